This is an optimization exercise on Yosys and OpenROAD, whose aim is small area, a short achievable clock period and few clock cycles per item, not a production implementation.
Where RTL was checked, it was by simulation tests only, not by an equivalence proof against the original.
Runs are listed by start time; runs that overlapped did not see each other's results, and the first one shown may already differ from the original design.
Not every run is shown, and edits may drop behaviour that the tests do not exercise.
No functional check of the RTL was part of runs 2 to 8 and 14.
Power is estimated from default activity; no workload was simulated.

`flow/config.mk`:
```
export PLATFORM = sky130hd
export DESIGN_NAME = atanh
export DESIGN_NICKNAME = atanh
export VERILOG_FILES = /design/flow/design.v
export SDC_FILE = /design/flow/constraint.sdc
export NUM_CORES = 4
export LEC_CHECK = 0
export CAP_MARGIN = 20
export CORE_MARGIN = 2
export CORE_UTILIZATION = 40
export PLACE_DENSITY = 0.6
export SLEW_MARGIN = 20
```
`flow/constraint.sdc`:
```
create_clock -name core_clock -period 7.5 [get_ports {clk}]
set_input_delay 1.5000 -clock core_clock [delete_from_list [all_inputs] [get_ports {clk}]]
set_output_delay 1.5000 -clock core_clock [all_outputs]
set_load 0.01 [all_outputs]
```
`flow/design.v`:
```
module atanh (
  input                     clk,
  input                     rstn,
  input                     trig,
  input  signed       [8:0] tanha,
  output logic              vld,
  output logic signed [8:0] a2_latch
);
  logic signed [8:0] a2;
  always_comb begin
    case (tanha)
      9'd0: a2 = 9'h1ff;
      9'd1: a2 = 9'h000;
      9'd2: a2 = 9'h001;
      9'd3: a2 = 9'h001;
      9'd4: a2 = 9'h002;
      9'd5: a2 = 9'h003;
      9'd6: a2 = 9'h003;
      9'd7: a2 = 9'h004;
      9'd8: a2 = 9'h005;
      9'd9: a2 = 9'h005;
      9'd10: a2 = 9'h006;
      9'd11: a2 = 9'h007;
      9'd12: a2 = 9'h007;
      9'd13: a2 = 9'h008;
      9'd14: a2 = 9'h008;
      9'd15: a2 = 9'h009;
      9'd16: a2 = 9'h00a;
      9'd17: a2 = 9'h00a;
      9'd18: a2 = 9'h00b;
      9'd19: a2 = 9'h00c;
      9'd20: a2 = 9'h00c;
      9'd21: a2 = 9'h00d;
      9'd22: a2 = 9'h00e;
      9'd23: a2 = 9'h00e;
      9'd24: a2 = 9'h00f;
      9'd25: a2 = 9'h00f;
      9'd26: a2 = 9'h010;
      9'd27: a2 = 9'h011;
      9'd28: a2 = 9'h011;
      9'd29: a2 = 9'h012;
      9'd30: a2 = 9'h013;
      9'd31: a2 = 9'h013;
      9'd32: a2 = 9'h014;
      9'd33: a2 = 9'h015;
      9'd34: a2 = 9'h015;
      9'd35: a2 = 9'h016;
      9'd36: a2 = 9'h017;
      9'd37: a2 = 9'h017;
      9'd38: a2 = 9'h018;
      9'd39: a2 = 9'h019;
      9'd40: a2 = 9'h019;
      9'd41: a2 = 9'h01a;
      9'd42: a2 = 9'h01a;
      9'd43: a2 = 9'h01b;
      9'd44: a2 = 9'h01c;
      9'd45: a2 = 9'h01c;
      9'd46: a2 = 9'h01d;
      9'd47: a2 = 9'h01e;
      9'd48: a2 = 9'h01e;
      9'd49: a2 = 9'h01f;
      9'd50: a2 = 9'h020;
      9'd51: a2 = 9'h020;
      9'd52: a2 = 9'h021;
      9'd53: a2 = 9'h022;
      9'd54: a2 = 9'h022;
      9'd55: a2 = 9'h023;
      9'd56: a2 = 9'h024;
      9'd57: a2 = 9'h024;
      9'd58: a2 = 9'h025;
      9'd59: a2 = 9'h026;
      9'd60: a2 = 9'h026;
      9'd61: a2 = 9'h027;
      9'd62: a2 = 9'h028;
      9'd63: a2 = 9'h028;
      9'd64: a2 = 9'h029;
      9'd65: a2 = 9'h02a;
      9'd66: a2 = 9'h02a;
      9'd67: a2 = 9'h02b;
      9'd68: a2 = 9'h02c;
      9'd69: a2 = 9'h02d;
      9'd70: a2 = 9'h02d;
      9'd71: a2 = 9'h02e;
      9'd72: a2 = 9'h02f;
      9'd73: a2 = 9'h02f;
      9'd74: a2 = 9'h030;
      9'd75: a2 = 9'h031;
      9'd76: a2 = 9'h031;
      9'd77: a2 = 9'h032;
      9'd78: a2 = 9'h033;
      9'd79: a2 = 9'h033;
      9'd80: a2 = 9'h034;
      9'd81: a2 = 9'h035;
      9'd82: a2 = 9'h036;
      9'd83: a2 = 9'h036;
      9'd84: a2 = 9'h037;
      9'd85: a2 = 9'h038;
      9'd86: a2 = 9'h038;
      9'd87: a2 = 9'h039;
      9'd88: a2 = 9'h03a;
      9'd89: a2 = 9'h03b;
      9'd90: a2 = 9'h03b;
      9'd91: a2 = 9'h03c;
      9'd92: a2 = 9'h03d;
      9'd93: a2 = 9'h03e;
      9'd94: a2 = 9'h03e;
      9'd95: a2 = 9'h03f;
      9'd96: a2 = 9'h040;
      9'd97: a2 = 9'h040;
      9'd98: a2 = 9'h041;
      9'd99: a2 = 9'h042;
      9'd100: a2 = 9'h043;
      9'd101: a2 = 9'h043;
      9'd102: a2 = 9'h044;
      9'd103: a2 = 9'h045;
      9'd104: a2 = 9'h046;
      9'd105: a2 = 9'h047;
      9'd106: a2 = 9'h047;
      9'd107: a2 = 9'h048;
      9'd108: a2 = 9'h049;
      9'd109: a2 = 9'h04a;
      9'd110: a2 = 9'h04a;
      9'd111: a2 = 9'h04b;
      9'd112: a2 = 9'h04c;
      9'd113: a2 = 9'h04d;
      9'd114: a2 = 9'h04e;
      9'd115: a2 = 9'h04e;
      9'd116: a2 = 9'h04f;
      9'd117: a2 = 9'h050;
      9'd118: a2 = 9'h051;
      9'd119: a2 = 9'h052;
      9'd120: a2 = 9'h052;
      9'd121: a2 = 9'h053;
      9'd122: a2 = 9'h054;
      9'd123: a2 = 9'h055;
      9'd124: a2 = 9'h056;
      9'd125: a2 = 9'h056;
      9'd126: a2 = 9'h057;
      9'd127: a2 = 9'h058;
      9'd128: a2 = 9'h059;
      9'd129: a2 = 9'h05a;
      9'd130: a2 = 9'h05b;
      9'd131: a2 = 9'h05c;
      9'd132: a2 = 9'h05c;
      9'd133: a2 = 9'h05d;
      9'd134: a2 = 9'h05e;
      9'd135: a2 = 9'h05f;
      9'd136: a2 = 9'h060;
      9'd137: a2 = 9'h061;
      9'd138: a2 = 9'h062;
      9'd139: a2 = 9'h063;
      9'd140: a2 = 9'h064;
      9'd141: a2 = 9'h064;
      9'd142: a2 = 9'h065;
      9'd143: a2 = 9'h066;
      9'd144: a2 = 9'h067;
      9'd145: a2 = 9'h068;
      9'd146: a2 = 9'h069;
      9'd147: a2 = 9'h06a;
      9'd148: a2 = 9'h06b;
      9'd149: a2 = 9'h06c;
      9'd150: a2 = 9'h06d;
      9'd151: a2 = 9'h06e;
      9'd152: a2 = 9'h06f;
      9'd153: a2 = 9'h070;
      9'd154: a2 = 9'h071;
      9'd155: a2 = 9'h072;
      9'd156: a2 = 9'h073;
      9'd157: a2 = 9'h074;
      9'd158: a2 = 9'h075;
      9'd159: a2 = 9'h076;
      9'd160: a2 = 9'h077;
      9'd161: a2 = 9'h078;
      9'd162: a2 = 9'h079;
      9'd163: a2 = 9'h07a;
      9'd164: a2 = 9'h07b;
      9'd165: a2 = 9'h07c;
      9'd166: a2 = 9'h07d;
      9'd167: a2 = 9'h07f;
      9'd168: a2 = 9'h080;
      9'd169: a2 = 9'h081;
      9'd170: a2 = 9'h082;
      9'd171: a2 = 9'h083;
      9'd172: a2 = 9'h084;
      9'd173: a2 = 9'h085;
      9'd174: a2 = 9'h087;
      9'd175: a2 = 9'h088;
      9'd176: a2 = 9'h089;
      9'd177: a2 = 9'h08a;
      9'd178: a2 = 9'h08b;
      9'd179: a2 = 9'h08d;
      9'd180: a2 = 9'h08e;
      9'd181: a2 = 9'h08f;
      9'd182: a2 = 9'h090;
      9'd183: a2 = 9'h092;
      9'd184: a2 = 9'h093;
      9'd185: a2 = 9'h094;
      9'd186: a2 = 9'h096;
      9'd187: a2 = 9'h097;
      9'd188: a2 = 9'h098;
      9'd189: a2 = 9'h09a;
      9'd190: a2 = 9'h09b;
      9'd191: a2 = 9'h09d;
      9'd192: a2 = 9'h09e;
      9'd193: a2 = 9'h0a0;
      9'd194: a2 = 9'h0a1;
      9'd195: a2 = 9'h0a3;
      9'd196: a2 = 9'h0a4;
      9'd197: a2 = 9'h0a6;
      9'd198: a2 = 9'h0a7;
      9'd199: a2 = 9'h0a9;
      9'd200: a2 = 9'h0aa;
      9'd201: a2 = 9'h0ac;
      9'd202: a2 = 9'h0ae;
      9'd203: a2 = 9'h0af;
      9'd204: a2 = 9'h0b1;
      9'd205: a2 = 9'h0b3;
      9'd206: a2 = 9'h0b5;
      9'd207: a2 = 9'h0b6;
      9'd208: a2 = 9'h0b6;
      9'd209: a2 = 9'h0b6;
      9'd210: a2 = 9'h0b6;
      9'd211: a2 = 9'h0b6;
      9'd212: a2 = 9'h0b6;
      9'd213: a2 = 9'h0b6;
      9'd214: a2 = 9'h0b6;
      9'd215: a2 = 9'h0b6;
      9'd216: a2 = 9'h0b6;
      9'd217: a2 = 9'h0b6;
      9'd218: a2 = 9'h0b6;
      9'd219: a2 = 9'h0b6;
      9'd220: a2 = 9'h0b6;
      9'd221: a2 = 9'h0b6;
      9'd222: a2 = 9'h0b6;
      9'd223: a2 = 9'h0b6;
      9'd224: a2 = 9'h0b6;
      9'd225: a2 = 9'h0b6;
      9'd226: a2 = 9'h0b6;
      9'd227: a2 = 9'h0b6;
      9'd228: a2 = 9'h0b6;
      9'd229: a2 = 9'h0b6;
      9'd230: a2 = 9'h0b6;
      9'd231: a2 = 9'h0b6;
      9'd232: a2 = 9'h0b6;
      9'd233: a2 = 9'h0b6;
      9'd234: a2 = 9'h0b6;
      9'd235: a2 = 9'h0b6;
      9'd236: a2 = 9'h0b6;
      9'd237: a2 = 9'h0b6;
      9'd238: a2 = 9'h0b6;
      9'd239: a2 = 9'h0b6;
      9'd240: a2 = 9'h0b6;
      9'd241: a2 = 9'h0b6;
      9'd242: a2 = 9'h0b6;
      9'd243: a2 = 9'h0b6;
      9'd244: a2 = 9'h0b6;
      9'd245: a2 = 9'h0b6;
      9'd246: a2 = 9'h0b6;
      9'd247: a2 = 9'h0b6;
      9'd248: a2 = 9'h0b6;
      9'd249: a2 = 9'h0b6;
      9'd250: a2 = 9'h0b6;
      9'd251: a2 = 9'h0b6;
      9'd252: a2 = 9'h0b6;
      9'd253: a2 = 9'h0b6;
      9'd254: a2 = 9'h0b6;
      9'd255: a2 = 9'h0b6;
      9'd256: a2 = 9'h149;
      9'd257: a2 = 9'h149;
      9'd258: a2 = 9'h149;
      9'd259: a2 = 9'h149;
      9'd260: a2 = 9'h149;
      9'd261: a2 = 9'h149;
      9'd262: a2 = 9'h149;
      9'd263: a2 = 9'h149;
      9'd264: a2 = 9'h149;
      9'd265: a2 = 9'h149;
      9'd266: a2 = 9'h149;
      9'd267: a2 = 9'h149;
      9'd268: a2 = 9'h149;
      9'd269: a2 = 9'h149;
      9'd270: a2 = 9'h149;
      9'd271: a2 = 9'h149;
      9'd272: a2 = 9'h149;
      9'd273: a2 = 9'h149;
      9'd274: a2 = 9'h149;
      9'd275: a2 = 9'h149;
      9'd276: a2 = 9'h149;
      9'd277: a2 = 9'h149;
      9'd278: a2 = 9'h149;
      9'd279: a2 = 9'h149;
      9'd280: a2 = 9'h149;
      9'd281: a2 = 9'h149;
      9'd282: a2 = 9'h149;
      9'd283: a2 = 9'h149;
      9'd284: a2 = 9'h149;
      9'd285: a2 = 9'h149;
      9'd286: a2 = 9'h149;
      9'd287: a2 = 9'h149;
      9'd288: a2 = 9'h149;
      9'd289: a2 = 9'h149;
      9'd290: a2 = 9'h149;
      9'd291: a2 = 9'h149;
      9'd292: a2 = 9'h149;
      9'd293: a2 = 9'h149;
      9'd294: a2 = 9'h149;
      9'd295: a2 = 9'h149;
      9'd296: a2 = 9'h149;
      9'd297: a2 = 9'h149;
      9'd298: a2 = 9'h149;
      9'd299: a2 = 9'h149;
      9'd300: a2 = 9'h149;
      9'd301: a2 = 9'h149;
      9'd302: a2 = 9'h149;
      9'd303: a2 = 9'h149;
      9'd304: a2 = 9'h149;
      9'd305: a2 = 9'h149;
      9'd306: a2 = 9'h14a;
      9'd307: a2 = 9'h14c;
      9'd308: a2 = 9'h14e;
      9'd309: a2 = 9'h150;
      9'd310: a2 = 9'h151;
      9'd311: a2 = 9'h153;
      9'd312: a2 = 9'h155;
      9'd313: a2 = 9'h156;
      9'd314: a2 = 9'h158;
      9'd315: a2 = 9'h159;
      9'd316: a2 = 9'h15b;
      9'd317: a2 = 9'h15c;
      9'd318: a2 = 9'h15e;
      9'd319: a2 = 9'h15f;
      9'd320: a2 = 9'h161;
      9'd321: a2 = 9'h162;
      9'd322: a2 = 9'h164;
      9'd323: a2 = 9'h165;
      9'd324: a2 = 9'h167;
      9'd325: a2 = 9'h168;
      9'd326: a2 = 9'h169;
      9'd327: a2 = 9'h16b;
      9'd328: a2 = 9'h16c;
      9'd329: a2 = 9'h16d;
      9'd330: a2 = 9'h16f;
      9'd331: a2 = 9'h170;
      9'd332: a2 = 9'h171;
      9'd333: a2 = 9'h172;
      9'd334: a2 = 9'h174;
      9'd335: a2 = 9'h175;
      9'd336: a2 = 9'h176;
      9'd337: a2 = 9'h177;
      9'd338: a2 = 9'h178;
      9'd339: a2 = 9'h17a;
      9'd340: a2 = 9'h17b;
      9'd341: a2 = 9'h17c;
      9'd342: a2 = 9'h17d;
      9'd343: a2 = 9'h17e;
      9'd344: a2 = 9'h17f;
      9'd345: a2 = 9'h180;
      9'd346: a2 = 9'h182;
      9'd347: a2 = 9'h183;
      9'd348: a2 = 9'h184;
      9'd349: a2 = 9'h185;
      9'd350: a2 = 9'h186;
      9'd351: a2 = 9'h187;
      9'd352: a2 = 9'h188;
      9'd353: a2 = 9'h189;
      9'd354: a2 = 9'h18a;
      9'd355: a2 = 9'h18b;
      9'd356: a2 = 9'h18c;
      9'd357: a2 = 9'h18d;
      9'd358: a2 = 9'h18e;
      9'd359: a2 = 9'h18f;
      9'd360: a2 = 9'h190;
      9'd361: a2 = 9'h191;
      9'd362: a2 = 9'h192;
      9'd363: a2 = 9'h193;
      9'd364: a2 = 9'h194;
      9'd365: a2 = 9'h195;
      9'd366: a2 = 9'h196;
      9'd367: a2 = 9'h197;
      9'd368: a2 = 9'h198;
      9'd369: a2 = 9'h199;
      9'd370: a2 = 9'h19a;
      9'd371: a2 = 9'h19b;
      9'd372: a2 = 9'h19b;
      9'd373: a2 = 9'h19c;
      9'd374: a2 = 9'h19d;
      9'd375: a2 = 9'h19e;
      9'd376: a2 = 9'h19f;
      9'd377: a2 = 9'h1a0;
      9'd378: a2 = 9'h1a1;
      9'd379: a2 = 9'h1a2;
      9'd380: a2 = 9'h1a3;
      9'd381: a2 = 9'h1a3;
      9'd382: a2 = 9'h1a4;
      9'd383: a2 = 9'h1a5;
      9'd384: a2 = 9'h1a6;
      9'd385: a2 = 9'h1a7;
      9'd386: a2 = 9'h1a8;
      9'd387: a2 = 9'h1a9;
      9'd388: a2 = 9'h1a9;
      9'd389: a2 = 9'h1aa;
      9'd390: a2 = 9'h1ab;
      9'd391: a2 = 9'h1ac;
      9'd392: a2 = 9'h1ad;
      9'd393: a2 = 9'h1ad;
      9'd394: a2 = 9'h1ae;
      9'd395: a2 = 9'h1af;
      9'd396: a2 = 9'h1b0;
      9'd397: a2 = 9'h1b1;
      9'd398: a2 = 9'h1b1;
      9'd399: a2 = 9'h1b2;
      9'd400: a2 = 9'h1b3;
      9'd401: a2 = 9'h1b4;
      9'd402: a2 = 9'h1b5;
      9'd403: a2 = 9'h1b5;
      9'd404: a2 = 9'h1b6;
      9'd405: a2 = 9'h1b7;
      9'd406: a2 = 9'h1b8;
      9'd407: a2 = 9'h1b8;
      9'd408: a2 = 9'h1b9;
      9'd409: a2 = 9'h1ba;
      9'd410: a2 = 9'h1bb;
      9'd411: a2 = 9'h1bc;
      9'd412: a2 = 9'h1bc;
      9'd413: a2 = 9'h1bd;
      9'd414: a2 = 9'h1be;
      9'd415: a2 = 9'h1bf;
      9'd416: a2 = 9'h1bf;
      9'd417: a2 = 9'h1c0;
      9'd418: a2 = 9'h1c1;
      9'd419: a2 = 9'h1c1;
      9'd420: a2 = 9'h1c2;
      9'd421: a2 = 9'h1c3;
      9'd422: a2 = 9'h1c4;
      9'd423: a2 = 9'h1c4;
      9'd424: a2 = 9'h1c5;
      9'd425: a2 = 9'h1c6;
      9'd426: a2 = 9'h1c7;
      9'd427: a2 = 9'h1c7;
      9'd428: a2 = 9'h1c8;
      9'd429: a2 = 9'h1c9;
      9'd430: a2 = 9'h1c9;
      9'd431: a2 = 9'h1ca;
      9'd432: a2 = 9'h1cb;
      9'd433: a2 = 9'h1cc;
      9'd434: a2 = 9'h1cc;
      9'd435: a2 = 9'h1cd;
      9'd436: a2 = 9'h1ce;
      9'd437: a2 = 9'h1ce;
      9'd438: a2 = 9'h1cf;
      9'd439: a2 = 9'h1d0;
      9'd440: a2 = 9'h1d0;
      9'd441: a2 = 9'h1d1;
      9'd442: a2 = 9'h1d2;
      9'd443: a2 = 9'h1d2;
      9'd444: a2 = 9'h1d3;
      9'd445: a2 = 9'h1d4;
      9'd446: a2 = 9'h1d5;
      9'd447: a2 = 9'h1d5;
      9'd448: a2 = 9'h1d6;
      9'd449: a2 = 9'h1d7;
      9'd450: a2 = 9'h1d7;
      9'd451: a2 = 9'h1d8;
      9'd452: a2 = 9'h1d9;
      9'd453: a2 = 9'h1d9;
      9'd454: a2 = 9'h1da;
      9'd455: a2 = 9'h1db;
      9'd456: a2 = 9'h1db;
      9'd457: a2 = 9'h1dc;
      9'd458: a2 = 9'h1dd;
      9'd459: a2 = 9'h1dd;
      9'd460: a2 = 9'h1de;
      9'd461: a2 = 9'h1df;
      9'd462: a2 = 9'h1df;
      9'd463: a2 = 9'h1e0;
      9'd464: a2 = 9'h1e1;
      9'd465: a2 = 9'h1e1;
      9'd466: a2 = 9'h1e2;
      9'd467: a2 = 9'h1e3;
      9'd468: a2 = 9'h1e3;
      9'd469: a2 = 9'h1e4;
      9'd470: a2 = 9'h1e5;
      9'd471: a2 = 9'h1e5;
      9'd472: a2 = 9'h1e6;
      9'd473: a2 = 9'h1e6;
      9'd474: a2 = 9'h1e7;
      9'd475: a2 = 9'h1e8;
      9'd476: a2 = 9'h1e8;
      9'd477: a2 = 9'h1e9;
      9'd478: a2 = 9'h1ea;
      9'd479: a2 = 9'h1ea;
      9'd480: a2 = 9'h1eb;
      9'd481: a2 = 9'h1ec;
      9'd482: a2 = 9'h1ec;
      9'd483: a2 = 9'h1ed;
      9'd484: a2 = 9'h1ee;
      9'd485: a2 = 9'h1ee;
      9'd486: a2 = 9'h1ef;
      9'd487: a2 = 9'h1f0;
      9'd488: a2 = 9'h1f0;
      9'd489: a2 = 9'h1f1;
      9'd490: a2 = 9'h1f1;
      9'd491: a2 = 9'h1f2;
      9'd492: a2 = 9'h1f3;
      9'd493: a2 = 9'h1f3;
      9'd494: a2 = 9'h1f4;
      9'd495: a2 = 9'h1f5;
      9'd496: a2 = 9'h1f5;
      9'd497: a2 = 9'h1f6;
      9'd498: a2 = 9'h1f7;
      9'd499: a2 = 9'h1f7;
      9'd500: a2 = 9'h1f8;
      9'd501: a2 = 9'h1f8;
      9'd502: a2 = 9'h1f9;
      9'd503: a2 = 9'h1fa;
      9'd504: a2 = 9'h1fa;
      9'd505: a2 = 9'h1fb;
      9'd506: a2 = 9'h1fc;
      9'd507: a2 = 9'h1fc;
      9'd508: a2 = 9'h1fd;
      9'd509: a2 = 9'h1fe;
      9'd510: a2 = 9'h1fe;
      9'd511: a2 = 9'h1ff;
      default: a2 = 9'h000;
    endcase
  end
  always_ff @(posedge clk or negedge rstn) begin
    if (!rstn) vld <= 1'b0;
    else vld <= trig;
  end
  always_ff @(posedge clk or negedge rstn) begin
    if (!rstn) a2_latch <= 9'd0;
    else if (trig) a2_latch <= a2;
  end
endmodule
```
`flow/run.sh`:
```
#!/bin/bash
# synth_recipe.tcl (not shown) runs the flow's synth.tcl, then flattens the netlist and writes it again
# the make line also repeats each setting of config.mk as NAME=value (left out here)
make -C /OpenROAD-flow-scripts/flow DESIGN_CONFIG=/design/flow/config.mk WORK_HOME=/design/flow/orfs CLKGATE_MAP_FILE= SYNTH_SCRIPT=/design/flow/synth_recipe.tcl finish
```
==> qor.txt, run 1 <==
status = aborted with a tool error
Stop stage = 1_2_yosys
first error = ERROR: TCL interpreter returned an error: Source files actually used in the design:
Warnings, synthesis = 1
Testbench counts, summed over its fixed seeds: cycles 2,048, ops 2,048.
==> inputs of run 2 (changes only) <==
==> flow/design.v (replaced) <==
module atanh (
  input                     clk,
  input                     rstn,
  input                     trig,
  input  signed       [8:0] tanha,
  output logic              vld,
  output logic signed [8:0] a2_latch
);
  wire        s = tanha[8];
  wire  [7:0] l = tanha[7:0];
  wire  [7:0] m = (l ^ {8{s}}) + {7'd0, s};   
  wire        z = ~|l;                        
  wire  [0:7] mr = m;                         
  wire  [0:7] gr;                             
  wire  [7:0] g = gr;
  logic [8:0] a2;
  wire nnew_n17, nnew_n18, nnew_n19, nnew_n20, nnew_n22, nnew_n23, nnew_n25, nnew_n26, nnew_n27, nnew_n28, nnew_n29, nnew_n30, nnew_n31, nnew_n32, nnew_n33, nnew_n34, nnew_n35, nnew_n36, nnew_n37, nnew_n38, nnew_n39, nnew_n40, nnew_n41, nnew_n42, nnew_n43, nnew_n44, nnew_n45, nnew_n46, nnew_n47, nnew_n48, nnew_n49, nnew_n50, nnew_n51, nnew_n52, nnew_n53, nnew_n54, nnew_n55, nnew_n56, nnew_n57, nnew_n58, nnew_n59, nnew_n60, nnew_n61, nnew_n62, nnew_n63, nnew_n64, nnew_n65, nnew_n66, nnew_n67, nnew_n68, nnew_n69, nnew_n70, nnew_n71, nnew_n72, nnew_n73, nnew_n74, nnew_n75, nnew_n76, nnew_n77, nnew_n78, nnew_n79, nnew_n80, nnew_n81, nnew_n82, nnew_n83, nnew_n84, nnew_n85, nnew_n86, nnew_n87, nnew_n88, nnew_n89, nnew_n90, nnew_n91, nnew_n92, nnew_n93, nnew_n94, nnew_n95, nnew_n96, nnew_n97, nnew_n98, nnew_n99, nnew_n100, nnew_n101, nnew_n102, nnew_n103, nnew_n104, nnew_n105, nnew_n106, nnew_n107, nnew_n108, nnew_n109, nnew_n110, nnew_n111, nnew_n112, nnew_n113, nnew_n114, nnew_n115, nnew_n116, nnew_n117, nnew_n118, nnew_n119, nnew_n120, nnew_n121, nnew_n122, nnew_n123, nnew_n124, nnew_n125, nnew_n126, nnew_n127, nnew_n128, nnew_n129, nnew_n130, nnew_n131, nnew_n132, nnew_n133, nnew_n134, nnew_n135, nnew_n136, nnew_n137, nnew_n138, nnew_n139, nnew_n140, nnew_n141, nnew_n142, nnew_n143, nnew_n144, nnew_n145, nnew_n146, nnew_n147, nnew_n148, nnew_n149, nnew_n150, nnew_n151, nnew_n152, nnew_n153, nnew_n154, nnew_n155, nnew_n156, nnew_n157, nnew_n158, nnew_n159, nnew_n160, nnew_n161, nnew_n162, nnew_n163, nnew_n164, nnew_n165, nnew_n166, nnew_n167, nnew_n168, nnew_n169, nnew_n170, nnew_n171, nnew_n172, nnew_n173, nnew_n174, nnew_n175, nnew_n176, nnew_n177, nnew_n178, nnew_n179, nnew_n180, nnew_n182, nnew_n183, nnew_n184, nnew_n185, nnew_n186, nnew_n187, nnew_n188, nnew_n189, nnew_n190, nnew_n191, nnew_n192, nnew_n193, nnew_n194, nnew_n195, nnew_n196, nnew_n197, nnew_n198, nnew_n199, nnew_n200, nnew_n201, nnew_n202, nnew_n203, nnew_n204, nnew_n206, nnew_n207, nnew_n208, nnew_n209, nnew_n210, nnew_n211, nnew_n212, nnew_n213, nnew_n214, nnew_n216, nnew_n217, nnew_n218, nnew_n219, nnew_n220, nnew_n221, nnew_n222, nnew_n223, nnew_n224, nnew_n225, nnew_n226, nnew_n227, nnew_n228, nnew_n229, nnew_n230, nnew_n231, nnew_n232, nnew_n233, nnew_n234, nnew_n235, nnew_n236, nnew_n237, nnew_n238, nnew_n240, nnew_n241, nnew_n242, nnew_n243, nnew_n244, nnew_n245, nnew_n246, nnew_n247, nnew_n248, nnew_n249, nnew_n250, nnew_n252, nnew_n253, nnew_n254, nnew_n255, nnew_n256, nnew_n257, nnew_n258, nnew_n259, nnew_n260, nnew_n261, nnew_n262, nnew_n263, nnew_n264, nnew_n265, nnew_n266, nnew_n267, nnew_n268, nnew_n269, nnew_n270, nnew_n271, nnew_n272, nnew_n273, nnew_n274, nnew_n275, nnew_n276, nnew_n277, nnew_n278, nnew_n279, nnew_n280, nnew_n281, nnew_n282, nnew_n283, nnew_n284, nnew_n285, nnew_n286, nnew_n287, nnew_n288, nnew_n289, nnew_n290, nnew_n291, nnew_n292, nnew_n293, nnew_n294, nnew_n295, nnew_n296, nnew_n297, nnew_n298, nnew_n299, nnew_n300, nnew_n301, nnew_n302, nnew_n303, nnew_n304, nnew_n305, nnew_n306, nnew_n307, nnew_n308, nnew_n309, nnew_n310, nnew_n311, nnew_n312, nnew_n313, nnew_n314;
  assign nnew_n17 = mr[0] & ~mr[1];
  assign nnew_n18 = ~mr[3] & ~mr[4];
  assign nnew_n19 = mr[2] & ~nnew_n18;
  assign nnew_n20 = nnew_n17 & ~nnew_n19;
  assign gr[0] = mr[0] & ~nnew_n20;
  assign nnew_n22 = ~mr[0] & mr[2];
  assign nnew_n23 = mr[1] & nnew_n22;
  assign gr[1] = nnew_n20 | nnew_n23;
  assign nnew_n25 = ~mr[0] & ~mr[1];
  assign nnew_n26 = mr[0] & mr[1];
  assign nnew_n27 = ~mr[2] & mr[5];
  assign nnew_n28 = mr[4] & mr[7];
  assign nnew_n29 = ~mr[2] & ~nnew_n28;
  assign nnew_n30 = ~nnew_n27 & ~nnew_n29;
  assign nnew_n31 = ~mr[6] & ~mr[7];
  assign nnew_n32 = ~mr[4] & nnew_n31;
  assign nnew_n33 = ~nnew_n30 & ~nnew_n32;
  assign nnew_n34 = nnew_n26 & ~nnew_n33;
  assign nnew_n35 = ~mr[2] & ~mr[4];
  assign nnew_n36 = mr[2] & ~mr[6];
  assign nnew_n37 = ~mr[4] & mr[5];
  assign nnew_n38 = ~nnew_n36 & nnew_n37;
  assign nnew_n39 = ~nnew_n35 & ~nnew_n38;
  assign nnew_n40 = mr[2] & mr[4];
  assign nnew_n41 = ~mr[5] & nnew_n40;
  assign nnew_n42 = nnew_n27 & ~nnew_n31;
  assign nnew_n43 = ~nnew_n41 & ~nnew_n42;
  assign nnew_n44 = nnew_n39 & nnew_n43;
  assign nnew_n45 = nnew_n25 & ~nnew_n44;
  assign nnew_n46 = ~mr[5] & ~mr[6];
  assign nnew_n47 = mr[4] & nnew_n46;
  assign nnew_n48 = mr[1] & ~nnew_n38;
  assign nnew_n49 = ~nnew_n47 & nnew_n48;
  assign nnew_n50 = ~nnew_n45 & ~nnew_n49;
  assign nnew_n51 = mr[6] & mr[7];
  assign nnew_n52 = mr[5] & ~nnew_n51;
  assign nnew_n53 = ~mr[7] & nnew_n36;
  assign nnew_n54 = mr[2] & mr[5];
  assign nnew_n55 = ~nnew_n53 & ~nnew_n54;
  assign nnew_n56 = ~nnew_n52 & nnew_n55;
  assign nnew_n57 = mr[4] & ~nnew_n52;
  assign nnew_n58 = nnew_n37 & nnew_n53;
  assign nnew_n59 = ~nnew_n57 & ~nnew_n58;
  assign nnew_n60 = ~nnew_n56 & nnew_n59;
  assign nnew_n61 = mr[0] & ~nnew_n60;
  assign nnew_n62 = nnew_n50 & ~nnew_n61;
  assign nnew_n63 = ~nnew_n34 & ~nnew_n62;
  assign nnew_n64 = ~mr[3] & ~nnew_n63;
  assign nnew_n65 = mr[2] & mr[7];
  assign nnew_n66 = mr[0] & ~nnew_n65;
  assign nnew_n67 = mr[3] & ~nnew_n40;
  assign nnew_n68 = ~nnew_n66 & nnew_n67;
  assign nnew_n69 = ~mr[3] & mr[7];
  assign nnew_n70 = nnew_n35 & nnew_n69;
  assign nnew_n71 = ~mr[1] & ~nnew_n70;
  assign nnew_n72 = ~nnew_n68 & nnew_n71;
  assign nnew_n73 = mr[1] & ~mr[2];
  assign nnew_n74 = mr[0] & ~nnew_n73;
  assign nnew_n75 = nnew_n69 & ~nnew_n74;
  assign nnew_n76 = mr[1] & ~mr[4];
  assign nnew_n77 = ~mr[0] & nnew_n76;
  assign nnew_n78 = ~nnew_n75 & ~nnew_n77;
  assign nnew_n79 = ~nnew_n72 & nnew_n78;
  assign nnew_n80 = ~mr[5] & ~nnew_n79;
  assign nnew_n81 = mr[0] & mr[4];
  assign nnew_n82 = ~mr[1] & mr[7];
  assign nnew_n83 = ~mr[4] & nnew_n82;
  assign nnew_n84 = ~nnew_n81 & ~nnew_n83;
  assign nnew_n85 = ~mr[2] & ~nnew_n84;
  assign nnew_n86 = ~nnew_n41 & ~nnew_n85;
  assign nnew_n87 = mr[6] & ~nnew_n86;
  assign nnew_n88 = ~nnew_n80 & nnew_n87;
  assign nnew_n89 = ~nnew_n64 & ~nnew_n88;
  assign nnew_n90 = mr[5] & mr[7];
  assign nnew_n91 = ~mr[1] & ~mr[2];
  assign nnew_n92 = mr[3] & ~nnew_n91;
  assign nnew_n93 = ~nnew_n35 & ~nnew_n40;
  assign nnew_n94 = nnew_n92 & ~nnew_n93;
  assign nnew_n95 = nnew_n90 & ~nnew_n94;
  assign nnew_n96 = ~mr[1] & mr[4];
  assign nnew_n97 = ~nnew_n76 & ~nnew_n96;
  assign nnew_n98 = ~mr[0] & nnew_n97;
  assign nnew_n99 = mr[2] & ~nnew_n28;
  assign nnew_n100 = nnew_n98 & ~nnew_n99;
  assign nnew_n101 = ~mr[5] & ~nnew_n100;
  assign nnew_n102 = ~nnew_n95 & ~nnew_n101;
  assign nnew_n103 = ~mr[3] & mr[4];
  assign nnew_n104 = mr[5] & nnew_n89;
  assign nnew_n105 = mr[4] & nnew_n104;
  assign nnew_n106 = mr[6] & ~nnew_n105;
  assign nnew_n107 = ~mr[2] & ~mr[7];
  assign nnew_n108 = mr[5] & ~nnew_n107;
  assign nnew_n109 = ~nnew_n65 & nnew_n108;
  assign nnew_n110 = ~mr[2] & ~mr[5];
  assign nnew_n111 = ~mr[1] & mr[3];
  assign nnew_n112 = ~nnew_n110 & nnew_n111;
  assign nnew_n113 = ~nnew_n109 & nnew_n112;
  assign nnew_n114 = nnew_n90 & nnew_n113;
  assign nnew_n115 = ~nnew_n40 & ~nnew_n73;
  assign nnew_n116 = ~mr[3] & ~nnew_n115;
  assign nnew_n117 = ~mr[5] & mr[7];
  assign nnew_n118 = ~mr[0] & nnew_n117;
  assign nnew_n119 = nnew_n116 & nnew_n118;
  assign nnew_n120 = ~nnew_n114 & ~nnew_n119;
  assign nnew_n121 = ~nnew_n106 & nnew_n120;
  assign nnew_n122 = ~nnew_n67 & ~nnew_n116;
  assign nnew_n123 = ~nnew_n28 & ~nnew_n122;
  assign nnew_n124 = ~mr[0] & ~nnew_n123;
  assign nnew_n125 = ~mr[4] & ~mr[7];
  assign nnew_n126 = mr[3] & ~nnew_n25;
  assign nnew_n127 = nnew_n125 & nnew_n126;
  assign nnew_n128 = nnew_n26 & ~nnew_n107;
  assign nnew_n129 = mr[5] & ~nnew_n128;
  assign nnew_n130 = ~nnew_n127 & nnew_n129;
  assign nnew_n131 = ~nnew_n124 & nnew_n130;
  assign nnew_n132 = ~nnew_n80 & ~nnew_n131;
  assign nnew_n133 = ~nnew_n121 & nnew_n132;
  assign nnew_n134 = mr[7] & ~nnew_n133;
  assign nnew_n135 = ~nnew_n103 & ~nnew_n134;
  assign nnew_n136 = ~nnew_n102 & ~nnew_n135;
  assign nnew_n137 = mr[0] & mr[3];
  assign nnew_n138 = ~mr[2] & ~nnew_n137;
  assign nnew_n139 = nnew_n26 & ~nnew_n138;
  assign nnew_n140 = mr[6] & ~nnew_n139;
  assign nnew_n141 = ~nnew_n136 & nnew_n140;
  assign nnew_n142 = ~nnew_n81 & nnew_n138;
  assign nnew_n143 = ~nnew_n19 & ~nnew_n142;
  assign nnew_n144 = ~nnew_n47 & ~nnew_n143;
  assign nnew_n145 = ~nnew_n103 & ~nnew_n144;
  assign nnew_n146 = mr[0] & ~mr[7];
  assign nnew_n147 = nnew_n145 & nnew_n146;
  assign nnew_n148 = nnew_n69 & nnew_n96;
  assign nnew_n149 = nnew_n132 & ~nnew_n148;
  assign nnew_n150 = ~nnew_n147 & ~nnew_n149;
  assign nnew_n151 = nnew_n121 & nnew_n150;
  assign nnew_n152 = ~nnew_n141 & ~nnew_n151;
  assign nnew_n153 = ~nnew_n27 & ~nnew_n41;
  assign nnew_n154 = ~mr[7] & nnew_n153;
  assign nnew_n155 = nnew_n152 & nnew_n154;
  assign nnew_n156 = nnew_n36 & ~nnew_n37;
  assign nnew_n157 = ~nnew_n47 & ~nnew_n156;
  assign nnew_n158 = ~nnew_n38 & nnew_n65;
  assign nnew_n159 = nnew_n157 & nnew_n158;
  assign nnew_n160 = nnew_n17 & ~nnew_n159;
  assign nnew_n161 = ~nnew_n152 & ~nnew_n153;
  assign nnew_n162 = nnew_n160 & ~nnew_n161;
  assign nnew_n163 = ~nnew_n155 & nnew_n162;
  assign nnew_n164 = ~nnew_n41 & nnew_n157;
  assign nnew_n165 = ~mr[1] & ~nnew_n164;
  assign nnew_n166 = ~mr[2] & nnew_n51;
  assign nnew_n167 = mr[4] & ~mr[6];
  assign nnew_n168 = nnew_n91 & ~nnew_n167;
  assign nnew_n169 = ~nnew_n166 & ~nnew_n168;
  assign nnew_n170 = ~mr[4] & ~mr[5];
  assign nnew_n171 = nnew_n97 & ~nnew_n170;
  assign nnew_n172 = ~nnew_n169 & nnew_n171;
  assign nnew_n173 = ~nnew_n31 & nnew_n37;
  assign nnew_n174 = mr[1] & ~nnew_n173;
  assign nnew_n175 = ~nnew_n57 & nnew_n174;
  assign nnew_n176 = ~nnew_n172 & ~nnew_n175;
  assign nnew_n177 = ~nnew_n165 & nnew_n176;
  assign nnew_n178 = mr[3] & ~nnew_n177;
  assign nnew_n179 = ~nnew_n137 & ~nnew_n178;
  assign nnew_n180 = ~nnew_n163 & ~nnew_n179;
  assign gr[5] = ~nnew_n89 | nnew_n180;
  assign nnew_n182 = mr[0] & mr[7];
  assign nnew_n183 = nnew_n46 & ~nnew_n182;
  assign nnew_n184 = gr[5] & nnew_n183;
  assign nnew_n185 = mr[4] & ~nnew_n184;
  assign nnew_n186 = mr[3] & ~nnew_n54;
  assign nnew_n187 = ~nnew_n180 & ~nnew_n186;
  assign nnew_n188 = ~mr[1] & ~nnew_n22;
  assign nnew_n189 = ~nnew_n23 & ~nnew_n188;
  assign nnew_n190 = ~nnew_n187 & ~nnew_n189;
  assign nnew_n191 = ~nnew_n185 & nnew_n190;
  assign nnew_n192 = nnew_n170 & gr[5];
  assign nnew_n193 = mr[4] & ~nnew_n46;
  assign nnew_n194 = mr[0] & ~mr[5];
  assign nnew_n195 = nnew_n73 & ~nnew_n194;
  assign nnew_n196 = nnew_n193 & nnew_n195;
  assign nnew_n197 = ~mr[3] & ~nnew_n196;
  assign nnew_n198 = nnew_n74 & ~nnew_n96;
  assign nnew_n199 = ~mr[1] & nnew_n22;
  assign nnew_n200 = ~nnew_n198 & ~nnew_n199;
  assign nnew_n201 = nnew_n197 & nnew_n200;
  assign nnew_n202 = mr[3] & nnew_n199;
  assign nnew_n203 = ~nnew_n201 & ~nnew_n202;
  assign nnew_n204 = ~nnew_n192 & ~nnew_n203;
  assign gr[3] = ~nnew_n191 & ~nnew_n204;
  assign nnew_n206 = mr[2] & ~gr[3];
  assign nnew_n207 = nnew_n25 & ~nnew_n206;
  assign nnew_n208 = ~nnew_n26 & ~nnew_n197;
  assign nnew_n209 = gr[3] & ~nnew_n208;
  assign nnew_n210 = mr[2] & ~nnew_n25;
  assign nnew_n211 = ~nnew_n209 & nnew_n210;
  assign nnew_n212 = ~mr[2] & nnew_n197;
  assign nnew_n213 = gr[3] & nnew_n212;
  assign nnew_n214 = ~nnew_n211 & ~nnew_n213;
  assign gr[2] = ~nnew_n207 & nnew_n214;
  assign nnew_n216 = ~mr[4] & ~nnew_n89;
  assign nnew_n217 = mr[3] & mr[4];
  assign nnew_n218 = ~mr[1] & ~nnew_n217;
  assign nnew_n219 = ~nnew_n216 & nnew_n218;
  assign nnew_n220 = gr[3] & nnew_n219;
  assign nnew_n221 = ~gr[5] & nnew_n193;
  assign nnew_n222 = ~mr[0] & ~nnew_n73;
  assign nnew_n223 = ~nnew_n221 & nnew_n222;
  assign nnew_n224 = ~nnew_n92 & ~nnew_n197;
  assign nnew_n225 = ~mr[4] & nnew_n180;
  assign nnew_n226 = ~nnew_n224 & ~nnew_n225;
  assign nnew_n227 = ~nnew_n223 & nnew_n226;
  assign nnew_n228 = ~nnew_n191 & ~nnew_n227;
  assign nnew_n229 = ~nnew_n139 & ~nnew_n228;
  assign nnew_n230 = mr[3] & nnew_n229;
  assign nnew_n231 = nnew_n220 & nnew_n230;
  assign nnew_n232 = ~nnew_n220 & ~nnew_n229;
  assign nnew_n233 = ~nnew_n97 & nnew_n184;
  assign nnew_n234 = nnew_n97 & ~nnew_n184;
  assign nnew_n235 = mr[0] & ~nnew_n104;
  assign nnew_n236 = ~nnew_n234 & nnew_n235;
  assign nnew_n237 = ~nnew_n233 & nnew_n236;
  assign nnew_n238 = ~nnew_n232 & ~nnew_n237;
  assign gr[4] = ~nnew_n231 & nnew_n238;
  assign nnew_n240 = ~mr[0] & ~nnew_n103;
  assign nnew_n241 = nnew_n149 & ~nnew_n240;
  assign nnew_n242 = ~mr[0] & nnew_n50;
  assign nnew_n243 = mr[6] & ~mr[7];
  assign nnew_n244 = mr[3] & ~mr[4];
  assign nnew_n245 = ~mr[5] & ~nnew_n244;
  assign nnew_n246 = nnew_n222 & nnew_n245;
  assign nnew_n247 = nnew_n243 & ~nnew_n246;
  assign nnew_n248 = ~nnew_n143 & nnew_n247;
  assign nnew_n249 = ~nnew_n242 & nnew_n248;
  assign nnew_n250 = ~nnew_n241 & nnew_n249;
  assign gr[6] = nnew_n152 | nnew_n250;
  assign nnew_n252 = ~mr[6] & gr[1];
  assign nnew_n253 = ~nnew_n63 & ~nnew_n252;
  assign nnew_n254 = mr[5] & ~mr[7];
  assign nnew_n255 = ~nnew_n117 & ~nnew_n254;
  assign nnew_n256 = mr[2] & ~nnew_n96;
  assign nnew_n257 = ~nnew_n255 & ~nnew_n256;
  assign nnew_n258 = ~nnew_n81 & nnew_n188;
  assign nnew_n259 = ~nnew_n98 & nnew_n258;
  assign nnew_n260 = nnew_n257 & ~nnew_n259;
  assign nnew_n261 = ~mr[0] & nnew_n256;
  assign nnew_n262 = mr[0] & nnew_n35;
  assign nnew_n263 = ~nnew_n261 & ~nnew_n262;
  assign nnew_n264 = nnew_n255 & ~nnew_n263;
  assign nnew_n265 = ~nnew_n260 & ~nnew_n264;
  assign nnew_n266 = ~mr[3] & ~nnew_n265;
  assign nnew_n267 = mr[3] & ~nnew_n160;
  assign nnew_n268 = nnew_n182 & ~nnew_n267;
  assign nnew_n269 = ~nnew_n266 & nnew_n268;
  assign nnew_n270 = ~nnew_n253 & nnew_n269;
  assign nnew_n271 = mr[6] & ~nnew_n113;
  assign nnew_n272 = ~nnew_n96 & ~nnew_n108;
  assign nnew_n273 = ~mr[6] & ~nnew_n125;
  assign nnew_n274 = nnew_n92 & nnew_n273;
  assign nnew_n275 = ~nnew_n28 & ~nnew_n274;
  assign nnew_n276 = ~nnew_n272 & nnew_n275;
  assign nnew_n277 = ~nnew_n271 & nnew_n276;
  assign nnew_n278 = mr[3] & ~mr[6];
  assign nnew_n279 = nnew_n110 & ~nnew_n278;
  assign nnew_n280 = nnew_n36 & nnew_n82;
  assign nnew_n281 = ~nnew_n117 & ~nnew_n280;
  assign nnew_n282 = ~nnew_n279 & nnew_n281;
  assign nnew_n283 = ~nnew_n46 & ~nnew_n217;
  assign nnew_n284 = nnew_n69 & nnew_n76;
  assign nnew_n285 = ~nnew_n283 & ~nnew_n284;
  assign nnew_n286 = nnew_n169 & nnew_n285;
  assign nnew_n287 = ~nnew_n282 & nnew_n286;
  assign nnew_n288 = ~nnew_n277 & ~nnew_n287;
  assign nnew_n289 = mr[2] & nnew_n257;
  assign nnew_n290 = ~mr[0] & ~nnew_n289;
  assign nnew_n291 = ~nnew_n288 & nnew_n290;
  assign nnew_n292 = ~nnew_n69 & ~nnew_n170;
  assign nnew_n293 = ~mr[0] & ~nnew_n243;
  assign nnew_n294 = ~nnew_n292 & ~nnew_n293;
  assign nnew_n295 = ~nnew_n159 & ~nnew_n294;
  assign nnew_n296 = ~nnew_n145 & nnew_n295;
  assign nnew_n297 = nnew_n188 & ~nnew_n296;
  assign nnew_n298 = ~nnew_n31 & ~nnew_n51;
  assign nnew_n299 = nnew_n138 & ~nnew_n298;
  assign nnew_n300 = nnew_n22 & nnew_n243;
  assign nnew_n301 = ~nnew_n299 & ~nnew_n300;
  assign nnew_n302 = mr[1] & mr[5];
  assign nnew_n303 = ~nnew_n301 & nnew_n302;
  assign nnew_n304 = ~nnew_n201 & nnew_n303;
  assign nnew_n305 = ~nnew_n297 & ~nnew_n304;
  assign nnew_n306 = ~nnew_n291 & nnew_n305;
  assign nnew_n307 = mr[4] & ~nnew_n107;
  assign nnew_n308 = ~nnew_n41 & nnew_n307;
  assign nnew_n309 = nnew_n188 & nnew_n308;
  assign nnew_n310 = ~nnew_n266 & ~nnew_n309;
  assign nnew_n311 = mr[6] & ~nnew_n310;
  assign nnew_n312 = nnew_n306 & ~nnew_n311;
  assign nnew_n313 = ~nnew_n270 & nnew_n312;
  assign nnew_n314 = nnew_n270 & ~nnew_n306;
  assign gr[7] = ~nnew_n313 & ~nnew_n314;
  always_comb begin
    if (z) a2 = s ? 9'h149 : 9'h1ff;   
    else if (s) a2 = ~{1'b0, g};
    else a2 = {1'b0, g};
  end
  always_ff @(posedge clk or negedge rstn) begin
    if (!rstn) vld <= 1'b0;
    else vld <= trig;
  end
  always_ff @(posedge clk or negedge rstn) begin
    if (!rstn) a2_latch <= 9'd0;
    else if (trig) a2_latch <= a2;
  end
endmodule
==> qor.txt, run 2 <==
clock sink total = 10
setup_tns = 0 ps
gr ovfl total = 0
Data required, critical path = 7620 ps
H-tree levels = 1
Clk pin slew, worst setup/hold paths = 40 ps
clk_skew = 0 ps
RePlAce Congestion = 0.927
DP HPWL = 5.49 mm
initial antenna violation count = 0
Root Driver = clkbuf_8
Mapped Nets = 367
VDD IR-drop max = 99.5 uV
ys async rst share = 1.00
clock buffer count from CTS = 3
area grow syn2layout = 13.3%
Avg Cell Area, Syn = 7.01 um^2
slew margin rel. = 0.507
core area = 5890 um^2
Starting Density = 0.411
vias in the first global route = 2,588
layout cells sized above 1 = 0.105
Die W = 81.8 um
total die area = 6690 um^2
worst r2r path cells = 2
top cells by area, synth = dfrtp_1 (10%), a21oi_1 (6.2%), ha_1 (5.2%)
hold depth = 1
first-pass GRT wire length = 12.9 mm
Critical Path End Type = register
number of flip-flops in the largest register = 9
CTS resizes = 0
worst hold path class = register to register
Largest Register = a2_latch
most frequent cell after synthesis = nor2_1
top cell type's share of synthesized area = 0.103
CTS tree = done
maxcap violations = 0
critical setup path kind = input pin to register
HP Start = a2_latch[4]
total wire length = 7.74 mm
leakage dissipation = 1.03 nW
most common cell after layout, fill and taps aside = nor2_1
Nets = 375
largest registers = a2_latch (9), vld (1)
Startpoint Class = input pin
Fin. Hold Viols = 0
CTS Buffer Depth = 2
synthesized instance count = 345
worst r2r src = a2_latch[5]
Final setup viols = 0
most frequent cells in the layout = nor2_1 (33), nand2_1 (32), a21oi_1 (30)
final period utilization = 0.853
RSZ-0062 raised after global routing = no
fin crit period = 6390 ps
Worst Hold End = a2_latch[4]
Starting DRT DRC Count = 164
synth cell count leaders = nor2_1 (33), nand2_1 (32), a21oi_1 (30)
Pre-antenna DRT Iters = 5
Hold Slack = 503 ps
library cells used by synthesis = 71
Routed WL per cell = 18.2 um
Max Fclk = 0.156 GHz
via count = 2,807
Synth Register Bits = 10
setup bufs post-CTS = 0
die height = 81.8 um
I/O Pins = 22
Post-synth EDFFs = 0
PD cells = 182 nW/um^2
FF-to-FF setup slack = 6710 ps
Crit Reg-Reg Endpoint = a2_latch[5]
I/O Buffers = 21
Placement Setup Slack = 885 ps
measured slew at the worst slew-check pin = 736 ps
CP Data Arrival Time = 6510 ps
mapped cell area = 2420 um^2
largest net degree at the start of global routing = 30
Synth area leader = dfrtp_1
post-synthesis sequential area ratio = 0.103
Warnings, synthesis = 1
status = finished clean
Worst-Skew Late Latency = 230 ps
ys flop type = dfrtp_1
Antenna diodes = 0
routed vias/inst = 6.59
GRT Util Overall = 0.241
# DRC = 0
Max FO, Critical Path = 23
Post-CTS Hold Fix Bufs = 0
max-slew violation count = 0
setup ws final = 1110 ps
Final ANT Viol Nets = 0
Cell Rows = 28
run 2: layer usage:
layer,share of wire,global-route usage
met1,0.45,0.334
met2,0.44,0.381
met3,0.095,0.0374
met4,0.017,0.0733
met5,0,0
run 2: worst max-delay path, cell delays in order:
cell and delay [ps]:
clkdlybuf4s50_1 540, buf_4 300, and4b_1 290, a32o_4 340
xnor2_2 610, a21oi_1 110, o31ai_2 380, a41o_1 330
o22ai_1 120, a32oi_1 390, a31o_1 300, a211oi_1 90
o2bb2ai_1 280, mux2_2 390, or3_1 340, a31o_1 200
run 2: cell type report:
type	instances	area [um^2]
multi-input combinational	296	2020
sequential	10	250
inverter	8	30.0
timing repair buffer	34	308
tap	75	93.8
clock buffer	3	41.3
fill	604	3140
run 2: power by group:
part | internal [mW] | total (mW) | leakage (nW) | switching, mW
clock network | 0.0349 | 0.0526 | 0.0216 | 0.0178
registers | 0.0697 | 0.0769 | 0.115 | 0.00727
logic | 0.154 | 0.370 | 0.894 | 0.215
run 2: cell families (layout without fill, tap and decap cells):
| logic type | after synthesis | after routing | share of synthesized area |
|---|---|---|---|
| AOI/OAI and AO/OA | 142 | 142 | 0.420 |
| xor gates and xnor gates | 19 | 19 | 0.0827 |
| adders and majority gates | 10 | 10 | 0.0517 |
| buffers and inverters | 39 | 45 | 0.0657 |
| DFF | 10 | 10 | 0.103 |
| muxes | 7 | 7 | 0.0315 |
| and+or+nand+nor | 118 | 118 | 0.245 |
run 2: worst max path at each step:
| stage | start | to | slack (ps) | cells past startpoint |
|---|---|---|---|---|
| after detailed placement | tanha[8] | a2_latch[5] | 880 | 17 |
| final | tanha[8] | a2_latch[5] | 1110 | 16 |
| after floorplan | tanha[8] | a2_latch[3] | 1460 | 18 |
| after CTS | tanha[8] | a2_latch[3] | 1090 | 17 |
| after global placement | tanha[8] | a2_latch[3] | 970 | 16 |
| after global routing | tanha[8] | a2_latch[3] | 860 | 16 |
run 2: per-stage QoR:
step	std cells	util	power, mW	instance area, um^2
global route	426	0.466	0.540	2740
floorplan	345	-	0.332	2420
finish	426	0.466	0.499	2740
CTS	426	0.464	0.493	2730
global placement	423	0.457	0.439	2690
detailed placement	423	0.457	0.438	2690
==> inputs of run 3 (changes only) <==
--- a/flow/config.mk
+++ b/flow/config.mk
@@ -7,2 +7,3 @@
 export LEC_CHECK = 0
+export ABC_AREA = 1
 export CAP_MARGIN = 20
==> qor.txt, run 3 <==
status = finished clean
I/O Buffers = 21
H-tree levels = 1
Max Fclk = 0.159 GHz
I/O Pins = 22
RePlAce Congestion = 1.06
Clock power frac = 0.158
Clk pin slew, worst setup/hold paths = 50 ps
hold depth = 2
worst hold path class = register to register
initial antenna violation count = 0
Data required, critical path = 7630 ps
Root Driver = clkbuf_8
Pre-antenna DRT Iters = 7
Post-synth EDFFs = 0
first-pass GRT wire length = 11.4 mm
layout cells sized above 1 = 0.154
Nets = 400
CP Data Arrival Time = 6410 ps
maxcap violations = 0
via count = 2,532
top cells by area, synth = nand2_1 (16%), dfrtp_1 (11%), inv_1 (6.2%)
gr ovfl total = 0
slowest stage delay, CP = 1080 ps
VDD IR-drop max = 86.9 uV
leakage dissipation = 1.23 nW
routed vias/inst = 5.64
critical path's slowest cell = clkdlybuf4s50_1
final period utilization = 0.838
core area = 5440 um^2
worst r2r path cells = 2
setup ws final = 1220 ps
Critical Path Source = tanha[8]
die height = 78.8 um
number of flip-flops in the largest register = 9
ys async rst share = 1.00
Sw Ratio = 0.501
Layout fillers = 607
Synth area leader = nand2_1
Avg Cell Area, Syn = 6.15 um^2
largest registers = a2_latch (9), vld (1)
sw power = 211 uW
library cells used by synthesis = 46
Warnings, synthesis = 1
# DRC = 0
largest net degree at the start of global routing = 20
setup bufs post-CTS = 0
Fin. Hold Viols = 0
Worst-Skew Late Latency = 230 ps
Antenna diodes = 0
mapped cell area = 2240 um^2
synth cell count leaders = nand2_1 (95), inv_1 (37), nor2_1 (29)
Flop pwr share = 0.167
clock buffer count from CTS = 3
Internal Pwr Total = 210 uW
CTS Buffer Depth = 2
Final Util = 0.460
Starting Density = 0.411
synthesized instance count = 364
Critical Path End Type = register
clock sink total = 10
Starting DRT DRC Count = 288
Max FO, Critical Path = 17
total die area = 6210 um^2
Die W = 78.8 um
post-synthesis sequential area ratio = 0.112
Final setup viols = 0
DP HPWL = 5.17 mm
Largest Register = a2_latch
Post-CTS Hold Fix Bufs = 0
fin crit period = 6280 ps
HP Start = a2_latch[1]
Final ANT Viol Nets = 0
most frequent cells in the layout = nand2_1 (95), inv_1 (37), nor2_1 (29)
critical setup path kind = input pin to register
most used cell, CP = nand2_1
GRT Util Overall = 0.228
RSZ-0062 raised after global routing = no
CTS tree = done
Top delay family on crit path = simple AND/OR/NAND/NOR gates
worst r2r src = a2_latch[8]
Startpoint Class = input pin
Hold Slack = 475 ps
Cell Rows = 27
setup_tns = 0 ps
CTS resizes = 0
Routed WL per cell = 15.0 um
Mapped Nets = 386
Bufs and invs on worst path = 4
max-slew violation count = 0
most common cell after layout, fill and taps aside = nand2_1
ys flop type = dfrtp_1
clk_skew = 0 ps
area grow syn2layout = 11.8%
top cell type's share of synthesized area = 0.159
Crit. path cell count = 39
measured slew at the worst slew-check pin = 932 ps
most frequent cell after synthesis = nand2_1
slew margin rel. = 0.377
Synth Register Bits = 10
PD cells = 168 nW/um^2
vias in the first global route = 2,352
proportion of power drawn by combinational gates = 0.675
Placement Setup Slack = 1090 ps
total wire length = 6.73 mm
[run 3: cell types whose count changed in the layout (fill, tap and decap cells not counted), sizes merged, moves of 7 or more]
cell    delta
nand2     +89
inv       +39
nand3     +21
xnor2     -14
a21oi     -12
buf       -12
nand4     +10
nor3       -8
a32oi      -7
nand2b     -7
[run 3: final timing paths]
check | to | slack (ps)
setup / recovery | a2_latch[5] | 1220
min in group asynchronous | a2_latch[7] | 1580
setup reg to reg | a2_latch[8] | 6830
hold / removal | a2_latch[1] | 470
hold reg to reg | a2_latch[1] | 470
max in group asynchronous | a2_latch[3] | 5610
[run 3: per-stage QoR]
stage               cell area [um^2]  total power, mW  instances
finish                          2500            0.420        449
global route                    2500            0.458        449
floorplan                       2240            0.273        364
detailed placement              2450            0.348        445
global placement                2450            0.350        445
CTS                             2500            0.417        449
[run 3: cell families (layout without fill, tap and decap cells)]
family / after synthesis / after routing / synth area share
adder cells (fa/ha/maj): 10 / 10 / 0.0559
flip-flops: 10 / 10 / 0.112
AND/OR/NAND/NOR: 205 / 205 / 0.467
XOR/XNOR: 7 / 7 / 0.0475
buffers and inverters: 61 / 74 / 0.130
AO/OA/AOI/OAI: 71 / 71 / 0.187
[run 3: power groups by stage]
stage	clock network, mW	logic [mW]	registers (mW)
finish	0.0664	0.284	0.0703
global route	0.0732	0.313	0.0719
CTS	0.0685	0.278	0.0705
detailed placement	0	0.277	0.0712
global placement	0	0.279	0.0706
floorplan	0	0.196	0.0763
[run 3: area by class of cell]
cell class | count | area, um^2 | area share
Multi-Input combinational cell | 293 | 1700 | 0.678
Inverter | 48 | 193 | 0.0770
Tap cell | 72 | 90.1 | 0.0360
Clock buffer | 4 | 55.1 | 0.0220
Timing Repair Buffer | 22 | 218 | 0.0870
Sequential cell | 10 | 250 | 0.100
[run 3: worst min-delay path: stages (launching register included)]
cell and delay, ps:
dfrtp_1 340, nand2_1 50, nand2_1 50
[run 3: routing by layer]
metal  up-vias  wire [um]  GRT usage
met5         -          0          0
met4         0        176     0.0789
met3        19        481     0.0375
met2       123       3040      0.361
met1      1160       3040      0.313
li1       1230          -          -
==> inputs of run 4 (changes only) <==
--- a/flow/config.mk
+++ b/flow/config.mk
@@ -12,2 +12,3 @@
 export PLACE_DENSITY = 0.6
+export SETUP_SLACK_MARGIN = 3
 export SLEW_MARGIN = 20
==> qor.txt, run 4 <==
Fin. Hold Viols = 0
Sw Ratio = 0.491
top cell type's share of synthesized area = 0.159
Nets = 474
number of flip-flops in the largest register = 9
clock buffer count from CTS = 3
# DRC = 0
maxcap violations = 0
PD cells = 156 nW/um^2
I/O Buffers = 21
Starting DRT DRC Count = 657
largest net degree at the start of global routing = 15
ys async rst share = 1.00
Final ANT Viol Nets = 0
max-slew violation count = 0
measured slew at the worst slew-check pin = 813 ps
vias in the first global route = 2,875
core area = 5440 um^2
sw power = 270 uW
I/O Pins = 22
Max FO, Critical Path = 5
routed vias/inst = 5.84
GRT Util Overall = 0.270
mapped cell area = 2240 um^2
post-synthesis sequential area ratio = 0.112
most frequent cell after synthesis = nand2_1
most used cell, CP = nand2_4
area of the multi-input gates = 2100 um^2
Avg Cell Area, Syn = 6.15 um^2
Largest Register = a2_latch
worst hold path class = register to register
Startpoint Class = input pin
synthesized instance count = 364
leakage dissipation = 1.70 nW
layout cells sized above 1 = 0.438
clock sink total = 10
RePlAce Congestion = 1.08
Root Driver = clkbuf_8
area grow syn2layout = 57.8%
critical path's slowest cell = nand4_1
total wire length = 8.93 mm
critical setup path kind = input pin to register
library cells used by synthesis = 46
Pre-antenna DRT Iters = 6
VDD IR-drop max = 97.9 uV
RSZ-0062 raised after global routing = yes
Max Fclk = 0.211 GHz
Clk pin slew, worst setup/hold paths = 40 ps
ys flop type = dfrtp_1
proportion of power drawn by combinational gates = 0.775
most frequent cells in the layout = nand2_1 (67), buf_4 (61), nand2_2 (29)
Final setup viols = 0
Hold Slack = 478 ps
CTS Buffer Depth = 2
largest registers = a2_latch (9), vld (1)
Post-synth EDFFs = 0
H-tree levels = 1
most common cell after layout, fill and taps aside = nand2_1
Die W = 78.8 um
total die area = 6210 um^2
Routed WL per cell = 17.1 um
slew margin rel. = 0.452
Synth area leader = nand2_1
Internal Pwr Total = 280 uW
gr ovfl total = 0
CTS tree = done
Clock power frac = 0.097
Antenna diodes = 0
initial antenna violation count = 0
Data required, critical path = 7620 ps
slowest stage delay, CP = 260 ps
Mapped Nets = 386
first-pass GRT wire length = 13.6 mm
Worst-Skew Late Latency = 230 ps
Post-CTS Hold Fix Bufs = 0
setup_tns = 0 ps
die height = 78.8 um
Cell Rows = 27
Synth Register Bits = 10
Reg area = 250 um^2
Layout fillers = 436
via count = 3,048
fin crit period = 4740 ps
synth cell count leaders = nand2_1 (95), inv_1 (37), nor2_1 (29)
top cells by area, synth = nand2_1 (16%), dfrtp_1 (11%), inv_1 (6.2%)
DP HPWL = 5.13 mm
clk_skew = 0 ps
Critical Path End Type = register
final period utilization = 0.632
Starting Density = 0.411
Warnings, synthesis = 1
Flop pwr share = 0.129
CP Data Arrival Time = 4860 ps
status = finished clean
==> run 4: metal layers <==
layer | up-vias | track usage | share of wire
met1 | 1383 | 0.341 | 0.38
met5 | - | 0 | 0
met4 | 0 | 0.100 | 0.060
met3 | 74 | 0.0568 | 0.10
met2 | 216 | 0.452 | 0.46
li1 | 1375 | - | -
==> run 4: area by class of cell <==
cell class,count,share of cell area
clock buffer,3,0.0117
inverter,48,0.0624
multi-input combinational,296,0.596
sequential,10,0.0709
tap,72,0.0255
timing repair buffer,93,0.234
==> run 4: timing repair <==
action,in CTS,in global routing
endpoints found under the setup margin,6,6
gates resized for setup,91,51
gates cloned,3,0
setup buffers,54,16
pin swaps,45,46
==> run 4: critical path: cells and delay by family <==
family	cells	cell delay (ps)
compound gates	3	410
fa+ha+maj	1	160
buf+inv	6	710
simple gates	23	2070
==> run 4: final timing paths <==
path	startpoint	end	slack [ps]	cells after the start
setup / recovery	tanha[8]	a2_latch[3]	2760	33
hold / removal	a2_latch[8]	a2_latch[8]	480	2
setup reg to reg	a2_latch[7]	a2_latch[7]	6850	2
hold reg to reg	a2_latch[8]	a2_latch[8]	480	2
max in group asynchronous	rstn	a2_latch[6]	5590	1
min in group asynchronous	rstn	a2_latch[7]	1590	1
==> run 4: logic make-up (layout without fill, tap and decap cells) <==
group,count (synthesis),count (layout),synth area share
fa+ha+maj,10,10,0.0559
flops,10,10,0.112
compound gates,71,71,0.187
buf+inv,61,144,0.130
xor+xnor,7,7,0.0475
simple gates,205,208,0.467
==> run 4: power by group through the flow <==
stage | sequential (mW) | clock [mW] | combinational (mW)
after floorplan | 0.0763 | 0 | 0.198
after global placement | 0.0709 | 0 | 0.283
after detailed placement | 0.0714 | 0 | 0.278
after CTS | 0.0707 | 0.0548 | 0.364
after global routing | 0.0721 | 0.0592 | 0.456
final | 0.0708 | 0.0533 | 0.427
==> run 4: per-stage QoR <==
stage	instances	util	setup slack [ps]	power [mW]	cell area (um^2)
6_report	522	0.649	2760	0.551	3530
5_1_grt	522	0.649	2470	0.587	3530
4_1_cts	506	0.594	2830	0.490	3230
3_5_place_dp	446	0.454	1370	0.349	2470
3_3_place_gp	446	0.454	1270	0.354	2470
2_1_floorplan	364	-	3030	0.274	2250
==> inputs of run 5 (changes only) <==
--- a/flow/config.mk
+++ b/flow/config.mk
@@ -12,3 +12,3 @@
 export PLACE_DENSITY = 0.6
-export SETUP_SLACK_MARGIN = 3
+export SETUP_SLACK_MARGIN = 4.5
 export SLEW_MARGIN = 20
==> qor.txt, run 5 <==
Worst-Skew Late Latency = 230 ps
GRT Util Overall = 0.283
clock buffer count from CTS = 3
leakage dissipation = 1.62 nW
top cell type's share of synthesized area = 0.159
gr ovfl total = 0
core area = 5440 um^2
CTS Buffer Depth = 2
post-synthesis sequential area ratio = 0.112
most frequent cells in the layout = nand2_1 (71), buf_4 (55), nand2_2 (29)
Placement Setup Slack = 1300 ps
Mapped Nets = 386
Data required, critical path = 7620 ps
PD cells = 163 nW/um^2
vias in the first global route = 2,929
Die W = 78.8 um
clock sink total = 10
synthesized instance count = 364
maxcap violations = 0
Final Cell Area = 3410 um^2
slowest stage delay, CP = 270 ps
Routed WL per cell = 16.6 um
via count = 2,988
Post-CTS Hold Fix Bufs = 0
most used cell, CP = nand2_1
die height = 78.8 um
synth cell count leaders = nand2_1 (95), inv_1 (37), nor2_1 (29)
CTS tree = done
library cells used by synthesis = 46
Max Fclk = 0.211 GHz
Max FO, Critical Path = 6
most common cell after layout, fill and taps aside = nand2_1
Root Driver = clkbuf_8
setup ws final = 2760 ps
Avg Cell Area, Syn = 6.15 um^2
routed vias/inst = 5.84
ys flop type = dfrtp_1
# DRC = 0
Warnings, synthesis = 1
Pre-antenna DRT Iters = 8
Clk pin slew, worst setup/hold paths = 40 ps
top cells by area, synth = nand2_1 (16%), dfrtp_1 (11%), inv_1 (6.2%)
worst hold path class = register to register
Antenna diodes = 0
area grow syn2layout = 52.3%
Fin. Hold Viols = 0
RePlAce Congestion = 1.08
setup_tns = 0 ps
I/O Buffers = 21
status = finished clean
critical setup path kind = input pin to register
Synth area leader = nand2_1
layout cells sized above 1 = 0.425
total wire length = 8.51 mm
Post-synth EDFFs = 0
largest registers = a2_latch (9), vld (1)
fin crit period = 4740 ps
clk_skew = 0 ps
largest net degree at the start of global routing = 15
CP Data Arrival Time = 4860 ps
Starting Density = 0.411
slew margin rel. = 0.662
Largest Register = a2_latch
Critical Path End Type = register
Final setup viols = 0
VDD IR-drop max = 110 uV
area post-placement = 2580 um^2
Final ANT Viol Nets = 0
first-pass GRT wire length = 14.0 mm
Cell Rows = 27
critical path's slowest cell = ha_4
final period utilization = 0.632
Inst Count DP = 445
RSZ-0062 raised after global routing = yes
Synth Register Bits = 10
initial antenna violation count = 0
Nets = 463
Post-Layout Cell Count = 512
measured slew at the worst slew-check pin = 502 ps
H-tree levels = 1
total die area = 6210 um^2
max-slew violation count = 0
Startpoint Class = input pin
Starting DRT DRC Count = 428
number of flip-flops in the largest register = 9
most frequent cell after synthesis = nand2_1
Hold Slack = 473 ps
I/O Pins = 22
ys async rst share = 1.00
mapped cell area = 2240 um^2
DP HPWL = 5.04 mm
## run 5: cell counts after synthesis
No cell type changed its count.
## run 5: logic make-up (layout without fill, tap and decap cells)
family / count (synthesis) / after routing / share of synthesized area
AOI/OAI and AO/OA: 71 / 71 / 0.187
xor gates and xnor gates: 7 / 7 / 0.0475
adders and majority gates: 10 / 10 / 0.0559
buffers and inverters: 61 / 136 / 0.130
DFF: 10 / 10 / 0.112
and+or+nand+nor: 205 / 206 / 0.467
## run 5: critical path: cells and delay by family
kind                       cells  cell delay (ps)
AOI/OAI and AO/OA              2              310
xor gates and xnor gates       1              230
adders and majority gates      1              270
buffers and inverters          4              460
and+or+nand+nor               26             2050
## run 5: worst paths after layout
path | start | end | slack, ps | depth (start not counted)
worst max register to register | a2_latch[4] | a2_latch[4] | 6860 | 2
worst max-delay path | tanha[8] | a2_latch[3] | 2760 | 34
max in group asynchronous | rstn | a2_latch[6] | 5630 | 1
worst min register to register | a2_latch[3] | a2_latch[3] | 470 | 2
worst min-delay path | a2_latch[3] | a2_latch[3] | 470 | 2
min in group asynchronous | rstn | a2_latch[7] | 1570 | 1
## run 5: final cells by class
type                       instances  area [um^2]
clock buffer                       4         55.1
fill                             468         2030
inverter                          48          224
multi-input combinational        294         2050
sequential                        10          250
tap                               72         90.1
timing repair buffer              84          738
## run 5: layer usage
metal  wire (um)  part of all wire  up-vias  global-route usage
met2        3950              0.46      236               0.474
met5           0                 0        -                   0
li1            -                 -     1360                   -
met3         872              0.10       64              0.0568
met4         567             0.067        0               0.163
met1        3120              0.37     1328               0.334
## run 5: report_power, final
| group | switching [mW] | internal [mW] | leakage [nW] |
|---|---|---|---|
| clock | 0.0199 | 0.0460 | 0.0288 |
| sequential | 0.00566 | 0.0649 | 0.120 |
| combinational | 0.240 | 0.180 | 1.47 |
## run 5: timing repair
item	4_1_cts	5_1_grt
buffers inserted	56	6
endpoints found under the setup margin	8	8
resized for setup	87	16
pin swaps	49	31
gates cloned	1	0
## run 5: metrics by stage
stage,total power [mW],util
after floorplan,0.291,-
after CTS,0.520,0.609
after detailed placement,0.360,0.474
after global placement,0.366,0.474
final,0.556,0.626
after global routing,0.592,0.626
==> inputs of run 6 (changes only) <==
==> flow/design.v (replaced) <==
module atanh (
  input                     clk,
  input                     rstn,
  input                     trig,
  input  signed       [8:0] tanha,
  output logic              vld,
  output logic signed [8:0] a2_latch
);
  wire        s = tanha[8];
  wire  [7:0] l = tanha[7:0];
  wire  [7:0] m = (l ^ {8{s}}) + {7'd0, s};   
  wire        z = ~|l;                        
  wire  [0:7] mr = m;                         
  wire  [0:7] gr;                             
  wire  [7:0] g = gr;
  logic [8:0] a2;
  wire nnew_n17, nnew_n18, nnew_n19, nnew_n20, nnew_n22, nnew_n23, nnew_n25, nnew_n26, nnew_n27, nnew_n28, nnew_n29, nnew_n30, nnew_n31, nnew_n32, nnew_n33, nnew_n34, nnew_n35, nnew_n36, nnew_n37, nnew_n38, nnew_n39, nnew_n40, nnew_n41, nnew_n42, nnew_n43, nnew_n44, nnew_n45, nnew_n46, nnew_n47, nnew_n48, nnew_n49, nnew_n50, nnew_n51, nnew_n52, nnew_n53, nnew_n54, nnew_n55, nnew_n56, nnew_n57, nnew_n58, nnew_n59, nnew_n60, nnew_n61, nnew_n62, nnew_n63, nnew_n64, nnew_n65, nnew_n66, nnew_n67, nnew_n68, nnew_n69, nnew_n70, nnew_n71, nnew_n72, nnew_n73, nnew_n74, nnew_n75, nnew_n76, nnew_n77, nnew_n78, nnew_n79, nnew_n80, nnew_n81, nnew_n82, nnew_n83, nnew_n84, nnew_n85, nnew_n86, nnew_n87, nnew_n88, nnew_n89, nnew_n90, nnew_n91, nnew_n92, nnew_n93, nnew_n94, nnew_n95, nnew_n96, nnew_n97, nnew_n98, nnew_n99, nnew_n100, nnew_n101, nnew_n102, nnew_n103, nnew_n104, nnew_n105, nnew_n106, nnew_n107, nnew_n108, nnew_n109, nnew_n110, nnew_n111, nnew_n112, nnew_n113, nnew_n114, nnew_n115, nnew_n116, nnew_n117, nnew_n118, nnew_n119, nnew_n120, nnew_n121, nnew_n122, nnew_n123, nnew_n124, nnew_n125, nnew_n126, nnew_n127, nnew_n128, nnew_n129, nnew_n130, nnew_n131, nnew_n132, nnew_n133, nnew_n134, nnew_n135, nnew_n136, nnew_n137, nnew_n138, nnew_n139, nnew_n140, nnew_n141, nnew_n142, nnew_n143, nnew_n144, nnew_n145, nnew_n146, nnew_n147, nnew_n148, nnew_n149, nnew_n150, nnew_n151, nnew_n152, nnew_n153, nnew_n154, nnew_n155, nnew_n156, nnew_n157, nnew_n158, nnew_n159, nnew_n160, nnew_n161, nnew_n162, nnew_n163, nnew_n164, nnew_n165, nnew_n166, nnew_n167, nnew_n168, nnew_n169, nnew_n170, nnew_n171, nnew_n172, nnew_n173, nnew_n174, nnew_n175, nnew_n176, nnew_n177, nnew_n178, nnew_n179, nnew_n180, nnew_n181, nnew_n182, nnew_n183, nnew_n184, nnew_n185, nnew_n186, nnew_n187, nnew_n188, nnew_n189, nnew_n190, nnew_n191, nnew_n192, nnew_n193, nnew_n194, nnew_n195, nnew_n197, nnew_n198, nnew_n199, nnew_n200, nnew_n201, nnew_n202, nnew_n203, nnew_n204, nnew_n205, nnew_n206, nnew_n207, nnew_n208, nnew_n209, nnew_n210, nnew_n211, nnew_n212, nnew_n213, nnew_n214, nnew_n216, nnew_n217, nnew_n218, nnew_n219, nnew_n220, nnew_n221, nnew_n222, nnew_n223, nnew_n224, nnew_n225, nnew_n227, nnew_n228, nnew_n229, nnew_n230, nnew_n231, nnew_n232, nnew_n233, nnew_n234, nnew_n235, nnew_n236, nnew_n237, nnew_n238, nnew_n239, nnew_n240, nnew_n241, nnew_n242, nnew_n243, nnew_n244, nnew_n245, nnew_n246, nnew_n247, nnew_n248, nnew_n249, nnew_n250, nnew_n251, nnew_n252, nnew_n253, nnew_n255, nnew_n256, nnew_n257, nnew_n258, nnew_n259, nnew_n260, nnew_n261, nnew_n262, nnew_n263, nnew_n264, nnew_n265, nnew_n266, nnew_n268, nnew_n269, nnew_n270, nnew_n271, nnew_n272, nnew_n273, nnew_n274, nnew_n275, nnew_n276, nnew_n277, nnew_n278, nnew_n279, nnew_n280, nnew_n281, nnew_n282, nnew_n283, nnew_n284, nnew_n285, nnew_n286, nnew_n287, nnew_n288, nnew_n289, nnew_n290, nnew_n291, nnew_n292, nnew_n293, nnew_n294, nnew_n295, nnew_n296, nnew_n297, nnew_n298, nnew_n299, nnew_n300, nnew_n301, nnew_n302, nnew_n303, nnew_n304, nnew_n305, nnew_n306, nnew_n307, nnew_n308, nnew_n309, nnew_n310, nnew_n311, nnew_n312, nnew_n313, nnew_n314, nnew_n315, nnew_n316, nnew_n317, nnew_n318, nnew_n319, nnew_n320, nnew_n321, nnew_n322, nnew_n323, nnew_n324, nnew_n325, nnew_n326, nnew_n327, nnew_n328, nnew_n329, nnew_n330;
  assign nnew_n17 = mr[0] & ~mr[1];
  assign nnew_n18 = ~mr[3] & ~mr[4];
  assign nnew_n19 = mr[2] & ~nnew_n18;
  assign nnew_n20 = nnew_n17 & ~nnew_n19;
  assign gr[0] = mr[0] & ~nnew_n20;
  assign nnew_n22 = ~mr[0] & mr[2];
  assign nnew_n23 = mr[1] & nnew_n22;
  assign gr[1] = nnew_n20 | nnew_n23;
  assign nnew_n25 = ~mr[0] & ~mr[1];
  assign nnew_n26 = mr[2] & mr[4];
  assign nnew_n27 = ~mr[5] & nnew_n26;
  assign nnew_n28 = ~mr[5] & ~mr[6];
  assign nnew_n29 = mr[4] & nnew_n28;
  assign nnew_n30 = mr[2] & ~mr[6];
  assign nnew_n31 = ~mr[4] & mr[5];
  assign nnew_n32 = nnew_n30 & ~nnew_n31;
  assign nnew_n33 = ~nnew_n29 & ~nnew_n32;
  assign nnew_n34 = ~nnew_n27 & nnew_n33;
  assign nnew_n35 = ~mr[1] & ~nnew_n34;
  assign nnew_n36 = ~mr[1] & ~mr[2];
  assign nnew_n37 = mr[4] & ~mr[6];
  assign nnew_n38 = nnew_n36 & ~nnew_n37;
  assign nnew_n39 = mr[6] & mr[7];
  assign nnew_n40 = ~mr[2] & nnew_n39;
  assign nnew_n41 = ~nnew_n38 & ~nnew_n40;
  assign nnew_n42 = mr[1] & ~mr[4];
  assign nnew_n43 = ~mr[1] & mr[4];
  assign nnew_n44 = ~nnew_n42 & ~nnew_n43;
  assign nnew_n45 = ~mr[4] & ~mr[5];
  assign nnew_n46 = nnew_n44 & ~nnew_n45;
  assign nnew_n47 = ~nnew_n41 & nnew_n46;
  assign nnew_n48 = mr[5] & ~nnew_n39;
  assign nnew_n49 = mr[4] & ~nnew_n48;
  assign nnew_n50 = ~mr[6] & ~mr[7];
  assign nnew_n51 = nnew_n31 & ~nnew_n50;
  assign nnew_n52 = mr[1] & ~nnew_n51;
  assign nnew_n53 = ~nnew_n49 & nnew_n52;
  assign nnew_n54 = ~nnew_n47 & ~nnew_n53;
  assign nnew_n55 = ~nnew_n35 & nnew_n54;
  assign nnew_n56 = ~mr[0] & nnew_n55;
  assign nnew_n57 = mr[3] & ~nnew_n56;
  assign nnew_n58 = mr[5] & mr[7];
  assign nnew_n59 = mr[3] & ~nnew_n36;
  assign nnew_n60 = ~mr[2] & ~mr[4];
  assign nnew_n61 = ~nnew_n26 & ~nnew_n60;
  assign nnew_n62 = nnew_n59 & ~nnew_n61;
  assign nnew_n63 = nnew_n58 & ~nnew_n62;
  assign nnew_n64 = ~mr[0] & nnew_n44;
  assign nnew_n65 = mr[4] & mr[7];
  assign nnew_n66 = mr[2] & ~nnew_n65;
  assign nnew_n67 = nnew_n64 & ~nnew_n66;
  assign nnew_n68 = ~mr[5] & ~nnew_n67;
  assign nnew_n69 = ~nnew_n63 & ~nnew_n68;
  assign nnew_n70 = ~mr[3] & mr[4];
  assign nnew_n71 = ~nnew_n69 & nnew_n70;
  assign nnew_n72 = mr[1] & ~mr[2];
  assign nnew_n73 = ~nnew_n26 & ~nnew_n72;
  assign nnew_n74 = ~mr[3] & ~nnew_n73;
  assign nnew_n75 = ~mr[5] & mr[7];
  assign nnew_n76 = ~mr[0] & nnew_n75;
  assign nnew_n77 = nnew_n74 & nnew_n76;
  assign nnew_n78 = ~mr[2] & ~mr[5];
  assign nnew_n79 = ~mr[1] & mr[3];
  assign nnew_n80 = ~nnew_n78 & nnew_n79;
  assign nnew_n81 = mr[2] & mr[7];
  assign nnew_n82 = ~mr[2] & ~mr[7];
  assign nnew_n83 = mr[5] & ~nnew_n82;
  assign nnew_n84 = ~nnew_n81 & nnew_n83;
  assign nnew_n85 = nnew_n80 & ~nnew_n84;
  assign nnew_n86 = nnew_n58 & nnew_n85;
  assign nnew_n87 = ~nnew_n77 & ~nnew_n86;
  assign nnew_n88 = ~mr[0] & nnew_n42;
  assign nnew_n89 = ~mr[3] & mr[7];
  assign nnew_n90 = mr[0] & ~nnew_n72;
  assign nnew_n91 = nnew_n89 & ~nnew_n90;
  assign nnew_n92 = ~nnew_n88 & ~nnew_n91;
  assign nnew_n93 = mr[3] & ~nnew_n26;
  assign nnew_n94 = mr[0] & ~nnew_n81;
  assign nnew_n95 = nnew_n93 & ~nnew_n94;
  assign nnew_n96 = nnew_n60 & nnew_n89;
  assign nnew_n97 = ~mr[1] & ~nnew_n96;
  assign nnew_n98 = ~nnew_n95 & nnew_n97;
  assign nnew_n99 = nnew_n92 & ~nnew_n98;
  assign nnew_n100 = ~mr[5] & ~nnew_n99;
  assign nnew_n101 = mr[0] & mr[1];
  assign nnew_n102 = ~nnew_n82 & nnew_n101;
  assign nnew_n103 = mr[5] & ~nnew_n102;
  assign nnew_n104 = ~mr[4] & ~mr[7];
  assign nnew_n105 = ~nnew_n25 & nnew_n104;
  assign nnew_n106 = mr[3] & nnew_n105;
  assign nnew_n107 = nnew_n103 & ~nnew_n106;
  assign nnew_n108 = ~nnew_n74 & ~nnew_n93;
  assign nnew_n109 = ~nnew_n65 & ~nnew_n108;
  assign nnew_n110 = ~mr[0] & ~nnew_n109;
  assign nnew_n111 = nnew_n107 & ~nnew_n110;
  assign nnew_n112 = ~nnew_n100 & ~nnew_n111;
  assign nnew_n113 = ~nnew_n87 & nnew_n112;
  assign nnew_n114 = ~mr[2] & mr[5];
  assign nnew_n115 = ~nnew_n50 & nnew_n114;
  assign nnew_n116 = ~nnew_n27 & ~nnew_n115;
  assign nnew_n117 = ~nnew_n30 & nnew_n31;
  assign nnew_n118 = ~nnew_n60 & ~nnew_n117;
  assign nnew_n119 = nnew_n116 & nnew_n118;
  assign nnew_n120 = nnew_n25 & ~nnew_n119;
  assign nnew_n121 = ~nnew_n29 & ~nnew_n117;
  assign nnew_n122 = mr[1] & nnew_n121;
  assign nnew_n123 = ~nnew_n120 & ~nnew_n122;
  assign nnew_n124 = ~mr[7] & nnew_n30;
  assign nnew_n125 = nnew_n31 & nnew_n124;
  assign nnew_n126 = ~nnew_n49 & ~nnew_n125;
  assign nnew_n127 = mr[2] & mr[5];
  assign nnew_n128 = ~nnew_n48 & ~nnew_n124;
  assign nnew_n129 = ~nnew_n127 & nnew_n128;
  assign nnew_n130 = nnew_n126 & ~nnew_n129;
  assign nnew_n131 = mr[0] & ~nnew_n130;
  assign nnew_n132 = nnew_n123 & ~nnew_n131;
  assign nnew_n133 = ~mr[5] & nnew_n65;
  assign nnew_n134 = ~mr[2] & ~nnew_n133;
  assign nnew_n135 = ~mr[4] & nnew_n50;
  assign nnew_n136 = nnew_n134 & ~nnew_n135;
  assign nnew_n137 = nnew_n101 & ~nnew_n136;
  assign nnew_n138 = ~nnew_n132 & ~nnew_n137;
  assign nnew_n139 = ~mr[3] & ~nnew_n138;
  assign nnew_n140 = mr[0] & mr[4];
  assign nnew_n141 = ~mr[1] & mr[7];
  assign nnew_n142 = ~mr[4] & nnew_n141;
  assign nnew_n143 = ~nnew_n140 & ~nnew_n142;
  assign nnew_n144 = ~mr[2] & ~nnew_n143;
  assign nnew_n145 = ~nnew_n27 & ~nnew_n144;
  assign nnew_n146 = mr[6] & ~nnew_n145;
  assign nnew_n147 = mr[4] & mr[5];
  assign nnew_n148 = ~nnew_n146 & nnew_n147;
  assign nnew_n149 = ~nnew_n139 & nnew_n148;
  assign nnew_n150 = mr[6] & nnew_n112;
  assign nnew_n151 = ~nnew_n149 & nnew_n150;
  assign nnew_n152 = ~nnew_n113 & ~nnew_n151;
  assign nnew_n153 = mr[7] & ~nnew_n69;
  assign nnew_n154 = nnew_n152 & nnew_n153;
  assign nnew_n155 = ~nnew_n71 & ~nnew_n154;
  assign nnew_n156 = mr[0] & mr[3];
  assign nnew_n157 = ~mr[2] & ~nnew_n156;
  assign nnew_n158 = nnew_n101 & ~nnew_n157;
  assign nnew_n159 = mr[6] & ~nnew_n158;
  assign nnew_n160 = nnew_n155 & nnew_n159;
  assign nnew_n161 = mr[6] & ~nnew_n149;
  assign nnew_n162 = nnew_n43 & nnew_n89;
  assign nnew_n163 = nnew_n112 & ~nnew_n162;
  assign nnew_n164 = ~nnew_n140 & nnew_n157;
  assign nnew_n165 = ~nnew_n19 & ~nnew_n164;
  assign nnew_n166 = ~nnew_n29 & ~nnew_n165;
  assign nnew_n167 = ~nnew_n70 & ~nnew_n166;
  assign nnew_n168 = mr[0] & ~mr[7];
  assign nnew_n169 = nnew_n167 & nnew_n168;
  assign nnew_n170 = ~nnew_n163 & ~nnew_n169;
  assign nnew_n171 = nnew_n87 & nnew_n170;
  assign nnew_n172 = ~nnew_n161 & nnew_n171;
  assign nnew_n173 = ~nnew_n27 & ~nnew_n114;
  assign nnew_n174 = ~mr[7] & nnew_n173;
  assign nnew_n175 = ~nnew_n172 & nnew_n174;
  assign nnew_n176 = ~nnew_n160 & nnew_n175;
  assign nnew_n177 = nnew_n81 & ~nnew_n117;
  assign nnew_n178 = nnew_n33 & nnew_n177;
  assign nnew_n179 = nnew_n17 & ~nnew_n178;
  assign nnew_n180 = nnew_n173 & nnew_n179;
  assign nnew_n181 = ~nnew_n172 & nnew_n179;
  assign nnew_n182 = ~nnew_n160 & nnew_n181;
  assign nnew_n183 = ~nnew_n180 & ~nnew_n182;
  assign nnew_n184 = ~nnew_n176 & ~nnew_n183;
  assign nnew_n185 = nnew_n57 & ~nnew_n184;
  assign nnew_n186 = mr[3] & ~nnew_n127;
  assign nnew_n187 = ~nnew_n185 & ~nnew_n186;
  assign nnew_n188 = ~mr[1] & ~nnew_n22;
  assign nnew_n189 = ~nnew_n23 & ~nnew_n188;
  assign nnew_n190 = ~nnew_n187 & ~nnew_n189;
  assign nnew_n191 = ~nnew_n100 & nnew_n146;
  assign nnew_n192 = ~nnew_n139 & ~nnew_n191;
  assign nnew_n193 = ~nnew_n57 & nnew_n192;
  assign nnew_n194 = ~nnew_n176 & nnew_n192;
  assign nnew_n195 = ~nnew_n183 & nnew_n194;
  assign gr[5] = ~nnew_n193 & ~nnew_n195;
  assign nnew_n197 = mr[0] & mr[7];
  assign nnew_n198 = nnew_n28 & ~nnew_n197;
  assign nnew_n199 = gr[5] & nnew_n198;
  assign nnew_n200 = mr[4] & ~nnew_n199;
  assign nnew_n201 = nnew_n190 & ~nnew_n200;
  assign nnew_n202 = mr[4] & ~nnew_n28;
  assign nnew_n203 = mr[0] & ~mr[5];
  assign nnew_n204 = nnew_n72 & ~nnew_n203;
  assign nnew_n205 = nnew_n202 & nnew_n204;
  assign nnew_n206 = ~mr[3] & ~nnew_n205;
  assign nnew_n207 = ~mr[1] & nnew_n22;
  assign nnew_n208 = ~nnew_n43 & nnew_n90;
  assign nnew_n209 = ~nnew_n207 & ~nnew_n208;
  assign nnew_n210 = nnew_n206 & nnew_n209;
  assign nnew_n211 = mr[3] & nnew_n207;
  assign nnew_n212 = ~nnew_n210 & ~nnew_n211;
  assign nnew_n213 = nnew_n45 & gr[5];
  assign nnew_n214 = ~nnew_n212 & ~nnew_n213;
  assign gr[3] = ~nnew_n201 & ~nnew_n214;
  assign nnew_n216 = mr[2] & ~gr[3];
  assign nnew_n217 = nnew_n25 & ~nnew_n216;
  assign nnew_n218 = ~nnew_n101 & ~nnew_n206;
  assign nnew_n219 = ~nnew_n214 & ~nnew_n218;
  assign nnew_n220 = ~nnew_n201 & nnew_n219;
  assign nnew_n221 = mr[2] & ~nnew_n25;
  assign nnew_n222 = ~nnew_n220 & nnew_n221;
  assign nnew_n223 = ~mr[2] & nnew_n206;
  assign nnew_n224 = gr[3] & nnew_n223;
  assign nnew_n225 = ~nnew_n222 & ~nnew_n224;
  assign gr[2] = ~nnew_n217 & nnew_n225;
  assign nnew_n227 = ~mr[0] & ~nnew_n72;
  assign nnew_n228 = ~gr[5] & nnew_n202;
  assign nnew_n229 = nnew_n227 & ~nnew_n228;
  assign nnew_n230 = ~mr[4] & nnew_n185;
  assign nnew_n231 = ~nnew_n59 & ~nnew_n206;
  assign nnew_n232 = ~nnew_n230 & ~nnew_n231;
  assign nnew_n233 = ~nnew_n229 & nnew_n232;
  assign nnew_n234 = ~nnew_n201 & ~nnew_n233;
  assign nnew_n235 = mr[3] & ~nnew_n158;
  assign nnew_n236 = ~nnew_n234 & nnew_n235;
  assign nnew_n237 = mr[3] & mr[4];
  assign nnew_n238 = ~mr[1] & ~nnew_n237;
  assign nnew_n239 = ~mr[4] & ~nnew_n192;
  assign nnew_n240 = nnew_n238 & ~nnew_n239;
  assign nnew_n241 = ~nnew_n214 & nnew_n240;
  assign nnew_n242 = ~nnew_n201 & nnew_n241;
  assign nnew_n243 = mr[5] & nnew_n192;
  assign nnew_n244 = mr[0] & ~nnew_n243;
  assign nnew_n245 = nnew_n44 & ~nnew_n199;
  assign nnew_n246 = nnew_n244 & ~nnew_n245;
  assign nnew_n247 = ~nnew_n44 & nnew_n199;
  assign nnew_n248 = nnew_n246 & ~nnew_n247;
  assign nnew_n249 = nnew_n242 & ~nnew_n248;
  assign nnew_n250 = ~nnew_n236 & nnew_n249;
  assign nnew_n251 = ~nnew_n158 & ~nnew_n234;
  assign nnew_n252 = ~nnew_n242 & ~nnew_n248;
  assign nnew_n253 = nnew_n251 & nnew_n252;
  assign gr[4] = nnew_n250 | nnew_n253;
  assign nnew_n255 = ~mr[0] & ~nnew_n70;
  assign nnew_n256 = nnew_n163 & ~nnew_n255;
  assign nnew_n257 = ~mr[0] & nnew_n123;
  assign nnew_n258 = mr[6] & ~mr[7];
  assign nnew_n259 = mr[3] & ~mr[4];
  assign nnew_n260 = ~mr[5] & ~nnew_n259;
  assign nnew_n261 = nnew_n227 & nnew_n260;
  assign nnew_n262 = nnew_n258 & ~nnew_n261;
  assign nnew_n263 = ~nnew_n165 & nnew_n262;
  assign nnew_n264 = ~nnew_n257 & nnew_n263;
  assign nnew_n265 = ~nnew_n256 & nnew_n264;
  assign nnew_n266 = ~nnew_n160 & ~nnew_n172;
  assign gr[6] = nnew_n265 | nnew_n266;
  assign nnew_n268 = ~mr[6] & gr[1];
  assign nnew_n269 = ~nnew_n138 & ~nnew_n268;
  assign nnew_n270 = mr[5] & ~mr[7];
  assign nnew_n271 = ~nnew_n75 & ~nnew_n270;
  assign nnew_n272 = mr[2] & ~nnew_n43;
  assign nnew_n273 = ~nnew_n271 & ~nnew_n272;
  assign nnew_n274 = ~nnew_n140 & nnew_n188;
  assign nnew_n275 = ~nnew_n64 & nnew_n274;
  assign nnew_n276 = nnew_n273 & ~nnew_n275;
  assign nnew_n277 = mr[0] & nnew_n60;
  assign nnew_n278 = ~mr[0] & nnew_n272;
  assign nnew_n279 = ~nnew_n277 & ~nnew_n278;
  assign nnew_n280 = nnew_n271 & ~nnew_n279;
  assign nnew_n281 = ~nnew_n276 & ~nnew_n280;
  assign nnew_n282 = ~mr[3] & ~nnew_n281;
  assign nnew_n283 = mr[3] & ~nnew_n179;
  assign nnew_n284 = nnew_n197 & ~nnew_n283;
  assign nnew_n285 = ~nnew_n282 & nnew_n284;
  assign nnew_n286 = ~nnew_n269 & nnew_n285;
  assign nnew_n287 = ~nnew_n45 & ~nnew_n89;
  assign nnew_n288 = ~mr[0] & ~nnew_n258;
  assign nnew_n289 = ~nnew_n287 & ~nnew_n288;
  assign nnew_n290 = ~nnew_n178 & ~nnew_n289;
  assign nnew_n291 = ~nnew_n167 & nnew_n290;
  assign nnew_n292 = nnew_n188 & ~nnew_n291;
  assign nnew_n293 = ~nnew_n39 & ~nnew_n50;
  assign nnew_n294 = nnew_n157 & ~nnew_n293;
  assign nnew_n295 = nnew_n22 & nnew_n258;
  assign nnew_n296 = ~nnew_n294 & ~nnew_n295;
  assign nnew_n297 = mr[1] & mr[5];
  assign nnew_n298 = ~nnew_n296 & nnew_n297;
  assign nnew_n299 = ~nnew_n210 & nnew_n298;
  assign nnew_n300 = ~nnew_n292 & ~nnew_n299;
  assign nnew_n301 = ~mr[6] & ~nnew_n104;
  assign nnew_n302 = nnew_n59 & nnew_n301;
  assign nnew_n303 = ~nnew_n65 & ~nnew_n302;
  assign nnew_n304 = ~nnew_n43 & ~nnew_n83;
  assign nnew_n305 = nnew_n303 & ~nnew_n304;
  assign nnew_n306 = mr[6] & ~nnew_n85;
  assign nnew_n307 = nnew_n305 & ~nnew_n306;
  assign nnew_n308 = mr[3] & ~mr[6];
  assign nnew_n309 = nnew_n78 & ~nnew_n308;
  assign nnew_n310 = nnew_n30 & nnew_n141;
  assign nnew_n311 = ~nnew_n75 & ~nnew_n310;
  assign nnew_n312 = ~nnew_n309 & nnew_n311;
  assign nnew_n313 = nnew_n42 & nnew_n89;
  assign nnew_n314 = ~nnew_n28 & ~nnew_n237;
  assign nnew_n315 = ~nnew_n313 & ~nnew_n314;
  assign nnew_n316 = nnew_n41 & nnew_n315;
  assign nnew_n317 = ~nnew_n312 & nnew_n316;
  assign nnew_n318 = ~nnew_n307 & ~nnew_n317;
  assign nnew_n319 = mr[2] & nnew_n273;
  assign nnew_n320 = ~mr[0] & ~nnew_n319;
  assign nnew_n321 = ~nnew_n318 & nnew_n320;
  assign nnew_n322 = nnew_n300 & ~nnew_n321;
  assign nnew_n323 = nnew_n286 & ~nnew_n322;
  assign nnew_n324 = mr[4] & ~nnew_n82;
  assign nnew_n325 = ~nnew_n27 & nnew_n188;
  assign nnew_n326 = nnew_n324 & nnew_n325;
  assign nnew_n327 = ~nnew_n282 & ~nnew_n326;
  assign nnew_n328 = mr[6] & ~nnew_n327;
  assign nnew_n329 = ~nnew_n286 & nnew_n322;
  assign nnew_n330 = ~nnew_n328 & nnew_n329;
  assign gr[7] = ~nnew_n323 & ~nnew_n330;
  always_comb begin
    if (z) a2 = s ? 9'h149 : 9'h1ff;   
    else if (s) a2 = ~{1'b0, g};
    else a2 = {1'b0, g};
  end
  always_ff @(posedge clk or negedge rstn) begin
    if (!rstn) vld <= 1'b0;
    else vld <= trig;
  end
  always_ff @(posedge clk or negedge rstn) begin
    if (!rstn) a2_latch <= 9'd0;
    else if (trig) a2_latch <= a2;
  end
endmodule
--- a/flow/config.mk
+++ b/flow/config.mk
@@ -12,3 +12,2 @@
 export PLACE_DENSITY = 0.6
-export SETUP_SLACK_MARGIN = 4.5
 export SLEW_MARGIN = 20
==> qor.txt, run 6 <==
GR met2 Demand/Resource = 0.379
PD cells = 178 nW/um^2
Final ANT Viol Nets = 0
Post-synth EDFFs = 0
routed vias/inst = 5.59
via count = 2,702
ys flop type = dfrtp_1
met3 Track Usage GR = 0.0230
DP HPWL = 5.32 mm
layout cells sized above 1 = 0.129
Starting DRT DRC Count = 360
RSZ-0062 raised after global routing = no
max-slew violation count = 0
top cell type's share of synthesized area = 0.225
Final Cell Area = 2510 um^2
Die W = 78.5 um
total wire length = 6.82 mm
RePlAce Congestion = 1.07
Critical Path End Type = register
worst hold path class = register to register
Warnings, synthesis = 1
Post-Layout Cell Count = 483
area grow syn2layout = 13.1%
measured slew at the worst slew-check pin = 747 ps
Cell Rows = 27
slowest stage delay, CP = 950 ps
VDD IR-drop max = 104 uV
status = finished clean
largest net degree at the start of global routing = 18
Antenna diodes = 0
clk_skew = 0 ps
CTS Buffer Depth = 2
core area = 5440 um^2
synth cell count leaders = nand2_1 (133), nand3_1 (36), inv_1 (35)
clock sink total = 10
critical path's slowest cell = clkdlybuf4s50_1
CTS tree = done
most frequent cells in the layout = nand2_1 (133), nand3_1 (36), inv_1 (35)
initial antenna violation count = 0
Nets = 434
Clk pin slew, worst setup/hold paths = 50 ps
CP Data Arrival Time = 5910 ps
Largest Register = a2_latch
Data required, critical path = 7620 ps
Startpoint Class = input pin
final period utilization = 0.772
die height = 78.5 um
Routed WL per cell = 14.1 um
Tot Pwr = 446 uW
library cells used by synthesis = 36
Bufs and invs on worst path = 4
met1 usage = 0.316
critical setup path kind = input pin to register
Starting Density = 0.408
largest registers = a2_latch (9), vld (1)
fin crit period = 5790 ps
CTS resizes = 0
number of flip-flops in the largest register = 9
Root Driver = clkbuf_8
slew margin rel. = 0.501
Worst-Skew Late Latency = 230 ps
mapped cell area = 2220 um^2
area post-placement = 2460 um^2
I/O Pins = 22
total die area = 6160 um^2
synthesized instance count = 395
Max FO, Critical Path = 16
Max Fclk = 0.173 GHz
ys async rst share = 1.00
GRT Util Overall = 0.230
first-pass GRT wire length = 11.6 mm
Top delay family on crit path = simple AND/OR/NAND/NOR gates
GRT Max-Usage Layer = met2
Mapped Nets = 417
maxcap violations = 0
most frequent cell after synthesis = nand2_1
Hold Slack = 482 ps
vias in the first global route = 2,414
I/O Buffers = 21
Placement Setup Slack = 1540 ps
Synth Register Bits = 10
Inst Count DP = 479
leakage dissipation = 1.28 nW
Pre-antenna DRT Iters = 5
setup_tns = 0 ps
# DRC = 0
H-tree levels = 1
post-synthesis sequential area ratio = 0.113
Synth area leader = nand2_1
top cells by area, synth = nand2_1 (22%), dfrtp_1 (11%), nand3_1 (8.1%)
gr ovfl total = 0
Post-CTS Hold Fix Bufs = 0
Final setup viols = 0
setup bufs post-CTS = 0
most used cell, CP = nand2_1
Avg Cell Area, Syn = 5.62 um^2
setup ws final = 1710 ps
clock buffer count from CTS = 3
most common cell after layout, fill and taps aside = nand2_1
Final Util = 0.462
Fin. Hold Viols = 0
==> run 6: cell count changes in the layout (fill, tap and decap cells not counted), moves of 6 or more <==
| cell | previous run | this run |
|---|---|---|
| buf_4 | 55 | 4 |
| clkdlybuf4s50_1 | 12 | 21 |
| dlygate4sd2_1 | 6 | 0 |
| inv_1 | 26 | 35 |
| nand2_1 | 71 | 133 |
| nand2_2 | 29 | 15 |
| nand2_4 | 20 | 1 |
| nand3_1 | 22 | 36 |
| nor2_1 | 21 | 28 |
| xor2_1 | 3 | 9 |
==> run 6: path summary, 6_finish.rpt <==
path                              from          end  slack [ps]  cells past startpoint
setup / recovery              tanha[8]  a2_latch[3]        1710                     30
hold / removal             a2_latch[6]  a2_latch[6]         480                      1
setup reg to reg           a2_latch[6]  a2_latch[6]        6850                      1
hold reg to reg            a2_latch[6]  a2_latch[6]         480                      1
max in group asynchronous         rstn  a2_latch[3]        5630                      1
min in group asynchronous         rstn  a2_latch[2]        1570                      1
==> run 6: cell families after synthesis <==
kind of cell | Yosys count | synth area share
simple gates | 237 | 0.481
compound gates | 67 | 0.171
buf+inv | 59 | 0.121
xor+xnor | 12 | 0.0575
fa+ha+maj | 10 | 0.0564
flops | 10 | 0.113
==> run 6: where the power goes <==
| part | leakage, nW | total [mW] | internal, mW | switching [mW] |
|---|---|---|---|---|
| Clock | 0.0288 | 0.0676 | 0.0462 | 0.0215 |
| Sequential | 0.120 | 0.0726 | 0.0660 | 0.00652 |
| Combinational | 1.13 | 0.306 | 0.108 | 0.198 |
| Total | 1.28 | 0.446 | 0.220 | 0.226 |
==> run 6: metal layers <==
layer | vias up | part of all wire
li1 | 1324 | -
met5 | - | 0
met3 | 35 | 0.10
met2 | 174 | 0.45
met1 | 1169 | 0.42
met4 | 0 | 0.030
==> run 6: layout make-up <==
type                       count  area [um^2]
tap                           72         90.1
clock buffer                   4         55.1
multi-input combinational    326         1700
inverter                      46          175
fill                         589         2930
timing repair buffer          25          240
sequential                    10          250
==> inputs of run 7 (changes only) <==
==> flow/flow/run.sh (new file) <==
#!/bin/bash
# Standard layout, with plain buffers (buf_2) on the ports and an area-oriented
# abc script in synthesis (flow/my_synth.tcl swaps only the abc script).
export MY_ABC_SCRIPT=$PWD/flow/abc.script
bash standard.sh SYNTH_SCRIPT=$PWD/flow/my_synth.tcl BUFFER_PORTS_ARGS="-buffer_cell sky130_fd_sc_hd__buf_2" finish > standard.log 2>&1
==> flow/flow/abc.script (new file) <==
strash
dch
map -a
topo
stime -c
upsize -c
dnsize -c
==> flow/flow/my_synth.tcl (new file) <==
proc synth {args} { yosys synth -nofsm -noshare {*}$args }
proc abc {args} {
  set i [lsearch $args -script]
  if { $i >= 0 && [info exists ::env(MY_ABC_SCRIPT)] } { lset args [expr {$i + 1}] $::env(MY_ABC_SCRIPT) }
  yosys abc {*}$args
}
source $::env(SCRIPTS_DIR)/synth.tcl
# left out here: clear keep_hierarchy, flatten, clean up, hide names made inside functions, write 1_2_yosys.v
==> flow/standard.sh (new file) <==
#!/bin/bash
# synth_recipe.tcl (not shown) runs the flow's synth.tcl, then flattens the netlist and writes it again
# the make line also repeats each setting of config.mk as NAME=value (left out here)
make -C /OpenROAD-flow-scripts/flow DESIGN_CONFIG=/design/flow/config.mk WORK_HOME=/design/flow/orfs CLKGATE_MAP_FILE= SYNTH_SCRIPT=/design/flow/synth_recipe.tcl "${@:-finish}"
removed: flow/run.sh
==> qor.txt, run 7 <==
total wire length = 6.06 mm
Post-synth EDFFs = 0
Starting Density = 0.409
final period utilization = 0.791
leakage dissipation = 0.906 nW
CP Data Arrival Time = 6040 ps
Final setup viols = 0
Post-CTS Hold Fix Bufs = 0
area grow syn2layout = 12.4%
most frequent cell after synthesis = nor2_1
critical setup path kind = input pin to register
H-tree levels = 1
initial antenna violation count = 0
slew margin rel. = 0.585
FF-to-FF setup slack = 6850 ps
first-pass GRT wire length = 10.0 mm
Die W = 73 um
layout cells sized above 1 = 0.216
vias in the first global route = 2,103
DP HPWL = 4.73 mm
Hold Slack = 471 ps
Placement Setup Slack = 1400 ps
I/O Pins = 22
Routed WL per cell = 15.8 um
Data required, critical path = 7600 ps
fin crit period = 5930 ps
Clk pin slew, worst setup/hold paths = 50 ps
via count = 2,293
PD cells = 196 nW/um^2
Max FO, Critical Path = 11
most frequent cells in the layout = nor2_1 (46), nand2_1 (42), clkinv_1 (27)
library cells used by synthesis = 50
RePlAce Congestion = 1.01
maxcap violations = 0
post-synthesis sequential area ratio = 0.131
Reg area = 250 um^2
Mapped Nets = 325
clk_skew = 0 ps
I/O Buffers = 21
Starting DRT DRC Count = 186
synthesized instance count = 303
Nets = 352
Root Driver = clkbuf_8
Startpoint Class = input pin
Fin. Hold Viols = 0
worst r2r path cells = 2
Final Util = 0.459
Synth Register Bits = 10
Cell Rows = 25
synth cell count leaders = nor2_1 (46), nand2_1 (42), clkinv_1 (27)
ys flop type = dfrtp_1
setup ws final = 1570 ps
max-slew violation count = 0
worst r2r src = a2_latch[2]
Critical Path End Type = register
Crit Reg-Reg Endpoint = a2_latch[2]
HP Start = a2_latch[3]
GRT Util Overall = 0.237
most common cell after layout, fill and taps aside = nor2_1
clock sink total = 10
hold depth = 2
RSZ-0062 raised after global routing = no
gr ovfl total = 0
largest registers = a2_latch (9), vld (1)
top cell type's share of synthesized area = 0.131
status = finished clean
total die area = 5330 um^2
Synth area leader = dfrtp_1
largest net degree at the start of global routing = 18
Largest Register = a2_latch
clock buffer count from CTS = 3
Final ANT Viol Nets = 0
Warnings, synthesis = 1
CTS Buffer Depth = 2
top cells by area, synth = dfrtp_1 (13%), nor2_1 (9.1%), nand2_1 (8.3%)
mapped cell area = 1900 um^2
setup bufs post-CTS = 0
VDD IR-drop max = 58.8 uV
CTS tree = done
ys async rst share = 1.00
Worst Hold End = a2_latch[3]
Antenna diodes = 0
number of flip-flops in the largest register = 9
die height = 73 um
routed vias/inst = 5.99
core area = 4660 um^2
setup_tns = 0 ps
Pre-antenna DRT Iters = 5
CTS resizes = 0
Max Fclk = 0.169 GHz
Avg Cell Area, Syn = 6.28 um^2
Layout fillers = 486
worst hold path class = register to register
measured slew at the worst slew-check pin = 606 ps
Worst-Skew Late Latency = 230 ps
# DRC = 0
area of the multi-input gates = 1470 um^2
==> run 7: cell families after synthesis <==
logic type      after synthesis  share of synthesized area
compound gates               94                      0.313
xor+xnor                     13                     0.0598
fa+ha+maj                    10                     0.0657
buf+inv                      47                     0.0992
flops                        10                      0.131
simple gates                129                      0.330
==> run 7: area by class of cell <==
cell class                      instances  area share
Multi-Input combinational cell        246       0.685
Sequential cell                        10       0.117
Inverter                               47      0.0883
Timing Repair Buffer                   22      0.0526
Tap cell                               54      0.0316
Clock buffer                            4      0.0257
==> run 7: worst max-delay path, stage by stage <==
cell and delay, ps:
buf_2 190, xnor2_1 240, inv_2 80, ha_1 560
clkinv_1 350, ha_1 330, nor3_1 230, o41ai_2 110
o31ai_1 130, o21a_1 260, o2111a_1 220, nor3_1 50
nor4_1 270, nor2_2 80, nor3_1 140, o21bai_2 160
nand3_2 80, o21ai_2 130, nor3_4 70, o21ai_2 160
nand2_2 100, o21ai_1 130, nor2_1 50, o21ai_1 160
xor2_1 170, o21ai_1 70
==> run 7: metal layers <==
metal  up-vias  track usage  part of all wire
met2       144        0.386              0.45
met1      1017        0.311              0.42
met3        37       0.0345             0.088
met5         -            0                 0
li1       1095            -                 -
met4         0       0.0947             0.044
==> run 7: metrics by stage <==
| stage | power (mW) | cell area [um^2] | std cells |
|---|---|---|---|
| final | 0.419 | 2140 | 383 |
| after floorplan | 0.276 | 1900 | 303 |
| after global routing | 0.457 | 2140 | 383 |
| after detailed placement | 0.349 | 2080 | 379 |
| after CTS | 0.416 | 2140 | 383 |
| after global placement | 0.355 | 2080 | 379 |
==> run 7: report_power, final <==
part / switching (mW) / internal (mW) / total [mW]
Sequential: 0.00532 / 0.0668 / 0.0721
Combinational: 0.188 / 0.0944 / 0.282
Clock: 0.0191 / 0.0460 / 0.0650
Total: 0.212 / 0.207 / 0.419
==> run 7: worst max path at each step <==
stage,start,slack (ps),depth (start not counted),to
4_1_cts,tanha[8],1630,26,a2_latch[5]
6_report,tanha[8],1570,26,a2_latch[5]
2_1_floorplan,tanha[0],2320,24,a2_latch[3]
5_1_grt,tanha[8],1150,26,a2_latch[5]
3_3_place_gp,tanha[8],1390,26,a2_latch[5]
3_5_place_dp,tanha[8],1400,26,a2_latch[5]
==> inputs of run 8 (changes only) <==
==> flow/flow/run.sh (replaced) <==
#!/bin/bash
# Standard layout, with plain buffers (buf_2) on the ports.
bash standard.sh BUFFER_PORTS_ARGS="-buffer_cell sky130_fd_sc_hd__buf_2" finish > standard.log 2>&1
removed: flow/flow/abc.script
removed: flow/flow/my_synth.tcl
==> qor.txt, run 8 <==
status = finished clean
Critical Path Source = tanha[8]
area grow syn2layout = 7.38%
setup_tns = 0 ps
Starting Density = 0.408
most frequent cells in the layout = nand2_1 (133), nand3_1 (36), inv_1 (35)
Mapped Nets = 417
Warnings, synthesis = 1
synth cell count leaders = nand2_1 (133), nand3_1 (36), inv_1 (35)
Final setup viols = 0
ys flop type = dfrtp_1
core area = 5440 um^2
Critical Path End Type = register
total die area = 6160 um^2
first-pass GRT wire length = 11.5 mm
max-slew violation count = 0
clock buffer count from CTS = 3
slew margin rel. = 0.263
top cells by area, synth = nand2_1 (22%), dfrtp_1 (11%), nand3_1 (8.1%)
most used cell, CP = nand2_1
Layout fillers = 607
VDD IR-drop max = 102 uV
Avg Cell Area, Syn = 5.62 um^2
CTS Buffer Depth = 2
most frequent cell after synthesis = nand2_1
Synth Register Bits = 10
fin crit period = 5520 ps
Worst-Skew Late Latency = 240 ps
Pre-antenna DRT Iters = 5
Max FO, Critical Path = 16
RSZ-0062 raised after global routing = no
clk_skew = 0 ps
Synth area leader = nand2_1
RePlAce Congestion = 1.06
routed vias/inst = 5.58
critical setup path kind = input pin to register
area of the multi-input gates = 1700 um^2
GRT Util Overall = 0.227
initial antenna violation count = 0
Routed WL per cell = 14.0 um
H-tree levels = 1
final period utilization = 0.736
top cell type's share of synthesized area = 0.225
Nets = 431
CTS resizes = 0
Starting DRT DRC Count = 230
mapped cell area = 2220 um^2
PD cells = 180 nW/um^2
setup bufs post-CTS = 0
Clk pin slew, worst setup/hold paths = 50 ps
number of flip-flops in the largest register = 9
layout cells sized above 1 = 0.174
HP Start = a2_latch[3]
Root Driver = clkbuf_8
worst hold path class = register to register
clock sink total = 10
CP Data Arrival Time = 5650 ps
Reg area = 250 um^2
Startpoint Class = input pin
Post-synth EDFFs = 0
FF-to-FF setup slack = 6840 ps
vias in the first global route = 2,415
Antenna diodes = 0
maxcap violations = 0
most common cell after layout, fill and taps aside = nand2_1
die height = 78.5 um
Data required, critical path = 7630 ps
measured slew at the worst slew-check pin = 1110 ps
Largest Register = a2_latch
largest net degree at the start of global routing = 22
Crit Reg-Reg Endpoint = a2_latch[6]
Final ANT Viol Nets = 0
synthesized instance count = 395
via count = 2,678
Hold Slack = 471 ps
I/O Buffers = 21
critical path's slowest cell = xor2_1
leakage dissipation = 1.27 nW
slowest stage delay, CP = 860 ps
gr ovfl total = 0
Max Fclk = 0.181 GHz
largest registers = a2_latch (9), vld (1)
library cells used by synthesis = 36
Cell Rows = 27
Post-CTS Hold Fix Bufs = 0
ys async rst share = 1.00
worst r2r path cells = 1
I/O Pins = 22
CTS tree = done
total wire length = 6.74 mm
Fin. Hold Viols = 0
Worst Hold End = a2_latch[3]
post-synthesis sequential area ratio = 0.113
worst r2r src = a2_latch[6]
hold depth = 2
# DRC = 0
Die W = 78.5 um
DP HPWL = 5.28 mm
run 8: layer usage:
layer  share of wire  global-route usage
met5               0                   0
met4           0.032              0.0737
met3           0.088              0.0172
met2            0.45               0.372
met1            0.43               0.314
run 8: cell type report:
type | count | area share
Sequential cell | 10 | 0.105
Tap cell | 72 | 0.0378
Clock buffer | 4 | 0.0231
Multi-Input combinational cell | 326 | 0.713
Timing Repair Buffer | 22 | 0.0472
Inverter | 46 | 0.0735
run 8: logic make-up (layout without fill, tap and decap cells):
logic type	after synthesis	count (layout)	synth area share
flops	10	10	0.113
fa+ha+maj	10	10	0.0564
xor+xnor	12	12	0.0575
buf+inv	59	72	0.121
simple gates	237	237	0.481
compound gates	67	67	0.171
run 8: worst max path at each step:
stage,cells past startpoint,endpoint
after floorplan,30,a2_latch[3]
after global placement,30,a2_latch[3]
after detailed placement,30,a2_latch[3]
after CTS,30,a2_latch[3]
after global routing,31,a2_latch[5]
final,30,a2_latch[3]
run 8: per-stage QoR:
step	setup slack [ps]	cells	util	area [um^2]	power, mW
2_1_floorplan	3260	395	-	2220	0.288
5_1_grt	1560	480	0.438	2380	0.470
6_report	1980	480	0.438	2380	0.428
4_1_cts	2050	480	0.438	2380	0.424
3_3_place_gp	1790	476	0.428	2330	0.359
3_5_place_dp	1810	476	0.428	2330	0.354
run 8: report_power, final:
part	internal [mW]	leakage (nW)	switching [mW]
clock network	0.0462	0.0288	0.0217
logic	0.0913	1.12	0.197
registers	0.0660	0.120	0.00591
run 8: worst max-delay path: cells and delay by family:
kind            cells  cell delay [ps]
xor+xnor            1              860
simple gates       21             2040
fa+ha+maj           2              460
buf+inv             4              520
compound gates      2              260
==> inputs of run 9 (changes only) <==
--- a/flow/design.v
+++ b/flow/design.v
@@ -10,3 +10,9 @@
   wire  [7:0] l = tanha[7:0];
-  wire  [7:0] m = (l ^ {8{s}}) + {7'd0, s};   
+  wire  [7:0] below;                          
+  assign below[0] = 1'b0;
+  genvar i;
+  for (i = 1; i < 8; i = i + 1) begin : g_below
+    assign below[i] = |l[i-1:0];
+  end
+  wire  [7:0] m = l ^ ({8{s}} & below);
   wire        z = ~|l;                        
--- a/flow/config.mk
+++ b/flow/config.mk
@@ -10,4 +10,4 @@
 export CORE_MARGIN = 2
-export CORE_UTILIZATION = 40
-export PLACE_DENSITY = 0.6
+export CORE_UTILIZATION = 70
+export PLACE_DENSITY = 0.85
 export SLEW_MARGIN = 20
==> qor.txt, run 9 <==
number of flip-flops in the largest register = 9
DP HPWL = 4.86 mm
Pre-antenna DRT Iters = 5
Antenna diodes = 0
ys async rst share = 1.00
Critical Path Source = tanha[0]
I/O Pins = 22
Tot Pwr = 312 uW
Warnings, synthesis = 1
worst hold path class = register to register
Routed WL per cell = 14.3 um
Post-synth EDFFs = 0
H-tree levels = 1
Synth area leader = nand2_1
total die area = 3600 um^2
Avg Cell Area, Syn = 5.66 um^2
mapped cell area = 2190 um^2
max-slew violation count = 0
ys flop type = dfrtp_1
via count = 2,641
Cell Rows = 20
Data required, critical path = 7660 ps
total wire length = 6.32 mm
Largest Register = a2_latch
Clk pin slew, worst setup/hold paths = 60 ps
area grow syn2layout = 3.60%
most common cell after layout, fill and taps aside = nand2_1
CTS tree = done
clock buffer count from CTS = 3
Sw Ratio = 0.524
most frequent cells in the layout = nand2_1 (128), nand3_1 (39), inv_1 (36)
worst r2r src = a2_latch[6]
final period utilization = 0.593
worst r2r path cells = 1
largest registers = a2_latch (9), vld (1)
clk_skew = 0 ps
top cells by area, synth = nand2_1 (22%), dfrtp_1 (11%), nand3_1 (8.9%)
critical setup path kind = input pin to register
PD cells = 137 nW/um^2
clock sink total = 10
Nets = 418
first-pass GRT wire length = 10.2 mm
leakage dissipation = 1.24 nW
Die W = 60.0 um
FF-to-FF setup slack = 6780 ps
post-synthesis sequential area ratio = 0.114
Root Driver = clkbuf_4
vias in the first global route = 2,246
Final ANT Viol Nets = 0
Max Fclk = 0.225 GHz
GRT Util Overall = 0.370
most frequent cell after synthesis = nand2_1
Crit Reg-Reg Endpoint = a2_latch[6]
status = finished clean
proportion of power drawn by combinational gates = 0.672
synthesized instance count = 387
VDD IR-drop max = 47.8 uV
Layout fillers = 264
routed vias/inst = 5.96
gr ovfl total = 0
largest net degree at the start of global routing = 22
core area = 3030 um^2
CTS resizes = 0
Internal Pwr Total = 148 uW
Critical Path End Type = register
Fin. Hold Viols = 0
Startpoint Class = input pin
Mapped Nets = 404
setup_tns = 0 ps
Placement Setup Slack = 2910 ps
initial antenna violation count = 0
destination of the critical timing path = a2_latch[5]
RSZ-0062 raised after global routing = no
synth cell count leaders = nand2_1 (128), nand3_1 (39), inv_1 (36)
Final Util = 0.750
Clock power frac = 0.111
Post-CTS Hold Fix Bufs = 0
measured slew at the worst slew-check pin = 445 ps
I/O Buffers = 21
fin crit period = 4440 ps
CTS Buffer Depth = 2
maxcap violations = 0
die height = 60.0 um
RePlAce Congestion = 1.10
CP Data Arrival Time = 4600 ps
Starting DRT DRC Count = 257
Max FO, Critical Path = 16
slew margin rel. = 0.702
setup ws final = 3060 ps
Flop pwr share = 0.217
Starting Density = 0.724
layout cells sized above 1 = 0.213
sw power = 164 uW
top cell type's share of synthesized area = 0.219
library cells used by synthesis = 42
Final setup viols = 0
setup bufs post-CTS = 0
# DRC = 0
Synth Register Bits = 10
Worst-Skew Late Latency = 260 ps
run 9: changes by cell type after synthesis, moves of 5 or more:
cell,before,now
nand2_4,1,7
nand2_1,133,128
o21ai_1,9,4
nand4_1,8,3
xor2_1,9,3
nand2_2,15,23
ha_1,10,5
run 9: worst max-delay path, stage by stage:
cell	delay (ps)
buf_2	340
inv_2	170
nand2_4	140
nand3_2	100
nand2_4	240
inv_6	90
nand3_1	170
nand2_1	100
o21ai_2	160
nand3_1	100
nand2_2	80
nand2_2	80
nand2_2	90
nand2_2	60
a21oi_1	210
nand2_1	70
nand2_1	90
nand2_1	70
a21oi_2	130
nand2_2	90
nand2_1	90
nand2_1	50
nand2_1	50
nand2_1	60
nand2_1	60
nand2_1	50
nand3_1	80
nand2_1	50
run 9: how the worst min path moves through the flow:
| stage | startpoint | endpoint | slack [ps] | depth (start not counted) |
|---|---|---|---|---|
| 6_report | a2_latch[5] | a2_latch[5] | 480 | 2 |
| 5_1_grt | a2_latch[3] | a2_latch[3] | 500 | 2 |
| 4_1_cts | a2_latch[5] | a2_latch[5] | 480 | 2 |
| 3_5_place_dp | a2_latch[7] | a2_latch[7] | 470 | 2 |
| 3_3_place_gp | a2_latch[5] | a2_latch[5] | 460 | 2 |
| 2_1_floorplan | a2_latch[3] | a2_latch[3] | 520 | 2 |
run 9: cell families after synthesis:
group,synth area share
adders and majority gates,0.0285
DFF,0.114
xor gates and xnor gates,0.0120
AOI/OAI and AO/OA,0.166
and+or+nand+nor,0.543
buffers and inverters,0.136
run 9: final cells by class:
cell class	instances	area (um^2)	share of cell area
Clock buffer	3	22.5	0.00992
Inverter	49	194	0.0854
Multi-Input combinational cell	316	1640	0.724
Sequential cell	10	250	0.110
Tap cell	44	55.1	0.0242
Timing Repair Buffer	21	105	0.0463
run 9: power by group through the flow:
| stage | combinational [mW] | clock, mW | sequential [mW] |
|---|---|---|---|
| final | 0.210 | 0.0348 | 0.0678 |
| after global routing | 0.233 | 0.0373 | 0.0692 |
| after CTS | 0.204 | 0.0358 | 0.0679 |
| after detailed placement | 0.202 | 0 | 0.0686 |
| after global placement | 0.201 | 0 | 0.0682 |
| after floorplan | 0.153 | 0 | 0.0740 |
run 9: metal layers:
layer / vias to the layer above / part of all wire / global-route usage
met3: 40 / 0.12 / 0.0606
met1: 1118 / 0.39 / 0.475
met4: 0 / 0.047 / 0.194
met5: - / 0 / 0
li1: 1275 / - / -
met2: 208 / 0.44 / 0.590
run 9: stage by stage:
step                std cells  cell area (um^2)  hold slack [ps]
floorplan                 387              2190              516
global placement          440              2250              457
detailed placement        440              2250              467
CTS                       443              2270              477
global route              443              2270              498
finish                    443              2270              477
Testbench counts for the RTL of run 9, summed over its fixed seeds: cycles 2,048, ops 2,048.
==> inputs of run 10 (changes only) <==
--- a/flow/config.mk
+++ b/flow/config.mk
@@ -10,4 +10,4 @@
 export CORE_MARGIN = 2
-export CORE_UTILIZATION = 70
-export PLACE_DENSITY = 0.85
+export CORE_UTILIZATION = 40
+export PLACE_DENSITY = 0.6
 export SLEW_MARGIN = 20
==> qor.txt, run 10 <==
setup_tns = 0 ps
Starting DRT DRC Count = 156
Placement Setup Slack = 2910 ps
CTS resizes = 0
I/O Buffers = 21
VDD IR-drop max = 81.5 uV
clock buffer count from CTS = 3
Startpoint Class = input pin
Starting Density = 0.421
Synth Register Bits = 10
post-synthesis sequential area ratio = 0.114
Cell Rows = 26
area of the multi-input gates = 1640 um^2
clk_skew = 0 ps
measured slew at the worst slew-check pin = 426 ps
Final setup viols = 0
Clk pin slew, worst setup/hold paths = 40 ps
Pre-antenna DRT Iters = 5
slew margin rel. = 0.716
largest net degree at the start of global routing = 22
max-slew violation count = 0
critical setup path kind = input pin to register
first-pass GRT wire length = 11.1 mm
number of flip-flops in the largest register = 9
# DRC = 0
proportion of power drawn by combinational gates = 0.614
Fin. Hold Viols = 0
fin crit period = 4430 ps
die height = 78.0 um
Max Fclk = 0.226 GHz
leakage dissipation = 1.25 nW
Final ANT Viol Nets = 0
Flop pwr share = 0.200
Internal Pwr Total = 176 uW
Worst-Skew Late Latency = 220 ps
Nets = 418
initial antenna violation count = 0
status = finished clean
Critical Path End Type = register
GRT Util Overall = 0.223
I/O Pins = 22
Final Util = 0.449
Routed WL per cell = 14.1 um
sw power = 165 uW
area post-placement = 2280 um^2
synth cell count leaders = nand2_1 (128), nand3_1 (39), inv_1 (36)
CTS tree = done
RePlAce Congestion = 1.05
top cell type's share of synthesized area = 0.219
gr ovfl total = 0
Post-Layout Cell Count = 470
CP Data Arrival Time = 4540 ps
library cells used by synthesis = 42
Post-CTS Hold Fix Bufs = 0
Max FO, Critical Path = 15
most frequent cells in the layout = nand2_1 (128), nand3_1 (39), inv_1 (36)
Layout fillers = 588
synthesized instance count = 387
Avg Cell Area, Syn = 5.66 um^2
slowest stage delay, CP = 280 ps
Sw Ratio = 0.484
layout cells sized above 1 = 0.215
total die area = 6090 um^2
HP Start = a2_latch[5]
Largest Register = a2_latch
CTS Buffer Depth = 2
mapped cell area = 2190 um^2
most common cell after layout, fill and taps aside = nand2_1
total wire length = 6.64 mm
maxcap violations = 0
Hold Slack = 474 ps
Synth area leader = nand2_1
setup ws final = 3070 ps
worst r2r src = a2_latch[6]
Reg area = 250 um^2
clock sink total = 10
ys flop type = dfrtp_1
most frequent cell after synthesis = nand2_1
Clock power frac = 0.186
Antenna diodes = 0
critical path's slowest cell = nand2_2
H-tree levels = 1
DP HPWL = 5.15 mm
ys async rst share = 1.00
final period utilization = 0.590
routed vias/inst = 5.39
Root Driver = clkbuf_8
Final Cell Area = 2340 um^2
via count = 2,534
PD cells = 146 nW/um^2
most used cell, CP = nand2_1
core area = 5200 um^2
Inst Count DP = 466
worst hold path class = register to register
Warnings, synthesis = 1
Data required, critical path = 7610 ps
setup bufs post-CTS = 0
Tot Pwr = 341 uW
Critical Path Source = tanha[0]
Post-synth EDFFs = 0
largest registers = a2_latch (9), vld (1)
area grow syn2layout = 6.56%
top cells by area, synth = nand2_1 (22%), dfrtp_1 (11%), nand3_1 (8.9%)
vias in the first global route = 2,364
Die W = 78.0 um
RSZ-0062 raised after global routing = no
Mapped Nets = 404
-- run 10: critical path, delay by kind of cell --
family	cells	cell delay (ps)
buf+inv	2	270
simple gates	25	2400
compound gates	2	340
-- run 10: routing by layer --
layer	up-vias	share of wire	global-route usage	wire length (um)
li1	1277	-	-	-
met1	1102	0.43	0.303	2890
met2	138	0.45	0.366	2960
met3	17	0.094	0.0207	623
met4	0	0.025	0.0842	166
met5	-	0	0	0
-- run 10: power by group through the flow --
stage,clock [mW],combinational (mW),sequential (mW)
after floorplan,0,0.153,0.0740
after global placement,0,0.208,0.0686
after detailed placement,0,0.205,0.0692
after CTS,0.0643,0.206,0.0685
after global routing,0.0676,0.234,0.0695
final,0.0635,0.210,0.0683
-- run 10: cell families (layout without fill, tap and decap cells) --
family	Yosys count	after routing	synth area share
XOR/XNOR	3	3	0.0120
AO/OA/AOI/OAI	62	62	0.166
AND/OR/NAND/NOR	246	246	0.543
buffers and inverters	61	74	0.136
flip-flops	10	10	0.114
adder cells (fa/ha/maj)	5	5	0.0285
-- run 10: area by class of cell --
cell class | instances | area share
clock buffer | 4 | 0.0236
timing repair buffer | 21 | 0.0450
inverter | 49 | 0.0830
multi-input combinational | 316 | 0.704
sequential | 10 | 0.107
tap | 70 | 0.0375
-- run 10: path summary, 6_finish.rpt --
path                               end  cells past startpoint  slack [ps]
setup / recovery           a2_latch[5]                     29        3070
hold / removal             a2_latch[5]                      2         470
setup reg to reg           a2_latch[6]                      1        6790
hold reg to reg            a2_latch[5]                      2         470
max in group asynchronous  a2_latch[5]                      1        6200
min in group asynchronous  a2_latch[6]                      1        1120
==> inputs of run 11 (changes only) <==
==> flow/flow/run.sh (replaced) <==
#!/bin/bash
# Standard layout, with plain buffers (buf_2) on the ports and an area-oriented
# abc script in synthesis (flow/my_synth.tcl swaps only the abc script).
export MY_ABC_SCRIPT=$PWD/flow/abc.script
bash standard.sh SYNTH_SCRIPT=$PWD/flow/my_synth.tcl BUFFER_PORTS_ARGS="-buffer_cell sky130_fd_sc_hd__buf_2" finish > standard.log 2>&1
==> flow/flow/abc.script (new file) <==
strash
dch
map -B 0.9
topo
stime -c
upsize -c
dnsize -c
==> flow/flow/my_synth.tcl (new file) <==
proc synth {args} { yosys synth -nofsm -noshare {*}$args }
proc abc {args} {
  set i [lsearch $args -script]
  if { $i >= 0 && [info exists ::env(MY_ABC_SCRIPT)] } { lset args [expr {$i + 1}] $::env(MY_ABC_SCRIPT) }
  yosys abc {*}$args
}
source $::env(SCRIPTS_DIR)/synth.tcl
# left out here: clear keep_hierarchy, flatten, clean up, hide names made inside functions, write 1_2_yosys.v
==> qor.txt, run 11 <==
CTS tree = done
Final ANT Viol Nets = 0
Sw Ratio = 0.496
met3 routed WL = 480 um
measured slew at the worst slew-check pin = 479 ps
top routing layer used = met4
Fin. Hold Viols = 0
CP Data Arrival Time = 4600 ps
ys flop type = dfrtp_1
area grow syn2layout = 11.5%
via count = 2,546
Starting Density = 0.418
mapped cell area = 2000 um^2
vias in the first global route = 2,325
RSZ-0062 raised after global routing = no
largest registers = a2_latch (9), vld (1)
Avg Cell Area, Syn = 5.33 um^2
worst hold path class = register to register
setup ws final = 3020 ps
fin crit period = 4480 ps
PD cells = 145 nW/um^2
layout cells sized above 1 = 0.173
status = finished clean
Synth area leader = nand2_1
die height = 74.7 um
Tot Pwr = 323 uW
CTS resizes = 0
clock sink total = 10
RePlAce Congestion = 1.07
Inst Count DP = 463
most common cell after layout, fill and taps aside = nand2_1
library cells used by synthesis = 35
Cell Rows = 25
most frequent cell after synthesis = nand2_1
Post-Layout Cell Count = 466
synth cell count leaders = nand2_1 (137), nand3_1 (42), clkinv_1 (34)
# DRC = 0
metal2 WL = 2.85 mm
Max FO, Critical Path = 17
Root Driver = clkbuf_8
Final setup viols = 0
H-tree levels = 1
first-pass GRT wire length = 10.8 mm
setup bufs post-CTS = 0
Post-synth EDFFs = 0
sw power = 160 uW
synthesized instance count = 375
final period utilization = 0.598
GRT Util Overall = 0.243
total wire length = 6.40 mm
CTS Buffer Depth = 2
Nets = 418
Max Fclk = 0.223 GHz
I/O Buffers = 21
Post-CTS Hold Fix Bufs = 0
Synth Register Bits = 10
largest net degree at the start of global routing = 22
setup_tns = 0 ps
Clock power frac = 0.161
gr ovfl total = 0
top cells by area, synth = nand2_1 (26%), dfrtp_1 (13%), nand3_1 (11%)
routed vias/inst = 5.46
critical setup path kind = input pin to register
Antenna diodes = 0
VDD IR-drop max = 58.7 uV
I/O Pins = 22
total die area = 5580 um^2
Pre-antenna DRT Iters = 6
most frequent cells in the layout = nand2_1 (137), nand3_1 (42), clkinv_1 (34)
Placement Setup Slack = 2850 ps
Routed WL per cell = 13.7 um
proportion of power drawn by combinational gates = 0.629
post-synthesis sequential area ratio = 0.125
top cell type's share of synthesized area = 0.257
Die W = 74.7 um
initial antenna violation count = 0
Critical Path End Type = register
number of flip-flops in the largest register = 9
leakage dissipation = 1.11 nW
DP HPWL = 5.06 mm
Largest Register = a2_latch
slew margin rel. = 0.679
Data required, critical path = 7620 ps
Flop pwr share = 0.210
Clk pin slew, worst setup/hold paths = 40 ps
core area = 4790 um^2
Startpoint Class = input pin
maxcap violations = 0
clk_skew = 0 ps
Warnings, synthesis = 1
clock buffer count from CTS = 3
ys async rst share = 1.00
Internal Pwr Total = 163 uW
wl on met1 = 2.80 mm
max-slew violation count = 0
Mapped Nets = 392
Worst-Skew Late Latency = 220 ps
Starting DRT DRC Count = 189
-- run 11: kinds of logic after synthesis --
family / share of synthesized area
compound gates: 0.184
xor+xnor: 0.0132
fa+ha+maj: 0.0313
buf+inv: 0.0958
flops: 0.125
simple gates: 0.550
-- run 11: power groups by stage --
| stage | logic, mW | clock network [mW] | registers [mW] |
|---|---|---|---|
| after floorplan | 0.139 | 0 | 0.0740 |
| after global routing | 0.230 | 0.0561 | 0.0689 |
| after global placement | 0.202 | 0 | 0.0686 |
| after detailed placement | 0.200 | 0 | 0.0686 |
| after CTS | 0.201 | 0.0534 | 0.0679 |
| final | 0.203 | 0.0522 | 0.0678 |
-- run 11: worst paths after layout --
kind	startpoint	slack [ps]	cells past startpoint	to
hold / removal	a2_latch[7]	470	2	a2_latch[7]
setup / recovery	tanha[0]	3020	27	a2_latch[3]
min in group asynchronous	rstn	1120	1	a2_latch[5]
hold reg to reg	a2_latch[7]	470	2	a2_latch[7]
setup reg to reg	a2_latch[6]	6800	1	a2_latch[6]
max in group asynchronous	rstn	6200	1	a2_latch[0]
-- run 11: metal layers --
metal / GRT usage / up-vias
met2: 0.410 / 114
met3: 0.0254 / 29
met5: 0 / -
met1: 0.313 / 1118
li1: - / 1285
met4: 0.107 / 0
-- run 11: area by class of cell --
cell class	instances	area, um^2
flip-flops and latches	10	250
multi-input cells	316	1560
repair buffers	21	105
well taps	67	83.8
fillers	550	2560
clock buffers	3	41.3
inverters	49	191
-- run 11: critical path: stages --
cell and delay [ps]:
buf_2 210, nor2_2 240, nand2_1 140, nand2_1 80
nand2_1 90, nand2_4 190, clkinv_1 270, nor3_1 280
nor2_1 90, nand2_1 110, nand3_1 90, nand2_1 100
inv_2 50, a21oi_1 210, nand2_1 80, nand2_1 90
nand2_1 70, a21oi_2 130, nand2_2 90, nand2_1 100
nand2_1 60, inv_2 40, nand2_1 50, nand2_1 60
nand2_1 40, nand3_1 60, nand2_1 50
-- run 11: per-stage QoR --
step                hold WS [ps]  utilization  area [um^2]
CTS                          478        0.466         2230
global placement             465        0.457         2190
detailed placement           468        0.457         2190
floorplan                    516            -         2000
finish                       472        0.466         2230
global route                 492        0.466         2230
==> inputs of run 12 (changes only) <==
--- a/flow/config.mk
+++ b/flow/config.mk
@@ -12,2 +12,3 @@
 export PLACE_DENSITY = 0.6
+export SETUP_SLACK_MARGIN = 3.7
 export SLEW_MARGIN = 20
==> qor.txt, run 12 <==
mapped cell area = 2000 um^2
Layout fillers = 441
Mapped Nets = 392
post-synthesis sequential area ratio = 0.125
Routed WL per cell = 17.9 um
top cells by area, synth = nand2_1 (26%), dfrtp_1 (13%), nand3_1 (11%)
first-pass GRT wire length = 13.3 mm
Antenna diodes = 0
Post-synth EDFFs = 0
slowest stage delay, CP = 230 ps
vias in the first global route = 2,701
setup ws final = 3270 ps
sw power = 215 uW
area grow syn2layout = 56.4%
final period utilization = 0.564
CTS Buffer Depth = 2
critical path's slowest cell = nor2_4
hold depth = 2
Worst-Skew Late Latency = 230 ps
Sw Ratio = 0.507
measured slew at the worst slew-check pin = 450 ps
routed vias/inst = 6.03
setup_tns = 0 ps
clock buffer count from CTS = 3
proportion of power drawn by combinational gates = 0.716
Largest Register = a2_latch
fin crit period = 4230 ps
CTS tree = done
Top delay family on crit path = simple AND/OR/NAND/NOR gates
Max Fclk = 0.236 GHz
ys async rst share = 1.00
layout cells sized above 1 = 0.434
Bufs and invs on worst path = 2
Fin. Hold Viols = 0
DP HPWL = 5.44 mm
most used cell, CP = nand2_2
Die W = 74.7 um
Clk pin slew, worst setup/hold paths = 40 ps
Root Driver = clkbuf_8
total wire length = 9.20 mm
Critical Path End Type = register
die height = 74.7 um
Final setup viols = 0
Placement Setup Slack = 2830 ps
most frequent cell after synthesis = nand2_1
VDD IR-drop max = 66.6 uV
RSZ-0062 raised after global routing = yes
Pre-antenna DRT Iters = 5
CP Data Arrival Time = 4340 ps
Tot Pwr = 425 uW
worst r2r src = a2_latch[6]
gr ovfl total = 0
largest registers = a2_latch (9), vld (1)
max-slew violation count = 0
slew margin rel. = 0.699
library cells used by synthesis = 35
I/O Buffers = 21
Crit. path cell count = 31
Internal Pwr Total = 210 uW
Clock power frac = 0.123
GRT Util Overall = 0.314
total die area = 5580 um^2
worst hold path class = register to register
critical setup path kind = input pin to register
Avg Cell Area, Syn = 5.33 um^2
H-tree levels = 1
Critical Path Source = tanha[1]
HP Start = a2_latch[5]
synth cell count leaders = nand2_1 (137), nand3_1 (42), clkinv_1 (34)
Starting Density = 0.418
area post-placement = 2210 um^2
Post-CTS Hold Fix Bufs = 0
Starting DRT DRC Count = 250
worst r2r path cells = 1
synthesized instance count = 375
clock sink total = 10
Startpoint Class = input pin
Final ANT Viol Nets = 0
# DRC = 0
Nets = 466
core area = 4790 um^2
PD cells = 136 nW/um^2
RePlAce Congestion = 0.981
initial antenna violation count = 0
most common cell after layout, fill and taps aside = nand2_1
via count = 3,099
largest net degree at the start of global routing = 22
Synth area leader = nand2_1
Data required, critical path = 7620 ps
Warnings, synthesis = 1
maxcap violations = 0
ys flop type = dfrtp_1
top cell type's share of synthesized area = 0.257
clk_skew = 0 ps
I/O Pins = 22
number of flip-flops in the largest register = 9
status = finished clean
most frequent cells in the layout = nand2_1 (96), nand2_2 (40), buf_4 (38)
Synth Register Bits = 10
Max FO, Critical Path = 7
Flop pwr share = 0.160
Hold Slack = 460 ps
Final Cell Area = 3130 um^2
leakage dissipation = 1.51 nW
Cell Rows = 25
## run 12: final timing paths
path,to,slack [ps]
max in group asynchronous,a2_latch[2],6200
min in group asynchronous,vld,1120
min reg2reg,a2_latch[5],460
max reg2reg,a2_latch[6],6800
max,a2_latch[5],3270
min,a2_latch[5],460
## run 12: metal layers
metal  share of wire  GRT usage
met1            0.37      0.386
met2            0.46      0.528
met3           0.099     0.0415
met4           0.070      0.175
met5               0          0
## run 12: cell type report
| class | instances | area [um^2] | share of cell area |
|---|---|---|---|
| flip-flops and latches | 10 | 250 | 0.0801 |
| well taps | 67 | 83.8 | 0.0268 |
| repair buffers | 66 | 490 | 0.157 |
| clock buffers | 3 | 41.3 | 0.0132 |
| multi-input cells | 319 | 2030 | 0.651 |
| inverters | 49 | 225 | 0.0721 |
## run 12: power groups by stage
stage | Clock, mW | Combinational (mW) | Sequential (mW)
after CTS | 0.0541 | 0.258 | 0.0683
after detailed placement | 0 | 0.206 | 0.0690
final | 0.0525 | 0.304 | 0.0682
after floorplan | 0 | 0.142 | 0.0740
after global placement | 0 | 0.209 | 0.0685
after global routing | 0.0570 | 0.326 | 0.0696
## run 12: kinds of logic (layout without fill, tap and decap cells)
family,after synthesis,in the layout,share of synthesized area
simple gates,246,249,0.550
compound gates,62,62,0.184
buf+inv,49,118,0.0958
flops,10,10,0.125
fa+ha+maj,5,5,0.0313
xor+xnor,3,3,0.0132
## run 12: worst min-delay path, stage by stage, from the launching register on
cell,delay (ps)
dfrtp_1,330
nand2_1,50
nand2_1,40
## run 12: timing repair
| action | 4_1_cts | 5_1_grt |
|---|---|---|
| gates cloned | 3 | 0 |
| pin swaps | 27 | 45 |
| endpoints found under the setup margin | 6 | 6 |
| buffers inserted | 33 | 12 |
| gates resized for setup | 84 | 55 |
## run 12: per-stage QoR
step / cells / utilization
finish: 514 / 0.653
global route: 514 / 0.653
CTS: 502 / 0.592
detailed placement: 463 / 0.463
global placement: 463 / 0.463
floorplan: 375 / -
==> inputs of run 13 (changes only) <==
--- a/flow/config.mk
+++ b/flow/config.mk
@@ -12,3 +12,3 @@
 export PLACE_DENSITY = 0.6
-export SETUP_SLACK_MARGIN = 3.7
+export SETUP_SLACK_MARGIN = 3.3
 export SLEW_MARGIN = 20
==> qor.txt, run 13 <==
total die area = 5580 um^2
I/O Buffers = 21
Reg area = 250 um^2
Data required, critical path = 7620 ps
# DRC = 0
initial antenna violation count = 0
layout cells sized above 1 = 0.419
Post-Layout Cell Count = 513
VDD IR-drop max = 61.0 uV
clock buffer count from CTS = 3
Routed WL per cell = 16.2 um
Final ANT Viol Nets = 0
Startpoint Class = input pin
gr ovfl total = 0
Final Util = 0.652
Root Driver = clkbuf_8
Final Cell Area = 3120 um^2
Clk pin slew, worst setup/hold paths = 40 ps
largest net degree at the start of global routing = 22
most frequent cells in the layout = nand2_1 (100), nand2_2 (39), buf_4 (36)
DP HPWL = 5.06 mm
most common cell after layout, fill and taps aside = nand2_1
critical path's slowest cell = nor3_2
Mapped Nets = 392
synthesized instance count = 375
Largest Register = a2_latch
worst r2r path cells = 1
measured slew at the worst slew-check pin = 485 ps
CTS Buffer Depth = 2
clk_skew = 0 ps
top cells by area, synth = nand2_1 (26%), dfrtp_1 (13%), nand3_1 (11%)
total wire length = 8.29 mm
post-synthesis sequential area ratio = 0.125
HP Start = a2_latch[7]
die height = 74.7 um
Fin. Hold Viols = 0
Final setup viols = 0
CTS tree = done
RSZ-0062 raised after global routing = yes
worst hold path class = register to register
top cell type's share of synthesized area = 0.257
routed vias/inst = 5.73
Post-synth EDFFs = 0
most used cell, CP = nand2_1
via count = 2,941
synth cell count leaders = nand2_1 (137), nand3_1 (42), clkinv_1 (34)
Hold Slack = 472 ps
maxcap violations = 0
FF-to-FF setup slack = 6800 ps
hold depth = 2
Synth area leader = nand2_1
mapped cell area = 2000 um^2
ys async rst share = 1.00
H-tree levels = 1
Die W = 74.7 um
status = finished clean
library cells used by synthesis = 35
Crit Reg-Reg Endpoint = a2_latch[6]
core area = 4790 um^2
first-pass GRT wire length = 10.8 mm
Layout fillers = 432
vias in the first global route = 2,352
critical setup path kind = input pin to register
Inst Count DP = 463
final period utilization = 0.541
area post-placement = 2190 um^2
leakage dissipation = 1.51 nW
Post-CTS Hold Fix Bufs = 0
Starting DRT DRC Count = 305
Critical Path End Type = register
RePlAce Congestion = 1.07
Pre-antenna DRT Iters = 7
Cell Rows = 25
most frequent cell after synthesis = nand2_1
Synth Register Bits = 10
worst r2r src = a2_latch[6]
max-slew violation count = 0
Worst-Skew Late Latency = 230 ps
CP Data Arrival Time = 4170 ps
area grow syn2layout = 56.0%
ys flop type = dfrtp_1
area of the multi-input gates = 2020 um^2
slowest stage delay, CP = 180 ps
Worst Hold End = a2_latch[7]
PD cells = 131 nW/um^2
I/O Pins = 22
Starting Density = 0.418
setup_tns = 0 ps
GRT Util Overall = 0.243
Avg Cell Area, Syn = 5.33 um^2
largest registers = a2_latch (9), vld (1)
Warnings, synthesis = 1
Antenna diodes = 0
fin crit period = 4050 ps
clock sink total = 10
Max FO, Critical Path = 9
Max Fclk = 0.247 GHz
slew margin rel. = 0.674
number of flip-flops in the largest register = 9
Nets = 465
-- run 13: cell types whose count changed in the layout (fill, tap and decap cells not counted), sizes merged --
cell      change
clkinv        -4
buf           -2
nand2         +2
inv           +3
clkinvlp      +1
clkbuf        -1
-- run 13: worst max path at each step --
| stage | cells past startpoint | end | start |
|---|---|---|---|
| 2_1_floorplan | 28 | a2_latch[3] | tanha[0] |
| 3_3_place_gp | 29 | a2_latch[3] | tanha[0] |
| 3_5_place_dp | 27 | a2_latch[3] | tanha[0] |
| 4_1_cts | 30 | a2_latch[3] | tanha[0] |
| 5_1_grt | 32 | a2_latch[5] | tanha[3] |
| 6_report | 30 | a2_latch[3] | tanha[2] |
-- run 13: layout make-up --
class | count | area share
multi-input combinational | 321 | 0.648
inverter | 49 | 0.0706
tap | 67 | 0.0269
timing repair buffer | 63 | 0.161
clock buffer | 3 | 0.0132
sequential | 10 | 0.0803
-- run 13: power by group --
group          switching, mW  total [mW]  internal, mW
clock                 0.0177      0.0526        0.0349
sequential           0.00402      0.0677        0.0637
combinational          0.182       0.289         0.107
-- run 13: logic make-up after synthesis --
group,Yosys count,synth area share
buf+inv,49,0.0958
xor+xnor,3,0.0132
simple gates,246,0.550
fa+ha+maj,5,0.0313
compound gates,62,0.184
flops,10,0.125
-- run 13: metrics by stage --
step	worst slack (ps)	total power, mW
finish	3450	0.409
global route	3220	0.437
CTS	3300	0.327
detailed placement	2850	0.268
global placement	2780	0.271
floorplan	3640	0.213
-- run 13: what timing repair did --
| item | 4_1_cts | 5_1_grt |
|---|---|---|
| pin swaps | 2 | 50 |
| cloned | 0 | 6 |
| setup buffers | 4 | 37 |
| gates resized for setup | 6 | 130 |
| setup endpoints to repair | 3 | 3 |
-- run 13: critical path: cells and delay by family --
family | cells | cell delay (ps)
compound gates | 1 | 150
buf+inv | 4 | 420
simple gates | 25 | 2070
-- run 13: per-layer routing --
metal / part of all wire / up-vias / GRT usage / wire length, um
met5: 0 / - / 0 / 0
met4: 0.054 / 0 / 0.113 / 450
met3: 0.10 / 58 / 0.0268 / 826
met2: 0.46 / 202 / 0.411 / 3780
met1: 0.39 / 1300 / 0.311 / 3230
li1: - / 1381 / - / -
==> inputs of run 14 (changes only) <==
==> flow/design.v (replaced) <==
module atanh (
  input                     clk,
  input                     rstn,
  input                     trig,
  input  signed       [8:0] tanha,
  output logic              vld,
  output logic signed [8:0] a2_latch
);
  wire        s = tanha[8];
  wire  [7:0] l = tanha[7:0];
  wire  [7:0] below;                          
  assign below[0] = 1'b0;
  genvar i;
  for (i = 1; i < 8; i = i + 1) begin : g_below
    assign below[i] = |l[i-1:0];
  end
  wire  [7:0] m = l ^ ({8{s}} & below);
  wire        z = ~|l;                        
  wire  [0:7] mr = m;                         
  wire  [0:7] gr;                             
  wire  [7:0] g = gr;
  wire  [8:0] a2;
  wire nnew_n17, nnew_n18, nnew_n19, nnew_n20, nnew_n21, nnew_n22, nnew_n23, nnew_n24, nnew_n25, nnew_n26, nnew_n27, nnew_n28, nnew_n29, nnew_n30, nnew_n31, nnew_n32, nnew_n33, nnew_n34, nnew_n35, nnew_n36, nnew_n37, nnew_n38, nnew_n39, nnew_n40, nnew_n41, nnew_n42, nnew_n43, nnew_n44, nnew_n45, nnew_n46, nnew_n47, nnew_n48, nnew_n49, nnew_n50, nnew_n51, nnew_n52, nnew_n53, nnew_n54, nnew_n55, nnew_n56, nnew_n57, nnew_n58, nnew_n59, nnew_n60, nnew_n61, nnew_n62, nnew_n63, nnew_n64, nnew_n65, nnew_n66, nnew_n67, nnew_n68, nnew_n69, nnew_n70, nnew_n71, nnew_n72, nnew_n73, nnew_n74, nnew_n75, nnew_n76, nnew_n77, nnew_n79, nnew_n80, nnew_n82, nnew_n83, nnew_n84, nnew_n85, nnew_n86, nnew_n87, nnew_n88, nnew_n89, nnew_n90, nnew_n91, nnew_n92, nnew_n93, nnew_n95, nnew_n96, nnew_n97, nnew_n98, nnew_n99, nnew_n100, nnew_n101, nnew_n102, nnew_n103, nnew_n104, nnew_n105, nnew_n106, nnew_n107, nnew_n108, nnew_n109, nnew_n110, nnew_n111, nnew_n113, nnew_n114, nnew_n115, nnew_n116, nnew_n117, nnew_n118, nnew_n119, nnew_n120, nnew_n121, nnew_n122, nnew_n123, nnew_n124, nnew_n125, nnew_n126, nnew_n127, nnew_n128, nnew_n129, nnew_n130, nnew_n131, nnew_n132, nnew_n133, nnew_n134, nnew_n135, nnew_n136, nnew_n137, nnew_n138, nnew_n139, nnew_n140, nnew_n141, nnew_n142, nnew_n143, nnew_n144, nnew_n145, nnew_n146, nnew_n147, nnew_n148, nnew_n149, nnew_n150, nnew_n151, nnew_n152, nnew_n153, nnew_n154, nnew_n155, nnew_n156, nnew_n157, nnew_n158, nnew_n159, nnew_n160, nnew_n161, nnew_n162, nnew_n163, nnew_n164, nnew_n165, nnew_n166, nnew_n167, nnew_n168, nnew_n169, nnew_n170, nnew_n171, nnew_n172, nnew_n173, nnew_n174, nnew_n175, nnew_n176, nnew_n177, nnew_n179, nnew_n180, nnew_n181, nnew_n182, nnew_n183, nnew_n184, nnew_n185, nnew_n186, nnew_n187, nnew_n188, nnew_n189, nnew_n190, nnew_n191, nnew_n193, nnew_n194, nnew_n195, nnew_n196, nnew_n197, nnew_n198, nnew_n199, nnew_n200, nnew_n201, nnew_n202, nnew_n203, nnew_n204, nnew_n205, nnew_n206, nnew_n207, nnew_n208, nnew_n209, nnew_n210, nnew_n211, nnew_n212, nnew_n213, nnew_n214, nnew_n215, nnew_n216, nnew_n217, nnew_n218, nnew_n219, nnew_n220, nnew_n221, nnew_n222, nnew_n223, nnew_n224, nnew_n225, nnew_n226, nnew_n227, nnew_n228, nnew_n229, nnew_n230, nnew_n231, nnew_n232, nnew_n233, nnew_n234, nnew_n235, nnew_n236, nnew_n237, nnew_n238, nnew_n239, nnew_n240, nnew_n241, nnew_n242, nnew_n243, nnew_n244, nnew_n245, nnew_n246, nnew_n247, nnew_n248, nnew_n249, nnew_n250, nnew_n251, nnew_n252, nnew_n253, nnew_n254, nnew_n255, nnew_n256, nnew_n257, nnew_n258, nnew_n259, nnew_n260, nnew_n261, nnew_n262, nnew_n263, nnew_n264, nnew_n265, nnew_n266, nnew_n267, nnew_n268, nnew_n269, nnew_n270, nnew_n271, nnew_n272, nnew_n273, nnew_n274, nnew_n275, nnew_n276, nnew_n278, nnew_n279, nnew_n280, nnew_n281, nnew_n282, nnew_n283, nnew_n284, nnew_n285, nnew_n286, nnew_n287, nnew_n288, nnew_n289, nnew_n290, nnew_n291, nnew_n292, nnew_n293, nnew_n294, nnew_n295, nnew_n296, nnew_n297, nnew_n298, nnew_n299, nnew_n300, nnew_n301, nnew_n302, nnew_n303, nnew_n304, nnew_n305, nnew_n306, nnew_n307, nnew_n308, nnew_n309, nnew_n310, nnew_n311, nnew_n312, nnew_n313;
  assign nnew_n17 = mr[3] & ~mr[4];
  assign nnew_n18 = mr[2] & ~nnew_n17;
  assign nnew_n19 = ~mr[2] & nnew_n17;
  assign nnew_n20 = ~nnew_n18 & ~nnew_n19;
  assign nnew_n21 = ~mr[0] & nnew_n20;
  assign nnew_n22 = mr[4] & ~mr[5];
  assign nnew_n23 = ~mr[6] & nnew_n22;
  assign nnew_n24 = mr[4] & ~nnew_n23;
  assign nnew_n25 = mr[5] & mr[6];
  assign nnew_n26 = ~mr[4] & ~nnew_n25;
  assign nnew_n27 = ~mr[2] & mr[5];
  assign nnew_n28 = nnew_n26 & ~nnew_n27;
  assign nnew_n29 = ~nnew_n24 & ~nnew_n28;
  assign nnew_n30 = ~mr[5] & ~mr[7];
  assign nnew_n31 = mr[3] & mr[7];
  assign nnew_n32 = ~nnew_n30 & ~nnew_n31;
  assign nnew_n33 = mr[2] & mr[4];
  assign nnew_n34 = ~nnew_n32 & nnew_n33;
  assign nnew_n35 = ~mr[3] & ~nnew_n34;
  assign nnew_n36 = ~nnew_n29 & nnew_n35;
  assign nnew_n37 = mr[1] & ~nnew_n36;
  assign nnew_n38 = ~mr[4] & mr[5];
  assign nnew_n39 = ~nnew_n22 & ~nnew_n38;
  assign nnew_n40 = mr[5] & mr[7];
  assign nnew_n41 = nnew_n39 & ~nnew_n40;
  assign nnew_n42 = nnew_n37 & nnew_n41;
  assign nnew_n43 = nnew_n21 & nnew_n42;
  assign nnew_n44 = ~mr[3] & nnew_n22;
  assign nnew_n45 = ~nnew_n38 & ~nnew_n44;
  assign nnew_n46 = ~mr[3] & ~mr[4];
  assign nnew_n47 = ~nnew_n45 & ~nnew_n46;
  assign nnew_n48 = mr[6] & nnew_n38;
  assign nnew_n49 = ~mr[1] & mr[2];
  assign nnew_n50 = ~nnew_n48 & nnew_n49;
  assign nnew_n51 = ~nnew_n47 & nnew_n50;
  assign nnew_n52 = ~nnew_n37 & ~nnew_n51;
  assign nnew_n53 = mr[2] & ~mr[5];
  assign nnew_n54 = ~mr[2] & ~nnew_n30;
  assign nnew_n55 = ~nnew_n53 & ~nnew_n54;
  assign nnew_n56 = mr[4] & mr[6];
  assign nnew_n57 = ~nnew_n55 & nnew_n56;
  assign nnew_n58 = mr[3] & ~nnew_n57;
  assign nnew_n59 = mr[7] & nnew_n38;
  assign nnew_n60 = ~nnew_n22 & ~nnew_n59;
  assign nnew_n61 = mr[1] & ~nnew_n60;
  assign nnew_n62 = ~mr[6] & ~nnew_n61;
  assign nnew_n63 = nnew_n58 & ~nnew_n62;
  assign nnew_n64 = nnew_n21 & ~nnew_n63;
  assign nnew_n65 = ~nnew_n52 & nnew_n64;
  assign nnew_n66 = ~nnew_n43 & ~nnew_n65;
  assign nnew_n67 = ~mr[6] & ~mr[7];
  assign nnew_n68 = ~nnew_n38 & nnew_n67;
  assign nnew_n69 = ~mr[3] & nnew_n68;
  assign nnew_n70 = ~mr[4] & nnew_n69;
  assign nnew_n71 = nnew_n66 & ~nnew_n70;
  assign nnew_n72 = ~mr[1] & ~mr[2];
  assign nnew_n73 = ~nnew_n71 & nnew_n72;
  assign nnew_n74 = ~mr[0] & ~nnew_n73;
  assign nnew_n75 = mr[2] & ~nnew_n46;
  assign nnew_n76 = mr[0] & ~mr[1];
  assign nnew_n77 = ~nnew_n75 & nnew_n76;
  assign gr[0] = ~nnew_n74 & ~nnew_n77;
  assign nnew_n79 = ~mr[0] & mr[2];
  assign nnew_n80 = mr[1] & nnew_n79;
  assign gr[1] = nnew_n77 | nnew_n80;
  assign nnew_n82 = mr[0] & ~mr[2];
  assign nnew_n83 = mr[1] & nnew_n82;
  assign nnew_n84 = mr[0] & mr[4];
  assign nnew_n85 = ~mr[3] & ~nnew_n84;
  assign nnew_n86 = ~nnew_n21 & nnew_n85;
  assign nnew_n87 = ~mr[1] & ~nnew_n86;
  assign nnew_n88 = ~nnew_n83 & ~nnew_n87;
  assign nnew_n89 = ~nnew_n70 & ~nnew_n88;
  assign nnew_n90 = nnew_n66 & nnew_n89;
  assign nnew_n91 = ~nnew_n79 & ~nnew_n82;
  assign nnew_n92 = nnew_n90 & ~nnew_n91;
  assign nnew_n93 = ~nnew_n90 & nnew_n91;
  assign gr[2] = nnew_n92 | nnew_n93;
  assign nnew_n95 = ~mr[0] & mr[1];
  assign nnew_n96 = ~nnew_n90 & ~nnew_n95;
  assign nnew_n97 = ~mr[2] & mr[4];
  assign nnew_n98 = ~mr[3] & ~nnew_n97;
  assign nnew_n99 = ~mr[3] & nnew_n82;
  assign nnew_n100 = ~mr[5] & nnew_n99;
  assign nnew_n101 = mr[1] & ~nnew_n100;
  assign nnew_n102 = ~nnew_n98 & nnew_n101;
  assign nnew_n103 = nnew_n66 & nnew_n102;
  assign nnew_n104 = nnew_n26 & nnew_n76;
  assign nnew_n105 = mr[7] & nnew_n84;
  assign nnew_n106 = nnew_n72 & ~nnew_n105;
  assign nnew_n107 = ~nnew_n24 & nnew_n106;
  assign nnew_n108 = ~nnew_n104 & ~nnew_n107;
  assign nnew_n109 = mr[3] & ~nnew_n79;
  assign nnew_n110 = nnew_n108 & nnew_n109;
  assign nnew_n111 = ~nnew_n103 & ~nnew_n110;
  assign gr[3] = nnew_n96 | ~nnew_n111;
  assign nnew_n113 = mr[3] & ~mr[5];
  assign nnew_n114 = ~mr[3] & mr[5];
  assign nnew_n115 = ~nnew_n113 & ~nnew_n114;
  assign nnew_n116 = mr[4] & ~nnew_n115;
  assign nnew_n117 = nnew_n20 & ~nnew_n116;
  assign nnew_n118 = ~nnew_n22 & ~nnew_n117;
  assign nnew_n119 = ~nnew_n49 & ~nnew_n83;
  assign nnew_n120 = nnew_n26 & ~nnew_n119;
  assign nnew_n121 = ~nnew_n87 & ~nnew_n120;
  assign nnew_n122 = nnew_n108 & ~nnew_n121;
  assign nnew_n123 = nnew_n71 & nnew_n122;
  assign nnew_n124 = nnew_n39 & nnew_n82;
  assign nnew_n125 = mr[3] & ~nnew_n124;
  assign nnew_n126 = ~mr[3] & nnew_n124;
  assign nnew_n127 = ~nnew_n125 & ~nnew_n126;
  assign nnew_n128 = ~nnew_n121 & nnew_n127;
  assign nnew_n129 = ~nnew_n123 & ~nnew_n128;
  assign nnew_n130 = ~nnew_n118 & ~nnew_n129;
  assign nnew_n131 = ~mr[6] & nnew_n55;
  assign nnew_n132 = ~nnew_n110 & nnew_n131;
  assign nnew_n133 = ~nnew_n103 & nnew_n132;
  assign nnew_n134 = ~nnew_n96 & nnew_n133;
  assign nnew_n135 = nnew_n27 & ~nnew_n67;
  assign nnew_n136 = nnew_n76 & ~nnew_n135;
  assign nnew_n137 = mr[6] & ~mr[7];
  assign nnew_n138 = ~nnew_n72 & ~nnew_n137;
  assign nnew_n139 = mr[5] & ~nnew_n138;
  assign nnew_n140 = ~mr[1] & ~nnew_n53;
  assign nnew_n141 = nnew_n67 & ~nnew_n140;
  assign nnew_n142 = mr[6] & mr[7];
  assign nnew_n143 = nnew_n72 & nnew_n142;
  assign nnew_n144 = ~nnew_n141 & ~nnew_n143;
  assign nnew_n145 = ~mr[4] & ~nnew_n144;
  assign nnew_n146 = ~nnew_n139 & ~nnew_n145;
  assign nnew_n147 = ~mr[3] & ~nnew_n146;
  assign nnew_n148 = nnew_n136 & ~nnew_n147;
  assign nnew_n149 = ~nnew_n134 & nnew_n148;
  assign nnew_n150 = ~nnew_n56 & nnew_n146;
  assign nnew_n151 = nnew_n99 & nnew_n150;
  assign nnew_n152 = ~nnew_n52 & ~nnew_n63;
  assign nnew_n153 = ~nnew_n42 & ~nnew_n152;
  assign nnew_n154 = ~nnew_n23 & ~nnew_n69;
  assign nnew_n155 = ~nnew_n47 & nnew_n154;
  assign nnew_n156 = ~nnew_n17 & ~nnew_n59;
  assign nnew_n157 = nnew_n142 & ~nnew_n156;
  assign nnew_n158 = nnew_n155 & ~nnew_n157;
  assign nnew_n159 = nnew_n72 & ~nnew_n158;
  assign nnew_n160 = ~mr[0] & ~nnew_n159;
  assign nnew_n161 = nnew_n153 & nnew_n160;
  assign nnew_n162 = ~nnew_n151 & ~nnew_n161;
  assign nnew_n163 = ~nnew_n129 & nnew_n162;
  assign nnew_n164 = ~nnew_n149 & nnew_n163;
  assign nnew_n165 = ~nnew_n130 & ~nnew_n164;
  assign nnew_n166 = ~nnew_n149 & nnew_n162;
  assign nnew_n167 = ~nnew_n39 & nnew_n152;
  assign nnew_n168 = ~nnew_n67 & ~nnew_n142;
  assign nnew_n169 = nnew_n167 & nnew_n168;
  assign nnew_n170 = mr[4] & ~nnew_n113;
  assign nnew_n171 = mr[2] & ~nnew_n170;
  assign nnew_n172 = nnew_n97 & ~nnew_n113;
  assign nnew_n173 = ~nnew_n171 & ~nnew_n172;
  assign nnew_n174 = ~nnew_n169 & nnew_n173;
  assign nnew_n175 = ~nnew_n166 & nnew_n174;
  assign nnew_n176 = nnew_n66 & nnew_n101;
  assign nnew_n177 = ~nnew_n175 & nnew_n176;
  assign gr[4] = nnew_n165 & ~nnew_n177;
  assign nnew_n179 = mr[5] & ~nnew_n56;
  assign nnew_n180 = mr[0] & ~nnew_n179;
  assign nnew_n181 = ~mr[7] & ~nnew_n22;
  assign nnew_n182 = nnew_n180 & nnew_n181;
  assign nnew_n183 = ~nnew_n114 & ~nnew_n180;
  assign nnew_n184 = ~nnew_n168 & ~nnew_n183;
  assign nnew_n185 = ~mr[3] & nnew_n180;
  assign nnew_n186 = nnew_n184 & ~nnew_n185;
  assign nnew_n187 = ~nnew_n182 & ~nnew_n186;
  assign nnew_n188 = mr[2] & mr[7];
  assign nnew_n189 = mr[0] & nnew_n188;
  assign nnew_n190 = ~nnew_n187 & nnew_n189;
  assign nnew_n191 = ~nnew_n169 & ~nnew_n190;
  assign gr[5] = nnew_n166 | ~nnew_n191;
  assign nnew_n193 = ~mr[1] & mr[3];
  assign nnew_n194 = ~mr[6] & ~nnew_n193;
  assign nnew_n195 = ~nnew_n39 & ~nnew_n115;
  assign nnew_n196 = ~mr[0] & nnew_n195;
  assign nnew_n197 = nnew_n22 & nnew_n31;
  assign nnew_n198 = nnew_n115 & nnew_n137;
  assign nnew_n199 = ~nnew_n197 & ~nnew_n198;
  assign nnew_n200 = nnew_n32 & ~nnew_n156;
  assign nnew_n201 = nnew_n199 & ~nnew_n200;
  assign nnew_n202 = ~nnew_n196 & nnew_n201;
  assign nnew_n203 = nnew_n194 & ~nnew_n202;
  assign nnew_n204 = mr[3] & mr[5];
  assign nnew_n205 = ~mr[0] & ~nnew_n168;
  assign nnew_n206 = ~nnew_n45 & nnew_n205;
  assign nnew_n207 = nnew_n49 & ~nnew_n206;
  assign nnew_n208 = nnew_n204 & nnew_n207;
  assign nnew_n209 = nnew_n72 & ~nnew_n204;
  assign nnew_n210 = ~mr[7] & nnew_n209;
  assign nnew_n211 = ~nnew_n44 & ~nnew_n210;
  assign nnew_n212 = ~mr[0] & ~nnew_n211;
  assign nnew_n213 = ~nnew_n208 & ~nnew_n212;
  assign nnew_n214 = ~nnew_n203 & nnew_n213;
  assign nnew_n215 = ~nnew_n80 & nnew_n111;
  assign nnew_n216 = nnew_n213 & nnew_n215;
  assign nnew_n217 = nnew_n165 & nnew_n216;
  assign nnew_n218 = ~nnew_n214 & ~nnew_n217;
  assign nnew_n219 = mr[6] & ~nnew_n31;
  assign nnew_n220 = ~nnew_n40 & ~nnew_n219;
  assign nnew_n221 = ~nnew_n38 & ~nnew_n76;
  assign nnew_n222 = ~mr[1] & ~mr[3];
  assign nnew_n223 = mr[0] & ~mr[7];
  assign nnew_n224 = ~nnew_n222 & ~nnew_n223;
  assign nnew_n225 = nnew_n221 & nnew_n224;
  assign nnew_n226 = mr[2] & ~nnew_n32;
  assign nnew_n227 = nnew_n225 & ~nnew_n226;
  assign nnew_n228 = ~nnew_n220 & nnew_n227;
  assign nnew_n229 = ~nnew_n218 & nnew_n228;
  assign nnew_n230 = ~nnew_n39 & nnew_n222;
  assign nnew_n231 = mr[6] & ~nnew_n230;
  assign nnew_n232 = ~mr[4] & ~mr[6];
  assign nnew_n233 = ~nnew_n27 & ~nnew_n232;
  assign nnew_n234 = ~nnew_n188 & nnew_n233;
  assign nnew_n235 = nnew_n150 & nnew_n234;
  assign nnew_n236 = ~nnew_n231 & ~nnew_n235;
  assign nnew_n237 = ~nnew_n167 & ~nnew_n236;
  assign nnew_n238 = nnew_n218 & ~nnew_n237;
  assign nnew_n239 = ~nnew_n229 & ~nnew_n238;
  assign nnew_n240 = ~mr[5] & ~nnew_n142;
  assign nnew_n241 = ~mr[3] & ~nnew_n240;
  assign nnew_n242 = ~mr[6] & ~nnew_n84;
  assign nnew_n243 = nnew_n241 & ~nnew_n242;
  assign nnew_n244 = ~nnew_n196 & ~nnew_n243;
  assign nnew_n245 = ~nnew_n205 & nnew_n244;
  assign nnew_n246 = ~mr[2] & nnew_n46;
  assign nnew_n247 = nnew_n39 & nnew_n75;
  assign nnew_n248 = ~nnew_n246 & ~nnew_n247;
  assign nnew_n249 = ~nnew_n223 & ~nnew_n248;
  assign nnew_n250 = mr[0] & ~nnew_n249;
  assign nnew_n251 = nnew_n245 & ~nnew_n250;
  assign nnew_n252 = ~nnew_n237 & nnew_n251;
  assign nnew_n253 = ~nnew_n166 & ~nnew_n252;
  assign nnew_n254 = nnew_n165 & ~nnew_n253;
  assign nnew_n255 = nnew_n215 & nnew_n254;
  assign nnew_n256 = mr[5] & nnew_n142;
  assign nnew_n257 = ~nnew_n240 & ~nnew_n256;
  assign nnew_n258 = ~nnew_n177 & nnew_n257;
  assign nnew_n259 = nnew_n255 & ~nnew_n258;
  assign nnew_n260 = ~mr[7] & nnew_n248;
  assign nnew_n261 = nnew_n245 & nnew_n260;
  assign nnew_n262 = ~nnew_n237 & nnew_n261;
  assign nnew_n263 = ~mr[1] & nnew_n48;
  assign nnew_n264 = ~mr[0] & ~nnew_n263;
  assign nnew_n265 = nnew_n150 & nnew_n233;
  assign nnew_n266 = nnew_n264 & ~nnew_n265;
  assign nnew_n267 = ~mr[0] & ~nnew_n53;
  assign nnew_n268 = ~mr[1] & ~nnew_n267;
  assign nnew_n269 = mr[3] & ~nnew_n268;
  assign nnew_n270 = ~nnew_n266 & nnew_n269;
  assign nnew_n271 = ~nnew_n249 & ~nnew_n260;
  assign nnew_n272 = mr[6] & nnew_n268;
  assign nnew_n273 = nnew_n271 & nnew_n272;
  assign nnew_n274 = ~nnew_n270 & ~nnew_n273;
  assign nnew_n275 = ~nnew_n262 & nnew_n274;
  assign nnew_n276 = ~nnew_n259 & nnew_n275;
  assign gr[6] = ~nnew_n239 | ~nnew_n276;
  assign nnew_n278 = ~mr[0] & ~mr[6];
  assign nnew_n279 = mr[3] & ~nnew_n278;
  assign nnew_n280 = ~nnew_n39 & ~nnew_n279;
  assign nnew_n281 = mr[7] & nnew_n280;
  assign nnew_n282 = mr[4] & nnew_n205;
  assign nnew_n283 = ~nnew_n281 & ~nnew_n282;
  assign nnew_n284 = mr[3] & nnew_n223;
  assign nnew_n285 = nnew_n72 & ~nnew_n284;
  assign nnew_n286 = ~nnew_n182 & nnew_n285;
  assign nnew_n287 = nnew_n283 & nnew_n286;
  assign nnew_n288 = mr[6] & ~nnew_n116;
  assign nnew_n289 = ~nnew_n162 & nnew_n288;
  assign nnew_n290 = nnew_n287 & ~nnew_n289;
  assign nnew_n291 = ~nnew_n166 & nnew_n187;
  assign nnew_n292 = ~mr[1] & nnew_n168;
  assign nnew_n293 = ~mr[6] & nnew_n116;
  assign nnew_n294 = nnew_n292 & ~nnew_n293;
  assign nnew_n295 = nnew_n166 & ~nnew_n294;
  assign nnew_n296 = ~nnew_n291 & ~nnew_n295;
  assign nnew_n297 = ~mr[7] & nnew_n108;
  assign nnew_n298 = ~mr[3] & ~nnew_n297;
  assign nnew_n299 = ~nnew_n165 & nnew_n298;
  assign nnew_n300 = nnew_n207 & ~nnew_n299;
  assign nnew_n301 = nnew_n79 & ~nnew_n201;
  assign nnew_n302 = ~mr[0] & mr[7];
  assign nnew_n303 = nnew_n240 & nnew_n302;
  assign nnew_n304 = mr[1] & ~nnew_n303;
  assign nnew_n305 = nnew_n46 & nnew_n302;
  assign nnew_n306 = ~nnew_n304 & ~nnew_n305;
  assign nnew_n307 = ~nnew_n301 & ~nnew_n306;
  assign nnew_n308 = ~nnew_n115 & ~nnew_n168;
  assign nnew_n309 = ~mr[2] & ~nnew_n308;
  assign nnew_n310 = ~nnew_n245 & nnew_n309;
  assign nnew_n311 = nnew_n307 & ~nnew_n310;
  assign nnew_n312 = ~nnew_n300 & ~nnew_n311;
  assign nnew_n313 = ~nnew_n296 & ~nnew_n312;
  assign gr[7] = ~nnew_n290 & ~nnew_n313;
  wire        zp = z & ~s;
  assign a2 = {s | zp, (g ^ {8{s}}) | {8{zp}}};
  always_ff @(posedge clk or negedge rstn) begin
    if (!rstn) vld <= 1'b0;
    else vld <= trig;
  end
  always_ff @(posedge clk or negedge rstn) begin
    if (!rstn) a2_latch <= 9'd0;
    else if (trig) a2_latch <= a2;
  end
endmodule
--- a/flow/config.mk
+++ b/flow/config.mk
@@ -12,3 +12,2 @@
 export PLACE_DENSITY = 0.6
-export SETUP_SLACK_MARGIN = 3.3
 export SLEW_MARGIN = 20
==> qor.txt, run 14 <==
setup ws final = 2730 ps
Synth Register Bits = 10
synthesized instance count = 357
Final setup viols = 0
Nets = 404
Fin. Hold Viols = 0
initial antenna violation count = 0
max-slew violation count = 0
mapped cell area = 1930 um^2
top cells by area, synth = nand2_1 (23%), dfrtp_1 (13%), nand3_1 (12%)
leakage dissipation = 1.05 nW
Post-CTS Hold Fix Bufs = 0
largest registers = a2_latch (9), vld (1)
total die area = 5410 um^2
H-tree levels = 1
Post-synth EDFFs = 0
Root Driver = clkbuf_8
Starting Density = 0.412
via count = 2,540
FF-to-FF setup slack = 6850 ps
Final ANT Viol Nets = 0
clock sink total = 10
Avg Cell Area, Syn = 5.41 um^2
Data required, critical path = 7630 ps
largest net degree at the start of global routing = 24
Bufs and invs on worst path = 4
area grow syn2layout = 11.8%
Starting DRT DRC Count = 251
worst hold path class = register to register
Max FO, Critical Path = 15
post-synthesis sequential area ratio = 0.129
Die W = 73.5 um
DP HPWL = 5.35 mm
most used cell, CP = nand2_1
Cell Rows = 25
Startpoint Class = input pin
measured slew at the worst slew-check pin = 679 ps
most common cell after layout, fill and taps aside = nand2_1
slew margin rel. = 0.536
Worst-Skew Late Latency = 240 ps
layout cells sized above 1 = 0.131
Largest Register = a2_latch
CTS resizes = 0
Mapped Nets = 378
maxcap violations = 0
die height = 73.5 um
I/O Buffers = 21
CTS Buffer Depth = 2
setup bufs post-CTS = 0
ys async rst share = 1.00
top cell type's share of synthesized area = 0.235
Clk pin slew, worst setup/hold paths = 50 ps
most frequent cell after synthesis = nand2_1
vias in the first global route = 2,397
PD cells = 161 nW/um^2
first-pass GRT wire length = 11.7 mm
number of flip-flops in the largest register = 9
# DRC = 0
Max Fclk = 0.210 GHz
Synth area leader = nand2_1
clk_skew = 0 ps
core area = 4690 um^2
synth cell count leaders = nand2_1 (121), nand3_1 (45), clkinv_1 (33)
library cells used by synthesis = 31
I/O Pins = 22
critical path's slowest cell = o21ai_0
clock buffer count from CTS = 3
CP Data Arrival Time = 4900 ps
total wire length = 6.95 mm
GRT Util Overall = 0.273
gr ovfl total = 0
Pre-antenna DRT Iters = 5
ys flop type = dfrtp_1
Antenna diodes = 0
RSZ-0062 raised after global routing = no
VDD IR-drop max = 66.7 uV
Top delay family on crit path = simple AND/OR/NAND/NOR gates
fin crit period = 4770 ps
routed vias/inst = 5.83
setup_tns = 0 ps
Critical Path End Type = register
Warnings, synthesis = 1
critical setup path kind = input pin to register
status = finished clean
final period utilization = 0.636
Routed WL per cell = 15.9 um
RePlAce Congestion = 0.973
Placement Setup Slack = 2620 ps
CTS tree = done
slowest stage delay, CP = 370 ps
most frequent cells in the layout = nand2_1 (121), nand3_1 (45), clkinv_1 (33)
-- run 14: cell count changes in the layout (fill, tap and decap cells not counted), moves of 8 or more --
cell / change
nor2_1: +9
buf_4: -36
nand2_1: +21
nand3_1: +18
o21ai_0: +10
nand2_2: -29
nand2_4: -19
nand3_2: -8
-- run 14: per-layer routing --
| layer | vias to the layer above | share of wire | track usage |
|---|---|---|---|
| met1 | 1121 | 0.46 | 0.381 |
| li1 | 1256 | - | - |
| met4 | 0 | 0.022 | 0.0869 |
| met3 | 18 | 0.087 | 0.0453 |
| met5 | - | 0 | 0 |
| met2 | 145 | 0.43 | 0.425 |
-- run 14: power by group --
part	internal (mW)	total [mW]	switching [mW]	leakage [nW]
sequential	0.0636	0.0679	0.00436	0.119
clock	0.0463	0.0689	0.0226	0.0288
combinational	0.0659	0.211	0.145	0.907
total	0.176	0.347	0.172	1.05
-- run 14: per-stage QoR --
stage / std cells / power, mW / hold slack, ps / util / cell area [um^2]
3_5_place_dp: 432 / 0.273 / 461 / 0.449 / 2110
5_1_grt: 436 / 0.378 / 500 / 0.461 / 2160
6_report: 436 / 0.347 / 468 / 0.461 / 2160
2_1_floorplan: 357 / 0.212 / 516 / - / 1930
3_3_place_gp: 432 / 0.275 / 460 / 0.449 / 2110
4_1_cts: 436 / 0.343 / 474 / 0.461 / 2160
-- run 14: worst paths after layout --
check	endpoint	from	cells after the start
max	a2_latch[1]	tanha[0]	26
min	a2_latch[6]	a2_latch[6]	2
max reg2reg	a2_latch[7]	a2_latch[7]	2
min reg2reg	a2_latch[6]	a2_latch[6]	2
max in group asynchronous	a2_latch[6]	rstn	1
min in group asynchronous	a2_latch[4]	rstn	1
-- run 14: layout make-up --
| type | instances | area, um^2 |
|---|---|---|
| fillers | 527 | 2530 |
| well taps | 54 | 67.6 |
| multi-input cells | 305 | 1520 |
| clock buffers | 4 | 55.1 |
| inverters | 42 | 168 |
| flip-flops and latches | 10 | 250 |
| repair buffers | 21 | 105 |
-- run 14: cells by family (layout without fill, tap and decap cells) --
group,Yosys count,after routing,synth area share
simple gates,228,228,0.523
flops,10,10,0.129
fa+ha+maj,9,9,0.0583
buf+inv,42,67,0.0867
compound gates,66,66,0.194
xor+xnor,2,2,0.00906
-- run 14: worst min-delay path, delay by kind of cell, from the launching register on --
kind,cells,cell delay [ps]
and+or+nand+nor,2,100
DFF,1,330
==> inputs of run 15 (changes only) <==
==> flow/design.v (replaced) <==
module atanh (
  input                     clk,
  input                     rstn,
  input                     trig,
  input  signed       [8:0] tanha,
  output logic              vld,
  output logic signed [8:0] a2_latch
);
  wire        s = tanha[8];
  wire  [7:0] l = tanha[7:0];
  wire  [7:0] below;                          
  assign below[0] = 1'b0;
  genvar i;
  for (i = 1; i < 8; i = i + 1) begin : g_below
    assign below[i] = |l[i-1:0];
  end
  wire  [7:0] m = l ^ ({8{s}} & below);
  wire        z = ~|l;                        
  wire  [0:7] mr = m;                         
  wire  [0:7] gr;                             
  wire  [7:0] g = gr;
  wire  [8:0] a2;
  wire nnew_n17, nnew_n18, nnew_n19, nnew_n20, nnew_n21, nnew_n22, nnew_n23, nnew_n24, nnew_n25, nnew_n26, nnew_n27, nnew_n28, nnew_n29, nnew_n30, nnew_n31, nnew_n32, nnew_n33, nnew_n34, nnew_n35, nnew_n36, nnew_n37, nnew_n38, nnew_n39, nnew_n40, nnew_n41, nnew_n42, nnew_n43, nnew_n44, nnew_n45, nnew_n46, nnew_n47, nnew_n48, nnew_n49, nnew_n50, nnew_n51, nnew_n52, nnew_n53, nnew_n54, nnew_n55, nnew_n56, nnew_n57, nnew_n58, nnew_n59, nnew_n60, nnew_n61, nnew_n62, nnew_n63, nnew_n64, nnew_n65, nnew_n66, nnew_n67, nnew_n68, nnew_n69, nnew_n70, nnew_n71, nnew_n72, nnew_n73, nnew_n74, nnew_n75, nnew_n77, nnew_n78, nnew_n80, nnew_n81, nnew_n82, nnew_n83, nnew_n84, nnew_n85, nnew_n86, nnew_n87, nnew_n88, nnew_n89, nnew_n90, nnew_n92, nnew_n93, nnew_n94, nnew_n95, nnew_n96, nnew_n97, nnew_n98, nnew_n99, nnew_n100, nnew_n101, nnew_n102, nnew_n103, nnew_n104, nnew_n105, nnew_n106, nnew_n107, nnew_n108, nnew_n110, nnew_n111, nnew_n112, nnew_n113, nnew_n114, nnew_n115, nnew_n116, nnew_n117, nnew_n118, nnew_n119, nnew_n120, nnew_n121, nnew_n122, nnew_n123, nnew_n124, nnew_n125, nnew_n126, nnew_n127, nnew_n128, nnew_n129, nnew_n130, nnew_n131, nnew_n132, nnew_n133, nnew_n134, nnew_n135, nnew_n136, nnew_n137, nnew_n138, nnew_n139, nnew_n140, nnew_n141, nnew_n142, nnew_n143, nnew_n144, nnew_n145, nnew_n146, nnew_n147, nnew_n148, nnew_n149, nnew_n150, nnew_n151, nnew_n152, nnew_n153, nnew_n154, nnew_n155, nnew_n156, nnew_n157, nnew_n158, nnew_n159, nnew_n160, nnew_n161, nnew_n162, nnew_n163, nnew_n164, nnew_n165, nnew_n166, nnew_n168, nnew_n169, nnew_n170, nnew_n171, nnew_n172, nnew_n173, nnew_n174, nnew_n175, nnew_n176, nnew_n177, nnew_n178, nnew_n179, nnew_n181, nnew_n182, nnew_n183, nnew_n184, nnew_n185, nnew_n186, nnew_n187, nnew_n188, nnew_n189, nnew_n190, nnew_n191, nnew_n192, nnew_n193, nnew_n194, nnew_n195, nnew_n196, nnew_n197, nnew_n198, nnew_n199, nnew_n200, nnew_n201, nnew_n202, nnew_n203, nnew_n204, nnew_n205, nnew_n206, nnew_n207, nnew_n208, nnew_n209, nnew_n210, nnew_n211, nnew_n212, nnew_n213, nnew_n214, nnew_n215, nnew_n216, nnew_n217, nnew_n218, nnew_n219, nnew_n220, nnew_n221, nnew_n222, nnew_n223, nnew_n224, nnew_n225, nnew_n226, nnew_n227, nnew_n228, nnew_n229, nnew_n230, nnew_n231, nnew_n232, nnew_n233, nnew_n234, nnew_n235, nnew_n236, nnew_n237, nnew_n238, nnew_n239, nnew_n240, nnew_n241, nnew_n242, nnew_n243, nnew_n244, nnew_n245, nnew_n246, nnew_n247, nnew_n248, nnew_n249, nnew_n250, nnew_n251, nnew_n252, nnew_n253, nnew_n254, nnew_n255, nnew_n256, nnew_n257, nnew_n258, nnew_n259, nnew_n261, nnew_n262, nnew_n263, nnew_n264, nnew_n265, nnew_n266, nnew_n267, nnew_n268, nnew_n269, nnew_n270, nnew_n271, nnew_n272, nnew_n273, nnew_n274, nnew_n275, nnew_n276, nnew_n277, nnew_n278, nnew_n279, nnew_n280, nnew_n281, nnew_n282, nnew_n283, nnew_n284, nnew_n285, nnew_n286, nnew_n287, nnew_n288, nnew_n289, nnew_n290, nnew_n291, nnew_n292, nnew_n293, nnew_n294, nnew_n295, nnew_n296;
  assign nnew_n17 = mr[3] & ~mr[4];
  assign nnew_n18 = ~mr[2] & ~nnew_n17;
  assign nnew_n19 = mr[2] & nnew_n17;
  assign nnew_n20 = ~nnew_n18 & ~nnew_n19;
  assign nnew_n21 = ~mr[0] & ~nnew_n20;
  assign nnew_n22 = ~mr[4] & mr[5];
  assign nnew_n23 = mr[6] & nnew_n22;
  assign nnew_n24 = ~mr[4] & ~nnew_n23;
  assign nnew_n25 = ~mr[2] & mr[5];
  assign nnew_n26 = nnew_n24 & ~nnew_n25;
  assign nnew_n27 = mr[4] & ~mr[5];
  assign nnew_n28 = ~mr[6] & nnew_n27;
  assign nnew_n29 = mr[4] & ~nnew_n28;
  assign nnew_n30 = ~nnew_n26 & ~nnew_n29;
  assign nnew_n31 = ~mr[5] & ~mr[7];
  assign nnew_n32 = mr[3] & mr[7];
  assign nnew_n33 = ~nnew_n31 & ~nnew_n32;
  assign nnew_n34 = mr[2] & ~nnew_n33;
  assign nnew_n35 = mr[4] & nnew_n34;
  assign nnew_n36 = ~mr[3] & ~nnew_n35;
  assign nnew_n37 = ~nnew_n30 & nnew_n36;
  assign nnew_n38 = mr[1] & ~nnew_n37;
  assign nnew_n39 = ~mr[3] & nnew_n27;
  assign nnew_n40 = ~nnew_n22 & ~nnew_n39;
  assign nnew_n41 = ~mr[3] & ~mr[4];
  assign nnew_n42 = ~nnew_n40 & ~nnew_n41;
  assign nnew_n43 = ~mr[1] & mr[2];
  assign nnew_n44 = ~nnew_n23 & nnew_n43;
  assign nnew_n45 = ~nnew_n42 & nnew_n44;
  assign nnew_n46 = ~nnew_n38 & ~nnew_n45;
  assign nnew_n47 = mr[7] & nnew_n22;
  assign nnew_n48 = ~nnew_n27 & ~nnew_n47;
  assign nnew_n49 = mr[1] & ~nnew_n48;
  assign nnew_n50 = ~mr[6] & ~nnew_n49;
  assign nnew_n51 = ~mr[2] & ~nnew_n31;
  assign nnew_n52 = mr[2] & ~mr[5];
  assign nnew_n53 = ~nnew_n51 & ~nnew_n52;
  assign nnew_n54 = mr[4] & mr[6];
  assign nnew_n55 = ~nnew_n53 & nnew_n54;
  assign nnew_n56 = mr[3] & ~nnew_n55;
  assign nnew_n57 = ~nnew_n50 & nnew_n56;
  assign nnew_n58 = ~nnew_n46 & ~nnew_n57;
  assign nnew_n59 = ~nnew_n22 & ~nnew_n27;
  assign nnew_n60 = mr[5] & mr[7];
  assign nnew_n61 = nnew_n59 & ~nnew_n60;
  assign nnew_n62 = nnew_n38 & nnew_n61;
  assign nnew_n63 = ~nnew_n58 & ~nnew_n62;
  assign nnew_n64 = nnew_n21 & ~nnew_n63;
  assign nnew_n65 = ~mr[6] & ~mr[7];
  assign nnew_n66 = ~mr[3] & ~nnew_n22;
  assign nnew_n67 = nnew_n65 & nnew_n66;
  assign nnew_n68 = ~mr[4] & nnew_n67;
  assign nnew_n69 = ~nnew_n64 & ~nnew_n68;
  assign nnew_n70 = ~mr[1] & ~mr[2];
  assign nnew_n71 = ~nnew_n69 & nnew_n70;
  assign nnew_n72 = ~mr[0] & ~nnew_n71;
  assign nnew_n73 = mr[2] & ~nnew_n41;
  assign nnew_n74 = mr[0] & ~mr[1];
  assign nnew_n75 = ~nnew_n73 & nnew_n74;
  assign gr[0] = ~nnew_n72 & ~nnew_n75;
  assign nnew_n77 = ~mr[0] & mr[2];
  assign nnew_n78 = mr[1] & nnew_n77;
  assign gr[1] = nnew_n75 | nnew_n78;
  assign nnew_n80 = mr[0] & ~mr[2];
  assign nnew_n81 = mr[1] & nnew_n80;
  assign nnew_n82 = mr[0] & mr[4];
  assign nnew_n83 = ~mr[3] & ~nnew_n82;
  assign nnew_n84 = ~nnew_n21 & nnew_n83;
  assign nnew_n85 = ~mr[1] & ~nnew_n84;
  assign nnew_n86 = ~nnew_n81 & ~nnew_n85;
  assign nnew_n87 = nnew_n69 & ~nnew_n86;
  assign nnew_n88 = ~nnew_n77 & ~nnew_n80;
  assign nnew_n89 = ~nnew_n87 & nnew_n88;
  assign nnew_n90 = nnew_n87 & ~nnew_n88;
  assign gr[2] = nnew_n89 | nnew_n90;
  assign nnew_n92 = ~mr[0] & mr[1];
  assign nnew_n93 = ~nnew_n87 & ~nnew_n92;
  assign nnew_n94 = ~mr[2] & mr[4];
  assign nnew_n95 = ~mr[3] & ~nnew_n94;
  assign nnew_n96 = ~mr[3] & nnew_n80;
  assign nnew_n97 = ~mr[5] & nnew_n96;
  assign nnew_n98 = mr[1] & ~nnew_n97;
  assign nnew_n99 = ~nnew_n64 & nnew_n98;
  assign nnew_n100 = ~nnew_n95 & nnew_n99;
  assign nnew_n101 = nnew_n24 & nnew_n74;
  assign nnew_n102 = mr[7] & nnew_n82;
  assign nnew_n103 = nnew_n70 & ~nnew_n102;
  assign nnew_n104 = ~nnew_n29 & nnew_n103;
  assign nnew_n105 = ~nnew_n101 & ~nnew_n104;
  assign nnew_n106 = mr[3] & ~nnew_n77;
  assign nnew_n107 = nnew_n105 & nnew_n106;
  assign nnew_n108 = ~nnew_n100 & ~nnew_n107;
  assign gr[3] = nnew_n93 | ~nnew_n108;
  assign nnew_n110 = ~mr[6] & nnew_n53;
  assign nnew_n111 = ~gr[3] & nnew_n110;
  assign nnew_n112 = mr[6] & ~mr[7];
  assign nnew_n113 = ~nnew_n70 & ~nnew_n112;
  assign nnew_n114 = mr[5] & ~nnew_n113;
  assign nnew_n115 = mr[6] & mr[7];
  assign nnew_n116 = nnew_n70 & nnew_n115;
  assign nnew_n117 = ~mr[1] & ~nnew_n52;
  assign nnew_n118 = nnew_n65 & ~nnew_n117;
  assign nnew_n119 = ~nnew_n116 & ~nnew_n118;
  assign nnew_n120 = ~mr[4] & ~nnew_n119;
  assign nnew_n121 = ~nnew_n114 & ~nnew_n120;
  assign nnew_n122 = ~mr[3] & ~nnew_n121;
  assign nnew_n123 = nnew_n25 & ~nnew_n65;
  assign nnew_n124 = nnew_n74 & ~nnew_n123;
  assign nnew_n125 = ~nnew_n122 & nnew_n124;
  assign nnew_n126 = ~nnew_n111 & nnew_n125;
  assign nnew_n127 = ~nnew_n54 & nnew_n121;
  assign nnew_n128 = nnew_n96 & nnew_n127;
  assign nnew_n129 = ~nnew_n17 & ~nnew_n47;
  assign nnew_n130 = nnew_n115 & ~nnew_n129;
  assign nnew_n131 = ~nnew_n28 & ~nnew_n67;
  assign nnew_n132 = ~nnew_n42 & nnew_n131;
  assign nnew_n133 = ~nnew_n130 & nnew_n132;
  assign nnew_n134 = nnew_n70 & ~nnew_n133;
  assign nnew_n135 = ~mr[0] & ~nnew_n134;
  assign nnew_n136 = nnew_n63 & nnew_n135;
  assign nnew_n137 = ~nnew_n128 & ~nnew_n136;
  assign nnew_n138 = ~nnew_n126 & nnew_n137;
  assign nnew_n139 = mr[3] & ~mr[5];
  assign nnew_n140 = ~mr[3] & mr[5];
  assign nnew_n141 = ~nnew_n139 & ~nnew_n140;
  assign nnew_n142 = mr[4] & ~nnew_n141;
  assign nnew_n143 = ~nnew_n20 & ~nnew_n142;
  assign nnew_n144 = ~nnew_n27 & ~nnew_n143;
  assign nnew_n145 = ~nnew_n138 & nnew_n144;
  assign nnew_n146 = ~nnew_n43 & ~nnew_n81;
  assign nnew_n147 = nnew_n24 & ~nnew_n146;
  assign nnew_n148 = ~nnew_n85 & ~nnew_n147;
  assign nnew_n149 = nnew_n69 & nnew_n105;
  assign nnew_n150 = nnew_n59 & nnew_n80;
  assign nnew_n151 = mr[3] & nnew_n150;
  assign nnew_n152 = ~mr[3] & ~nnew_n150;
  assign nnew_n153 = ~nnew_n151 & ~nnew_n152;
  assign nnew_n154 = ~nnew_n149 & nnew_n153;
  assign nnew_n155 = ~nnew_n148 & ~nnew_n154;
  assign nnew_n156 = ~nnew_n145 & nnew_n155;
  assign nnew_n157 = nnew_n58 & ~nnew_n59;
  assign nnew_n158 = ~nnew_n65 & ~nnew_n115;
  assign nnew_n159 = nnew_n157 & nnew_n158;
  assign nnew_n160 = ~nnew_n138 & ~nnew_n159;
  assign nnew_n161 = mr[4] & ~nnew_n139;
  assign nnew_n162 = mr[2] & ~nnew_n161;
  assign nnew_n163 = nnew_n94 & ~nnew_n139;
  assign nnew_n164 = ~nnew_n162 & ~nnew_n163;
  assign nnew_n165 = nnew_n160 & nnew_n164;
  assign nnew_n166 = nnew_n99 & ~nnew_n165;
  assign gr[4] = ~nnew_n156 & ~nnew_n166;
  assign nnew_n168 = mr[5] & ~nnew_n54;
  assign nnew_n169 = mr[0] & ~nnew_n168;
  assign nnew_n170 = ~mr[7] & ~nnew_n27;
  assign nnew_n171 = nnew_n169 & nnew_n170;
  assign nnew_n172 = ~mr[3] & nnew_n169;
  assign nnew_n173 = ~nnew_n140 & ~nnew_n169;
  assign nnew_n174 = ~nnew_n158 & ~nnew_n173;
  assign nnew_n175 = ~nnew_n172 & nnew_n174;
  assign nnew_n176 = ~nnew_n171 & ~nnew_n175;
  assign nnew_n177 = mr[2] & mr[7];
  assign nnew_n178 = mr[0] & nnew_n177;
  assign nnew_n179 = ~nnew_n176 & nnew_n178;
  assign gr[5] = ~nnew_n160 | nnew_n179;
  assign nnew_n181 = ~nnew_n78 & nnew_n108;
  assign nnew_n182 = ~nnew_n156 & nnew_n181;
  assign nnew_n183 = ~mr[0] & ~nnew_n59;
  assign nnew_n184 = ~nnew_n141 & nnew_n183;
  assign nnew_n185 = nnew_n33 & ~nnew_n129;
  assign nnew_n186 = nnew_n112 & nnew_n141;
  assign nnew_n187 = nnew_n27 & nnew_n32;
  assign nnew_n188 = ~nnew_n186 & ~nnew_n187;
  assign nnew_n189 = ~nnew_n185 & nnew_n188;
  assign nnew_n190 = ~nnew_n184 & nnew_n189;
  assign nnew_n191 = ~mr[1] & mr[3];
  assign nnew_n192 = ~mr[6] & ~nnew_n191;
  assign nnew_n193 = ~nnew_n190 & nnew_n192;
  assign nnew_n194 = ~nnew_n182 & nnew_n193;
  assign nnew_n195 = mr[3] & mr[5];
  assign nnew_n196 = ~mr[0] & ~nnew_n158;
  assign nnew_n197 = ~nnew_n40 & nnew_n196;
  assign nnew_n198 = nnew_n43 & ~nnew_n197;
  assign nnew_n199 = nnew_n195 & nnew_n198;
  assign nnew_n200 = ~mr[7] & nnew_n70;
  assign nnew_n201 = ~nnew_n195 & nnew_n200;
  assign nnew_n202 = ~nnew_n39 & ~nnew_n201;
  assign nnew_n203 = ~mr[0] & ~nnew_n202;
  assign nnew_n204 = ~nnew_n199 & ~nnew_n203;
  assign nnew_n205 = ~nnew_n194 & nnew_n204;
  assign nnew_n206 = mr[6] & ~nnew_n32;
  assign nnew_n207 = ~nnew_n60 & ~nnew_n206;
  assign nnew_n208 = ~nnew_n22 & ~nnew_n74;
  assign nnew_n209 = ~mr[1] & ~mr[3];
  assign nnew_n210 = mr[0] & ~mr[7];
  assign nnew_n211 = ~nnew_n209 & ~nnew_n210;
  assign nnew_n212 = nnew_n208 & nnew_n211;
  assign nnew_n213 = ~nnew_n34 & nnew_n212;
  assign nnew_n214 = ~nnew_n207 & nnew_n213;
  assign nnew_n215 = nnew_n205 & nnew_n214;
  assign nnew_n216 = ~mr[4] & ~mr[6];
  assign nnew_n217 = ~nnew_n25 & ~nnew_n216;
  assign nnew_n218 = nnew_n127 & nnew_n217;
  assign nnew_n219 = ~nnew_n177 & nnew_n218;
  assign nnew_n220 = ~nnew_n59 & nnew_n209;
  assign nnew_n221 = mr[6] & ~nnew_n220;
  assign nnew_n222 = ~nnew_n219 & ~nnew_n221;
  assign nnew_n223 = ~nnew_n157 & ~nnew_n222;
  assign nnew_n224 = ~nnew_n205 & ~nnew_n223;
  assign nnew_n225 = ~mr[5] & ~nnew_n115;
  assign nnew_n226 = mr[5] & nnew_n115;
  assign nnew_n227 = ~nnew_n225 & ~nnew_n226;
  assign nnew_n228 = ~nnew_n166 & nnew_n227;
  assign nnew_n229 = ~mr[6] & ~nnew_n82;
  assign nnew_n230 = ~mr[3] & ~nnew_n225;
  assign nnew_n231 = ~nnew_n229 & nnew_n230;
  assign nnew_n232 = ~nnew_n184 & ~nnew_n196;
  assign nnew_n233 = ~nnew_n231 & nnew_n232;
  assign nnew_n234 = ~nnew_n223 & nnew_n233;
  assign nnew_n235 = nnew_n59 & nnew_n73;
  assign nnew_n236 = ~mr[2] & nnew_n41;
  assign nnew_n237 = ~nnew_n235 & ~nnew_n236;
  assign nnew_n238 = ~nnew_n210 & ~nnew_n237;
  assign nnew_n239 = mr[0] & ~nnew_n238;
  assign nnew_n240 = nnew_n234 & ~nnew_n239;
  assign nnew_n241 = ~nnew_n138 & ~nnew_n240;
  assign nnew_n242 = nnew_n182 & ~nnew_n241;
  assign nnew_n243 = ~nnew_n228 & nnew_n242;
  assign nnew_n244 = ~mr[7] & nnew_n237;
  assign nnew_n245 = nnew_n234 & nnew_n244;
  assign nnew_n246 = ~mr[1] & nnew_n23;
  assign nnew_n247 = ~mr[0] & ~nnew_n246;
  assign nnew_n248 = ~nnew_n218 & nnew_n247;
  assign nnew_n249 = ~mr[0] & ~nnew_n52;
  assign nnew_n250 = ~mr[1] & ~nnew_n249;
  assign nnew_n251 = mr[3] & ~nnew_n250;
  assign nnew_n252 = ~nnew_n248 & nnew_n251;
  assign nnew_n253 = mr[6] & nnew_n250;
  assign nnew_n254 = ~nnew_n244 & nnew_n253;
  assign nnew_n255 = ~nnew_n238 & nnew_n254;
  assign nnew_n256 = ~nnew_n252 & ~nnew_n255;
  assign nnew_n257 = ~nnew_n245 & nnew_n256;
  assign nnew_n258 = ~nnew_n243 & nnew_n257;
  assign nnew_n259 = ~nnew_n224 & nnew_n258;
  assign gr[6] = nnew_n215 | ~nnew_n259;
  assign nnew_n261 = mr[6] & ~nnew_n142;
  assign nnew_n262 = ~nnew_n137 & nnew_n261;
  assign nnew_n263 = mr[3] & nnew_n210;
  assign nnew_n264 = nnew_n70 & ~nnew_n263;
  assign nnew_n265 = ~nnew_n171 & nnew_n264;
  assign nnew_n266 = mr[4] & nnew_n196;
  assign nnew_n267 = ~mr[0] & ~mr[6];
  assign nnew_n268 = mr[3] & ~nnew_n267;
  assign nnew_n269 = mr[7] & ~nnew_n59;
  assign nnew_n270 = ~nnew_n268 & nnew_n269;
  assign nnew_n271 = ~nnew_n266 & ~nnew_n270;
  assign nnew_n272 = nnew_n265 & nnew_n271;
  assign nnew_n273 = ~nnew_n262 & nnew_n272;
  assign nnew_n274 = ~mr[7] & nnew_n105;
  assign nnew_n275 = ~mr[3] & ~nnew_n274;
  assign nnew_n276 = nnew_n156 & nnew_n275;
  assign nnew_n277 = nnew_n198 & ~nnew_n276;
  assign nnew_n278 = ~nnew_n141 & ~nnew_n158;
  assign nnew_n279 = ~mr[2] & ~nnew_n278;
  assign nnew_n280 = ~nnew_n233 & nnew_n279;
  assign nnew_n281 = nnew_n77 & ~nnew_n189;
  assign nnew_n282 = ~mr[0] & mr[7];
  assign nnew_n283 = nnew_n225 & nnew_n282;
  assign nnew_n284 = mr[1] & ~nnew_n283;
  assign nnew_n285 = nnew_n41 & nnew_n282;
  assign nnew_n286 = ~nnew_n284 & ~nnew_n285;
  assign nnew_n287 = ~nnew_n281 & ~nnew_n286;
  assign nnew_n288 = ~nnew_n280 & nnew_n287;
  assign nnew_n289 = ~nnew_n277 & ~nnew_n288;
  assign nnew_n290 = ~nnew_n138 & ~nnew_n176;
  assign nnew_n291 = ~mr[6] & nnew_n142;
  assign nnew_n292 = ~mr[1] & nnew_n158;
  assign nnew_n293 = ~nnew_n291 & nnew_n292;
  assign nnew_n294 = nnew_n138 & nnew_n293;
  assign nnew_n295 = ~nnew_n290 & ~nnew_n294;
  assign nnew_n296 = ~nnew_n289 & nnew_n295;
  assign gr[7] = ~nnew_n273 & ~nnew_n296;
  wire        zp = z & ~s;
  assign a2 = {s | zp, (g ^ {8{s}}) | {8{zp}}};
  always_ff @(posedge clk or negedge rstn) begin
    if (!rstn) vld <= 1'b0;
    else vld <= trig;
  end
  always_ff @(posedge clk or negedge rstn) begin
    if (!rstn) a2_latch <= 9'd0;
    else if (trig) a2_latch <= a2;
  end
endmodule
==> flow/flow/run.sh (replaced) <==
#!/bin/bash
# The standard layout (standard.sh), with three changes that only affect how
# the layout is made:
#  - synthesis uses flow/my_synth.tcl, which is synth_recipe.tcl with the abc
#    mapping script swapped for flow/abc.script (area mapping without abc's
#    own buffering; registers are mapped exactly as in the standard synthesis);
#  - no full/half-adder extraction (ADDER_MAP_FILE empty), so the table logic
#    is mapped as plain gates;
#  - plain buf_2 cells as the port buffers.
export MY_ABC_SCRIPT=$PWD/flow/abc.script
bash standard.sh SYNTH_SCRIPT=$PWD/flow/my_synth.tcl ADDER_MAP_FILE= \
  BUFFER_PORTS_ARGS="-buffer_cell sky130_fd_sc_hd__buf_2" finish > standard.log 2>&1
==> qor.txt, run 15 <==
vias in the first global route = 2,039
first-pass GRT wire length = 9.58 mm
maxcap violations = 0
slew margin rel. = 0.630
CTS Buffer Depth = 2
area grow syn2layout = 12.0%
Pre-antenna DRT Iters = 5
sw power = 150 uW
Routed WL per cell = 14.7 um
critical setup path kind = input pin to register
top cells by area, synth = nand2_1 (19%), dfrtp_1 (14%), nand3_1 (9.4%)
Starting DRT DRC Count = 177
largest registers = a2_latch (9), vld (1)
synthesized instance count = 309
Mapped Nets = 321
setup bufs post-CTS = 0
Critical Path End Type = register
most frequent cells in the layout = nand2_1 (90), nand3_1 (33), o21ai_0 (31)
initial antenna violation count = 0
Die W = 70.4 um
clock sink total = 10
ys async rst share = 1.00
Flop pwr share = 0.218
max-slew violation count = 0
via count = 2,236
Root Driver = clkbuf_8
Top delay family on crit path = simple AND/OR/NAND/NOR gates
most common cell after layout, fill and taps aside = nand2_1
Final Util = 0.460
Worst Hold End = a2_latch[2]
RSZ-0062 raised after global routing = no
Crit Reg-Reg Endpoint = a2_latch[8]
die height = 70.4 um
status = finished clean
I/O Pins = 22
CTS tree = done
Nets = 347
clock buffer count from CTS = 3
number of flip-flops in the largest register = 9
library cells used by synthesis = 32
Antenna diodes = 0
total wire length = 5.66 mm
worst hold path class = register to register
GRT Util Overall = 0.237
Worst-Skew Late Latency = 230 ps
CTS resizes = 0
ys flop type = dfrtp_1
Bufs and invs on worst path = 2
Final setup viols = 0
# DRC = 0
core area = 4290 um^2
Startpoint Class = input pin
Sw Ratio = 0.488
Starting Density = 0.411
Clock power frac = 0.175
total die area = 4960 um^2
slowest stage delay, CP = 280 ps
Post-synth EDFFs = 0
leakage dissipation = 0.900 nW
Data required, critical path = 7620 ps
Warnings, synthesis = 1
setup_tns = 0 ps
post-synthesis sequential area ratio = 0.142
HP Start = a2_latch[2]
critical path's slowest cell = nor2_2
Cell Rows = 24
H-tree levels = 1
Synth area leader = nand2_1
proportion of power drawn by combinational gates = 0.606
Post-Layout Cell Count = 385
final period utilization = 0.583
Largest Register = a2_latch
FF-to-FF setup slack = 6850 ps
most frequent cell after synthesis = nand2_1
worst r2r src = a2_latch[8]
Post-CTS Hold Fix Bufs = 0
largest net degree at the start of global routing = 19
DP HPWL = 4.38 mm
routed vias/inst = 5.81
Max FO, Critical Path = 12
I/O Buffers = 21
Max Fclk = 0.229 GHz
Clk pin slew, worst setup/hold paths = 40 ps
Synth Register Bits = 10
fin crit period = 4370 ps
Final ANT Viol Nets = 0
layout cells sized above 1 = 0.204
CP Data Arrival Time = 4490 ps
top cell type's share of synthesized area = 0.191
synth cell count leaders = nand2_1 (90), nand3_1 (33), o21ai_0 (31)
clk_skew = 0 ps
mapped cell area = 1760 um^2
Tot Pwr = 307 uW
gr ovfl total = 0
PD cells = 155 nW/um^2
RePlAce Congestion = 1.03
Inst Count DP = 382
Fin. Hold Viols = 0
measured slew at the worst slew-check pin = 555 ps
most used cell, CP = nand2_1
hold depth = 1
Avg Cell Area, Syn = 5.71 um^2
VDD IR-drop max = 78.9 uV
worst r2r path cells = 2
Internal Pwr Total = 157 uW
## run 15: worst reg2reg max path, delay by kind of cell, from the launching register on
kind               cells  cell delay, ps
and+or+nand+nor        1              60
DFF                    1             370
AOI/OAI and AO/OA      1              80
## run 15: how the worst max path moves through the flow
| stage | startpoint | to | slack, ps | cells after the start |
|---|---|---|---|---|
| after floorplan | tanha[0] | a2_latch[1] | 3710 | 28 |
| after global placement | tanha[0] | a2_latch[1] | 2970 | 29 |
| after detailed placement | tanha[0] | a2_latch[1] | 2960 | 27 |
| after CTS | tanha[0] | a2_latch[1] | 3210 | 27 |
| after global routing | tanha[0] | a2_latch[1] | 2690 | 27 |
| final | tanha[0] | a2_latch[1] | 3130 | 29 |
## run 15: logic make-up (layout without fill, tap and decap cells)
kind of cell | count (synthesis) | count (layout) | synth area share
AND/OR/NAND/NOR | 182 | 182 | 0.504
buffers and inverters | 39 | 63 | 0.0872
XOR/XNOR | 4 | 4 | 0.0199
flip-flops | 10 | 10 | 0.142
AO/OA/AOI/OAI | 74 | 74 | 0.248
## run 15: final cells by class
class / instances / area, um^2
timing repair buffer: 21 / 105
inverter: 39 / 154
fill: 473 / 2320
tap: 52 / 65.1
multi-input combinational: 260 / 1360
clock buffer: 3 / 41.3
sequential: 10 / 250
## run 15: routing by layer
layer,track usage,vias to the layer above,part of all wire
li1,-,1103,-
met1,0.325,967,0.43
met2,0.363,144,0.44
met3,0.0519,22,0.095
met4,0.0919,0,0.039
met5,0,-,0
## run 15: power by group through the flow
| stage | Clock [mW] | Combinational (mW) | Sequential, mW |
|---|---|---|---|
| 2_1_floorplan | 0 | 0.129 | 0.0727 |
| 3_3_place_gp | 0 | 0.186 | 0.0678 |
| 3_5_place_dp | 0 | 0.182 | 0.0678 |
| 4_1_cts | 0.0560 | 0.183 | 0.0670 |
| 5_1_grt | 0.0588 | 0.208 | 0.0686 |
| 6_report | 0.0539 | 0.186 | 0.0670 |
## run 15: metrics by stage
stage,hold slack (ps),setup slack (ps),instance area [um^2]
after floorplan,516,3710,1760
after global placement,457,2970,1930
after detailed placement,462,2960,1930
after CTS,473,3210,1980
after global routing,492,2690,1980
final,466,3130,1980
Testbench counts for the RTL of run 15, summed over its fixed seeds: cycles 2,048, ops 2,048.
==> inputs of run 16 (changes only) <==
--- a/flow/config.mk
+++ b/flow/config.mk
@@ -11,2 +11,3 @@
 export CORE_UTILIZATION = 40
+export CTS_BUF_LIST = sky130_fd_sc_hd__clkbuf_2
 export PLACE_DENSITY = 0.6
==> qor.txt, run 16 <==
area grow syn2layout = 10.5%
Post-CTS Hold Fix Bufs = 0
Data required, critical path = 7650 ps
Clk pin slew, worst setup/hold paths = 90 ps
Fin. Hold Viols = 0
H-tree levels = 1
Hold Slack = 478 ps
initial antenna violation count = 0
slew margin rel. = 0.635
sw power = 150 uW
leakage dissipation = 0.891 nW
Final Util = 0.454
top cell type's share of synthesized area = 0.191
vias in the first global route = 2,054
Max FO, Critical Path = 12
Starting Density = 0.411
Layout fillers = 473
area of the multi-input gates = 1360 um^2
setup_tns = 0 ps
Final ANT Viol Nets = 0
first-pass GRT wire length = 9.63 mm
Root Driver = clkbuf_2
core area = 4290 um^2
CTS tree = done
most frequent cell after synthesis = nand2_1
setup ws final = 3150 ps
most frequent cells in the layout = nand2_1 (90), nand3_1 (33), o21ai_0 (31)
ys async rst share = 1.00
largest registers = a2_latch (9), vld (1)
Starting DRT DRC Count = 176
Startpoint Class = input pin
routed vias/inst = 5.84
Largest Register = a2_latch
most used cell, CP = nand2_1
number of flip-flops in the largest register = 9
top cells by area, synth = nand2_1 (19%), dfrtp_1 (14%), nand3_1 (9.4%)
measured slew at the worst slew-check pin = 547 ps
post-synthesis sequential area ratio = 0.142
clk_skew = 0 ps
Synth area leader = nand2_1
max-slew violation count = 0
ys flop type = dfrtp_1
critical setup path kind = input pin to register
fin crit period = 4350 ps
total die area = 4960 um^2
CP Data Arrival Time = 4500 ps
I/O Pins = 22
CTS resizes = 0
final period utilization = 0.580
Flop pwr share = 0.236
via count = 2,249
proportion of power drawn by combinational gates = 0.660
Antenna diodes = 0
I/O Buffers = 21
status = finished clean
Top delay family on crit path = simple AND/OR/NAND/NOR gates
maxcap violations = 0
Placement Setup Slack = 2960 ps
Nets = 347
# DRC = 0
synth cell count leaders = nand2_1 (90), nand3_1 (33), o21ai_0 (31)
die height = 70.4 um
Critical Path End Type = register
clock buffer count from CTS = 3
Sw Ratio = 0.530
RePlAce Congestion = 1.03
GRT Util Overall = 0.239
clock sink total = 10
total wire length = 5.68 mm
PD cells = 145 nW/um^2
most common cell after layout, fill and taps aside = nand2_1
Final setup viols = 0
Die W = 70.4 um
RSZ-0062 raised after global routing = no
Post-synth EDFFs = 0
layout cells sized above 1 = 0.204
Worst-Skew Late Latency = 250 ps
Clock power frac = 0.104
slowest stage delay, CP = 270 ps
Cell Rows = 24
library cells used by synthesis = 32
Warnings, synthesis = 1
synthesized instance count = 309
mapped cell area = 1760 um^2
Mapped Nets = 321
Pre-antenna DRT Iters = 5
Reg area = 250 um^2
Routed WL per cell = 14.8 um
setup bufs post-CTS = 0
worst hold path class = register to register
DP HPWL = 4.38 mm
Max Fclk = 0.230 GHz
Synth Register Bits = 10
Internal Pwr Total = 133 uW
CTS Buffer Depth = 2
Avg Cell Area, Syn = 5.71 um^2
critical path's slowest cell = nor2_2
largest net degree at the start of global routing = 19
gr ovfl total = 0
Bufs and invs on worst path = 2
Tot Pwr = 282 uW
VDD IR-drop max = 44.2 uV
## run 16: cell counts after synthesis
Identical to the previous run, type by type.
## run 16: stage by stage
step / std cells / area (um^2)
after CTS: 385 / 1950
after floorplan: 309 / 1760
after global routing: 385 / 1950
after detailed placement: 382 / 1930
final: 385 / 1950
after global placement: 382 / 1930
## run 16: logic make-up after synthesis
logic type             after synthesis  share of synthesized area
AND/OR/NAND/NOR                    182                      0.504
flip-flops                          10                      0.142
XOR/XNOR                             4                     0.0199
AO/OA/AOI/OAI                       74                      0.248
buffers and inverters               39                     0.0872
## run 16: worst paths after layout
check	from	end	slack [ps]	cells past startpoint
max in group asynchronous	rstn	a2_latch[1]	6220	1
worst min-delay path	a2_latch[2]	a2_latch[2]	480	1
min in group asynchronous	rstn	a2_latch[8]	1080	1
worst max-delay path	tanha[0]	a2_latch[1]	3150	29
worst min register to register	a2_latch[2]	a2_latch[2]	480	1
worst max register to register	a2_latch[8]	a2_latch[8]	6850	2
## run 16: final cells by class
| cell class | instances | area share |
|---|---|---|
| multi-input combinational | 260 | 0.698 |
| tap | 52 | 0.0334 |
| sequential | 10 | 0.128 |
| inverter | 39 | 0.0789 |
| timing repair buffer | 21 | 0.0539 |
| clock buffer | 3 | 0.00770 |
## run 16: power groups by stage
stage               Sequential (mW)  Combinational, mW  Clock, mW
floorplan                    0.0727              0.129          0
global placement             0.0678              0.186          0
detailed placement           0.0678              0.182          0
CTS                          0.0667              0.183     0.0301
global route                 0.0683              0.208     0.0328
finish                       0.0667              0.186     0.0293
## run 16: per-layer routing
layer,part of all wire,global-route usage,vias up,wire length (um)
met2,0.43,0.365,137,2460
li1,-,-,1102,-
met1,0.42,0.325,980,2370
met5,0,0,-,0
met4,0.048,0.0983,0,271
met3,0.10,0.0519,30,579
==> inputs of run 17 (changes only) <==
==> flow/flow/abc.script (replaced) <==
strash
dch
map -B 0.9
strash
dch -f
map -B 0.9
topo
stime -c
upsize -c
dnsize -c
==> qor.txt, run 17 <==
DP HPWL = 4.44 mm
total die area = 4890 um^2
synth cell count leaders = nand2_1 (86), nand3_1 (33), nor2_1 (26)
core area = 4090 um^2
Reg area = 250 um^2
area grow syn2layout = 10.7%
via count = 2,242
I/O Pins = 22
first-pass GRT wire length = 9.93 mm
setup bufs post-CTS = 0
largest net degree at the start of global routing = 20
vias in the first global route = 2,149
Data required, critical path = 7650 ps
CP Data Arrival Time = 4370 ps
Max FO, Critical Path = 13
Routed WL per cell = 15.0 um
Nets = 346
# DRC = 0
synthesized instance count = 308
status = finished clean
slew margin rel. = 0.707
clk_skew = 0 ps
Inst Count DP = 379
PD cells = 147 nW/um^2
worst r2r src = a2_latch[2]
Max Fclk = 0.237 GHz
Mapped Nets = 320
critical setup path kind = input pin to register
setup_tns = 0 ps
Root Driver = clkbuf_2
Worst-Skew Late Latency = 240 ps
final period utilization = 0.564
Placement Setup Slack = 3090 ps
Critical Path End Type = register
initial antenna violation count = 0
Cell Rows = 23
Warnings, synthesis = 1
Layout fillers = 454
top cells by area, synth = nand2_1 (19%), dfrtp_1 (14%), nand3_1 (9.5%)
Post-synth EDFFs = 0
maxcap violations = 0
GRT Util Overall = 0.244
library cells used by synthesis = 31
leakage dissipation = 0.894 nW
routed vias/inst = 5.85
Final ANT Viol Nets = 0
CTS resizes = 0
ys async rst share = 1.00
I/O Buffers = 21
Synth Register Bits = 10
HP Start = a2_latch[5]
VDD IR-drop max = 39.6 uV
clock buffer count from CTS = 3
setup ws final = 3270 ps
die height = 70.0 um
Antenna diodes = 0
Startpoint Class = input pin
CTS tree = done
post-synthesis sequential area ratio = 0.144
Pre-antenna DRT Iters = 5
max-slew violation count = 0
Hold Slack = 484 ps
area of the multi-input gates = 1340 um^2
Synth area leader = nand2_1
measured slew at the worst slew-check pin = 436 ps
Post-Layout Cell Count = 383
total wire length = 5.76 mm
Die W = 70.0 um
top cell type's share of synthesized area = 0.185
Clk pin slew, worst setup/hold paths = 100 ps
largest registers = a2_latch (9), vld (1)
Starting Density = 0.426
Post-CTS Hold Fix Bufs = 0
CTS Buffer Depth = 2
mapped cell area = 1740 um^2
RSZ-0062 raised after global routing = no
clock sink total = 10
gr ovfl total = 0
number of flip-flops in the largest register = 9
most frequent cell after synthesis = nand2_1
most common cell after layout, fill and taps aside = nand2_1
Largest Register = a2_latch
Final setup viols = 0
layout cells sized above 1 = 0.213
Starting DRT DRC Count = 225
H-tree levels = 1
Avg Cell Area, Syn = 5.65 um^2
fin crit period = 4230 ps
RePlAce Congestion = 1.01
Fin. Hold Viols = 0
Critical Path Source = tanha[0]
most frequent cells in the layout = nand2_1 (86), nand3_1 (33), nor2_1 (26)
worst hold path class = register to register
ys flop type = dfrtp_1
## run 17: cell count changes after synthesis, sizes merged, moves of 2 or more
cell | previous run | this run
clkinv | 28 | 24
inv | 11 | 15
nand2 | 111 | 108
nand4 | 4 | 7
nor2 | 26 | 29
o21ai | 37 | 34
a21oi | 18 | 16
## run 17: layout make-up
type | instances | area share
well taps | 50 | 0.0325
multi-input cells | 259 | 0.695
inverters | 39 | 0.0786
flip-flops and latches | 10 | 0.130
clock inverters | 1 | 0.00195
repair buffers | 21 | 0.0545
clock buffers | 3 | 0.00779
## run 17: worst paths after layout
kind,depth (start not counted),slack [ps],to
min in group asynchronous,1,1090,a2_latch[3]
setup reg to reg,2,6780,a2_latch[2]
hold reg to reg,2,480,a2_latch[5]
setup / recovery,25,3270,a2_latch[1]
max in group asynchronous,1,6230,a2_latch[5]
hold / removal,2,480,a2_latch[5]
## run 17: stage by stage
step            util  cell area (um^2)  power, mW
6_report       0.472              1930      0.283
5_1_grt        0.472              1930      0.310
4_1_cts        0.472              1930      0.280
3_5_place_dp   0.467              1910      0.249
3_3_place_gp   0.467              1910      0.252
2_1_floorplan      -              1740      0.200
## run 17: layer usage
layer  GRT usage  vias to the layer above  wire length (um)
li1            -                     1108                 -
met1       0.328                      960              2490
met2       0.381                      137              2450
met3      0.0332                       37               528
met4       0.120                        0               289
met5           0                        -                 0
## run 17: cell families after synthesis
group,share of synthesized area
and+or+nand+nor,0.519
AOI/OAI and AO/OA,0.230
buffers and inverters,0.0870
DFF,0.144
xor gates and xnor gates,0.0201
## run 17: where the power goes
group          switching, mW  leakage [nW]  internal (mW)
clock                 0.0176        0.0140         0.0116
sequential           0.00405         0.119         0.0628
combinational          0.128         0.760         0.0583
## run 17: worst max-delay path, cell delays in order
cell     delay [ps]
buf_2           180
nor2_4          200
nand4_1         150
nor2_1          220
o21ai_0         130
nand2_2         250
nand2_1         210
o31ai_1         350
inv_2            50
nand3_1          80
nand2_1          80
inv_2            70
nand3_2          60
nand2_2         100
nand2_4          70
nand2_2          60
nand2_2          60
nand2_1          70
nand2_1          60
nand2_1          70
nand2_1          60
nand3_1          90
nand2_1          50
nand3_1          70
nand2_1          50
==> inputs of run 18 (changes only) <==
==> flow/flow/run.sh (replaced) <==
#!/bin/bash
# The standard layout (standard.sh), with changes that only affect how the
# layout is made:
#  - synthesis uses flow/my_synth.tcl, which is synth_recipe.tcl with the abc
#    mapping script swapped for flow/abc.script (registers are mapped exactly
#    as in the standard synthesis);
#  - no full/half-adder extraction (ADDER_MAP_FILE empty), so the table logic
#    is mapped as plain gates;
#  - plain buf_2 cells as the port buffers, buf_1 on the outputs
#    (flow/ports.tcl, run before the resize step of placement).
export MY_ABC_SCRIPT=$PWD/flow/abc.script
bash standard.sh SYNTH_SCRIPT=$PWD/flow/my_synth.tcl ADDER_MAP_FILE= \
  BUFFER_PORTS_ARGS="-buffer_cell sky130_fd_sc_hd__buf_2" \
  PRE_RESIZE_TCL=$PWD/flow/ports.tcl finish > standard.log 2>&1
==> flow/flow/ports.tcl (new file) <==
# Output ports drive only the fixed 10 fF load and have slack to spare, so
# their port buffers (inserted by buffer_ports as buf_2) are made buf_1.
foreach inst [get_cells output*] {
  replace_cell $inst sky130_fd_sc_hd__buf_1
}
==> qor.txt, run 18 <==
status = finished clean
mapped cell area = 1740 um^2
CTS Buffer Depth = 2
first-pass GRT wire length = 9.83 mm
I/O Buffers = 21
RePlAce Congestion = 1.01
area grow syn2layout = 9.99%
DP HPWL = 4.43 mm
Starting DRT DRC Count = 199
Bufs and invs on worst path = 3
PD cells = 146 nW/um^2
Starting Density = 0.426
Tot Pwr = 280 uW
clock buffer count from CTS = 3
most frequent cells in the layout = nand2_1 (86), nand3_1 (33), nor2_1 (26)
worst hold path class = register to register
leakage dissipation = 0.864 nW
Top delay family on crit path = simple AND/OR/NAND/NOR gates
Synth Register Bits = 10
total die area = 4890 um^2
GRT Util Overall = 0.240
Pre-antenna DRT Iters = 4
synthesized instance count = 308
fin crit period = 4200 ps
ys async rst share = 1.00
Largest Register = a2_latch
CTS resizes = 0
Post-CTS Hold Fix Bufs = 0
most used cell, CP = nand2_1
RSZ-0062 raised after global routing = no
initial antenna violation count = 0
clk_skew = 0 ps
Warnings, synthesis = 1
hold depth = 2
setup bufs post-CTS = 0
Post-synth EDFFs = 0
clock sink total = 10
total wire length = 5.76 mm
largest net degree at the start of global routing = 20
most frequent cell after synthesis = nand2_1
Data required, critical path = 7640 ps
maxcap violations = 0
measured slew at the worst slew-check pin = 460 ps
most common cell after layout, fill and taps aside = nand2_1
Routed WL per cell = 15.0 um
die height = 70.0 um
Layout fillers = 448
slowest stage delay, CP = 340 ps
post-synthesis sequential area ratio = 0.144
synth cell count leaders = nand2_1 (86), nand3_1 (33), nor2_1 (26)
top cells by area, synth = nand2_1 (19%), dfrtp_1 (14%), nand3_1 (9.5%)
number of flip-flops in the largest register = 9
Placement Setup Slack = 3090 ps
Reg area = 250 um^2
critical path's slowest cell = o31ai_1
ys flop type = dfrtp_1
vias in the first global route = 2,138
Die W = 70.0 um
routed vias/inst = 5.85
critical setup path kind = input pin to register
Avg Cell Area, Syn = 5.65 um^2
largest registers = a2_latch (9), vld (1)
CP Data Arrival Time = 4340 ps
CTS tree = done
Synth area leader = nand2_1
Cell Rows = 23
Worst-Skew Late Latency = 240 ps
Max FO, Critical Path = 13
Antenna diodes = 0
Final setup viols = 0
layout cells sized above 1 = 0.183
setup_tns = 0 ps
gr ovfl total = 0
setup ws final = 3300 ps
area of the multi-input gates = 1340 um^2
H-tree levels = 1
Nets = 346
max-slew violation count = 0
Critical Path End Type = register
top cell type's share of synthesized area = 0.185
library cells used by synthesis = 31
worst r2r path cells = 2
Max Fclk = 0.238 GHz
VDD IR-drop max = 35.4 uV
slew margin rel. = 0.691
Startpoint Class = input pin
Final ANT Viol Nets = 0
# DRC = 0
Fin. Hold Viols = 0
via count = 2,241
I/O Pins = 22
Clk pin slew, worst setup/hold paths = 100 ps
final period utilization = 0.560
Mapped Nets = 320
Root Driver = clkbuf_2
Crit. path cell count = 25
core area = 4090 um^2
==> run 18: cell counts after synthesis <==
Identical to the previous run, type by type.
==> run 18: cells by family after synthesis <==
logic type	synth area share
simple gates	0.519
compound gates	0.230
buf+inv	0.0870
flops	0.144
xor+xnor	0.0201
==> run 18: cell type report <==
| cell class | count | area share |
|---|---|---|
| multi-input cells | 259 | 0.699 |
| flip-flops and latches | 10 | 0.131 |
| inverters | 39 | 0.0791 |
| repair buffers | 21 | 0.0484 |
| well taps | 50 | 0.0327 |
| clock buffers | 3 | 0.00784 |
| clock inverters | 1 | 0.00196 |
==> run 18: report_power, final <==
group / internal, mW / switching (mW)
combinational: 0.0559 / 0.128
sequential: 0.0628 / 0.00414
clock: 0.0116 / 0.0178
total: 0.130 / 0.150
==> run 18: path summary, 6_finish.rpt <==
check / slack, ps / from / endpoint
worst max-delay path: 3300 / tanha[0] / a2_latch[1]
worst min register to register: 480 / a2_latch[5] / a2_latch[5]
min in group asynchronous: 1100 / rstn / a2_latch[3]
worst min-delay path: 480 / a2_latch[5] / a2_latch[5]
max in group asynchronous: 6220 / rstn / a2_latch[5]
worst max register to register: 6770 / a2_latch[2] / a2_latch[2]
==> run 18: worst reg2reg max path: stages (launching register included) <==
cell      delay, ps
dfrtp_1         400
o21ai_0         150
clkinv_1         70
==> run 18: per-layer routing <==
metal,share of wire,global-route usage,vias to the layer above
met5,0,0,-
met4,0.043,0.109,0
met3,0.10,0.0245,29
met2,0.42,0.371,144
met1,0.43,0.335,971
li1,-,-,1097
==> run 18: per-stage QoR <==
step | cell area [um^2] | hold WS, ps | std cells | utilization
detailed placement | 1900 | 465 | 379 | 0.464
floorplan | 1740 | 516 | 308 | -
finish | 1910 | 484 | 383 | 0.468
global placement | 1910 | 459 | 379 | 0.467
global route | 1910 | 523 | 383 | 0.468
CTS | 1910 | 490 | 383 | 0.468
==> inputs of run 19 (changes only) <==
==> flow/design.v (replaced) <==
module atanh (
  input                     clk,
  input                     rstn,
  input                     trig,
  input  signed       [8:0] tanha,
  output logic              vld,
  output logic signed [8:0] a2_latch
);
  wire        s = tanha[8];
  wire  [7:0] l = tanha[7:0];
  wire  [7:0] below;                          
  assign below[0] = 1'b0;
  genvar i;
  for (i = 1; i < 8; i = i + 1) begin : g_below
    assign below[i] = |l[i-1:0];
  end
  wire  [7:0] m = l ^ ({8{s}} & below);
  wire        z = ~|l;                        
  wire  [0:7] mr = m;                         
  wire  [0:7] gr;                             
  wire  [7:0] g = gr;
  wire  [8:0] a2;
  wire nnew_n17, nnew_n18, nnew_n19, nnew_n20, nnew_n21, nnew_n22, nnew_n23, nnew_n24, nnew_n25, nnew_n26, nnew_n27, nnew_n28, nnew_n29, nnew_n30, nnew_n31, nnew_n32, nnew_n33, nnew_n36, nnew_n37, nnew_n38, nnew_n39, nnew_n40, nnew_n41, nnew_n42, nnew_n43, nnew_n44, nnew_n45, nnew_n46, nnew_n47, nnew_n48, nnew_n49, nnew_n50, nnew_n51, nnew_n52, nnew_n53, nnew_n54, nnew_n55, nnew_n56, nnew_n57, nnew_n58, nnew_n59, nnew_n60, nnew_n61, nnew_n62, nnew_n63, nnew_n64, nnew_n65, nnew_n66, nnew_n67, nnew_n68, nnew_n69, nnew_n70, nnew_n71, nnew_n72, nnew_n73, nnew_n74, nnew_n75, nnew_n76, nnew_n77, nnew_n78, nnew_n79, nnew_n80, nnew_n81, nnew_n82, nnew_n83, nnew_n84, nnew_n85, nnew_n86, nnew_n87, nnew_n88, nnew_n89, nnew_n90, nnew_n91, nnew_n92, nnew_n93, nnew_n94, nnew_n95, nnew_n96, nnew_n97, nnew_n98, nnew_n99, nnew_n100, nnew_n101, nnew_n102, nnew_n103, nnew_n104, nnew_n105, nnew_n106, nnew_n107, nnew_n108, nnew_n109, nnew_n110, nnew_n111, nnew_n112, nnew_n113, nnew_n114, nnew_n115, nnew_n116, nnew_n117, nnew_n118, nnew_n119, nnew_n120, nnew_n121, nnew_n122, nnew_n123, nnew_n124, nnew_n125, nnew_n126, nnew_n127, nnew_n128, nnew_n129, nnew_n130, nnew_n131, nnew_n132, nnew_n133, nnew_n134, nnew_n135, nnew_n136, nnew_n138, nnew_n139, nnew_n140, nnew_n141, nnew_n142, nnew_n143, nnew_n144, nnew_n145, nnew_n146, nnew_n147, nnew_n148, nnew_n149, nnew_n150, nnew_n151, nnew_n152, nnew_n153, nnew_n154, nnew_n155, nnew_n156, nnew_n157, nnew_n158, nnew_n160, nnew_n161, nnew_n162, nnew_n163, nnew_n164, nnew_n165, nnew_n166, nnew_n167, nnew_n168, nnew_n169, nnew_n170, nnew_n171, nnew_n172, nnew_n173, nnew_n174, nnew_n175, nnew_n176, nnew_n177, nnew_n178, nnew_n179, nnew_n180, nnew_n181, nnew_n182, nnew_n183, nnew_n184, nnew_n185, nnew_n186, nnew_n187, nnew_n188, nnew_n189, nnew_n190, nnew_n191, nnew_n192, nnew_n193, nnew_n194, nnew_n196, nnew_n198, nnew_n199, nnew_n200, nnew_n201, nnew_n202, nnew_n203, nnew_n204, nnew_n205, nnew_n206, nnew_n207, nnew_n208, nnew_n209, nnew_n210, nnew_n211, nnew_n212, nnew_n213, nnew_n214, nnew_n215, nnew_n216, nnew_n217, nnew_n218, nnew_n219, nnew_n220, nnew_n221, nnew_n222, nnew_n223, nnew_n224, nnew_n225, nnew_n226, nnew_n227, nnew_n228, nnew_n229, nnew_n230, nnew_n231, nnew_n232, nnew_n233, nnew_n234, nnew_n235, nnew_n236, nnew_n237, nnew_n238, nnew_n239, nnew_n240, nnew_n241, nnew_n242, nnew_n243, nnew_n244, nnew_n245, nnew_n246, nnew_n247, nnew_n248, nnew_n249, nnew_n250, nnew_n251, nnew_n253, nnew_n254, nnew_n255, nnew_n256, nnew_n257, nnew_n258, nnew_n259, nnew_n260, nnew_n261, nnew_n262, nnew_n263, nnew_n264, nnew_n265, nnew_n266, nnew_n267, nnew_n268, nnew_n269, nnew_n270, nnew_n271, nnew_n272, nnew_n273, nnew_n274, nnew_n275, nnew_n276, nnew_n277, nnew_n278, nnew_n279, nnew_n280, nnew_n281, nnew_n282, nnew_n283, nnew_n284, nnew_n285, nnew_n286, nnew_n287, nnew_n288, nnew_n289, nnew_n290, nnew_n291, nnew_n292, nnew_n293, nnew_n294, nnew_n295, nnew_n296, nnew_n297, nnew_n298, nnew_n299, nnew_n300;
  assign nnew_n17 = ~mr[4] & mr[5];
  assign nnew_n18 = ~mr[6] & ~mr[7];
  assign nnew_n19 = ~nnew_n17 & nnew_n18;
  assign nnew_n20 = mr[0] & ~mr[1];
  assign nnew_n21 = ~nnew_n19 & ~nnew_n20;
  assign nnew_n22 = ~mr[0] & mr[1];
  assign nnew_n23 = ~mr[4] & ~nnew_n22;
  assign nnew_n24 = ~nnew_n21 & nnew_n23;
  assign nnew_n25 = ~mr[2] & ~mr[3];
  assign nnew_n26 = nnew_n24 & nnew_n25;
  assign nnew_n27 = ~mr[0] & ~nnew_n26;
  assign nnew_n28 = mr[2] & mr[3];
  assign nnew_n29 = mr[2] & mr[4];
  assign nnew_n30 = ~nnew_n28 & ~nnew_n29;
  assign nnew_n31 = nnew_n20 & nnew_n30;
  assign nnew_n32 = ~mr[0] & mr[2];
  assign nnew_n33 = mr[1] & nnew_n32;
  assign gr[1] = nnew_n31 | nnew_n33;
  assign gr[0] = ~nnew_n27 & ~gr[1];
  assign nnew_n36 = mr[4] & ~mr[5];
  assign nnew_n37 = nnew_n28 & nnew_n36;
  assign nnew_n38 = mr[6] & nnew_n37;
  assign nnew_n39 = ~mr[2] & mr[7];
  assign nnew_n40 = ~mr[4] & ~nnew_n39;
  assign nnew_n41 = mr[2] & ~mr[7];
  assign nnew_n42 = nnew_n36 & ~nnew_n41;
  assign nnew_n43 = ~mr[3] & ~nnew_n42;
  assign nnew_n44 = ~nnew_n40 & nnew_n43;
  assign nnew_n45 = ~mr[5] & ~nnew_n44;
  assign nnew_n46 = nnew_n30 & ~nnew_n45;
  assign nnew_n47 = ~mr[1] & nnew_n46;
  assign nnew_n48 = mr[4] & mr[5];
  assign nnew_n49 = ~mr[3] & ~nnew_n48;
  assign nnew_n50 = ~nnew_n39 & ~nnew_n41;
  assign nnew_n51 = ~nnew_n49 & nnew_n50;
  assign nnew_n52 = mr[5] & ~mr[7];
  assign nnew_n53 = ~mr[3] & ~nnew_n52;
  assign nnew_n54 = ~mr[4] & ~mr[7];
  assign nnew_n55 = nnew_n53 & ~nnew_n54;
  assign nnew_n56 = ~nnew_n17 & ~nnew_n36;
  assign nnew_n57 = nnew_n55 & nnew_n56;
  assign nnew_n58 = ~mr[2] & ~nnew_n53;
  assign nnew_n59 = mr[3] & mr[5];
  assign nnew_n60 = ~mr[4] & nnew_n59;
  assign nnew_n61 = ~nnew_n58 & ~nnew_n60;
  assign nnew_n62 = ~nnew_n57 & nnew_n61;
  assign nnew_n63 = nnew_n51 & nnew_n62;
  assign nnew_n64 = mr[1] & mr[4];
  assign nnew_n65 = ~mr[3] & mr[5];
  assign nnew_n66 = ~mr[7] & nnew_n65;
  assign nnew_n67 = ~nnew_n64 & ~nnew_n66;
  assign nnew_n68 = ~nnew_n63 & nnew_n67;
  assign nnew_n69 = ~nnew_n47 & nnew_n68;
  assign nnew_n70 = nnew_n28 & ~nnew_n56;
  assign nnew_n71 = ~nnew_n69 & ~nnew_n70;
  assign nnew_n72 = ~mr[1] & ~mr[2];
  assign nnew_n73 = ~mr[5] & mr[7];
  assign nnew_n74 = ~mr[3] & nnew_n73;
  assign nnew_n75 = nnew_n72 & nnew_n74;
  assign nnew_n76 = mr[3] & ~mr[5];
  assign nnew_n77 = nnew_n41 & ~nnew_n76;
  assign nnew_n78 = ~nnew_n75 & ~nnew_n77;
  assign nnew_n79 = ~mr[4] & ~nnew_n78;
  assign nnew_n80 = ~nnew_n52 & ~nnew_n73;
  assign nnew_n81 = mr[1] & nnew_n80;
  assign nnew_n82 = ~nnew_n51 & ~nnew_n81;
  assign nnew_n83 = ~nnew_n79 & nnew_n82;
  assign nnew_n84 = ~mr[6] & ~nnew_n83;
  assign nnew_n85 = ~nnew_n71 & nnew_n84;
  assign nnew_n86 = ~nnew_n69 & ~nnew_n84;
  assign nnew_n87 = nnew_n65 & nnew_n72;
  assign nnew_n88 = mr[1] & ~nnew_n25;
  assign nnew_n89 = mr[0] & ~nnew_n88;
  assign nnew_n90 = ~nnew_n87 & nnew_n89;
  assign nnew_n91 = ~nnew_n86 & nnew_n90;
  assign nnew_n92 = ~nnew_n85 & nnew_n91;
  assign nnew_n93 = mr[6] & mr[7];
  assign nnew_n94 = ~mr[3] & ~mr[5];
  assign nnew_n95 = ~mr[2] & ~nnew_n94;
  assign nnew_n96 = nnew_n93 & nnew_n95;
  assign nnew_n97 = mr[5] & mr[6];
  assign nnew_n98 = mr[2] & ~mr[3];
  assign nnew_n99 = ~nnew_n97 & nnew_n98;
  assign nnew_n100 = ~nnew_n96 & ~nnew_n99;
  assign nnew_n101 = ~mr[4] & ~nnew_n100;
  assign nnew_n102 = ~nnew_n19 & ~nnew_n36;
  assign nnew_n103 = nnew_n25 & ~nnew_n102;
  assign nnew_n104 = ~mr[2] & ~mr[4];
  assign nnew_n105 = nnew_n59 & nnew_n104;
  assign nnew_n106 = ~mr[0] & ~mr[1];
  assign nnew_n107 = ~nnew_n105 & nnew_n106;
  assign nnew_n108 = ~nnew_n103 & nnew_n107;
  assign nnew_n109 = nnew_n29 & nnew_n65;
  assign nnew_n110 = ~nnew_n29 & ~nnew_n104;
  assign nnew_n111 = nnew_n59 & nnew_n110;
  assign nnew_n112 = mr[3] & ~mr[6];
  assign nnew_n113 = ~nnew_n104 & nnew_n112;
  assign nnew_n114 = ~nnew_n111 & nnew_n113;
  assign nnew_n115 = ~nnew_n109 & ~nnew_n114;
  assign nnew_n116 = nnew_n108 & nnew_n115;
  assign nnew_n117 = ~nnew_n101 & nnew_n116;
  assign nnew_n118 = nnew_n36 & ~nnew_n93;
  assign nnew_n119 = mr[3] & ~nnew_n118;
  assign nnew_n120 = nnew_n29 & nnew_n93;
  assign nnew_n121 = nnew_n17 & ~nnew_n18;
  assign nnew_n122 = ~nnew_n120 & ~nnew_n121;
  assign nnew_n123 = nnew_n119 & nnew_n122;
  assign nnew_n124 = ~nnew_n112 & nnew_n118;
  assign nnew_n125 = ~mr[5] & ~mr[6];
  assign nnew_n126 = ~mr[2] & nnew_n125;
  assign nnew_n127 = ~nnew_n29 & ~nnew_n126;
  assign nnew_n128 = nnew_n124 & ~nnew_n127;
  assign nnew_n129 = mr[2] & ~mr[6];
  assign nnew_n130 = ~mr[3] & nnew_n17;
  assign nnew_n131 = ~nnew_n129 & nnew_n130;
  assign nnew_n132 = nnew_n22 & ~nnew_n131;
  assign nnew_n133 = ~nnew_n128 & nnew_n132;
  assign nnew_n134 = ~nnew_n123 & nnew_n133;
  assign nnew_n135 = ~nnew_n117 & ~nnew_n134;
  assign nnew_n136 = ~nnew_n92 & nnew_n135;
  assign gr[5] = nnew_n38 | nnew_n136;
  assign nnew_n138 = ~nnew_n32 & ~nnew_n88;
  assign nnew_n139 = gr[5] & ~nnew_n138;
  assign nnew_n140 = mr[3] & ~mr[4];
  assign nnew_n141 = nnew_n139 & nnew_n140;
  assign nnew_n142 = mr[3] & ~nnew_n141;
  assign nnew_n143 = ~mr[1] & nnew_n32;
  assign nnew_n144 = ~nnew_n24 & ~nnew_n143;
  assign nnew_n145 = ~nnew_n142 & ~nnew_n144;
  assign nnew_n146 = ~nnew_n72 & nnew_n144;
  assign nnew_n147 = nnew_n142 & nnew_n146;
  assign nnew_n148 = ~nnew_n145 & ~nnew_n147;
  assign nnew_n149 = ~mr[0] & ~mr[2];
  assign nnew_n150 = mr[0] & ~nnew_n25;
  assign nnew_n151 = ~nnew_n149 & ~nnew_n150;
  assign nnew_n152 = ~nnew_n148 & nnew_n151;
  assign nnew_n153 = ~gr[0] & nnew_n149;
  assign nnew_n154 = ~mr[1] & nnew_n153;
  assign nnew_n155 = nnew_n20 & ~nnew_n30;
  assign nnew_n156 = nnew_n22 & ~nnew_n153;
  assign nnew_n157 = ~nnew_n155 & ~nnew_n156;
  assign nnew_n158 = ~nnew_n154 & nnew_n157;
  assign gr[2] = ~nnew_n152 & nnew_n158;
  assign nnew_n160 = mr[1] & mr[3];
  assign nnew_n161 = ~mr[1] & ~mr[3];
  assign nnew_n162 = ~nnew_n32 & ~nnew_n104;
  assign nnew_n163 = ~nnew_n161 & nnew_n162;
  assign nnew_n164 = ~nnew_n160 & ~nnew_n163;
  assign nnew_n165 = ~mr[2] & nnew_n160;
  assign nnew_n166 = ~nnew_n25 & ~nnew_n28;
  assign nnew_n167 = mr[0] & ~nnew_n166;
  assign nnew_n168 = ~nnew_n165 & ~nnew_n167;
  assign nnew_n169 = nnew_n141 & nnew_n168;
  assign nnew_n170 = ~mr[3] & mr[4];
  assign nnew_n171 = nnew_n108 & nnew_n170;
  assign nnew_n172 = mr[4] & ~nnew_n125;
  assign nnew_n173 = ~nnew_n161 & ~nnew_n172;
  assign nnew_n174 = ~mr[2] & nnew_n173;
  assign nnew_n175 = mr[2] & ~nnew_n173;
  assign nnew_n176 = ~nnew_n174 & ~nnew_n175;
  assign nnew_n177 = ~nnew_n139 & ~nnew_n176;
  assign nnew_n178 = ~nnew_n171 & ~nnew_n177;
  assign nnew_n179 = nnew_n168 & nnew_n178;
  assign nnew_n180 = ~mr[1] & ~mr[4];
  assign nnew_n181 = ~nnew_n64 & ~nnew_n180;
  assign nnew_n182 = ~nnew_n85 & ~nnew_n181;
  assign nnew_n183 = nnew_n85 & nnew_n181;
  assign nnew_n184 = nnew_n91 & ~nnew_n183;
  assign nnew_n185 = ~nnew_n182 & nnew_n184;
  assign nnew_n186 = ~mr[1] & ~nnew_n170;
  assign nnew_n187 = ~nnew_n70 & nnew_n186;
  assign nnew_n188 = ~nnew_n185 & ~nnew_n187;
  assign nnew_n189 = mr[0] & ~nnew_n94;
  assign nnew_n190 = nnew_n188 & nnew_n189;
  assign nnew_n191 = ~mr[5] & nnew_n185;
  assign nnew_n192 = ~nnew_n141 & ~nnew_n191;
  assign nnew_n193 = ~nnew_n190 & nnew_n192;
  assign nnew_n194 = ~nnew_n179 & nnew_n193;
  assign gr[4] = nnew_n169 | nnew_n194;
  assign nnew_n196 = ~nnew_n164 & ~gr[4];
  assign gr[3] = ~nnew_n148 | nnew_n196;
  assign nnew_n198 = nnew_n73 & ~nnew_n178;
  assign nnew_n199 = mr[3] & ~mr[7];
  assign nnew_n200 = mr[1] & ~nnew_n98;
  assign nnew_n201 = ~nnew_n199 & ~nnew_n200;
  assign nnew_n202 = nnew_n110 & ~nnew_n201;
  assign nnew_n203 = mr[5] & ~nnew_n202;
  assign nnew_n204 = nnew_n178 & nnew_n203;
  assign nnew_n205 = nnew_n36 & nnew_n149;
  assign nnew_n206 = ~nnew_n32 & ~nnew_n37;
  assign nnew_n207 = nnew_n32 & nnew_n37;
  assign nnew_n208 = ~mr[6] & mr[7];
  assign nnew_n209 = ~nnew_n56 & ~nnew_n208;
  assign nnew_n210 = ~nnew_n207 & nnew_n209;
  assign nnew_n211 = ~nnew_n206 & nnew_n210;
  assign nnew_n212 = ~nnew_n205 & ~nnew_n211;
  assign nnew_n213 = nnew_n181 & nnew_n212;
  assign nnew_n214 = ~mr[7] & nnew_n48;
  assign nnew_n215 = mr[1] & ~nnew_n214;
  assign nnew_n216 = ~nnew_n76 & ~nnew_n215;
  assign nnew_n217 = ~nnew_n213 & ~nnew_n216;
  assign nnew_n218 = nnew_n27 & ~nnew_n217;
  assign nnew_n219 = ~nnew_n204 & nnew_n218;
  assign nnew_n220 = ~nnew_n198 & nnew_n219;
  assign nnew_n221 = ~nnew_n83 & ~nnew_n188;
  assign nnew_n222 = nnew_n89 & ~nnew_n221;
  assign nnew_n223 = mr[6] & ~mr[7];
  assign nnew_n224 = ~nnew_n212 & ~nnew_n223;
  assign nnew_n225 = ~nnew_n81 & ~nnew_n93;
  assign nnew_n226 = ~nnew_n224 & nnew_n225;
  assign nnew_n227 = nnew_n222 & nnew_n226;
  assign nnew_n228 = mr[6] & ~nnew_n222;
  assign nnew_n229 = ~nnew_n227 & ~nnew_n228;
  assign nnew_n230 = ~nnew_n220 & nnew_n229;
  assign nnew_n231 = ~nnew_n46 & nnew_n55;
  assign nnew_n232 = nnew_n54 & nnew_n95;
  assign nnew_n233 = nnew_n29 & nnew_n73;
  assign nnew_n234 = ~mr[1] & ~nnew_n60;
  assign nnew_n235 = ~nnew_n233 & nnew_n234;
  assign nnew_n236 = ~nnew_n232 & nnew_n235;
  assign nnew_n237 = ~nnew_n231 & nnew_n236;
  assign nnew_n238 = ~mr[2] & nnew_n199;
  assign nnew_n239 = mr[4] & ~nnew_n238;
  assign nnew_n240 = ~mr[7] & nnew_n98;
  assign nnew_n241 = ~mr[5] & ~nnew_n240;
  assign nnew_n242 = ~nnew_n239 & nnew_n241;
  assign nnew_n243 = ~nnew_n44 & nnew_n215;
  assign nnew_n244 = ~nnew_n242 & nnew_n243;
  assign nnew_n245 = ~nnew_n237 & ~nnew_n244;
  assign nnew_n246 = ~nnew_n41 & nnew_n111;
  assign nnew_n247 = ~mr[0] & ~nnew_n246;
  assign nnew_n248 = ~nnew_n245 & nnew_n247;
  assign nnew_n249 = ~nnew_n83 & nnew_n89;
  assign nnew_n250 = mr[6] & ~nnew_n249;
  assign nnew_n251 = ~nnew_n248 & nnew_n250;
  assign gr[6] = nnew_n230 | nnew_n251;
  assign nnew_n253 = nnew_n139 & nnew_n223;
  assign nnew_n254 = mr[1] & ~nnew_n125;
  assign nnew_n255 = mr[4] & ~mr[7];
  assign nnew_n256 = ~nnew_n97 & nnew_n255;
  assign nnew_n257 = nnew_n48 & nnew_n208;
  assign nnew_n258 = ~mr[0] & ~nnew_n257;
  assign nnew_n259 = ~nnew_n256 & ~nnew_n258;
  assign nnew_n260 = nnew_n62 & nnew_n259;
  assign nnew_n261 = ~nnew_n254 & ~nnew_n260;
  assign nnew_n262 = ~nnew_n253 & nnew_n261;
  assign nnew_n263 = mr[7] & ~nnew_n94;
  assign nnew_n264 = nnew_n129 & nnew_n263;
  assign nnew_n265 = ~nnew_n238 & ~nnew_n264;
  assign nnew_n266 = mr[0] & ~nnew_n265;
  assign nnew_n267 = ~nnew_n262 & nnew_n266;
  assign nnew_n268 = mr[6] & nnew_n25;
  assign nnew_n269 = ~nnew_n80 & nnew_n268;
  assign nnew_n270 = ~gr[4] & nnew_n269;
  assign nnew_n271 = nnew_n262 & ~nnew_n266;
  assign nnew_n272 = ~nnew_n270 & nnew_n271;
  assign nnew_n273 = ~nnew_n267 & ~nnew_n272;
  assign nnew_n274 = mr[3] & nnew_n80;
  assign nnew_n275 = nnew_n19 & ~nnew_n65;
  assign nnew_n276 = ~nnew_n274 & ~nnew_n275;
  assign nnew_n277 = mr[2] & ~nnew_n276;
  assign nnew_n278 = mr[6] & ~nnew_n54;
  assign nnew_n279 = ~nnew_n52 & ~nnew_n278;
  assign nnew_n280 = ~nnew_n48 & ~nnew_n88;
  assign nnew_n281 = ~nnew_n279 & nnew_n280;
  assign nnew_n282 = ~mr[1] & ~nnew_n127;
  assign nnew_n283 = nnew_n65 & nnew_n223;
  assign nnew_n284 = nnew_n258 & ~nnew_n283;
  assign nnew_n285 = ~nnew_n282 & nnew_n284;
  assign nnew_n286 = ~nnew_n281 & nnew_n285;
  assign nnew_n287 = ~nnew_n277 & nnew_n286;
  assign nnew_n288 = ~nnew_n224 & ~nnew_n287;
  assign nnew_n289 = ~nnew_n273 & nnew_n288;
  assign nnew_n290 = ~mr[6] & ~nnew_n74;
  assign nnew_n291 = ~nnew_n274 & nnew_n290;
  assign nnew_n292 = mr[7] & nnew_n97;
  assign nnew_n293 = ~nnew_n37 & ~nnew_n41;
  assign nnew_n294 = ~nnew_n292 & nnew_n293;
  assign nnew_n295 = ~nnew_n124 & nnew_n294;
  assign nnew_n296 = ~nnew_n291 & nnew_n295;
  assign nnew_n297 = nnew_n287 & ~nnew_n296;
  assign nnew_n298 = mr[1] & ~nnew_n269;
  assign nnew_n299 = ~nnew_n297 & nnew_n298;
  assign nnew_n300 = ~nnew_n92 & nnew_n299;
  assign gr[7] = ~nnew_n289 & ~nnew_n300;
  wire        zp = z & ~s;
  assign a2 = {s | zp, (g ^ {8{s}}) | {8{zp}}};
  always_ff @(posedge clk or negedge rstn) begin
    if (!rstn) vld <= 1'b0;
    else vld <= trig;
  end
  always_ff @(posedge clk or negedge rstn) begin
    if (!rstn) a2_latch <= 9'd0;
    else if (trig) a2_latch <= a2;
  end
endmodule
==> qor.txt, run 19 <==
status = finished clean
largest net degree at the start of global routing = 22
gr ovfl total = 0
post-synthesis simple-gate area fraction = 0.568
Max FO, Critical Path = 11
hold depth = 2
Data required, critical path = 7660 ps
Die W = 70.4 um
# DRC = 0
library cells used by synthesis = 34
Cell Rows = 24
Post-synth EDFFs = 0
clk_skew = 0 ps
initial antenna violation count = 0
via count = 2,362
Starting DRT DRC Count = 264
total die area = 4950 um^2
layout cells sized above 1 = 0.176
clock sink total = 10
setup bufs post-CTS = 0
die height = 70.4 um
largest family of logic cells by synthesized area = simple AND/OR/NAND/NOR gates
core area = 4290 um^2
CTS Buffer Depth = 2
Top delay family on crit path = simple AND/OR/NAND/NOR gates
Nets = 359
CTS tree = done
VDD IR-drop max = 53.6 uV
final period utilization = 0.540
top cell type's share of synthesized area = 0.211
slew margin rel. = 0.456
setup_tns = 0 ps
Synth Register Bits = 10
Largest Register = a2_latch
PD cells = 146 nW/um^2
mapped cell area = 1760 um^2
vias in the first global route = 2,197
ys async rst share = 1.00
measured slew at the worst slew-check pin = 808 ps
Synth Area in Adders = 0
Fin. Hold Viols = 0
post-synthesis mux area share = 0
fin crit period = 4050 ps
Antenna diodes = 0
Final setup viols = 0
leakage dissipation = 0.884 nW
post-synthesis sequential area ratio = 0.142
Inst Count DP = 394
Startpoint Class = input pin
critical path's slowest cell = nor2_2
Worst-Skew Late Latency = 260 ps
total wire length = 6.47 mm
Bufs and invs on worst path = 2
most frequent cells in the layout = nand2_1 (99), nand3_1 (39), nor2_1 (32)
maxcap violations = 0
synth cell count leaders = nand2_1 (99), nand3_1 (39), nor2_1 (32)
top cells by area, synth = nand2_1 (21%), dfrtp_1 (14%), nand3_1 (11%)
GRT Util Overall = 0.269
Routed WL per cell = 16.3 um
Pre-antenna DRT Iters = 5
largest registers = a2_latch (9), vld (1)
area grow syn2layout = 10.0%
Max Fclk = 0.247 GHz
Hold Slack = 492 ps
Post-Layout Cell Count = 398
first-pass GRT wire length = 10.7 mm
H-tree levels = 1
CP Data Arrival Time = 4210 ps
critical setup path kind = input pin to register
DP HPWL = 5.13 mm
worst r2r path cells = 2
Mapped Nets = 333
Critical Path End Type = register
most used cell, CP = nand2_1
number of flip-flops in the largest register = 9
Clk pin slew, worst setup/hold paths = 110 ps
Final ANT Viol Nets = 0
I/O Buffers = 21
routed vias/inst = 5.93
Starting Density = 0.410
most common cell after layout, fill and taps aside = nand2_1
Root Driver = clkbuf_2
RePlAce Congestion = 0.973
XOR/XNOR Fraction of Synth Area = 0.00994
clock buffer count from CTS = 3
Synth area leader = nand2_1
ys flop type = dfrtp_1
Warnings, synthesis = 1
slowest stage delay, CP = 260 ps
synthesized instance count = 321
Crit. path cell count = 24
CTS resizes = 0
Post-CTS Hold Fix Bufs = 0
crit path cell chain = buf_2 -> inv_2 -> nand2_1 -> nand2_2 -> nand3_1 -> nand2_2 -> nor2_2 -> nand2_1 -> nor2_1 -> nand2_1 -> nand3_1 -> nor2_1 -> nor2_2 -> nand2_2 -> nand2_4 -> nand2_4 -> nor2_1 -> nor2_1 -> nand2_1 -> nand2_1 -> o21ai_2 -> a21oi_1 -> o21ai_1 -> nand2_1
RSZ-0062 raised after global routing = no
Avg Cell Area, Syn = 5.49 um^2
I/O Pins = 22
worst hold path class = register to register
most frequent cell after synthesis = nand2_1
area fraction in compound gates after synthesis = 0.214
max-slew violation count = 0
run 19: worst paths after layout:
| path | to | start | slack (ps) |
|---|---|---|---|
| worst min register to register | a2_latch[2] | a2_latch[2] | 490 |
| max in group asynchronous | a2_latch[0] | rstn | 6230 |
| worst min-delay path | a2_latch[2] | a2_latch[2] | 490 |
| min in group asynchronous | a2_latch[8] | rstn | 1060 |
| worst max register to register | a2_latch[8] | a2_latch[8] | 6840 |
| worst max-delay path | a2_latch[4] | tanha[0] | 3450 |
run 19: logic make-up (layout without fill, tap and decap cells):
family | after synthesis | after routing
xor+xnor | 2 | 2
compound gates | 64 | 64
simple gates | 215 | 215
flops | 10 | 10
buf+inv | 30 | 55
run 19: final cells by class:
| type | instances | area [um^2] |
|---|---|---|
| well taps | 52 | 65.1 |
| flip-flops and latches | 10 | 250 |
| clock buffers | 3 | 15.0 |
| fillers | 483 | 2360 |
| clock inverters | 1 | 3.75 |
| inverters | 30 | 115 |
| repair buffers | 21 | 92.6 |
| multi-input cells | 281 | 1400 |
run 19: power by group:
group          switching [mW]  internal, mW  leakage, nW
registers             0.00450        0.0627        0.120
logic                   0.129        0.0549        0.751
clock network          0.0206        0.0116       0.0140
run 19: stage by stage:
stage,util,setup WS [ps],power (mW),area [um^2]
6_report,0.451,3450,0.283,1940
5_1_grt,0.451,3070,0.309,1940
4_1_cts,0.451,3490,0.280,1940
3_5_place_dp,0.447,3210,0.248,1920
3_3_place_gp,0.450,3200,0.253,1930
2_1_floorplan,-,3880,0.197,1760
run 19: worst register-to-register path: stages, from the launching register on:
cell and delay (ps):
dfrtp_1 400, nand2_1 60, o21ai_0 90
run 19: layer usage:
metal | global-route usage | part of all wire
met3 | 0.0390 | 0.092
met5 | 0 | 0
met2 | 0.452 | 0.47
met1 | 0.337 | 0.40
met4 | 0.122 | 0.047
Testbench counts for the RTL of run 19, summed over its fixed seeds: cycles 2,048, ops 2,048.
==> inputs of run 20 (changes only) <==
--- a/flow/config.mk
+++ b/flow/config.mk
@@ -11,3 +11,3 @@
 export CORE_UTILIZATION = 40
-export CTS_BUF_LIST = sky130_fd_sc_hd__clkbuf_2
+export CTS_BUF_LIST = sky130_fd_sc_hd__clkbuf_2 sky130_fd_sc_hd__clkbuf_4
 export PLACE_DENSITY = 0.6
==> qor.txt, run 20 <==
setup ws final = 3440 ps
Synth area leader = nand2_1
mapped cell area = 1760 um^2
slew margin rel. = 0.438
GRT Util Overall = 0.268
measured slew at the worst slew-check pin = 834 ps
clock buffer count from CTS = 3
destination of the critical timing path = a2_latch[4]
worst hold path class = register to register
area post-placement = 1920 um^2
via count = 2,374
top cells by area, synth = nand2_1 (21%), dfrtp_1 (14%), nand3_1 (11%)
Largest Register = a2_latch
routed vias/inst = 5.96
setup_tns = 0 ps
Fin. Hold Viols = 0
synth cell count leaders = nand2_1 (99), nand3_1 (39), nor2_1 (32)
most common cell after layout, fill and taps aside = nand2_1
CP Data Arrival Time = 4220 ps
Die W = 70.4 um
final period utilization = 0.541
core area = 4290 um^2
RSZ-0062 raised after global routing = no
Root Driver = clkbuf_4
Tot Pwr = 292 uW
total wire length = 6.50 mm
Avg Cell Area, Syn = 5.49 um^2
Worst-Skew Late Latency = 270 ps
Synth Register Bits = 10
max-slew violation count = 0
ys flop type = dfrtp_1
worst r2r src = a2_latch[8]
library cells used by synthesis = 34
first-pass GRT wire length = 10.6 mm
CTS Buffer Depth = 2
vias in the first global route = 2,190
Clk pin slew, worst setup/hold paths = 80 ps
layout cells sized above 1 = 0.176
Inst Count DP = 394
Final setup viols = 0
Pre-antenna DRT Iters = 5
Nets = 359
Data required, critical path = 7660 ps
most frequent cell after synthesis = nand2_1
status = finished clean
VDD IR-drop max = 54.1 uV
Max Fclk = 0.247 GHz
Crit Reg-Reg Endpoint = a2_latch[8]
Starting DRT DRC Count = 215
top cell type's share of synthesized area = 0.211
Final Util = 0.453
synthesized instance count = 321
Layout fillers = 482
I/O Buffers = 21
setup bufs post-CTS = 0
HP Start = a2_latch[2]
ys async rst share = 1.00
# DRC = 0
critical setup path kind = input pin to register
clock sink total = 10
Critical Path Source = tanha[0]
clk_skew = 0 ps
number of flip-flops in the largest register = 9
Hold Slack = 483 ps
Post-synth EDFFs = 0
Placement Setup Slack = 3210 ps
Routed WL per cell = 16.3 um
Final Cell Area = 1950 um^2
FF-to-FF setup slack = 6840 ps
post-synthesis sequential area ratio = 0.142
die height = 70.4 um
H-tree levels = 1
Post-CTS Hold Fix Bufs = 0
total die area = 4950 um^2
Warnings, synthesis = 1
RePlAce Congestion = 0.973
maxcap violations = 0
Startpoint Class = input pin
CTS resizes = 0
most frequent cells in the layout = nand2_1 (99), nand3_1 (39), nor2_1 (32)
Starting Density = 0.410
area grow syn2layout = 10.4%
CTS tree = done
Final ANT Viol Nets = 0
I/O Pins = 22
PD cells = 150 nW/um^2
Critical Path End Type = register
gr ovfl total = 0
initial antenna violation count = 0
Post-Layout Cell Count = 398
DP HPWL = 5.13 mm
largest registers = a2_latch (9), vld (1)
leakage dissipation = 0.886 nW
Mapped Nets = 333
worst r2r path cells = 2
largest net degree at the start of global routing = 22
Max FO, Critical Path = 11
fin crit period = 4060 ps
Cell Rows = 24
Antenna diodes = 0
[run 20: layer usage]
layer / up-vias / track usage / part of all wire
met4: 0 / 0.130 / 0.041
met1: 1059 / 0.336 / 0.41
li1: 1151 / - / -
met5: - / 0 / 0
met2: 129 / 0.448 / 0.47
met3: 35 / 0.0390 / 0.075
[run 20: where the power goes]
group	internal (mW)	switching (mW)
registers	0.0627	0.00444
clock network	0.0193	0.0209
logic	0.0549	0.129
total	0.137	0.155
[run 20: logic make-up after synthesis]
| logic type | count (synthesis) | synth area share |
|---|---|---|
| and+or+nand+nor | 215 | 0.568 |
| xor gates and xnor gates | 2 | 0.00994 |
| AOI/OAI and AO/OA | 64 | 0.214 |
| buffers and inverters | 30 | 0.0653 |
| DFF | 10 | 0.142 |
[run 20: critical path, cell delays in order]
cell     delay [ps]
buf_2           220
inv_2           140
nand2_1         160
nand2_2          80
nand3_1         100
nand2_2         180
nor2_2          260
nand2_1         100
nor2_1          170
nand2_1          70
nand3_1          80
nor2_1           60
nor2_2          140
nand2_2          80
nand2_4          80
nand2_4          60
nor2_1          120
nor2_1           50
nand2_1          70
nand2_1         110
o21ai_2         150
a21oi_1          80
o21ai_1          90
nand2_1          60
[run 20: how the worst min path moves through the flow]
stage / slack [ps] / endpoint / cells after the start
2_1_floorplan: 520 / a2_latch[4] / 2
3_3_place_gp: 460 / a2_latch[0] / 2
3_5_place_dp: 470 / a2_latch[5] / 2
4_1_cts: 480 / a2_latch[5] / 2
5_1_grt: 520 / a2_latch[3] / 2
6_report: 480 / a2_latch[2] / 2
[run 20: area by class of cell]
type	instances	area, um^2	share of cell area
flip-flops and latches	10	250	0.129
repair buffers	21	92.6	0.0476
clock buffers	3	22.5	0.0116
inverters	30	115	0.0592
multi-input cells	281	1400	0.718
well taps	52	65.1	0.0334
clock inverters	1	3.75	0.00193
==> inputs of run 21 (changes only) <==
--- a/flow/config.mk
+++ b/flow/config.mk
@@ -11,3 +11,3 @@
 export CORE_UTILIZATION = 40
-export CTS_BUF_LIST = sky130_fd_sc_hd__clkbuf_2 sky130_fd_sc_hd__clkbuf_4
+export CTS_BUF_LIST = sky130_fd_sc_hd__clkbuf_4
 export PLACE_DENSITY = 0.6
==> qor.txt, run 21 <==
top cells by area, synth = nand2_1 (21%), dfrtp_1 (14%), nand3_1 (11%)
proportion of power drawn by combinational gates = 0.632
hold depth = 2
Post-Layout Cell Count = 398
library cells used by synthesis = 34
Layout fillers = 482
clock buffer count from CTS = 3
CTS Buffer Depth = 2
Synth area leader = nand2_1
Fin. Hold Viols = 0
RSZ-0062 raised after global routing = no
Mapped Nets = 333
H-tree levels = 1
GRT Util Overall = 0.268
PD cells = 150 nW/um^2
Clk pin slew, worst setup/hold paths = 80 ps
synth cell count leaders = nand2_1 (99), nand3_1 (39), nor2_1 (32)
setup bufs post-CTS = 0
Post-synth EDFFs = 0
CP Data Arrival Time = 4220 ps
maxcap violations = 0
FF-to-FF setup slack = 6840 ps
Nets = 359
layout cells sized above 1 = 0.176
Max Fclk = 0.247 GHz
fin crit period = 4060 ps
sw power = 155 uW
final period utilization = 0.541
setup_tns = 0 ps
core area = 4290 um^2
Inst Count DP = 394
Root Driver = clkbuf_4
die height = 70.4 um
ys async rst share = 1.00
Worst-Skew Late Latency = 270 ps
VDD IR-drop max = 54.1 uV
Critical Path End Type = register
leakage dissipation = 0.886 nW
most frequent cells in the layout = nand2_1 (99), nand3_1 (39), nor2_1 (32)
Largest Register = a2_latch
max-slew violation count = 0
most common cell after layout, fill and taps aside = nand2_1
Avg Cell Area, Syn = 5.49 um^2
mapped cell area = 1760 um^2
first-pass GRT wire length = 10.6 mm
ys flop type = dfrtp_1
worst r2r path cells = 2
Starting DRT DRC Count = 215
most frequent cell after synthesis = nand2_1
Placement Setup Slack = 3210 ps
critical setup path kind = input pin to register
via count = 2,374
Internal Pwr Total = 137 uW
largest net degree at the start of global routing = 22
vias in the first global route = 2,190
Final setup viols = 0
status = finished clean
I/O Pins = 22
post-synthesis sequential area ratio = 0.142
clk_skew = 0 ps
Final ANT Viol Nets = 0
Max FO, Critical Path = 11
area grow syn2layout = 10.4%
initial antenna violation count = 0
Antenna diodes = 0
routed vias/inst = 5.96
CTS resizes = 0
synthesized instance count = 321
setup ws final = 3440 ps
gr ovfl total = 0
I/O Buffers = 21
DP HPWL = 5.13 mm
Data required, critical path = 7660 ps
clock sink total = 10
total wire length = 6.50 mm
measured slew at the worst slew-check pin = 834 ps
Cell Rows = 24
slew margin rel. = 0.438
Flop pwr share = 0.230
Final Util = 0.453
area post-placement = 1920 um^2
Routed WL per cell = 16.3 um
Synth Register Bits = 10
Sw Ratio = 0.531
Warnings, synthesis = 1
Die W = 70.4 um
total die area = 4950 um^2
top cell type's share of synthesized area = 0.211
largest registers = a2_latch (9), vld (1)
Final Cell Area = 1950 um^2
RePlAce Congestion = 0.973
Startpoint Class = input pin
Post-CTS Hold Fix Bufs = 0
Hold Slack = 483 ps
CTS tree = done
Pre-antenna DRT Iters = 5
Tot Pwr = 292 uW
worst hold path class = register to register
number of flip-flops in the largest register = 9
# DRC = 0
Starting Density = 0.410
Clock power frac = 0.138
-- run 21: cell counts in the layout (fill, tap and decap cells not counted) --
Identical to the previous run, type by type.
-- run 21: power by group through the flow --
stage | logic [mW] | clock network [mW] | registers, mW
after global routing | 0.205 | 0.0435 | 0.0686
after detailed placement | 0.180 | 0 | 0.0684
after global placement | 0.185 | 0 | 0.0679
final | 0.184 | 0.0402 | 0.0671
after floorplan | 0.125 | 0 | 0.0725
after CTS | 0.181 | 0.0401 | 0.0674
-- run 21: kinds of logic after synthesis --
kind of cell           after synthesis  share of synthesized area
AO/OA/AOI/OAI                       64                      0.214
XOR/XNOR                             2                    0.00994
buffers and inverters               30                     0.0653
AND/OR/NAND/NOR                    215                      0.568
flip-flops                          10                      0.142
-- run 21: critical path, cell delays in order --
cell	delay [ps]
buf_2	220
inv_2	140
nand2_1	160
nand2_2	80
nand3_1	100
nand2_2	180
nor2_2	260
nand2_1	100
nor2_1	170
nand2_1	70
nand3_1	80
nor2_1	60
nor2_2	140
nand2_2	80
nand2_4	80
nand2_4	60
nor2_1	120
nor2_1	50
nand2_1	70
nand2_1	110
o21ai_2	150
a21oi_1	80
o21ai_1	90
nand2_1	60
-- run 21: final cells by class --
class                      count  area [um^2]  share of cell area
tap                           52         65.1              0.0334
multi-input combinational    281         1400               0.718
clock inverter                 1         3.75             0.00193
sequential                    10          250               0.129
inverter                      30          115              0.0592
timing repair buffer          21         92.6              0.0476
clock buffer                   3         22.5              0.0116
-- run 21: path summary, 6_finish.rpt --
path | startpoint | end
max in group asynchronous | rstn | a2_latch[0]
min reg2reg | a2_latch[2] | a2_latch[2]
min | a2_latch[2] | a2_latch[2]
max reg2reg | a2_latch[8] | a2_latch[8]
max | tanha[0] | a2_latch[4]
min in group asynchronous | rstn | a2_latch[5]
-- run 21: routing by layer --
layer	routed length (um)	global-route usage	vias up
li1	-	-	1151
met1	2690	0.336	1059
met2	3060	0.448	129
met3	487	0.0390	35
met4	265	0.130	0
met5	0	0	-
==> inputs of run 22 (changes only) <==
==> flow/design.v (replaced) <==
module atanh (
  input                     clk,
  input                     rstn,
  input                     trig,
  input  signed       [8:0] tanha,
  output logic              vld,
  output logic signed [8:0] a2_latch
);
  wire        s = tanha[8];
  wire  [7:0] l = tanha[7:0];
  wire  [7:0] below;                          
  assign below[0] = 1'b0;
  genvar i;
  for (i = 1; i < 8; i = i + 1) begin : g_below
    assign below[i] = |l[i-1:0];
  end
  wire  [7:0] m = l ^ ({8{s}} & below);
  wire        z = ~|l;                        
  wire  [0:7] mr = m;                         
  wire  [0:7] gr;                             
  wire  [7:0] g = gr;
  wire  [8:0] a2;
  wire nnew_n17, nnew_n18, nnew_n19, nnew_n20, nnew_n21, nnew_n22, nnew_n23, nnew_n24, nnew_n25, nnew_n26, nnew_n27, nnew_n29, nnew_n30, nnew_n32, nnew_n33, nnew_n34, nnew_n35, nnew_n36, nnew_n37, nnew_n38, nnew_n39, nnew_n40, nnew_n41, nnew_n42, nnew_n43, nnew_n45, nnew_n46, nnew_n47, nnew_n48, nnew_n49, nnew_n50, nnew_n51, nnew_n52, nnew_n53, nnew_n54, nnew_n55, nnew_n56, nnew_n57, nnew_n58, nnew_n59, nnew_n60, nnew_n61, nnew_n62, nnew_n63, nnew_n64, nnew_n65, nnew_n66, nnew_n67, nnew_n68, nnew_n69, nnew_n70, nnew_n71, nnew_n72, nnew_n73, nnew_n74, nnew_n75, nnew_n76, nnew_n77, nnew_n78, nnew_n80, nnew_n81, nnew_n82, nnew_n83, nnew_n84, nnew_n85, nnew_n86, nnew_n87, nnew_n88, nnew_n89, nnew_n90, nnew_n91, nnew_n92, nnew_n93, nnew_n94, nnew_n95, nnew_n96, nnew_n97, nnew_n98, nnew_n99, nnew_n100, nnew_n101, nnew_n102, nnew_n103, nnew_n104, nnew_n105, nnew_n106, nnew_n107, nnew_n108, nnew_n109, nnew_n110, nnew_n111, nnew_n112, nnew_n113, nnew_n114, nnew_n115, nnew_n116, nnew_n117, nnew_n118, nnew_n119, nnew_n120, nnew_n121, nnew_n122, nnew_n123, nnew_n124, nnew_n125, nnew_n126, nnew_n127, nnew_n128, nnew_n129, nnew_n130, nnew_n131, nnew_n132, nnew_n133, nnew_n135, nnew_n136, nnew_n137, nnew_n138, nnew_n139, nnew_n140, nnew_n141, nnew_n142, nnew_n143, nnew_n144, nnew_n145, nnew_n146, nnew_n147, nnew_n148, nnew_n149, nnew_n150, nnew_n151, nnew_n152, nnew_n153, nnew_n154, nnew_n155, nnew_n156, nnew_n157, nnew_n158, nnew_n159, nnew_n160, nnew_n161, nnew_n162, nnew_n163, nnew_n164, nnew_n165, nnew_n166, nnew_n167, nnew_n168, nnew_n169, nnew_n170, nnew_n171, nnew_n172, nnew_n173, nnew_n174, nnew_n175, nnew_n176, nnew_n177, nnew_n178, nnew_n179, nnew_n180, nnew_n181, nnew_n182, nnew_n183, nnew_n184, nnew_n185, nnew_n186, nnew_n187, nnew_n188, nnew_n189, nnew_n190, nnew_n191, nnew_n192, nnew_n193, nnew_n194, nnew_n195, nnew_n196, nnew_n197, nnew_n198, nnew_n199, nnew_n200, nnew_n201, nnew_n202, nnew_n203, nnew_n204, nnew_n205, nnew_n206, nnew_n207, nnew_n208, nnew_n209, nnew_n210, nnew_n211, nnew_n213, nnew_n214, nnew_n215, nnew_n216, nnew_n217, nnew_n218, nnew_n219, nnew_n220, nnew_n221, nnew_n222, nnew_n223, nnew_n224, nnew_n225, nnew_n226, nnew_n227, nnew_n228, nnew_n229, nnew_n230, nnew_n231, nnew_n232, nnew_n233, nnew_n234, nnew_n235, nnew_n236, nnew_n237, nnew_n238, nnew_n239, nnew_n240, nnew_n241, nnew_n242, nnew_n243, nnew_n244, nnew_n245, nnew_n246, nnew_n247, nnew_n248, nnew_n249, nnew_n250, nnew_n251, nnew_n252, nnew_n253, nnew_n254, nnew_n255, nnew_n256, nnew_n257, nnew_n258, nnew_n259, nnew_n260, nnew_n261, nnew_n262, nnew_n263, nnew_n264, nnew_n265, nnew_n266, nnew_n267, nnew_n268, nnew_n269, nnew_n270, nnew_n271, nnew_n272, nnew_n273, nnew_n274, nnew_n275, nnew_n276, nnew_n277, nnew_n278, nnew_n279, nnew_n280, nnew_n281, nnew_n282, nnew_n283, nnew_n284, nnew_n285, nnew_n286, nnew_n287, nnew_n288, nnew_n289, nnew_n290, nnew_n291, nnew_n292, nnew_n293, nnew_n294, nnew_n295, nnew_n297, nnew_n298, nnew_n299, nnew_n300, nnew_n301, nnew_n302, nnew_n303, nnew_n304, nnew_n305, nnew_n306, nnew_n307, nnew_n308, nnew_n309, nnew_n310, nnew_n311, nnew_n312, nnew_n313, nnew_n314, nnew_n315, nnew_n316, nnew_n317, nnew_n318, nnew_n319, nnew_n320, nnew_n321, nnew_n322, nnew_n323, nnew_n324, nnew_n325, nnew_n326, nnew_n327, nnew_n328, nnew_n329, nnew_n330, nnew_n331, nnew_n332, nnew_n333, nnew_n334, nnew_n335, nnew_n336, nnew_n337, nnew_n338, nnew_n339, nnew_n340, nnew_n341, nnew_n342, nnew_n343, nnew_n344, nnew_n345, nnew_n346, nnew_n347, nnew_n348, nnew_n349, nnew_n350, nnew_n351, nnew_n352, nnew_n353, nnew_n354, nnew_n355, nnew_n356, nnew_n357, nnew_n358, nnew_n359, nnew_n360, nnew_n361, nnew_n362, nnew_n363, nnew_n364, nnew_n365, nnew_n366, nnew_n367, nnew_n368, nnew_n369, nnew_n370, nnew_n371, nnew_n372, nnew_n373, nnew_n374, nnew_n375, nnew_n376, nnew_n377, nnew_n378, nnew_n379, nnew_n380, nnew_n381, nnew_n382;
  assign nnew_n17 = ~mr[5] & ~mr[6];
  assign nnew_n18 = ~mr[7] & nnew_n17;
  assign nnew_n19 = ~mr[4] & nnew_n18;
  assign nnew_n20 = ~mr[3] & nnew_n19;
  assign nnew_n21 = ~mr[2] & nnew_n20;
  assign nnew_n22 = ~mr[1] & nnew_n21;
  assign nnew_n23 = ~mr[0] & ~nnew_n22;
  assign nnew_n24 = ~mr[3] & ~mr[4];
  assign nnew_n25 = mr[2] & ~nnew_n24;
  assign nnew_n26 = ~mr[1] & ~nnew_n25;
  assign nnew_n27 = mr[0] & nnew_n26;
  assign gr[0] = ~nnew_n23 & ~nnew_n27;
  assign nnew_n29 = mr[1] & mr[2];
  assign nnew_n30 = ~mr[0] & nnew_n29;
  assign gr[1] = nnew_n27 | nnew_n30;
  assign nnew_n32 = ~mr[4] & nnew_n17;
  assign nnew_n33 = mr[3] & ~nnew_n32;
  assign nnew_n34 = mr[2] & nnew_n33;
  assign nnew_n35 = ~nnew_n21 & ~nnew_n34;
  assign nnew_n36 = ~mr[1] & nnew_n35;
  assign nnew_n37 = ~nnew_n29 & ~nnew_n36;
  assign nnew_n38 = ~mr[0] & ~nnew_n37;
  assign nnew_n39 = ~mr[2] & nnew_n24;
  assign nnew_n40 = ~nnew_n25 & ~nnew_n39;
  assign nnew_n41 = mr[1] & ~nnew_n21;
  assign nnew_n42 = ~nnew_n40 & ~nnew_n41;
  assign nnew_n43 = mr[0] & nnew_n42;
  assign gr[2] = ~nnew_n38 & ~nnew_n43;
  assign nnew_n45 = mr[4] & ~nnew_n17;
  assign nnew_n46 = mr[3] & nnew_n45;
  assign nnew_n47 = ~nnew_n20 & ~nnew_n46;
  assign nnew_n48 = ~mr[2] & nnew_n47;
  assign nnew_n49 = ~nnew_n34 & ~nnew_n48;
  assign nnew_n50 = ~mr[1] & ~nnew_n49;
  assign nnew_n51 = mr[5] & mr[6];
  assign nnew_n52 = mr[5] & mr[7];
  assign nnew_n53 = ~nnew_n51 & ~nnew_n52;
  assign nnew_n54 = ~mr[4] & nnew_n53;
  assign nnew_n55 = mr[3] & ~nnew_n54;
  assign nnew_n56 = ~mr[3] & ~nnew_n45;
  assign nnew_n57 = ~mr[2] & ~nnew_n56;
  assign nnew_n58 = ~nnew_n55 & ~nnew_n57;
  assign nnew_n59 = mr[1] & nnew_n58;
  assign nnew_n60 = ~nnew_n50 & ~nnew_n59;
  assign nnew_n61 = ~mr[0] & nnew_n60;
  assign nnew_n62 = mr[4] & ~nnew_n18;
  assign nnew_n63 = mr[3] & nnew_n62;
  assign nnew_n64 = ~nnew_n24 & ~nnew_n63;
  assign nnew_n65 = ~mr[3] & mr[4];
  assign nnew_n66 = ~mr[4] & ~nnew_n51;
  assign nnew_n67 = mr[3] & nnew_n66;
  assign nnew_n68 = ~nnew_n65 & ~nnew_n67;
  assign nnew_n69 = mr[2] & nnew_n68;
  assign nnew_n70 = nnew_n64 & ~nnew_n69;
  assign nnew_n71 = ~mr[1] & nnew_n70;
  assign nnew_n72 = mr[4] & mr[5];
  assign nnew_n73 = ~nnew_n19 & ~nnew_n72;
  assign nnew_n74 = ~mr[3] & nnew_n73;
  assign nnew_n75 = ~mr[2] & nnew_n74;
  assign nnew_n76 = mr[1] & nnew_n75;
  assign nnew_n77 = ~nnew_n71 & ~nnew_n76;
  assign nnew_n78 = mr[0] & nnew_n77;
  assign gr[3] = nnew_n61 | nnew_n78;
  assign nnew_n80 = mr[3] & ~nnew_n45;
  assign nnew_n81 = mr[4] & ~nnew_n53;
  assign nnew_n82 = ~mr[3] & nnew_n81;
  assign nnew_n83 = ~nnew_n80 & ~nnew_n82;
  assign nnew_n84 = ~mr[2] & ~nnew_n83;
  assign nnew_n85 = ~mr[3] & nnew_n66;
  assign nnew_n86 = mr[4] & nnew_n51;
  assign nnew_n87 = ~nnew_n32 & ~nnew_n86;
  assign nnew_n88 = mr[3] & nnew_n87;
  assign nnew_n89 = ~nnew_n85 & ~nnew_n88;
  assign nnew_n90 = mr[2] & nnew_n89;
  assign nnew_n91 = ~nnew_n84 & ~nnew_n90;
  assign nnew_n92 = ~mr[1] & nnew_n91;
  assign nnew_n93 = ~mr[3] & nnew_n45;
  assign nnew_n94 = mr[3] & nnew_n54;
  assign nnew_n95 = ~nnew_n93 & ~nnew_n94;
  assign nnew_n96 = ~mr[2] & nnew_n95;
  assign nnew_n97 = mr[7] & ~nnew_n17;
  assign nnew_n98 = ~mr[5] & ~nnew_n97;
  assign nnew_n99 = mr[4] & ~nnew_n98;
  assign nnew_n100 = ~mr[3] & ~nnew_n99;
  assign nnew_n101 = mr[7] & nnew_n51;
  assign nnew_n102 = mr[4] & nnew_n101;
  assign nnew_n103 = ~nnew_n54 & ~nnew_n102;
  assign nnew_n104 = mr[3] & nnew_n103;
  assign nnew_n105 = ~nnew_n100 & ~nnew_n104;
  assign nnew_n106 = mr[2] & nnew_n105;
  assign nnew_n107 = ~nnew_n96 & ~nnew_n106;
  assign nnew_n108 = mr[1] & nnew_n107;
  assign nnew_n109 = ~nnew_n92 & ~nnew_n108;
  assign nnew_n110 = ~mr[0] & ~nnew_n109;
  assign nnew_n111 = ~nnew_n19 & ~nnew_n62;
  assign nnew_n112 = mr[3] & nnew_n111;
  assign nnew_n113 = ~nnew_n24 & ~nnew_n112;
  assign nnew_n114 = ~mr[2] & nnew_n113;
  assign nnew_n115 = ~mr[4] & ~nnew_n18;
  assign nnew_n116 = ~nnew_n101 & ~nnew_n115;
  assign nnew_n117 = ~mr[3] & ~nnew_n116;
  assign nnew_n118 = mr[4] & ~mr[5];
  assign nnew_n119 = ~mr[4] & nnew_n51;
  assign nnew_n120 = ~nnew_n118 & ~nnew_n119;
  assign nnew_n121 = mr[3] & nnew_n120;
  assign nnew_n122 = ~nnew_n117 & ~nnew_n121;
  assign nnew_n123 = mr[2] & nnew_n122;
  assign nnew_n124 = ~nnew_n114 & ~nnew_n123;
  assign nnew_n125 = ~mr[1] & nnew_n124;
  assign nnew_n126 = ~nnew_n18 & ~nnew_n101;
  assign nnew_n127 = ~mr[4] & nnew_n126;
  assign nnew_n128 = ~nnew_n72 & ~nnew_n127;
  assign nnew_n129 = ~mr[3] & nnew_n128;
  assign nnew_n130 = ~mr[2] & nnew_n129;
  assign nnew_n131 = mr[1] & nnew_n130;
  assign nnew_n132 = ~nnew_n125 & ~nnew_n131;
  assign nnew_n133 = mr[0] & nnew_n132;
  assign gr[4] = ~nnew_n110 & ~nnew_n133;
  assign nnew_n135 = ~nnew_n81 & ~nnew_n127;
  assign nnew_n136 = ~mr[3] & nnew_n135;
  assign nnew_n137 = ~mr[4] & nnew_n98;
  assign nnew_n138 = ~nnew_n45 & ~nnew_n137;
  assign nnew_n139 = mr[3] & nnew_n138;
  assign nnew_n140 = ~nnew_n136 & ~nnew_n139;
  assign nnew_n141 = ~mr[2] & ~nnew_n140;
  assign nnew_n142 = ~mr[3] & ~nnew_n120;
  assign nnew_n143 = mr[4] & ~nnew_n51;
  assign nnew_n144 = ~nnew_n17 & ~nnew_n143;
  assign nnew_n145 = mr[3] & nnew_n144;
  assign nnew_n146 = ~nnew_n142 & ~nnew_n145;
  assign nnew_n147 = mr[2] & nnew_n146;
  assign nnew_n148 = ~nnew_n141 & ~nnew_n147;
  assign nnew_n149 = ~mr[1] & ~nnew_n148;
  assign nnew_n150 = ~mr[4] & mr[5];
  assign nnew_n151 = mr[4] & nnew_n17;
  assign nnew_n152 = ~nnew_n150 & ~nnew_n151;
  assign nnew_n153 = ~mr[3] & ~nnew_n152;
  assign nnew_n154 = ~mr[4] & ~nnew_n53;
  assign nnew_n155 = mr[4] & nnew_n98;
  assign nnew_n156 = ~nnew_n154 & ~nnew_n155;
  assign nnew_n157 = mr[3] & nnew_n156;
  assign nnew_n158 = ~nnew_n153 & ~nnew_n157;
  assign nnew_n159 = ~mr[2] & nnew_n158;
  assign nnew_n160 = ~nnew_n119 & ~nnew_n155;
  assign nnew_n161 = ~mr[3] & ~nnew_n160;
  assign nnew_n162 = ~nnew_n17 & ~nnew_n51;
  assign nnew_n163 = ~mr[7] & ~nnew_n17;
  assign nnew_n164 = ~nnew_n162 & ~nnew_n163;
  assign nnew_n165 = mr[4] & nnew_n164;
  assign nnew_n166 = ~nnew_n154 & ~nnew_n165;
  assign nnew_n167 = mr[3] & nnew_n166;
  assign nnew_n168 = ~nnew_n161 & ~nnew_n167;
  assign nnew_n169 = mr[2] & nnew_n168;
  assign nnew_n170 = ~nnew_n159 & ~nnew_n169;
  assign nnew_n171 = mr[1] & nnew_n170;
  assign nnew_n172 = ~nnew_n149 & ~nnew_n171;
  assign nnew_n173 = ~mr[0] & ~nnew_n172;
  assign nnew_n174 = ~mr[4] & ~nnew_n98;
  assign nnew_n175 = ~mr[5] & ~nnew_n174;
  assign nnew_n176 = ~mr[3] & ~nnew_n175;
  assign nnew_n177 = ~mr[5] & mr[7];
  assign nnew_n178 = ~mr[7] & nnew_n162;
  assign nnew_n179 = ~nnew_n177 & ~nnew_n178;
  assign nnew_n180 = mr[3] & nnew_n179;
  assign nnew_n181 = ~nnew_n176 & ~nnew_n180;
  assign nnew_n182 = ~mr[2] & nnew_n181;
  assign nnew_n183 = ~mr[4] & ~nnew_n179;
  assign nnew_n184 = mr[5] & ~mr[6];
  assign nnew_n185 = mr[5] & ~mr[7];
  assign nnew_n186 = ~nnew_n184 & ~nnew_n185;
  assign nnew_n187 = mr[4] & nnew_n186;
  assign nnew_n188 = ~nnew_n183 & ~nnew_n187;
  assign nnew_n189 = ~mr[3] & nnew_n188;
  assign nnew_n190 = mr[7] & nnew_n162;
  assign nnew_n191 = ~nnew_n184 & ~nnew_n190;
  assign nnew_n192 = ~mr[4] & nnew_n191;
  assign nnew_n193 = ~mr[5] & mr[6];
  assign nnew_n194 = mr[7] & ~nnew_n184;
  assign nnew_n195 = ~nnew_n193 & ~nnew_n194;
  assign nnew_n196 = mr[4] & nnew_n195;
  assign nnew_n197 = ~nnew_n192 & ~nnew_n196;
  assign nnew_n198 = mr[3] & nnew_n197;
  assign nnew_n199 = ~nnew_n189 & ~nnew_n198;
  assign nnew_n200 = mr[2] & nnew_n199;
  assign nnew_n201 = ~nnew_n182 & ~nnew_n200;
  assign nnew_n202 = ~mr[1] & ~nnew_n201;
  assign nnew_n203 = ~mr[4] & ~nnew_n195;
  assign nnew_n204 = ~mr[6] & ~nnew_n194;
  assign nnew_n205 = mr[4] & nnew_n204;
  assign nnew_n206 = ~nnew_n203 & ~nnew_n205;
  assign nnew_n207 = ~mr[3] & ~nnew_n206;
  assign nnew_n208 = ~mr[2] & nnew_n207;
  assign nnew_n209 = mr[1] & nnew_n208;
  assign nnew_n210 = ~nnew_n202 & ~nnew_n209;
  assign nnew_n211 = mr[0] & nnew_n210;
  assign gr[5] = nnew_n173 | nnew_n211;
  assign nnew_n213 = ~nnew_n178 & ~nnew_n193;
  assign nnew_n214 = mr[4] & nnew_n213;
  assign nnew_n215 = ~nnew_n203 & ~nnew_n214;
  assign nnew_n216 = ~mr[3] & ~nnew_n215;
  assign nnew_n217 = ~nnew_n192 & ~nnew_n214;
  assign nnew_n218 = mr[3] & nnew_n217;
  assign nnew_n219 = ~nnew_n216 & ~nnew_n218;
  assign nnew_n220 = ~mr[2] & nnew_n219;
  assign nnew_n221 = ~mr[3] & ~nnew_n197;
  assign nnew_n222 = mr[4] & ~nnew_n191;
  assign nnew_n223 = ~mr[4] & nnew_n213;
  assign nnew_n224 = ~nnew_n222 & ~nnew_n223;
  assign nnew_n225 = mr[3] & nnew_n224;
  assign nnew_n226 = ~nnew_n221 & ~nnew_n225;
  assign nnew_n227 = mr[2] & nnew_n226;
  assign nnew_n228 = ~nnew_n220 & ~nnew_n227;
  assign nnew_n229 = ~mr[1] & ~nnew_n228;
  assign nnew_n230 = ~mr[3] & nnew_n215;
  assign nnew_n231 = ~mr[4] & ~nnew_n213;
  assign nnew_n232 = ~mr[7] & nnew_n184;
  assign nnew_n233 = mr[7] & nnew_n193;
  assign nnew_n234 = ~nnew_n232 & ~nnew_n233;
  assign nnew_n235 = mr[4] & nnew_n234;
  assign nnew_n236 = ~nnew_n231 & ~nnew_n235;
  assign nnew_n237 = mr[3] & nnew_n236;
  assign nnew_n238 = ~nnew_n230 & ~nnew_n237;
  assign nnew_n239 = ~mr[2] & ~nnew_n238;
  assign nnew_n240 = ~mr[4] & ~nnew_n191;
  assign nnew_n241 = ~nnew_n235 & ~nnew_n240;
  assign nnew_n242 = ~mr[3] & ~nnew_n241;
  assign nnew_n243 = mr[6] & mr[7];
  assign nnew_n244 = ~nnew_n178 & ~nnew_n243;
  assign nnew_n245 = ~mr[4] & nnew_n244;
  assign nnew_n246 = ~mr[7] & ~nnew_n193;
  assign nnew_n247 = mr[6] & ~nnew_n246;
  assign nnew_n248 = mr[4] & nnew_n247;
  assign nnew_n249 = ~nnew_n245 & ~nnew_n248;
  assign nnew_n250 = mr[3] & nnew_n249;
  assign nnew_n251 = ~nnew_n242 & ~nnew_n250;
  assign nnew_n252 = mr[2] & nnew_n251;
  assign nnew_n253 = ~nnew_n239 & ~nnew_n252;
  assign nnew_n254 = mr[1] & nnew_n253;
  assign nnew_n255 = ~nnew_n229 & ~nnew_n254;
  assign nnew_n256 = ~mr[0] & ~nnew_n255;
  assign nnew_n257 = ~mr[6] & ~mr[7];
  assign nnew_n258 = ~nnew_n190 & ~nnew_n257;
  assign nnew_n259 = ~mr[4] & nnew_n258;
  assign nnew_n260 = ~nnew_n248 & ~nnew_n259;
  assign nnew_n261 = ~mr[3] & ~nnew_n260;
  assign nnew_n262 = ~mr[6] & mr[7];
  assign nnew_n263 = mr[6] & ~mr[7];
  assign nnew_n264 = ~nnew_n262 & ~nnew_n263;
  assign nnew_n265 = mr[3] & nnew_n264;
  assign nnew_n266 = ~nnew_n261 & ~nnew_n265;
  assign nnew_n267 = ~mr[2] & ~nnew_n266;
  assign nnew_n268 = ~mr[4] & ~nnew_n264;
  assign nnew_n269 = ~nnew_n193 & ~nnew_n263;
  assign nnew_n270 = mr[4] & nnew_n269;
  assign nnew_n271 = ~nnew_n268 & ~nnew_n270;
  assign nnew_n272 = ~mr[3] & ~nnew_n271;
  assign nnew_n273 = ~mr[7] & ~nnew_n162;
  assign nnew_n274 = ~nnew_n233 & ~nnew_n273;
  assign nnew_n275 = ~mr[4] & nnew_n274;
  assign nnew_n276 = mr[7] & ~nnew_n162;
  assign nnew_n277 = ~nnew_n232 & ~nnew_n276;
  assign nnew_n278 = mr[4] & nnew_n277;
  assign nnew_n279 = ~nnew_n275 & ~nnew_n278;
  assign nnew_n280 = mr[3] & nnew_n279;
  assign nnew_n281 = ~nnew_n272 & ~nnew_n280;
  assign nnew_n282 = mr[2] & nnew_n281;
  assign nnew_n283 = ~nnew_n267 & ~nnew_n282;
  assign nnew_n284 = ~mr[1] & nnew_n283;
  assign nnew_n285 = ~nnew_n178 & ~nnew_n276;
  assign nnew_n286 = ~mr[4] & nnew_n285;
  assign nnew_n287 = mr[7] & nnew_n17;
  assign nnew_n288 = ~nnew_n185 & ~nnew_n287;
  assign nnew_n289 = mr[4] & nnew_n288;
  assign nnew_n290 = ~nnew_n286 & ~nnew_n289;
  assign nnew_n291 = ~mr[3] & nnew_n290;
  assign nnew_n292 = ~mr[2] & nnew_n291;
  assign nnew_n293 = mr[1] & nnew_n292;
  assign nnew_n294 = ~nnew_n284 & ~nnew_n293;
  assign nnew_n295 = mr[0] & nnew_n294;
  assign gr[6] = nnew_n256 | nnew_n295;
  assign nnew_n297 = ~nnew_n190 & ~nnew_n263;
  assign nnew_n298 = ~mr[4] & ~nnew_n297;
  assign nnew_n299 = mr[7] & nnew_n184;
  assign nnew_n300 = ~nnew_n263 & ~nnew_n299;
  assign nnew_n301 = mr[4] & nnew_n300;
  assign nnew_n302 = ~nnew_n298 & ~nnew_n301;
  assign nnew_n303 = ~mr[3] & ~nnew_n302;
  assign nnew_n304 = ~mr[7] & nnew_n193;
  assign nnew_n305 = ~nnew_n299 & ~nnew_n304;
  assign nnew_n306 = mr[4] & ~nnew_n305;
  assign nnew_n307 = ~mr[4] & nnew_n305;
  assign nnew_n308 = ~nnew_n306 & ~nnew_n307;
  assign nnew_n309 = mr[3] & nnew_n308;
  assign nnew_n310 = ~nnew_n303 & ~nnew_n309;
  assign nnew_n311 = ~mr[2] & nnew_n310;
  assign nnew_n312 = ~mr[4] & ~nnew_n274;
  assign nnew_n313 = mr[4] & nnew_n274;
  assign nnew_n314 = ~nnew_n312 & ~nnew_n313;
  assign nnew_n315 = ~mr[3] & nnew_n314;
  assign nnew_n316 = ~mr[4] & nnew_n277;
  assign nnew_n317 = mr[4] & nnew_n305;
  assign nnew_n318 = ~nnew_n316 & ~nnew_n317;
  assign nnew_n319 = mr[3] & nnew_n318;
  assign nnew_n320 = ~nnew_n315 & ~nnew_n319;
  assign nnew_n321 = mr[2] & nnew_n320;
  assign nnew_n322 = ~nnew_n311 & ~nnew_n321;
  assign nnew_n323 = ~mr[1] & nnew_n322;
  assign nnew_n324 = ~nnew_n286 & ~nnew_n317;
  assign nnew_n325 = ~mr[3] & nnew_n324;
  assign nnew_n326 = mr[4] & ~nnew_n285;
  assign nnew_n327 = nnew_n277 & ~nnew_n326;
  assign nnew_n328 = mr[3] & nnew_n327;
  assign nnew_n329 = ~nnew_n325 & ~nnew_n328;
  assign nnew_n330 = ~mr[2] & ~nnew_n329;
  assign nnew_n331 = mr[4] & nnew_n285;
  assign nnew_n332 = ~nnew_n52 & ~nnew_n178;
  assign nnew_n333 = ~mr[4] & nnew_n332;
  assign nnew_n334 = ~nnew_n331 & ~nnew_n333;
  assign nnew_n335 = ~mr[3] & nnew_n334;
  assign nnew_n336 = ~mr[4] & nnew_n288;
  assign nnew_n337 = ~mr[7] & nnew_n51;
  assign nnew_n338 = ~nnew_n177 & ~nnew_n337;
  assign nnew_n339 = mr[4] & nnew_n338;
  assign nnew_n340 = ~nnew_n336 & ~nnew_n339;
  assign nnew_n341 = mr[3] & nnew_n340;
  assign nnew_n342 = ~nnew_n335 & ~nnew_n341;
  assign nnew_n343 = mr[2] & nnew_n342;
  assign nnew_n344 = ~nnew_n330 & ~nnew_n343;
  assign nnew_n345 = mr[1] & nnew_n344;
  assign nnew_n346 = ~nnew_n323 & ~nnew_n345;
  assign nnew_n347 = ~mr[0] & nnew_n346;
  assign nnew_n348 = mr[3] & mr[7];
  assign nnew_n349 = mr[4] & ~nnew_n338;
  assign nnew_n350 = ~nnew_n177 & ~nnew_n185;
  assign nnew_n351 = ~mr[4] & nnew_n350;
  assign nnew_n352 = ~nnew_n349 & ~nnew_n351;
  assign nnew_n353 = ~mr[3] & nnew_n352;
  assign nnew_n354 = ~nnew_n348 & ~nnew_n353;
  assign nnew_n355 = ~mr[2] & nnew_n354;
  assign nnew_n356 = mr[7] & ~nnew_n51;
  assign nnew_n357 = ~mr[4] & ~nnew_n356;
  assign nnew_n358 = ~mr[7] & ~nnew_n51;
  assign nnew_n359 = ~nnew_n101 & ~nnew_n358;
  assign nnew_n360 = mr[4] & nnew_n359;
  assign nnew_n361 = ~nnew_n357 & ~nnew_n360;
  assign nnew_n362 = ~mr[3] & nnew_n361;
  assign nnew_n363 = ~mr[5] & ~mr[7];
  assign nnew_n364 = ~nnew_n190 & ~nnew_n363;
  assign nnew_n365 = ~mr[4] & ~nnew_n364;
  assign nnew_n366 = ~nnew_n178 & ~nnew_n262;
  assign nnew_n367 = mr[4] & nnew_n366;
  assign nnew_n368 = ~nnew_n365 & ~nnew_n367;
  assign nnew_n369 = mr[3] & nnew_n368;
  assign nnew_n370 = ~nnew_n362 & ~nnew_n369;
  assign nnew_n371 = mr[2] & nnew_n370;
  assign nnew_n372 = ~nnew_n355 & ~nnew_n371;
  assign nnew_n373 = ~mr[1] & ~nnew_n372;
  assign nnew_n374 = ~mr[4] & ~mr[6];
  assign nnew_n375 = ~nnew_n185 & ~nnew_n190;
  assign nnew_n376 = mr[4] & nnew_n375;
  assign nnew_n377 = ~nnew_n374 & ~nnew_n376;
  assign nnew_n378 = ~mr[3] & nnew_n377;
  assign nnew_n379 = ~mr[2] & nnew_n378;
  assign nnew_n380 = mr[1] & nnew_n379;
  assign nnew_n381 = ~nnew_n373 & ~nnew_n380;
  assign nnew_n382 = mr[0] & nnew_n381;
  assign gr[7] = ~nnew_n347 & ~nnew_n382;
  wire        zp = z & ~s;
  assign a2 = {s | zp, (g ^ {8{s}}) | {8{zp}}};
  always_ff @(posedge clk or negedge rstn) begin
    if (!rstn) vld <= 1'b0;
    else vld <= trig;
  end
  always_ff @(posedge clk or negedge rstn) begin
    if (!rstn) a2_latch <= 9'd0;
    else if (trig) a2_latch <= a2;
  end
endmodule
==> qor.txt, run 22 <==
status = finished clean
gr ovfl total = 0
GRT Util Overall = 0.238
post-synthesis mux area share = 0
Post-CTS Hold Fix Bufs = 0
Worst-Skew Late Latency = 260 ps
PD cells = 136 nW/um^2
RSZ-0062 raised after global routing = no
RePlAce Congestion = 0.967
clock buffer count from CTS = 3
Final setup viols = 0
post-synthesis sequential area ratio = 0.134
maxcap violations = 0
Avg Cell Area, Syn = 5.35 um^2
Fin. Hold Viols = 0
max-slew violation count = 0
slew margin rel. = 0.707
setup_tns = 0 ps
I/O Pins = 22
Routed WL per cell = 13.6 um
Data required, critical path = 7660 ps
H-tree levels = 1
synth cell count leaders = nand2_1 (138), nand3_1 (68), nor2_1 (26)
setup ws final = 4210 ps
hold depth = 2
largest family of logic cells by synthesized area = simple AND/OR/NAND/NOR gates
Starting DRT DRC Count = 231
die height = 72.3 um
Nets = 387
Synth area leader = nand2_1
CP Data Arrival Time = 3450 ps
sw power = 143 uW
CTS resizes = 0
via count = 2,446
Final Util = 0.464
Sw Ratio = 0.516
fin crit period = 3290 ps
worst r2r path cells = 2
Largest Register = a2_latch
synthesized instance count = 349
Post-synth EDFFs = 0
FF-to-FF setup slack = 6850 ps
Tot Pwr = 277 uW
post-synthesis simple-gate area fraction = 0.637
I/O Buffers = 21
CTS Buffer Depth = 2
Pre-antenna DRT Iters = 5
first-pass GRT wire length = 10.1 mm
routed vias/inst = 5.76
library cells used by synthesis = 24
Placement Setup Slack = 3970 ps
final period utilization = 0.439
XOR/XNOR Fraction of Synth Area = 0.0295
Final ANT Viol Nets = 0
Root Driver = clkbuf_4
total wire length = 5.80 mm
measured slew at the worst slew-check pin = 439 ps
Synth Register Bits = 10
Antenna diodes = 0
Max Fclk = 0.304 GHz
total die area = 5230 um^2
Starting Density = 0.423
area fraction in compound gates after synthesis = 0.136
Clock power frac = 0.131
Clk pin slew, worst setup/hold paths = 60 ps
clock sink total = 10
area post-placement = 2020 um^2
clk_skew = 0 ps
largest net degree at the start of global routing = 26
Startpoint Class = input pin
core area = 4410 um^2
mapped cell area = 1870 um^2
most frequent cells in the layout = nand2_1 (138), nand3_1 (68), nor2_1 (26)
ys flop type = dfrtp_1
HP Start = a2_latch[0]
proportion of power drawn by combinational gates = 0.630
layout cells sized above 1 = 0.155
largest registers = a2_latch (9), vld (1)
leakage dissipation = 1.03 nW
Internal Pwr Total = 134 uW
critical setup path kind = input pin to register
worst r2r src = a2_latch[8]
setup bufs post-CTS = 0
vias in the first global route = 2,165
top cells by area, synth = nand2_1 (28%), nand3_1 (18%), dfrtp_1 (13%)
ys async rst share = 1.00
most common cell after layout, fill and taps aside = nand2_1
Post-Layout Cell Count = 425
CTS tree = done
Mapped Nets = 361
number of flip-flops in the largest register = 9
VDD IR-drop max = 64.5 uV
Hold Slack = 479 ps
Max FO, Critical Path = 12
Warnings, synthesis = 1
most frequent cell after synthesis = nand2_1
Die W = 72.3 um
Crit Reg-Reg Endpoint = a2_latch[8]
top cell type's share of synthesized area = 0.277
worst hold path class = register to register
area grow syn2layout = 9.65%
Synth Area in Adders = 0
Cell Rows = 24
# DRC = 0
Flop pwr share = 0.239
DP HPWL = 4.59 mm
initial antenna violation count = 0
Inst Count DP = 422
Final Cell Area = 2050 um^2
Worst Hold End = a2_latch[0]
Critical Path End Type = register
## run 22: changes by cell type in the layout (fill, tap and decap cells not counted), moves of 5 or more
cell     delta
nor3_1      -5
o21ai_0     -7
nand2_1    +39
nand2_2    -12
nand3_1    +29
nor2_1      -6
## run 22: routing by layer
metal,global-route usage,vias up,share of wire,wire (um)
li1,-,1228,-,-
met1,0.363,1103,0.48,2780
met2,0.359,107,0.43,2510
met3,0.0333,8,0.069,402
met4,0.0419,0,0.017,101
met5,0,-,0,0
## run 22: how the worst max path moves through the flow
stage / start / slack (ps) / depth (start not counted) / endpoint
after floorplan: tanha[0] / 4490 / 12 / a2_latch[5]
after detailed placement: tanha[0] / 3970 / 17 / a2_latch[0]
after global placement: tanha[0] / 3950 / 16 / a2_latch[0]
final: tanha[0] / 4210 / 17 / a2_latch[0]
after global routing: tanha[0] / 3880 / 17 / a2_latch[2]
after CTS: tanha[0] / 4240 / 17 / a2_latch[2]
## run 22: cells by family after synthesis
group                  count (synthesis)
AO/OA/AOI/OAI                         46
buffers and inverters                 31
flip-flops                            10
XOR/XNOR                               2
AND/OR/NAND/NOR                      260
## run 22: critical path: stages
cell	delay, ps
buf_2	180
nor2_4	200
nand3_1	190
nand2_1	160
inv_2	50
nand2_1	90
nand2_4	120
nor2_1	330
nand2_1	100
nor2_1	90
nor2_1	50
nand3_1	80
nand2_1	60
nand2_1	50
nand3_1	60
nand3_1	90
nand2_1	50
## run 22: layout make-up
cell class,count,area (um^2)
Sequential cell,10,250
Clock buffer,3,22.5
Timing Repair Buffer,21,92.6
Fill cell,491,2370
Multi-Input combinational cell,308,1500
Inverter,31,119
Tap cell,52,65.1
## run 22: power groups by stage
stage                     Sequential [mW]  Combinational (mW)  Clock, mW
after floorplan                    0.0714               0.122          0
after global placement             0.0669               0.176          0
after detailed placement           0.0672               0.172          0
after CTS                          0.0663               0.172     0.0367
after global routing               0.0674               0.198     0.0397
final                              0.0663               0.175     0.0363
Testbench counts for the RTL of run 22, summed over its fixed seeds: cycles 2,048, ops 2,048.
==> inputs of run 23 (changes only) <==
--- a/flow/config.mk
+++ b/flow/config.mk
@@ -10,5 +10,5 @@
 export CORE_MARGIN = 2
-export CORE_UTILIZATION = 40
+export CORE_UTILIZATION = 65
 export CTS_BUF_LIST = sky130_fd_sc_hd__clkbuf_4
-export PLACE_DENSITY = 0.6
+export PLACE_DENSITY = 0.8
 export SLEW_MARGIN = 20
==> qor.txt, run 23 <==
status = finished clean
Startpoint Class = input pin
# DRC = 0
DP HPWL = 4.44 mm
final period utilization = 0.443
core area = 2730 um^2
Cell Rows = 19
setup_tns = 0 ps
total die area = 3320 um^2
Placement Setup Slack = 3910 ps
Synth area leader = nand2_1
RePlAce Congestion = 1.08
Clk pin slew, worst setup/hold paths = 70 ps
synthesized instance count = 349
worst hold path class = register to register
largest registers = a2_latch (9), vld (1)
most common cell after layout, fill and taps aside = nand2_1
vias in the first global route = 2,196
GR met2 Demand/Resource = 0.565
synth cell count leaders = nand2_1 (138), nand3_1 (68), nor2_1 (26)
initial antenna violation count = 0
largest net degree at the start of global routing = 26
post-synthesis sequential area ratio = 0.134
crit path cell chain = buf_2 -> nor2_4 -> nand4_2 -> nand2_1 -> nand2_1 -> nand2_2 -> nand2_1 -> nor2_2 -> nand3_1 -> nand2_1 -> nand2_1 -> nand2_1 -> a21oi_1 -> o21ai_1 -> nand2_1
setup ws final = 4170 ps
Mapped Nets = 361
slew margin rel. = 0.704
first-pass GRT wire length = 9.87 mm
area grow syn2layout = 8.44%
critical setup path kind = input pin to register
Critical Path End Type = register
Starting Density = 0.683
Antenna diodes = 0
top cell type's share of synthesized area = 0.277
critical path's slowest cell = nand2_2
Warnings, synthesis = 1
I/O Pins = 22
Critical Path Source = tanha[0]
destination of the critical timing path = a2_latch[4]
slowest stage delay, CP = 250 ps
clock buffer count from CTS = 3
routed vias/inst = 6.13
Final ANT Viol Nets = 0
met3 Track Usage GR = 0.0930
ys flop type = dfrtp_1
Avg Cell Area, Syn = 5.35 um^2
GRT Max-Usage Layer = met2
CP Data Arrival Time = 3480 ps
top cells by area, synth = nand2_1 (28%), nand3_1 (18%), dfrtp_1 (13%)
CTS tree = done
Layout fillers = 260
Final setup viols = 0
setup bufs post-CTS = 0
layout cells sized above 1 = 0.155
RSZ-0062 raised after global routing = no
clk_skew = 0 ps
die height = 57.6 um
CTS resizes = 0
Max Fclk = 0.301 GHz
measured slew at the worst slew-check pin = 443 ps
maxcap violations = 0
Synth Register Bits = 10
ys async rst share = 1.00
Post-synth EDFFs = 0
library cells used by synthesis = 24
PD cells = 138 nW/um^2
Fin. Hold Viols = 0
Crit. path cell count = 15
Routed WL per cell = 13.9 um
total wire length = 5.65 mm
number of flip-flops in the largest register = 9
GRT Util Overall = 0.374
Post-CTS Hold Fix Bufs = 0
Root Driver = clkbuf_4
gr ovfl total = 0
Data required, critical path = 7650 ps
most frequent cells in the layout = nand2_1 (138), nand3_1 (68), nor2_1 (26)
Worst-Skew Late Latency = 260 ps
Starting DRT DRC Count = 305
Die W = 57.6 um
FF-to-FF setup slack = 6850 ps
fin crit period = 3330 ps
worst r2r path cells = 2
Nets = 387
leakage dissipation = 1.04 nW
met1 usage = 0.536
Top delay family on crit path = simple AND/OR/NAND/NOR gates
worst r2r src = a2_latch[8]
Largest Register = a2_latch
I/O Buffers = 21
Crit Reg-Reg Endpoint = a2_latch[8]
clock sink total = 10
most frequent cell after synthesis = nand2_1
mapped cell area = 1870 um^2
most used cell, CP = nand2_1
max-slew violation count = 0
Pre-antenna DRT Iters = 5
VDD IR-drop max = 183 uV
Max FO, Critical Path = 16
CTS Buffer Depth = 2
via count = 2,484
Bufs and invs on worst path = 1
H-tree levels = 1
-- run 23: cell counts after synthesis --
No cell type changed its count.
-- run 23: layout make-up --
| type | instances | area [um^2] | share of cell area |
|---|---|---|---|
| Clock buffer | 3 | 22.5 | 0.0111 |
| Clock inverter | 1 | 3.75 | 0.00185 |
| Inverter | 31 | 119 | 0.0587 |
| Multi-Input combinational cell | 308 | 1500 | 0.740 |
| Sequential cell | 10 | 250 | 0.124 |
| Tap cell | 31 | 38.8 | 0.0192 |
| Timing Repair Buffer | 21 | 92.6 | 0.0457 |
-- run 23: how the worst min path moves through the flow --
stage                 from           to  slack [ps]  depth (start not counted)
3_3_place_gp   a2_latch[0]  a2_latch[0]         460                          2
5_1_grt        a2_latch[1]  a2_latch[1]         510                          2
6_report       a2_latch[0]  a2_latch[0]         480                          2
3_5_place_dp   a2_latch[2]  a2_latch[2]         460                          2
2_1_floorplan  a2_latch[4]  a2_latch[4]         520                          2
4_1_cts        a2_latch[5]  a2_latch[5]         480                          2
-- run 23: cell families after synthesis --
kind of cell              Yosys count  share of synthesized area
xor gates and xnor gates            2                     0.0295
DFF                                10                      0.134
buffers and inverters              31                     0.0637
AOI/OAI and AO/OA                  46                      0.136
and+or+nand+nor                   260                      0.637
-- run 23: per-layer routing --
metal / up-vias / wire [um]
li1: 1217 / -
met1: 1085 / 2300
met2: 168 / 2530
met3: 14 / 691
met4: 0 / 125
met5: - / 0
-- run 23: report_power, final --
part / leakage, nW / switching, mW / internal [mW]
logic: 0.901 / 0.122 / 0.0536
registers: 0.120 / 0.00408 / 0.0622
clock network: 0.0154 / 0.0190 / 0.0192
-- run 23: tightest hold or removal path: stages, from the launching register on --
cell,delay (ps)
dfrtp_1,340
nand2_1,50
nand2_1,50
-- run 23: through the flow --
stage	hold slack (ps)	power (mW)	instance area (um^2)	util	cells
after floorplan	515	0.193	1870	-	349
after global placement	458	0.238	2010	0.735	401
after detailed placement	464	0.238	2000	0.731	401
after CTS	482	0.276	2020	0.741	405
after global routing	511	0.306	2020	0.741	405
final	477	0.280	2020	0.741	405
==> inputs of run 24 (changes only) <==
--- a/flow/config.mk
+++ b/flow/config.mk
@@ -10,5 +10,6 @@
 export CORE_MARGIN = 2
-export CORE_UTILIZATION = 65
+export CORE_UTILIZATION = 40
 export CTS_BUF_LIST = sky130_fd_sc_hd__clkbuf_4
-export PLACE_DENSITY = 0.8
+export GPL_TIMING_DRIVEN = 1
+export PLACE_DENSITY = 0.6
 export SLEW_MARGIN = 20
==> qor.txt, run 24 <==
clock sink total = 10
via count = 2,446
core area = 4410 um^2
Post-CTS Hold Fix Bufs = 0
GRT Util Overall = 0.238
synthesized instance count = 349
setup_tns = 0 ps
crit path cell chain = buf_2 -> nor2_4 -> nand3_1 -> nand2_1 -> inv_2 -> nand2_1 -> nand2_4 -> nor2_1 -> nand2_1 -> nor2_1 -> nor2_1 -> nand3_1 -> nand2_1 -> nand2_1 -> nand3_1 -> nand3_1 -> nand2_1
largest registers = a2_latch (9), vld (1)
Data required, critical path = 7660 ps
library cells used by synthesis = 24
gr ovfl total = 0
Routed WL per cell = 13.6 um
area post-placement = 2020 um^2
Root Driver = clkbuf_4
die height = 72.3 um
slew margin rel. = 0.707
VDD IR-drop max = 64.5 uV
routed vias/inst = 5.76
first-pass GRT wire length = 10.1 mm
Max Fclk = 0.304 GHz
most used cell, CP = nand2_1
Pre-antenna DRT Iters = 5
RePlAce Congestion = 0.967
Warnings, synthesis = 1
mapped cell area = 1870 um^2
H-tree levels = 1
FF-to-FF setup slack = 6850 ps
setup bufs post-CTS = 0
PD cells = 136 nW/um^2
Mapped Nets = 361
total die area = 5230 um^2
Worst-Skew Late Latency = 260 ps
Final Cell Area = 2050 um^2
Synth Register Bits = 10
status = finished clean
vias in the first global route = 2,165
Startpoint Class = input pin
max-slew violation count = 0
Avg Cell Area, Syn = 5.35 um^2
Starting DRT DRC Count = 231
number of flip-flops in the largest register = 9
I/O Pins = 22
Tot Pwr = 277 uW
Layout fillers = 491
Max FO, Critical Path = 12
I/O Buffers = 21
Critical Path End Type = register
Fin. Hold Viols = 0
area grow syn2layout = 9.65%
Cell Rows = 24
Final setup viols = 0
fin crit period = 3290 ps
CTS Buffer Depth = 2
clock buffer count from CTS = 3
maxcap violations = 0
CTS resizes = 0
Starting Density = 0.423
slowest stage delay, CP = 330 ps
measured slew at the worst slew-check pin = 439 ps
total wire length = 5.80 mm
leakage dissipation = 1.03 nW
Final ANT Viol Nets = 0
critical path's slowest cell = nor2_1
CTS tree = done
worst hold path class = register to register
most common cell after layout, fill and taps aside = nand2_1
most frequent cell after synthesis = nand2_1
layout cells sized above 1 = 0.155
ys flop type = dfrtp_1
largest net degree at the start of global routing = 26
Post-synth EDFFs = 0
critical setup path kind = input pin to register
Largest Register = a2_latch
Antenna diodes = 0
most frequent cells in the layout = nand2_1 (138), nand3_1 (68), nor2_1 (26)
CP Data Arrival Time = 3450 ps
# DRC = 0
final period utilization = 0.439
Nets = 387
Die W = 72.3 um
top cells by area, synth = nand2_1 (28%), nand3_1 (18%), dfrtp_1 (13%)
DP HPWL = 4.59 mm
Synth area leader = nand2_1
top cell type's share of synthesized area = 0.277
RSZ-0062 raised after global routing = no
initial antenna violation count = 0
ys async rst share = 1.00
synth cell count leaders = nand2_1 (138), nand3_1 (68), nor2_1 (26)
Clk pin slew, worst setup/hold paths = 60 ps
clk_skew = 0 ps
post-synthesis sequential area ratio = 0.134
-- run 24: cell counts after synthesis --
No cell type changed its count.
-- run 24: cells by family after synthesis --
family / after synthesis / share of synthesized area
AND/OR/NAND/NOR: 260 / 0.637
AO/OA/AOI/OAI: 46 / 0.136
buffers and inverters: 31 / 0.0637
flip-flops: 10 / 0.134
XOR/XNOR: 2 / 0.0295
-- run 24: stage by stage --
step / util / cells / setup WS (ps) / hold WS, ps
2_1_floorplan: - / 349 / 4490 / 515
3_3_place_gp: 0.461 / 422 / 3950 / 461
3_5_place_dp: 0.459 / 422 / 3970 / 467
4_1_cts: 0.464 / 425 / 4240 / 484
5_1_grt: 0.464 / 425 / 3880 / 515
6_report: 0.464 / 425 / 4210 / 479
-- run 24: final timing paths --
check | start | to | cells past startpoint
setup / recovery | tanha[0] | a2_latch[0] | 17
hold / removal | a2_latch[0] | a2_latch[0] | 2
setup reg to reg | a2_latch[8] | a2_latch[8] | 2
hold reg to reg | a2_latch[0] | a2_latch[0] | 2
max in group asynchronous | rstn | a2_latch[5] | 1
min in group asynchronous | rstn | a2_latch[8] | 1
-- run 24: final cells by class --
type | count | area [um^2] | area share
Tap cell | 52 | 65.1 | 0.0318
Sequential cell | 10 | 250 | 0.122
Timing Repair Buffer | 21 | 92.6 | 0.0452
Multi-Input combinational cell | 308 | 1500 | 0.732
Clock buffer | 3 | 22.5 | 0.0110
Inverter | 31 | 119 | 0.0581
-- run 24: layer usage --
layer  up-vias  wire [um]  GRT usage
met2       107       2510      0.359
met3         8        402     0.0333
met1      1103       2780      0.363
met4         0        101     0.0419
met5         -          0          0
li1       1228          -          -
-- run 24: power by group --
group | total [mW] | switching [mW] | internal, mW
sequential | 0.0663 | 0.00406 | 0.0622
clock | 0.0363 | 0.0177 | 0.0185
combinational | 0.175 | 0.121 | 0.0536
-- run 24: critical path, delay by kind of cell --
kind	cells	cell delay, ps
simple gates	15	1720
buf+inv	2	230

-- separate check: timing with driven ports --
The results above use ideal ports. As a check the final layouts listed here were re-extracted and re-timed, cells and wires unchanged. Step 1 assumes that a clkbuf_16 drives the clock port and a buf_2 every other input. Step 2 times the ports against the registers' clock, not the clock port: input delays grow and output delays shrink by t, the midpoint of the rising clock arrivals with the driver on. Three values: ideal ports, drivers, drivers and shift; two values: the first two.
run	shift t [ns]	setup slack, ns	clock arrival spread, ns	worst data-port slew with drivers (ns)
run 2	0.249	1.106 / 1.103 / 0.854	0.002 / 0.002	0.03
run 3	0.254	1.218 / 1.217 / 0.963	0.006 / 0.005	0.04
run 4	0.249	2.756 / 2.714 / 2.464	0.003 / 0.003	0.06
run 5	0.250	2.759 / 2.717 / 2.467	0.003 / 0.002	0.08
run 6	0.255	1.709 / 1.704 / 1.449	0.002 / 0.003	0.03
run 7	0.251	1.567 / 1.569 / 1.319	0.003 / 0.003	0.03
run 8	0.257	1.978 / 1.978 / 1.721	0.002 / 0.002	0.04
run 9	0.279	3.056 / 3.050 / 2.772	0.003 / 0.003	0.03
run 10	0.247	3.073 / 3.079 / 2.832	0.002 / 0.002	0.03
run 11	0.246	3.016 / 3.020 / 2.774	0.003 / 0.002	0.03
run 12	0.247	3.271 / 3.253 / 3.005	0.002 / 0.001	0.06
run 13	0.248	3.445 / 3.392 / 3.144	0.002 / 0.002	0.13
run 14	0.262	2.730 / 2.732 / 2.470	0.007 / 0.007	0.03
run 15	0.248	3.126 / 3.127 / 2.878	0.005 / 0.005	0.03
run 16	0.269	3.146 / 3.148 / 2.879	0.007 / 0.008	0.03
run 17	0.263	3.272 / 3.272 / 3.010	0.004 / 0.005	0.03
run 18	0.258	3.304 / 3.306 / 3.049	0.003 / 0.003	0.03
run 19	0.286	3.451 / 3.450 / 3.164	0.013 / 0.014	0.03
run 20	0.294	3.444 / 3.443 / 3.149	0.010 / 0.010	0.03
run 21	0.294	3.444 / 3.443 / 3.149	0.010 / 0.010	0.03
run 22	0.277	4.208 / 4.206 / 3.930	0.001 / 0.001	0.03
run 23	0.284	4.174 / 4.176 / 3.891	0.001 / 0.001	0.03
run 24	0.277	4.208 / 4.206 / 3.930	0.001 / 0.001	0.03
After both steps setup and hold are still met in every run listed. For run 13, which loses most, drivers alone change the setup slack by -0.053 ns; drivers and shift together by -0.301 ns.
